Source: an optimization exercise on an open RTL-to-GDS flow (aim: small area, a short achievable clock period and few clock cycles per item). Production flows keep margins and buffers that such runs may drop. At most, simulation tests tie the RTL to the original design; equivalence was not proved. Order is by start time. A run may have started before the one above it ended, and the first run may already hold edits. Some runs may be left out. An edit can pass the tests and still lose a function that they never use. Function not checked in runs 3, 4, 9 to 19, 22 and 25: the RTL went through the layout flow alone. Power and IR drop assume default switching activity.

File: flow/config.mk
export PLATFORM = sky130hd
export DESIGN_NAME = sort_top
export DESIGN_NICKNAME = sort_top
export VERILOG_FILES = /design/flow/design.v
export SDC_FILE = /design/flow/constraint.sdc
export NUM_CORES = 4
export LEC_CHECK = 0
export CAP_MARGIN = 20
export CORE_MARGIN = 2
export CORE_UTILIZATION = 40
export PLACE_DENSITY = 0.6
export SLEW_MARGIN = 20
File: flow/constraint.sdc
create_clock -name core_clock -period 6.5 [get_ports {t_clk}]
set_input_delay 1.3000 -clock core_clock [delete_from_list [all_inputs] [get_ports {t_clk}]]
set_output_delay 1.3000 -clock core_clock [all_outputs]
set_load 0.01 [all_outputs]
File: flow/design.v
`timescale 1ns / 1ps
module dp_comp(a,b,lt,gt,eq);
parameter datawidth = 8;
input [datawidth-1:0] a,b;
output reg lt,gt,eq;
always @(a or b) begin
lt <= 0;
gt <= 0;
eq <= 0;
	if (a<b)
		lt <= 1;
	else if (a>b)
		gt <= 1;
	else
		eq <= 1; 
end
endmodule
`timescale 1ns / 1ps
module dp_inc(a,b);
parameter  datawidth = 8;
input [datawidth-1:0] a;
output reg [datawidth-1:0] b;
always@(a) begin
	b<=a+1;
end
endmodule
`timescale 1ns / 1ps
module dp_sub(a,b,c);
parameter datawidth = 8;
input [datawidth-1:0] a,b;
output reg [datawidth-1:0] c;
always@(a or b) begin
	c <= a-b;
end
endmodule
`timescale 1ns / 1ps
module dp_mux2x1(a,b,sel,c);
parameter datawidth = 8;
input [datawidth-1:0] a,b;
input sel;
output reg [datawidth-1:0] c;
always@(a or b or sel) begin
	if (sel == 1)
		c <= a;
	else
		c <= b;
end
endmodule
`timescale 1ns / 1ps
module dp_reg(a,b,clk,clr,ld);
parameter datawidth = 8;
input[datawidth-1:0] a;
input clr, ld, clk;
output reg [datawidth-1:0] b;
always@(posedge clk) begin
	if (clr == 1)
		b <= 0;
	else if (ld == 1)
		b <= a;
end
endmodule
`timescale 1ns / 1ps
module DataMemory(Address, WriteData, Clk, MemWrite, MemRead, ReadData); 
    input [4:0] Address;   
    input [7:0] WriteData;  
    input Clk;
    input MemWrite;         
    input MemRead;          
    output reg[7:0] ReadData; 
    reg [7:0] Memory[0:31];    
    always @(posedge Clk) begin      
        if (MemWrite==1)
            Memory[Address] <= WriteData;
    end
    always @(Address or MemRead) begin
        if (MemRead == 1)
            ReadData <= Memory[Address];    
    else
        ReadData <= 8'h00;
    end 
endmodule
`timescale 1ns / 1ps
module datapath(d_clk,d_c_clr,d_c_ld,d_d_ld,d_d_clr,d_t1_ld,d_t2_ld,d_sel_add,d_sel_data,d_c_lt_n_1, d_d_lt_n_1_c, d_t1_gt_t2,d_n,d_wdata,d_address, d_rdata,d_i_clr, d_i_ld, d_done,d_i_lt_n_1);
input [7:0] d_rdata;
input [5:0] d_n;
input d_clk,d_c_clr,d_c_ld,d_d_ld,d_d_clr,d_t1_ld,d_t2_ld,d_sel_add,d_sel_data,d_i_clr,d_i_ld,d_done;
output d_t1_gt_t2,d_c_lt_n_1,d_d_lt_n_1_c,d_i_lt_n_1;
output [4:0] d_address;
output [7:0] d_wdata;
wire [5:0] d_c_input,d_c_val,d_d_input,d_d_val,d_n_1,d_n_1_c,d_i_input,d_i_val,d_add_d;
wire [7:0] d_temp1,d_temp2;
dp_reg #(.datawidth (6)) c_reg (d_c_input, d_c_val,d_clk,d_c_clr,d_c_ld);
dp_inc #(.datawidth (6)) c_inc (d_c_val, d_c_input);
dp_sub #(.datawidth (6)) c_sub (d_n,1,d_n_1);
dp_comp #(.datawidth (6)) c_lt(d_c_val,d_n_1,d_c_lt_n_1,,);
dp_reg #(.datawidth (6)) d_reg (d_d_input, d_d_val,d_clk,d_d_clr,d_d_ld);
dp_inc #(.datawidth (6)) d_inc (d_d_val, d_d_input);
dp_sub #(.datawidth (6)) d_sub (d_n_1,d_c_val,d_n_1_c);
dp_comp #(.datawidth (6)) d_lt(d_d_val,d_n_1_c,d_d_lt_n_1_c,,);
dp_mux2x1 #(.datawidth (6)) mux2x1_1 (d_d_input, d_d_val, d_sel_add,d_add_d);
dp_reg #(.datawidth (6)) i_reg (d_i_input, d_i_val,d_clk,d_i_clr,d_i_ld);
dp_inc #(.datawidth (6)) i_inc (d_i_val, d_i_input);
dp_comp #(.datawidth (6)) i_lt(d_i_val,d_n_1,d_i_lt_n_1,,);
dp_mux2x1 #(.datawidth (5)) mux2x1_2 (d_i_val, d_add_d, d_done,d_address);
dp_reg #(.datawidth (8)) temp1_reg (d_rdata, d_temp1,d_clk,0,d_t1_ld);
dp_reg #(.datawidth (8)) temp2_reg (d_rdata, d_temp2,d_clk,0,d_t2_ld);
dp_comp #(.datawidth (8)) t1t2_gt(d_temp1,d_temp2,,d_t1_gt_t2,);
dp_mux2x1 #(.datawidth (8)) mux2x1_3 (d_temp2,d_temp1,d_sel_data,d_wdata);
endmodule
`timescale 1ns / 1ps
module controller(c_clk,c_rst,c_go,c_c_ld,c_c_clr,c_d_ld,c_d_clr,c_t1_ld,c_t2_ld,c_sel_add,c_sel_data,c_c_lt_n_1,c_d_lt_n_1_c,c_t1_gt_t2, c_re, c_we,c_i_clr,c_i_ld,c_done,c_i_lt_n_1,c_idle);
input c_clk,c_rst,c_go,c_c_lt_n_1,c_d_lt_n_1_c,c_t1_gt_t2,c_i_lt_n_1;
output reg c_c_ld,c_c_clr,c_d_ld,c_d_clr,c_t1_ld,c_t2_ld,c_sel_add,c_sel_data,c_re,c_we,c_i_clr,c_i_ld,c_done;
output c_idle;
reg [3:0] state, nstate;
parameter [3:0] s_wait = 0, init_c = 1, check_c = 2, init_d = 3, check_d = 4, read_t1 = 5, read_t2 = 6, check_t1_t2 = 7, write_t1 = 8, write_t2 = 9, inc_d = 10, inc_c = 11, check_i = 12, read_sorted = 13, inc_i = 14;
always@(state, c_go, c_c_lt_n_1, c_d_lt_n_1_c, c_t1_gt_t2, c_i_lt_n_1) begin
c_c_ld <= 0;
c_c_clr <= 0;
c_d_ld <= 0;
c_d_clr <= 0;
c_t1_ld <= 0;
c_t2_ld <= 0;
c_sel_add <= 0;
c_sel_data <= 0;
c_we <= 0;
c_i_clr <= 0;
c_i_ld <= 0;
c_re <= 0;
c_done <= 0;
case(state)
	s_wait: begin
	   c_done <= 0;
	   c_re <= 0;
	   if (c_go == 0 )
			nstate <= s_wait;
	   else
			nstate <= init_c;
	end
	init_c: begin
	   c_c_clr <= 1;
	   c_c_ld <= 0;
	   c_d_clr <= 0;
	   c_d_ld <= 0;
	   c_i_clr <= 1;
       c_i_ld <= 0;
       c_re <= 0;
	   nstate <= check_c;	
	end
	check_c: begin
	   c_c_clr <= 0;
	   c_c_ld <= 0;
	   if (c_c_lt_n_1 == 1)
		  nstate <= init_d;
	   else 
		  nstate <= check_i;
	end
	init_d: begin
	   c_d_clr <= 1;
	   nstate <= check_d;
	end
    check_d: begin
	   c_d_clr <= 0;
	   c_d_ld <= 0;
	   if (c_d_lt_n_1_c == 1)
		  nstate <= read_t1;
	   else 
		  nstate <= inc_c;
	end
	read_t1: begin
	   c_t1_ld <= 1;
	   c_sel_add <= 0;
	   c_done <= 0;
	   c_re <= 1;
	   nstate <= read_t2;
	end
	read_t2: begin
	   c_t1_ld <= 0;
	   c_t2_ld <= 1;
	   c_sel_add <= 1;
	   c_done <= 0;
	   c_re <= 1;
	   nstate <= check_t1_t2;
	end
	check_t1_t2: begin
	   c_t2_ld <= 0;
	   c_re <= 0;
	   if (c_t1_gt_t2 == 1)
	       nstate <= write_t1;
		else
		   nstate <= inc_d;
	end
	write_t1: begin
	   c_we <= 1;
	   c_sel_add <= 1;
	   c_sel_data <= 0;
	   c_done <= 0;
	   nstate <= write_t2;
	end
	write_t2: begin
	   c_we <= 1;
	   c_sel_add <= 0;
	   c_sel_data <= 1;
	   c_done <= 0;
	   nstate <= inc_d;
	end
	inc_d: begin
	   c_d_ld <= 1;
	   c_we <= 0;
	   c_re <= 0;
	   nstate <= check_d;
	end
	inc_c: begin
	   c_c_ld <= 1;
	   nstate <= check_c;
	end
	check_i: begin
	   c_i_clr <= 0;
       c_i_ld <= 0;
       c_done <= 1;    
       nstate <= read_sorted;
    end
    read_sorted: begin
        c_re <= 1;
        c_done <= 1;
        if (c_i_lt_n_1 == 1)
           nstate <= inc_i;
        else
           nstate <= s_wait;
     end
     inc_i: begin
        c_done <= 1;
        c_i_ld <= 1;
        nstate <= check_i;
     end 
	default: begin
		nstate <= s_wait;
	end
	endcase
end
assign c_idle = (state == s_wait);
always@(posedge c_clk) begin
	if (c_rst==1) begin
		state <= s_wait;
	end
	else begin
	   state <= nstate;
	end
end
endmodule
`timescale 1ns / 1ps
module sort_top ( t_go, t_rst, t_clk, t_n, t_wr_en, t_wr_addr, t_wr_data, t_sorted_data, t_done);
input t_go, t_rst, t_clk;
input [5:0] t_n;
input t_wr_en;
input [4:0] t_wr_addr;
input [7:0] t_wr_data;
output [7:0] t_sorted_data;
output t_done;
wire t_c_ld,t_c_clr,t_d_ld,t_d_clr,t_t1_ld,t_t1_clr,t_t2_ld,t_t2_clr,t_sel_add,t_sel_data,t_c_lt_n_1,t_d_lt_n_1_c,t_t1_gt_t2,t_re,t_we,t_i_clr,t_i_ld,t_i_lt_n_1;
wire [4:0] t_address;
wire [7:0] t_wdata;
wire t_done_phase, t_idle;
wire [4:0] m_address;
wire [7:0] m_wdata;
wire m_we;
assign m_address = t_idle ? t_wr_addr : t_address;
assign m_wdata = t_idle ? t_wr_data : t_wdata;
assign m_we = t_idle ? t_wr_en : t_we;
assign t_done = t_done_phase & t_re;
controller sort_controller (t_clk,t_rst,t_go,t_c_ld,t_c_clr,t_d_ld,t_d_clr,t_t1_ld,t_t2_ld,t_sel_add,t_sel_data,t_c_lt_n_1,t_d_lt_n_1_c,t_t1_gt_t2,t_re,t_we,t_i_clr,t_i_ld,t_done_phase,t_i_lt_n_1,t_idle);
datapath sort_datapath(t_clk,t_c_clr,t_c_ld,t_d_ld,t_d_clr,t_t1_ld,t_t2_ld,t_sel_add,t_sel_data,t_c_lt_n_1,t_d_lt_n_1_c,t_t1_gt_t2,t_n,t_wdata,t_address,t_sorted_data,t_i_clr,t_i_ld,t_done_phase,t_i_lt_n_1);
DataMemory sort_datamemory(m_address,m_wdata,t_clk,m_we,t_re,t_sorted_data); 
endmodule
File: flow/run.sh
#!/bin/bash
# synth_recipe.tcl (not shown) runs the flow's synth.tcl, then flattens the netlist and writes it again
# the make line also repeats each setting of config.mk as NAME=value (left out here)
make -C /OpenROAD-flow-scripts/flow DESIGN_CONFIG=/design/flow/config.mk WORK_HOME=/design/flow/orfs CLKGATE_MAP_FILE= SYNTH_SCRIPT=/design/flow/synth_recipe.tcl finish
==> run notes, run 1 <==
- Area of the core region: 32620 um2
- Status: no timing/DRC/antenna violations
- Top cells by instance count after synthesis: sky130_fd_sc_hd__edfxtp_1 (272), sky130_fd_sc_hd__nand2_1 (239), sky130_fd_sc_hd__nand3_1 (102)
- CTS tree: built
- Worst reg2reg path endpoint: sort_datamemory.Memory[25][1]
- Number of cells produced by synthesis: 1125
- Cell depth of the worst hold path: 2
- Reported max-cap violation count: 0
- Largest net degree at the start of global routing: 51
- Power share of the combinational group: 30.5%
- Number of filler instances in the final layout: 2934
- Setup TNS Final: 0 ps
- Share of power burned in registers: 40.5%
- RSZ-0062 raised after global routing: false
- Routed len/inst: 20.24 um
- Post-CTS Repair Setup Buffers: 0
- Clk Latency, worst-skew pair: 580 ps
- Via count of the first global-routing pass: 8445
- Number of synthesized register bits: 294
- Post-layout nets: 1216
- Internal power: 0.003764 W
- Post-layout power: 0.005721 W
- Critical Path Fanout Max: 35
- Die Outline Area: 34670 um2
- Minimum setup slack among reg-to-reg paths: 2450 ps
- Fraction of final layout cells sized beyond drive strength 1: 8.670%
- Synthesis-to-finish area growth: 14.24%
- Leading area contributor after synthesis: sky130_fd_sc_hd__edfxtp_1
- Maximum clock frequency: 0.1611 GHz
- Synthesized netlist net count: 1177
- Worst Max-Slew Pin Slew: 968.1 ps
- CP arrival: 4910 ps
- WS Path Type: reg -> out
- Initial drt markers: 891
- Most frequently used cell type in the post-synthesis netlist: sky130_fd_sc_hd__edfxtp_1
- Origin of the critical flop-to-flop path: sort_controller.state[0]
- Clock Sinks: 294
- Avg Vias per Cell: 5.487
- Number of enable-type register cells in the synthesized netlist: 272
- Worst clock skew on the final layout: 21.24 ps
- Number of cells on the worst reg-to-reg path: 7
- H-Tree Depth: 1
- Syn Area/Cell: 11.80 um2
- Number of antenna-violating nets in the routed design: 0
- TritonCTS buffer count: 31
- Setup crit start kind: register
- Cts hold-fix bufs: 0
- Antenna fix cells: 0
- Critical Path Source: sort_controller.state[1]
- FP Rows: 66
- Gpl congestion: 0.9066
- Largest vdd supply drop: 0.0002484 V
- HPWL after detailed placement: 21.68 mm
- Share of the clock period used by the worst path after layout: 95.48%
- First-pass GRT wire length: 50.22 mm
- Final Setup Violations: 0
- Cell Pwr Density: 377.2 nW/um2
- Synthesized cell area: 13280 um2
- Required time reported for the critical path endpoint: 5200 ps
- Port Buf Inserts: 31
- Via count: 8944
- Effective utilization at floorplan: 40.71%
- Share of flip-flops with an asynchronous set or reset after synthesis: 0%
- Number of search-and-repair iterations in the first detailed-routing pass: 5
- Cell types with the largest area share after synthesis: sky130_fd_sc_hd__edfxtp_1 (62%), sky130_fd_sc_hd__nand2_1 (6.8%), sky130_fd_sc_hd__nand3_1 (3.8%)
- Clock tree buffer depth: 3
- Clock root buffer: sky130_fd_sc_hd__clkbuf_16
- Die H: 186.2 um
- Share of synthesized area occupied by flip-flops and latches: 64.83%
- Initial antenna violation count: 0
- Main synth FF type: sky130_fd_sc_hd__edfxtp_1
- Drc violations: 0
- Pins Over Slew Limit: 0
- Min-Delay Endpoint: sort_datapath.i_reg.b[5]
- Die width: 186.2 um
- Final routed wirelength across all metal layers: 32.99 mm
- Minimum period implied by the final worst setup slack: 6206 ps
- Overall routing resource usage: 19.12%
- GRT overflow: 0
- Endpoints failing hold: 0
- IO Count: 32
- Slew Limit Headroom: 35.22%
- Crit end category: primary output
- Clock network power share: 29.0%
- Count of distinct cell types in the synthesized netlist: 65
- Pleak: 5.438 nW
- Start point of the worst min-delay path: sort_datapath.i_reg.b[5]
- Type of the tightest min-delay check: reg -> reg
- Top cell type's share of synthesized area: 61.52%
- Reg clk slew, reported paths: 60 ps
- Number of warnings issued by yosys: 16
- Psw: 0.001957 W
- Post-cts gate resize count: 0
- Fraction of power spent switching nets: 34.21%
[layer usage]
layer | track usage [%] | routed length [um] | part of all wire [%] | vias to the layer above
met3 | 3.583 | 2536 | 7.7 | 52
met5 | 0 | 0 | 0 | -
met1 | 27.37 | 14910 | 45 | 4368
met2 | 30.23 | 14900 | 45 | 339
li1 | - | - | - | 4185
met4 | 4.630 | 640 | 1.9 | 0
[sequential cells by signal, summed over array words and instances (netlist names)]
name / cells
sort_datapath.i_reg.b: 6
sort_datamemory.Memory: 256
sort_datapath.d_reg.b: 6
sort_datapath.temp1_reg.b: 8
sort_datapath.temp2_reg.b: 8
sort_datapath.c_reg.b: 6
sort_controller.state: 4
[worst max-delay path by stage]
stage | to | depth (start not counted)
after global placement | t_sorted_data[3] | 8
after global routing | t_sorted_data[7] | 10
after CTS | t_sorted_data[6] | 8
final | t_sorted_data[7] | 10
after detailed placement | t_sorted_data[6] | 7
after floorplan | t_sorted_data[2] | 9
[cell usage in the layout (no fill, tap or decap), types with 21 or more instances in the layout]
cell,n
sky130_fd_sc_hd__edfxtp_1,272
sky130_fd_sc_hd__nand2_1,239
sky130_fd_sc_hd__nand3_1,102
sky130_fd_sc_hd__nor2_1,65
sky130_fd_sc_hd__a21oi_1,59
sky130_fd_sc_hd__mux2i_1,48
sky130_fd_sc_hd__clkbuf_16,31
sky130_fd_sc_hd__clkdlybuf4s50_1,31
sky130_fd_sc_hd__buf_4,31
sky130_fd_sc_hd__ha_1,28
sky130_fd_sc_hd__o21ai_0,25
sky130_fd_sc_hd__inv_1,25
sky130_fd_sc_hd__dfxtp_1,21
[stage by stage]
stage	std cells	cell area, um2	util [%]	setup slack [ps]	hold WS, ps
finish	1630	15170	46.50	294.1	552.7
global route	1630	15170	46.50	2.359	591.4
floorplan	1125	13280	-	2319	485.5
CTS	1629	15140	46.40	145.7	549.0
global placement	1572	14180	43.47	696.1	525.0
detailed placement	1572	14180	43.47	639.6	534.5
[final cells by class]
cell class,instances,area [um2],share of cell area (%)
Sequential cell,294,8610,56.76
Multi-Input combinational cell,746,4342,28.62
Clock buffer,38,802.0,5.287
Timing Repair Buffer,65,610.6,4.025
Tap cell,442,553.0,3.646
Clock inverter,19,153.9,1.015
Inverter,26,97.59,0.6434
[power groups by stage]
stage	Sequential [W]	Clock [W]	Combinational, W
floorplan	0.00234	0	0.00112
global placement	0.00235	0	0.00171
detailed placement	0.00235	0	0.00171
CTS	0.00232	0.00169	0.00172
global route	0.00232	0.00176	0.00191
finish	0.00232	0.00166	0.00174
[critical path, stage by stage (launching register included)]
cell and delay (ps):
sky130_fd_sc_hd__dfxtp_1 550, sky130_fd_sc_hd__buf_4 300, sky130_fd_sc_hd__nor4_4 660, sky130_fd_sc_hd__nand2_1 230
sky130_fd_sc_hd__o21a_2 450, sky130_fd_sc_hd__buf_4 330, sky130_fd_sc_hd__nand3_1 80, sky130_fd_sc_hd__a21oi_1 100
sky130_fd_sc_hd__or4_1 490, sky130_fd_sc_hd__nor4_2 460, sky130_fd_sc_hd__clkdlybuf4s50_1 650
[cell families (layout without fill, tap and decap cells)]
kind of cell / count (synthesis) / after routing / share of synthesized area, %
DFF: 294 / 294 / 64.83
and+or+nand+nor: 478 / 478 / 16.24
xor gates and xnor gates: 20 / 20 / 1.319
adders and majority gates: 29 / 29 / 2.789
muxes: 49 / 49 / 3.703
AOI/OAI and AO/OA: 170 / 170 / 8.217
buffers and inverters: 85 / 148 / 2.902
Testbench counts, summed over its fixed seeds: cycles 153,520, items 1,645.
==> inputs of run 2 (changes only) <==
==> flow/design.v (replaced) <==
`timescale 1ns / 1ps
module sort_top ( t_go, t_rst, t_clk, t_n, t_wr_en, t_wr_addr, t_wr_data, t_sorted_data, t_done);
input t_go, t_rst, t_clk;
input [5:0] t_n;
input t_wr_en;
input [4:0] t_wr_addr;
input [7:0] t_wr_data;
output [7:0] t_sorted_data;
output t_done;
localparam N = 32;
reg       wv;
reg [4:0] wa;
reg [7:0] wd;
reg       busy;
reg [5:0] nreg;
reg [5:0] rem;
reg [7:0] v  [0:N-1];
reg [4:0] a  [0:N-1];
reg       vl [0:N-1];
wire ins_mode = wv & ~busy;
wire [N:0]   h;    
wire [N-1:0] m;    
wire [N-1:0] d;    
wire [N-1:0] ins;  
genvar k;
generate
  for (k = 0; k < N; k = k + 1) begin : g_cmp
    assign h[k] = ~vl[k] | (v[k] > wd);
    assign m[k] = vl[k] & (a[k] == wa);
    assign ins[k] = d[k] ? h[k+1] : h[k];
  end
endgenerate
assign h[N] = 1'b1;
wire [N-1:0] p0 = m;
wire [N-1:0] p1, p2, p3, p4, p5;
generate
  for (k = 0; k < N; k = k + 1) begin : g_pre
    assign p1[k] = (k >= 1)  ? (p0[k] | p0[(k >= 1)  ? k-1  : 0]) : p0[k];
    assign p2[k] = (k >= 2)  ? (p1[k] | p1[(k >= 2)  ? k-2  : 0]) : p1[k];
    assign p3[k] = (k >= 4)  ? (p2[k] | p2[(k >= 4)  ? k-4  : 0]) : p2[k];
    assign p4[k] = (k >= 8)  ? (p3[k] | p3[(k >= 8)  ? k-8  : 0]) : p3[k];
    assign p5[k] = (k >= 16) ? (p4[k] | p4[(k >= 16) ? k-16 : 0]) : p4[k];
  end
endgenerate
assign d = p5;
generate
  for (k = 0; k < N; k = k + 1) begin : g_cell
    wire insp = (k == 0) ? 1'b0 : ins[k-1];
    wire dp   = (k == 0) ? 1'b0 : d[k-1];
    wire s_right = busy | (ins_mode & ~ins[k] & d[k]);
    wire s_left  = ins_mode & ins[k] & insp & ~dp;
    wire s_w     = ins_mode & ins[k] & ~insp;
    wire [7:0] vr = (k == N-1) ? 8'd0 : v[(k == N-1) ? k : k+1];
    wire [4:0] ar = (k == N-1) ? 5'd0 : a[(k == N-1) ? k : k+1];
    wire       lr = (k == N-1) ? 1'b0 : vl[(k == N-1) ? k : k+1];
    wire [7:0] vlf = (k == 0) ? 8'd0 : v[(k == 0) ? k : k-1];
    wire [4:0] alf = (k == 0) ? 5'd0 : a[(k == 0) ? k : k-1];
    wire       llf = (k == 0) ? 1'b0 : vl[(k == 0) ? k : k-1];
    always @(posedge t_clk) begin
      if (s_right) begin
        v[k] <= vr; a[k] <= ar;
      end else if (s_w) begin
        v[k] <= wd; a[k] <= wa;
      end else if (s_left) begin
        v[k] <= vlf; a[k] <= alf;
      end
      if (t_rst)
        vl[k] <= 1'b0;
      else if (s_right)
        vl[k] <= lr;
      else if (s_w)
        vl[k] <= 1'b1;
      else if (s_left)
        vl[k] <= llf;
    end
  end
endgenerate
wire good = vl[0] & ({1'b0, a[0]} < nreg);
assign t_done = busy & good;
assign t_sorted_data = v[0];
always @(posedge t_clk) begin
  wa <= t_wr_addr;
  wd <= t_wr_data;
  nreg <= t_n;
  if (t_rst) begin
    wv <= 1'b0;
    busy <= 1'b0;
  end else begin
    wv <= t_wr_en & ~busy;
    if (!busy) begin
      if (t_go) busy <= 1'b1;
      rem <= t_n;
    end else if (good) begin
      rem <= rem - 6'd1;
      if (rem == 6'd1) busy <= 1'b0;
    end
  end
end
endmodule
==> run notes, run 2 <==
- Most frequently used cell type in the post-synthesis netlist: sky130_fd_sc_hd__edfxtp_1
- Count of distinct cell types in the synthesized netlist: 99
- Number of cells on the worst reg-to-reg path: 10
- Main synth FF type: sky130_fd_sc_hd__edfxtp_1
- Worst Max-Slew Pin Slew: 1077 ps
- Number of enable-type register cells in the synthesized netlist: 409
- WS Path Type: reg -> reg
- Share of flip-flops with an asynchronous set or reset after synthesis: 0%
- Share of power burned in registers: 45.0%
- Reg clk slew, reported paths: 60 ps
- Fraction of final layout cells sized beyond drive strength 1: 8.920%
- Overall routing resource usage: 23.48%
- Share of the clock period used by the worst path after layout: 77.22%
- Routed len/inst: 23.25 um
- Worst-path cell chain: xor2_1, nor4_1, a32oi_1, and3_2, nand4_4, nor3_2, mux2i_1, nand3_1, nand3_1, o221ai_1
- Initial drt markers: 2416
- FP Rows: 105
- Register containing the most flip-flops in the final layout: v
- TritonCTS buffer count: 56
- Maximum clock frequency: 0.1992 GHz
- Status: no timing/DRC/antenna violations
- GRT overflow: 0
- RSZ-0062 raised after global routing: false
- Via count: 26382
- Port Buf Inserts: 31
- Post-CTS Repair Setup Buffers: 0
- Number of flip-flops in the largest register: 256
- Pleak: 14.75 nW
- Share of synthesized area occupied by flip-flops and latches: 41.16%
- Top cell type's share of synthesized area: 37.16%
- Crit end category: register
- Minimum setup slack among reg-to-reg paths: 1480 ps
- Fraction of power spent switching nets: 31.38%
- Critical Path Fanout Max: 64
- Number of synthesized register bits: 475
- Antenna fix cells: 0
- Leading cell type in the layout, fill and taps excluded: sky130_fd_sc_hd__edfxtp_1
- Slew Limit Headroom: 28.14%
- Leading area contributor after synthesis: sky130_fd_sc_hd__edfxtp_1
- Commonest non-fill, non-tap cells in the layout: sky130_fd_sc_hd__edfxtp_1 (409), sky130_fd_sc_hd__nor2_1 (306), sky130_fd_sc_hd__a21oi_1 (299)
- Area of the core region: 81980 um2
- H-Tree Depth: 2
- Post-cts gate resize count: 0
- Cts hold-fix bufs: 0
- Effective utilization at floorplan: 40.31%
- Worst setup timing slack at the placement stage: 1576 ps
- Psw: 0.002970 W
- Via count of the first global-routing pass: 25334
- CP most frequent cell: sky130_fd_sc_hd__nand3_1
- Origin of the critical flop-to-flop path: wa[3]
- Clock tree buffer depth: 3
- Setup crit start kind: register
- Internal power: 0.006495 W
- Number of search-and-repair iterations in the first detailed-routing pass: 6
- Drc violations: 0
- Number of cells produced by synthesis: 3285
- Type of the tightest min-delay check: reg -> reg
- First-pass GRT wire length: 156.0 mm
- Cell Pwr Density: 259.3 nW/um2
- Setup TNS Final: 0 ps
- Start point of the worst min-delay path: v[31][6]
- Number of warnings issued by yosys: 4
- Die Outline Area: 84930 um2
- Avg Vias per Cell: 6.027
- Worst clock skew on the final layout: 26.38 ps
- Crit path max-delay cell type: sky130_fd_sc_hd__dfxtp_4
- Synthesis-to-finish area growth: 10.48%
- Worst reg2reg path endpoint: v[22][0]
- Synthesized cell area: 33050 um2
- Synthesized netlist net count: 3570
- Largest registers in the final layout: v: 256 flops, a: 160 flops, vl: 32 flops
- Final Setup Violations: 0
- Initial antenna violation count: 0
- Setup slack after layout: 1481 ps
- Cell types with the largest area share after synthesis: sky130_fd_sc_hd__edfxtp_1 (37%), sky130_fd_sc_hd__ha_1 (9.9%), sky130_fd_sc_hd__mux2i_1 (8.7%)
- Reported max-cap violation count: 0
- Largest vdd supply drop: 0.0001931 V
- Post-layout nets: 3545
- Syn Area/Cell: 10.06 um2
- Endpoints failing hold: 0
- Largest stage delay on the critical path: 990 ps
- Gpl congestion: 0.8619
- Final routed wirelength across all metal layers: 101.7 mm
- Minimum period implied by the final worst setup slack: 5019 ps
- Clk Latency, worst-skew pair: 640 ps
- Cell depth of the worst hold path: 2
- Power share of the combinational group: 20.7%
- Clock root buffer: sky130_fd_sc_hd__clkbuf_16
- Clock Sinks: 475
- HPWL after detailed placement: 71.64 mm
- Pins Over Slew Limit: 0
- IO Count: 32
- Clock network power share: 34.3%
- CP arrival: 5360 ps
- Required time reported for the critical path endpoint: 6840 ps
- Number of antenna-violating nets in the routed design: 0
- Top cells by instance count after synthesis: sky130_fd_sc_hd__edfxtp_1 (409), sky130_fd_sc_hd__nor2_1 (308), sky130_fd_sc_hd__a21oi_1 (307)
- Largest net degree at the start of global routing: 65
- Min-Delay Endpoint: v[31][6]
- Die width: 291.4 um
- Die H: 291.4 um
- CTS tree: built
==> run 2: changes by cell type in the layout (fill, tap and decap cells not counted), moves of 70 or more <==
cell / previous run / this run
sky130_fd_sc_hd__nor2_1: 65 / 306
sky130_fd_sc_hd__edfxtp_1: 272 / 409
sky130_fd_sc_hd__nand2_1: 239 / 146
sky130_fd_sc_hd__ha_1: 28 / 262
sky130_fd_sc_hd__xor2_1: 12 / 112
sky130_fd_sc_hd__a21oi_1: 59 / 299
sky130_fd_sc_hd__inv_1: 25 / 119
sky130_fd_sc_hd__o21ai_0: 25 / 115
sky130_fd_sc_hd__o221ai_1: 0 / 70
sky130_fd_sc_hd__mux2i_1: 48 / 287
==> run 2: worst max-delay path, delay by kind of cell (launching register included) <==
kind                      cells  cell delay (ps)
DFF                           1              990
AOI/OAI and AO/OA             2              630
and+or+nand+nor               6             2560
muxes                         1              290
xor gates and xnor gates      1              200
==> run 2: cell type report <==
class | count | area (um2)
repair buffers | 125 | 1044
clock inverters | 30 | 247.7
well taps | 1070 | 1339
flip-flops and latches | 475 | 13630
clock buffers | 75 | 1598
multi-input cells | 2475 | 18170
inverters | 127 | 476.7
fillers | 7903 | 45470
==> run 2: kinds of logic after synthesis <==
group	count (synthesis)	share of synthesized area, %
simple gates	907	13.86
compound gates	841	16.93
buf+inv	335	4.608
flops	475	41.16
mux	301	9.170
fa+ha+maj	262	9.920
xor+xnor	164	4.347
==> run 2: how the worst max path moves through the flow <==
stage / from / end / slack, ps / cells after the start
final: wa[3] / v[22][0] / 1480 / 10
after global placement: wa[3] / v[11][4] / 1510 / 9
after floorplan: wd[5] / vl[22] / 1530 / 12
after CTS: wd[4] / v[10][6] / 1540 / 10
after detailed placement: wd[4] / v[10][4] / 1580 / 10
after global routing: wa[3] / v[22][0] / 1110 / 10
==> run 2: stage by stage <==
stage                     power, W  hold WS [ps]  std cells  utilization (%)  area, um2
after global placement    0.006196         483.5       4268            42.10      34520
final                     0.009465         499.0       4377            44.53      36510
after global routing      0.009906         527.1       4377            44.53      36510
after CTS                 0.009477         501.4       4375            44.41      36410
after floorplan           0.005553         468.9       3285                -      33050
after detailed placement  0.006238         493.2       4270            42.16      34560
==> run 2: power by group through the flow <==
stage	Clock, W	Combinational, W	Sequential [W]
6_report	0.00325	0.00196	0.00426
5_1_grt	0.00340	0.00221	0.00429
3_3_place_gp	0	0.00189	0.00431
3_5_place_dp	0	0.00193	0.00431
4_1_cts	0.00329	0.00194	0.00425
2_1_floorplan	0	0.00148	0.00408
==> run 2: per-layer routing <==
layer / wire length [um] / track usage [%] / share of wire [%]
met4: 2648 / 6.211 / 2.6
met2: 46190 / 37.55 / 45
met1: 47140 / 33.65 / 46
met3: 5776 / 2.688 / 5.7
met5: 0 / 0 / 0
Testbench counts for the RTL of run 2, summed over its fixed seeds: cycles 3,354, items 1,645.
==> inputs of run 3 (changes only) <==
--- a/flow/design.v
+++ b/flow/design.v
@@ -18,6 +18,25 @@
 reg [4:0] a  [0:N-1];
 reg       vl [0:N-1];
 wire ins_mode = wv & ~busy;
+function gt8(input [7:0] x, input [7:0] y);
+  reg [7:0] g, l;
+  reg [3:0] g1, l1;
+  reg [1:0] g2, l2;
+  integer i;
+  begin
+    g = x & ~y;
+    l = ~x & y;
+    for (i = 0; i < 4; i = i + 1) begin
+      g1[i] = g[2*i+1] | (~l[2*i+1] & g[2*i]);
+      l1[i] = l[2*i+1] | (~g[2*i+1] & l[2*i]);
+    end
+    for (i = 0; i < 2; i = i + 1) begin
+      g2[i] = g1[2*i+1] | (~l1[2*i+1] & g1[2*i]);
+      l2[i] = l1[2*i+1] | (~g1[2*i+1] & l1[2*i]);
+    end
+    gt8 = g2[1] | (~l2[1] & g2[0]);
+  end
+endfunction
 wire [N:0]   h;    
 wire [N-1:0] m;    
 wire [N-1:0] d;    
@@ -25,7 +44,7 @@
 genvar k;
 generate
   for (k = 0; k < N; k = k + 1) begin : g_cmp
-    assign h[k] = ~vl[k] | (v[k] > wd);
+    assign h[k] = ~vl[k] | gt8(v[k], wd);
     assign m[k] = vl[k] & (a[k] == wa);
     assign ins[k] = d[k] ? h[k+1] : h[k];
   end
@@ -56,22 +75,11 @@
     wire [7:0] vlf = (k == 0) ? 8'd0 : v[(k == 0) ? k : k-1];
     wire [4:0] alf = (k == 0) ? 5'd0 : a[(k == 0) ? k : k-1];
     wire       llf = (k == 0) ? 1'b0 : vl[(k == 0) ? k : k-1];
+    wire s_hold = ~(s_right | s_w | s_left);
     always @(posedge t_clk) begin
-      if (s_right) begin
-        v[k] <= vr; a[k] <= ar;
-      end else if (s_w) begin
-        v[k] <= wd; a[k] <= wa;
-      end else if (s_left) begin
-        v[k] <= vlf; a[k] <= alf;
-      end
-      if (t_rst)
-        vl[k] <= 1'b0;
-      else if (s_right)
-        vl[k] <= lr;
-      else if (s_w)
-        vl[k] <= 1'b1;
-      else if (s_left)
-        vl[k] <= llf;
+      v[k] <= ({8{s_right}} & vr) | ({8{s_w}} & wd) | ({8{s_left}} & vlf) | ({8{s_hold}} & v[k]);
+      a[k] <= ({5{s_right}} & ar) | ({5{s_w}} & wa) | ({5{s_left}} & alf) | ({5{s_hold}} & a[k]);
+      vl[k] <= ~t_rst & ((s_right & lr) | s_w | (s_left & llf) | (s_hold & vl[k]));
     end
   end
 endgenerate
==> run notes, run 3 <==
- Status: no timing/DRC/antenna violations
- Number of search-and-repair iterations in the first detailed-routing pass: 14
- Post-cts gate resize count: 0
- Final cell utilization of the core: 45.08%
- WS Path Type: reg -> reg
- Number of cells produced by synthesis: 3247
- Setup TNS Final: 0 ps
- Main synth FF type: sky130_fd_sc_hd__dfxtp_1
- Minimum period implied by the final worst setup slack: 5539 ps
- Die width: 265.1 um
- H-Tree Depth: 2
- Met2 global-route usage: 47.61%
- Crit end category: register
- GRT met3 Usage: 6.971%
- Slew Limit Headroom: 14.70%
- Routed len/inst: 28.56 um
- Top cells by instance count after synthesis: sky130_fd_sc_hd__dfxtp_1 (469), sky130_fd_sc_hd__nand2_1 (441), sky130_fd_sc_hd__a222oi_1 (222)
- Share of the clock period used by the worst path after layout: 85.21%
- Crit path max-delay cell type: sky130_fd_sc_hd__dfxtp_2
- Register containing the most flip-flops in the final layout: v
- Worst-path cell chain: xor2_1, nor4_1, a32o_1, or4_1, nor3_1, a21oi_1, or2_2, o2bb2ai_1, a21boi_1, a221o_1
- GRT overflow: 0
- Clock Sinks: 475
- Via count: 28471
- Final Setup Violations: 0
- Largest net degree at the start of global routing: 51
- Avg Vias per Cell: 6.963
- Post-CTS Repair Setup Buffers: 0
- Number of flip-flops in the largest register: 256
- Number of enable-type register cells in the synthesized netlist: 6
- Largest registers in the final layout: v: 256 flops, a: 160 flops, vl: 32 flops
- Cell Pwr Density: 371.5 nW/um2
- Post-layout nets: 3201
- Die Outline Area: 70260 um2
- Met1 Resource Use GR: 43.76%
- Worst Max-Slew Pin Slew: 1276 ps
- Required time reported for the critical path endpoint: 7010 ps
- Final routed wirelength across all metal layers: 116.8 mm
- Worst clock skew on the final layout: 29.42 ps
- Synthesized netlist net count: 3276
- Initial drt markers: 5607
- Synthesis-to-finish area growth: 11.26%
- Maximum clock frequency: 0.1805 GHz
- Drc violations: 0
- Share of flip-flops with an asynchronous set or reset after synthesis: 0%
- Initial antenna violation count: 3
- Count of distinct cell types in the synthesized netlist: 85
- Via count of the first global-routing pass: 26620
- Port Buf Inserts: 31
- Reg clk slew, reported paths: 60 ps
- Overall routing resource usage: 32.08%
- Leading area contributor after synthesis: sky130_fd_sc_hd__dfxtp_1
- CTS tree: built
- Number of warnings issued by yosys: 4
- Largest stage delay on the critical path: 960 ps
- Leading cell type in the layout, fill and taps excluded: sky130_fd_sc_hd__dfxtp_1
- Setup crit start kind: register
- RSZ-0062 raised after global routing: false
- CP arrival: 6050 ps
- Number of filler instances in the final layout: 6451
- IO Count: 32
- Area of the core region: 67280 um2
- FP Rows: 95
- Endpoints failing hold: 0
- Commonest non-fill, non-tap cells in the layout: sky130_fd_sc_hd__dfxtp_1 (455), sky130_fd_sc_hd__nand2_1 (439), sky130_fd_sc_hd__a222oi_1 (222)
- Layer carrying the most global-route usage: met2
- Number of synthesized register bits: 475
- Post-layout power: 0.01127 W
- Type of the tightest min-delay check: reg -> reg
- Reported max-cap violation count: 0
- Clock tree buffer depth: 3
- Pleak: 11.32 nW
- Die H: 265.1 um
- Syn Area/Cell: 8.396 um2
- Setup slack after layout: 961.3 ps
- Share of synthesized area occupied by flip-flops and latches: 35.10%
- Fraction of final layout cells sized beyond drive strength 1: 8.771%
- HPWL after detailed placement: 79.43 mm
- Synthesized cell area: 27260 um2
- Critical Path Fanout Max: 31
- Pins Over Slew Limit: 0
- TritonCTS buffer count: 54
- First-pass GRT wire length: 173.2 mm
- Effective utilization at floorplan: 40.52%
- Most frequently used cell type in the post-synthesis netlist: sky130_fd_sc_hd__dfxtp_1
- Number of antenna-violating nets in the routed design: 0
- Gpl congestion: 0.9800
- Cell types with the largest area share after synthesis: sky130_fd_sc_hd__dfxtp_1 (34%), sky130_fd_sc_hd__a222oi_1 (8.2%), sky130_fd_sc_hd__nand2_1 (6.1%)
- Cts hold-fix bufs: 0
- Top cell type's share of synthesized area: 34.44%
- Clock root buffer: sky130_fd_sc_hd__clkbuf_16
- Largest vdd supply drop: 0.0002471 V
- Worst setup timing slack at the placement stage: 1182 ps
- Clk Latency, worst-skew pair: 630 ps
==> run 3: cell types whose count changed after synthesis, sizes merged, moves of 242 or more <==
cell	change
a21oi	-242
dfxtp	+403
edfxtp	-403
ha	-256
mux2i	-274
nand2	+293
==> run 3: kinds of logic (layout without fill, tap and decap cells) <==
group	count (synthesis)	after routing	synth area share, %
and+or+nand+nor	978	978	17.51
xor gates and xnor gates	164	164	5.269
DFF	475	475	35.10
buffers and inverters	433	401	6.265
AOI/OAI and AO/OA	1095	1095	32.00
other	0	1	0
muxes	22	22	0.8628
adders and majority gates	80	80	2.992
==> run 3: final timing paths <==
| kind | from | endpoint | slack (ps) | cells past startpoint |
|---|---|---|---|---|
| max reg2reg | wa[3] | v[24][3] | 960 | 10 |
| min reg2reg | v[2][4] | v[2][4] | 460 | 2 |
| min | v[2][4] | v[2][4] | 460 | 2 |
| max | wa[3] | v[24][3] | 960 | 10 |
==> run 3: worst max-delay path: cells and delay by family (launching register included) <==
kind,cells,cell delay [ps]
compound gates,5,2310
simple gates,4,1910
flops,1,960
xor+xnor,1,200
==> run 3: layer usage <==
metal	vias to the layer above	wire length [um]
met5	-	13
met2	1960	49260
met1	13794	46700
li1	12361	-
met3	354	14510
met4	2	6266
==> run 3: cell type report <==
cell class / count / area, um2 / share of cell area, %
clock buffer: 77 / 1558 / 5.136
sequential: 475 / 9587 / 31.61
timing repair buffer: 131 / 1099 / 3.622
tap: 873 / 1092 / 3.601
multi-input combinational: 2339 / 16160 / 53.27
inverter: 171 / 641.9 / 2.116
clock inverter: 22 / 195.2 / 0.6435
antenna: 1 / 2.502 / 0.008250
==> run 3: through the flow <==
stage          hold slack, ps  area (um2)  cells
6_report                464.8       30330   4089
5_1_grt                 499.9       30330   4088
4_1_cts                 470.0       30270   4085
3_5_place_dp            460.4       28510   3986
3_3_place_gp            457.0       28480   3985
2_1_floorplan           435.9       27260   3247
==> run 3: where the power goes <==
part	internal (W)	leakage (nW)	switching (W)	total, W
sequential	0.00387	3.91	0.00158	0.00545
combinational	0.00140	6.54	0.00132	0.00272
clock	0.00178	0.865	0.00132	0.00309
==> inputs of run 4 (changes only) <==
==> flow/design.v (replaced) <==
`timescale 1ns / 1ps
module sort_top ( t_go, t_rst, t_clk, t_n, t_wr_en, t_wr_addr, t_wr_data, t_sorted_data, t_done);
input t_go, t_rst, t_clk;
input [5:0] t_n;
input t_wr_en;
input [4:0] t_wr_addr;
input [7:0] t_wr_data;
output [7:0] t_sorted_data;
output t_done;
localparam N = 32;
reg [7:0] v [0:N-1];
reg       sorting;       
reg       outp;          
reg       phase;         
reg [5:0] cnt;           
wire idle = ~sorting & ~outp;
wire go = idle & t_go;
wire round = go | sorting;
wire rphase = sorting & phase;     
function gt8(input [7:0] x, input [7:0] y);
  reg [7:0] g, l;
  reg [3:0] g1, l1;
  reg [1:0] g2, l2;
  integer i;
  begin
    g = x & ~y;
    l = ~x & y;
    for (i = 0; i < 4; i = i + 1) begin
      g1[i] = g[2*i+1] | (~l[2*i+1] & g[2*i]);
      l1[i] = l[2*i+1] | (~g[2*i+1] & l[2*i]);
    end
    for (i = 0; i < 2; i = i + 1) begin
      g2[i] = g1[2*i+1] | (~l1[2*i+1] & g1[2*i]);
      l2[i] = l1[2*i+1] | (~g1[2*i+1] & l1[2*i]);
    end
    gt8 = g2[1] | (~l2[1] & g2[0]);
  end
endfunction
wire [N-2:0] sw;
genvar k;
generate
  for (k = 0; k < N-1; k = k + 1) begin : g_pair
    wire in_n = (t_n > k + 1);
    wire par = (k % 2 == 1);
    assign sw[k] = round & (rphase == par) & in_n & gt8(v[k], v[k+1]);
  end
endgenerate
generate
  for (k = 0; k < N; k = k + 1) begin : g_cell
    wire s_wr    = idle & t_wr_en & (t_wr_addr == k);
    wire s_right = outp | ((k < N-1) ? sw[(k < N-1) ? k : 0] : 1'b0);
    wire s_left  = (k > 0) ? sw[(k > 0) ? k-1 : 0] : 1'b0;
    wire s_hold  = ~(s_wr | s_right | s_left);
    wire [7:0] vr = (k < N-1) ? v[(k < N-1) ? k+1 : k] : 8'd0;
    wire [7:0] vf = (k > 0) ? v[(k > 0) ? k-1 : k] : 8'd0;
    always @(posedge t_clk)
      v[k] <= ({8{s_wr}} & t_wr_data) | ({8{s_right}} & vr) | ({8{s_left}} & vf) | ({8{s_hold}} & v[k]);
  end
endgenerate
assign t_sorted_data = v[0];
assign t_done = outp;
always @(posedge t_clk) begin
  if (t_rst) begin
    sorting <= 1'b0;
    outp <= 1'b0;
  end else if (go) begin
    phase <= 1'b1;
    if (t_n == 6'd1) begin
      outp <= 1'b1;
      cnt <= t_n;
    end else begin
      sorting <= 1'b1;
      cnt <= t_n - 6'd1;
    end
  end else if (sorting) begin
    phase <= ~phase;
    if (cnt == 6'd1) begin
      sorting <= 1'b0;
      outp <= 1'b1;
      cnt <= t_n;
    end else begin
      cnt <= cnt - 6'd1;
    end
  end else if (outp) begin
    if (cnt == 6'd1) outp <= 1'b0;
    cnt <= cnt - 6'd1;
  end
end
endmodule
--- a/flow/config.mk
+++ b/flow/config.mk
@@ -8,5 +8,6 @@
 export CAP_MARGIN = 20
 export CORE_MARGIN = 2
 export CORE_UTILIZATION = 40
-export PLACE_DENSITY = 0.6
+export PLACE_DENSITY = 0.5
+export SETUP_SLACK_MARGIN = 4.0
 export SLEW_MARGIN = 20
==> run notes, run 4 <==
- Final design instance area without fill: 24890 um2
- WS Path Type: in -> reg
- Final Setup Violations: 0
- Fraction of the mapped netlist area in simple logic gates: 19.98%
- Avg Vias per Cell: 6.645
- Initial antenna violation count: 0
- FP Rows: 78
- Largest registers in the final layout: v: 256 flops, cnt: 6 flops
- Critical Path Fanout Max: 6
- Reported max-cap violation count: 0
- Largest family of logic cells by synthesized area: compound AO/OA/AOI/OAI gates
- Reg clk slew, reported paths: 60 ps
- Number of flip-flops in the largest register: 256
- Share of flip-flops with an asynchronous set or reset after synthesis: 0%
- Largest vdd supply drop: 0.0002255 V
- Setup TNS Final: 0 ps
- Top cells by instance count after synthesis: sky130_fd_sc_hd__dfxtp_1 (258), sky130_fd_sc_hd__nand2_1 (196), sky130_fd_sc_hd__inv_1 (159)
- Setup crit start kind: input port
- Adder-cell share of the synthesized area: 5.878%
- Compound-gate portion of the synthesized area: 38.14%
- RSZ-0062 raised after global routing: true
- Cell types with the largest area share after synthesis: sky130_fd_sc_hd__dfxtp_1 (28%), sky130_fd_sc_hd__a221o_1 (8.0%), sky130_fd_sc_hd__maj3_1 (5.2%)
- Number of antenna-violating nets in the routed design: 0
- TritonCTS buffer count: 36
- Worst clock skew on the final layout: 10.23 ps
- Synthesized netlist net count: 2362
- Drc violations: 0
- Syn Area/Cell: 7.952 um2
- Effective utilization at floorplan: 40.72%
- Die Outline Area: 48140 um2
- Endpoints failing hold: 0
- Area of the core region: 45580 um2
- Number of filler instances in the final layout: 4221
- Routed len/inst: 25.55 um
- Main synth FF type: sky130_fd_sc_hd__dfxtp_1
- Overall routing resource usage: 32.27%
- Die width: 219.4 um
- Number of warnings issued by yosys: 2
- Largest net degree at the start of global routing: 50
- IO Count: 32
- HPWL after detailed placement: 51.39 mm
- GRT overflow: 0
- Post-layout power: 0.01166 W
- Clock root buffer: sky130_fd_sc_hd__clkbuf_16
- Number of synthesized register bits: 265
- Multiplexer share of the synthesized area: 0%
- Die H: 219.4 um
- Minimum period implied by the final worst setup slack: 2800 ps
- Cts hold-fix bufs: 0
- Clock Sinks: 265
- Crit end category: register
- Number of cells produced by synthesis: 2334
- Pleak: 9.034 nW
- CTS tree: built
- Worst Max-Slew Pin Slew: 901.5 ps
- Top cell type's share of synthesized area: 27.83%
- XOR/XNOR share of the synthesized area: 0.1888%
- Commonest non-fill, non-tap cells in the layout: sky130_fd_sc_hd__dfxtp_1 (235), sky130_fd_sc_hd__nand2_1 (160), sky130_fd_sc_hd__inv_1 (155)
- Leading area contributor after synthesis: sky130_fd_sc_hd__dfxtp_1
- Share of synthesized area occupied by flip-flops and latches: 28.96%
- Fraction of final layout cells sized beyond drive strength 1: 26.37%
- Number of search-and-repair iterations in the first detailed-routing pass: 8
- Most frequently used cell type in the post-synthesis netlist: sky130_fd_sc_hd__dfxtp_1
- Number of enable-type register cells in the synthesized netlist: 7
- Clk Latency, worst-skew pair: 550 ps
- Required time reported for the critical path endpoint: 6930 ps
- Synthesized cell area: 18560 um2
- Leading cell type in the layout, fill and taps excluded: sky130_fd_sc_hd__dfxtp_1
- Pins Over Slew Limit: 0
- Via count: 20751
- Cell Pwr Density: 468.3 nW/um2
- Via count of the first global-routing pass: 19520
- Synthesis-to-finish area growth: 34.10%
- Type of the tightest min-delay check: reg -> reg
- Count of distinct cell types in the synthesized netlist: 86
- Register containing the most flip-flops in the final layout: v
- Gpl congestion: 0.8682
- Initial drt markers: 2213
- Post-layout nets: 2524
- Maximum clock frequency: 0.3572 GHz
- Clock tree buffer depth: 3
- Slew Limit Headroom: 39.90%
- H-Tree Depth: 2
- Port Buf Inserts: 31
- Area of placed instances: 19920 um2
- Share of the clock period used by the worst path after layout: 43.07%
- CP arrival: 3230 ps
- Final routed wirelength across all metal layers: 79.78 mm
- Status: no timing/DRC/antenna violations
- First-pass GRT wire length: 120.6 mm
[run 4: power by group]
part	internal, W	total, W	switching [W]	leakage [nW]
registers	0.00231	0.00354	0.00123	2.21
clock network	0.00131	0.00211	0.000809	0.605
logic	0.00289	0.00600	0.00311	6.22
total	0.00651	0.0117	0.00515	9.03
[run 4: logic make-up (layout without fill, tap and decap cells)]
| group | count (synthesis) | after routing |
|---|---|---|
| AND/OR/NAND/NOR | 731 | 738 |
| adder cells (fa/ha/maj) | 107 | 107 |
| XOR/XNOR | 4 | 4 |
| flip-flops | 265 | 265 |
| other | 0 | 1 |
| buffers and inverters | 325 | 494 |
| AO/OA/AOI/OAI | 902 | 914 |
[run 4: critical path, stage by stage]
cell                      delay, ps
sky130_fd_sc_hd__buf_8           80
sky130_fd_sc_hd__or3b_4         430
sky130_fd_sc_hd__buf_12         150
sky130_fd_sc_hd__nand2_8         90
sky130_fd_sc_hd__o21ai_4        120
sky130_fd_sc_hd__nor3b_4        350
sky130_fd_sc_hd__nor2_1          90
sky130_fd_sc_hd__nor4b_4        140
sky130_fd_sc_hd__buf_4          170
sky130_fd_sc_hd__a221o_1        290
[run 4: area by class of cell]
cell class	count	area [um2]	share of cell area, %
diodes	1	2.502	0.01005
well taps	600	750.7	3.016
inverters	159	616.8	2.478
repair buffers	271	2725	10.95
flip-flops and latches	265	5424	21.79
clock inverters	15	198.9	0.7993
multi-input cells	1763	14140	56.81
clock buffers	49	1031	4.142
[run 4: worst paths after layout]
check / startpoint / cells after the start / slack (ps) / endpoint
worst min register to register: v[0][0] / 2 / 520 / v[1][0]
worst max register to register: v[5][4] / 9 / 3840 / v[4][7]
worst min-delay path: v[0][0] / 2 / 520 / v[1][0]
worst max-delay path: t_go / 10 / 3700 / v[27][1]
[run 4: stage by stage]
stage	worst slack (ps)	hold WS, ps	util [%]	std cells
2_1_floorplan	3250	476.9	-	2334
3_3_place_gp	1998	515.6	43.68	2827
3_5_place_dp	1897	515.8	43.70	2827
4_1_cts	3740	529.2	51.92	3066
5_1_grt	3673	546.7	54.61	3122
6_report	3700	521.7	54.61	3123
[run 4: routing by layer]
metal / GRT usage, % / up-vias / wire (um)
met5: 0 / - / 0
met4: 12.32 / 0 / 2924
met3: 5.184 / 153 / 5363
met2: 50.75 / 810 / 36350
met1: 44.17 / 10342 / 35150
li1: - / 9446 / -
[run 4: timing repair]
| item | 4_1_cts | 5_1_grt |
|---|---|---|
| cloned | 21 | 5 |
| endpoints found under the setup margin | 273 | 262 |
| pin swaps | 112 | 75 |
| buffers inserted | 154 | 51 |
| gates resized for setup | 344 | 153 |
==> inputs of run 5 (changes only) <==
--- a/flow/design.v
+++ b/flow/design.v
@@ -9,12 +9,16 @@
 output t_done;
 localparam N = 32;
 reg [7:0] v [0:N-1];
+reg       go_q, wv_q;
+reg [5:0] n_q;
+reg [4:0] wa_q;
+reg [7:0] wd_q;
 reg       sorting;       
 reg       outp;          
 reg       phase;         
 reg [5:0] cnt;           
 wire idle = ~sorting & ~outp;
-wire go = idle & t_go;
+wire go = idle & go_q;
 wire round = go | sorting;
 wire rphase = sorting & phase;     
 function gt8(input [7:0] x, input [7:0] y);
@@ -40,44 +44,56 @@
 genvar k;
 generate
   for (k = 0; k < N-1; k = k + 1) begin : g_pair
-    wire in_n = (t_n > k + 1);
+    wire in_n = (n_q > k + 1);
     wire par = (k % 2 == 1);
     assign sw[k] = round & (rphase == par) & in_n & gt8(v[k], v[k+1]);
   end
 endgenerate
 generate
   for (k = 0; k < N; k = k + 1) begin : g_cell
-    wire s_wr    = idle & t_wr_en & (t_wr_addr == k);
+    wire s_wr    = idle & wv_q & (wa_q == k);
     wire s_right = outp | ((k < N-1) ? sw[(k < N-1) ? k : 0] : 1'b0);
     wire s_left  = (k > 0) ? sw[(k > 0) ? k-1 : 0] : 1'b0;
     wire s_hold  = ~(s_wr | s_right | s_left);
     wire [7:0] vr = (k < N-1) ? v[(k < N-1) ? k+1 : k] : 8'd0;
     wire [7:0] vf = (k > 0) ? v[(k > 0) ? k-1 : k] : 8'd0;
     always @(posedge t_clk)
-      v[k] <= ({8{s_wr}} & t_wr_data) | ({8{s_right}} & vr) | ({8{s_left}} & vf) | ({8{s_hold}} & v[k]);
+      v[k] <= ({8{s_wr}} & wd_q) | ({8{s_right}} & vr) | ({8{s_left}} & vf) | ({8{s_hold}} & v[k]);
   end
 endgenerate
 assign t_sorted_data = v[0];
 assign t_done = outp;
+always @(posedge t_clk) begin
+  n_q <= t_n;
+  wa_q <= t_wr_addr;
+  wd_q <= t_wr_data;
+  if (t_rst) begin
+    go_q <= 1'b0;
+    wv_q <= 1'b0;
+  end else begin
+    go_q <= t_go;
+    wv_q <= t_wr_en;
+  end
+end
 always @(posedge t_clk) begin
   if (t_rst) begin
     sorting <= 1'b0;
     outp <= 1'b0;
   end else if (go) begin
     phase <= 1'b1;
-    if (t_n == 6'd1) begin
+    if (n_q == 6'd1) begin
       outp <= 1'b1;
-      cnt <= t_n;
+      cnt <= n_q;
     end else begin
       sorting <= 1'b1;
-      cnt <= t_n - 6'd1;
+      cnt <= n_q - 6'd1;
     end
   end else if (sorting) begin
     phase <= ~phase;
     if (cnt == 6'd1) begin
       sorting <= 1'b0;
       outp <= 1'b1;
-      cnt <= t_n;
+      cnt <= n_q;
     end else begin
       cnt <= cnt - 6'd1;
     end
==> run notes, run 5 <==
- Post-layout nets: 2403
- Most frequently used cell type in the post-synthesis netlist: sky130_fd_sc_hd__dfxtp_1
- Count of distinct cell types in the synthesized netlist: 91
- Gpl congestion: 0.8537
- Worst-case hold slack: 485.2 ps
- Largest vdd supply drop: 0.0002431 V
- Crit path capture: t_sorted_data[2]
- CTS tree: built
- Via count of the first global-routing pass: 18292
- Die Outline Area: 49240 um2
- Leading cell type in the layout, fill and taps excluded: sky130_fd_sc_hd__nand2_1
- Fraction of power spent switching nets: 42.33%
- Type of the tightest min-delay check: reg -> reg
- Via count: 20015
- Number of cells on the worst reg-to-reg path: 8
- Number of warnings issued by yosys: 2
- Post-layout power: 0.01044 W
- Syn Area/Cell: 8.075 um2
- Die H: 221.9 um
- RSZ-0062 raised after global routing: true
- Status: no timing/DRC/antenna violations
- Clock network power share: 22.5%
- Overall routing resource usage: 29.35%
- Routed len/inst: 25.20 um
- Commonest non-fill, non-tap cells in the layout: sky130_fd_sc_hd__nand2_1 (235), sky130_fd_sc_hd__dfxtp_1 (213), sky130_fd_sc_hd__inv_1 (144)
- Port Buf Inserts: 31
- Clock root buffer: sky130_fd_sc_hd__clkbuf_16
- Number of cells on the critical path: 1
- Number of placed cells counting well taps: 2841
- Pins Over Slew Limit: 0
- Reg clk slew, reported paths: 60 ps
- IO Count: 32
- Critical Path Fanout Max: 5
- Final routed wirelength across all metal layers: 75.91 mm
- FP Rows: 79
- CP bufs+invs: 1
- Final Setup Violations: 0
- Critical Path Source: v[0][2]
- Fraction of final layout cells sized beyond drive strength 1: 18.88%
- Slew Limit Headroom: 46.21%
- Clock Sinks: 286
- Cts hold-fix bufs: 0
- Die width: 221.9 um
- HPWL after detailed placement: 48.69 mm
- Worst setup timing slack at the placement stage: 3048 ps
- Setup slack after layout: 4021 ps
- Leading area contributor after synthesis: sky130_fd_sc_hd__dfxtp_1
- GRT overflow: 0
- WS Path Type: reg -> out
- Crit path max-delay cell type: sky130_fd_sc_hd__dfxtp_2
- H-Tree Depth: 2
- Clk Latency, worst-skew pair: 560 ps
- Minimum period implied by the final worst setup slack: 2479 ps
- Minimum setup slack among reg-to-reg paths: 4030 ps
- Number of filler instances in the final layout: 4448
- Cell types with the largest area share after synthesis: sky130_fd_sc_hd__dfxtp_1 (29%), sky130_fd_sc_hd__a221o_1 (6.5%), sky130_fd_sc_hd__a32o_1 (4.8%)
- Register containing the most flip-flops in the final layout: v
- Top cells by instance count after synthesis: sky130_fd_sc_hd__dfxtp_1 (279), sky130_fd_sc_hd__nand2_1 (241), sky130_fd_sc_hd__inv_1 (149)
- Effective utilization at floorplan: 40.62%
- Main synth FF type: sky130_fd_sc_hd__dfxtp_1
- Worst clock skew on the final layout: 14.57 ps
- CP arrival: 1180 ps
- Reported max-cap violation count: 0
- Crit end category: primary output
- Largest registers in the final layout: v: 256 flops, wd_q: 8 flops
- Largest stage delay on the critical path: 370 ps
- Number of antenna-violating nets in the routed design: 0
- Number of enable-type register cells in the synthesized netlist: 7
- Drc violations: 0
- Worst Max-Slew Pin Slew: 804.8 ps
- Initial drt markers: 2182
- Worst reg2reg path endpoint: v[29][7]
- Endpoints failing hold: 0
- Family with the most delay on the worst path: flip-flops
- Origin of the critical flop-to-flop path: n_q[3]
- Largest net degree at the start of global routing: 69
- Initial antenna violation count: 0
- Share of flip-flops with an asynchronous set or reset after synthesis: 0%
- Avg Vias per Cell: 6.645
- Setup TNS Final: 0 ps
- Internal power: 0.006019 W
- Share of power burned in registers: 34.8%
- Required time reported for the critical path endpoint: 5200 ps
- Maximum clock frequency: 0.4034 GHz
- Worst-path cell chain: clkdlybuf4s15_1
- Psw: 0.004417 W
- Non-filler cells, final: 3012
- Synthesis-to-finish area growth: 20.76%
- Cell Pwr Density: 455.1 nW/um2
- Synthesized cell area: 18990 um2
- Setup crit start kind: register
- Synthesized netlist net count: 2380
- Share of synthesized area occupied by flip-flops and latches: 30.52%
- Number of flip-flops in the largest register: 256
- First-pass GRT wire length: 114.7 mm
- Clock tree buffer depth: 3
- Share of the clock period used by the worst path after layout: 38.14%
- Number of cells produced by synthesis: 2352
- Number of search-and-repair iterations in the first detailed-routing pass: 5
- Number of synthesized register bits: 286
- Antenna fix cells: 0
- TritonCTS buffer count: 39
- Power share of the combinational group: 42.7%
- Area of the core region: 46750 um2
- Pleak: 8.328 nW
- Top cell type's share of synthesized area: 29.41%
## run 5: cell types whose count changed after synthesis, moves of 25 or more
cell,change
sky130_fd_sc_hd__o21ai_0,-33
sky130_fd_sc_hd__a221o_1,-25
sky130_fd_sc_hd__nor2_1,-42
sky130_fd_sc_hd__a32o_1,+74
sky130_fd_sc_hd__nand2_1,+45
sky130_fd_sc_hd__nand2b_1,-28
sky130_fd_sc_hd__and3_1,+30
## run 5: layout make-up
type                            count  area (um2)  share of cell area (%)
Clock buffer                       61        1262                   5.505
Clock inverter                     10       152.6                  0.6656
Inverter                          149       565.5                   2.466
Multi-Input combinational cell   1737       12790                   55.77
Sequential cell                   286        5943                   25.91
Tap cell                          607       759.5                   3.312
Timing Repair Buffer              162        1461                   6.372
## run 5: tightest hold or removal path, cell delays in order (launching register included)
cell and delay [ps]:
sky130_fd_sc_hd__dfxtp_2 340, sky130_fd_sc_hd__nand2_1 60, sky130_fd_sc_hd__o21ai_1 50
## run 5: cells by family (layout without fill, tap and decap cells)
family	after synthesis	count (layout)	synth area share [%]
xor gates and xnor gates	4	4	0.1845
and+or+nand+nor	772	773	20.49
buffers and inverters	334	382	6.911
DFF	286	286	30.52
AOI/OAI and AO/OA	846	850	35.93
adders and majority gates	110	110	5.969
## run 5: stage by stage
stage	util, %	cell area, um2
after detailed placement	41.95	19610
after floorplan	-	19000
after global routing	49.05	22930
after CTS	47.23	22080
final	49.05	22930
after global placement	41.95	19610
## run 5: worst min-delay path by stage
stage                        start       end  slack [ps]  depth (start not counted)
after floorplan            v[5][1]   v[5][1]         440                          2
after global placement     v[5][1]   v[5][1]         480                          2
after detailed placement   v[5][1]   v[5][1]         490                          2
after CTS                  v[5][1]   v[5][1]         500                          2
after global routing      v[10][0]  v[10][0]         500                          1
final                     v[26][1]  v[26][1]         490                          2
## run 5: power by group through the flow
stage	Clock, W	Sequential, W	Combinational, W
3_3_place_gp	0	0.00354	0.00365
4_1_cts	0.00239	0.00354	0.00406
3_5_place_dp	0	0.00355	0.00370
6_report	0.00235	0.00363	0.00445
2_1_floorplan	0	0.00297	0.00311
5_1_grt	0.00246	0.00372	0.00485
## run 5: timing repair
action                     in CTS  in global routing
buffers inserted               47                 42
hold endpoints to repair        0                  0
cloned                          3                  8
setup endpoints to repair     278                225
gates resized for setup       184                135
pin swaps                      23                 57
## run 5: per-layer routing
layer	wire (um)	share of wire (%)	up-vias	track usage, %
met5	0	0	-	0
met4	2382	3.1	0	9.874
met3	6706	8.8	120	5.990
met2	31460	41	926	41.89
met1	35370	47	9799	43.46
li1	-	-	9170	-
Testbench counts for the RTL of run 5, summed over its fixed seeds: cycles 4,999, items 1,645.
==> inputs of run 6 (changes only) <==
--- a/flow/config.mk
+++ b/flow/config.mk
@@ -9,5 +9,5 @@
 export CORE_MARGIN = 2
 export CORE_UTILIZATION = 40
 export PLACE_DENSITY = 0.5
-export SETUP_SLACK_MARGIN = 4.0
+export SETUP_SLACK_MARGIN = 2.5
 export SLEW_MARGIN = 20
==> run notes, run 6 <==
- Crit end category: primary output
- Commonest non-fill, non-tap cells in the layout: sky130_fd_sc_hd__dfxtp_1 (278), sky130_fd_sc_hd__nand2_1 (241), sky130_fd_sc_hd__inv_1 (148)
- Critical Path Fanout Max: 60
- Number of cells on the worst reg-to-reg path: 8
- Most frequently used cell type in the post-synthesis netlist: sky130_fd_sc_hd__dfxtp_1
- GRT overflow: 0
- Number of warnings issued by yosys: 2
- Syn Area/Cell: 8.075 um2
- HPWL after detailed placement: 45.29 mm
- Via count of the first global-routing pass: 17753
- Top cells by instance count after synthesis: sky130_fd_sc_hd__dfxtp_1 (279), sky130_fd_sc_hd__nand2_1 (241), sky130_fd_sc_hd__inv_1 (149)
- Cell depth of the worst hold path: 2
- WS Path Type: reg -> out
- Leading area contributor after synthesis: sky130_fd_sc_hd__dfxtp_1
- Fraction of final layout cells sized beyond drive strength 1: 7.338%
- Final routed wirelength across all metal layers: 67.20 mm
- Worst-case hold slack: 481.1 ps
- Number of search-and-repair iterations in the first detailed-routing pass: 5
- Reported max-cap violation count: 0
- Top cell type's share of synthesized area: 29.41%
- Overall routing resource usage: 26.48%
- CTS tree: built
- Area of placed instances: 19610 um2
- Minimum setup slack among reg-to-reg paths: 2900 ps
- First-pass GRT wire length: 105.4 mm
- Number of filler instances in the final layout: 4694
- Slew Limit Headroom: 24.37%
- Worst Max-Slew Pin Slew: 1134 ps
- Largest vdd supply drop: 0.0002015 V
- Share of synthesized area occupied by flip-flops and latches: 30.52%
- Number of cells produced by synthesis: 2352
- Required time reported for the critical path endpoint: 5200 ps
- Clk Latency, worst-skew pair: 560 ps
- Clock root buffer: sky130_fd_sc_hd__clkbuf_16
- RSZ-0062 raised after global routing: false
- H-Tree Depth: 2
- Register containing the most flip-flops in the final layout: v
- Via count: 19064
- Clock tree buffer depth: 3
- Port Buf Inserts: 31
- Cell Pwr Density: 449.7 nW/um2
- Final Setup Violations: 0
- Minimum period implied by the final worst setup slack: 3827 ps
- Worst clock skew on the final layout: 13.05 ps
- Main synth FF type: sky130_fd_sc_hd__dfxtp_1
- Reg clk slew, reported paths: 60 ps
- Die H: 221.9 um
- Effective utilization at floorplan: 40.62%
- Initial antenna violation count: 0
- Min-Delay Endpoint: v[5][1]
- Start point of the worst min-delay path: v[5][1]
- Setup TNS Final: 0 ps
- Post-cts gate resize count: 1
- Maximum clock frequency: 0.2613 GHz
- FP Rows: 79
- Setup crit start kind: register
- Cts hold-fix bufs: 0
- Leading cell type in the layout, fill and taps excluded: sky130_fd_sc_hd__dfxtp_1
- Endpoints failing hold: 0
- Synthesis-to-finish area growth: 10.04%
- Die width: 221.9 um
- Initial drt markers: 1525
- Final cell utilization of the core: 44.70%
- Die Outline Area: 49240 um2
- Type of the tightest min-delay check: reg -> reg
- CP arrival: 2530 ps
- Avg Vias per Cell: 6.551
- Share of flip-flops with an asynchronous set or reset after synthesis: 0%
- Gpl congestion: 0.8426
- Routed len/inst: 23.09 um
- Largest registers in the final layout: v: 256 flops, wd_q: 8 flops
- Number of enable-type register cells in the synthesized netlist: 7
- Final design instance area without fill: 20900 um2
- Largest net degree at the start of global routing: 61
- Origin of the critical flop-to-flop path: outp
- Area of the core region: 46750 um2
- Worst reg2reg path endpoint: v[28][7]
- Number of flip-flops in the largest register: 256
- Synthesized netlist net count: 2380
- Clock Sinks: 286
- Share of the clock period used by the worst path after layout: 58.88%
- Cell types with the largest area share after synthesis: sky130_fd_sc_hd__dfxtp_1 (29%), sky130_fd_sc_hd__a221o_1 (6.5%), sky130_fd_sc_hd__a32o_1 (4.8%)
- Status: no timing/DRC/antenna violations
- Pleak: 7.501 nW
- TritonCTS buffer count: 38
- Pins Over Slew Limit: 0
- Count of distinct cell types in the synthesized netlist: 91
- Number of antenna-violating nets in the routed design: 0
- Drc violations: 0
- Synthesized cell area: 18990 um2
- Antenna fix cells: 0
- Post-layout power: 0.009398 W
- Post-CTS Repair Setup Buffers: 0
- Post-layout nets: 2304
- Number of synthesized register bits: 286
- IO Count: 32
==> run 6: through the flow <==
stage	std cells	setup slack, ps
floorplan	2352	3859
global placement	2841	2875
detailed placement	2841	2832
CTS	2908	2660
global route	2910	2595
finish	2910	2673
==> run 6: worst max-delay path by stage <==
| stage | slack, ps | start | depth (start not counted) | end |
|---|---|---|---|---|
| after floorplan | 3860 | n_q[0] | 11 | v[9][7] |
| after global placement | 2870 | outp | 7 | v[5][6] |
| after detailed placement | 2830 | outp | 7 | v[5][2] |
| after CTS | 2660 | outp | 2 | t_done |
| after global routing | 2590 | outp | 2 | t_done |
| final | 2670 | outp | 2 | t_done |
==> run 6: worst max-delay path: stages (launching register included) <==
cell	delay (ps)
sky130_fd_sc_hd__dfxtp_4	800
sky130_fd_sc_hd__buf_6	500
sky130_fd_sc_hd__clkdlybuf4s50_1	630
==> run 6: power breakdown <==
group          switching, W  internal [W]  total [W]  leakage (nW)
clock              0.000848       0.00131    0.00215         0.641
sequential          0.00109       0.00238    0.00348          2.37
combinational       0.00204       0.00173    0.00377          4.49
==> run 6: metal layers <==
metal / global-route usage, % / up-vias / part of all wire (%)
li1: - / 8966 / -
met1: 38.48 / 9379 / 48
met2: 41.06 / 625 / 44
met3: 3.141 / 94 / 6.0
met4: 7.563 / 0 / 2.3
met5: 0 / - / 0
==> run 6: cell type report <==
type                            count  area, um2  area share (%)
Clock buffer                       56       1194           5.712
Clock inverter                     11      80.08          0.3832
Inverter                          149      559.3           2.676
Multi-Input combinational cell   1732      11910           57.00
Sequential cell                   286       5799           27.75
Tap cell                          607      759.5           3.634
Timing Repair Buffer               69      594.3           2.844
==> run 6: kinds of logic after synthesis <==
logic type,count (synthesis),share of synthesized area [%]
simple gates,772,20.49
xor+xnor,4,0.1845
fa+ha+maj,110,5.969
flops,286,30.52
compound gates,846,35.93
buf+inv,334,6.911
==> inputs of run 7 (changes only) <==
--- a/flow/config.mk
+++ b/flow/config.mk
@@ -9,5 +9,5 @@
 export CORE_MARGIN = 2
 export CORE_UTILIZATION = 40
 export PLACE_DENSITY = 0.5
-export SETUP_SLACK_MARGIN = 2.5
+export SETUP_SLACK_MARGIN = 4.4
 export SLEW_MARGIN = 20
==> run notes, run 7 <==
- Critical Path Source: v[1][0]
- WS Path Type: reg -> reg
- Syn Area/Cell: 8.075 um2
- Post-layout nets: 2609
- Register containing the most flip-flops in the final layout: v
- Worst-path cell chain: nor2b_4, maj3_2, maj3_2, o211ai_1, a221oi_4, buf_12, buf_4, a32oi_1, o221ai_1
- Number of cells produced by synthesis: 2352
- Cell types with the largest area share after synthesis: sky130_fd_sc_hd__dfxtp_1 (29%), sky130_fd_sc_hd__a221o_1 (6.5%), sky130_fd_sc_hd__a32o_1 (4.8%)
- RSZ-0062 raised after global routing: true
- XOR/XNOR share of the synthesized area: 0.1845%
- Setup crit start kind: register
- Leading cell type in the layout, fill and taps excluded: sky130_fd_sc_hd__nand2_1
- Share of the clock period used by the worst path after layout: 39.93%
- FP Rows: 79
- Clock tree buffer depth: 3
- H-Tree Depth: 2
- Family with the most delay on the worst path: compound AO/OA/AOI/OAI gates
- Critical Path Fanout Max: 7
- Minimum period implied by the final worst setup slack: 2596 ps
- Final routed wirelength across all metal layers: 81.54 mm
- Synthesized netlist net count: 2380
- Initial antenna violation count: 0
- Via count of the first global-routing pass: 20079
- IO Count: 32
- Endpoints failing hold: 0
- Initial drt markers: 2298
- Largest registers in the final layout: v: 256 flops, wd_q: 8 flops
- Multiplexer share of the synthesized area: 0%
- Origin of the critical flop-to-flop path: v[1][0]
- Share of power burned in registers: 30.8%
- Number of search-and-repair iterations in the first detailed-routing pass: 5
- Highest metal used: met4
- Clk Latency, worst-skew pair: 580 ps
- Fraction of the mapped netlist area in simple logic gates: 20.49%
- Largest family of logic cells by synthesized area: compound AO/OA/AOI/OAI gates
- Avg Vias per Cell: 6.652
- Effective utilization at floorplan: 40.62%
- Crit end category: register
- Largest vdd supply drop: 0.0002721 V
- Power share of the combinational group: 51.5%
- Crit path max-delay cell type: sky130_fd_sc_hd__o211ai_1
- Most frequently used cell type in the post-synthesis netlist: sky130_fd_sc_hd__dfxtp_1
- Clock network power share: 17.6%
- Synthesis-to-finish area growth: 43.07%
- Number of antenna-violating nets in the routed design: 0
- TritonCTS buffer count: 37
- Total met2 wirelength after detailed routing: 38.23 mm
- Pleak: 10.08 nW
- Port Buf Inserts: 31
- Number of synthesized register bits: 286
- Adder-cell share of the synthesized area: 5.969%
- Required time reported for the critical path endpoint: 6920 ps
- Clock root buffer: sky130_fd_sc_hd__clkbuf_16
- Commonest non-fill, non-tap cells in the layout: sky130_fd_sc_hd__nand2_1 (218), sky130_fd_sc_hd__buf_4 (209), sky130_fd_sc_hd__inv_1 (135)
- Psw: 0.005154 W
- Start point of the worst min-delay path: v[10][5]
- Clock Sinks: 286
- Number of enable-type register cells in the synthesized netlist: 7
- Main synth FF type: sky130_fd_sc_hd__dfxtp_1
- Final design instance area without fill: 27170 um2
- Count of distinct cell types in the synthesized netlist: 91
- Cell Pwr Density: 442.1 nW/um2
- CTS tree: built
- Drc violations: 0
- CP arrival: 3020 ps
- Maximum clock frequency: 0.3853 GHz
- Fraction of final layout cells sized beyond drive strength 1: 38.49%
- Area of placed instances: 20230 um2
- Fraction of power spent switching nets: 42.91%
- Top cells by instance count after synthesis: sky130_fd_sc_hd__dfxtp_1 (279), sky130_fd_sc_hd__nand2_1 (241), sky130_fd_sc_hd__inv_1 (149)
- Top cell type's share of synthesized area: 29.41%
- Worst Max-Slew Pin Slew: 621.4 ps
- First-pass GRT wire length: 122.2 mm
- Number of flip-flops in the largest register: 256
- Slew Limit Headroom: 58.26%
- Leading area contributor after synthesis: sky130_fd_sc_hd__dfxtp_1
- Setup TNS Final: 0 ps
- Number of warnings issued by yosys: 2
- Status: no timing/DRC/antenna violations
- CP most frequent cell: sky130_fd_sc_hd__maj3_2
- Die Outline Area: 49240 um2
- Area of the core region: 46750 um2
- Internal power: 0.006858 W
- Reg clk slew, reported paths: 60 ps
- HPWL after detailed placement: 46.93 mm
- Largest stage delay on the critical path: 450 ps
- WL met3: 5.166 mm
- Cts hold-fix bufs: 0
- Final Setup Violations: 0
- Type of the tightest min-delay check: reg -> reg
- Die H: 221.9 um
- Routed len/inst: 25.38 um
- Wire length on met1: 35.67 mm
- Pins Over Slew Limit: 0
- Reported max-cap violation count: 0
- Overall routing resource usage: 31.08%
- Number of filler instances in the final layout: 4140
- Worst clock skew on the final layout: 23.64 ps
- Via count: 21374
- Share of synthesized area occupied by flip-flops and latches: 30.52%
- Largest net degree at the start of global routing: 59
- Die width: 221.9 um
- Antenna fix cells: 0
- Compound-gate portion of the synthesized area: 35.93%
- Gpl congestion: 0.8724
- GRT overflow: 0
- Synthesized cell area: 18990 um2
- CP bufs+invs: 2
- Share of flip-flops with an asynchronous set or reset after synthesis: 0%
==> run 7: per-stage QoR <==
step / power (W) / hold slack [ps] / std cells / setup slack (ps) / util, %
after global routing: 0.01263 / 496.3 / 3213 / 3856 / 58.12
final: 0.01201 / 473.2 / 3213 / 3904 / 58.12
after global placement: 0.007468 / 483.2 / 2831 / 3065 / 43.28
after CTS: 0.01118 / 482.2 / 3119 / 3865 / 53.96
after floorplan: 0.006431 / 442.9 / 2352 / 4139 / -
after detailed placement: 0.007530 / 491.0 / 2831 / 2994 / 43.28
==> run 7: power groups by stage <==
| stage | Sequential [W] | Combinational [W] | Clock [W] |
|---|---|---|---|
| after floorplan | 0.00301 | 0.00342 | 0 |
| after global placement | 0.00356 | 0.00391 | 0 |
| after detailed placement | 0.00356 | 0.00397 | 0 |
| after CTS | 0.00359 | 0.00545 | 0.00214 |
| after global routing | 0.00381 | 0.00660 | 0.00222 |
| final | 0.00370 | 0.00619 | 0.00212 |
==> run 7: area by class of cell <==
class	instances	area [um2]	area share [%]
multi-input cells	1756	14890	54.81
clock inverters	5	78.83	0.2901
flip-flops and latches	286	6165	22.69
well taps	607	759.5	2.795
inverters	149	578.1	2.127
clock buffers	59	1131	4.163
repair buffers	351	3567	13.13
==> run 7: logic make-up after synthesis <==
group / count (synthesis)
adders and majority gates: 110
xor gates and xnor gates: 4
AOI/OAI and AO/OA: 846
buffers and inverters: 334
and+or+nand+nor: 772
DFF: 286
==> run 7: per-layer routing <==
layer | GRT usage [%] | up-vias
li1 | - | 9642
met1 | 42.92 | 10701
met2 | 50.73 | 865
met3 | 3.803 | 166
met4 | 9.241 | 0
met5 | 0 | -
==> run 7: what timing repair did <==
action / in CTS / in global routing
pin swaps: 202 / 166
setup buffers: 197 / 86
gates cloned: 27 / 8
setup endpoints to repair: 280 / 268
resized for setup: 523 / 293
==> run 7: worst register-to-register path, delay by kind of cell (launching register included) <==
kind	cells	cell delay, ps
adders and majority gates	2	600
DFF	1	340
AOI/OAI and AO/OA	4	1070
and+or+nand+nor	1	120
buffers and inverters	2	330
==> run 7: path summary, 6_finish.rpt <==
path / cells after the start / slack [ps] / to
min reg2reg: 1 / 470 / v[10][5]
min: 1 / 470 / v[10][5]
max reg2reg: 9 / 3900 / v[2][4]
max: 9 / 3900 / v[2][4]
==> inputs of run 8 (changes only) <==
==> flow/flow/run.sh (new file) <==
#!/bin/bash
# The standard layout (standard.sh), except that abc maps the logic with an
# area-oriented script (flow/area.abc) in place of ORFS's speed script. The
# synthesis is otherwise synth_recipe.tcl unchanged, so the registers and their
# names are the standard synthesis's. Each tool's output goes to a log here.
set -euo pipefail
W=$PWD
{
  printf 'proc abc {args} {\n'
  printf '  set i [lsearch -exact $args -script]\n'
  printf '  if {$i >= 0} { lset args [expr {$i + 1}] %s }\n' "$W/flow/area.abc"
  printf '  yosys abc {*}$args\n'
  printf '}\n'
  cat "$W/synth_recipe.tcl"
} > "$W/area_synth.tcl"
sed "s#SYNTH_SCRIPT=[^ ]*synth_recipe.tcl#SYNTH_SCRIPT=$W/area_synth.tcl#" "$W/standard.sh" > "$W/area_standard.sh"
grep -q "SYNTH_SCRIPT=$W/area_synth.tcl" "$W/area_standard.sh"
bash "$W/area_standard.sh" > "$W/make.log" 2>&1
==> flow/flow/area.abc (new file) <==
strash
dch
map -a
topo
stime -c
==> flow/standard.sh (new file) <==
#!/bin/bash
# synth_recipe.tcl (not shown) runs the flow's synth.tcl, then flattens the netlist and writes it again
# the make line also repeats each setting of config.mk as NAME=value (left out here)
make -C /OpenROAD-flow-scripts/flow DESIGN_CONFIG=/design/flow/config.mk WORK_HOME=/design/flow/orfs CLKGATE_MAP_FILE= SYNTH_SCRIPT=/design/flow/synth_recipe.tcl "${@:-finish}"
--- a/flow/config.mk
+++ b/flow/config.mk
@@ -9,5 +9,5 @@
 export CORE_MARGIN = 2
 export CORE_UTILIZATION = 40
 export PLACE_DENSITY = 0.5
-export SETUP_SLACK_MARGIN = 4.4
+export SETUP_SLACK_MARGIN = 4.0
 export SLEW_MARGIN = 20
removed: flow/run.sh
==> run notes, run 8 <==
- Share of flip-flops with an asynchronous set or reset after synthesis: 0%
- Worst-path cell chain: clkdlybuf4s15_1
- Effective utilization at floorplan: 40.48%
- Overall routing resource usage: 28.24%
- Clk Latency, worst-skew pair: 560 ps
- Leading area contributor after synthesis: sky130_fd_sc_hd__dfxtp_1
- Via count: 17858
- Worst setup timing slack at the placement stage: 2804 ps
- Number of warnings issued by yosys: 2
- Synthesized cell area: 16080 um2
- Number of enable-type register cells in the synthesized netlist: 7
- Synthesized netlist net count: 2357
- Syn Area/Cell: 6.906 um2
- Leading cell type in the layout, fill and taps excluded: sky130_fd_sc_hd__nand2_1
- Clock tree buffer depth: 3
- Register containing the most flip-flops in the final layout: v
- CTS tree: built
- Die width: 204.5 um
- CP arrival: 1180 ps
- Port Buf Inserts: 31
- Setup crit start kind: register
- Endpoints failing hold: 0
- Start point of the worst min-delay path: v[0][4]
- Antenna fix cells: 0
- Largest stage delay on the critical path: 370 ps
- Area of the core region: 39730 um2
- Critical Path Fanout Max: 4
- Share of the clock period used by the worst path after layout: 38.10%
- Largest registers in the final layout: v: 256 flops, wd_q: 8 flops
- TritonCTS buffer count: 37
- Type of the tightest min-delay check: reg -> reg
- Most frequently used cell type in the post-synthesis netlist: sky130_fd_sc_hd__nand2_1
- Crit path max-delay cell type: sky130_fd_sc_hd__dfxtp_2
- Gpl congestion: 0.9284
- Final routed wirelength across all metal layers: 58.95 mm
- Top cells by instance count after synthesis: sky130_fd_sc_hd__nand2_1 (461), sky130_fd_sc_hd__clkinv_1 (375), sky130_fd_sc_hd__nor2_1 (317)
- Die H: 204.5 um
- Die Outline Area: 41830 um2
- Crit end category: primary output
- Number of synthesized register bits: 286
- FP Rows: 73
- Initial antenna violation count: 1
- Number of cells on the worst reg-to-reg path: 6
- Status: no timing/DRC/antenna violations
- Fraction of final layout cells sized beyond drive strength 1: 11.52%
- Origin of the critical flop-to-flop path: outp
- Non-filler cells, final: 2999
- Initial drt markers: 1348
- Minimum period implied by the final worst setup slack: 2476 ps
- CP bufs+invs: 1
- Number of antenna-violating nets in the routed design: 0
- Family with the most delay on the worst path: flip-flops
- Clock Sinks: 286
- Area used by sequential logic in the layout: 5824 um2
- Worst Max-Slew Pin Slew: 670.9 ps
- Number of placed cells counting well taps: 2894
- Top cell type's share of synthesized area: 34.73%
- Reg clk slew, reported paths: 50 ps
- Via count of the first global-routing pass: 17093
- Largest net degree at the start of global routing: 32
- Synthesis-to-finish area growth: 19.65%
- Minimum setup slack among reg-to-reg paths: 4100 ps
- Main synth FF type: sky130_fd_sc_hd__dfxtp_1
- Count of distinct cell types in the synthesized netlist: 27
- Pleak: 6.357 nW
- Number of filler instances in the final layout: 4115
- Avg Vias per Cell: 5.955
- GRT overflow: 0
- Pins Over Slew Limit: 0
- RSZ-0062 raised after global routing: true
- Commonest non-fill, non-tap cells in the layout: sky130_fd_sc_hd__nand2_1 (426), sky130_fd_sc_hd__clkinv_1 (340), sky130_fd_sc_hd__nor2_1 (269)
- Cell types with the largest area share after synthesis: sky130_fd_sc_hd__dfxtp_1 (35%), sky130_fd_sc_hd__nand2_1 (11%), sky130_fd_sc_hd__o221ai_1 (9.5%)
- Share of synthesized area occupied by flip-flops and latches: 36.03%
- H-Tree Depth: 2
- Clock root buffer: sky130_fd_sc_hd__clkbuf_16
- HPWL after detailed placement: 42.49 mm
- Post-layout nets: 2476
- Area used by multi-input combinational logic: 9433 um2
- Reported max-cap violation count: 0
- Routed len/inst: 19.66 um
- Final Setup Violations: 0
- Worst clock skew on the final layout: 19.07 ps
- Slew Limit Headroom: 55.27%
- Drc violations: 0
- Setup slack after layout: 4024 ps
- WS Path Type: reg -> out
- IO Count: 32
- Largest vdd supply drop: 0.0002299 V
- First-pass GRT wire length: 94.21 mm
- Cell Pwr Density: 479.9 nW/um2
- Number of search-and-repair iterations in the first detailed-routing pass: 5
- Min-Delay Endpoint: v[0][4]
- Worst reg2reg path endpoint: v[5][5]
- Maximum clock frequency: 0.4038 GHz
- Number of cells produced by synthesis: 2329
- Cell depth of the worst hold path: 2
- Required time reported for the critical path endpoint: 5200 ps
- Setup TNS Final: 0 ps
- Number of flip-flops in the largest register: 256
==> run 8: layout make-up <==
type	instances	area share, %
Multi-Input combinational cell	1669	49.02
Sequential cell	286	30.26
Inverter	375	7.516
Clock buffer	57	5.942
Timing Repair Buffer	79	3.608
Tap cell	525	3.413
Clock inverter	8	0.2406
==> run 8: how the worst max path moves through the flow <==
| stage | startpoint | to | slack (ps) | cells after the start |
|---|---|---|---|---|
| floorplan | n_q[4] | v[28][0] | 3990 | 10 |
| global placement | outp | v[2][3] | 2990 | 12 |
| detailed placement | outp | v[2][2] | 2800 | 12 |
| CTS | n_q[0] | v[15][4] | 3950 | 8 |
| global route | v[2][6] | v[2][1] | 3950 | 9 |
| finish | v[0][0] | t_sorted_data[0] | 4020 | 1 |
==> run 8: power by group <==
part | switching (W) | internal [W]
registers | 0.000706 | 0.00240
clock network | 0.000833 | 0.00121
logic | 0.00262 | 0.00147
total | 0.00416 | 0.00508
==> run 8: worst reg2reg max path, stage by stage (launching register included) <==
cell	delay (ps)
sky130_fd_sc_hd__dfxtp_4	370
sky130_fd_sc_hd__buf_4	300
sky130_fd_sc_hd__clkinv_2	580
sky130_fd_sc_hd__nand2_1	530
sky130_fd_sc_hd__nor2_1	80
sky130_fd_sc_hd__nand2_1	260
sky130_fd_sc_hd__o221ai_1	160
==> run 8: metal layers <==
| metal | track usage (%) | routed length [um] |
|---|---|---|
| met2 | 45.67 | 26530 |
| met1 | 38.65 | 27510 |
| met3 | 4.773 | 3379 |
| met4 | 8.100 | 1517 |
| met5 | 0 | 12 |
==> run 8: cells by family after synthesis <==
kind of cell / count (synthesis) / synth area share, %
XOR/XNOR: 4 / 0.2178
adder cells (fa/ha/maj): 5 / 0.3890
AND/OR/NAND/NOR: 837 / 20.09
AO/OA/AOI/OAI: 822 / 34.52
buffers and inverters: 375 / 8.751
flip-flops: 286 / 36.03
==> run 8: what timing repair did <==
item                                    4_1_cts  5_1_grt
gates cloned                                  0        1
buffers inserted                             24       15
endpoints found under the setup margin      265      260
hold buffers                                  0        0
gates resized for setup                     151       84
pin swaps                                    14        9
==> run 8: stage by stage <==
| step | total power [W] | hold slack, ps | utilization, % | instance area [um2] |
|---|---|---|---|---|
| 6_report | 0.009236 | 492.3 | 48.44 | 19240 |
| 5_1_grt | 0.009938 | 505.6 | 48.44 | 19240 |
| 4_1_cts | 0.009115 | 507.7 | 47.59 | 18910 |
| 3_5_place_dp | 0.006735 | 508.1 | 43.16 | 17150 |
| 3_3_place_gp | 0.006701 | 495.3 | 43.16 | 17150 |
| 2_1_floorplan | 0.005566 | 466.3 | - | 16110 |
==> inputs of run 9 (changes only) <==
==> flow/design.v (replaced) <==
`timescale 1ns / 1ps
module sort_top ( t_go, t_rst, t_clk, t_n, t_wr_en, t_wr_addr, t_wr_data, t_sorted_data, t_done);
input t_go, t_rst, t_clk;
input [5:0] t_n;
input t_wr_en;
input [4:0] t_wr_addr;
input [7:0] t_wr_data;
output [7:0] t_sorted_data;
output t_done;
localparam N = 32;
reg [7:0] v [0:N-1];
reg       act_e;         
reg       act_o;         
reg       outp;          
reg [5:0] cnt;           
reg [5:0] n_q;           
reg       calm;          
wire idle = ~act_e & ~act_o & ~outp;
function gt8(input [7:0] x, input [7:0] y);
  reg [7:0] g, l;
  reg [3:0] g1, l1;
  reg [1:0] g2, l2;
  integer i;
  begin
    g = x & ~y;
    l = ~x & y;
    for (i = 0; i < 4; i = i + 1) begin
      g1[i] = g[2*i+1] | (~l[2*i+1] & g[2*i]);
      l1[i] = l[2*i+1] | (~g[2*i+1] & l[2*i]);
    end
    for (i = 0; i < 2; i = i + 1) begin
      g2[i] = g1[2*i+1] | (~l1[2*i+1] & g1[2*i]);
      l2[i] = l1[2*i+1] | (~g1[2*i+1] & l1[2*i]);
    end
    gt8 = g2[1] | (~l2[1] & g2[0]);
  end
endfunction
wire [N-2:0] sw;
genvar k;
generate
  for (k = 0; k < N-1; k = k + 1) begin : g_pair
    wire act = (k % 2 == 1) ? act_o : act_e;
    assign sw[k] = act & (n_q > k + 1) & gt8(v[k], v[k+1]);
  end
endgenerate
generate
  for (k = 0; k < N; k = k + 1) begin : g_cell
    wire s_wr    = t_wr_en & (t_wr_addr == k);
    wire s_right = outp | ((k < N-1) ? sw[(k < N-1) ? k : 0] : 1'b0);
    wire s_left  = (k > 0) ? sw[(k > 0) ? k-1 : 0] : 1'b0;
    wire s_hold  = ~(s_wr | s_right | s_left);
    wire [7:0] vr = (k < N-1) ? v[(k < N-1) ? k+1 : k] : 8'd0;
    wire [7:0] vf = (k > 0) ? v[(k > 0) ? k-1 : k] : 8'd0;
    always @(posedge t_clk)
      v[k] <= ({8{s_wr}} & t_wr_data) | ({8{s_right}} & vr) | ({8{s_left}} & vf) | ({8{s_hold}} & v[k]);
  end
endgenerate
assign t_sorted_data = v[0];
assign t_done = outp;
always @(posedge t_clk) begin
  n_q <= t_n;
  if (t_rst) begin
    act_e <= 1'b0;
    act_o <= 1'b0;
    outp <= 1'b0;
  end else if (idle) begin
    act_e <= t_go;
    cnt <= t_n;
    calm <= 1'b0;
  end else if (act_e | act_o) begin
    calm <= ~(|sw);
    if (cnt == 6'd1 || (calm && !(|sw))) begin
      act_e <= 1'b0;
      act_o <= 1'b0;
      outp <= 1'b1;
      cnt <= n_q;
    end else begin
      act_e <= act_o;
      act_o <= act_e;
      cnt <= cnt - 6'd1;
    end
  end else begin
    if (cnt == 6'd1) outp <= 1'b0;
    cnt <= cnt - 6'd1;
  end
end
endmodule
==> run notes, run 9 <==
- Fraction of power spent switching nets: 45.55%
- Post-layout nets: 2445
- CTS tree: built
- Overall routing resource usage: 27.88%
- Reported max-cap violation count: 0
- Pins Over Slew Limit: 0
- Area of placed instances: 17020 um2
- Die width: 202.1 um
- Cell Pwr Density: 477.1 nW/um2
- Crit end category: register
- Worst setup timing slack at the placement stage: 2419 ps
- Effective utilization at floorplan: 40.61%
- Number of search-and-repair iterations in the first detailed-routing pass: 6
- Power share of the combinational group: 46.2%
- Cts hold-fix bufs: 0
- Internal power: 0.005183 W
- Number of warnings issued by yosys: 2
- Area of the core region: 38650 um2
- Final routed wirelength across all metal layers: 57.85 mm
- Number of filler instances in the final layout: 3868
- GRT overflow: 0
- Die H: 202.1 um
- IO Count: 32
- Maximum clock frequency: 0.3282 GHz
- Minimum period implied by the final worst setup slack: 3047 ps
- HPWL after detailed placement: 41.52 mm
- Final cell utilization of the core: 51.63%
- Slew Limit Headroom: 35.92%
- Reg clk slew, reported paths: 60 ps
- Final Setup Violations: 0
- CP arrival: 3350 ps
- WS Path Type: reg -> reg
- Required time reported for the critical path endpoint: 6800 ps
- Avg Vias per Cell: 5.916
- First-pass GRT wire length: 92.18 mm
- Number of antenna-violating nets in the routed design: 0
- Worst Max-Slew Pin Slew: 961.2 ps
- Synthesized cell area: 15700 um2
- Share of synthesized area occupied by flip-flops and latches: 35.14%
- Setup crit start kind: register
- Cell types with the largest area share after synthesis: sky130_fd_sc_hd__dfxtp_1 (34%), sky130_fd_sc_hd__nand2_1 (13%), sky130_fd_sc_hd__a22oi_1 (9.0%)
- Antenna fix cells: 0
- Clock network power share: 19.8%
- Critical Path Fanout Max: 6
- Largest registers in the final layout: v: 256 flops, cnt: 6 flops, n_q: 6 flops
- Endpoints failing hold: 0
- Type of the tightest min-delay check: reg -> reg
- TritonCTS buffer count: 35
- Post-layout power: 0.009520 W
- Largest vdd supply drop: 0.0002225 V
- Share of power burned in registers: 34.0%
- Number of synthesized register bits: 272
- Pleak: 6.939 nW
- Leading area contributor after synthesis: sky130_fd_sc_hd__dfxtp_1
- Area used by multi-input combinational logic: 10020 um2
- Fraction of final layout cells sized beyond drive strength 1: 23.27%
- Worst clock skew on the final layout: 16.02 ps
- Commonest non-fill, non-tap cells in the layout: sky130_fd_sc_hd__nand2_1 (504), sky130_fd_sc_hd__clkinv_1 (235), sky130_fd_sc_hd__a22oi_1 (188)
- Initial antenna violation count: 0
- Routed len/inst: 19.52 um
- FP Rows: 72
- Most frequently used cell type in the post-synthesis netlist: sky130_fd_sc_hd__nand2_1
- Synthesized netlist net count: 2276
- H-Tree Depth: 2
- RSZ-0062 raised after global routing: true
- Syn Area/Cell: 6.973 um2
- Top cell type's share of synthesized area: 33.80%
- Synthesis-to-finish area growth: 27.13%
- Via count of the first global-routing pass: 16574
- Main synth FF type: sky130_fd_sc_hd__dfxtp_1
- Drc violations: 0
- Share of the clock period used by the worst path after layout: 46.88%
- Area used by sequential logic in the layout: 5644 um2
- Initial drt markers: 1127
- Number of cells produced by synthesis: 2251
- Via count: 17528
- Largest net degree at the start of global routing: 32
- Leading cell type in the layout, fill and taps excluded: sky130_fd_sc_hd__nand2_1
- Share of flip-flops with an asynchronous set or reset after synthesis: 0%
- Clock tree buffer depth: 3
- Psw: 0.004337 W
- Clk Latency, worst-skew pair: 550 ps
- Die Outline Area: 40840 um2
- Count of distinct cell types in the synthesized netlist: 29
- Top cells by instance count after synthesis: sky130_fd_sc_hd__nand2_1 (531), sky130_fd_sc_hd__clkinv_1 (351), sky130_fd_sc_hd__dfxtp_1 (265)
- Number of enable-type register cells in the synthesized netlist: 7
- Final design instance area without fill: 19950 um2
- Setup TNS Final: 0 ps
- Setup slack after layout: 3453 ps
- Gpl congestion: 0.8653
- Register containing the most flip-flops in the final layout: v
- Clock Sinks: 272
- Clock root buffer: sky130_fd_sc_hd__clkbuf_16
- Number of flip-flops in the largest register: 256
- Port Buf Inserts: 31
- Status: no timing/DRC/antenna violations
run 9: cells by family (layout without fill, tap and decap cells):
family / Yosys count / after routing / share of synthesized area, %
buffers and inverters: 351 / 543 / 8.394
and+or+nand+nor: 832 / 834 / 20.75
DFF: 272 / 272 / 35.14
adders and majority gates: 2 / 2 / 0.1594
xor gates and xnor gates: 4 / 4 / 0.2232
AOI/OAI and AO/OA: 790 / 790 / 35.34
run 9: power groups by stage:
stage,registers [W],logic (W),clock network [W]
floorplan,0.00295,0.00292,0
detailed placement,0.00317,0.00391,0
CTS,0.00316,0.00419,0.00192
global placement,0.00317,0.00387,0
global route,0.00334,0.00495,0.00199
finish,0.00324,0.00440,0.00189
run 9: metal layers:
metal | routed length (um) | GRT usage, % | vias up
met5 | 0 | 0 | -
met4 | 1293 | 8.446 | 0
met3 | 2427 | 2.806 | 81
met2 | 27000 | 45.99 | 437
met1 | 27120 | 38.54 | 8389
li1 | - | - | 8621
run 9: path summary, 6_finish.rpt:
check | startpoint | endpoint | slack, ps | cells after the start
min reg2reg | v[4][4] | v[4][4] | 460 | 2
max reg2reg | n_q[5] | cnt[5] | 3450 | 13
min | v[4][4] | v[4][4] | 460 | 2
max | n_q[5] | cnt[5] | 3450 | 13
run 9: final cells by class:
class	count	area share (%)
Clock buffer	59	5.355
Clock inverter	3	0.07524
Inverter	351	7.249
Multi-Input combinational cell	1630	50.22
Sequential cell	272	28.29
Tap cell	518	3.248
Timing Repair Buffer	129	5.524
Timing Repair inverter	1	0.04389
run 9: worst max-delay path: stages, from the launching register on:
cell and delay [ps]:
sky130_fd_sc_hd__dfxtp_4 380, sky130_fd_sc_hd__nor2_4 150, sky130_fd_sc_hd__clkinv_4 100, sky130_fd_sc_hd__buf_4 150
sky130_fd_sc_hd__o311ai_4 330, sky130_fd_sc_hd__nand4_1 200, sky130_fd_sc_hd__nor4_4 400, sky130_fd_sc_hd__nand4_1 200
sky130_fd_sc_hd__o21ai_2 220, sky130_fd_sc_hd__clkinv_2 100, sky130_fd_sc_hd__nor2_4 220, sky130_fd_sc_hd__clkinv_4 130
sky130_fd_sc_hd__o21ai_2 140, sky130_fd_sc_hd__o21ai_1 70
run 9: through the flow:
step           hold slack [ps]  instances
3_5_place_dp             456.8       2806
5_1_grt                  480.7       2963
6_report                 462.7       2963
3_3_place_gp             445.2       2806
2_1_floorplan            436.7       2251
4_1_cts                  468.3       2933
run 9: what timing repair did:
action	in CTS	in global routing
buffers inserted	62	30
pin swaps	42	43
cloned	3	0
setup endpoints to repair	275	259
gates resized for setup	241	216
==> inputs of run 10 (changes only) <==
==> flow/design.v (replaced) <==
`timescale 1ns / 1ps
module sort_top ( t_go, t_rst, t_clk, t_n, t_wr_en, t_wr_addr, t_wr_data, t_sorted_data, t_done);
input t_go, t_rst, t_clk;
input [5:0] t_n;
input t_wr_en;
input [4:0] t_wr_addr;
input [7:0] t_wr_data;
output [7:0] t_sorted_data;
output t_done;
localparam R = 4;        
localparam C = 8;        
reg [7:0] v [0:R-1][0:C-1];
reg       act_e;         
reg       act_o;         
reg       merge;         
reg       calm;          
reg [3:0] cnt;           
reg [5:0] left;          
reg [3:0] rl [0:R-1];    
reg [5:0] n_q;           
reg [7:0] out_q;
reg       done_q;
wire idle = ~act_e & ~act_o & ~merge;
function gt8(input [7:0] x, input [7:0] y);
  reg [7:0] g, l;
  reg [3:0] g1, l1;
  reg [1:0] g2, l2;
  integer i;
  begin
    g = x & ~y;
    l = ~x & y;
    for (i = 0; i < 4; i = i + 1) begin
      g1[i] = g[2*i+1] | (~l[2*i+1] & g[2*i]);
      l1[i] = l[2*i+1] | (~g[2*i+1] & l[2*i]);
    end
    for (i = 0; i < 2; i = i + 1) begin
      g2[i] = g1[2*i+1] | (~l1[2*i+1] & g1[2*i]);
      l2[i] = l1[2*i+1] | (~g1[2*i+1] & l1[2*i]);
    end
    gt8 = g2[1] | (~l2[1] & g2[0]);
  end
endfunction
wire [C-2:0] sw [0:R-1];
wire [R-1:0] row_sw;
wire [R-1:0] hv;
wire [R-1:0] win;
genvar r, j, q;
generate
  for (r = 0; r < R; r = r + 1) begin : g_row
    for (j = 0; j < C-1; j = j + 1) begin : g_pair
      wire act = (j % 2 == 1) ? act_o : act_e;
      assign sw[r][j] = act & (n_q > R * (j + 1) + r) & gt8(v[r][j], v[r][j+1]);
    end
    assign row_sw[r] = |sw[r];
    assign hv[r] = (rl[r] != 4'd0);
    wire [R-1:0] beats;
    for (q = 0; q < R; q = q + 1) begin : g_beat
      if (q == r) begin : g_self
        assign beats[q] = 1'b1;
      end else if (q < r) begin : g_lo
        assign beats[q] = ~hv[q] | gt8(v[q][0], v[r][0]);
      end else begin : g_hi
        assign beats[q] = ~hv[q] | ~gt8(v[r][0], v[q][0]);
      end
    end
    assign win[r] = hv[r] & (&beats);
  end
endgenerate
generate
  for (r = 0; r < R; r = r + 1) begin : g_rc
    for (j = 0; j < C; j = j + 1) begin : g_cell
      wire s_wr    = t_wr_en & (t_wr_addr == R * j + r);
      wire s_right = (merge & win[r]) | ((j < C-1) ? sw[r][(j < C-1) ? j : 0] : 1'b0);
      wire s_left  = (j > 0) ? sw[r][(j > 0) ? j-1 : 0] : 1'b0;
      wire s_hold  = ~(s_wr | s_right | s_left);
      wire [7:0] vr = (j < C-1) ? v[r][(j < C-1) ? j+1 : j] : 8'd0;
      wire [7:0] vf = (j > 0) ? v[r][(j > 0) ? j-1 : j] : 8'd0;
      always @(posedge t_clk)
        v[r][j] <= ({8{s_wr}} & t_wr_data) | ({8{s_right}} & vr) | ({8{s_left}} & vf) | ({8{s_hold}} & v[r][j]);
    end
    always @(posedge t_clk) begin
      if (idle)
        rl[r] <= (t_n + (R - 1 - r)) >> 2;
      else if (merge & win[r])
        rl[r] <= rl[r] - 4'd1;
    end
  end
endgenerate
wire [7:0] head_min = ({8{win[0]}} & v[0][0]) | ({8{win[1]}} & v[1][0]) | ({8{win[2]}} & v[2][0]) | ({8{win[3]}} & v[3][0]);
assign t_sorted_data = out_q;
assign t_done = done_q;
always @(posedge t_clk) begin
  n_q <= t_n;
  out_q <= head_min;
  if (t_rst) begin
    act_e <= 1'b0;
    act_o <= 1'b0;
    merge <= 1'b0;
    done_q <= 1'b0;
  end else begin
    done_q <= merge;
    if (idle) begin
      act_e <= t_go;
      cnt <= (t_n + 6'd3) >> 2;
      left <= t_n;
      calm <= 1'b0;
    end else if (act_e | act_o) begin
      calm <= ~(|row_sw);
      if (cnt == 4'd1 || (calm && !(|row_sw))) begin
        act_e <= 1'b0;
        act_o <= 1'b0;
        merge <= 1'b1;
      end else begin
        act_e <= act_o;
        act_o <= act_e;
        cnt <= cnt - 4'd1;
      end
    end else begin
      if (left == 6'd1) merge <= 1'b0;
      left <= left - 6'd1;
    end
  end
end
endmodule
==> run notes, run 10 <==
- Status: no timing/DRC/antenna violations
- Family with the most delay on the worst path: buffers and inverters
- Reg clk slew, reported paths: 60 ps
- H-Tree Depth: 2
- Worst clock skew on the final layout: 18.13 ps
- Post-layout nets: 2733
- Area of placed instances: 18510 um2
- Start point of the worst min-delay path: v[15][7]
- Number of enable-type register cells in the synthesized netlist: 27
- Largest stage delay on the critical path: 590 ps
- Avg Vias per Cell: 6.191
- Top cell type's share of synthesized area: 31.97%
- Initial drt markers: 1903
- Die H: 211.1 um
- Post-layout power: 0.01250 W
- Min-Delay Endpoint: v[15][7]
- Number of placed cells counting well taps: 2981
- Cell depth of the worst hold path: 2
- Required time reported for the critical path endpoint: 6690 ps
- GRT overflow: 0
- Effective utilization at floorplan: 40.72%
- Register containing the most flip-flops in the final layout: v
- Antenna fix cells: 0
- Worst-path cell chain: nor2_1, clkinv_1, nor2_2, clkinv_1, o21ai_1
- Largest net degree at the start of global routing: 41
- Die width: 211.1 um
- Synthesized netlist net count: 2439
- Cell types with the largest area share after synthesis: sky130_fd_sc_hd__dfxtp_1 (32%), sky130_fd_sc_hd__nand2_1 (11%), sky130_fd_sc_hd__clkinv_1 (8.5%)
- Share of the clock period used by the worst path after layout: 40.55%
- Worst Max-Slew Pin Slew: 801.4 ps
- Largest vdd supply drop: 0.0002819 V
- Setup TNS Final: 0 ps
- Main synth FF type: sky130_fd_sc_hd__dfxtp_1
- TritonCTS buffer count: 38
- Number of search-and-repair iterations in the first detailed-routing pass: 5
- Port Buf Inserts: 31
- Number of synthesized register bits: 301
- Clock Sinks: 301
- Number of flip-flops in the largest register: 256
- Critical Path Fanout Max: 10
- FP Rows: 75
- Overall routing resource usage: 32.45%
- Reported max-cap violation count: 0
- Share of synthesized area occupied by flip-flops and latches: 36.70%
- Commonest non-fill, non-tap cells in the layout: sky130_fd_sc_hd__nand2_1 (453), sky130_fd_sc_hd__clkinv_1 (206), sky130_fd_sc_hd__dfxtp_1 (180), sky130_fd_sc_hd__buf_4 (180), sky130_fd_sc_hd__a22oi_1 (151)
- Clock root buffer: sky130_fd_sc_hd__clkbuf_16
- Synthesis-to-finish area growth: 40.42%
- RSZ-0062 raised after global routing: true
- Routed len/inst: 22.77 um
- Drc violations: 0
- Pleak: 8.795 nW
- Origin of the critical flop-to-flop path: act_e
- Via count: 20195
- Minimum setup slack among reg-to-reg paths: 3860 ps
- Clk Latency, worst-skew pair: 570 ps
- Number of warnings issued by yosys: 3
- Setup crit start kind: register
- IO Count: 32
- CTS tree: built
- Pins Over Slew Limit: 0
- Count of distinct cell types in the synthesized netlist: 35
- Final routed wirelength across all metal layers: 74.28 mm
- Number of antenna-violating nets in the routed design: 0
- Clock tree buffer depth: 3
- Cts hold-fix bufs: 0
- Type of the tightest min-delay check: reg -> reg
- Worst reg2reg path endpoint: rl[1][3]
- Crit path max-delay cell type: sky130_fd_sc_hd__o21ai_1
- Most frequently used cell type in the post-synthesis netlist: sky130_fd_sc_hd__nand2_1
- Number of cells on the worst reg-to-reg path: 5
- Leading cell type in the layout, fill and taps excluded: sky130_fd_sc_hd__nand2_1
- First-pass GRT wire length: 112.0 mm
- Minimum period implied by the final worst setup slack: 2636 ps
- Die Outline Area: 44560 um2
- Crit end category: register
- Initial antenna violation count: 0
- Maximum clock frequency: 0.3794 GHz
- Fraction of final layout cells sized beyond drive strength 1: 32.50%
- Slew Limit Headroom: 46.24%
- Leading area contributor after synthesis: sky130_fd_sc_hd__dfxtp_1
- Endpoints failing hold: 0
- CP most frequent cell: sky130_fd_sc_hd__clkinv_1
- Gpl congestion: 0.9808
- Synthesized cell area: 17160 um2
- Top cells by instance count after synthesis: sky130_fd_sc_hd__nand2_1 (500), sky130_fd_sc_hd__clkinv_1 (389), sky130_fd_sc_hd__dfxtp_1 (274)
- Cell Pwr Density: 518.9 nW/um2
- Syn Area/Cell: 7.143 um2
- CP bufs+invs: 2
- Final Setup Violations: 0
- HPWL after detailed placement: 50.36 mm
- Final design instance area without fill: 24090 um2
- Non-filler cells, final: 3262
- Number of cells produced by synthesis: 2402
- WS Path Type: reg -> reg
- Via count of the first global-routing pass: 18794
- Largest registers in the final layout: v: 256 flops, rl: 16 flops, out_q: 8 flops
- Share of flip-flops with an asynchronous set or reset after synthesis: 0%
- Area of the core region: 42130 um2
- CP arrival: 2820 ps
## run 10: worst max path at each step
stage | start | endpoint | slack [ps] | depth (start not counted)
global placement | v[3][6] | cnt[1] | 2560 | 12
finish | act_e | rl[1][3] | 3860 | 5
floorplan | t_wr_en | v[18][1] | 3830 | 7
global route | v[16][1] | v[29][5] | 3830 | 16
CTS | v[16][1] | v[19][5] | 3890 | 13
detailed placement | v[3][6] | cnt[2] | 2650 | 12
## run 10: report_power, final
| group | leakage, nW | internal (W) | switching [W] |
|---|---|---|---|
| Combinational | 5.59 | 0.00259 | 0.00393 |
| Clock | 0.614 | 0.00129 | 0.000869 |
| Sequential | 2.59 | 0.00278 | 0.00105 |
| Total | 8.79 | 0.00666 | 0.00584 |
## run 10: logic make-up (layout without fill, tap and decap cells)
| family | after synthesis | after routing | share of synthesized area [%] |
|---|---|---|---|
| compound gates | 834 | 834 | 33.55 |
| mux | 1 | 1 | 0.05835 |
| buf+inv | 389 | 707 | 8.511 |
| flops | 301 | 301 | 36.70 |
| fa+ha+maj | 14 | 14 | 1.021 |
| xor+xnor | 11 | 11 | 0.5616 |
| simple gates | 852 | 855 | 19.60 |
## run 10: what timing repair did
item,CTS,global route
resized for setup,567,277
buffers inserted,138,73
endpoints found under the setup margin,299,282
pin swaps,101,83
gates cloned,3,0
## run 10: area by class of cell
cell class                      count  area (um2)
Timing Repair Buffer              251        2315
Inverter                          389        1827
Clock inverter                      5       50.05
Fill cell                        3888       18040
Multi-Input combinational cell   1715       11550
Tap cell                          539       674.4
Clock buffer                       62        1195
Sequential cell                   301        6481
## run 10: tightest hold or removal path: stages (launching register included)
cell and delay (ps):
sky130_fd_sc_hd__dfxtp_1 330, sky130_fd_sc_hd__nand2_1 60, sky130_fd_sc_hd__o221ai_1 60
## run 10: routing by layer
layer / track usage [%] / part of all wire, % / vias up
met5: 0 / 0 / -
met4: 12.17 / 4.1 / 0
met3: 6.185 / 7.6 / 185
met2: 51.62 / 46 / 868
met1: 43.66 / 42 / 9713
li1: - / - / 9429
## run 10: stage by stage
stage               hold WS, ps  util [%]  setup WS (ps)
floorplan                 436.7         -           3827
global placement          446.2     43.94           2563
detailed placement        455.2     43.94           2648
CTS                       468.4     53.97           3892
global route              508.9     57.18           3829
finish                    480.8     57.18           3864
==> inputs of run 11 (changes only) <==
--- a/flow/design.v
+++ b/flow/design.v
@@ -13,7 +13,8 @@
 reg       act_e;         
 reg       act_o;         
 reg       merge;         
-reg       calm;          
+reg       calm1;         
+reg       calm2;         
 reg [3:0] cnt;           
 reg [5:0] left;          
 reg [3:0] rl [0:R-1];    
@@ -103,10 +104,12 @@
       act_e <= t_go;
       cnt <= (t_n + 6'd3) >> 2;
       left <= t_n;
-      calm <= 1'b0;
+      calm1 <= 1'b0;
+      calm2 <= 1'b0;
     end else if (act_e | act_o) begin
-      calm <= ~(|row_sw);
-      if (cnt == 4'd1 || (calm && !(|row_sw))) begin
+      calm1 <= ~(|row_sw);
+      calm2 <= calm1;
+      if (cnt == 4'd1 || (calm1 && calm2)) begin
         act_e <= 1'b0;
         act_o <= 1'b0;
         merge <= 1'b1;
==> run notes, run 11 <==
- Status: no timing/DRC/antenna violations
- Largest vdd supply drop: 0.0002759 V
- RSZ-0062 raised after global routing: true
- Adder-cell share of the synthesized area: 1.036%
- Via count of the first global-routing pass: 18168
- Largest net degree at the start of global routing: 26
- Final design instance area without fill: 23040 um2
- Number of synthesized register bits: 302
- Cell types with the largest area share after synthesis: sky130_fd_sc_hd__dfxtp_1 (32%), sky130_fd_sc_hd__o221ai_1 (9.7%), sky130_fd_sc_hd__nand2_1 (8.3%)
- Effective utilization at floorplan: 40.39%
- Gpl congestion: 0.9491
- Initial antenna violation count: 0
- Share of flip-flops with an asynchronous set or reset after synthesis: 0%
- Synthesized cell area: 16910 um2
- Number of enable-type register cells in the synthesized netlist: 28
- Fraction of final layout cells sized beyond drive strength 1: 27.04%
- Critical Path Fanout Max: 8
- Synthesis-to-finish area growth: 36.27%
- HPWL after detailed placement: 49.67 mm
- Most frequently used cell type in the post-synthesis netlist: sky130_fd_sc_hd__nand2_1
- Final cell utilization of the core: 55.05%
- Avg Vias per Cell: 6.272
- Worst Max-Slew Pin Slew: 786.7 ps
- Initial drt markers: 2110
- Crit end category: register
- Post-layout nets: 2583
- Via count: 19525
- Required time reported for the critical path endpoint: 6940 ps
- Die Outline Area: 43930 um2
- Clock Sinks: 302
- CP arrival: 3160 ps
- Setup crit start kind: register
- Setup TNS Final: 0 ps
- Syn Area/Cell: 7.357 um2
- Largest family of logic cells by synthesized area: compound AO/OA/AOI/OAI gates
- Area of placed instances: 18170 um2
- Main synth FF type: sky130_fd_sc_hd__dfxtp_1
- H-Tree Depth: 2
- TritonCTS buffer count: 38
- Reported max-cap violation count: 0
- IO Count: 32
- Largest stage delay on the critical path: 480 ps
- Port Buf Inserts: 31
- Overall routing resource usage: 31.94%
- CP most frequent cell: sky130_fd_sc_hd__clkinv_4
- Number of filler instances in the final layout: 3943
- Type of the tightest min-delay check: reg -> reg
- Top cells by instance count after synthesis: sky130_fd_sc_hd__nand2_1 (373), sky130_fd_sc_hd__clkinv_1 (371), sky130_fd_sc_hd__dfxtp_1 (274)
- Die width: 209.6 um
- FP Rows: 75
- Share of synthesized area occupied by flip-flops and latches: 37.42%
- Top cell type's share of synthesized area: 32.45%
- Pins Over Slew Limit: 0
- Leading cell type in the layout, fill and taps excluded: sky130_fd_sc_hd__nand2_1
- Clk Latency, worst-skew pair: 570 ps
- Endpoints failing hold: 0
- Worst clock skew on the final layout: 21.67 ps
- Slew Limit Headroom: 47.23%
- Largest registers in the final layout: v: 256 flops, rl: 16 flops, out_q: 8 flops
- Maximum clock frequency: 0.3674 GHz
- Final Setup Violations: 0
- Register containing the most flip-flops in the final layout: v
- WS Path Type: reg -> reg
- Clock root buffer: sky130_fd_sc_hd__clkbuf_16
- First-pass GRT wire length: 109.4 mm
- Commonest non-fill, non-tap cells in the layout: sky130_fd_sc_hd__nand2_1 (329), sky130_fd_sc_hd__clkinv_1 (260), sky130_fd_sc_hd__dfxtp_1 (235)
- Die H: 209.6 um
- XOR/XNOR share of the synthesized area: 0.4663%
- Worst-path cell chain: nor2_1, o21ai_0, nand3_2, o211a_4, a2111oi_4, nand2_2, clkinv_4, nor2_4, clkinv_4, nor3_4, buf_6, a221oi_2, o21ai_1
- Reg clk slew, reported paths: 60 ps
- Fraction of the mapped netlist area in simple logic gates: 18.18%
- Leading area contributor after synthesis: sky130_fd_sc_hd__dfxtp_1
- Area of the core region: 41850 um2
- Number of search-and-repair iterations in the first detailed-routing pass: 7
- Synthesized netlist net count: 2335
- Multiplexer share of the synthesized area: 0%
- Routed len/inst: 23.15 um
- Cell Pwr Density: 522.4 nW/um2
- Number of warnings issued by yosys: 3
- Number of antenna-violating nets in the routed design: 0
- Count of distinct cell types in the synthesized netlist: 38
- Number of flip-flops in the largest register: 256
- Final routed wirelength across all metal layers: 72.06 mm
- Crit path max-delay cell type: sky130_fd_sc_hd__a2111oi_4
- Minimum period implied by the final worst setup slack: 2722 ps
- Number of cells produced by synthesis: 2298
- GRT overflow: 0
- Clock tree buffer depth: 3
- Pleak: 8.103 nW
- Compound-gate portion of the synthesized area: 34.67%
- CTS tree: built
- Drc violations: 0
- Share of the clock period used by the worst path after layout: 41.88%
- Antenna fix cells: 0
==> run 11: cell types whose count changed in the layout (fill, tap and decap cells not counted), moves of 15 or more <==
cell	before	now
sky130_fd_sc_hd__a22oi_1	151	134
sky130_fd_sc_hd__a21oi_1	85	104
sky130_fd_sc_hd__clkinv_1	206	260
sky130_fd_sc_hd__nand2_1	453	329
sky130_fd_sc_hd__o221ai_1	111	129
sky130_fd_sc_hd__dfxtp_2	67	17
sky130_fd_sc_hd__dfxtp_1	180	235
sky130_fd_sc_hd__clkinv_2	76	40
sky130_fd_sc_hd__o22ai_1	38	62
sky130_fd_sc_hd__a31oi_1	71	27
sky130_fd_sc_hd__nor2_1	124	177
sky130_fd_sc_hd__buf_4	180	138
sky130_fd_sc_hd__o2111ai_1	44	29
sky130_fd_sc_hd__o221ai_2	26	56
==> run 11: where the power goes <==
| group | switching, W | total [W] | internal, W |
|---|---|---|---|
| clock network | 0.000878 | 0.00220 | 0.00132 |
| registers | 0.000990 | 0.00374 | 0.00275 |
| logic | 0.00365 | 0.00610 | 0.00245 |
| total | 0.00552 | 0.0120 | 0.00651 |
==> run 11: routing by layer <==
layer | global-route usage (%) | share of wire [%] | vias up
met2 | 50.07 | 45 | 805
met3 | 5.447 | 7.9 | 177
met5 | 0 | 0 | -
met4 | 11.74 | 3.7 | 0
li1 | - | - | 9126
met1 | 44.23 | 43 | 9417
==> run 11: cells by family after synthesis <==
logic type,Yosys count
compound gates,831
simple gates,771
buf+inv,371
flops,302
fa+ha+maj,14
xor+xnor,9
==> run 11: path summary, 6_finish.rpt <==
path | endpoint | depth (start not counted) | slack [ps] | start
worst max register to register | v[14][7] | 13 | 3780 | v[0][5]
worst min-delay path | v[7][3] | 2 | 480 | v[7][3]
worst min register to register | v[7][3] | 2 | 480 | v[7][3]
worst max-delay path | v[14][7] | 13 | 3780 | v[0][5]
==> run 11: cell type report <==
| type | instances | area [um2] | area share (%) |
|---|---|---|---|
| multi-input combinational | 1629 | 11210 | 48.67 |
| tap | 539 | 674.4 | 2.927 |
| clock inverter | 8 | 90.09 | 0.3910 |
| sequential | 302 | 6430 | 27.91 |
| inverter | 371 | 1640 | 7.120 |
| clock buffer | 60 | 1177 | 5.111 |
| timing repair buffer | 204 | 1813 | 7.869 |
==> run 11: timing repair <==
item                       CTS  global route
gates resized for setup    365           281
pin swaps                   58            73
setup buffers              105            59
setup endpoints to repair  303           282
cloned                       4             0
hold buffers                 0             0
==> run 11: critical path: cells and delay by family, from the launching register on <==
| kind | cells | cell delay (ps) |
|---|---|---|
| compound gates | 5 | 1250 |
| buf+inv | 3 | 340 |
| simple gates | 5 | 540 |
| flops | 1 | 460 |
==> run 11: metrics by stage <==
| stage | setup slack, ps | std cells | hold WS, ps | total power, W |
|---|---|---|---|---|
| 2_1_floorplan | 3907 | 2298 | 443.5 | 0.006542 |
| 3_3_place_gp | 2637 | 2877 | 457.4 | 0.007985 |
| 3_5_place_dp | 2682 | 2877 | 459.1 | 0.008017 |
| 4_1_cts | 3767 | 3054 | 476.0 | 0.01105 |
| 5_1_grt | 3677 | 3113 | 512.5 | 0.01276 |
| 6_report | 3778 | 3113 | 483.6 | 0.01204 |
==> inputs of run 12 (changes only) <==
--- a/flow/config.mk
+++ b/flow/config.mk
@@ -7,7 +7,8 @@
 export LEC_CHECK = 0
 export CAP_MARGIN = 20
 export CORE_MARGIN = 2
-export CORE_UTILIZATION = 40
-export PLACE_DENSITY = 0.5
+export CORE_UTILIZATION = 55
+export CTS_BUF_LIST = sky130_fd_sc_hd__clkbuf_8
+export PLACE_DENSITY = 0.65
 export SETUP_SLACK_MARGIN = 4.0
 export SLEW_MARGIN = 20
==> run notes, run 12 <==
- Post-layout nets: 2583
- Largest registers in the final layout: v: 256 flops, rl: 16 flops, out_q: 8 flops
- Minimum setup slack among reg-to-reg paths: 3780 ps
- Maximum clock frequency: 0.3679 GHz
- IO Count: 32
- Power share of the combinational group: 51.6%
- Clock Sinks: 302
- Area used by multi-input combinational logic: 11240 um2
- Origin of the critical flop-to-flop path: v[24][0]
- Number of warnings issued by yosys: 3
- Reported max-cap violation count: 0
- Effective utilization at floorplan: 55.56%
- Pleak: 8.026 nW
- Leading cell type in the layout, fill and taps excluded: sky130_fd_sc_hd__nand2_1
- Number of synthesized register bits: 302
- Setup TNS Final: 0 ps
- Clock tree buffer depth: 3
- Worst Max-Slew Pin Slew: 851.8 ps
- Crit path capture: v[13][2]
- Largest net degree at the start of global routing: 26
- Count of distinct cell types in the synthesized netlist: 38
- Fraction of power spent switching nets: 47.67%
- Number of search-and-repair iterations in the first detailed-routing pass: 8
- Psw: 0.005419 W
- Type of the tightest min-delay check: reg -> reg
- H-Tree Depth: 2
- Share of synthesized area occupied by flip-flops and latches: 37.42%
- Worst clock skew on the final layout: 35.60 ps
- Overall routing resource usage: 40.18%
- Status: no timing/DRC/antenna violations
- Register containing the most flip-flops in the final layout: v
- WS Path Type: reg -> reg
- Syn Area/Cell: 7.357 um2
- Largest vdd supply drop: 0.0002557 V
- Reg clk slew, reported paths: 60 ps
- Clk Latency, worst-skew pair: 640 ps
- TritonCTS buffer count: 53
- Cell types with the largest area share after synthesis: sky130_fd_sc_hd__dfxtp_1 (32%), sky130_fd_sc_hd__o221ai_1 (9.7%), sky130_fd_sc_hd__nand2_1 (8.3%)
- First-pass GRT wire length: 101.2 mm
- Initial antenna violation count: 2
- Minimum period implied by the final worst setup slack: 2718 ps
- Setup slack after layout: 3782 ps
- Commonest non-fill, non-tap cells in the layout: sky130_fd_sc_hd__nand2_1 (325), sky130_fd_sc_hd__clkinv_1 (279), sky130_fd_sc_hd__dfxtp_1 (235)
- Internal power: 0.005948 W
- Die H: 179.3 um
- Clock network power share: 15.6%
- CTS tree: built
- Synthesized netlist net count: 2335
- Initial drt markers: 2754
- Crit end category: register
- Final Setup Violations: 0
- Area of the core region: 30430 um2
- Pins Over Slew Limit: 0
- Number of enable-type register cells in the synthesized netlist: 28
- Fraction of final layout cells sized beyond drive strength 1: 26.83%
- Worst reg2reg path endpoint: v[13][2]
- GRT overflow: 0
- Share of flip-flops with an asynchronous set or reset after synthesis: 0%
- Share of the clock period used by the worst path after layout: 41.82%
- RSZ-0062 raised after global routing: true
- Most frequently used cell type in the post-synthesis netlist: sky130_fd_sc_hd__nand2_1
- Critical Path Source: v[24][0]
- Gpl congestion: 1.062
- Required time reported for the critical path endpoint: 7060 ps
- Top cells by instance count after synthesis: sky130_fd_sc_hd__nand2_1 (373), sky130_fd_sc_hd__clkinv_1 (371), sky130_fd_sc_hd__dfxtp_1 (274)
- Die Outline Area: 32160 um2
- Routed len/inst: 23.00 um
- Die width: 179.3 um
- Final routed wirelength across all metal layers: 68.69 mm
- Endpoints failing hold: 0
- Leading area contributor after synthesis: sky130_fd_sc_hd__dfxtp_1
- Via count of the first global-routing pass: 18183
- Number of cells on the worst reg-to-reg path: 14
- Worst setup timing slack at the placement stage: 2776 ps
- Synthesized cell area: 16910 um2
- CP arrival: 3280 ps
- Antenna fix cells: 0
- Cell depth of the worst hold path: 2
- Synthesis-to-finish area growth: 33.67%
- Number of filler instances in the final layout: 2334
- Area used by sequential logic in the layout: 6432 um2
- Clock root buffer: sky130_fd_sc_hd__clkbuf_8
- FP Rows: 64
- Share of power burned in registers: 32.7%
- Via count: 20386
- Top cell type's share of synthesized area: 32.45%
- Post-layout power: 0.01137 W
- Number of cells produced by synthesis: 2298
- Critical Path Fanout Max: 8
- Number of antenna-violating nets in the routed design: 0
- Slew Limit Headroom: 43.06%
- Main synth FF type: sky130_fd_sc_hd__dfxtp_1
- Avg Vias per Cell: 6.827
- Setup crit start kind: register
- Port Buf Inserts: 31
- Cell Pwr Density: 503.0 nW/um2
- Number of flip-flops in the largest register: 256
- Drc violations: 0
- HPWL after detailed placement: 45.05 mm
[run 12: cell counts after synthesis]
Identical to the previous run, type by type.
[run 12: area by class of cell]
type / count / area share [%]
multi-input cells: 1628 / 49.75
flip-flops and latches: 302 / 28.46
repair buffers: 188 / 7.818
inverters: 371 / 7.087
clock buffers: 62 / 3.776
well taps: 396 / 2.193
clock inverters: 37 / 0.8194
repair inverters: 2 / 0.09413
[run 12: routing by layer]
layer | GRT usage (%) | part of all wire (%) | vias to the layer above
met5 | 0 | 0.064 | -
met2 | 61.17 | 44 | 1424
li1 | - | - | 9097
met4 | 16.87 | 4.8 | 2
met3 | 10.75 | 13 | 315
met1 | 53.78 | 39 | 9548
[run 12: timing repair]
item                       4_1_cts  5_1_grt
hold endpoints to repair         0        0
buffers inserted                98       49
setup endpoints to repair      299      282
hold buffers                     0        0
gates cloned                     4        2
pin swaps                       43       74
resized for setup              349      309
[run 12: stage by stage]
stage | std cells | instance area (um2) | hold slack, ps | util [%]
after floorplan | 2298 | 17130 | 443.5 | -
after global placement | 2734 | 18000 | 457.5 | 59.15
after detailed placement | 2734 | 18000 | 464.0 | 59.15
after CTS | 2935 | 20970 | 479.3 | 68.91
after global routing | 2986 | 22600 | 518.9 | 74.26
final | 2986 | 22600 | 480.0 | 74.26
[run 12: kinds of logic after synthesis]
logic type	share of synthesized area, %
xor+xnor	0.4662
buf+inv	8.237
flops	37.42
fa+ha+maj	1.036
simple gates	18.18
compound gates	34.67
[run 12: worst max-delay path, cell delays in order, from the launching register on]
cell and delay [ps]:
sky130_fd_sc_hd__dfxtp_1 350, sky130_fd_sc_hd__clkinv_2 120, sky130_fd_sc_hd__a22oi_2 90, sky130_fd_sc_hd__o41ai_4 410, sky130_fd_sc_hd__nand3_1 170, sky130_fd_sc_hd__a41oi_2 320
sky130_fd_sc_hd__a2111oi_4 90, sky130_fd_sc_hd__nand2_2 190, sky130_fd_sc_hd__clkinv_4 110, sky130_fd_sc_hd__buf_6 130, sky130_fd_sc_hd__buf_6 110, sky130_fd_sc_hd__nor2_4 100
sky130_fd_sc_hd__o211ai_1 120, sky130_fd_sc_hd__buf_4 200, sky130_fd_sc_hd__o221ai_2 140
[run 12: how the worst min path moves through the flow]
stage / end / slack (ps) / from
after floorplan: v[29][0] / 440 / v[28][0]
after global placement: v[7][7] / 460 / v[7][7]
after detailed placement: v[7][3] / 460 / v[7][3]
after CTS: v[7][3] / 480 / v[7][3]
after global routing: v[31][7] / 520 / v[31][7]
final: v[7][3] / 480 / v[7][3]
[run 12: power by group through the flow]
stage	logic [W]	registers (W)	clock network, W
floorplan	0.00323	0.00331	0
global placement	0.00423	0.00358	0
detailed placement	0.00432	0.00359	0
CTS	0.00494	0.00361	0.00177
global route	0.00631	0.00380	0.00185
finish	0.00587	0.00372	0.00177
==> inputs of run 13 (changes only) <==
--- a/flow/config.mk
+++ b/flow/config.mk
@@ -10,5 +10,5 @@
 export CORE_UTILIZATION = 55
 export CTS_BUF_LIST = sky130_fd_sc_hd__clkbuf_8
 export PLACE_DENSITY = 0.65
-export SETUP_SLACK_MARGIN = 4.0
+export SETUP_SLACK_MARGIN = 3.6
 export SLEW_MARGIN = 20
==> run notes, run 13 <==
- Status: no timing/DRC/antenna violations
- TritonCTS buffer count: 51
- Worst-path cell chain: clkdlybuf4s50_1, clkinv_1, nor2_4, clkinv_1, nor2_1, clkinv_1, nor2_4, nor3_2, clkinv_1, o221ai_1
- Cell types with the largest area share after synthesis: sky130_fd_sc_hd__dfxtp_1 (32%), sky130_fd_sc_hd__o221ai_1 (9.7%), sky130_fd_sc_hd__nand2_1 (8.3%)
- Worst clock skew on the final layout: 17.57 ps
- RSZ-0062 raised after global routing: true
- Synthesized netlist net count: 2335
- Family with the most delay on the worst path: buffers and inverters
- First-pass GRT wire length: 98.08 mm
- Cell Pwr Density: 509.3 nW/um2
- Critical Path Fanout Max: 5
- Largest registers in the final layout: v: 256 flops, rl: 16 flops, out_q: 8 flops
- Register containing the most flip-flops in the final layout: v
- Clock tree buffer depth: 3
- Die H: 179.3 um
- Synthesis-to-finish area growth: 19.41%
- Post-layout nets: 2481
- CP bufs+invs: 5
- Largest net degree at the start of global routing: 36
- Die Outline Area: 32160 um2
- Count of distinct cell types in the synthesized netlist: 38
- Main synth FF type: sky130_fd_sc_hd__dfxtp_1
- Clock Sinks: 302
- Initial antenna violation count: 2
- Leading area contributor after synthesis: sky130_fd_sc_hd__dfxtp_1
- WS Path Type: in -> reg
- Via count of the first global-routing pass: 17361
- Number of flip-flops in the largest register: 256
- IO Count: 32
- CTS tree: built
- Final Setup Violations: 0
- Required time reported for the critical path endpoint: 6940 ps
- Reg clk slew, reported paths: 60 ps
- Top cells by instance count after synthesis: sky130_fd_sc_hd__nand2_1 (373), sky130_fd_sc_hd__clkinv_1 (371), sky130_fd_sc_hd__dfxtp_1 (274)
- Largest stage delay on the critical path: 590 ps
- Drc violations: 0
- Worst Max-Slew Pin Slew: 1097 ps
- Port Buf Inserts: 31
- Gpl congestion: 1.013
- Overall routing resource usage: 38.85%
- Routed len/inst: 22.23 um
- Crit path max-delay cell type: sky130_fd_sc_hd__clkdlybuf4s50_1
- Share of flip-flops with an asynchronous set or reset after synthesis: 0%
- GRT overflow: 0
- Effective utilization at floorplan: 55.56%
- Most frequently used cell type in the post-synthesis netlist: sky130_fd_sc_hd__nand2_1
- CP arrival: 3340 ps
- Endpoints failing hold: 0
- Pleak: 7.042 nW
- Type of the tightest min-delay check: reg -> reg
- Pins Over Slew Limit: 0
- CP most frequent cell: sky130_fd_sc_hd__clkinv_1
- FP Rows: 64
- Fraction of final layout cells sized beyond drive strength 1: 13.97%
- Via count: 19417
- Initial drt markers: 2322
- Area of the core region: 30430 um2
- Leading cell type in the layout, fill and taps excluded: sky130_fd_sc_hd__nand2_1
- Final cell utilization of the core: 66.34%
- Minimum period implied by the final worst setup slack: 2891 ps
- Die width: 179.3 um
- HPWL after detailed placement: 45.16 mm
- Reported max-cap violation count: 0
- Number of enable-type register cells in the synthesized netlist: 28
- Share of the clock period used by the worst path after layout: 44.48%
- Top cell type's share of synthesized area: 32.45%
- Avg Vias per Cell: 6.737
- Synthesized cell area: 16910 um2
- Number of antenna-violating nets in the routed design: 0
- Commonest non-fill, non-tap cells in the layout: sky130_fd_sc_hd__nand2_1 (352), sky130_fd_sc_hd__clkinv_1 (320), sky130_fd_sc_hd__dfxtp_1 (248)
- Number of placed cells counting well taps: 2736
- Worst setup timing slack at the placement stage: 2265 ps
- Maximum clock frequency: 0.3459 GHz
- Number of warnings issued by yosys: 3
- Slew Limit Headroom: 26.77%
- Non-filler cells, final: 2882
- Number of filler instances in the final layout: 2684
- Number of cells produced by synthesis: 2298
- Number of synthesized register bits: 302
- H-Tree Depth: 2
- Share of synthesized area occupied by flip-flops and latches: 37.42%
- Clk Latency, worst-skew pair: 580 ps
- Clock root buffer: sky130_fd_sc_hd__clkbuf_8
- Crit end category: register
- Number of search-and-repair iterations in the first detailed-routing pass: 6
- Largest vdd supply drop: 0.0002969 V
- Setup slack after layout: 3609 ps
- Final routed wirelength across all metal layers: 64.07 mm
- Syn Area/Cell: 7.357 um2
- Setup crit start kind: input port
- Setup TNS Final: 0 ps
==> run 13: cell count changes in the layout (fill, tap and decap cells not counted), sizes merged <==
cell | previous run | this run
dlymetal6s2s | 3 | 0
clkinvlp | 8 | 6
clkdlybuf4s50 | 14 | 31
dlygate4sd2 | 6 | 0
clkdlybuf4s15 | 6 | 0
diode | 0 | 2
clkinv | 349 | 351
inv | 52 | 40
nor2 | 270 | 267
buf | 158 | 62
bufinv | 1 | 4
==> run 13: layout make-up <==
class,count,area [um2],share of cell area (%)
clock buffers,63,867.1,4.295
inverters,371,1481,7.339
multi-input cells,1625,9947,49.27
flip-flops and latches,302,6384,31.62
diodes,2,5.005,0.02479
clock inverters,30,201.4,0.9979
well taps,396,495.5,2.454
repair buffers,93,805.8,3.992
==> run 13: power breakdown <==
part | internal, W | switching [W]
Clock | 0.000992 | 0.000814
Combinational | 0.00178 | 0.00303
Sequential | 0.00271 | 0.000953
Total | 0.00549 | 0.00479
==> run 13: path summary, 6_finish.rpt <==
check,startpoint,end,slack [ps],cells after the start
worst max register to register,act_o,v[4][7],3640,6
worst min-delay path,v[7][7],v[7][7],480,2
worst min register to register,v[7][7],v[7][7],480,2
worst max-delay path,t_wr_addr[0],v[28][6],3610,10
==> run 13: per-layer routing <==
layer  part of all wire [%]  track usage, %  routed length [um]
met5                  0.025               0                  16
met4                    4.0           15.69                2584
met3                     11           9.203                7345
met2                     43           58.11               27560
met1                     41           53.88               26560
==> run 13: logic make-up (layout without fill, tap and decap cells) <==
family | count (synthesis) | after routing | synth area share (%)
other cells | 0 | 2 | 0
fa+ha+maj | 14 | 14 | 1.036
flops | 302 | 302 | 37.42
compound gates | 831 | 831 | 34.67
simple gates | 771 | 771 | 18.18
xor+xnor | 9 | 9 | 0.4662
buf+inv | 371 | 557 | 8.237
==> run 13: repair_timing <==
item	CTS	global route
cloned	0	1
hold buffers	0	0
pin swaps	9	24
endpoints found under the setup margin	273	262
gates resized for setup	146	138
setup buffers	12	38
==> run 13: metrics by stage <==
stage,hold slack (ps),total power (W),area (um2)
after floorplan,443.5,0.006472,16930
after global placement,457.3,0.007727,17820
after detailed placement,464.0,0.007844,17820
after CTS,479.7,0.009845,19450
after global routing,498.8,0.01094,20180
final,476.5,0.01028,20190
==> run 13: tightest hold or removal path, delay by kind of cell (launching register included) <==
family | cells | cell delay [ps]
AND/OR/NAND/NOR | 1 | 60
flip-flops | 1 | 330
AO/OA/AOI/OAI | 1 | 50
==> inputs of run 14 (changes only) <==
--- a/flow/design.v
+++ b/flow/design.v
@@ -7,21 +7,21 @@
 input [7:0] t_wr_data;
 output [7:0] t_sorted_data;
 output t_done;
-localparam R = 4;        
-localparam C = 8;        
+localparam R = 2;        
+localparam C = 16;       
 reg [7:0] v [0:R-1][0:C-1];
 reg       act_e;         
 reg       act_o;         
 reg       merge;         
 reg       calm1;         
 reg       calm2;         
-reg [3:0] cnt;           
+reg [4:0] cnt;           
 reg [5:0] left;          
-reg [3:0] rl [0:R-1];    
+reg [4:0] rl [0:R-1];    
 reg [5:0] n_q;           
 reg [7:0] out_q;
 reg       done_q;
-wire idle = ~act_e & ~act_o & ~merge;
+reg       idle;          
 function gt8(input [7:0] x, input [7:0] y);
   reg [7:0] g, l;
   reg [3:0] g1, l1;
@@ -53,7 +53,7 @@
       assign sw[r][j] = act & (n_q > R * (j + 1) + r) & gt8(v[r][j], v[r][j+1]);
     end
     assign row_sw[r] = |sw[r];
-    assign hv[r] = (rl[r] != 4'd0);
+    assign hv[r] = (rl[r] != 5'd0);
     wire [R-1:0] beats;
     for (q = 0; q < R; q = q + 1) begin : g_beat
       if (q == r) begin : g_self
@@ -81,13 +81,13 @@
     end
     always @(posedge t_clk) begin
       if (idle)
-        rl[r] <= (t_n + (R - 1 - r)) >> 2;
+        rl[r] <= (t_n + (R - 1 - r)) >> 1;
       else if (merge & win[r])
-        rl[r] <= rl[r] - 4'd1;
+        rl[r] <= rl[r] - 5'd1;
     end
   end
 endgenerate
-wire [7:0] head_min = ({8{win[0]}} & v[0][0]) | ({8{win[1]}} & v[1][0]) | ({8{win[2]}} & v[2][0]) | ({8{win[3]}} & v[3][0]);
+wire [7:0] head_min = ({8{win[0]}} & v[0][0]) | ({8{win[1]}} & v[1][0]);
 assign t_sorted_data = out_q;
 assign t_done = done_q;
 always @(posedge t_clk) begin
@@ -97,29 +97,34 @@
     act_e <= 1'b0;
     act_o <= 1'b0;
     merge <= 1'b0;
+    idle <= 1'b1;
     done_q <= 1'b0;
   end else begin
     done_q <= merge;
     if (idle) begin
       act_e <= t_go;
-      cnt <= (t_n + 6'd3) >> 2;
+      idle <= ~t_go;
+      cnt <= (t_n + 6'd1) >> 1;
       left <= t_n;
       calm1 <= 1'b0;
       calm2 <= 1'b0;
     end else if (act_e | act_o) begin
       calm1 <= ~(|row_sw);
       calm2 <= calm1;
-      if (cnt == 4'd1 || (calm1 && calm2)) begin
+      if (cnt == 5'd1 || (calm1 && calm2)) begin
         act_e <= 1'b0;
         act_o <= 1'b0;
         merge <= 1'b1;
       end else begin
         act_e <= act_o;
         act_o <= act_e;
-        cnt <= cnt - 4'd1;
+        cnt <= cnt - 5'd1;
       end
     end else begin
-      if (left == 6'd1) merge <= 1'b0;
+      if (left == 6'd1) begin
+        merge <= 1'b0;
+        idle <= 1'b1;
+      end
       left <= left - 6'd1;
     end
   end
==> flow/config.mk (replaced) <==
export PLATFORM = sky130hd
export DESIGN_NAME = sort_top
export DESIGN_NICKNAME = sort_top
export VERILOG_FILES = /design/flow/design.v
export SDC_FILE = /design/flow/constraint.sdc
export NUM_CORES = 4
export LEC_CHECK = 0
export CAP_MARGIN = 20
export CORE_MARGIN = 2
export CORE_UTILIZATION = 40
export PLACE_DENSITY = 0.5
export SETUP_SLACK_MARGIN = 4.0
export SLEW_MARGIN = 20
==> run notes, run 14 <==
- Number of enable-type register cells in the synthesized netlist: 23
- Number of flip-flops in the largest register: 256
- H-Tree Depth: 2
- Top cell type's share of synthesized area: 32.70%
- Origin of the critical flop-to-flop path: v[30][2]
- Register containing the most flip-flops in the final layout: v
- Setup crit start kind: register
- Clock tree buffer depth: 3
- Critical Path Source: out_q[7]
- Leading area contributor after synthesis: sky130_fd_sc_hd__dfxtp_1
- Clock Sinks: 298
- Via count: 18817
- Drc violations: 0
- Largest net degree at the start of global routing: 30
- Final design instance area without fill: 21000 um2
- Share of synthesized area occupied by flip-flops and latches: 36.80%
- Final Setup Violations: 0
- Final routed wirelength across all metal layers: 63.89 mm
- Die Outline Area: 43740 um2
- Pleak: 7.427 nW
- Status: no timing/DRC/antenna violations
- Start point of the worst min-delay path: v[31][5]
- Pins Over Slew Limit: 0
- Clk Latency, worst-skew pair: 550 ps
- Largest vdd supply drop: 0.0002675 V
- Overall routing resource usage: 28.80%
- RSZ-0062 raised after global routing: true
- Crit end category: primary output
- CTS tree: built
- Count of distinct cell types in the synthesized netlist: 28
- Crit path max-delay cell type: sky130_fd_sc_hd__dfxtp_1
- Slew Limit Headroom: 28.96%
- Critical Path Fanout Max: 1
- Initial drt markers: 1735
- Setup slack after layout: 4037 ps
- Non-filler cells, final: 3177
- Cts hold-fix bufs: 0
- Reg clk slew, reported paths: 60 ps
- Worst clock skew on the final layout: 15.46 ps
- Largest stage delay on the critical path: 340 ps
- Die width: 209.2 um
- Via count of the first global-routing pass: 17631
- Commonest non-fill, non-tap cells in the layout: sky130_fd_sc_hd__nand2_1 (658), sky130_fd_sc_hd__clkinv_1 (284), sky130_fd_sc_hd__dfxtp_1 (230)
- Post-layout nets: 2643
- Clock root buffer: sky130_fd_sc_hd__clkbuf_16
- Fraction of final layout cells sized beyond drive strength 1: 17.25%
- Number of cells produced by synthesis: 2442
- TritonCTS buffer count: 39
- Number of filler instances in the final layout: 4275
- Required time reported for the critical path endpoint: 5200 ps
- Port Buf Inserts: 31
- Synthesis-to-finish area growth: 24.71%
- Synthesized cell area: 16830 um2
- Number of search-and-repair iterations in the first detailed-routing pass: 6
- Number of warnings issued by yosys: 3
- Most frequently used cell type in the post-synthesis netlist: sky130_fd_sc_hd__nand2_1
- Antenna fix cells: 0
- Share of flip-flops with an asynchronous set or reset after synthesis: 0%
- Area of the core region: 41760 um2
- Syn Area/Cell: 6.894 um2
- Area of placed instances: 17920 um2
- IO Count: 32
- GRT overflow: 0
- Maximum clock frequency: 0.4060 GHz
- Family with the most delay on the worst path: flip-flops
- Number of placed cells counting well taps: 3019
- Share of the clock period used by the worst path after layout: 37.89%
- Worst Max-Slew Pin Slew: 1066 ps
- Worst-case hold slack: 476.6 ps
- Main synth FF type: sky130_fd_sc_hd__dfxtp_1
- Type of the tightest min-delay check: reg -> reg
- CP arrival: 1160 ps
- Routed len/inst: 20.11 um
- Endpoints failing hold: 0
- WS Path Type: reg -> out
- First-pass GRT wire length: 100.5 mm
- CP bufs+invs: 1
- Top cells by instance count after synthesis: sky130_fd_sc_hd__nand2_1 (698), sky130_fd_sc_hd__clkinv_1 (377), sky130_fd_sc_hd__dfxtp_1 (275)
- Die H: 209.2 um
- Leading cell type in the layout, fill and taps excluded: sky130_fd_sc_hd__nand2_1
- Reported max-cap violation count: 0
- Minimum period implied by the final worst setup slack: 2463 ps
- Effective utilization at floorplan: 40.31%
- Cell types with the largest area share after synthesis: sky130_fd_sc_hd__dfxtp_1 (33%), sky130_fd_sc_hd__nand2_1 (16%), sky130_fd_sc_hd__clkinv_1 (8.4%)
- FP Rows: 75
- Initial antenna violation count: 0
- HPWL after detailed placement: 45.86 mm
- Number of antenna-violating nets in the routed design: 0
- Synthesized netlist net count: 2474
- Setup TNS Final: 0 ps
- Worst setup timing slack at the placement stage: 2725 ps
- Number of synthesized register bits: 298
- Cell Pwr Density: 466.4 nW/um2
- Largest registers in the final layout: v: 256 flops, rl: 10 flops, out_q: 8 flops
- Avg Vias per Cell: 5.923
- Worst-path cell chain: dlygate4sd2_1
- Gpl congestion: 0.8748
-- run 14: layout make-up --
class / count / area [um2] / share of cell area, %
clock buffers: 58 / 1200 / 5.715
clock inverters: 10 / 100.1 / 0.4768
inverters: 377 / 1570 / 7.479
multi-input cells: 1767 / 10080 / 48.03
flip-flops and latches: 298 / 6262 / 29.83
well taps: 539 / 674.4 / 3.212
repair buffers: 128 / 1104 / 5.256
-- run 14: final timing paths --
path                                          to  depth (start not counted)  slack (ps)
worst min-delay path                    v[31][5]                          2         480
worst max register to register             calm1                          8        4040
worst max-delay path            t_sorted_data[7]                          1        4040
worst min register to register          v[31][5]                          2         480
-- run 14: what timing repair did --
action,in CTS,in global routing
resized for setup,192,198
pin swaps,27,29
setup endpoints to repair,288,261
cloned,0,2
buffers inserted,32,56
-- run 14: per-layer routing --
metal / vias up / global-route usage, % / part of all wire [%]
li1: 9156 / - / -
met4: 0 / 9.409 / 2.7
met2: 597 / 45.03 / 44
met5: - / 0 / 0
met3: 105 / 3.291 / 5.8
met1: 8959 / 41.33 / 47
-- run 14: metrics by stage --
step	power [W]	utilization, %
2_1_floorplan	0.005897	-
3_3_place_gp	0.007142	42.91
3_5_place_dp	0.007170	42.91
4_1_cts	0.009528	47.98
5_1_grt	0.01049	50.28
6_report	0.009793	50.28
-- run 14: cell families (layout without fill, tap and decap cells) --
group,Yosys count,count (layout),share of synthesized area (%)
and+or+nand+nor,1045,1045,24.09
AOI/OAI and AO/OA,705,705,29.62
buffers and inverters,377,573,8.406
DFF,298,298,36.80
adders and majority gates,9,9,0.6689
xor gates and xnor gates,8,8,0.4162
-- run 14: report_power, final --
group          switching, W  internal [W]  leakage, nW
registers          0.000909       0.00260         2.53
logic               0.00252       0.00156         4.25
clock network      0.000857       0.00135        0.643
total               0.00429       0.00550         7.43
-- run 14: worst reg2reg max path: cells and delay by family (launching register included) --
family          cells  cell delay, ps
compound gates      3             520
buf+inv             1             240
flops               1             400
simple gates        4            1080
==> inputs of run 15 (changes only) <==
==> flow/design.v (replaced) <==
`timescale 1ns / 1ps
module sort_top ( t_go, t_rst, t_clk, t_n, t_wr_en, t_wr_addr, t_wr_data, t_sorted_data, t_done);
input t_go, t_rst, t_clk;
input [5:0] t_n;
input t_wr_en;
input [4:0] t_wr_addr;
input [7:0] t_wr_data;
output [7:0] t_sorted_data;
output t_done;
localparam N = 32;
reg [7:0] v [0:N-1];
reg       act_e;         
reg       act_o;         
reg       outp;          
reg [5:0] cnt;           
reg [5:0] n_q;           
reg       calm1;         
reg       calm2;         
wire idle = ~act_e & ~act_o & ~outp;
function gt8(input [7:0] x, input [7:0] y);
  reg [7:0] g, l;
  reg [3:0] g1, l1;
  reg [1:0] g2, l2;
  integer i;
  begin
    g = x & ~y;
    l = ~x & y;
    for (i = 0; i < 4; i = i + 1) begin
      g1[i] = g[2*i+1] | (~l[2*i+1] & g[2*i]);
      l1[i] = l[2*i+1] | (~g[2*i+1] & l[2*i]);
    end
    for (i = 0; i < 2; i = i + 1) begin
      g2[i] = g1[2*i+1] | (~l1[2*i+1] & g1[2*i]);
      l2[i] = l1[2*i+1] | (~g1[2*i+1] & l1[2*i]);
    end
    gt8 = g2[1] | (~l2[1] & g2[0]);
  end
endfunction
wire [N-2:0] sw;
genvar k;
generate
  for (k = 0; k < N-1; k = k + 1) begin : g_pair
    wire act = (k % 2 == 1) ? act_o : act_e;
    assign sw[k] = act & (n_q > k + 1) & gt8(v[k], v[k+1]);
  end
endgenerate
generate
  for (k = 0; k < N; k = k + 1) begin : g_cell
    wire s_wr    = t_wr_en & (t_wr_addr == k);
    wire s_right = outp | ((k < N-1) ? sw[(k < N-1) ? k : 0] : 1'b0);
    wire s_left  = (k > 0) ? sw[(k > 0) ? k-1 : 0] : 1'b0;
    wire s_hold  = ~(s_wr | s_right | s_left);
    wire [7:0] vr = (k < N-1) ? v[(k < N-1) ? k+1 : k] : 8'd0;
    wire [7:0] vf = (k > 0) ? v[(k > 0) ? k-1 : k] : 8'd0;
    always @(posedge t_clk)
      v[k] <= ({8{s_wr}} & t_wr_data) | ({8{s_right}} & vr) | ({8{s_left}} & vf) | ({8{s_hold}} & v[k]);
  end
endgenerate
assign t_sorted_data = v[0];
assign t_done = outp;
always @(posedge t_clk) begin
  n_q <= t_n;
  if (t_rst) begin
    act_e <= 1'b0;
    act_o <= 1'b0;
    outp <= 1'b0;
  end else if (idle) begin
    act_e <= t_go;
    cnt <= t_n;
    calm1 <= 1'b0;
    calm2 <= 1'b0;
  end else if (act_e | act_o) begin
    calm1 <= ~(|sw);
    calm2 <= calm1;
    if (cnt == 6'd1 || (calm1 && calm2)) begin
      act_e <= 1'b0;
      act_o <= 1'b0;
      outp <= 1'b1;
      cnt <= n_q;
    end else begin
      act_e <= act_o;
      act_o <= act_e;
      cnt <= cnt - 6'd1;
    end
  end else begin
    if (cnt == 6'd1) outp <= 1'b0;
    cnt <= cnt - 6'd1;
  end
end
endmodule
==> run notes, run 15 <==
- Status: no timing/DRC/antenna violations
- Effective utilization at floorplan: 40.79%
- Count of distinct cell types in the synthesized netlist: 27
- CP bufs+invs: 1
- Setup crit start kind: register
- Syn Area/Cell: 6.854 um2
- Number of synthesized register bits: 273
- Required time reported for the critical path endpoint: 5200 ps
- Post-layout nets: 2483
- Synthesized cell area: 15840 um2
- Via count: 17784
- Pins Over Slew Limit: 0
- Fraction of final layout cells sized beyond drive strength 1: 14.38%
- FP Rows: 72
- Maximum clock frequency: 0.4049 GHz
- Cell depth of the worst hold path: 2
- Share of the clock period used by the worst path after layout: 37.99%
- Initial drt markers: 1344
- Die H: 203.0 um
- Origin of the critical flop-to-flop path: n_q[5]
- Cts hold-fix bufs: 0
- Commonest non-fill, non-tap cells in the layout: sky130_fd_sc_hd__nand2_1 (578), sky130_fd_sc_hd__clkinv_1 (305), sky130_fd_sc_hd__dfxtp_1 (248)
- Drc violations: 0
- Number of flip-flops in the largest register: 256
- Register containing the most flip-flops in the final layout: v
- Clock Sinks: 273
- Minimum setup slack among reg-to-reg paths: 4040 ps
- Number of warnings issued by yosys: 2
- Pleak: 6.758 nW
- Minimum period implied by the final worst setup slack: 2470 ps
- Largest registers in the final layout: v: 256 flops, cnt: 6 flops, n_q: 6 flops
- Routed len/inst: 19.48 um
- Family with the most delay on the worst path: flip-flops
- Share of synthesized area occupied by flip-flops and latches: 35.01%
- Top cells by instance count after synthesis: sky130_fd_sc_hd__nand2_1 (598), sky130_fd_sc_hd__clkinv_1 (365), sky130_fd_sc_hd__dfxtp_1 (265)
- Largest family of logic cells by synthesized area: compound AO/OA/AOI/OAI gates
- Crit end category: primary output
- RSZ-0062 raised after global routing: true
- TritonCTS buffer count: 37
- XOR/XNOR share of the synthesized area: 0.2212%
- CTS tree: built
- Gpl congestion: 0.8476
- Antenna fix cells: 0
- Worst clock skew on the final layout: 13.34 ps
- Number of search-and-repair iterations in the first detailed-routing pass: 5
- Crit path max-delay cell type: sky130_fd_sc_hd__dfxtp_2
- Setup TNS Final: 0 ps
- Number of antenna-violating nets in the routed design: 0
- Cell types with the largest area share after synthesis: sky130_fd_sc_hd__dfxtp_1 (33%), sky130_fd_sc_hd__nand2_1 (14%), sky130_fd_sc_hd__clkinv_1 (8.6%)
- Port Buf Inserts: 31
- Worst reg2reg path endpoint: calm1
- Number of cells on the worst reg-to-reg path: 9
- Main synth FF type: sky130_fd_sc_hd__dfxtp_1
- Die Outline Area: 41200 um2
- Reported max-cap violation count: 0
- Clock root buffer: sky130_fd_sc_hd__clkbuf_16
- Start point of the worst min-delay path: v[28][2]
- Slew Limit Headroom: 34.57%
- Worst-case hold slack: 482.9 ps
- WS Path Type: reg -> out
- Critical Path Fanout Max: 4
- Multiplexer share of the synthesized area: 0%
- Via count of the first global-routing pass: 17034
- Reg clk slew, reported paths: 60 ps
- Area of the core region: 38830 um2
- Largest vdd supply drop: 0.0002060 V
- Min-Delay Endpoint: v[28][2]
- Share of flip-flops with an asynchronous set or reset after synthesis: 0%
- Final routed wirelength across all metal layers: 58.47 mm
- Adder-cell share of the synthesized area: 0.1580%
- Overall routing resource usage: 28.13%
- Leading area contributor after synthesis: sky130_fd_sc_hd__dfxtp_1
- Worst Max-Slew Pin Slew: 981.5 ps
- CP arrival: 1170 ps
- Endpoints failing hold: 0
- Leading cell type in the layout, fill and taps excluded: sky130_fd_sc_hd__nand2_1
- HPWL after detailed placement: 42.24 mm
- Synthesis-to-finish area growth: 24.15%
- Die width: 203.0 um
- Compound-gate portion of the synthesized area: 33.67%
- Fraction of the mapped netlist area in simple logic gates: 22.29%
- Avg Vias per Cell: 5.926
- Final Setup Violations: 0
- Worst-path cell chain: clkdlybuf4s15_1
- Initial antenna violation count: 0
- Number of enable-type register cells in the synthesized netlist: 8
- Type of the tightest min-delay check: reg -> reg
- Post-layout power: 0.009693 W
- Largest net degree at the start of global routing: 32
- Number of cells produced by synthesis: 2311
- Clk Latency, worst-skew pair: 550 ps
- Top cell type's share of synthesized area: 33.49%
- Largest stage delay on the critical path: 380 ps
- IO Count: 32
- First-pass GRT wire length: 93.31 mm
- Cell Pwr Density: 492.9 nW/um2
- GRT overflow: 0
- Most frequently used cell type in the post-synthesis netlist: sky130_fd_sc_hd__nand2_1
- Clock tree buffer depth: 3
- Synthesized netlist net count: 2336
- H-Tree Depth: 2
==> run 15: cell count changes in the layout (fill, tap and decap cells not counted), sizes merged, moves of 19 or more <==
cell / change
o2111ai: -81
nor2: -50
inv: -24
a22oi: +75
o21ai: -30
clkinv: +19
o211ai: +91
o221ai: -36
nor3: +24
nand2: -100
a31oi: +51
o22ai: -27
buf: -22
==> run 15: cell type report <==
cell class | instances | area (um2)
Fill cell | 3903 | 19160
Timing Repair Buffer | 108 | 992.2
Sequential cell | 273 | 5572
Clock inverter | 4 | 23.77
Multi-Input combinational cell | 1673 | 9813
Tap cell | 518 | 648.1
Clock buffer | 60 | 1145
Inverter | 365 | 1470
==> run 15: worst max-delay path by stage <==
stage,start,endpoint,depth (start not counted)
finish,v[0][0],t_sorted_data[0],1
global placement,v[29][3],v[28][0],12
detailed placement,t_wr_addr[3],v[12][7],10
floorplan,v[29][3],v[28][0],12
CTS,n_q[5],calm1,9
global route,n_q[2],calm1,10
==> run 15: per-layer routing <==
layer / up-vias / share of wire [%] / track usage (%)
met5: - / 0 / 0
met4: 0 / 3.2 / 10.90
met3: 123 / 4.9 / 4.141
met2: 445 / 46 / 45.46
met1: 8522 / 46 / 37.85
li1: 8694 / - / -
==> run 15: cell families (layout without fill, tap and decap cells) <==
group	count (synthesis)	in the layout
XOR/XNOR	4	4
buffers and inverters	365	537
flip-flops	273	273
adder cells (fa/ha/maj)	2	2
AND/OR/NAND/NOR	903	903
AO/OA/AOI/OAI	764	764
==> run 15: per-stage QoR <==
step,setup WS [ps],std cells,util (%),instance area (um2)
floorplan,3946,2311,-,15950
global placement,2806,2867,43.63,16940
detailed placement,2818,2867,43.63,16940
CTS,3958,2976,49.37,19170
global route,3883,3001,50.64,19660
finish,4030,3001,50.64,19660
==> run 15: what timing repair did <==
action / in CTS / in global routing
buffers inserted: 45 / 24
gates cloned: 0 / 1
pin swaps: 32 / 32
gates resized for setup: 202 / 103
setup endpoints to repair: 266 / 258
==> run 15: report_power, final <==
group | internal, W | switching (W)
clock | 0.00120 | 0.000798
sequential | 0.00243 | 0.000942
combinational | 0.00161 | 0.00271
total | 0.00524 | 0.00445
==> inputs of run 16 (changes only) <==
==> flow/design.v (replaced) <==
`timescale 1ns / 1ps
module sort_top ( t_go, t_rst, t_clk, t_n, t_wr_en, t_wr_addr, t_wr_data, t_sorted_data, t_done);
input t_go, t_rst, t_clk;
input [5:0] t_n;
input t_wr_en;
input [4:0] t_wr_addr;
input [7:0] t_wr_data;
output [7:0] t_sorted_data;
output t_done;
localparam R = 4;        
localparam C = 8;        
reg [7:0] v [0:R-1][0:C-1];
reg       act_e;         
reg       act_o;         
reg       merge;         
reg       calm1;         
reg       calm2;         
reg [3:0] cnt;           
reg [5:0] left;          
reg [3:0] rl [0:R-1];    
reg [5:0] n_q;           
reg [7:0] out_q;
reg       done_q;
reg       idle;          
function gt8(input [7:0] x, input [7:0] y);
  reg [7:0] g, l;
  reg [3:0] g1, l1;
  reg [1:0] g2, l2;
  integer i;
  begin
    g = x & ~y;
    l = ~x & y;
    for (i = 0; i < 4; i = i + 1) begin
      g1[i] = g[2*i+1] | (~l[2*i+1] & g[2*i]);
      l1[i] = l[2*i+1] | (~g[2*i+1] & l[2*i]);
    end
    for (i = 0; i < 2; i = i + 1) begin
      g2[i] = g1[2*i+1] | (~l1[2*i+1] & g1[2*i]);
      l2[i] = l1[2*i+1] | (~g1[2*i+1] & l1[2*i]);
    end
    gt8 = g2[1] | (~l2[1] & g2[0]);
  end
endfunction
wire [C-2:0] sw [0:R-1];
wire [R-1:0] row_sw;
wire [R-1:0] hv;
wire [R-1:0] win;
genvar r, j, q;
generate
  for (r = 0; r < R; r = r + 1) begin : g_row
    for (j = 0; j < C-1; j = j + 1) begin : g_pair
      wire act = (j % 2 == 1) ? act_o : act_e;
      assign sw[r][j] = act & (n_q > R * (j + 1) + r) & gt8(v[r][j], v[r][j+1]);
    end
    assign row_sw[r] = |sw[r];
    assign hv[r] = (rl[r] != 4'd0);
    wire [R-1:0] beats;
    for (q = 0; q < R; q = q + 1) begin : g_beat
      if (q == r) begin : g_self
        assign beats[q] = 1'b1;
      end else if (q < r) begin : g_lo
        assign beats[q] = ~hv[q] | gt8(v[q][0], v[r][0]);
      end else begin : g_hi
        assign beats[q] = ~hv[q] | ~gt8(v[r][0], v[q][0]);
      end
    end
    assign win[r] = hv[r] & (&beats);
  end
endgenerate
generate
  for (r = 0; r < R; r = r + 1) begin : g_rc
    for (j = 0; j < C; j = j + 1) begin : g_cell
      wire s_wr    = t_wr_en & (t_wr_addr == R * j + r);
      wire s_right = (merge & win[r]) | ((j < C-1) ? sw[r][(j < C-1) ? j : 0] : 1'b0);
      wire s_left  = (j > 0) ? sw[r][(j > 0) ? j-1 : 0] : 1'b0;
      wire s_hold  = ~(s_wr | s_right | s_left);
      wire [7:0] vr = (j < C-1) ? v[r][(j < C-1) ? j+1 : j] : 8'd0;
      wire [7:0] vf = (j > 0) ? v[r][(j > 0) ? j-1 : j] : 8'd0;
      always @(posedge t_clk)
        v[r][j] <= ({8{s_wr}} & t_wr_data) | ({8{s_right}} & vr) | ({8{s_left}} & vf) | ({8{s_hold}} & v[r][j]);
    end
    always @(posedge t_clk) begin
      if (idle)
        rl[r] <= (t_n + (R - 1 - r)) >> 2;
      else if (merge & win[r])
        rl[r] <= rl[r] - 4'd1;
    end
  end
endgenerate
wire [7:0] head_min = ({8{win[0]}} & v[0][0]) | ({8{win[1]}} & v[1][0]) | ({8{win[2]}} & v[2][0]) | ({8{win[3]}} & v[3][0]);
assign t_sorted_data = out_q;
assign t_done = done_q;
always @(posedge t_clk) begin
  n_q <= t_n;
  out_q <= head_min;
  if (t_rst) begin
    act_e <= 1'b0;
    act_o <= 1'b0;
    merge <= 1'b0;
    idle <= 1'b1;
    done_q <= 1'b0;
  end else begin
    done_q <= merge;
    if (idle) begin
      act_e <= t_go;
      idle <= ~t_go;
      cnt <= (t_n + 6'd3) >> 2;
      left <= t_n;
      calm1 <= 1'b0;
      calm2 <= 1'b0;
    end else if (act_e | act_o) begin
      calm1 <= ~(|row_sw);
      calm2 <= calm1;
      if (cnt == 4'd1 || (calm1 && calm2)) begin
        act_e <= 1'b0;
        act_o <= 1'b0;
        merge <= 1'b1;
      end else begin
        act_e <= act_o;
        act_o <= act_e;
        cnt <= cnt - 4'd1;
      end
    end else begin
      if (left == 6'd1) begin
        merge <= 1'b0;
        idle <= 1'b1;
      end
      left <= left - 6'd1;
    end
  end
end
endmodule
--- a/flow/config.mk
+++ b/flow/config.mk
@@ -7,7 +7,8 @@
 export LEC_CHECK = 0
 export CAP_MARGIN = 20
 export CORE_MARGIN = 2
-export CORE_UTILIZATION = 40
-export PLACE_DENSITY = 0.5
-export SETUP_SLACK_MARGIN = 4.0
+export CORE_UTILIZATION = 55
+export CTS_BUF_LIST = sky130_fd_sc_hd__clkbuf_8
+export PLACE_DENSITY = 0.65
+export SETUP_SLACK_MARGIN = 3.3
 export SLEW_MARGIN = 20
==> run notes, run 16 <==
- Final cell utilization of the core: 64.05%
- Met2 global-route usage: 57.02%
- Clock root buffer: sky130_fd_sc_hd__clkbuf_8
- Drc violations: 0
- Clk Latency, worst-skew pair: 610 ps
- Number of antenna-violating nets in the routed design: 0
- Reported max-cap violation count: 0
- RSZ-0062 raised after global routing: true
- Endpoints failing hold: 0
- Layer carrying the most global-route usage: met2
- Number of warnings issued by yosys: 3
- Share of synthesized area occupied by flip-flops and latches: 37.56%
- Type of the tightest min-delay check: reg -> reg
- Most frequently used cell type in the post-synthesis netlist: sky130_fd_sc_hd__clkinv_1
- Critical Path Fanout Max: 11
- Synthesized cell area: 16900 um2
- Worst Max-Slew Pin Slew: 897.9 ps
- H-Tree Depth: 2
- Routed len/inst: 21.04 um
- FP Rows: 64
- Cts hold-fix bufs: 0
- Maximum clock frequency: 0.3053 GHz
- Status: no timing/DRC/antenna violations
- Main synth FF type: sky130_fd_sc_hd__dfxtp_1
- Post-layout nets: 2426
- Required time reported for the critical path endpoint: 6760 ps
- Number of cells produced by synthesis: 2265
- Fraction of final layout cells sized beyond drive strength 1: 8.840%
- Number of flip-flops in the largest register: 256
- Fraction of power spent switching nets: 45.80%
- Gpl congestion: 0.9795
- Via count: 18587
- Number of enable-type register cells in the synthesized netlist: 28
- Pleak: 6.777 nW
- Overall routing resource usage: 36.24%
- Final Setup Violations: 0
- Worst clock skew on the final layout: 41.62 ps
- Clock Sinks: 303
- Area of placed instances: 17790 um2
- Initial antenna violation count: 2
- Slew Limit Headroom: 39.77%
- IO Count: 32
- Count of distinct cell types in the synthesized netlist: 38
- Psw: 0.004430 W
- Number of search-and-repair iterations in the first detailed-routing pass: 6
- Final routed wirelength across all metal layers: 59.60 mm
- Reg clk slew, reported paths: 60 ps
- Die width: 179.3 um
- Die H: 179.3 um
- GRT overflow: 0
- Clock tree buffer depth: 3
- CTS tree: built
- Largest registers in the final layout: v: 256 flops, rl: 16 flops, out_q: 8 flops
- Synthesized netlist net count: 2302
- Leading cell type in the layout, fill and taps excluded: sky130_fd_sc_hd__clkinv_1
- HPWL after detailed placement: 43.23 mm
- Share of the clock period used by the worst path after layout: 50.39%
- Avg Vias per Cell: 6.563
- Die Outline Area: 32140 um2
- Internal power: 0.005243 W
- CP arrival: 3540 ps
- Number of synthesized register bits: 303
- Met1 Resource Use GR: 48.69%
- WS Path Type: reg -> reg
- Leading area contributor after synthesis: sky130_fd_sc_hd__dfxtp_1
- Largest net degree at the start of global routing: 39
- Share of flip-flops with an asynchronous set or reset after synthesis: 0%
- Minimum period implied by the final worst setup slack: 3275 ps
- Final design instance area without fill: 19490 um2
- Largest vdd supply drop: 0.0002530 V
- Crit end category: register
- Via count of the first global-routing pass: 16614
- Register containing the most flip-flops in the final layout: v
- Cell Pwr Density: 496.3 nW/um2
- Share of power burned in registers: 36.7%
- Commonest non-fill, non-tap cells in the layout: sky130_fd_sc_hd__clkinv_1 (352), sky130_fd_sc_hd__nand2_1 (304), sky130_fd_sc_hd__dfxtp_1 (271)
- First-pass GRT wire length: 91.68 mm
- GRT met3 Usage: 6.446%
- Top cells by instance count after synthesis: sky130_fd_sc_hd__clkinv_1 (366), sky130_fd_sc_hd__nand2_1 (314), sky130_fd_sc_hd__nor2_1 (283)
- Cell types with the largest area share after synthesis: sky130_fd_sc_hd__dfxtp_1 (33%), sky130_fd_sc_hd__o221ai_1 (10%), sky130_fd_sc_hd__clkinv_1 (8.1%)
- Effective utilization at floorplan: 55.53%
- Port Buf Inserts: 31
- Clock network power share: 18.2%
- TritonCTS buffer count: 53
- Setup crit start kind: register
- Pins Over Slew Limit: 0
- Top cell type's share of synthesized area: 32.58%
- Syn Area/Cell: 7.460 um2
- Setup TNS Final: 0 ps
- Synthesis-to-finish area growth: 15.35%
- Area of the core region: 30430 um2
- Initial drt markers: 2303
- Power share of the combinational group: 45.1%
==> run 16: cell count changes after synthesis, moves of 9 or more <==
cell and change:
sky130_fd_sc_hd__dfxtp_1 +10, sky130_fd_sc_hd__nand3_1 +9, sky130_fd_sc_hd__o221ai_1 +123, sky130_fd_sc_hd__o211ai_1 -14
sky130_fd_sc_hd__ha_1 +12, sky130_fd_sc_hd__nor2_1 +77, sky130_fd_sc_hd__a21oi_1 +35, sky130_fd_sc_hd__o2111ai_1 -72
sky130_fd_sc_hd__edfxtp_1 +20, sky130_fd_sc_hd__a31oi_1 -68, sky130_fd_sc_hd__nand2_1 -284, sky130_fd_sc_hd__o22ai_1 +51
==> run 16: cells by family (layout without fill, tap and decap cells) <==
kind of cell / after synthesis / count (layout) / synth area share [%]
other: 0 / 4 / 0
flip-flops: 303 / 303 / 37.56
AO/OA/AOI/OAI: 857 / 857 / 35.82
AND/OR/NAND/NOR: 713 / 714 / 16.84
XOR/XNOR: 12 / 12 / 0.6220
adder cells (fa/ha/maj): 14 / 14 / 1.037
buffers and inverters: 366 / 532 / 8.130
==> run 16: repair_timing <==
item / 4_1_cts / 5_1_grt
endpoints found under the setup margin: 273 / 257
setup buffers: 10 / 15
cloned: 0 / 1
gates resized for setup: 55 / 62
pin swaps: 2 / 3
hold endpoints to repair: 0 / 0
==> run 16: stage by stage <==
step | total power (W) | cells | worst slack, ps | hold slack [ps]
after floorplan | 0.006339 | 2265 | 3669 | 443.6
after global placement | 0.007496 | 2704 | 2095 | 458.7
after detailed placement | 0.007618 | 2704 | 2180 | 468.6
after CTS | 0.009460 | 2812 | 3258 | 483.5
after global routing | 0.01034 | 2828 | 3127 | 500.1
final | 0.009673 | 2832 | 3225 | 485.8
==> run 16: cell type report <==
cell class              instances  area, um2
clock buffers                  69      949.7
diodes                          4      10.01
clock inverters                29      122.6
multi-input cells            1597       9557
flip-flops and latches        303       6351
repair buffers                 68      600.6
well taps                     396      495.5
fillers                      2760      10940
inverters                     366       1405
==> run 16: critical path, stage by stage (launching register included) <==
cell	delay, ps
sky130_fd_sc_hd__dfxtp_1	500
sky130_fd_sc_hd__clkinv_2	200
sky130_fd_sc_hd__a221oi_1	420
sky130_fd_sc_hd__nor4_2	110
sky130_fd_sc_hd__a2111oi_2	380
sky130_fd_sc_hd__o21a_1	180
sky130_fd_sc_hd__nand3_2	200
sky130_fd_sc_hd__nor2_1	160
sky130_fd_sc_hd__buf_4	270
sky130_fd_sc_hd__clkinv_1	270
sky130_fd_sc_hd__nand2_1	240
==> run 16: per-layer routing <==
layer | vias to the layer above | part of all wire [%]
met5 | - | 0.023
met4 | 2 | 4.7
met1 | 8774 | 42
li1 | 8784 | -
met3 | 188 | 8.7
met2 | 839 | 44
==> run 16: path summary, 6_finish.rpt <==
kind / depth (start not counted) / slack [ps] / startpoint / to
min reg2reg: 2 / 490 / v[6][6] / v[6][6]
max: 10 / 3220 / v[24][3] / rl[2][0]
max reg2reg: 10 / 3220 / v[24][3] / rl[2][0]
min: 2 / 490 / v[6][6] / v[6][6]
==> run 16: power by group through the flow <==
stage	Combinational [W]	Clock, W	Sequential [W]
2_1_floorplan	0.00306	0	0.00328
3_3_place_gp	0.00398	0	0.00351
3_5_place_dp	0.00409	0	0.00353
4_1_cts	0.00418	0.00178	0.00350
5_1_grt	0.00484	0.00187	0.00364
6_report	0.00436	0.00176	0.00355
==> inputs of run 17 (changes only) <==
--- a/flow/design.v
+++ b/flow/design.v
@@ -7,17 +7,17 @@
 input [7:0] t_wr_data;
 output [7:0] t_sorted_data;
 output t_done;
-localparam R = 4;        
-localparam C = 8;        
+localparam R = 2;        
+localparam C = 16;       
 reg [7:0] v [0:R-1][0:C-1];
 reg       act_e;         
 reg       act_o;         
 reg       merge;         
 reg       calm1;         
 reg       calm2;         
-reg [3:0] cnt;           
+reg [4:0] cnt;           
 reg [5:0] left;          
-reg [3:0] rl [0:R-1];    
+reg [4:0] rl [0:R-1];    
 reg [5:0] n_q;           
 reg [7:0] out_q;
 reg       done_q;
@@ -45,6 +45,14 @@
 wire [R-1:0] row_sw;
 wire [R-1:0] hv;
 wire [R-1:0] win;
+reg          b_lt;
+assign win[0] = hv[0] & (~hv[1] | ~b_lt);
+assign win[1] = hv[1] & (~hv[0] | b_lt);
+wire [R-1:0] adv;
+assign adv[0] = (merge & win[0]) | sw[0][0];
+assign adv[1] = (merge & win[1]) | sw[1][0];
+wire b_lt_next = adv[0] ? (adv[1] ? gt8(v[0][1], v[1][1]) : gt8(v[0][1], v[1][0]))
+                        : (adv[1] ? gt8(v[0][0], v[1][1]) : gt8(v[0][0], v[1][0]));
 genvar r, j, q;
 generate
   for (r = 0; r < R; r = r + 1) begin : g_row
@@ -53,18 +61,7 @@
       assign sw[r][j] = act & (n_q > R * (j + 1) + r) & gt8(v[r][j], v[r][j+1]);
     end
     assign row_sw[r] = |sw[r];
-    assign hv[r] = (rl[r] != 4'd0);
-    wire [R-1:0] beats;
-    for (q = 0; q < R; q = q + 1) begin : g_beat
-      if (q == r) begin : g_self
-        assign beats[q] = 1'b1;
-      end else if (q < r) begin : g_lo
-        assign beats[q] = ~hv[q] | gt8(v[q][0], v[r][0]);
-      end else begin : g_hi
-        assign beats[q] = ~hv[q] | ~gt8(v[r][0], v[q][0]);
-      end
-    end
-    assign win[r] = hv[r] & (&beats);
+    assign hv[r] = (rl[r] != 5'd0);
   end
 endgenerate
 generate
@@ -81,18 +78,19 @@
     end
     always @(posedge t_clk) begin
       if (idle)
-        rl[r] <= (t_n + (R - 1 - r)) >> 2;
+        rl[r] <= (t_n + (R - 1 - r)) >> 1;
       else if (merge & win[r])
-        rl[r] <= rl[r] - 4'd1;
+        rl[r] <= rl[r] - 5'd1;
     end
   end
 endgenerate
-wire [7:0] head_min = ({8{win[0]}} & v[0][0]) | ({8{win[1]}} & v[1][0]) | ({8{win[2]}} & v[2][0]) | ({8{win[3]}} & v[3][0]);
+wire [7:0] head_min = ({8{win[0]}} & v[0][0]) | ({8{win[1]}} & v[1][0]);
 assign t_sorted_data = out_q;
 assign t_done = done_q;
 always @(posedge t_clk) begin
   n_q <= t_n;
   out_q <= head_min;
+  b_lt <= b_lt_next;
   if (t_rst) begin
     act_e <= 1'b0;
     act_o <= 1'b0;
@@ -104,21 +102,21 @@
     if (idle) begin
       act_e <= t_go;
       idle <= ~t_go;
-      cnt <= (t_n + 6'd3) >> 2;
+      cnt <= (t_n + 6'd1) >> 1;
       left <= t_n;
       calm1 <= 1'b0;
       calm2 <= 1'b0;
     end else if (act_e | act_o) begin
       calm1 <= ~(|row_sw);
       calm2 <= calm1;
-      if (cnt == 4'd1 || (calm1 && calm2)) begin
+      if (cnt == 5'd1 || (calm1 && calm2)) begin
         act_e <= 1'b0;
         act_o <= 1'b0;
         merge <= 1'b1;
       end else begin
         act_e <= act_o;
         act_o <= act_e;
-        cnt <= cnt - 4'd1;
+        cnt <= cnt - 5'd1;
       end
     end else begin
       if (left == 6'd1) begin
==> flow/config.mk (replaced) <==
export PLATFORM = sky130hd
export DESIGN_NAME = sort_top
export DESIGN_NICKNAME = sort_top
export VERILOG_FILES = /design/flow/design.v
export SDC_FILE = /design/flow/constraint.sdc
export NUM_CORES = 4
export LEC_CHECK = 0
export CAP_MARGIN = 20
export CORE_MARGIN = 2
export CORE_UTILIZATION = 40
export PLACE_DENSITY = 0.5
export SETUP_SLACK_MARGIN = 4.0
export SLEW_MARGIN = 20
==> run notes, run 17 <==
- Status: no timing/DRC/antenna violations
- Highest metal used: met4
- Number of flip-flops in the largest register: 256
- Synthesized cell area: 17060 um2
- Endpoints failing hold: 0
- Psw: 0.004782 W
- Die H: 210.5 um
- Top cell type's share of synthesized area: 32.39%
- Required time reported for the critical path endpoint: 5200 ps
- Clock root buffer: sky130_fd_sc_hd__clkbuf_16
- Initial antenna violation count: 0
- Slew Limit Headroom: 40.87%
- Family with the most delay on the worst path: flip-flops
- Final cell utilization of the core: 51.14%
- Power share of the combinational group: 44.8%
- RSZ-0062 raised after global routing: true
- Cell types with the largest area share after synthesis: sky130_fd_sc_hd__dfxtp_1 (32%), sky130_fd_sc_hd__nand2_1 (12%), sky130_fd_sc_hd__clkinv_1 (8.4%)
- Final Setup Violations: 0
- Share of synthesized area occupied by flip-flops and latches: 36.44%
- Share of flip-flops with an asynchronous set or reset after synthesis: 0%
- Overall routing resource usage: 30.26%
- Register containing the most flip-flops in the final layout: v
- FP Rows: 75
- Syn Area/Cell: 7.129 um2
- CP bufs+invs: 1
- Gpl congestion: 0.8871
- Die Outline Area: 44310 um2
- Internal power: 0.005721 W
- Number of synthesized register bits: 299
- Antenna fix cells: 0
- Start point of the worst min-delay path: v[9][3]
- Leading cell type in the layout, fill and taps excluded: sky130_fd_sc_hd__nand2_1
- Setup crit start kind: register
- First-pass GRT wire length: 105.4 mm
- WL met3: 4.376 mm
- Critical Path Source: out_q[2]
- Area used by multi-input combinational logic: 10440 um2
- Clk Latency, worst-skew pair: 560 ps
- Fraction of power spent switching nets: 45.53%
- CTS tree: built
- Final routed wirelength across all metal layers: 67.37 mm
- Worst clock skew on the final layout: 13.95 ps
- Largest registers in the final layout: v: 256 flops, rl: 10 flops, out_q: 8 flops
- Clock network power share: 20.9%
- Type of the tightest min-delay check: reg -> reg
- Number of cells produced by synthesis: 2393
- Pleak: 7.504 nW
- Count of distinct cell types in the synthesized netlist: 32
- IO Count: 32
- Maximum clock frequency: 0.4092 GHz
- Cell Pwr Density: 488.5 nW/um2
- Leading area contributor after synthesis: sky130_fd_sc_hd__dfxtp_1
- Number of enable-type register cells in the synthesized netlist: 23
- Avg Vias per Cell: 6.128
- Setup TNS Final: 0 ps
- Synthesis-to-finish area growth: 26.03%
- Area used by sequential logic in the layout: 6272 um2
- Reported max-cap violation count: 0
- Area of the core region: 42040 um2
- Wire length on met1: 29.16 mm
- Final design instance area without fill: 21500 um2
- Largest vdd supply drop: 0.0002461 V
- Number of antenna-violating nets in the routed design: 0
- HPWL after detailed placement: 47.96 mm
- Total met2 wirelength after detailed routing: 31.35 mm
- Commonest non-fill, non-tap cells in the layout: sky130_fd_sc_hd__nand2_1 (524), sky130_fd_sc_hd__clkinv_1 (280), sky130_fd_sc_hd__dfxtp_1 (237)
- Area of placed instances: 18210 um2
- Worst setup timing slack at the placement stage: 2880 ps
- Main synth FF type: sky130_fd_sc_hd__dfxtp_1
- Origin of the critical flop-to-flop path: v[28][2]
- Number of search-and-repair iterations in the first detailed-routing pass: 6
- Reg clk slew, reported paths: 60 ps
- Setup slack after layout: 4056 ps
- H-Tree Depth: 2
- Clock tree buffer depth: 3
- Die width: 210.5 um
- Minimum period implied by the final worst setup slack: 2444 ps
- Top cells by instance count after synthesis: sky130_fd_sc_hd__nand2_1 (553), sky130_fd_sc_hd__clkinv_1 (384), sky130_fd_sc_hd__dfxtp_1 (276)
- Effective utilization at floorplan: 40.58%
- Worst Max-Slew Pin Slew: 886.9 ps
- Share of the clock period used by the worst path after layout: 37.60%
- Clock Sinks: 299
- Drc violations: 0
- Synthesized netlist net count: 2425
- CP arrival: 1140 ps
- Number of filler instances in the final layout: 4183
- Port Buf Inserts: 31
- Pins Over Slew Limit: 0
- Critical Path Fanout Max: 1
- TritonCTS buffer count: 39
- Largest stage delay on the critical path: 320 ps
- Cts hold-fix bufs: 0
- Crit end category: primary output
- GRT overflow: 0
- Number of warnings issued by yosys: 3
- Via count of the first global-routing pass: 18347
- Worst-path cell chain: dlygate4sd2_1
- Initial drt markers: 1776
- Largest net degree at the start of global routing: 30
- Via count: 19280
- Worst-case hold slack: 467.8 ps
- Routed len/inst: 21.42 um
- Share of power burned in registers: 34.3%
- Fraction of final layout cells sized beyond drive strength 1: 19.18%
- Post-layout nets: 2610
- WS Path Type: reg -> out
- Most frequently used cell type in the post-synthesis netlist: sky130_fd_sc_hd__nand2_1
- Crit path max-delay cell type: sky130_fd_sc_hd__dfxtp_1
==> run 17: cell types whose count changed in the layout (fill, tap and decap cells not counted), sizes merged, moves of 22 or more <==
cell	before	now
clkinv	360	338
clkdlybuf4s50	31	7
buf	37	117
o221ai	200	121
o22ai	70	47
nor2	284	220
nand2	314	553
a21oi	120	80
a31oi	37	96
o2111ai	5	71
==> run 17: worst register-to-register path: stages (launching register included) <==
cell and delay (ps):
sky130_fd_sc_hd__dfxtp_2 400, sky130_fd_sc_hd__clkinv_1 170, sky130_fd_sc_hd__nand2_1 100, sky130_fd_sc_hd__a21oi_1 60, sky130_fd_sc_hd__a31oi_1 170, sky130_fd_sc_hd__o21ai_0 150, sky130_fd_sc_hd__nand2_2 160, sky130_fd_sc_hd__clkinv_4 120
sky130_fd_sc_hd__nor4_4 300, sky130_fd_sc_hd__nand4_1 330, sky130_fd_sc_hd__nor3_2 270
==> run 17: through the flow <==
step	instances	power, W
6_report	3146	0.01050
5_1_grt	3146	0.01126
4_1_cts	3108	0.01023
3_5_place_dp	2974	0.007790
3_3_place_gp	2974	0.007725
2_1_floorplan	2393	0.006398
==> run 17: final cells by class <==
class | count | share of cell area (%)
Timing Repair Buffer | 140 | 5.599
Inverter | 384 | 7.554
Sequential cell | 299 | 29.17
Clock inverter | 11 | 0.5296
Timing Repair inverter | 2 | 0.06402
Multi-Input combinational cell | 1712 | 48.58
Tap cell | 539 | 3.137
Clock buffer | 59 | 5.366
==> run 17: power by group through the flow <==
stage	Combinational, W	Sequential (W)	Clock [W]
after floorplan	0.00313	0.00327	0
after global placement	0.00416	0.00356	0
after detailed placement	0.00423	0.00356	0
after CTS	0.00447	0.00354	0.00222
after global routing	0.00526	0.00371	0.00229
final	0.00471	0.00360	0.00219
==> run 17: final timing paths <==
| path | depth (start not counted) | slack [ps] | to |
|---|---|---|---|
| worst min-delay path | 2 | 470 | v[9][3] |
| worst min register to register | 2 | 470 | v[9][3] |
| worst max register to register | 10 | 4100 | calm1 |
| worst max-delay path | 1 | 4060 | t_sorted_data[2] |
==> run 17: cell families (layout without fill, tap and decap cells) <==
family / after synthesis / after routing / share of synthesized area, %
flip-flops: 299 / 299 / 36.44
AND/OR/NAND/NOR: 886 / 888 / 20.53
AO/OA/AOI/OAI: 808 / 808 / 33.56
adder cells (fa/ha/maj): 9 / 9 / 0.6601
buffers and inverters: 384 / 596 / 8.449
XOR/XNOR: 7 / 7 / 0.3594
==> run 17: what timing repair did <==
action | in CTS | in global routing
gates cloned | 4 | 0
setup endpoints to repair | 283 | 264
pin swaps | 40 | 19
buffers inserted | 60 | 38
gates resized for setup | 252 | 146
hold endpoints to repair | 0 | 0
==> run 17: layer usage <==
metal | track usage [%] | vias up
met1 | 40.16 | 9249
met5 | 0 | -
met2 | 49.53 | 680
met3 | 4.380 | 149
li1 | - | 9202
met4 | 12.26 | 0
==> inputs of run 18 (changes only) <==
--- a/flow/config.mk
+++ b/flow/config.mk
@@ -9,5 +9,5 @@
 export CORE_MARGIN = 2
 export CORE_UTILIZATION = 40
 export PLACE_DENSITY = 0.5
-export SETUP_SLACK_MARGIN = 4.0
+export SETUP_SLACK_MARGIN = 3.6
 export SLEW_MARGIN = 20
==> run notes, run 18 <==
- Leading cell type in the layout, fill and taps excluded: sky130_fd_sc_hd__nand2_1
- Effective utilization at floorplan: 40.58%
- Main synth FF type: sky130_fd_sc_hd__dfxtp_1
- Final cell utilization of the core: 48.33%
- Number of filler instances in the final layout: 4284
- Drc violations: 0
- Syn Area/Cell: 7.129 um2
- Top cells by instance count after synthesis: sky130_fd_sc_hd__nand2_1 (553), sky130_fd_sc_hd__clkinv_1 (384), sky130_fd_sc_hd__dfxtp_1 (276)
- Reported max-cap violation count: 0
- Crit end category: register
- Fraction of final layout cells sized beyond drive strength 1: 10.39%
- Area of the core region: 42040 um2
- Non-filler cells, final: 3089
- First-pass GRT wire length: 100.2 mm
- Cell types with the largest area share after synthesis: sky130_fd_sc_hd__dfxtp_1 (32%), sky130_fd_sc_hd__nand2_1 (12%), sky130_fd_sc_hd__clkinv_1 (8.4%)
- Worst setup timing slack at the placement stage: 2439 ps
- Setup crit start kind: input port
- Share of synthesized area occupied by flip-flops and latches: 36.44%
- Crit path max-delay cell type: sky130_fd_sc_hd__clkdlybuf4s50_1
- Synthesized netlist net count: 2425
- Share of flip-flops with an asynchronous set or reset after synthesis: 0%
- Register containing the most flip-flops in the final layout: v
- Area of placed instances: 18090 um2
- Die Outline Area: 44310 um2
- Port Buf Inserts: 31
- HPWL after detailed placement: 46.55 mm
- Number of enable-type register cells in the synthesized netlist: 23
- Count of distinct cell types in the synthesized netlist: 32
- Number of search-and-repair iterations in the first detailed-routing pass: 6
- Initial drt markers: 1599
- TritonCTS buffer count: 39
- Status: no timing/DRC/antenna violations
- Number of flip-flops in the largest register: 256
- Top cell type's share of synthesized area: 32.39%
- Multiplexer share of the synthesized area: 0%
- Minimum period implied by the final worst setup slack: 2794 ps
- Type of the tightest min-delay check: reg -> reg
- Antenna fix cells: 0
- CP arrival: 3230 ps
- Maximum clock frequency: 0.3579 GHz
- Clock Sinks: 299
- Adder-cell share of the synthesized area: 0.6601%
- FP Rows: 75
- Compound-gate portion of the synthesized area: 33.56%
- CTS tree: built
- Required time reported for the critical path endpoint: 6940 ps
- Number of warnings issued by yosys: 3
- RSZ-0062 raised after global routing: true
- Fraction of the mapped netlist area in simple logic gates: 20.53%
- Final routed wirelength across all metal layers: 64.59 mm
- Synthesized cell area: 17060 um2
- Gpl congestion: 0.8895
- Cell Pwr Density: 500.2 nW/um2
- XOR/XNOR share of the synthesized area: 0.3594%
- Via count: 18507
- Synthesis-to-finish area growth: 19.10%
- Largest stage delay on the critical path: 530 ps
- Clk Latency, worst-skew pair: 570 ps
- Number of synthesized register bits: 299
- Die width: 210.5 um
- Avg Vias per Cell: 5.991
- GRT overflow: 0
- Most frequently used cell type in the post-synthesis netlist: sky130_fd_sc_hd__nand2_1
- Slew Limit Headroom: 36.43%
- Number of cells produced by synthesis: 2393
- Commonest non-fill, non-tap cells in the layout: sky130_fd_sc_hd__nand2_1 (533), sky130_fd_sc_hd__clkinv_1 (354), sky130_fd_sc_hd__dfxtp_1 (272)
- Overall routing resource usage: 28.78%
- Largest family of logic cells by synthesized area: compound AO/OA/AOI/OAI gates
- Reg clk slew, reported paths: 50 ps
- Number of placed cells counting well taps: 2974
- Clock tree buffer depth: 3
- Area used by multi-input combinational logic: 9963 um2
- Number of antenna-violating nets in the routed design: 0
- Via count of the first global-routing pass: 17368
- Pins Over Slew Limit: 0
- Final Setup Violations: 0
- CP bufs+invs: 3
- Worst-path cell chain: clkdlybuf4s50_1, clkinv_1, nor2_1, clkinv_4, nor2_2, nor3_4, nand2_1, o211ai_1
- Largest registers in the final layout: v: 256 flops, rl: 10 flops, out_q: 8 flops
- WS Path Type: in -> reg
- Setup slack after layout: 3706 ps
- IO Count: 32
- Share of the clock period used by the worst path after layout: 42.99%
- Routed len/inst: 20.91 um
- Initial antenna violation count: 1
- Post-layout nets: 2552
- Setup TNS Final: 0 ps
- Endpoints failing hold: 0
- H-Tree Depth: 2
- Largest net degree at the start of global routing: 30
- Final design instance area without fill: 20320 um2
- Clock root buffer: sky130_fd_sc_hd__clkbuf_16
- Critical Path Fanout Max: 15
- Largest vdd supply drop: 0.0002713 V
- Leading area contributor after synthesis: sky130_fd_sc_hd__dfxtp_1
- Worst Max-Slew Pin Slew: 952.2 ps
- Pleak: 6.943 nW
- Area used by sequential logic in the layout: 6221 um2
- Family with the most delay on the worst path: buffers and inverters
- Die H: 210.5 um
- Worst clock skew on the final layout: 27.38 ps
## run 18: stage by stage
step / power, W / hold slack, ps
2_1_floorplan: 0.006388 / 421.8
3_3_place_gp: 0.007701 / 445.0
3_5_place_dp: 0.007755 / 450.8
4_1_cts: 0.01003 / 465.3
5_1_grt: 0.01093 / 481.2
6_report: 0.01016 / 463.7
## run 18: kinds of logic after synthesis
family / count (synthesis)
simple gates: 886
flops: 299
fa+ha+maj: 9
compound gates: 808
buf+inv: 384
xor+xnor: 7
## run 18: final timing paths
kind,start,to,slack (ps),depth (start not counted)
max,t_wr_en,v[17][2],3710,8
min reg2reg,v[9][3],v[9][3],460,2
min,v[9][3],v[9][3],460,2
max reg2reg,n_q[5],calm1,3730,9
## run 18: cell type report
class | instances | area share (%)
Sequential cell | 299 | 30.62
Timing Repair Buffer | 86 | 3.424
Clock inverter | 5 | 0.2463
Multi-Input combinational cell | 1710 | 49.04
Clock buffer | 66 | 6.054
Inverter | 384 | 7.298
Tap cell | 539 | 3.319
## run 18: layer usage
metal  part of all wire, %  vias up  global-route usage (%)
li1                      -     9068                       -
met5                     0        -                       0
met3                   6.4      136                   5.066
met2                    46      573                   46.73
met1                    44     8730                   38.09
met4                   3.8        0                   11.27
## run 18: worst min-delay path, delay by kind of cell, from the launching register on
kind,cells,cell delay (ps)
DFF,1,330
and+or+nand+nor,2,100
## run 18: power by group
group          switching [W]  leakage, nW  internal [W]
Clock               0.000864        0.631       0.00132
Combinational        0.00276         3.79       0.00164
Sequential          0.000951         2.53       0.00262
## run 18: repair_timing
action	in CTS	in global routing
resized for setup	110	71
setup buffers	1	43
endpoints found under the setup margin	255	255
hold buffers	0	0
pin swaps	2	23
==> inputs of run 19 (changes only) <==
==> flow/flow/run.sh (replaced) <==
#!/bin/bash
# The standard layout (standard.sh), except that abc maps the logic with an
# area-oriented script (flow/area.abc) in place of ORFS's speed script, and
# that the make variables listed in flow/make_args.txt (one per line) are
# added to ORFS's make command line. The synthesis is otherwise
# synth_recipe.tcl unchanged, so the registers and their names are the
# standard synthesis's. Each tool's output goes to a log here.
set -euo pipefail
W=$PWD
{
  printf 'proc abc {args} {\n'
  printf '  set i [lsearch -exact $args -script]\n'
  printf '  if {$i >= 0} { lset args [expr {$i + 1}] %s }\n' "$W/flow/area.abc"
  printf '  yosys abc {*}$args\n'
  printf '}\n'
  cat "$W/synth_recipe.tcl"
} > "$W/area_synth.tcl"
EXTRA=""
if [[ -f "$W/flow/make_args.txt" ]]; then
  while IFS= read -r line; do
    [[ -n "$line" ]] && EXTRA+=" '$line'"
  done < "$W/flow/make_args.txt"
fi
sed -e "s#SYNTH_SCRIPT=[^ ]*synth_recipe.tcl#SYNTH_SCRIPT=$W/area_synth.tcl#" \
    -e "s#^make -C \([^ ]*\) #make -C \1$EXTRA #" "$W/standard.sh" > "$W/area_standard.sh"
grep -q "SYNTH_SCRIPT=$W/area_synth.tcl" "$W/area_standard.sh"
bash "$W/area_standard.sh" > "$W/make.log" 2>&1
==> flow/flow/make_args.txt (new file) <==
MATCH_CELL_FOOTPRINT=0
BUFFER_PORTS_ARGS=-buffer_cell sky130_fd_sc_hd__buf_2
--- a/flow/config.mk
+++ b/flow/config.mk
@@ -9,5 +9,5 @@
 export CORE_MARGIN = 2
 export CORE_UTILIZATION = 40
 export PLACE_DENSITY = 0.5
-export SETUP_SLACK_MARGIN = 3.6
+export SETUP_SLACK_MARGIN = 4.0
 export SLEW_MARGIN = 20
==> run notes, run 19 <==
- Final routed wirelength across all metal layers: 67.64 mm
- Initial drt markers: 1682
- Family with the most delay on the worst path: buffers and inverters
- Minimum setup slack among reg-to-reg paths: 3990 ps
- Cts hold-fix bufs: 0
- Leading cell type in the layout, fill and taps excluded: sky130_fd_sc_hd__nand2_1
- RSZ-0062 raised after global routing: true
- Clock root buffer: sky130_fd_sc_hd__clkbuf_16
- Synthesized cell area: 17060 um2
- Via count: 19134
- Type of the tightest min-delay check: reg -> reg
- Via count of the first global-routing pass: 17929
- Leading area contributor after synthesis: sky130_fd_sc_hd__dfxtp_1
- Reported max-cap violation count: 0
- Number of cells on the critical path: 3
- Setup crit start kind: input port
- Clock tree buffer depth: 3
- Top cells by instance count after synthesis: sky130_fd_sc_hd__nand2_1 (553), sky130_fd_sc_hd__clkinv_1 (384), sky130_fd_sc_hd__dfxtp_1 (276)
- Register containing the most flip-flops in the final layout: v
- CP bufs+invs: 2
- Overall routing resource usage: 30.06%
- Number of flip-flops in the largest register: 256
- Number of cells produced by synthesis: 2393
- Origin of the critical flop-to-flop path: n_q[2]
- Largest registers in the final layout: v: 256 flops, rl: 10 flops, out_q: 8 flops
- Worst clock skew on the final layout: 14.93 ps
- Share of synthesized area occupied by flip-flops and latches: 36.44%
- Crit path capture: v[0][1]
- WS Path Type: in -> reg
- Number of synthesized register bits: 299
- Setup slack after layout: 3959 ps
- Main synth FF type: sky130_fd_sc_hd__dfxtp_1
- FP Rows: 75
- Largest stage delay on the critical path: 750 ps
- Crit path max-delay cell type: sky130_fd_sc_hd__buf_2
- Count of distinct cell types in the synthesized netlist: 32
- Crit end category: register
- Worst-case hold slack: 463.0 ps
- Largest vdd supply drop: 0.0002884 V
- Number of placed cells counting well taps: 2973
- First-pass GRT wire length: 104.8 mm
- Reg clk slew, reported paths: 60 ps
- Worst reg2reg path endpoint: v[6][5]
- Die Outline Area: 44310 um2
- Die H: 210.5 um
- Top cell type's share of synthesized area: 32.39%
- Effective utilization at floorplan: 40.58%
- Worst setup timing slack at the placement stage: 2937 ps
- CP arrival: 3020 ps
- Endpoints failing hold: 0
- H-Tree Depth: 2
- Number of cells on the worst reg-to-reg path: 11
- Cell Pwr Density: 495.8 nW/um2
- Synthesized netlist net count: 2425
- Syn Area/Cell: 7.129 um2
- Number of enable-type register cells in the synthesized netlist: 23
- Slew Limit Headroom: 31.57%
- Share of the clock period used by the worst path after layout: 39.10%
- Critical Path Source: t_wr_data[1]
- Port Buf Inserts: 31
- Post-layout nets: 2600
- HPWL after detailed placement: 48.46 mm
- Critical Path Fanout Max: 29
- Clk Latency, worst-skew pair: 560 ps
- Routed len/inst: 21.58 um
- Drc violations: 0
- Pleak: 7.263 nW
- Avg Vias per Cell: 6.105
- Status: no timing/DRC/antenna violations
- Cell types with the largest area share after synthesis: sky130_fd_sc_hd__dfxtp_1 (32%), sky130_fd_sc_hd__nand2_1 (12%), sky130_fd_sc_hd__clkinv_1 (8.4%)
- Final design instance area without fill: 21000 um2
- CTS tree: built
- Die width: 210.5 um
- GRT overflow: 0
- Worst Max-Slew Pin Slew: 1026 ps
- Share of flip-flops with an asynchronous set or reset after synthesis: 0%
- Synthesis-to-finish area growth: 23.13%
- Final Setup Violations: 0
- IO Count: 32
- Required time reported for the critical path endpoint: 6980 ps
- Number of antenna-violating nets in the routed design: 0
- Largest net degree at the start of global routing: 30
- Clock Sinks: 299
- Setup TNS Final: 0 ps
- Fraction of final layout cells sized beyond drive strength 1: 15.88%
- Non-filler cells, final: 3134
- Most frequently used cell type in the post-synthesis netlist: sky130_fd_sc_hd__nand2_1
- Worst-path cell chain: buf_2, clkinv_1, o221ai_1
- Gpl congestion: 0.8813
- Area of placed instances: 18110 um2
- Maximum clock frequency: 0.3935 GHz
- Commonest non-fill, non-tap cells in the layout: sky130_fd_sc_hd__nand2_1 (528), sky130_fd_sc_hd__clkinv_1 (318), sky130_fd_sc_hd__dfxtp_1 (264)
- Initial antenna violation count: 1
- Antenna fix cells: 0
- Number of warnings issued by yosys: 3
- Pins Over Slew Limit: 0
- Minimum period implied by the final worst setup slack: 2541 ps
- TritonCTS buffer count: 38
- Area of the core region: 42040 um2
- Number of search-and-repair iterations in the first detailed-routing pass: 5
run 19: worst min path at each step:
stage,start,endpoint,slack [ps],cells after the start
after floorplan,merge,done_q,420,2
after global placement,v[30][3],v[30][3],450,2
after detailed placement,v[9][0],v[9][0],460,2
after CTS,v[9][3],v[9][3],470,2
after global routing,merge,done_q,510,2
final,merge,done_q,460,2
run 19: area by class of cell:
| cell class | count | area, um2 |
|---|---|---|
| Multi-Input combinational cell | 1710 | 10300 |
| Fill cell | 4178 | 21040 |
| Tap cell | 539 | 674.4 |
| Sequential cell | 299 | 6233 |
| Inverter | 384 | 1531 |
| Timing Repair Buffer | 134 | 1036 |
| Clock buffer | 63 | 1209 |
| Clock inverter | 4 | 16.27 |
| Timing Repair inverter | 1 | 7.507 |
run 19: per-stage QoR:
stage / utilization (%) / power (W)
6_report: 49.96 / 0.01041
5_1_grt: 49.96 / 0.01118
4_1_cts: 48.30 / 0.01019
3_5_place_dp: 43.09 / 0.007783
3_3_place_gp: 43.09 / 0.007725
2_1_floorplan: - / 0.006404
run 19: worst reg2reg max path, stage by stage (launching register included):
cell and delay [ps]:
sky130_fd_sc_hd__dfxtp_1 480, sky130_fd_sc_hd__clkinv_1 190, sky130_fd_sc_hd__nor2_1 220, sky130_fd_sc_hd__nor2_4 70, sky130_fd_sc_hd__a211oi_1 410, sky130_fd_sc_hd__nand2_4 180, sky130_fd_sc_hd__clkinvlp_4 190, sky130_fd_sc_hd__nor2_4 60
sky130_fd_sc_hd__clkinv_1 80, sky130_fd_sc_hd__nor3_4 50, sky130_fd_sc_hd__buf_12 140, sky130_fd_sc_hd__a221o_2 320
run 19: kinds of logic (layout without fill, tap and decap cells):
group	Yosys count	after routing	share of synthesized area, %
XOR/XNOR	7	7	0.3594
AND/OR/NAND/NOR	886	886	20.53
buffers and inverters	384	586	8.449
adder cells (fa/ha/maj)	9	9	0.6601
AO/OA/AOI/OAI	808	808	33.56
flip-flops	299	299	36.44
run 19: power breakdown:
part	total (W)	switching, W	internal (W)	leakage (nW)
clock network	0.00211	0.000852	0.00126	0.600
registers	0.00361	0.000981	0.00262	2.53
logic	0.00470	0.00292	0.00178	4.13
total	0.0104	0.00475	0.00566	7.26
run 19: timing repair:
item,in CTS,in global routing
gates cloned,1,0
pin swaps,15,21
hold endpoints to repair,0,0
buffers inserted,45,48
resized for setup,151,98
setup endpoints to repair,268,254
run 19: per-layer routing:
metal / global-route usage (%) / part of all wire, % / wire length, um / vias up
met5: 0 / 0.013 / 9 / -
met4: 10.85 / 3.9 / 2608 / 2
met3: 4.648 / 6.0 / 4045 / 148
met2: 49.67 / 46 / 31320 / 641
met1: 39.83 / 44 / 29650 / 9182
li1: - / - / - / 9161
==> inputs of run 20 (changes only) <==
--- a/flow/design.v
+++ b/flow/design.v
@@ -16,7 +16,6 @@
 reg       calm1;         
 reg       calm2;         
 reg [4:0] cnt;           
-reg [5:0] left;          
 reg [4:0] rl [0:R-1];    
 reg [5:0] n_q;           
 reg [7:0] out_q;
@@ -103,7 +102,6 @@
       act_e <= t_go;
       idle <= ~t_go;
       cnt <= (t_n + 6'd1) >> 1;
-      left <= t_n;
       calm1 <= 1'b0;
       calm2 <= 1'b0;
     end else if (act_e | act_o) begin
@@ -119,11 +117,10 @@
         cnt <= cnt - 5'd1;
       end
     end else begin
-      if (left == 6'd1) begin
+      if ((rl[0] == 5'd1 && rl[1] == 5'd0) || (rl[0] == 5'd0 && rl[1] == 5'd1)) begin
         merge <= 1'b0;
         idle <= 1'b1;
       end
-      left <= left - 6'd1;
     end
   end
 end
==> flow/flow/make_args.txt (replaced) <==
MATCH_CELL_FOOTPRINT=0
BUFFER_PORTS_ARGS=-buffer_cell sky130_fd_sc_hd__buf_4
==> run notes, run 20 <==
- Via count: 18511
- Number of antenna-violating nets in the routed design: 0
- Psw: 0.004633 W
- CP arrival: 2880 ps
- Die H: 208.4 um
- Share of synthesized area occupied by flip-flops and latches: 36.12%
- Gpl congestion: 0.8893
- Critical Path Fanout Max: 6
- First-pass GRT wire length: 100.2 mm
- Crit end category: register
- Number of cells produced by synthesis: 2366
- Synthesized netlist net count: 2398
- Routed len/inst: 20.95 um
- Initial drt markers: 1720
- GRT overflow: 0
- Start point of the worst min-delay path: v[16][3]
- Slew Limit Headroom: 39.52%
- Required time reported for the critical path endpoint: 6880 ps
- Final routed wirelength across all metal layers: 64.40 mm
- Internal power: 0.005492 W
- WS Path Type: reg -> reg
- Final design instance area without fill: 20420 um2
- Area of the core region: 41020 um2
- Initial antenna violation count: 0
- Worst clock skew on the final layout: 17.52 ps
- Reg clk slew, reported paths: 60 ps
- Endpoints failing hold: 0
- TritonCTS buffer count: 36
- Clk Latency, worst-skew pair: 550 ps
- Top cells by instance count after synthesis: sky130_fd_sc_hd__nand2_1 (546), sky130_fd_sc_hd__clkinv_1 (374), sky130_fd_sc_hd__dfxtp_1 (276)
- RSZ-0062 raised after global routing: true
- Cell Pwr Density: 495.9 nW/um2
- Largest vdd supply drop: 0.0002165 V
- Largest net degree at the start of global routing: 30
- Origin of the critical flop-to-flop path: n_q[5]
- Pleak: 6.987 nW
- Number of flip-flops in the largest register: 256
- Setup crit start kind: register
- CTS tree: built
- Clock tree buffer depth: 3
- Antenna fix cells: 0
- Clock Sinks: 293
- Clock root buffer: sky130_fd_sc_hd__clkbuf_16
- HPWL after detailed placement: 46.33 mm
- Leading area contributor after synthesis: sky130_fd_sc_hd__dfxtp_1
- Clock network power share: 18.8%
- Syn Area/Cell: 7.063 um2
- Number of enable-type register cells in the synthesized netlist: 17
- Reported max-cap violation count: 0
- Area used by multi-input combinational logic: 10110 um2
- Cell types with the largest area share after synthesis: sky130_fd_sc_hd__dfxtp_1 (33%), sky130_fd_sc_hd__nand2_1 (12%), sky130_fd_sc_hd__clkinv_1 (8.4%)
- Area of placed instances: 17780 um2
- Count of distinct cell types in the synthesized netlist: 29
- Status: no timing/DRC/antenna violations
- Type of the tightest min-delay check: reg -> reg
- Number of cells on the worst reg-to-reg path: 9
- Share of flip-flops with an asynchronous set or reset after synthesis: 0%
- Fraction of final layout cells sized beyond drive strength 1: 15.46%
- Power share of the combinational group: 45.6%
- Maximum clock frequency: 0.4002 GHz
- Number of warnings issued by yosys: 3
- Worst reg2reg path endpoint: calm1
- Drc violations: 0
- Die width: 208.4 um
- Register containing the most flip-flops in the final layout: v
- Setup TNS Final: 0 ps
- Largest registers in the final layout: v: 256 flops, rl: 10 flops, out_q: 8 flops
- Number of synthesized register bits: 293
- Pins Over Slew Limit: 0
- Effective utilization at floorplan: 40.74%
- Die Outline Area: 43430 um2
- Worst Max-Slew Pin Slew: 900.3 ps
- Share of power burned in registers: 35.5%
- Fraction of power spent switching nets: 45.76%
- Cell depth of the worst hold path: 2
- Minimum setup slack among reg-to-reg paths: 4000 ps
- Synthesized cell area: 16710 um2
- IO Count: 32
- Leading cell type in the layout, fill and taps excluded: sky130_fd_sc_hd__nand2_1
- Synthesis-to-finish area growth: 22.19%
- Post-layout nets: 2555
- Final Setup Violations: 0
- Most frequently used cell type in the post-synthesis netlist: sky130_fd_sc_hd__nand2_1
- FP Rows: 74
- Overall routing resource usage: 29.00%
- Number of search-and-repair iterations in the first detailed-routing pass: 6
- Min-Delay Endpoint: v[16][3]
- Avg Vias per Cell: 6.022
- H-Tree Depth: 2
- Area used by sequential logic in the layout: 6062 um2
- Number of filler instances in the final layout: 4122
- Top cell type's share of synthesized area: 33.06%
- Via count of the first global-routing pass: 17138
- Port Buf Inserts: 31
- Main synth FF type: sky130_fd_sc_hd__dfxtp_1
- Share of the clock period used by the worst path after layout: 38.44%
- Commonest non-fill, non-tap cells in the layout: sky130_fd_sc_hd__nand2_1 (517), sky130_fd_sc_hd__clkinv_1 (305), sky130_fd_sc_hd__dfxtp_1 (257)
- Minimum period implied by the final worst setup slack: 2499 ps
run 20: cell types whose count changed in the layout (fill, tap and decap cells not counted), sizes merged, moves of 13 or more:
cell    delta
o211ai    -14
a22oi     -13
buf       -16
o21ai     +32
clkinv    -14
a21oi     +20
run 20: worst max-delay path by stage:
stage                 start  endpoint  slack [ps]
floorplan           t_wr_en  v[29][0]        3840
finish               n_q[5]     calm1        4000
global placement     n_q[5]      b_lt        2910
global route        v[4][3]     calm1        3860
detailed placement   n_q[5]      b_lt        2790
CTS                  n_q[3]     calm1        3990
run 20: final cells by class:
| class | instances | area share [%] |
|---|---|---|
| multi-input combinational | 1699 | 49.53 |
| sequential | 293 | 29.69 |
| inverter | 374 | 7.377 |
| clock buffer | 57 | 5.196 |
| timing repair buffer | 118 | 4.920 |
| tap | 532 | 3.260 |
| timing repair inverter | 1 | 0.02451 |
run 20: cell families after synthesis:
family,count (synthesis),share of synthesized area [%]
AO/OA/AOI/OAI,823,34.14
XOR/XNOR,9,0.4717
adder cells (fa/ha/maj),9,0.6739
buffers and inverters,374,8.401
flip-flops,293,36.12
AND/OR/NAND/NOR,858,20.19
run 20: worst max-delay path, stage by stage, from the launching register on:
cell	delay, ps
sky130_fd_sc_hd__dfxtp_2	360
sky130_fd_sc_hd__nor2_4	200
sky130_fd_sc_hd__inv_2	130
sky130_fd_sc_hd__nor2_4	210
sky130_fd_sc_hd__a21oi_1	190
sky130_fd_sc_hd__nand2_2	190
sky130_fd_sc_hd__clkinvlp_4	170
sky130_fd_sc_hd__nor4_4	470
sky130_fd_sc_hd__nand4_1	170
sky130_fd_sc_hd__nor4_1	230
run 20: power by group through the flow:
stage / Clock, W / Combinational (W) / Sequential [W]
after floorplan: 0 / 0.00312 / 0.00326
after detailed placement: 0 / 0.00418 / 0.00357
final: 0.00190 / 0.00462 / 0.00360
after global routing: 0.00200 / 0.00520 / 0.00371
after global placement: 0 / 0.00412 / 0.00357
after CTS: 0.00194 / 0.00437 / 0.00355
run 20: layer usage:
| layer | part of all wire, % | vias to the layer above | GRT usage, % | routed length (um) |
|---|---|---|---|---|
| li1 | - | 9016 | - | - |
| met2 | 43 | 600 | 44.35 | 27830 |
| met4 | 3.2 | 0 | 9.402 | 2055 |
| met5 | 0 | - | 0 | 0 |
| met1 | 47 | 8765 | 41.74 | 30570 |
| met3 | 6.1 | 130 | 4.287 | 3948 |
run 20: per-stage QoR:
step | hold slack, ps | instances | total power [W] | worst slack [ps] | utilization [%]
after floorplan | 437.1 | 2366 | 0.006377 | 3838 | -
after global placement | 456.2 | 2933 | 0.007693 | 2912 | 43.34
after detailed placement | 459.0 | 2933 | 0.007747 | 2791 | 43.34
after CTS | 474.9 | 3018 | 0.009858 | 3995 | 47.62
after global routing | 498.3 | 3074 | 0.01090 | 3863 | 49.78
final | 472.2 | 3074 | 0.01013 | 4001 | 49.78
run 20: timing repair:
| action | in CTS | in global routing |
|---|---|---|
| buffers inserted | 28 | 55 |
| pin swaps | 12 | 32 |
| gates cloned | 0 | 1 |
| gates resized for setup | 140 | 120 |
| setup endpoints to repair | 268 | 259 |
| hold buffers | 0 | 0 |
Testbench counts for the RTL of run 20, summed over its fixed seeds: cycles 4,189, items 1,645.
==> inputs of run 21 (changes only) <==
==> flow/flow/make_args.txt (replaced) <==
MATCH_CELL_FOOTPRINT=0
==> run notes, run 21 <==
- Routed len/inst: 20.84 um
- Antenna fix cells: 0
- Maximum clock frequency: 0.4021 GHz
- Die width: 208.4 um
- Cell Pwr Density: 495.8 nW/um2
- Port Buf Inserts: 31
- Leading area contributor after synthesis: sky130_fd_sc_hd__dfxtp_1
- RSZ-0062 raised after global routing: true
- Final design instance area without fill: 20910 um2
- Start point of the worst min-delay path: v[16][3]
- Required time reported for the critical path endpoint: 6960 ps
- CP bufs+invs: 2
- CP arrival: 2950 ps
- GRT overflow: 0
- Count of distinct cell types in the synthesized netlist: 29
- Commonest non-fill, non-tap cells in the layout: sky130_fd_sc_hd__nand2_1 (510), sky130_fd_sc_hd__clkinv_1 (299), sky130_fd_sc_hd__dfxtp_1 (253)
- Via count: 18672
- Clock Sinks: 293
- Worst Max-Slew Pin Slew: 993.2 ps
- Number of placed cells counting well taps: 2939
- Non-filler cells, final: 3110
- Die H: 208.4 um
- Setup crit start kind: input port
- Die Outline Area: 43430 um2
- Crit path max-delay cell type: sky130_fd_sc_hd__buf_2
- Crit end category: register
- Worst-path cell chain: buf_2, clkinv_1, o221ai_1
- Critical Path Fanout Max: 28
- Fraction of final layout cells sized beyond drive strength 1: 16.68%
- Drc violations: 0
- Minimum period implied by the final worst setup slack: 2487 ps
- Via count of the first global-routing pass: 17322
- Synthesized netlist net count: 2398
- Status: no timing/DRC/antenna violations
- Avg Vias per Cell: 6.004
- Cell types with the largest area share after synthesis: sky130_fd_sc_hd__dfxtp_1 (33%), sky130_fd_sc_hd__nand2_1 (12%), sky130_fd_sc_hd__clkinv_1 (8.4%)
- Number of enable-type register cells in the synthesized netlist: 17
- Final Setup Violations: 0
- Pins Over Slew Limit: 0
- HPWL after detailed placement: 46.55 mm
- Largest registers in the final layout: v: 256 flops, rl: 10 flops, out_q: 8 flops
- Reported max-cap violation count: 0
- Type of the tightest min-delay check: reg -> reg
- Share of the clock period used by the worst path after layout: 38.26%
- Endpoints failing hold: 0
- Number of filler instances in the final layout: 4148
- Largest stage delay on the critical path: 740 ps
- Number of synthesized register bits: 293
- Origin of the critical flop-to-flop path: v[28][2]
- Number of search-and-repair iterations in the first detailed-routing pass: 7
- Slew Limit Headroom: 33.79%
- Area of placed instances: 17860 um2
- Post-layout nets: 2586
- Number of warnings issued by yosys: 3
- Share of synthesized area occupied by flip-flops and latches: 36.12%
- Register containing the most flip-flops in the final layout: v
- Leading cell type in the layout, fill and taps excluded: sky130_fd_sc_hd__nand2_1
- Number of cells produced by synthesis: 2366
- Reg clk slew, reported paths: 60 ps
- Largest vdd supply drop: 0.0002556 V
- Area used by sequential logic in the layout: 6070 um2
- Syn Area/Cell: 7.063 um2
- Worst clock skew on the final layout: 25.27 ps
- First-pass GRT wire length: 100.4 mm
- Share of flip-flops with an asynchronous set or reset after synthesis: 0%
- WS Path Type: in -> reg
- Family with the most delay on the worst path: buffers and inverters
- Initial drt markers: 1488
- Setup TNS Final: 0 ps
- Critical Path Source: t_wr_data[3]
- CTS tree: built
- Main synth FF type: sky130_fd_sc_hd__dfxtp_1
- Clock tree buffer depth: 3
- Clk Latency, worst-skew pair: 570 ps
- Final routed wirelength across all metal layers: 64.81 mm
- Synthesis-to-finish area growth: 25.14%
- Overall routing resource usage: 29.01%
- Clock root buffer: sky130_fd_sc_hd__clkbuf_16
- FP Rows: 74
- Effective utilization at floorplan: 40.74%
- Area used by multi-input combinational logic: 10180 um2
- Initial antenna violation count: 0
- Top cells by instance count after synthesis: sky130_fd_sc_hd__nand2_1 (546), sky130_fd_sc_hd__clkinv_1 (374), sky130_fd_sc_hd__dfxtp_1 (276)
- Number of flip-flops in the largest register: 256
- Pleak: 7.337 nW
- Gpl congestion: 0.8711
- Synthesized cell area: 16710 um2
- Most frequently used cell type in the post-synthesis netlist: sky130_fd_sc_hd__nand2_1
- Number of antenna-violating nets in the routed design: 0
- Top cell type's share of synthesized area: 33.06%
- IO Count: 32
- Area of the core region: 41020 um2
- H-Tree Depth: 2
- Largest net degree at the start of global routing: 30
- TritonCTS buffer count: 38
run 21: cell counts after synthesis:
Identical to the previous run, type by type.
run 21: worst reg2reg max path, stage by stage, from the launching register on:
cell and delay, ps:
sky130_fd_sc_hd__dfxtp_1 400, sky130_fd_sc_hd__clkinv_1 190, sky130_fd_sc_hd__nor3_1 290, sky130_fd_sc_hd__a311oi_2 100, sky130_fd_sc_hd__o311ai_2 320, sky130_fd_sc_hd__nand4_1 220, sky130_fd_sc_hd__inv_2 160, sky130_fd_sc_hd__buf_4 150
sky130_fd_sc_hd__nor3_4 40, sky130_fd_sc_hd__buf_4 150, sky130_fd_sc_hd__a221o_2 320
run 21: power by group:
group          total, W  switching [W]  internal [W]  leakage (nW)
registers       0.00360       0.000989       0.00261          2.47
clock network   0.00208       0.000832       0.00125         0.580
logic           0.00469        0.00289       0.00180          4.29
total            0.0104        0.00471       0.00566          7.34
run 21: path summary, 6_finish.rpt:
path	slack, ps	endpoint	depth (start not counted)
max reg2reg	4040	v[29][4]	10
min reg2reg	480	v[16][3]	2
max	4010	v[0][3]	3
min	480	v[16][3]	2
run 21: cell type report:
cell class | count | share of cell area, %
multi-input combinational | 1701 | 48.69
tap | 532 | 3.183
timing repair buffer | 146 | 6.168
clock inverter | 11 | 0.6163
clock buffer | 53 | 5.062
sequential | 293 | 29.02
inverter | 374 | 7.257
run 21: logic make-up after synthesis:
logic type / Yosys count / share of synthesized area, %
buffers and inverters: 374 / 8.401
xor gates and xnor gates: 9 / 0.4717
AOI/OAI and AO/OA: 823 / 34.14
DFF: 293 / 36.12
and+or+nand+nor: 858 / 20.19
adders and majority gates: 9 / 0.6739
run 21: stage by stage:
stage	setup slack [ps]	hold slack [ps]	utilization (%)	power, W
after floorplan	3838	437.1	-	0.006377
after global placement	2750	456.1	43.54	0.007709
after detailed placement	2675	465.4	43.54	0.007773
after CTS	3769	479.9	49.04	0.01006
after global routing	3877	517.2	50.99	0.01115
final	4013	480.4	50.99	0.01037
run 21: what timing repair did:
item,in CTS,in global routing
pin swaps,28,23
setup endpoints to repair,277,266
gates cloned,2,1
hold buffers,0,0
buffers inserted,45,59
resized for setup,181,128
run 21: routing by layer:
layer  wire, um  up-vias  share of wire, %  GRT usage (%)
li1           -     9067                 -              -
met1      29790     8859                46          40.34
met2      29190      639                45          46.48
met3       4190      107               6.5          4.543
met4       1629        0               2.5          8.236
met5          0        -                 0              0
==> inputs of run 22 (changes only) <==
--- a/flow/design.v
+++ b/flow/design.v
@@ -17,7 +17,6 @@
 reg       calm2;         
 reg [4:0] cnt;           
 reg [4:0] rl [0:R-1];    
-reg [5:0] n_q;           
 reg [7:0] out_q;
 reg       done_q;
 reg       idle;          
@@ -56,8 +55,8 @@
 generate
   for (r = 0; r < R; r = r + 1) begin : g_row
     for (j = 0; j < C-1; j = j + 1) begin : g_pair
-      wire act = (j % 2 == 1) ? act_o : act_e;
-      assign sw[r][j] = act & (n_q > R * (j + 1) + r) & gt8(v[r][j], v[r][j+1]);
+      wire act = (j % 2 == 1) ? act_o : (act_e | (idle & t_go));
+      assign sw[r][j] = act & (t_n > R * (j + 1) + r) & gt8(v[r][j], v[r][j+1]);
     end
     assign row_sw[r] = |sw[r];
     assign hv[r] = (rl[r] != 5'd0);
@@ -87,7 +86,6 @@
 assign t_sorted_data = out_q;
 assign t_done = done_q;
 always @(posedge t_clk) begin
-  n_q <= t_n;
   out_q <= head_min;
   b_lt <= b_lt_next;
   if (t_rst) begin
@@ -99,10 +97,15 @@
   end else begin
     done_q <= merge;
     if (idle) begin
-      act_e <= t_go;
       idle <= ~t_go;
-      cnt <= (t_n + 6'd1) >> 1;
-      calm1 <= 1'b0;
+      if (t_go) begin
+        if (t_n <= 6'd2)
+          merge <= 1'b1;
+        else
+          act_o <= 1'b1;
+      end
+      cnt <= ((t_n + 6'd1) >> 1) - 5'd1;
+      calm1 <= ~(|row_sw);
       calm2 <= 1'b0;
     end else if (act_e | act_o) begin
       calm1 <= ~(|row_sw);
==> flow/flow/make_args.txt (replaced) <==
MATCH_CELL_FOOTPRINT=0
BUFFER_PORTS_ARGS=-buffer_cell sky130_fd_sc_hd__buf_4
--- a/flow/config.mk
+++ b/flow/config.mk
@@ -9,5 +9,5 @@
 export CORE_MARGIN = 2
 export CORE_UTILIZATION = 40
 export PLACE_DENSITY = 0.5
-export SETUP_SLACK_MARGIN = 4.0
+export SETUP_SLACK_MARGIN = 4.2
 export SLEW_MARGIN = 20
==> run notes, run 22 <==
- Status: no timing/DRC/antenna violations
- Fraction of final layout cells sized beyond drive strength 1: 25.27%
- H-Tree Depth: 2
- Clk Latency, worst-skew pair: 560 ps
- Cell depth of the worst hold path: 2
- Die H: 209.6 um
- Area of placed instances: 18530 um2
- Final cell utilization of the core: 55.76%
- Leading area contributor after synthesis: sky130_fd_sc_hd__dfxtp_1
- Share of the clock period used by the worst path after layout: 44.29%
- Fraction of power spent switching nets: 45.31%
- Worst reg2reg path endpoint: calm1
- Power share of the combinational group: 50.3%
- Pleak: 8.187 nW
- Largest registers in the final layout: v: 256 flops, rl: 10 flops, out_q: 8 flops
- Type of the tightest min-delay check: reg -> reg
- Maximum clock frequency: 0.3474 GHz
- GRT met3 Usage: 3.442%
- WS Path Type: in -> reg
- Met2 global-route usage: 52.17%
- Worst clock skew on the final layout: 27.61 ps
- Psw: 0.004830 W
- Synthesis-to-finish area growth: 38.00%
- Share of synthesized area occupied by flip-flops and latches: 34.98%
- Antenna fix cells: 0
- Clock tree buffer depth: 3
- Final design instance area without fill: 23340 um2
- Number of enable-type register cells in the synthesized netlist: 17
- Min-Delay Endpoint: v[10][2]
- Commonest non-fill, non-tap cells in the layout: sky130_fd_sc_hd__nand2_1 (515), sky130_fd_sc_hd__clkinv_1 (298), sky130_fd_sc_hd__dfxtp_1 (263)
- Overall routing resource usage: 30.28%
- Internal power: 0.005831 W
- Die width: 209.6 um
- Port Buf Inserts: 31
- Number of antenna-violating nets in the routed design: 0
- Largest vdd supply drop: 0.0002534 V
- Cell types with the largest area share after synthesis: sky130_fd_sc_hd__dfxtp_1 (32%), sky130_fd_sc_hd__nand2_1 (13%), sky130_fd_sc_hd__clkinv_1 (8.3%)
- Crit end category: register
- Slew Limit Headroom: 46.79%
- Setup slack after layout: 3621 ps
- Avg Vias per Cell: 6.019
- Area of the core region: 41850 um2
- Origin of the critical flop-to-flop path: v[27][5]
- Cts hold-fix bufs: 0
- RSZ-0062 raised after global routing: true
- Share of power burned in registers: 30.0%
- Final Setup Violations: 0
- Number of flip-flops in the largest register: 256
- CTS tree: built
- Post-layout nets: 2741
- Critical Path Fanout Max: 4
- Endpoints failing hold: 0
- Synthesized netlist net count: 2469
- Largest net degree at the start of global routing: 31
- Layer carrying the most global-route usage: met2
- Number of cells produced by synthesis: 2433
- Minimum period implied by the final worst setup slack: 2879 ps
- Clock root buffer: sky130_fd_sc_hd__clkbuf_16
- Main synth FF type: sky130_fd_sc_hd__dfxtp_1
- Pins Over Slew Limit: 0
- Minimum setup slack among reg-to-reg paths: 3800 ps
- Initial antenna violation count: 0
- Final routed wirelength across all metal layers: 68.30 mm
- Number of warnings issued by yosys: 3
- Leading cell type in the layout, fill and taps excluded: sky130_fd_sc_hd__nand2_1
- Initial drt markers: 1249
- Most frequently used cell type in the post-synthesis netlist: sky130_fd_sc_hd__nand2_1
- Routed len/inst: 20.91 um
- Cell Pwr Density: 456.8 nW/um2
- Post-layout power: 0.01066 W
- CP arrival: 3270 ps
- GRT overflow: 0
- Setup crit start kind: input port
- TritonCTS buffer count: 37
- Via count: 19657
- Die Outline Area: 43940 um2
- Number of synthesized register bits: 287
- Via count of the first global-routing pass: 18540
- Drc violations: 0
- Syn Area/Cell: 6.950 um2
- Effective utilization at floorplan: 40.40%
- Synthesized cell area: 16910 um2
- Top cells by instance count after synthesis: sky130_fd_sc_hd__nand2_1 (600), sky130_fd_sc_hd__clkinv_1 (374), sky130_fd_sc_hd__dfxtp_1 (270)
- Setup TNS Final: 0 ps
- IO Count: 32
- Reported max-cap violation count: 0
- Number of cells on the worst reg-to-reg path: 10
- Gpl congestion: 0.8831
- Number of search-and-repair iterations in the first detailed-routing pass: 5
- First-pass GRT wire length: 105.0 mm
- Start point of the worst min-delay path: v[10][2]
- Share of flip-flops with an asynchronous set or reset after synthesis: 0%
- FP Rows: 75
- Worst setup timing slack at the placement stage: 2575 ps
- Register containing the most flip-flops in the final layout: v
- Top cell type's share of synthesized area: 31.96%
- Required time reported for the critical path endpoint: 6890 ps
- Clock Sinks: 287
- Worst Max-Slew Pin Slew: 795.2 ps
- Clock network power share: 19.8%
- Met1 Resource Use GR: 39.05%
- Reg clk slew, reported paths: 60 ps
- HPWL after detailed placement: 47.16 mm
- Count of distinct cell types in the synthesized netlist: 33
run 22: changes by cell type in the layout (fill, tap and decap cells not counted), sizes merged, moves of 19 or more:
cell,change
nor2,+19
nand2,+55
o211ai,+20
o21ai,-26
buf,+110
o221ai,-36
run 22: kinds of logic (layout without fill, tap and decap cells):
family | count (synthesis) | in the layout | share of synthesized area, %
AO/OA/AOI/OAI | 801 | 801 | 33.04
adder cells (fa/ha/maj) | 13 | 13 | 0.9619
flip-flops | 287 | 287 | 34.98
AND/OR/NAND/NOR | 943 | 944 | 21.92
multiplexers | 2 | 2 | 0.1184
buffers and inverters | 374 | 667 | 8.302
XOR/XNOR | 13 | 13 | 0.6733
run 22: worst max path at each step:
stage               startpoint  cells after the start        to
floorplan               t_n[5]                     12     calm1
global placement        t_n[4]                     11     calm1
detailed placement      t_n[3]                     14     calm1
CTS                     t_n[4]                     14     calm1
global route            t_n[4]                     16  v[26][4]
finish                  t_n[4]                     12     calm1
run 22: power groups by stage:
| stage | clock network (W) | registers (W) | logic [W] |
|---|---|---|---|
| floorplan | 0 | 0.00293 | 0.00306 |
| global placement | 0 | 0.00317 | 0.00408 |
| detailed placement | 0 | 0.00316 | 0.00415 |
| CTS | 0.00215 | 0.00314 | 0.00473 |
| global route | 0.00221 | 0.00328 | 0.00588 |
| finish | 0.00211 | 0.00319 | 0.00536 |
run 22: area by class of cell:
type                            count  area (um2)
Fill cell                        3970       18520
Multi-Input combinational cell   1773       11760
Sequential cell                   287        5924
Timing Repair Buffer              232        2216
Inverter                          374        1548
Clock buffer                       56        1140
Tap cell                          539       674.4
Clock inverter                      5       78.83
run 22: worst max-delay path, stage by stage:
cell and delay [ps]:
sky130_fd_sc_hd__buf_12 90, sky130_fd_sc_hd__clkinvlp_4 130, sky130_fd_sc_hd__nor2_4 180, sky130_fd_sc_hd__inv_4 50, sky130_fd_sc_hd__nor3_4 210, sky130_fd_sc_hd__buf_6 140, sky130_fd_sc_hd__a211oi_4 70, sky130_fd_sc_hd__nand2_2 140
sky130_fd_sc_hd__clkinvlp_4 140, sky130_fd_sc_hd__nor4_4 510, sky130_fd_sc_hd__nand3_1 150, sky130_fd_sc_hd__nor4_2 140
run 22: layer usage:
metal | vias to the layer above | share of wire, %
met5 | - | 0
met4 | 0 | 3.3
met3 | 153 | 5.0
met2 | 573 | 49
met1 | 9492 | 43
li1 | 9439 | -
run 22: timing repair:
| item | in CTS | in global routing |
|---|---|---|
| pin swaps | 66 | 77 |
| setup endpoints to repair | 285 | 276 |
| gates resized for setup | 234 | 216 |
| gates cloned | 1 | 1 |
| hold endpoints to repair | 0 | 0 |
| setup buffers | 127 | 72 |
run 22: stage by stage:
stage | std cells | hold slack [ps]
finish | 3266 | 467.6
global route | 3266 | 497.7
CTS | 3193 | 465.7
detailed placement | 3004 | 451.6
global placement | 3004 | 445.6
floorplan | 2433 | 436.7
==> inputs of run 23 (changes only) <==
--- a/flow/design.v
+++ b/flow/design.v
@@ -17,6 +17,7 @@
 reg       calm2;         
 reg [4:0] cnt;           
 reg [4:0] rl [0:R-1];    
+reg [5:0] n_q;           
 reg [7:0] out_q;
 reg       done_q;
 reg       idle;          
@@ -55,8 +56,8 @@
 generate
   for (r = 0; r < R; r = r + 1) begin : g_row
     for (j = 0; j < C-1; j = j + 1) begin : g_pair
-      wire act = (j % 2 == 1) ? act_o : (act_e | (idle & t_go));
-      assign sw[r][j] = act & (t_n > R * (j + 1) + r) & gt8(v[r][j], v[r][j+1]);
+      wire act = (j % 2 == 1) ? act_o : act_e;
+      assign sw[r][j] = act & (n_q > R * (j + 1) + r) & gt8(v[r][j], v[r][j+1]);
     end
     assign row_sw[r] = |sw[r];
     assign hv[r] = (rl[r] != 5'd0);
@@ -86,6 +87,7 @@
 assign t_sorted_data = out_q;
 assign t_done = done_q;
 always @(posedge t_clk) begin
+  n_q <= t_n;
   out_q <= head_min;
   b_lt <= b_lt_next;
   if (t_rst) begin
@@ -97,15 +99,10 @@
   end else begin
     done_q <= merge;
     if (idle) begin
+      act_e <= t_go;
       idle <= ~t_go;
-      if (t_go) begin
-        if (t_n <= 6'd2)
-          merge <= 1'b1;
-        else
-          act_o <= 1'b1;
-      end
-      cnt <= ((t_n + 6'd1) >> 1) - 5'd1;
-      calm1 <= ~(|row_sw);
+      cnt <= (t_n + 6'd1) >> 1;
+      calm1 <= 1'b0;
       calm2 <= 1'b0;
     end else if (act_e | act_o) begin
       calm1 <= ~(|row_sw);
--- a/flow/config.mk
+++ b/flow/config.mk
@@ -9,5 +9,5 @@
 export CORE_MARGIN = 2
 export CORE_UTILIZATION = 40
 export PLACE_DENSITY = 0.5
-export SETUP_SLACK_MARGIN = 4.2
+export SETUP_SLACK_MARGIN = 4.4
 export SLEW_MARGIN = 20
==> run notes, run 23 <==
- Worst Max-Slew Pin Slew: 621.2 ps
- Worst clock skew on the final layout: 24.11 ps
- Initial antenna violation count: 0
- Number of search-and-repair iterations in the first detailed-routing pass: 6
- HPWL after detailed placement: 46.33 mm
- Internal power: 0.006375 W
- Largest vdd supply drop: 0.0002425 V
- CTS tree: built
- Largest registers in the final layout: v: 256 flops, rl: 10 flops, out_q: 8 flops
- Largest net degree at the start of global routing: 30
- RSZ-0062 raised after global routing: true
- TritonCTS buffer count: 37
- Clock root buffer: sky130_fd_sc_hd__clkbuf_16
- Synthesized cell area: 16710 um2
- Gpl congestion: 0.9210
- Number of placed cells counting well taps: 2930
- WS Path Type: reg -> reg
- Crit path max-delay cell type: sky130_fd_sc_hd__nor4_4
- Type of the tightest min-delay check: reg -> reg
- Power share of the combinational group: 50.6%
- Reported max-cap violation count: 0
- Cell Pwr Density: 482.3 nW/um2
- Share of flip-flops with an asynchronous set or reset after synthesis: 0%
- Worst setup timing slack at the placement stage: 2802 ps
- Cts hold-fix bufs: 0
- Share of power burned in registers: 32.2%
- Pleak: 8.734 nW
- Area of the core region: 41020 um2
- Synthesis-to-finish area growth: 47.63%
- Number of warnings issued by yosys: 3
- Setup crit start kind: register
- Share of the clock period used by the worst path after layout: 36.33%
- Leading cell type in the layout, fill and taps excluded: sky130_fd_sc_hd__nand2_1
- Critical Path Fanout Max: 5
- Most frequently used cell type in the post-synthesis netlist: sky130_fd_sc_hd__nand2_1
- Avg Vias per Cell: 6.046
- Register containing the most flip-flops in the final layout: v
- Number of antenna-violating nets in the routed design: 0
- H-Tree Depth: 2
- Non-filler cells, final: 3254
- Commonest non-fill, non-tap cells in the layout: sky130_fd_sc_hd__nand2_1 (440), sky130_fd_sc_hd__buf_4 (196), sky130_fd_sc_hd__dfxtp_1 (185)
- Syn Area/Cell: 7.063 um2
- Minimum period implied by the final worst setup slack: 2361 ps
- Die Outline Area: 43430 um2
- GRT overflow: 0
- Status: no timing/DRC/antenna violations
- Clock network power share: 17.2%
- Fraction of power spent switching nets: 46.42%
- Via count: 19674
- Reg clk slew, reported paths: 60 ps
- Overall routing resource usage: 29.86%
- Clock Sinks: 293
- Setup TNS Final: 0 ps
- Number of cells on the worst reg-to-reg path: 10
- Share of synthesized area occupied by flip-flops and latches: 36.12%
- Number of synthesized register bits: 293
- CP arrival: 2730 ps
- Worst-path cell chain: inv_4, o211ai_1, o221ai_1, o211ai_1, nand2_1, nand2_4, clkinvlp_4, nor4_4, nand4_1, nor4_2
- Drc violations: 0
- Crit end category: register
- Maximum clock frequency: 0.4235 GHz
- Endpoints failing hold: 0
- Number of cells produced by synthesis: 2366
- Antenna fix cells: 0
- Via count of the first global-routing pass: 17680
- Top cells by instance count after synthesis: sky130_fd_sc_hd__nand2_1 (546), sky130_fd_sc_hd__clkinv_1 (374), sky130_fd_sc_hd__dfxtp_1 (276)
- Number of enable-type register cells in the synthesized netlist: 17
- Leading area contributor after synthesis: sky130_fd_sc_hd__dfxtp_1
- Cell depth of the worst hold path: 2
- Psw: 0.005523 W
- Area of placed instances: 18010 um2
- Fraction of final layout cells sized beyond drive strength 1: 40.67%
- Critical Path Source: v[7][1]
- CP most frequent cell: sky130_fd_sc_hd__o211ai_1
- Initial drt markers: 1500
- Number of flip-flops in the largest register: 256
- Final routed wirelength across all metal layers: 69.31 mm
- Origin of the critical flop-to-flop path: v[7][1]
- Main synth FF type: sky130_fd_sc_hd__dfxtp_1
- Synthesized netlist net count: 2398
- Pins Over Slew Limit: 0
- Required time reported for the critical path endpoint: 6870 ps
- Largest stage delay on the critical path: 490 ps
- First-pass GRT wire length: 103.2 mm
- IO Count: 32
- Slew Limit Headroom: 57.51%
- Effective utilization at floorplan: 40.74%
- Port Buf Inserts: 31
- Crit path capture: calm1
- Count of distinct cell types in the synthesized netlist: 29
- Setup slack after layout: 4139 ps
- Top cell type's share of synthesized area: 33.06%
- Clk Latency, worst-skew pair: 560 ps
- FP Rows: 74
- Die H: 208.4 um
- Worst reg2reg path endpoint: calm1
- Cell types with the largest area share after synthesis: sky130_fd_sc_hd__dfxtp_1 (33%), sky130_fd_sc_hd__nand2_1 (12%), sky130_fd_sc_hd__clkinv_1 (8.4%)
- Final Setup Violations: 0
- Die width: 208.4 um
- Clock tree buffer depth: 3
- Routed len/inst: 21.30 um
- Post-layout nets: 2732
- Final design instance area without fill: 24670 um2
- Minimum setup slack among reg-to-reg paths: 4140 ps
## run 23: cell count changes in the layout (fill, tap and decap cells not counted), moves of 22 or more
cell | before | now
sky130_fd_sc_hd__buf_4 | 142 | 196
sky130_fd_sc_hd__nand2_2 | 47 | 69
sky130_fd_sc_hd__clkinvlp_4 | 23 | 48
sky130_fd_sc_hd__a22oi_1 | 144 | 96
sky130_fd_sc_hd__dfxtp_1 | 263 | 185
sky130_fd_sc_hd__dfxtp_2 | 7 | 76
sky130_fd_sc_hd__inv_2 | 37 | 130
sky130_fd_sc_hd__o221ai_2 | 38 | 85
sky130_fd_sc_hd__nand2_1 | 515 | 440
sky130_fd_sc_hd__a22oi_2 | 8 | 48
sky130_fd_sc_hd__o21ai_1 | 12 | 38
sky130_fd_sc_hd__nor2_1 | 154 | 113
sky130_fd_sc_hd__clkinv_1 | 298 | 174
## run 23: how the worst min path moves through the flow
stage / slack (ps) / endpoint / startpoint
2_1_floorplan: 440 / v[16][3] / v[16][3]
3_3_place_gp: 460 / v[16][3] / v[16][3]
3_5_place_dp: 460 / v[12][3] / v[12][3]
4_1_cts: 490 / v[12][3] / v[12][3]
5_1_grt: 510 / v[4][3] / v[4][3]
6_report: 500 / v[13][1] / v[14][1]
## run 23: metrics by stage
step | hold WS (ps) | util [%] | total power (W)
after global routing | 512.1 | 60.15 | 0.01271
after CTS | 492.6 | 52.52 | 0.01076
final | 496.4 | 60.15 | 0.01190
after global placement | 455.3 | 43.91 | 0.007741
after detailed placement | 462.0 | 43.91 | 0.007799
after floorplan | 443.6 | - | 0.006427
## run 23: timing repair
action | 4_1_cts | 5_1_grt
resized for setup | 398 | 556
endpoints found under the setup margin | 280 | 277
pin swaps | 68 | 138
setup buffers | 132 | 125
gates cloned | 2 | 4
hold endpoints to repair | 0 | 0
## run 23: cells by family after synthesis
| kind of cell | share of synthesized area (%) |
|---|---|
| xor+xnor | 0.4717 |
| fa+ha+maj | 0.6739 |
| buf+inv | 8.401 |
| flops | 36.12 |
| simple gates | 20.19 |
| compound gates | 34.14 |
## run 23: power groups by stage
stage	Sequential, W	Clock (W)	Combinational [W]
after floorplan	0.00326	0	0.00317
after global placement	0.00355	0	0.00419
after detailed placement	0.00355	0	0.00424
after CTS	0.00365	0.00208	0.00503
after global routing	0.00395	0.00214	0.00662
final	0.00383	0.00205	0.00602
## run 23: critical path: cells and delay by family (launching register included)
family                 cells  cell delay [ps]
buffers and inverters      2              200
AO/OA/AOI/OAI              3              460
flip-flops                 1              390
AND/OR/NAND/NOR            5             1120
## run 23: per-layer routing
metal | GRT usage, % | vias to the layer above | share of wire, %
met5 | 0 | - | 0
li1 | - | 9370 | -
met1 | 43.17 | 9555 | 46
met2 | 46.07 | 600 | 45
met3 | 3.426 | 149 | 5.6
met4 | 9.973 | 0 | 3.4
## run 23: cell type report
type / count / area [um2]
timing repair inverter: 2 / 12.51
fill: 3697 / 16350
sequential: 293 / 6187
clock buffer: 54 / 1094
multi-input combinational: 1702 / 12160
clock inverter: 7 / 67.56
timing repair buffer: 290 / 2829
inverter: 374 / 1660
tap: 532 / 665.6
Testbench counts for the RTL of run 23, summed over its fixed seeds: cycles 4,189, items 1,645.
==> inputs of run 24 (changes only) <==
--- a/flow/config.mk
+++ b/flow/config.mk
@@ -9,5 +9,5 @@
 export CORE_MARGIN = 2
 export CORE_UTILIZATION = 40
 export PLACE_DENSITY = 0.5
-export SETUP_SLACK_MARGIN = 4.4
+export SETUP_SLACK_MARGIN = 4.2
 export SLEW_MARGIN = 20
==> run notes, run 24 <==
- Status: no timing/DRC/antenna violations
- Crit path capture: calm1
- Syn Area/Cell: 7.063 um2
- Via count of the first global-routing pass: 17390
- Worst setup timing slack at the placement stage: 3064 ps
- Largest net degree at the start of global routing: 30
- Number of cells on the worst reg-to-reg path: 11
- Area of the core region: 41020 um2
- Clock network power share: 19.5%
- Top cell type's share of synthesized area: 33.06%
- Reg clk slew, reported paths: 60 ps
- Most frequently used cell type in the post-synthesis netlist: sky130_fd_sc_hd__nand2_1
- WL met3: 3.933 mm
- Setup slack after layout: 4168 ps
- Critical Path Source: v[12][3]
- Effective utilization at floorplan: 40.74%
- Die width: 208.4 um
- WS Path Type: reg -> reg
- Setup crit start kind: register
- HPWL after detailed placement: 46.80 mm
- Slew Limit Headroom: 51.06%
- Worst reg2reg path endpoint: calm1
- Commonest non-fill, non-tap cells in the layout: sky130_fd_sc_hd__nand2_1 (510), sky130_fd_sc_hd__clkinv_1 (244), sky130_fd_sc_hd__dfxtp_1 (217)
- Leading cell type in the layout, fill and taps excluded: sky130_fd_sc_hd__nand2_1
- Initial drt markers: 1634
- Final Setup Violations: 0
- Clock tree buffer depth: 3
- Largest vdd supply drop: 0.0002541 V
- Type of the tightest min-delay check: reg -> reg
- Pleak: 7.603 nW
- GRT overflow: 0
- Share of synthesized area occupied by flip-flops and latches: 36.12%
- Synthesized netlist net count: 2398
- Clock root buffer: sky130_fd_sc_hd__clkbuf_16
- Largest registers in the final layout: v: 256 flops, rl: 10 flops, out_q: 8 flops
- Port Buf Inserts: 31
- Post-layout nets: 2620
- IO Count: 32
- Power share of the combinational group: 46.6%
- Initial antenna violation count: 0
- Leading area contributor after synthesis: sky130_fd_sc_hd__dfxtp_1
- Worst clock skew on the final layout: 27.07 ps
- Main synth FF type: sky130_fd_sc_hd__dfxtp_1
- Die H: 208.4 um
- Number of antenna-violating nets in the routed design: 0
- Maximum clock frequency: 0.4288 GHz
- Top cells by instance count after synthesis: sky130_fd_sc_hd__nand2_1 (546), sky130_fd_sc_hd__clkinv_1 (374), sky130_fd_sc_hd__dfxtp_1 (276)
- Fraction of final layout cells sized beyond drive strength 1: 24.02%
- CTS tree: built
- Antenna fix cells: 0
- Endpoints failing hold: 0
- Routed len/inst: 20.91 um
- Pins Over Slew Limit: 0
- First-pass GRT wire length: 101.2 mm
- Number of filler instances in the final layout: 4066
- Psw: 0.004877 W
- Minimum setup slack among reg-to-reg paths: 4170 ps
- Avg Vias per Cell: 6.032
- Number of flip-flops in the largest register: 256
- Worst Max-Slew Pin Slew: 728.5 ps
- Drc violations: 0
- Minimum period implied by the final worst setup slack: 2332 ps
- Origin of the critical flop-to-flop path: v[12][3]
- Overall routing resource usage: 29.30%
- Share of power burned in registers: 34.0%
- Number of cells produced by synthesis: 2366
- Via count: 18982
- Final routed wirelength across all metal layers: 65.81 mm
- Gpl congestion: 0.9095
- Register containing the most flip-flops in the final layout: v
- Share of flip-flops with an asynchronous set or reset after synthesis: 0%
- Total met2 wirelength after detailed routing: 29.31 mm
- Critical Path Fanout Max: 4
- H-Tree Depth: 2
- Synthesized cell area: 16710 um2
- Clock Sinks: 293
- Share of the clock period used by the worst path after layout: 35.88%
- Fraction of power spent switching nets: 45.48%
- Highest metal used: met4
- Wire length on met1: 30.83 mm
- Cell Pwr Density: 494.5 nW/um2
- Cell types with the largest area share after synthesis: sky130_fd_sc_hd__dfxtp_1 (33%), sky130_fd_sc_hd__nand2_1 (12%), sky130_fd_sc_hd__clkinv_1 (8.4%)
- Required time reported for the critical path endpoint: 6900 ps
- Internal power: 0.005846 W
- TritonCTS buffer count: 37
- FP Rows: 74
- Clk Latency, worst-skew pair: 570 ps
- RSZ-0062 raised after global routing: true
- Number of synthesized register bits: 293
- Die Outline Area: 43430 um2
- Crit end category: register
- Reported max-cap violation count: 0
- Count of distinct cell types in the synthesized netlist: 29
- Setup TNS Final: 0 ps
- Synthesis-to-finish area growth: 29.76%
- Number of enable-type register cells in the synthesized netlist: 17
- CP arrival: 2730 ps
- Number of warnings issued by yosys: 3
- Number of search-and-repair iterations in the first detailed-routing pass: 5
run 24: changes by cell type in the layout (fill, tap and decap cells not counted), moves of 47 or more:
cell	change
sky130_fd_sc_hd__buf_6	-47
sky130_fd_sc_hd__o221ai_1	+83
sky130_fd_sc_hd__nand2_2	-52
sky130_fd_sc_hd__clkinv_1	+70
sky130_fd_sc_hd__o221ai_2	-83
sky130_fd_sc_hd__nand2_1	+70
run 24: how the worst min path moves through the flow:
| stage | cells after the start | end | start | slack [ps] |
|---|---|---|---|---|
| floorplan | 2 | v[16][3] | v[16][3] | 440 |
| global placement | 2 | v[16][3] | v[16][3] | 460 |
| detailed placement | 2 | v[16][3] | v[16][3] | 460 |
| CTS | 2 | v[16][3] | v[16][3] | 480 |
| global route | 2 | v[16][3] | v[16][3] | 500 |
| finish | 2 | v[16][3] | v[16][3] | 480 |
run 24: final cells by class:
| cell class | instances | area, um2 | share of cell area, % |
|---|---|---|---|
| Multi-Input combinational cell | 1699 | 10510 | 48.49 |
| Sequential cell | 293 | 6125 | 28.24 |
| Timing Repair Buffer | 183 | 1607 | 7.409 |
| Inverter | 374 | 1550 | 7.149 |
| Clock buffer | 59 | 1185 | 5.464 |
| Tap cell | 532 | 665.6 | 3.070 |
| Clock inverter | 7 | 38.79 | 0.1789 |
run 24: logic make-up (layout without fill, tap and decap cells):
logic type	after synthesis	count (layout)	synth area share, %
compound gates	823	823	34.14
xor+xnor	9	9	0.4717
fa+ha+maj	9	9	0.6739
buf+inv	374	623	8.401
flops	293	293	36.12
simple gates	858	858	20.19
run 24: power groups by stage:
stage / clock [W] / sequential, W / combinational [W]
floorplan: 0 / 0.00326 / 0.00314
global route: 0.00220 / 0.00374 / 0.00555
global placement: 0 / 0.00354 / 0.00418
detailed placement: 0 / 0.00355 / 0.00424
CTS: 0.00213 / 0.00354 / 0.00457
finish: 0.00209 / 0.00364 / 0.00499
run 24: worst max-delay path: stages (launching register included):
cell                         delay (ps)
sky130_fd_sc_hd__dfxtp_1            350
sky130_fd_sc_hd__inv_2               70
sky130_fd_sc_hd__buf_4              140
sky130_fd_sc_hd__nand2_1             90
sky130_fd_sc_hd__nand3_1            130
sky130_fd_sc_hd__a31oi_4            230
sky130_fd_sc_hd__o21ai_4            110
sky130_fd_sc_hd__nand3_2            120
sky130_fd_sc_hd__clkinvlp_4         120
sky130_fd_sc_hd__nor4_4             300
sky130_fd_sc_hd__nand4_1            250
sky130_fd_sc_hd__nor4_2             260
run 24: through the flow:
step	cells	utilization, %	total power [W]	instance area [um2]	hold WS, ps
2_1_floorplan	2366	-	0.006399	17000	443.6
3_3_place_gp	2932	43.69	0.007722	17920	456.1
3_5_place_dp	2932	43.71	0.007785	17930	462.0
4_1_cts	3054	49.59	0.01025	20340	476.2
5_1_grt	3147	52.87	0.01148	21680	499.8
6_report	3147	52.87	0.01072	21680	476.8
run 24: timing repair:
action / 4_1_cts / 5_1_grt
pin swaps: 27 / 60
resized for setup: 212 / 216
hold buffers: 0 / 0
gates cloned: 0 / 0
setup endpoints to repair: 277 / 258
buffers inserted: 56 / 93
hold endpoints to repair: 0 / 0
run 24: routing by layer:
layer / global-route usage (%) / vias to the layer above
met4: 9.030 / 0
met2: 46.00 / 647
met5: 0 / -
met1: 42.02 / 9068
li1: - / 9144
met3: 3.336 / 123
==> inputs of run 25 (changes only) <==
--- a/flow/design.v
+++ b/flow/design.v
@@ -17,7 +17,6 @@
 reg       calm2;         
 reg [4:0] cnt;           
 reg [4:0] rl [0:R-1];    
-reg [5:0] n_q;           
 reg [7:0] out_q;
 reg       done_q;
 reg       idle;          
@@ -56,8 +55,8 @@
 generate
   for (r = 0; r < R; r = r + 1) begin : g_row
     for (j = 0; j < C-1; j = j + 1) begin : g_pair
-      wire act = (j % 2 == 1) ? act_o : act_e;
-      assign sw[r][j] = act & (n_q > R * (j + 1) + r) & gt8(v[r][j], v[r][j+1]);
+      wire act = (j % 2 == 1) ? act_o : (act_e | (idle & t_go));
+      assign sw[r][j] = act & (t_n > R * (j + 1) + r) & gt8(v[r][j], v[r][j+1]);
     end
     assign row_sw[r] = |sw[r];
     assign hv[r] = (rl[r] != 5'd0);
@@ -87,7 +86,6 @@
 assign t_sorted_data = out_q;
 assign t_done = done_q;
 always @(posedge t_clk) begin
-  n_q <= t_n;
   out_q <= head_min;
   b_lt <= b_lt_next;
   if (t_rst) begin
@@ -99,9 +97,14 @@
   end else begin
     done_q <= merge;
     if (idle) begin
-      act_e <= t_go;
       idle <= ~t_go;
-      cnt <= (t_n + 6'd1) >> 1;
+      if (t_go) begin
+        if (t_n <= 6'd2)
+          merge <= 1'b1;
+        else
+          act_o <= 1'b1;
+      end
+      cnt <= ((t_n + 6'd1) >> 1) - 5'd1;
       calm1 <= 1'b0;
       calm2 <= 1'b0;
     end else if (act_e | act_o) begin
==> run notes, run 25 <==
- Count of distinct cell types in the synthesized netlist: 37
- Share of flip-flops with an asynchronous set or reset after synthesis: 0%
- Antenna fix cells: 0
- Number of flip-flops in the largest register: 256
- Cell Pwr Density: 466.3 nW/um2
- Number of synthesized register bits: 287
- Cell types with the largest area share after synthesis: sky130_fd_sc_hd__dfxtp_1 (32%), sky130_fd_sc_hd__nand2_1 (13%), sky130_fd_sc_hd__clkinv_1 (8.4%)
- Routed len/inst: 21.47 um
- Most frequently used cell type in the post-synthesis netlist: sky130_fd_sc_hd__nand2_1
- Synthesized cell area: 16910 um2
- Area of placed instances: 18530 um2
- Largest net degree at the start of global routing: 30
- Share of synthesized area occupied by flip-flops and latches: 34.98%
- GRT overflow: 0
- Type of the tightest min-delay check: reg -> reg
- Clock root buffer: sky130_fd_sc_hd__clkbuf_16
- Die width: 209.6 um
- Area used by multi-input combinational logic: 12070 um2
- Pins Over Slew Limit: 0
- Main synth FF type: sky130_fd_sc_hd__dfxtp_1
- H-Tree Depth: 2
- Die Outline Area: 43940 um2
- Minimum setup slack among reg-to-reg paths: 3930 ps
- Worst Max-Slew Pin Slew: 796.3 ps
- Number of warnings issued by yosys: 3
- Commonest non-fill, non-tap cells in the layout: sky130_fd_sc_hd__nand2_1 (519), sky130_fd_sc_hd__clkinv_1 (305), sky130_fd_sc_hd__dfxtp_1 (256)
- Die H: 209.6 um
- Clock tree buffer depth: 3
- Number of enable-type register cells in the synthesized netlist: 17
- Largest vdd supply drop: 0.0002695 V
- Number of cells produced by synthesis: 2418
- Worst clock skew on the final layout: 18.26 ps
- Leading area contributor after synthesis: sky130_fd_sc_hd__dfxtp_1
- WS Path Type: in -> reg
- Top cells by instance count after synthesis: sky130_fd_sc_hd__nand2_1 (601), sky130_fd_sc_hd__clkinv_1 (378), sky130_fd_sc_hd__dfxtp_1 (270)
- Number of search-and-repair iterations in the first detailed-routing pass: 5
- IO Count: 32
- Largest stage delay on the critical path: 290 ps
- Drc violations: 0
- Clk Latency, worst-skew pair: 570 ps
- Top cell type's share of synthesized area: 31.96%
- Effective utilization at floorplan: 40.41%
- Setup crit start kind: input port
- Share of the clock period used by the worst path after layout: 42.74%
- Setup TNS Final: 0 ps
- Final design instance area without fill: 23960 um2
- Critical Path Fanout Max: 8
- CP arrival: 3180 ps
- Family with the most delay on the worst path: simple AND/OR/NAND/NOR gates
- CP bufs+invs: 4
- Crit end category: register
- Gpl congestion: 0.8958
- Status: no timing/DRC/antenna violations
- Maximum clock frequency: 0.3600 GHz
- TritonCTS buffer count: 39
- Number of filler instances in the final layout: 3877
- RSZ-0062 raised after global routing: true
- Required time reported for the critical path endpoint: 6900 ps
- Pleak: 8.373 nW
- Area of the core region: 41850 um2
- Worst-path cell chain: buf_12, clkinvlp_4, buf_12, nor3_4, buf_6, a221oi_4, nand2_2, nand4_1, nor3_2, nand3_2, nor3_2
- Synthesized netlist net count: 2455
- Register containing the most flip-flops in the final layout: v
- Syn Area/Cell: 6.994 um2
- Port Buf Inserts: 31
- Number of antenna-violating nets in the routed design: 0
- Final routed wirelength across all metal layers: 70.33 mm
- Largest registers in the final layout: v: 256 flops, rl: 10 flops, out_q: 8 flops
- Final Setup Violations: 0
- Avg Vias per Cell: 6.061
- Reg clk slew, reported paths: 60 ps
- Post-layout power: 0.01117 W
- Minimum period implied by the final worst setup slack: 2778 ps
- Fraction of final layout cells sized beyond drive strength 1: 27.69%
- Post-layout nets: 2745
- Initial antenna violation count: 0
- Endpoints failing hold: 0
- Reported max-cap violation count: 0
- CTS tree: built
- Crit path max-delay cell type: sky130_fd_sc_hd__nor3_4
- Leading cell type in the layout, fill and taps excluded: sky130_fd_sc_hd__nand2_1
- FP Rows: 75
- Via count: 19856
- Overall routing resource usage: 31.10%
- Initial drt markers: 1662
- Via count of the first global-routing pass: 18618
- Slew Limit Headroom: 46.75%
- First-pass GRT wire length: 108.0 mm
- HPWL after detailed placement: 48.90 mm
- Clock Sinks: 287
- Area used by sequential logic in the layout: 5933 um2
- Cts hold-fix bufs: 0
- Synthesis-to-finish area growth: 41.68%
## run 25: cell types whose count changed after synthesis, sizes merged, moves of 6 or more
| cell | previous run | this run |
|---|---|---|
| nand3 | 46 | 54 |
| nand2 | 546 | 601 |
| a21oi | 100 | 79 |
| o221ai | 126 | 97 |
| o211ai | 82 | 101 |
| o2111ai | 69 | 75 |
| nor2 | 206 | 215 |
| nand4 | 8 | 2 |
| dfxtp | 276 | 270 |
| o21ai | 135 | 103 |
## run 25: through the flow
step           hold WS, ps  util [%]  cells  setup WS, ps
3_5_place_dp         448.1     44.28   2989          2678
5_1_grt              475.9     57.25   3276          3664
6_report             460.4     57.25   3276          3722
2_1_floorplan        433.6         -   2418          3579
3_3_place_gp         443.3     44.28   2989          2733
4_1_cts              460.6     53.07   3196          3794
## run 25: tightest hold or removal path, stage by stage (launching register included)
cell	delay (ps)
sky130_fd_sc_hd__dfxtp_1	330
sky130_fd_sc_hd__nand2_1	50
sky130_fd_sc_hd__nand3_1	50
## run 25: layout make-up
type | count | area share [%]
Timing Repair Buffer | 249 | 9.885
Sequential cell | 287 | 24.76
Clock buffer | 61 | 5.180
Multi-Input combinational cell | 1753 | 50.37
Inverter | 378 | 6.694
Tap cell | 539 | 2.814
Clock inverter | 9 | 0.2924
## run 25: cell families (layout without fill, tap and decap cells)
kind of cell	Yosys count	in the layout	share of synthesized area (%)
xor+xnor	14	14	0.7250
fa+ha+maj	14	14	1.036
flops	287	287	34.98
compound gates	796	796	33.22
mux	3	3	0.1776
buf+inv	378	697	8.389
simple gates	926	926	21.48
## run 25: path summary, 6_finish.rpt
path | from | cells after the start | endpoint
worst max-delay path | t_n[2] | 11 | calm1
worst min-delay path | v[27][0] | 2 | v[27][0]
worst max register to register | v[22][1] | 11 | v[23][1]
worst min register to register | v[27][0] | 2 | v[27][0]
## run 25: power breakdown
group | switching (W) | internal (W) | leakage (nW)
logic | 0.00341 | 0.00231 | 5.31
registers | 0.000817 | 0.00243 | 2.41
clock network | 0.000870 | 0.00135 | 0.658
total | 0.00509 | 0.00608 | 8.37
## run 25: what timing repair did
item,CTS,global route
setup buffers,137,80
gates resized for setup,290,247
pin swaps,98,110
endpoints found under the setup margin,284,277
## run 25: layer usage
metal / up-vias / global-route usage (%) / wire, um
met5: - / 0 / 0
met4: 0 / 10.44 / 2281
met3: 136 / 4.220 / 3928
met2: 632 / 51.51 / 33330
met1: 9649 / 41.78 / 30790
li1: 9439 / - / -
==> inputs of run 26 (changes only) <==
--- a/flow/design.v
+++ b/flow/design.v
@@ -17,6 +17,7 @@
 reg       calm2;         
 reg [4:0] cnt;           
 reg [4:0] rl [0:R-1];    
+reg [5:0] n_q;           
 reg [7:0] out_q;
 reg       done_q;
 reg       idle;          
@@ -55,8 +56,8 @@
 generate
   for (r = 0; r < R; r = r + 1) begin : g_row
     for (j = 0; j < C-1; j = j + 1) begin : g_pair
-      wire act = (j % 2 == 1) ? act_o : (act_e | (idle & t_go));
-      assign sw[r][j] = act & (t_n > R * (j + 1) + r) & gt8(v[r][j], v[r][j+1]);
+      wire act = (j % 2 == 1) ? act_o : act_e;
+      assign sw[r][j] = act & (n_q > R * (j + 1) + r) & gt8(v[r][j], v[r][j+1]);
     end
     assign row_sw[r] = |sw[r];
     assign hv[r] = (rl[r] != 5'd0);
@@ -86,6 +87,7 @@
 assign t_sorted_data = out_q;
 assign t_done = done_q;
 always @(posedge t_clk) begin
+  n_q <= t_n;
   out_q <= head_min;
   b_lt <= b_lt_next;
   if (t_rst) begin
@@ -97,14 +99,9 @@
   end else begin
     done_q <= merge;
     if (idle) begin
+      act_e <= t_go;
       idle <= ~t_go;
-      if (t_go) begin
-        if (t_n <= 6'd2)
-          merge <= 1'b1;
-        else
-          act_o <= 1'b1;
-      end
-      cnt <= ((t_n + 6'd1) >> 1) - 5'd1;
+      cnt <= (t_n + 6'd1) >> 1;
       calm1 <= 1'b0;
       calm2 <= 1'b0;
     end else if (act_e | act_o) begin
==> flow/flow/area.abc (replaced) <==
strash
dch
map -a
strash
dch
map -a
strash
dch
map -a
strash
dch
map -a
strash
dch
map -a
strash
dch
map -a
strash
dch
map -a
strash
dch
map -a
strash
dch
map -a
strash
dch
map -a
topo
stime -c
==> run notes, run 26 <==
- Status: no timing/DRC/antenna violations
- Reported max-cap violation count: 0
- Number of synthesized register bits: 293
- Number of cells on the worst reg-to-reg path: 11
- Non-filler cells, final: 2806
- Worst-case hold slack: 490.9 ps
- Gpl congestion: 0.8717
- Largest vdd supply drop: 0.0002784 V
- Number of flip-flops in the largest register: 256
- Final Setup Violations: 0
- Fraction of final layout cells sized beyond drive strength 1: 37.06%
- Worst clock skew on the final layout: 13.99 ps
- FP Rows: 72
- Effective utilization at floorplan: 40.50%
- Share of the clock period used by the worst path after layout: 38.49%
- Antenna fix cells: 0
- Fraction of power spent switching nets: 43.51%
- Die H: 201.6 um
- Crit end category: register
- Drc violations: 0
- Largest registers in the final layout: v: 256 flops, rl: 10 flops, out_q: 8 flops
- Leading area contributor after synthesis: sky130_fd_sc_hd__dfxtp_1
- Count of distinct cell types in the synthesized netlist: 33
- Largest net degree at the start of global routing: 27
- Synthesized cell area: 15620 um2
- Syn Area/Cell: 7.931 um2
- Die Outline Area: 40640 um2
- IO Count: 32
- Share of synthesized area occupied by flip-flops and latches: 38.65%
- CTS tree: built
- Synthesis-to-finish area growth: 41.69%
- WS Path Type: reg -> reg
- Maximum clock frequency: 0.3997 GHz
- Clock network power share: 18.3%
- Final routed wirelength across all metal layers: 65.51 mm
- Post-layout nets: 2296
- Setup crit start kind: register
- RSZ-0062 raised after global routing: true
- Commonest non-fill, non-tap cells in the layout: sky130_fd_sc_hd__nand2_1 (210), sky130_fd_sc_hd__dfxtp_1 (208), sky130_fd_sc_hd__clkinv_1 (195)
- Number of placed cells counting well taps: 2521
- H-Tree Depth: 2
- Number of warnings issued by yosys: 3
- Worst setup timing slack at the placement stage: 2783 ps
- Internal power: 0.006069 W
- Most frequently used cell type in the post-synthesis netlist: sky130_fd_sc_hd__clkinv_1
- Setup TNS Final: 0 ps
- Routed len/inst: 23.35 um
- Main synth FF type: sky130_fd_sc_hd__dfxtp_1
- Cts hold-fix bufs: 0
- Type of the tightest min-delay check: reg -> reg
- Share of flip-flops with an asynchronous set or reset after synthesis: 0%
- Register containing the most flip-flops in the final layout: v
- Port Buf Inserts: 31
- Overall routing resource usage: 31.41%
- Clock Sinks: 293
- Top cells by instance count after synthesis: sky130_fd_sc_hd__clkinv_1 (301), sky130_fd_sc_hd__nand2_1 (290), sky130_fd_sc_hd__dfxtp_1 (276)
- Number of cells produced by synthesis: 1969
- Required time reported for the critical path endpoint: 6870 ps
- First-pass GRT wire length: 101.4 mm
- Number of enable-type register cells in the synthesized netlist: 17
- Clock tree buffer depth: 3
- Synthesized netlist net count: 2001
- Via count: 17864
- TritonCTS buffer count: 37
- Clock root buffer: sky130_fd_sc_hd__clkbuf_16
- Initial antenna violation count: 1
- Die width: 201.6 um
- Initial drt markers: 1355
- HPWL after detailed placement: 45.15 mm
- Pleak: 7.949 nW
- GRT overflow: 0
- Cell Pwr Density: 485.6 nW/um2
- Share of power burned in registers: 35.1%
- Number of antenna-violating nets in the routed design: 0
- Worst Max-Slew Pin Slew: 743.5 ps
- Final cell utilization of the core: 57.39%
- Via count of the first global-routing pass: 16824
- Top cell type's share of synthesized area: 35.38%
- Psw: 0.004674 W
- Power share of the combinational group: 46.6%
- Pins Over Slew Limit: 0
- Endpoints failing hold: 0
- Reg clk slew, reported paths: 60 ps
- Slew Limit Headroom: 50.05%
- Number of search-and-repair iterations in the first detailed-routing pass: 5
- Cell types with the largest area share after synthesis: sky130_fd_sc_hd__dfxtp_1 (35%), sky130_fd_sc_hd__a22oi_1 (13%), sky130_fd_sc_hd__clkinv_1 (7.2%)
- Cell depth of the worst hold path: 2
- Setup slack after layout: 3998 ps
- Leading cell type in the layout, fill and taps excluded: sky130_fd_sc_hd__nand2_1
- Minimum period implied by the final worst setup slack: 2502 ps
- Clk Latency, worst-skew pair: 550 ps
- Area of the core region: 38560 um2
- Critical Path Fanout Max: 7
- CP arrival: 2870 ps
- Avg Vias per Cell: 6.366
[run 26: changes by cell type in the layout (fill, tap and decap cells not counted), moves of 56 or more]
cell	before	now
sky130_fd_sc_hd__nand2_1	519	210
sky130_fd_sc_hd__clkinv_1	305	195
sky130_fd_sc_hd__o22ai_1	49	156
sky130_fd_sc_hd__a31oi_1	95	9
sky130_fd_sc_hd__nor2_1	145	72
sky130_fd_sc_hd__a22oi_1	129	187
sky130_fd_sc_hd__o2111ai_1	59	2
sky130_fd_sc_hd__a22oi_2	18	74
[run 26: critical path: stages, from the launching register on]
cell and delay (ps):
sky130_fd_sc_hd__dfxtp_4 400, sky130_fd_sc_hd__nor2_4 190, sky130_fd_sc_hd__nor2_1 100, sky130_fd_sc_hd__nor2_2 180, sky130_fd_sc_hd__inv_2 110, sky130_fd_sc_hd__a31oi_4 210
sky130_fd_sc_hd__a211oi_1 100, sky130_fd_sc_hd__nand2_2 120, sky130_fd_sc_hd__nand4_1 210, sky130_fd_sc_hd__nor3_4 330, sky130_fd_sc_hd__nand3_2 140, sky130_fd_sc_hd__nor4_4 240
[run 26: final timing paths]
kind                                from        to  slack [ps]
worst min-delay path            v[29][1]  v[29][1]         490
worst max-delay path              n_q[2]     calm1        4000
worst min register to register  v[29][1]  v[29][1]         490
worst max register to register    n_q[2]     calm1        4000
[run 26: cell type report]
type | count | area [um2]
Timing Repair inverter | 1 | 7.507
Fill cell | 3536 | 16430
Sequential cell | 293 | 6161
Multi-Input combinational cell | 1375 | 10460
Timing Repair Buffer | 255 | 2460
Inverter | 301 | 1269
Tap cell | 518 | 648.1
Clock inverter | 5 | 25.02
Clock buffer | 58 | 1095
[run 26: through the flow]
| stage | area, um2 | power [W] |
|---|---|---|
| finish | 22130 | 0.01074 |
| global route | 22130 | 0.01144 |
| CTS | 20440 | 0.01013 |
| detailed placement | 16750 | 0.007299 |
| global placement | 16750 | 0.007280 |
| floorplan | 15840 | 0.006049 |
[run 26: repair_timing]
action | CTS | global route
cloned | 2 | 0
pin swaps | 70 | 91
gates resized for setup | 403 | 263
endpoints found under the hold margin | 0 | 0
setup buffers | 133 | 87
setup endpoints to repair | 275 | 275
[run 26: power by group through the flow]
| stage | registers (W) | logic [W] | clock network, W |
|---|---|---|---|
| 2_1_floorplan | 0.00327 | 0.00278 | 0 |
| 3_3_place_gp | 0.00361 | 0.00367 | 0 |
| 3_5_place_dp | 0.00359 | 0.00370 | 0 |
| 4_1_cts | 0.00364 | 0.00449 | 0.00200 |
| 5_1_grt | 0.00388 | 0.00549 | 0.00207 |
| 6_report | 0.00377 | 0.00501 | 0.00197 |
[run 26: per-layer routing]
| metal | share of wire (%) | track usage (%) |
|---|---|---|
| met5 | 0 | 0 |
| met4 | 3.3 | 10.82 |
| met3 | 6.1 | 4.260 |
| met2 | 47 | 51.11 |
| met1 | 44 | 42.78 |
[run 26: cells by family after synthesis]
family / after synthesis / synth area share [%]
buf+inv: 301 / 7.235
fa+ha+maj: 9 / 0.7211
flops: 293 / 38.65
xor+xnor: 5 / 0.2805
compound gates: 861 / 40.29
simple gates: 500 / 12.82
Testbench counts for the RTL of run 26, summed over its fixed seeds: cycles 4,189, items 1,645.
==> inputs of run 27 (changes only) <==
--- a/flow/config.mk
+++ b/flow/config.mk
@@ -7,7 +7,7 @@
 export LEC_CHECK = 0
 export CAP_MARGIN = 20
 export CORE_MARGIN = 2
-export CORE_UTILIZATION = 40
-export PLACE_DENSITY = 0.5
+export CORE_UTILIZATION = 45
+export PLACE_DENSITY = 0.6
 export SETUP_SLACK_MARGIN = 4.2
 export SLEW_MARGIN = 20
==> run notes, run 27 <==
- Antenna fix cells: 0
- Crit end category: register
- CP arrival: 3010 ps
- Clock root buffer: sky130_fd_sc_hd__clkbuf_16
- Commonest non-fill, non-tap cells in the layout: sky130_fd_sc_hd__buf_4 (230), sky130_fd_sc_hd__nand2_1 (223), sky130_fd_sc_hd__a22oi_1 (207)
- Critical Path Source: v[28][0]
- Gpl congestion: 0.9113
- Via count: 18575
- RSZ-0062 raised after global routing: true
- Required time reported for the critical path endpoint: 6800 ps
- Critical Path Fanout Max: 4
- Fraction of final layout cells sized beyond drive strength 1: 38.49%
- Top cell type's share of synthesized area: 35.38%
- Final Setup Violations: 0
- Most frequently used cell type in the post-synthesis netlist: sky130_fd_sc_hd__clkinv_1
- Endpoints failing hold: 0
- Area of placed instances: 16650 um2
- Initial antenna violation count: 0
- Number of cells produced by synthesis: 1969
- Largest stage delay on the critical path: 390 ps
- HPWL after detailed placement: 41.88 mm
- Clock Sinks: 293
- IO Count: 32
- Leading area contributor after synthesis: sky130_fd_sc_hd__dfxtp_1
- Minimum period implied by the final worst setup slack: 2704 ps
- Maximum clock frequency: 0.3698 GHz
- Number of synthesized register bits: 293
- CTS tree: built
- Slew Limit Headroom: 47.98%
- Avg Vias per Cell: 6.643
- Die width: 190.3 um
- Synthesized netlist net count: 2001
- Number of warnings issued by yosys: 3
- Number of search-and-repair iterations in the first detailed-routing pass: 7
- Reported max-cap violation count: 0
- Synthesized cell area: 15620 um2
- Area of the core region: 34370 um2
- Initial drt markers: 2161
- Type of the tightest min-delay check: reg -> reg
- Largest registers in the final layout: v: 256 flops, rl: 10 flops, out_q: 8 flops
- Port Buf Inserts: 31
- Main synth FF type: sky130_fd_sc_hd__dfxtp_1
- Cell types with the largest area share after synthesis: sky130_fd_sc_hd__dfxtp_1 (35%), sky130_fd_sc_hd__a22oi_1 (13%), sky130_fd_sc_hd__clkinv_1 (7.2%)
- H-Tree Depth: 2
- Count of distinct cell types in the synthesized netlist: 33
- Drc violations: 0
- Start point of the worst min-delay path: v[16][4]
- Largest vdd supply drop: 0.0002787 V
- Worst-path cell chain: clkinv_1, a31oi_1, o21ai_1, nand4_1, a32oi_1, nand3_2, inv_2, nor3_2, nand4_1, nor4_4, nand3_2, nor4_4
- Number of enable-type register cells in the synthesized netlist: 17
- Syn Area/Cell: 7.931 um2
- Share of the clock period used by the worst path after layout: 41.61%
- Clock tree buffer depth: 3
- Area used by multi-input combinational logic: 10400 um2
- Die Outline Area: 36210 um2
- TritonCTS buffer count: 36
- Number of filler instances in the final layout: 2841
- Routed len/inst: 23.07 um
- GRT overflow: 0
- Minimum setup slack among reg-to-reg paths: 3800 ps
- Largest net degree at the start of global routing: 27
- Setup crit start kind: register
- First-pass GRT wire length: 96.45 mm
- Worst Max-Slew Pin Slew: 775.6 ps
- Cts hold-fix bufs: 0
- WS Path Type: reg -> reg
- Non-filler cells, final: 2796
- Die H: 190.3 um
- Overall routing resource usage: 33.23%
- Effective utilization at floorplan: 45.43%
- Cell Pwr Density: 481.7 nW/um2
- Reg clk slew, reported paths: 60 ps
- Final design instance area without fill: 22400 um2
- Pleak: 8.263 nW
- Setup TNS Final: 0 ps
- Worst clock skew on the final layout: 16.54 ps
- Number of flip-flops in the largest register: 256
- Leading cell type in the layout, fill and taps excluded: sky130_fd_sc_hd__buf_4
- Register containing the most flip-flops in the final layout: v
- Number of antenna-violating nets in the routed design: 0
- Pins Over Slew Limit: 0
- Share of flip-flops with an asynchronous set or reset after synthesis: 0%
- Crit path max-delay cell type: sky130_fd_sc_hd__dfxtp_1
- Number of placed cells counting well taps: 2456
- Status: no timing/DRC/antenna violations
- Origin of the critical flop-to-flop path: v[28][0]
- Via count of the first global-routing pass: 17019
- Top cells by instance count after synthesis: sky130_fd_sc_hd__clkinv_1 (301), sky130_fd_sc_hd__nand2_1 (290), sky130_fd_sc_hd__dfxtp_1 (276)
- Area used by sequential logic in the layout: 6176 um2
- Clk Latency, worst-skew pair: 540 ps
- FP Rows: 68
- Synthesis-to-finish area growth: 43.45%
- Share of synthesized area occupied by flip-flops and latches: 38.65%
- Post-layout nets: 2347
- Final routed wirelength across all metal layers: 64.50 mm
[run 27: path summary, 6_finish.rpt]
check / endpoint / cells after the start
worst min-delay path: v[16][4] / 2
worst min register to register: v[16][4] / 2
worst max register to register: calm1 / 12
worst max-delay path: calm1 / 12
[run 27: logic make-up (layout without fill, tap and decap cells)]
kind of cell	after synthesis	after routing	synth area share, %
AND/OR/NAND/NOR	500	501	12.82
buffers and inverters	301	672	7.235
flip-flops	293	293	38.65
XOR/XNOR	5	5	0.2805
AO/OA/AOI/OAI	861	861	40.29
adder cells (fa/ha/maj)	9	9	0.7211
[run 27: report_power, final]
part | leakage (nW) | total (W) | switching [W] | internal [W]
logic | 5.19 | 0.00503 | 0.00275 | 0.00228
registers | 2.49 | 0.00374 | 0.00111 | 0.00263
clock network | 0.581 | 0.00202 | 0.000818 | 0.00120
total | 8.26 | 0.0108 | 0.00468 | 0.00611
[run 27: worst max-delay path, delay by kind of cell, from the launching register on]
kind | cells | cell delay [ps]
AOI/OAI and AO/OA | 3 | 460
buffers and inverters | 2 | 250
DFF | 1 | 390
and+or+nand+nor | 7 | 1380
[run 27: layout make-up]
class                   instances  area share [%]
clock buffers                  56           4.898
clock inverters                 8          0.3239
inverters                     301           5.613
multi-input cells            1376           46.44
flip-flops and latches        293           27.57
well taps                     455           2.541
repair buffers                306           12.58
repair inverters                1         0.03351
[run 27: stage by stage]
step | hold slack [ps] | total power, W | utilization (%) | setup WS (ps)
6_report | 485.3 | 0.01079 | 65.17 | 3796
5_1_grt | 516.8 | 0.01140 | 65.17 | 3649
4_1_cts | 483.1 | 0.009940 | 58.73 | 3717
3_5_place_dp | 468.1 | 0.007223 | 48.45 | 2334
3_3_place_gp | 454.7 | 0.007175 | 48.45 | 2128
2_1_floorplan | 424.7 | 0.006049 | - | 3867
[run 27: what timing repair did]
item | CTS | global route
buffers inserted | 143 | 129
setup endpoints to repair | 269 | 284
pin swaps | 73 | 92
resized for setup | 354 | 301
gates cloned | 1 | 3
[run 27: per-layer routing]
layer	track usage, %	vias to the layer above	share of wire, %
li1	-	8374	-
met1	45.10	8985	41
met2	52.97	996	46
met3	5.502	220	9.0
met4	12.70	0	4.4
met5	0	-	0
==> inputs of run 28 (changes only) <==
==> flow/flow/area.abc (replaced) <==
strash
dch
map -a
topo
stime -c
--- a/flow/config.mk
+++ b/flow/config.mk
@@ -7,7 +7,7 @@
 export LEC_CHECK = 0
 export CAP_MARGIN = 20
 export CORE_MARGIN = 2
-export CORE_UTILIZATION = 45
-export PLACE_DENSITY = 0.6
-export SETUP_SLACK_MARGIN = 4.2
+export CORE_UTILIZATION = 40
+export PLACE_DENSITY = 0.5
+export SETUP_SLACK_MARGIN = 4.1
 export SLEW_MARGIN = 20
==> run notes, run 28 <==
- Leading area contributor after synthesis: sky130_fd_sc_hd__dfxtp_1
- Count of distinct cell types in the synthesized netlist: 29
- IO Count: 32
- Area used by sequential logic in the layout: 6076 um2
- Final Setup Violations: 0
- Pleak: 7.229 nW
- Largest vdd supply drop: 0.0002496 V
- Largest registers in the final layout: v: 256 flops, rl: 10 flops, out_q: 8 flops
- Worst clock skew on the final layout: 19.25 ps
- Cell depth of the worst hold path: 2
- Worst-case hold slack: 487.4 ps
- Clock tree buffer depth: 3
- CP arrival: 2780 ps
- Area used by multi-input combinational logic: 10320 um2
- Endpoints failing hold: 0
- Top cell type's share of synthesized area: 33.06%
- Maximum clock frequency: 0.4147 GHz
- Share of the clock period used by the worst path after layout: 37.10%
- Number of cells produced by synthesis: 2366
- Die width: 208.4 um
- Setup TNS Final: 0 ps
- Share of synthesized area occupied by flip-flops and latches: 36.12%
- Share of flip-flops with an asynchronous set or reset after synthesis: 0%
- Post-layout nets: 2572
- Effective utilization at floorplan: 40.74%
- Cell types with the largest area share after synthesis: sky130_fd_sc_hd__dfxtp_1 (33%), sky130_fd_sc_hd__nand2_1 (12%), sky130_fd_sc_hd__clkinv_1 (8.4%)
- Critical Path Fanout Max: 5
- RSZ-0062 raised after global routing: true
- Syn Area/Cell: 7.063 um2
- Start point of the worst min-delay path: v[21][3]
- Setup crit start kind: register
- Critical Path Source: n_q[5]
- Register containing the most flip-flops in the final layout: v
- Area of placed instances: 17880 um2
- Die H: 208.4 um
- Type of the tightest min-delay check: reg -> reg
- First-pass GRT wire length: 100.7 mm
- Number of synthesized register bits: 293
- Gpl congestion: 0.9071
- Overall routing resource usage: 29.10%
- CTS tree: built
- Reg clk slew, reported paths: 60 ps
- Top cells by instance count after synthesis: sky130_fd_sc_hd__nand2_1 (546), sky130_fd_sc_hd__clkinv_1 (374), sky130_fd_sc_hd__dfxtp_1 (276)
- Clock root buffer: sky130_fd_sc_hd__clkbuf_16
- Synthesis-to-finish area growth: 24.99%
- Slew Limit Headroom: 49.45%
- Final design instance area without fill: 20890 um2
- Worst Max-Slew Pin Slew: 752.5 ps
- Main synth FF type: sky130_fd_sc_hd__dfxtp_1
- Worst setup timing slack at the placement stage: 2837 ps
- Clock Sinks: 293
- Minimum period implied by the final worst setup slack: 2411 ps
- Crit path capture: calm1
- Number of cells on the worst reg-to-reg path: 10
- Setup slack after layout: 4089 ps
- Leading cell type in the layout, fill and taps excluded: sky130_fd_sc_hd__nand2_1
- Routed len/inst: 20.84 um
- Synthesized netlist net count: 2398
- Non-filler cells, final: 3097
- Number of search-and-repair iterations in the first detailed-routing pass: 5
- Largest net degree at the start of global routing: 30
- Avg Vias per Cell: 6.036
- Via count of the first global-routing pass: 17154
- Number of enable-type register cells in the synthesized netlist: 17
- Cts hold-fix bufs: 0
- Required time reported for the critical path endpoint: 6870 ps
- Synthesized cell area: 16710 um2
- Number of flip-flops in the largest register: 256
- Minimum setup slack among reg-to-reg paths: 4090 ps
- Area of the core region: 41020 um2
- Pins Over Slew Limit: 0
- GRT overflow: 0
- FP Rows: 74
- Commonest non-fill, non-tap cells in the layout: sky130_fd_sc_hd__nand2_1 (513), sky130_fd_sc_hd__clkinv_1 (268), sky130_fd_sc_hd__dfxtp_1 (250)
- Drc violations: 0
- HPWL after detailed placement: 46.68 mm
- Clk Latency, worst-skew pair: 550 ps
- Reported max-cap violation count: 0
- H-Tree Depth: 2
- Number of placed cells counting well taps: 2932
- Fraction of final layout cells sized beyond drive strength 1: 18.83%
- Initial drt markers: 1360
- Status: no timing/DRC/antenna violations
- Number of antenna-violating nets in the routed design: 0
- Initial antenna violation count: 1
- Origin of the critical flop-to-flop path: n_q[5]
- Port Buf Inserts: 31
- Worst reg2reg path endpoint: calm1
- Crit end category: register
- Cell Pwr Density: 497.2 nW/um2
- TritonCTS buffer count: 37
- Most frequently used cell type in the post-synthesis netlist: sky130_fd_sc_hd__nand2_1
- Die Outline Area: 43430 um2
- Final routed wirelength across all metal layers: 64.54 mm
- WS Path Type: reg -> reg
- Number of filler instances in the final layout: 4177
- Number of warnings issued by yosys: 3
- Via count: 18692
- Antenna fix cells: 0
## run 28: cell types whose count changed after synthesis, sizes merged, moves of 26 or more
cell / before / now
nand2: 290 / 546
a22oi: 261 / 144
o22ai: 156 / 47
a31oi: 11 / 93
nor2: 129 / 206
clkinv: 301 / 374
o2111ai: 3 / 69
a221o: 58 / 7
o21ai: 86 / 135
a21oi: 61 / 100
a221oi: 26 / 0
## run 28: repair_timing
action                     in CTS  in global routing
hold endpoints to repair        0                  0
setup endpoints to repair     268                266
resized for setup             155                164
pin swaps                      19                 35
setup buffers                  39                 62
gates cloned                    0                  0
## run 28: worst min path at each step
stage,endpoint,slack [ps]
5_1_grt,v[4][0],510
2_1_floorplan,v[16][3],440
3_5_place_dp,v[16][3],460
3_3_place_gp,v[16][3],450
6_report,v[22][3],490
4_1_cts,v[16][3],470
## run 28: metal layers
layer	wire [um]	vias up	global-route usage [%]
met5	10	-	0
met4	1782	2	9.228
met3	3818	110	3.094
met2	28550	632	45.16
met1	30370	8878	42.20
li1	-	9070	-
## run 28: stage by stage
step | total power (W) | util [%]
global placement | 0.007712 | 43.58
finish | 0.01038 | 50.92
detailed placement | 0.007769 | 43.58
global route | 0.01115 | 50.92
CTS | 0.01008 | 48.61
floorplan | 0.006390 | -
## run 28: where the power goes
group          total, W  internal, W  switching (W)  leakage [nW]
Combinational   0.00474      0.00181        0.00293          4.16
Clock           0.00205      0.00122       0.000824         0.595
Sequential      0.00359      0.00261       0.000987          2.47
## run 28: cells by family after synthesis
group	after synthesis	synth area share (%)
XOR/XNOR	9	0.4717
flip-flops	293	36.12
AND/OR/NAND/NOR	858	20.19
adder cells (fa/ha/maj)	9	0.6739
AO/OA/AOI/OAI	823	34.14
buffers and inverters	374	8.401
## run 28: cell type report
type / count / share of cell area (%)
multi-input combinational: 1699 / 49.40
clock buffer: 60 / 5.613
timing repair buffer: 135 / 5.206
inverter: 374 / 7.410
sequential: 293 / 29.09
tap: 532 / 3.187
clock inverter: 4 / 0.09585
## run 28: critical path, stage by stage, from the launching register on
cell and delay (ps):
sky130_fd_sc_hd__dfxtp_4 420, sky130_fd_sc_hd__clkinvlp_4 160, sky130_fd_sc_hd__nand2_4 130, sky130_fd_sc_hd__nor3_4 60
sky130_fd_sc_hd__nand2_1 60, sky130_fd_sc_hd__a21oi_1 150, sky130_fd_sc_hd__nand2_4 160, sky130_fd_sc_hd__clkinvlp_4 160
sky130_fd_sc_hd__nor4_4 400, sky130_fd_sc_hd__nand4_1 230, sky130_fd_sc_hd__nor4_1 290
==> inputs of run 29 (changes only) <==
--- a/flow/config.mk
+++ b/flow/config.mk
@@ -9,5 +9,5 @@
 export CORE_MARGIN = 2
 export CORE_UTILIZATION = 40
 export PLACE_DENSITY = 0.5
-export SETUP_SLACK_MARGIN = 4.1
+export SETUP_SLACK_MARGIN = 4.3
 export SLEW_MARGIN = 20
==> run notes, run 29 <==
- Via count: 19222
- First-pass GRT wire length: 101.5 mm
- Number of warnings issued by yosys: 3
- Number of cells on the worst reg-to-reg path: 8
- Commonest non-fill, non-tap cells in the layout: sky130_fd_sc_hd__nand2_1 (488), sky130_fd_sc_hd__clkinv_1 (198), sky130_fd_sc_hd__dfxtp_1 (192)
- Number of synthesized register bits: 293
- Die H: 208.4 um
- Avg Vias per Cell: 6.071
- Post-layout nets: 2641
- Area of the core region: 41020 um2
- H-Tree Depth: 2
- Overall routing resource usage: 29.45%
- WS Path Type: in -> reg
- Leading area contributor after synthesis: sky130_fd_sc_hd__dfxtp_1
- Cell Pwr Density: 490.5 nW/um2
- Top cell type's share of synthesized area: 33.06%
- Pleak: 7.875 nW
- Power share of the combinational group: 48.1%
- Share of synthesized area occupied by flip-flops and latches: 36.12%
- Synthesis-to-finish area growth: 34.24%
- Clock root buffer: sky130_fd_sc_hd__clkbuf_16
- Status: no timing/DRC/antenna violations
- Reg clk slew, reported paths: 60 ps
- Required time reported for the critical path endpoint: 6910 ps
- Die Outline Area: 43430 um2
- FP Rows: 74
- Port Buf Inserts: 31
- Share of power burned in registers: 33.6%
- Syn Area/Cell: 7.063 um2
- Via count of the first global-routing pass: 17537
- Share of flip-flops with an asynchronous set or reset after synthesis: 0%
- Pins Over Slew Limit: 0
- Largest net degree at the start of global routing: 30
- Largest vdd supply drop: 0.0002366 V
- Initial drt markers: 1611
- Reported max-cap violation count: 0
- GRT overflow: 0
- Final Setup Violations: 0
- CTS tree: built
- Die width: 208.4 um
- Drc violations: 0
- Maximum clock frequency: 0.4321 GHz
- Count of distinct cell types in the synthesized netlist: 29
- Setup TNS Final: 0 ps
- Worst Max-Slew Pin Slew: 708.5 ps
- Crit end category: register
- Number of antenna-violating nets in the routed design: 0
- Final design instance area without fill: 22430 um2
- Clock tree buffer depth: 3
- Leading cell type in the layout, fill and taps excluded: sky130_fd_sc_hd__nand2_1
- Top cells by instance count after synthesis: sky130_fd_sc_hd__nand2_1 (546), sky130_fd_sc_hd__clkinv_1 (374), sky130_fd_sc_hd__dfxtp_1 (276)
- Largest registers in the final layout: v: 256 flops, rl: 10 flops, out_q: 8 flops
- HPWL after detailed placement: 46.46 mm
- Number of cells produced by synthesis: 2366
- Number of flip-flops in the largest register: 256
- TritonCTS buffer count: 36
- Effective utilization at floorplan: 40.74%
- WL met3: 4.087 mm
- Share of the clock period used by the worst path after layout: 35.61%
- Synthesized cell area: 16710 um2
- Psw: 0.005040 W
- Register containing the most flip-flops in the final layout: v
- Synthesized netlist net count: 2398
- Initial antenna violation count: 1
- Cell types with the largest area share after synthesis: sky130_fd_sc_hd__dfxtp_1 (33%), sky130_fd_sc_hd__nand2_1 (12%), sky130_fd_sc_hd__clkinv_1 (8.4%)
- Cts hold-fix bufs: 0
- IO Count: 32
- Type of the tightest min-delay check: reg -> reg
- Antenna fix cells: 0
- Highest metal used: met5
- Clock network power share: 18.3%
- Minimum period implied by the final worst setup slack: 2314 ps
- Final routed wirelength across all metal layers: 66.65 mm
- RSZ-0062 raised after global routing: true
- Clock Sinks: 293
- Slew Limit Headroom: 52.41%
- Setup crit start kind: input port
- CP arrival: 2720 ps
- Critical Path Fanout Max: 8
- Number of enable-type register cells in the synthesized netlist: 17
- Internal power: 0.005964 W
- Endpoints failing hold: 0
- Clk Latency, worst-skew pair: 550 ps
- Fraction of power spent switching nets: 45.81%
- Total met2 wirelength after detailed routing: 29.74 mm
- Area of placed instances: 17980 um2
- Routed len/inst: 21.05 um
- Worst clock skew on the final layout: 17.29 ps
- Gpl congestion: 0.9091
- Main synth FF type: sky130_fd_sc_hd__dfxtp_1
- Fraction of final layout cells sized beyond drive strength 1: 30.49%
- Number of filler instances in the final layout: 3961
- Number of search-and-repair iterations in the first detailed-routing pass: 6
- Cell depth of the worst hold path: 2
- Most frequently used cell type in the post-synthesis netlist: sky130_fd_sc_hd__nand2_1
- Wire length on met1: 30.81 mm
## run 29: worst paths after layout
kind | start | to | slack (ps)
max | t_wr_en | v[28][7] | 4190
min | v[19][3] | v[20][3] | 490
max reg2reg | n_q[3] | calm1 | 4210
min reg2reg | v[19][3] | v[20][3] | 490
## run 29: logic make-up (layout without fill, tap and decap cells)
kind of cell    Yosys count  count (layout)  share of synthesized area [%]
simple gates            858             861                          20.19
compound gates          823             823                          34.14
buf+inv                 374             639                          8.401
flops                   293             293                          36.12
fa+ha+maj                 9               9                         0.6739
xor+xnor                  9               9                         0.4717
## run 29: power by group through the flow
stage          clock [W]  sequential (W)  combinational (W)
3_3_place_gp           0         0.00355            0.00418
6_report         0.00201         0.00369            0.00530
5_1_grt          0.00210         0.00381            0.00587
2_1_floorplan          0         0.00326            0.00316
3_5_place_dp           0         0.00355            0.00426
4_1_cts          0.00204         0.00356            0.00471
## run 29: per-stage QoR
stage / std cells / util, % / setup slack (ps) / total power, W / hold slack (ps)
floorplan: 2366 / - / 3849 / 0.006419 / 443.6
global placement: 2931 / 43.83 / 3179 / 0.007739 / 456.4
detailed placement: 2931 / 43.83 / 3171 / 0.007808 / 459.0
CTS: 3083 / 50.44 / 4198 / 0.01031 / 473.7
global route: 3166 / 54.69 / 4068 / 0.01179 / 507.8
finish: 3166 / 54.69 / 4186 / 0.01100 / 489.9
## run 29: layout make-up
cell class	count	area, um2	area share, %
inverters	374	1555	6.933
clock inverters	8	87.58	0.3904
multi-input cells	1702	11090	49.43
clock buffers	55	1054	4.696
repair buffers	202	1812	8.076
well taps	532	665.6	2.967
flip-flops and latches	293	6171	27.51
## run 29: critical path, stage by stage
cell                         delay, ps
sky130_fd_sc_hd__buf_8              90
sky130_fd_sc_hd__clkinvlp_4        120
sky130_fd_sc_hd__nor2_4            180
sky130_fd_sc_hd__clkinvlp_4        160
sky130_fd_sc_hd__buf_12            180
sky130_fd_sc_hd__buf_6             120
sky130_fd_sc_hd__nor2_4            170
sky130_fd_sc_hd__nor3_2             70
sky130_fd_sc_hd__inv_2             180
sky130_fd_sc_hd__o221ai_2          130
## run 29: repair_timing
item | CTS | global route
pin swaps | 45 | 83
buffers inserted | 89 | 79
gates resized for setup | 266 | 358
cloned | 0 | 4
endpoints found under the setup margin | 280 | 269
## run 29: routing by layer
metal | GRT usage [%] | vias to the layer above
li1 | - | 9182
met3 | 4.332 | 126
met2 | 45.69 | 638
met1 | 41.69 | 9274
met4 | 10.02 | 2
met5 | 0 | -
==> inputs of run 30 (changes only) <==
--- a/flow/design.v
+++ b/flow/design.v
@@ -13,7 +13,8 @@
 reg       act_e;         
 reg       act_o;         
 reg       merge;         
-reg       calm1;         
+reg [3:0] calm_q;        
+wire      calm1 = &calm_q;  
 reg       calm2;         
 reg [4:0] cnt;           
 reg [4:0] rl [0:R-1];    
@@ -42,6 +43,7 @@
 endfunction
 wire [C-2:0] sw [0:R-1];
 wire [R-1:0] row_sw;
+wire [2*R-1:0] half_sw;
 wire [R-1:0] hv;
 wire [R-1:0] win;
 reg          b_lt;
@@ -60,6 +62,8 @@
       assign sw[r][j] = act & (n_q > R * (j + 1) + r) & gt8(v[r][j], v[r][j+1]);
     end
     assign row_sw[r] = |sw[r];
+    assign half_sw[2*r]   = |sw[r][C/2-1:0];
+    assign half_sw[2*r+1] = |sw[r][C-2:C/2];
     assign hv[r] = (rl[r] != 5'd0);
   end
 endgenerate
@@ -102,10 +106,10 @@
       act_e <= t_go;
       idle <= ~t_go;
       cnt <= (t_n + 6'd1) >> 1;
-      calm1 <= 1'b0;
+      calm_q <= 4'd0;
       calm2 <= 1'b0;
     end else if (act_e | act_o) begin
-      calm1 <= ~(|row_sw);
+      calm_q <= ~half_sw;
       calm2 <= calm1;
       if (cnt == 5'd1 || (calm1 && calm2)) begin
         act_e <= 1'b0;
--- a/flow/config.mk
+++ b/flow/config.mk
@@ -9,5 +9,5 @@
 export CORE_MARGIN = 2
 export CORE_UTILIZATION = 40
 export PLACE_DENSITY = 0.5
-export SETUP_SLACK_MARGIN = 4.3
+export SETUP_SLACK_MARGIN = 4.2
 export SLEW_MARGIN = 20
==> run notes, run 30 <==
- Status: no timing/DRC/antenna violations
- Number of flip-flops in the largest register: 256
- Clk Latency, worst-skew pair: 560 ps
- Pleak: 7.232 nW
- Overall routing resource usage: 28.46%
- Number of antenna-violating nets in the routed design: 0
- Minimum setup slack among reg-to-reg paths: 4240 ps
- Main synth FF type: sky130_fd_sc_hd__dfxtp_1
- Setup TNS Final: 0 ps
- Number of cells produced by synthesis: 2329
- Avg Vias per Cell: 5.972
- Die width: 208.1 um
- Cell depth of the worst hold path: 2
- Worst Max-Slew Pin Slew: 766.3 ps
- HPWL after detailed placement: 45.97 mm
- Drc violations: 0
- Worst clock skew on the final layout: 19.41 ps
- Die Outline Area: 43310 um2
- Share of power burned in registers: 35.6%
- Number of cells on the critical path: 1
- Internal power: 0.005449 W
- Syn Area/Cell: 7.155 um2
- Crit end category: primary output
- Final Setup Violations: 0
- CP arrival: 980 ps
- Top cell type's share of synthesized area: 33.16%
- Required time reported for the critical path endpoint: 5200 ps
- Fraction of power spent switching nets: 44.05%
- Slew Limit Headroom: 48.52%
- CTS tree: built
- Power share of the combinational group: 43.3%
- RSZ-0062 raised after global routing: true
- Largest stage delay on the critical path: 320 ps
- Number of synthesized register bits: 296
- Clock Sinks: 296
- Final cell utilization of the core: 50.69%
- Number of search-and-repair iterations in the first detailed-routing pass: 5
- Clock root buffer: sky130_fd_sc_hd__clkbuf_16
- Via count of the first global-routing pass: 17100
- Routed len/inst: 20.62 um
- Worst-path cell chain: buf_6
- Via count: 18377
- Port Buf Inserts: 31
- Crit path max-delay cell type: sky130_fd_sc_hd__dfxtp_2
- Post-layout nets: 2549
- Type of the tightest min-delay check: reg -> reg
- GRT overflow: 0
- Count of distinct cell types in the synthesized netlist: 30
- Cell Pwr Density: 468.5 nW/um2
- FP Rows: 74
- IO Count: 32
- Post-layout power: 0.009740 W
- Family with the most delay on the worst path: flip-flops
- Endpoints failing hold: 0
- Most frequently used cell type in the post-synthesis netlist: sky130_fd_sc_hd__nand2_1
- Area of the core region: 41020 um2
- Pins Over Slew Limit: 0
- Top cells by instance count after synthesis: sky130_fd_sc_hd__nand2_1 (509), sky130_fd_sc_hd__clkinv_1 (382), sky130_fd_sc_hd__dfxtp_1 (276)
- Reg clk slew, reported paths: 60 ps
- Critical Path Fanout Max: 1
- Share of flip-flops with an asynchronous set or reset after synthesis: 0%
- Share of the clock period used by the worst path after layout: 35.13%
- Fraction of final layout cells sized beyond drive strength 1: 19.10%
- Psw: 0.004291 W
- Largest vdd supply drop: 0.0003024 V
- CP bufs+invs: 1
- Leading area contributor after synthesis: sky130_fd_sc_hd__dfxtp_1
- Cell types with the largest area share after synthesis: sky130_fd_sc_hd__dfxtp_1 (33%), sky130_fd_sc_hd__nand2_1 (11%), sky130_fd_sc_hd__clkinv_1 (8.6%)
- TritonCTS buffer count: 37
- Clock network power share: 21.1%
- Synthesized cell area: 16660 um2
- Final routed wirelength across all metal layers: 63.45 mm
- Share of synthesized area occupied by flip-flops and latches: 36.76%
- Largest registers in the final layout: v: 256 flops, rl: 10 flops, out_q: 8 flops
- Number of enable-type register cells in the synthesized netlist: 20
- Commonest non-fill, non-tap cells in the layout: sky130_fd_sc_hd__nand2_1 (458), sky130_fd_sc_hd__clkinv_1 (297), sky130_fd_sc_hd__dfxtp_1 (249)
- Setup crit start kind: register
- Leading cell type in the layout, fill and taps excluded: sky130_fd_sc_hd__nand2_1
- H-Tree Depth: 2
- Gpl congestion: 0.8817
- Synthesized netlist net count: 2361
- Clock tree buffer depth: 3
- Initial antenna violation count: 0
- Die H: 208.1 um
- WS Path Type: reg -> out
- Initial drt markers: 1367
- Effective utilization at floorplan: 40.63%
- Largest net degree at the start of global routing: 31
- Number of warnings issued by yosys: 3
- Minimum period implied by the final worst setup slack: 2284 ps
- Reported max-cap violation count: 0
- Register containing the most flip-flops in the final layout: v
- Synthesis-to-finish area growth: 24.77%
- First-pass GRT wire length: 98.55 mm
- Maximum clock frequency: 0.4379 GHz
- Antenna fix cells: 0
- Number of cells on the worst reg-to-reg path: 12
## run 30: path summary, 6_finish.rpt
kind	start	endpoint
min reg2reg	v[15][6]	v[14][6]
min	v[15][6]	v[14][6]
max	done_q	t_done
max reg2reg	rl[1][0]	b_lt
## run 30: power by group through the flow
stage | logic, W | registers, W | clock network, W
4_1_cts | 0.00392 | 0.00342 | 0.00209
2_1_floorplan | 0.00281 | 0.00317 | 0
3_3_place_gp | 0.00370 | 0.00345 | 0
3_5_place_dp | 0.00374 | 0.00344 | 0
6_report | 0.00422 | 0.00347 | 0.00205
5_1_grt | 0.00471 | 0.00357 | 0.00216
## run 30: through the flow
stage	worst slack, ps	instances	area, um2	hold WS [ps]
final	4216	3077	20790	496.6
after global routing	4133	3077	20790	527.5
after CTS	4103	2993	19700	504.5
after detailed placement	3160	2896	17770	488.7
after global placement	3181	2896	17770	473.1
after floorplan	3966	2329	16840	437.1
## run 30: kinds of logic (layout without fill, tap and decap cells)
family	Yosys count	after routing	share of synthesized area, %
AO/OA/AOI/OAI	784	784	33.51
adder cells (fa/ha/maj)	9	9	0.6757
flip-flops	296	296	36.76
AND/OR/NAND/NOR	849	850	19.98
buffers and inverters	382	597	8.604
XOR/XNOR	9	9	0.4730
## run 30: final cells by class
cell class,count,area (um2)
Timing Repair Buffer,148,1181
Multi-Input combinational cell,1652,10050
Inverter,382,1546
Clock buffer,58,1107
Tap cell,532,665.6
Clock inverter,9,72.57
Sequential cell,296,6165
Fill cell,4123,20220
## run 30: what timing repair did
item                       in CTS  in global routing
setup endpoints to repair     281                269
cloned                          1                  0
hold buffers                    0                  0
buffers inserted               29                 84
resized for setup             169                140
pin swaps                      13                 30
## run 30: per-layer routing
layer | vias up | wire, um | global-route usage (%)
met5 | - | 0 | 0
met4 | 0 | 1748 | 9.377
met3 | 112 | 4111 | 3.894
met2 | 581 | 28530 | 45.72
met1 | 8691 | 29060 | 39.39
li1 | 8993 | - | -
Testbench counts for the RTL of run 30, summed over its fixed seeds: cycles 4,189, items 1,645.
==> inputs of run 31 (changes only) <==
--- a/flow/config.mk
+++ b/flow/config.mk
@@ -8,6 +8,8 @@
 export CAP_MARGIN = 20
 export CORE_MARGIN = 2
 export CORE_UTILIZATION = 40
+export CTS_CLUSTER_DIAMETER = 60
+export CTS_CLUSTER_SIZE = 24
 export PLACE_DENSITY = 0.5
-export SETUP_SLACK_MARGIN = 4.2
+export SETUP_SLACK_MARGIN = 4.3
 export SLEW_MARGIN = 20
==> run notes, run 31 <==
- Status: no timing/DRC/antenna violations
- Family with the most delay on the worst path: flip-flops
- Share of the clock period used by the worst path after layout: 35.08%
- Number of warnings issued by yosys: 3
- Setup crit start kind: register
- Met2 global-route usage: 45.37%
- Area used by multi-input combinational logic: 10380 um2
- Gpl congestion: 0.9162
- Final Setup Violations: 0
- Die H: 208.1 um
- Area used by sequential logic in the layout: 6223 um2
- Number of cells produced by synthesis: 2329
- Number of antenna-violating nets in the routed design: 0
- RSZ-0062 raised after global routing: true
- Die width: 208.1 um
- Area of the core region: 41020 um2
- Reg clk slew, reported paths: 70 ps
- Top cell type's share of synthesized area: 33.16%
- WS Path Type: reg -> out
- Required time reported for the critical path endpoint: 5200 ps
- TritonCTS buffer count: 37
- Crit end category: primary output
- Non-filler cells, final: 3115
- Reported max-cap violation count: 0
- Number of search-and-repair iterations in the first detailed-routing pass: 6
- Maximum clock frequency: 0.4385 GHz
- Clock tree buffer depth: 3
- Synthesis-to-finish area growth: 29.53%
- Number of placed cells counting well taps: 2894
- Leading area contributor after synthesis: sky130_fd_sc_hd__dfxtp_1
- Final routed wirelength across all metal layers: 64.68 mm
- Register containing the most flip-flops in the final layout: v
- Minimum period implied by the final worst setup slack: 2280 ps
- FP Rows: 74
- Most frequently used cell type in the post-synthesis netlist: sky130_fd_sc_hd__nand2_1
- Top cells by instance count after synthesis: sky130_fd_sc_hd__nand2_1 (509), sky130_fd_sc_hd__clkinv_1 (382), sky130_fd_sc_hd__dfxtp_1 (276)
- Slew Limit Headroom: 54.28%
- Crit path max-delay cell type: sky130_fd_sc_hd__dfxtp_2
- Port Buf Inserts: 31
- GRT overflow: 0
- Largest stage delay on the critical path: 320 ps
- Post-layout nets: 2588
- Synthesized cell area: 16660 um2
- Type of the tightest min-delay check: reg -> reg
- CTS tree: built
- Cts hold-fix bufs: 0
- Pins Over Slew Limit: 0
- Worst Max-Slew Pin Slew: 685.8 ps
- Number of filler instances in the final layout: 4110
- Clock Sinks: 296
- Cell Pwr Density: 462.6 nW/um2
- Worst clock skew on the final layout: 22.53 ps
- Clock root buffer: sky130_fd_sc_hd__clkbuf_16
- Layer carrying the most global-route usage: met2
- Setup TNS Final: 0 ps
- Pleak: 7.507 nW
- Largest registers in the final layout: v: 256 flops, rl: 10 flops, out_q: 8 flops
- Die Outline Area: 43310 um2
- First-pass GRT wire length: 100.5 mm
- Number of synthesized register bits: 296
- Via count: 18697
- Met1 Resource Use GR: 40.49%
- Leading cell type in the layout, fill and taps excluded: sky130_fd_sc_hd__nand2_1
- Number of flip-flops in the largest register: 256
- IO Count: 32
- Fraction of final layout cells sized beyond drive strength 1: 25.76%
- Via count of the first global-routing pass: 17319
- HPWL after detailed placement: 45.94 mm
- Share of synthesized area occupied by flip-flops and latches: 36.76%
- Critical Path Fanout Max: 1
- Routed len/inst: 20.76 um
- Initial antenna violation count: 0
- H-Tree Depth: 2
- Number of enable-type register cells in the synthesized netlist: 20
- Share of flip-flops with an asynchronous set or reset after synthesis: 0%
- Largest net degree at the start of global routing: 32
- Initial drt markers: 1550
- GRT met3 Usage: 3.562%
- Main synth FF type: sky130_fd_sc_hd__dfxtp_1
- Drc violations: 0
- CP bufs+invs: 1
- Synthesized netlist net count: 2361
- Commonest non-fill, non-tap cells in the layout: sky130_fd_sc_hd__nand2_1 (448), sky130_fd_sc_hd__clkinv_1 (254), sky130_fd_sc_hd__dfxtp_1 (218)
- Clk Latency, worst-skew pair: 560 ps
- Cell types with the largest area share after synthesis: sky130_fd_sc_hd__dfxtp_1 (33%), sky130_fd_sc_hd__nand2_1 (11%), sky130_fd_sc_hd__clkinv_1 (8.6%)
- Worst-path cell chain: buf_6
- Effective utilization at floorplan: 40.63%
- Syn Area/Cell: 7.155 um2
- CP arrival: 980 ps
- Largest vdd supply drop: 0.0002397 V
- Avg Vias per Cell: 6.002
- Count of distinct cell types in the synthesized netlist: 30
- Overall routing resource usage: 28.98%
- Endpoints failing hold: 0
## run 31: area by class of cell
| type | instances | area share [%] |
|---|---|---|
| Clock inverter | 21 | 0.8695 |
| Timing Repair Buffer | 188 | 7.193 |
| Multi-Input combinational cell | 1651 | 48.07 |
| Tap cell | 532 | 3.084 |
| Sequential cell | 296 | 28.83 |
| Inverter | 382 | 7.437 |
| Clock buffer | 44 | 4.504 |
| Antenna cell | 1 | 0.01159 |
## run 31: where the power goes
group / internal (W) / switching, W / total, W
clock network: 0.00113 / 0.000893 / 0.00202
registers: 0.00259 / 0.000938 / 0.00353
logic: 0.00178 / 0.00265 / 0.00443
total: 0.00550 / 0.00448 / 0.00998
## run 31: metal layers
layer | share of wire (%) | up-vias
li1 | - | 9065
met2 | 45 | 574
met1 | 46 | 8933
met4 | 3.7 | 0
met3 | 5.6 | 125
met5 | 0 | -
## run 31: final timing paths
path	slack (ps)	cells past startpoint	to	start
min reg2reg	500	2	v[18][0]	v[19][0]
max reg2reg	4350	12	b_lt	n_q[5]
max	4220	1	t_sorted_data[3]	out_q[3]
min	500	2	v[18][0]	v[19][0]
## run 31: logic make-up after synthesis
family                   synth area share (%)
XOR/XNOR                               0.4730
AO/OA/AOI/OAI                           33.51
adder cells (fa/ha/maj)                0.6757
flip-flops                              36.76
AND/OR/NAND/NOR                         19.98
buffers and inverters                   8.604
## run 31: repair_timing
| item | in CTS | in global routing |
|---|---|---|
| resized for setup | 233 | 201 |
| gates cloned | 0 | 0 |
| buffers inserted | 64 | 91 |
| pin swaps | 27 | 54 |
| setup endpoints to repair | 295 | 283 |
## run 31: metrics by stage
| stage | hold slack (ps) | worst slack (ps) | utilization, % | instance area, um2 | total power (W) |
|---|---|---|---|---|---|
| after floorplan | 448.2 | 3966 | - | 16960 | 0.005989 |
| after global placement | 482.1 | 3038 | 43.58 | 17880 | 0.007179 |
| after detailed placement | 479.3 | 3136 | 43.58 | 17880 | 0.007206 |
| after CTS | 496.3 | 4191 | 49.53 | 20310 | 0.009591 |
| after global routing | 531.0 | 4185 | 52.62 | 21580 | 0.01067 |
| final | 498.1 | 4220 | 52.63 | 21590 | 0.009985 |
==> inputs of run 32 (changes only) <==
==> flow/flow/make_args.txt (replaced) <==
MATCH_CELL_FOOTPRINT=0
BUFFER_PORTS_ARGS=-buffer_cell sky130_fd_sc_hd__buf_4
CTS_ARGS=-sink_clustering_enable -repair_clock_nets -dont_use_dummy_load
--- a/flow/config.mk
+++ b/flow/config.mk
@@ -8,8 +8,6 @@
 export CAP_MARGIN = 20
 export CORE_MARGIN = 2
 export CORE_UTILIZATION = 40
-export CTS_CLUSTER_DIAMETER = 60
-export CTS_CLUSTER_SIZE = 24
 export PLACE_DENSITY = 0.5
-export SETUP_SLACK_MARGIN = 4.3
+export SETUP_SLACK_MARGIN = 4.2
 export SLEW_MARGIN = 20
==> run notes, run 32 <==
- Antenna fix cells: 0
- Gpl congestion: 0.8817
- First-pass GRT wire length: 98.28 mm
- Clock root buffer: sky130_fd_sc_hd__clkbuf_16
- Share of the clock period used by the worst path after layout: 35.35%
- HPWL after detailed placement: 45.97 mm
- Final Setup Violations: 0
- Port Buf Inserts: 31
- Die H: 208.1 um
- GRT overflow: 0
- Pins Over Slew Limit: 0
- Fraction of final layout cells sized beyond drive strength 1: 19.01%
- Die Outline Area: 43310 um2
- Via count of the first global-routing pass: 17067
- Setup slack after layout: 4202 ps
- Commonest non-fill, non-tap cells in the layout: sky130_fd_sc_hd__nand2_1 (459), sky130_fd_sc_hd__clkinv_1 (293), sky130_fd_sc_hd__dfxtp_1 (251)
- Maximum clock frequency: 0.4352 GHz
- Overall routing resource usage: 28.42%
- Endpoints failing hold: 0
- Synthesis-to-finish area growth: 23.82%
- Most frequently used cell type in the post-synthesis netlist: sky130_fd_sc_hd__nand2_1
- Area of the core region: 41020 um2
- Setup crit start kind: register
- Minimum period implied by the final worst setup slack: 2298 ps
- Number of filler instances in the final layout: 4135
- Top cells by instance count after synthesis: sky130_fd_sc_hd__nand2_1 (509), sky130_fd_sc_hd__clkinv_1 (382), sky130_fd_sc_hd__dfxtp_1 (276)
- Syn Area/Cell: 7.155 um2
- Effective utilization at floorplan: 40.63%
- Via count: 18518
- Number of flip-flops in the largest register: 256
- Worst setup timing slack at the placement stage: 3160 ps
- Setup TNS Final: 0 ps
- Die width: 208.1 um
- Number of enable-type register cells in the synthesized netlist: 20
- Leading area contributor after synthesis: sky130_fd_sc_hd__dfxtp_1
- Initial antenna violation count: 1
- Post-layout nets: 2559
- Reported max-cap violation count: 0
- Status: no timing/DRC/antenna violations
- IO Count: 32
- Top cell type's share of synthesized area: 33.16%
- Register containing the most flip-flops in the final layout: v
- Largest registers in the final layout: v: 256 flops, rl: 10 flops, out_q: 8 flops
- Leading cell type in the layout, fill and taps excluded: sky130_fd_sc_hd__nand2_1
- Worst Max-Slew Pin Slew: 771.1 ps
- Initial drt markers: 1462
- Clk Latency, worst-skew pair: 570 ps
- Largest net degree at the start of global routing: 31
- Critical Path Fanout Max: 8
- Number of antenna-violating nets in the routed design: 0
- Largest vdd supply drop: 0.0002786 V
- Slew Limit Headroom: 48.20%
- Avg Vias per Cell: 6.058
- Routed len/inst: 20.85 um
- TritonCTS buffer count: 37
- Crit end category: register
- Number of search-and-repair iterations in the first detailed-routing pass: 6
- Drc violations: 0
- H-Tree Depth: 2
- Cell types with the largest area share after synthesis: sky130_fd_sc_hd__dfxtp_1 (33%), sky130_fd_sc_hd__nand2_1 (11%), sky130_fd_sc_hd__clkinv_1 (8.6%)
- Clock Sinks: 296
- FP Rows: 74
- CP arrival: 2750 ps
- Clock tree buffer depth: 3
- WS Path Type: reg -> reg
- Reg clk slew, reported paths: 60 ps
- RSZ-0062 raised after global routing: true
- CTS tree: built
- Number of synthesized register bits: 296
- Synthesized cell area: 16660 um2
- Type of the tightest min-delay check: reg -> reg
- Main synth FF type: sky130_fd_sc_hd__dfxtp_1
- Share of flip-flops with an asynchronous set or reset after synthesis: 0%
- Worst clock skew on the final layout: 35.75 ps
- Pleak: 7.137 nW
- Synthesized netlist net count: 2361
- Share of synthesized area occupied by flip-flops and latches: 36.76%
- Cell Pwr Density: 459.4 nW/um2
- Number of warnings issued by yosys: 3
- Count of distinct cell types in the synthesized netlist: 30
- Cts hold-fix bufs: 0
- Final routed wirelength across all metal layers: 63.75 mm
- Required time reported for the critical path endpoint: 6950 ps
- Number of cells produced by synthesis: 2329
==> run 32: cell counts after synthesis <==
Identical to the previous run, type by type.
==> run 32: layer usage <==
metal,routed length (um),GRT usage (%),vias up
li1,-,-,8996
met1,29450,39.23,8824
met2,28760,45.51,583
met3,3712,4.045,113
met4,1823,9.700,2
met5,9,0,-
==> run 32: worst max-delay path: stages, from the launching register on <==
cell                       delay [ps]
sky130_fd_sc_hd__edfxtp_1         430
sky130_fd_sc_hd__clkinv_1          90
sky130_fd_sc_hd__ha_1             200
sky130_fd_sc_hd__nand3_4          120
sky130_fd_sc_hd__a21oi_2          170
sky130_fd_sc_hd__inv_2             70
sky130_fd_sc_hd__nor2_1           150
sky130_fd_sc_hd__buf_6            230
sky130_fd_sc_hd__buf_4            180
sky130_fd_sc_hd__nor2_4            40
sky130_fd_sc_hd__buf_4            140
sky130_fd_sc_hd__buf_4            130
sky130_fd_sc_hd__a32o_1           240
==> run 32: cells by family (layout without fill, tap and decap cells) <==
family,after synthesis,count (layout),share of synthesized area [%]
AOI/OAI and AO/OA,784,784,33.51
xor gates and xnor gates,9,9,0.4730
adders and majority gates,9,9,0.6757
buffers and inverters,382,577,8.604
DFF,296,296,36.76
and+or+nand+nor,849,850,19.98
==> run 32: through the flow <==
step	utilization (%)	hold slack, ps	total power [W]	std cells	cell area (um2)
3_3_place_gp	43.33	473.1	0.007145	2896	17770
2_1_floorplan	-	437.1	0.005976	2329	16840
5_1_grt	50.31	526.4	0.01017	3057	20630
6_report	50.31	497.1	0.009480	3057	20630
4_1_cts	47.30	503.5	0.009140	2963	19400
3_5_place_dp	43.33	488.7	0.007177	2896	17770
==> run 32: area by class of cell <==
type,count,area [um2],share of cell area (%)
inverters,382,1551,7.519
clock buffers,37,925.9,4.487
well taps,532,665.6,3.226
flip-flops and latches,296,6165,29.88
multi-input cells,1652,10060,48.75
repair buffers,158,1266,6.137
==> run 32: repair_timing <==
action | in CTS | in global routing
setup endpoints to repair | 276 | 271
cloned | 1 | 0
resized for setup | 148 | 153
buffers inserted | 29 | 94
hold endpoints to repair | 0 | 0
pin swaps | 12 | 36
==> run 32: worst paths after layout <==
| path | start | end | slack [ps] | depth (start not counted) |
|---|---|---|---|---|
| setup reg to reg | rl[1][0] | b_lt | 4200 | 12 |
| setup / recovery | rl[1][0] | b_lt | 4200 | 12 |
| hold / removal | v[15][6] | v[14][6] | 500 | 2 |
| hold reg to reg | v[15][6] | v[14][6] | 500 | 2 |
==> run 32: report_power, final <==
group | switching [W] | total (W) | leakage [nW] | internal [W]
clock network | 0.000776 | 0.00177 | 0.456 | 0.000997
registers | 0.000900 | 0.00347 | 2.51 | 0.00257
logic | 0.00255 | 0.00424 | 4.17 | 0.00168
==> inputs of run 33 (changes only) <==
==> flow/flow/make_args.txt (replaced) <==
MATCH_CELL_FOOTPRINT=0
BUFFER_PORTS_ARGS=-buffer_cell sky130_fd_sc_hd__buf_4
--- a/flow/config.mk
+++ b/flow/config.mk
@@ -7,7 +7,7 @@
 export LEC_CHECK = 0
 export CAP_MARGIN = 20
 export CORE_MARGIN = 2
-export CORE_UTILIZATION = 40
-export PLACE_DENSITY = 0.5
+export CORE_UTILIZATION = 35
+export PLACE_DENSITY = 0.45
 export SETUP_SLACK_MARGIN = 4.2
 export SLEW_MARGIN = 20
==> run notes, run 33 <==
- Reg clk slew, reported paths: 50 ps
- Number of cells produced by synthesis: 2329
- Share of synthesized area occupied by flip-flops and latches: 36.76%
- GRT overflow: 0
- Worst-path cell chain: buf_6
- Pins Over Slew Limit: 0
- Top cells by instance count after synthesis: sky130_fd_sc_hd__nand2_1 (509), sky130_fd_sc_hd__clkinv_1 (382), sky130_fd_sc_hd__dfxtp_1 (276)
- Number of synthesized register bits: 296
- Number of antenna-violating nets in the routed design: 0
- Minimum period implied by the final worst setup slack: 2282 ps
- Leading area contributor after synthesis: sky130_fd_sc_hd__dfxtp_1
- Via count of the first global-routing pass: 17189
- Synthesis-to-finish area growth: 26.89%
- Clock tree buffer depth: 3
- H-Tree Depth: 2
- Number of search-and-repair iterations in the first detailed-routing pass: 6
- Largest net degree at the start of global routing: 32
- Cell depth of the worst hold path: 2
- Clk Latency, worst-skew pair: 560 ps
- Clock Sinks: 296
- Initial drt markers: 1529
- FP Rows: 79
- Top cell type's share of synthesized area: 33.16%
- Slew Limit Headroom: 42.13%
- Share of the clock period used by the worst path after layout: 35.11%
- Post-layout nets: 2563
- Number of cells on the worst reg-to-reg path: 7
- Final routed wirelength across all metal layers: 66.40 mm
- Largest vdd supply drop: 0.0002325 V
- Drc violations: 0
- Type of the tightest min-delay check: reg -> reg
- Die Outline Area: 49380 um2
- Setup crit start kind: register
- Routed len/inst: 20.98 um
- Most frequently used cell type in the post-synthesis netlist: sky130_fd_sc_hd__nand2_1
- CP arrival: 980 ps
- Cell types with the largest area share after synthesis: sky130_fd_sc_hd__dfxtp_1 (33%), sky130_fd_sc_hd__nand2_1 (11%), sky130_fd_sc_hd__clkinv_1 (8.6%)
- Worst reg2reg path endpoint: calm_q[2]
- Crit path max-delay cell type: sky130_fd_sc_hd__dfxtp_2
- Register containing the most flip-flops in the final layout: v
- RSZ-0062 raised after global routing: true
- Die H: 222.2 um
- Min-Delay Endpoint: v[14][6]
- Effective utilization at floorplan: 35.64%
- Share of flip-flops with an asynchronous set or reset after synthesis: 0%
- HPWL after detailed placement: 47.98 mm
- Overall routing resource usage: 26.10%
- Initial antenna violation count: 0
- Reported max-cap violation count: 0
- Worst Max-Slew Pin Slew: 861.5 ps
- Main synth FF type: sky130_fd_sc_hd__dfxtp_1
- Maximum clock frequency: 0.4381 GHz
- Number of enable-type register cells in the synthesized netlist: 20
- Crit end category: primary output
- WS Path Type: reg -> out
- Worst clock skew on the final layout: 10.93 ps
- Family with the most delay on the worst path: flip-flops
- Pleak: 7.336 nW
- Gpl congestion: 0.8963
- Number of warnings issued by yosys: 3
- Port Buf Inserts: 31
- Cell Pwr Density: 468.6 nW/um2
- Status: no timing/DRC/antenna violations
- Area of the core region: 46750 um2
- Fraction of final layout cells sized beyond drive strength 1: 20.57%
- Antenna fix cells: 0
- Setup slack after layout: 4218 ps
- Count of distinct cell types in the synthesized netlist: 30
- Endpoints failing hold: 0
- First-pass GRT wire length: 102.4 mm
- IO Count: 32
- Number of flip-flops in the largest register: 256
- Via count: 18461
- Die width: 222.2 um
- Start point of the worst min-delay path: v[15][6]
- Critical Path Fanout Max: 1
- Largest registers in the final layout: v: 256 flops, rl: 10 flops, out_q: 8 flops
- Avg Vias per Cell: 5.835
- Setup TNS Final: 0 ps
- Number of cells on the critical path: 1
- Syn Area/Cell: 7.155 um2
- Origin of the critical flop-to-flop path: n_q[2]
- Largest stage delay on the critical path: 320 ps
- Final design instance area without fill: 21150 um2
- Clock root buffer: sky130_fd_sc_hd__clkbuf_16
- Worst setup timing slack at the placement stage: 3226 ps
- Minimum setup slack among reg-to-reg paths: 4260 ps
- CP bufs+invs: 1
- Area of placed instances: 17850 um2
- TritonCTS buffer count: 38
- Final Setup Violations: 0
- Required time reported for the critical path endpoint: 5200 ps
- Leading cell type in the layout, fill and taps excluded: sky130_fd_sc_hd__nand2_1
- Commonest non-fill, non-tap cells in the layout: sky130_fd_sc_hd__nand2_1 (454), sky130_fd_sc_hd__clkinv_1 (286), sky130_fd_sc_hd__dfxtp_1 (238)
- CTS tree: built
- Synthesized cell area: 16660 um2
- Synthesized netlist net count: 2361
-- run 33: changes by cell type in the layout (fill, tap and decap cells not counted), moves of 7 or more --
cell	change
sky130_fd_sc_hd__clkbuf_1	+13
sky130_fd_sc_hd__clkbuf_8	+8
sky130_fd_sc_hd__clkinv_1	-7
sky130_fd_sc_hd__dfxtp_1	-13
sky130_fd_sc_hd__dfxtp_2	+8
sky130_fd_sc_hd__inv_2	+11
sky130_fd_sc_hd__nand2_4	+7
-- run 33: per-stage QoR --
| stage | hold WS (ps) | utilization [%] | total power (W) | instances |
|---|---|---|---|---|
| 3_3_place_gp | 472.5 | 38.18 | 0.007224 | 2969 |
| 5_1_grt | 507.3 | 45.23 | 0.01062 | 3164 |
| 4_1_cts | 494.9 | 42.73 | 0.009599 | 3077 |
| 3_5_place_dp | 470.2 | 38.18 | 0.007241 | 2969 |
| 6_report | 493.7 | 45.23 | 0.009909 | 3164 |
| 2_1_floorplan | 437.1 | - | 0.005976 | 2329 |
-- run 33: logic make-up after synthesis --
logic type | after synthesis | synth area share, %
AOI/OAI and AO/OA | 784 | 33.51
xor gates and xnor gates | 9 | 0.4730
adders and majority gates | 9 | 0.6757
buffers and inverters | 382 | 8.604
DFF | 296 | 36.76
and+or+nand+nor | 849 | 19.98
-- run 33: power breakdown --
part,total (W),switching (W),internal (W),leakage [nW]
clock,0.00212,0.000846,0.00128,0.598
combinational,0.00428,0.00260,0.00168,4.23
sequential,0.00350,0.000929,0.00258,2.51
total,0.00991,0.00437,0.00553,7.34
-- run 33: repair_timing --
| action | 4_1_cts | 5_1_grt |
|---|---|---|
| hold buffers | 0 | 0 |
| buffers inserted | 41 | 87 |
| endpoints found under the setup margin | 289 | 280 |
| resized for setup | 195 | 167 |
| pin swaps | 12 | 38 |
| cloned | 1 | 0 |
-- run 33: worst min-delay path: cells and delay by family (launching register included) --
family | cells | cell delay (ps)
flops | 1 | 330
compound gates | 1 | 70
simple gates | 1 | 60
-- run 33: worst max-delay path by stage --
stage | slack [ps] | end | start
3_5_place_dp | 3230 | v[5][0] | t_wr_en
2_1_floorplan | 3970 | v[7][0] | t_wr_addr[1]
3_3_place_gp | 3180 | v[5][0] | t_wr_en
6_report | 4220 | t_sorted_data[1] | out_q[1]
4_1_cts | 4100 | v[17][1] | t_wr_en
5_1_grt | 4160 | v[30][5] | rl[0][2]
-- run 33: layout make-up --
cell class / count / area (um2)
fillers: 4830 / 25610
multi-input cells: 1651 / 10150
flip-flops and latches: 296 / 6193
inverters: 382 / 1541
repair buffers: 162 / 1274
clock buffers: 62 / 1185
well taps: 607 / 759.5
clock inverters: 4 / 46.29
-- run 33: routing by layer --
| layer | track usage [%] | up-vias | wire length (um) |
|---|---|---|---|
| li1 | - | 9003 | - |
| met5 | 0 | - | 0 |
| met3 | 4.033 | 66 | 3536 |
| met1 | 36.39 | 8891 | 31370 |
| met4 | 4.708 | 0 | 890 |
| met2 | 42.96 | 501 | 30600 |
==> inputs of run 34 (changes only) <==
==> flow/flow/make_args.txt (replaced) <==
MATCH_CELL_FOOTPRINT=0
BUFFER_PORTS_ARGS=-buffer_cell sky130_fd_sc_hd__buf_4
CTS_ARGS=-sink_clustering_enable -repair_clock_nets -sink_clustering_size 40 -sink_clustering_max_diameter 80
--- a/flow/config.mk
+++ b/flow/config.mk
@@ -7,7 +7,7 @@
 export LEC_CHECK = 0
 export CAP_MARGIN = 20
 export CORE_MARGIN = 2
-export CORE_UTILIZATION = 35
-export PLACE_DENSITY = 0.45
+export CORE_UTILIZATION = 40
+export PLACE_DENSITY = 0.5
 export SETUP_SLACK_MARGIN = 4.2
 export SLEW_MARGIN = 20
==> run notes, run 34 <==
- Synthesized cell area: 16660 um2
- Internal power: 0.004984 W
- HPWL after detailed placement: 45.97 mm
- Critical Path Fanout Max: 1
- Share of power burned in registers: 37.5%
- Most frequently used cell type in the post-synthesis netlist: sky130_fd_sc_hd__nand2_1
- Largest registers in the final layout: v: 256 flops, rl: 10 flops, out_q: 8 flops
- Count of distinct cell types in the synthesized netlist: 30
- Initial drt markers: 1584
- Number of cells on the worst reg-to-reg path: 6
- Cell Pwr Density: 451.1 nW/um2
- Number of search-and-repair iterations in the first detailed-routing pass: 6
- Minimum setup slack among reg-to-reg paths: 4220 ps
- Start point of the worst min-delay path: v[15][6]
- Overall routing resource usage: 27.96%
- Number of placed cells counting well taps: 2896
- Clock Sinks: 296
- Routed len/inst: 20.74 um
- Worst clock skew on the final layout: 20.86 ps
- Synthesis-to-finish area growth: 23.17%
- Top cell type's share of synthesized area: 33.16%
- Required time reported for the critical path endpoint: 5200 ps
- Final routed wirelength across all metal layers: 63.42 mm
- Port Buf Inserts: 31
- Syn Area/Cell: 7.155 um2
- First-pass GRT wire length: 97.58 mm
- Cell types with the largest area share after synthesis: sky130_fd_sc_hd__dfxtp_1 (33%), sky130_fd_sc_hd__nand2_1 (11%), sky130_fd_sc_hd__clkinv_1 (8.6%)
- Number of warnings issued by yosys: 3
- Largest net degree at the start of global routing: 31
- Crit path max-delay cell type: sky130_fd_sc_hd__dfxtp_2
- Setup crit start kind: register
- Effective utilization at floorplan: 40.63%
- Setup TNS Final: 0 ps
- GRT overflow: 0
- Clk Latency, worst-skew pair: 570 ps
- Reported max-cap violation count: 0
- Number of enable-type register cells in the synthesized netlist: 20
- Worst setup timing slack at the placement stage: 3160 ps
- Type of the tightest min-delay check: reg -> reg
- Power share of the combinational group: 45.6%
- Final Setup Violations: 0
- Slew Limit Headroom: 48.17%
- Fraction of power spent switching nets: 46.17%
- Share of synthesized area occupied by flip-flops and latches: 36.76%
- Setup slack after layout: 4185 ps
- Worst-path cell chain: buf_6
- Die width: 208.1 um
- Leading cell type in the layout, fill and taps excluded: sky130_fd_sc_hd__nand2_1
- IO Count: 32
- Largest vdd supply drop: 0.0002501 V
- CP arrival: 1020 ps
- Largest stage delay on the critical path: 340 ps
- Die H: 208.1 um
- Commonest non-fill, non-tap cells in the layout: sky130_fd_sc_hd__nand2_1 (457), sky130_fd_sc_hd__clkinv_1 (291), sky130_fd_sc_hd__dfxtp_1 (243)
- Antenna fix cells: 0
- Min-Delay Endpoint: v[14][6]
- Number of cells on the critical path: 1
- Non-filler cells, final: 3058
- Clock tree buffer depth: 3
- TritonCTS buffer count: 22
- Main synth FF type: sky130_fd_sc_hd__dfxtp_1
- Post-layout nets: 2542
- WS Path Type: reg -> out
- Minimum period implied by the final worst setup slack: 2316 ps
- Area of the core region: 41020 um2
- Maximum clock frequency: 0.4319 GHz
- Die Outline Area: 43310 um2
- Number of antenna-violating nets in the routed design: 0
- Number of flip-flops in the largest register: 256
- RSZ-0062 raised after global routing: true
- Drc violations: 0
- Pins Over Slew Limit: 0
- Clock network power share: 16.9%
- FP Rows: 74
- Share of flip-flops with an asynchronous set or reset after synthesis: 0%
- Via count: 18487
- Gpl congestion: 0.8817
- Register containing the most flip-flops in the final layout: v
- Via count of the first global-routing pass: 16969
- Pleak: 7.068 nW
- Worst reg2reg path endpoint: act_e
- Number of cells produced by synthesis: 2329
- Cell depth of the worst hold path: 2
- Top cells by instance count after synthesis: sky130_fd_sc_hd__nand2_1 (509), sky130_fd_sc_hd__clkinv_1 (382), sky130_fd_sc_hd__dfxtp_1 (276)
- Worst-case hold slack: 502.6 ps
- Cts hold-fix bufs: 0
- Worst Max-Slew Pin Slew: 771.5 ps
- Endpoints failing hold: 0
- Family with the most delay on the worst path: flip-flops
- Number of synthesized register bits: 296
- Avg Vias per Cell: 6.045
- CP bufs+invs: 1
- Initial antenna violation count: 1
- CTS tree: built
- Synthesized netlist net count: 2361
- Share of the clock period used by the worst path after layout: 35.62%
- Fraction of final layout cells sized beyond drive strength 1: 19.68%
- Origin of the critical flop-to-flop path: act_e
- Clock root buffer: sky130_fd_sc_hd__clkbuf_16
- Reg clk slew, reported paths: 100 ps
- Status: no timing/DRC/antenna violations
- Psw: 0.004275 W
- Crit end category: primary output
- H-Tree Depth: 1
- Leading area contributor after synthesis: sky130_fd_sc_hd__dfxtp_1
## run 34: cell families (layout without fill, tap and decap cells)
logic type | Yosys count | after routing | synth area share [%]
buffers and inverters | 382 | 579 | 8.604
AND/OR/NAND/NOR | 849 | 849 | 19.98
flip-flops | 296 | 296 | 36.76
adder cells (fa/ha/maj) | 9 | 9 | 0.6757
AO/OA/AOI/OAI | 784 | 784 | 33.51
XOR/XNOR | 9 | 9 | 0.4730
## run 34: cell type report
cell class / count / area (um2)
fillers: 4158 / 20490
multi-input cells: 1651 / 10080
flip-flops and latches: 296 / 6177
inverters: 382 / 1553
repair buffers: 157 / 1266
well taps: 532 / 665.6
clock buffers: 24 / 589.3
clock inverters: 16 / 198.9
## run 34: repair_timing
action | CTS | global route
gates cloned | 0 | 1
hold endpoints to repair | 0 | 0
pin swaps | 12 | 38
gates resized for setup | 154 | 170
buffers inserted | 32 | 89
endpoints found under the setup margin | 281 | 278
## run 34: routing by layer
| metal | share of wire [%] | vias to the layer above | GRT usage (%) |
|---|---|---|---|
| met3 | 5.6 | 103 | 3.336 |
| met1 | 47 | 8820 | 39.33 |
| li1 | - | 8967 | - |
| met4 | 2.6 | 2 | 7.988 |
| met2 | 45 | 595 | 45.07 |
| met5 | 0.019 | - | 0 |
## run 34: worst max-delay path by stage
stage / slack, ps / end / start
final: 4180 / t_sorted_data[1] / out_q[1]
after global routing: 4140 / t_sorted_data[0] / out_q[0]
after CTS: 4070 / v[23][0] / t_wr_en
after detailed placement: 3160 / v[19][6] / n_q[5]
after global placement: 3180 / v[0][4] / n_q[5]
after floorplan: 3970 / v[7][0] / t_wr_addr[1]
## run 34: per-stage QoR
stage | area [um2] | utilization, % | total power [W]
2_1_floorplan | 16840 | - | 0.005976
3_3_place_gp | 17770 | 43.33 | 0.007145
3_5_place_dp | 17770 | 43.33 | 0.007177
4_1_cts | 19290 | 47.02 | 0.008929
5_1_grt | 20530 | 50.04 | 0.009943
6_report | 20530 | 50.04 | 0.009259
## run 34: power by group through the flow
stage | Sequential [W] | Clock (W) | Combinational, W
2_1_floorplan | 0.00317 | 0 | 0.00281
3_3_place_gp | 0.00345 | 0 | 0.00370
3_5_place_dp | 0.00344 | 0 | 0.00374
4_1_cts | 0.00342 | 0.00160 | 0.00391
5_1_grt | 0.00357 | 0.00166 | 0.00471
6_report | 0.00347 | 0.00157 | 0.00422
==> inputs of run 35 (changes only) <==
==> flow/flow/area.abc (replaced) <==
strash
dch
map -a
strash
dch
map -a
topo
stime -c
==> flow/flow/make_args.txt (replaced) <==
MATCH_CELL_FOOTPRINT=0
BUFFER_PORTS_ARGS=-buffer_cell sky130_fd_sc_hd__buf_4
==> run notes, run 35 <==
- Status: no timing/DRC/antenna violations
- Type of the tightest min-delay check: reg -> reg
- Pins Over Slew Limit: 0
- Share of flip-flops with an asynchronous set or reset after synthesis: 0%
- Setup TNS Final: 0 ps
- Share of synthesized area occupied by flip-flops and latches: 37.80%
- Psw: 0.004621 W
- CTS tree: built
- Largest registers in the final layout: v: 256 flops, rl: 10 flops, out_q: 8 flops
- Area used by sequential logic in the layout: 6220 um2
- Worst-case hold slack: 492.2 ps
- IO Count: 32
- Share of power burned in registers: 34.9%
- HPWL after detailed placement: 44.87 mm
- Main synth FF type: sky130_fd_sc_hd__dfxtp_1
- Register containing the most flip-flops in the final layout: v
- Fraction of final layout cells sized beyond drive strength 1: 29.25%
- Number of warnings issued by yosys: 3
- Clock network power share: 20.1%
- Synthesized netlist net count: 2179
- Reg clk slew, reported paths: 60 ps
- Fraction of power spent switching nets: 43.92%
- Largest vdd supply drop: 0.0002452 V
- Cell depth of the worst hold path: 2
- CP arrival: 2810 ps
- Avg Vias per Cell: 6.210
- Endpoints failing hold: 0
- Initial drt markers: 1667
- Synthesis-to-finish area growth: 34.54%
- Via count of the first global-routing pass: 16924
- Number of flip-flops in the largest register: 256
- RSZ-0062 raised after global routing: true
- Minimum setup slack among reg-to-reg paths: 4200 ps
- Clock root buffer: sky130_fd_sc_hd__clkbuf_16
- Maximum clock frequency: 0.4191 GHz
- Leading cell type in the layout, fill and taps excluded: sky130_fd_sc_hd__nand2_1
- Minimum period implied by the final worst setup slack: 2386 ps
- Drc violations: 0
- Die H: 205.3 um
- Area of placed instances: 17440 um2
- Leading area contributor after synthesis: sky130_fd_sc_hd__dfxtp_1
- Critical Path Fanout Max: 8
- Routed len/inst: 22.01 um
- Gpl congestion: 0.9020
- Internal power: 0.005901 W
- Number of cells produced by synthesis: 2147
- Via count: 18463
- Most frequently used cell type in the post-synthesis netlist: sky130_fd_sc_hd__nand2_1
- H-Tree Depth: 2
- Largest net degree at the start of global routing: 27
- Overall routing resource usage: 30.53%
- Syn Area/Cell: 7.549 um2
- Initial antenna violation count: 1
- Clock tree buffer depth: 3
- Clock Sinks: 296
- Final Setup Violations: 0
- Top cells by instance count after synthesis: sky130_fd_sc_hd__nand2_1 (362), sky130_fd_sc_hd__clkinv_1 (308), sky130_fd_sc_hd__dfxtp_1 (276)
- FP Rows: 73
- Number of synthesized register bits: 296
- Effective utilization at floorplan: 40.70%
- TritonCTS buffer count: 38
- Worst clock skew on the final layout: 20.83 ps
- GRT overflow: 0
- Reported max-cap violation count: 0
- Commonest non-fill, non-tap cells in the layout: sky130_fd_sc_hd__nand2_1 (315), sky130_fd_sc_hd__a22oi_1 (229), sky130_fd_sc_hd__dfxtp_1 (219)
- WS Path Type: in -> reg
- Post-layout nets: 2454
- Number of enable-type register cells in the synthesized netlist: 20
- Cell Pwr Density: 482.5 nW/um2
- Count of distinct cell types in the synthesized netlist: 37
- Die Outline Area: 42140 um2
- Share of the clock period used by the worst path after layout: 36.71%
- Synthesized cell area: 16210 um2
- Top cell type's share of synthesized area: 34.09%
- Final routed wirelength across all metal layers: 65.45 mm
- Cts hold-fix bufs: 0
- Clk Latency, worst-skew pair: 570 ps
- Pleak: 7.824 nW
- Antenna fix cells: 0
- Setup crit start kind: input port
- Crit end category: register
- Required time reported for the critical path endpoint: 6930 ps
- Number of filler instances in the final layout: 3869
- Number of cells on the worst reg-to-reg path: 9
- First-pass GRT wire length: 101.0 mm
- Number of antenna-violating nets in the routed design: 0
- Area used by multi-input combinational logic: 10380 um2
- Final design instance area without fill: 21800 um2
- Cell types with the largest area share after synthesis: sky130_fd_sc_hd__dfxtp_1 (34%), sky130_fd_sc_hd__a22oi_1 (12%), sky130_fd_sc_hd__nand2_1 (8.4%)
- Die width: 205.3 um
- Number of search-and-repair iterations in the first detailed-routing pass: 7
- Slew Limit Headroom: 51.23%
- Area of the core region: 39820 um2
- Worst Max-Slew Pin Slew: 728.8 ps
- Power share of the combinational group: 45.0%
- Port Buf Inserts: 31
==> run 35: cell count changes in the layout (fill, tap and decap cells not counted), moves of 65 or more <==
| cell | previous run | this run |
|---|---|---|
| sky130_fd_sc_hd__o211ai_1 | 26 | 114 |
| sky130_fd_sc_hd__buf_4 | 140 | 205 |
| sky130_fd_sc_hd__nand2_1 | 457 | 315 |
| sky130_fd_sc_hd__a22oi_1 | 151 | 229 |
| sky130_fd_sc_hd__clkinv_1 | 291 | 190 |
| sky130_fd_sc_hd__o221ai_1 | 155 | 86 |
| sky130_fd_sc_hd__o2111ai_1 | 96 | 5 |
==> run 35: stage by stage <==
stage / util [%] / cells / worst slack (ps) / total power (W)
after CTS: 50.89 / 2876 / 4167 / 0.009960
after detailed placement: 43.79 / 2704 / 2923 / 0.007525
after global routing: 54.75 / 2973 / 4069 / 0.01124
after floorplan: - / 2147 / 3787 / 0.006264
after global placement: 43.79 / 2704 / 2951 / 0.007496
final: 54.75 / 2973 / 4114 / 0.01052
==> run 35: path summary, 6_finish.rpt <==
path,from,endpoint
setup / recovery,t_wr_addr[1],v[29][2]
hold / removal,v[23][2],v[23][2]
setup reg to reg,n_q[3],v[3][3]
hold reg to reg,v[23][2],v[23][2]
==> run 35: final cells by class <==
cell class,count,share of cell area [%]
clock inverter,4,0.2525
multi-input combinational,1543,47.62
sequential,296,28.52
inverter,308,6.088
timing repair buffer,235,9.129
tap,525,3.013
clock buffer,62,5.377
==> run 35: worst max-delay path: stages <==
cell and delay [ps]:
sky130_fd_sc_hd__buf_4 120, sky130_fd_sc_hd__clkinv_1 100, sky130_fd_sc_hd__nor2_2 250, sky130_fd_sc_hd__nand2_1 230, sky130_fd_sc_hd__nor2_4 250, sky130_fd_sc_hd__nor3_4 70
sky130_fd_sc_hd__buf_12 140, sky130_fd_sc_hd__a221o_2 340
==> run 35: power groups by stage <==
stage | Sequential (W) | Combinational, W | Clock [W]
2_1_floorplan | 0.00329 | 0.00298 | 0
3_3_place_gp | 0.00361 | 0.00389 | 0
3_5_place_dp | 0.00359 | 0.00393 | 0
4_1_cts | 0.00356 | 0.00425 | 0.00215
5_1_grt | 0.00378 | 0.00523 | 0.00223
6_report | 0.00367 | 0.00474 | 0.00212
==> run 35: what timing repair did <==
item	CTS	global route
setup endpoints to repair	290	267
gates cloned	0	1
buffers inserted	106	96
pin swaps	54	73
gates resized for setup	235	243
==> run 35: logic make-up (layout without fill, tap and decap cells) <==
group                      Yosys count  count (layout)  synth area share (%)
buffers and inverters              308             609                 7.133
DFF                                296             296                 37.80
xor gates and xnor gates             5               5                0.2703
AOI/OAI and AO/OA                  851             851                 37.21
adders and majority gates           11              11                0.8184
and+or+nand+nor                    676             676                 16.77
==> run 35: layer usage <==
metal	track usage (%)	vias to the layer above	share of wire, %
met2	46.71	737	44
li1	-	8693	-
met1	44.46	8903	46
met3	4.482	128	7.3
met4	8.684	2	3.2
met5	0	-	0.037
==> inputs of run 36 (changes only) <==
==> flow/flow/area.abc (replaced) <==
strash
dch
map -a
topo
stime -c
--- a/flow/config.mk
+++ b/flow/config.mk
@@ -9,5 +9,5 @@
 export CORE_MARGIN = 2
 export CORE_UTILIZATION = 40
 export PLACE_DENSITY = 0.5
-export SETUP_SLACK_MARGIN = 4.2
+export SETUP_SLACK_MARGIN = 4.25
 export SLEW_MARGIN = 20
==> run notes, run 36 <==
- Status: no timing/DRC/antenna violations
- Leading cell type in the layout, fill and taps excluded: sky130_fd_sc_hd__nand2_1
- Reported max-cap violation count: 0
- Pleak: 7.373 nW
- Worst-path cell chain: buf_6
- Clock Sinks: 296
- Commonest non-fill, non-tap cells in the layout: sky130_fd_sc_hd__nand2_1 (453), sky130_fd_sc_hd__clkinv_1 (264), sky130_fd_sc_hd__dfxtp_1 (239)
- Gpl congestion: 0.8787
- GRT overflow: 0
- Cell Pwr Density: 462.3 nW/um2
- Area of the core region: 41020 um2
- Area of placed instances: 17930 um2
- Crit end category: primary output
- Critical Path Fanout Max: 1
- Synthesized cell area: 16660 um2
- Top cell type's share of synthesized area: 33.16%
- Via count of the first global-routing pass: 17142
- Number of warnings issued by yosys: 3
- Register containing the most flip-flops in the final layout: v
- Number of antenna-violating nets in the routed design: 0
- Avg Vias per Cell: 5.967
- Effective utilization at floorplan: 40.63%
- Synthesis-to-finish area growth: 27.04%
- Slew Limit Headroom: 57.33%
- Port Buf Inserts: 31
- Family with the most delay on the worst path: flip-flops
- IO Count: 32
- Largest vdd supply drop: 0.0001952 V
- CTS tree: built
- Largest stage delay on the critical path: 320 ps
- Overall routing resource usage: 28.52%
- Clk Latency, worst-skew pair: 570 ps
- H-Tree Depth: 2
- WS Path Type: reg -> out
- Pins Over Slew Limit: 0
- Largest net degree at the start of global routing: 31
- Share of flip-flops with an asynchronous set or reset after synthesis: 0%
- Crit path max-delay cell type: sky130_fd_sc_hd__dfxtp_2
- Share of synthesized area occupied by flip-flops and latches: 36.76%
- Clock root buffer: sky130_fd_sc_hd__clkbuf_16
- Die width: 208.1 um
- Type of the tightest min-delay check: reg -> reg
- Setup crit start kind: register
- Die H: 208.1 um
- Required time reported for the critical path endpoint: 5200 ps
- CP bufs+invs: 1
- CP arrival: 990 ps
- Number of enable-type register cells in the synthesized netlist: 20
- Number of cells produced by synthesis: 2329
- Main synth FF type: sky130_fd_sc_hd__dfxtp_1
- Most frequently used cell type in the post-synthesis netlist: sky130_fd_sc_hd__nand2_1
- TritonCTS buffer count: 37
- Syn Area/Cell: 7.155 um2
- Fraction of final layout cells sized beyond drive strength 1: 22.88%
- Routed len/inst: 20.59 um
- Largest registers in the final layout: v: 256 flops, rl: 10 flops, out_q: 8 flops
- Minimum period implied by the final worst setup slack: 2285 ps
- Reg clk slew, reported paths: 60 ps
- Die Outline Area: 43310 um2
- Number of flip-flops in the largest register: 256
- Initial antenna violation count: 2
- Top cells by instance count after synthesis: sky130_fd_sc_hd__nand2_1 (509), sky130_fd_sc_hd__clkinv_1 (382), sky130_fd_sc_hd__dfxtp_1 (276)
- Endpoints failing hold: 0
- First-pass GRT wire length: 98.39 mm
- Share of the clock period used by the worst path after layout: 35.16%
- HPWL after detailed placement: 45.78 mm
- Leading area contributor after synthesis: sky130_fd_sc_hd__dfxtp_1
- Final Setup Violations: 0
- Maximum clock frequency: 0.4376 GHz
- Final design instance area without fill: 21170 um2
- Cts hold-fix bufs: 0
- Synthesized netlist net count: 2361
- Worst clock skew on the final layout: 18.88 ps
- Setup TNS Final: 0 ps
- Worst Max-Slew Pin Slew: 637.7 ps
- Initial drt markers: 1505
- Clock tree buffer depth: 3
- Cell types with the largest area share after synthesis: sky130_fd_sc_hd__dfxtp_1 (33%), sky130_fd_sc_hd__nand2_1 (11%), sky130_fd_sc_hd__clkinv_1 (8.6%)
- RSZ-0062 raised after global routing: true
- Final routed wirelength across all metal layers: 63.70 mm
- Number of synthesized register bits: 296
- Drc violations: 0
- Post-layout nets: 2565
- Cell depth of the worst hold path: 2
- Number of search-and-repair iterations in the first detailed-routing pass: 6
- Count of distinct cell types in the synthesized netlist: 30
- Number of cells on the worst reg-to-reg path: 9
- Number of cells on the critical path: 1
- Number of filler instances in the final layout: 4136
- FP Rows: 74
- Via count: 18462
==> run 36: cell count changes after synthesis, sizes merged, moves of 25 or more <==
cell | before | now
o2111ai | 6 | 99
nor3 | 47 | 22
o211ai | 114 | 26
o221ai | 92 | 162
nand2 | 362 | 509
clkinv | 308 | 382
o22ai | 112 | 76
a22oi | 252 | 152
nor2 | 190 | 238
==> run 36: report_power, final <==
part	internal, W	switching, W	leakage, nW
Sequential	0.00258	0.000909	2.51
Clock	0.00115	0.000855	0.558
Combinational	0.00171	0.00259	4.30
Total	0.00543	0.00436	7.37
==> run 36: final timing paths <==
path	start	slack [ps]	end
setup / recovery	out_q[2]	4210	t_sorted_data[2]
hold / removal	v[15][6]	490	v[14][6]
setup reg to reg	n_q[0]	4310	v[5][0]
hold reg to reg	v[15][6]	490	v[14][6]
==> run 36: worst register-to-register path, cell delays in order (launching register included) <==
cell and delay (ps):
sky130_fd_sc_hd__dfxtp_1 570, sky130_fd_sc_hd__clkinv_1 210, sky130_fd_sc_hd__nor2_4 250, sky130_fd_sc_hd__nand3_1 110
sky130_fd_sc_hd__a21oi_1 250, sky130_fd_sc_hd__nand2_2 130, sky130_fd_sc_hd__clkinvlp_4 150, sky130_fd_sc_hd__nor2_1 60
sky130_fd_sc_hd__nand2_2 180, sky130_fd_sc_hd__o221ai_1 130
==> run 36: metrics by stage <==
| stage | utilization [%] | hold WS, ps | setup slack, ps | instances | power [W] |
|---|---|---|---|---|---|
| 6_report | 51.62 | 486.4 | 4215 | 3094 | 0.009788 |
| 4_1_cts | 48.73 | 490.7 | 4190 | 3013 | 0.009438 |
| 3_5_place_dp | 43.72 | 476.3 | 3050 | 2894 | 0.007214 |
| 3_3_place_gp | 43.72 | 473.8 | 3119 | 2894 | 0.007187 |
| 5_1_grt | 51.61 | 508.3 | 4174 | 3093 | 0.01049 |
| 2_1_floorplan | - | 448.2 | 3965 | 2329 | 0.005998 |
==> run 36: cell type report <==
cell class | count | area, um2 | share of cell area, %
Multi-Input combinational cell | 1651 | 10260 | 48.47
Sequential cell | 296 | 6182 | 29.20
Inverter | 382 | 1569 | 7.411
Timing Repair Buffer | 165 | 1354 | 6.394
Clock buffer | 56 | 1080 | 5.100
Tap cell | 532 | 665.6 | 3.144
Clock inverter | 11 | 57.56 | 0.2719
Antenna cell | 1 | 2.502 | 0.01182
==> run 36: metal layers <==
layer | global-route usage (%) | wire length (um)
met1 | 39.54 | 29040
met2 | 43.73 | 27800
met3 | 5.509 | 4203
met4 | 11.04 | 2646
met5 | 0 | 12
==> run 36: kinds of logic after synthesis <==
family                     count (synthesis)  share of synthesized area [%]
and+or+nand+nor                          849                          19.98
AOI/OAI and AO/OA                        784                          33.51
buffers and inverters                    382                          8.604
DFF                                      296                          36.76
xor gates and xnor gates                   9                         0.4730
adders and majority gates                  9                         0.6757
==> run 36: timing repair <==
action                     CTS  global route
setup buffers               52            80
gates resized for setup    173           183
pin swaps                   15            49
hold endpoints to repair     0             0
setup endpoints to repair  280           285
==> inputs of run 37 (changes only) <==
--- a/flow/config.mk
+++ b/flow/config.mk
@@ -8,6 +8,7 @@
 export CAP_MARGIN = 20
 export CORE_MARGIN = 2
 export CORE_UTILIZATION = 40
+export GPL_ROUTABILITY_DRIVEN = 0
 export PLACE_DENSITY = 0.5
-export SETUP_SLACK_MARGIN = 4.25
+export SETUP_SLACK_MARGIN = 4.2
 export SLEW_MARGIN = 20
==> run notes, run 37 <==
- Overall routing resource usage: 28.46%
- Drc violations: 0
- Initial drt markers: 1324
- Leading area contributor after synthesis: sky130_fd_sc_hd__dfxtp_1
- Via count of the first global-routing pass: 17459
- Count of distinct cell types in the synthesized netlist: 30
- Number of antenna-violating nets in the routed design: 0
- Synthesized cell area: 16660 um2
- Slew Limit Headroom: 52.13%
- Effective utilization at floorplan: 40.63%
- First-pass GRT wire length: 99.48 mm
- Number of flip-flops in the largest register: 256
- Worst clock skew on the final layout: 23.08 ps
- Status: no timing/DRC/antenna violations
- Largest registers in the final layout: v: 256 flops, rl: 10 flops, out_q: 8 flops
- Cell Pwr Density: 463.4 nW/um2
- Clock tree buffer depth: 3
- Top cell type's share of synthesized area: 33.16%
- Worst Max-Slew Pin Slew: 712.6 ps
- Family with the most delay on the worst path: flip-flops
- Port Buf Inserts: 31
- Largest stage delay on the critical path: 320 ps
- Via count: 18554
- Clock root buffer: sky130_fd_sc_hd__clkbuf_16
- Crit path max-delay cell type: sky130_fd_sc_hd__dfxtp_2
- Number of synthesized register bits: 296
- CTS tree: built
- Clock Sinks: 296
- Top cells by instance count after synthesis: sky130_fd_sc_hd__nand2_1 (509), sky130_fd_sc_hd__clkinv_1 (382), sky130_fd_sc_hd__dfxtp_1 (276)
- Number of enable-type register cells in the synthesized netlist: 20
- Largest net degree at the start of global routing: 32
- Number of cells produced by synthesis: 2329
- CP arrival: 1000 ps
- Largest vdd supply drop: 0.0002282 V
- Area of placed instances: 17780 um2
- Share of synthesized area occupied by flip-flops and latches: 36.76%
- Commonest non-fill, non-tap cells in the layout: sky130_fd_sc_hd__nand2_1 (449), sky130_fd_sc_hd__clkinv_1 (284), sky130_fd_sc_hd__dfxtp_1 (248)
- Reg clk slew, reported paths: 60 ps
- TritonCTS buffer count: 38
- Clk Latency, worst-skew pair: 560 ps
- Share of the clock period used by the worst path after layout: 35.39%
- Reported max-cap violation count: 0
- Die Outline Area: 43310 um2
- Synthesis-to-finish area growth: 26.59%
- Leading cell type in the layout, fill and taps excluded: sky130_fd_sc_hd__nand2_1
- Register containing the most flip-flops in the final layout: v
- Antenna fix cells: 0
- Crit end category: primary output
- Cts hold-fix bufs: 0
- WS Path Type: reg -> out
- Avg Vias per Cell: 6.008
- Most frequently used cell type in the post-synthesis netlist: sky130_fd_sc_hd__nand2_1
- Final Setup Violations: 0
- Share of flip-flops with an asynchronous set or reset after synthesis: 0%
- Syn Area/Cell: 7.155 um2
- Routed len/inst: 20.57 um
- Pins Over Slew Limit: 0
- H-Tree Depth: 2
- Initial antenna violation count: 0
- GRT overflow: 0
- Required time reported for the critical path endpoint: 5200 ps
- Worst-path cell chain: buf_6
- Number of warnings issued by yosys: 3
- Die H: 208.1 um
- Area of the core region: 41020 um2
- Setup crit start kind: register
- Type of the tightest min-delay check: reg -> reg
- Minimum period implied by the final worst setup slack: 2300 ps
- Final design instance area without fill: 21100 um2
- Final routed wirelength across all metal layers: 63.51 mm
- Cell types with the largest area share after synthesis: sky130_fd_sc_hd__dfxtp_1 (33%), sky130_fd_sc_hd__nand2_1 (11%), sky130_fd_sc_hd__clkinv_1 (8.6%)
- Number of search-and-repair iterations in the first detailed-routing pass: 5
- CP bufs+invs: 1
- Pleak: 7.320 nW
- Critical Path Fanout Max: 1
- Synthesized netlist net count: 2361
- Fraction of final layout cells sized beyond drive strength 1: 21.48%
- FP Rows: 74
- Setup TNS Final: 0 ps
- HPWL after detailed placement: 45.91 mm
- Endpoints failing hold: 0
- Main synth FF type: sky130_fd_sc_hd__dfxtp_1
- Number of filler instances in the final layout: 4075
- Maximum clock frequency: 0.4348 GHz
- IO Count: 32
- RSZ-0062 raised after global routing: true
- Post-layout nets: 2565
- Die width: 208.1 um
[run 37: cell counts after synthesis]
Identical to the previous run, type by type.
[run 37: report_power, final]
group          switching [W]  internal, W
logic                0.00260      0.00172
registers           0.000900      0.00257
clock network       0.000829      0.00116
total                0.00433      0.00545
[run 37: worst paths after layout]
path             from          endpoint  slack [ps]  cells past startpoint
max          out_q[2]  t_sorted_data[2]        4200                      1
min          v[15][6]          v[14][6]         490                      2
max reg2reg  v[21][2]         calm_q[2]        4220                      7
min reg2reg  v[15][6]          v[14][6]         490                      2
[run 37: final cells by class]
| type | count | area [um2] | area share, % |
|---|---|---|---|
| multi-input cells | 1651 | 10230 | 48.51 |
| flip-flops and latches | 296 | 6168 | 29.24 |
| clock buffers | 57 | 1094 | 5.184 |
| clock inverters | 6 | 40.04 | 0.1898 |
| inverters | 382 | 1549 | 7.342 |
| well taps | 532 | 665.6 | 3.155 |
| repair buffers | 164 | 1346 | 6.382 |
[run 37: metal layers]
metal,GRT usage [%],wire length (um),up-vias
li1,-,-,9008
met1,39.29,29540,8914
met2,45.83,28900,522
met3,3.683,3326,110
met4,9.725,1749,0
met5,0,0,-
[run 37: what timing repair did]
item	CTS	global route
resized for setup	176	182
cloned	0	0
hold endpoints to repair	0	0
endpoints found under the setup margin	272	279
pin swaps	14	42
buffers inserted	30	98
[run 37: kinds of logic (layout without fill, tap and decap cells)]
kind of cell / count (synthesis) / in the layout / share of synthesized area (%)
compound gates: 784 / 784 / 33.51
simple gates: 849 / 849 / 19.98
flops: 296 / 296 / 36.76
buf+inv: 382 / 609 / 8.604
fa+ha+maj: 9 / 9 / 0.6757
xor+xnor: 9 / 9 / 0.4730
[run 37: through the flow]
stage	setup WS (ps)	hold slack [ps]	power, W	util, %	cells
after CTS	4112	502.7	0.009354	48.02	2990
after detailed placement	3189	488.1	0.007187	43.34	2897
after global placement	3219	478.4	0.007147	43.34	2897
after global routing	4106	519.0	0.01048	51.43	3088
final	4200	487.2	0.009776	51.43	3088
after floorplan	3966	437.1	0.005976	-	2329
==> inputs of run 38 (changes only) <==
--- a/flow/config.mk
+++ b/flow/config.mk
@@ -7,8 +7,7 @@
 export LEC_CHECK = 0
 export CAP_MARGIN = 20
 export CORE_MARGIN = 2
-export CORE_UTILIZATION = 40
-export GPL_ROUTABILITY_DRIVEN = 0
-export PLACE_DENSITY = 0.5
+export CORE_UTILIZATION = 55
+export PLACE_DENSITY = 0.65
 export SETUP_SLACK_MARGIN = 4.2
 export SLEW_MARGIN = 20
==> run notes, run 38 <==
- Slew Limit Headroom: 42.36%
- Number of search-and-repair iterations in the first detailed-routing pass: 6
- Clock root buffer: sky130_fd_sc_hd__clkbuf_16
- Initial drt markers: 1788
- Share of synthesized area occupied by flip-flops and latches: 36.76%
- Number of flip-flops in the largest register: 256
- Reported max-cap violation count: 0
- Largest net degree at the start of global routing: 32
- Clk Latency, worst-skew pair: 520 ps
- WS Path Type: reg -> reg
- Effective utilization at floorplan: 56.08%
- Cell Pwr Density: 465.8 nW/um2
- Syn Area/Cell: 7.155 um2
- Synthesized cell area: 16660 um2
- Largest vdd supply drop: 0.0003068 V
- Antenna fix cells: 0
- Die width: 178.1 um
- Commonest non-fill, non-tap cells in the layout: sky130_fd_sc_hd__nand2_1 (455), sky130_fd_sc_hd__clkinv_1 (294), sky130_fd_sc_hd__dfxtp_1 (260)
- Overall routing resource usage: 35.71%
- Count of distinct cell types in the synthesized netlist: 30
- Worst Max-Slew Pin Slew: 857.9 ps
- Largest registers in the final layout: v: 256 flops, rl: 10 flops, out_q: 8 flops
- Pleak: 7.139 nW
- IO Count: 32
- Number of synthesized register bits: 296
- Start point of the worst min-delay path: v[15][3]
- Top cells by instance count after synthesis: sky130_fd_sc_hd__nand2_1 (509), sky130_fd_sc_hd__clkinv_1 (382), sky130_fd_sc_hd__dfxtp_1 (276)
- Cell depth of the worst hold path: 2
- TritonCTS buffer count: 35
- Share of the clock period used by the worst path after layout: 34.96%
- Min-Delay Endpoint: v[14][3]
- Required time reported for the critical path endpoint: 6880 ps
- Cts hold-fix bufs: 0
- Reg clk slew, reported paths: 60 ps
- Leading area contributor after synthesis: sky130_fd_sc_hd__dfxtp_1
- H-Tree Depth: 2
- Post-layout power: 0.009531 W
- Setup crit start kind: register
- HPWL after detailed placement: 41.17 mm
- Worst-case hold slack: 510.1 ps
- RSZ-0062 raised after global routing: true
- Top cell type's share of synthesized area: 33.16%
- CTS tree: built
- Minimum setup slack among reg-to-reg paths: 4230 ps
- Drc violations: 0
- Synthesized netlist net count: 2361
- Synthesis-to-finish area growth: 22.79%
- GRT overflow: 0
- CP arrival: 2650 ps
- Final Setup Violations: 0
- Number of warnings issued by yosys: 3
- Number of cells produced by synthesis: 2329
- Die H: 178.1 um
- Gpl congestion: 0.9263
- Final routed wirelength across all metal layers: 59.01 mm
- Minimum period implied by the final worst setup slack: 2273 ps
- Number of enable-type register cells in the synthesized netlist: 20
- Endpoints failing hold: 0
- Clock Sinks: 296
- Pins Over Slew Limit: 0
- Origin of the critical flop-to-flop path: n_q[1]
- Worst reg2reg path endpoint: v[5][5]
- FP Rows: 63
- Worst clock skew on the final layout: 15.10 ps
- Share of flip-flops with an asynchronous set or reset after synthesis: 0%
- Number of cells on the worst reg-to-reg path: 9
- Leading cell type in the layout, fill and taps excluded: sky130_fd_sc_hd__nand2_1
- Status: no timing/DRC/antenna violations
- Critical Path Fanout Max: 8
- Maximum clock frequency: 0.4400 GHz
- Setup TNS Final: 0 ps
- Number of filler instances in the final layout: 2597
- Routed len/inst: 20.17 um
- Avg Vias per Cell: 6.480
- Cell types with the largest area share after synthesis: sky130_fd_sc_hd__dfxtp_1 (33%), sky130_fd_sc_hd__nand2_1 (11%), sky130_fd_sc_hd__clkinv_1 (8.6%)
- Initial antenna violation count: 0
- Area of the core region: 29720 um2
- Via count: 18961
- Die Outline Area: 31710 um2
- Main synth FF type: sky130_fd_sc_hd__dfxtp_1
- Fraction of final layout cells sized beyond drive strength 1: 18.57%
- Type of the tightest min-delay check: reg -> reg
- Port Buf Inserts: 31
- First-pass GRT wire length: 90.89 mm
- Crit end category: register
- Post-layout nets: 2544
- Clock tree buffer depth: 3
- Most frequently used cell type in the post-synthesis netlist: sky130_fd_sc_hd__nand2_1
- Register containing the most flip-flops in the final layout: v
- Number of antenna-violating nets in the routed design: 0
- Via count of the first global-routing pass: 16901
[run 38: layout make-up]
class                   count  area [um2]  area share (%)
multi-input cells        1651       10040           49.06
well taps                 390       488.0           2.385
clock buffers              58        1065           5.204
repair buffers            146        1125           5.497
flip-flops and latches    296        6156           30.08
inverters                 382        1549           7.570
clock inverters             3       40.04          0.1957
[run 38: how the worst max path moves through the flow]
stage / start / to / slack, ps / depth (start not counted)
finish: n_q[1] / v[5][5] / 4230 / 9
floorplan: t_wr_addr[1] / v[7][0] / 3970 / 9
global route: v[5][1] / v[5][0] / 4080 / 10
global placement: t_wr_addr[2] / v[1][6] / 3410 / 9
CTS: t_wr_en / v[23][4] / 4080 / 8
detailed placement: rl[0][2] / v[22][5] / 3250 / 12
[run 38: what timing repair did]
| action | CTS | global route |
|---|---|---|
| hold endpoints to repair | 0 | 0 |
| setup endpoints to repair | 270 | 270 |
| gates resized for setup | 129 | 163 |
| setup buffers | 26 | 85 |
| pin swaps | 11 | 38 |
| cloned | 1 | 0 |
[run 38: layer usage]
| metal | wire length (um) | part of all wire [%] | track usage [%] |
|---|---|---|---|
| met1 | 24760 | 42 | 48.52 |
| met2 | 26440 | 45 | 57.22 |
| met3 | 5450 | 9.2 | 5.818 |
| met4 | 2353 | 4.0 | 13.01 |
| met5 | 0 | 0 | 0 |
[run 38: metrics by stage]
step,std cells,cell area (um2),worst slack [ps],utilization [%]
global route,2926,20460,4077,68.86
global placement,2753,17590,3410,59.18
CTS,2841,19260,4080,64.82
floorplan,2329,16840,3966,-
detailed placement,2753,17590,3250,59.18
finish,2926,20460,4227,68.86
[run 38: where the power goes]
group          total, W  internal, W  switching [W]  leakage, nW
registers       0.00346      0.00257       0.000896         2.50
clock network   0.00193      0.00115       0.000778        0.539
logic           0.00414      0.00163        0.00251         4.10
[run 38: logic make-up after synthesis]
family	synth area share [%]
xor+xnor	0.4730
compound gates	33.51
fa+ha+maj	0.6757
buf+inv	8.604
simple gates	19.98
flops	36.76
[run 38: worst max-delay path, stage by stage (launching register included)]
cell and delay (ps):
sky130_fd_sc_hd__dfxtp_2 490, sky130_fd_sc_hd__clkinv_1 190, sky130_fd_sc_hd__nor2_2 300, sky130_fd_sc_hd__nand3_1 150
sky130_fd_sc_hd__a21oi_2 270, sky130_fd_sc_hd__nand2_1 180, sky130_fd_sc_hd__clkinvlp_4 180, sky130_fd_sc_hd__nor2_1 60
sky130_fd_sc_hd__nand2_2 160, sky130_fd_sc_hd__o2111ai_1 130
==> inputs of run 39 (changes only) <==
--- a/flow/config.mk
+++ b/flow/config.mk
@@ -7,7 +7,7 @@
 export LEC_CHECK = 0
 export CAP_MARGIN = 20
 export CORE_MARGIN = 2
-export CORE_UTILIZATION = 55
-export PLACE_DENSITY = 0.65
+export CORE_UTILIZATION = 50
+export PLACE_DENSITY = 0.55
 export SETUP_SLACK_MARGIN = 4.2
 export SLEW_MARGIN = 20
==> run notes, run 39 <==
- GRT overflow: 0
- Largest stage delay on the critical path: 300 ps
- Routed len/inst: 19.92 um
- Worst setup timing slack at the placement stage: 3257 ps
- Die width: 186.6 um
- Slew Limit Headroom: 37.94%
- Largest net degree at the start of global routing: 32
- Origin of the critical flop-to-flop path: v[1][5]
- Clk Latency, worst-skew pair: 530 ps
- Initial drt markers: 1733
- Setup crit start kind: register
- Setup TNS Final: 0 ps
- Via count of the first global-routing pass: 16953
- Worst-path cell chain: buf_4
- Layer carrying the most global-route usage: met2
- Critical Path Fanout Max: 1
- Cell depth of the worst hold path: 2
- Gpl congestion: 0.9279
- Port Buf Inserts: 31
- Worst Max-Slew Pin Slew: 923.7 ps
- Via count: 18657
- Worst clock skew on the final layout: 17.61 ps
- Number of filler instances in the final layout: 3097
- Share of flip-flops with an asynchronous set or reset after synthesis: 0%
- Share of the clock period used by the worst path after layout: 34.66%
- Start point of the worst min-delay path: v[15][3]
- Synthesized netlist net count: 2361
- TritonCTS buffer count: 36
- Crit path max-delay cell type: sky130_fd_sc_hd__dfxtp_1
- Largest vdd supply drop: 0.0002521 V
- Fraction of final layout cells sized beyond drive strength 1: 17.86%
- Maximum clock frequency: 0.4439 GHz
- Pins Over Slew Limit: 0
- Effective utilization at floorplan: 50.96%
- Worst reg2reg path endpoint: b_lt
- Family with the most delay on the worst path: flip-flops
- Leading area contributor after synthesis: sky130_fd_sc_hd__dfxtp_1
- Pleak: 7.058 nW
- Number of synthesized register bits: 296
- Status: no timing/DRC/antenna violations
- IO Count: 32
- Leading cell type in the layout, fill and taps excluded: sky130_fd_sc_hd__nand2_1
- Initial antenna violation count: 0
- Required time reported for the critical path endpoint: 5200 ps
- Crit end category: primary output
- Number of cells on the worst reg-to-reg path: 10
- Die Outline Area: 34810 um2
- Share of synthesized area occupied by flip-flops and latches: 36.76%
- RSZ-0062 raised after global routing: true
- CP bufs+invs: 1
- Reg clk slew, reported paths: 60 ps
- Largest registers in the final layout: v: 256 flops, rl: 10 flops, out_q: 8 flops
- Number of cells produced by synthesis: 2329
- Commonest non-fill, non-tap cells in the layout: sky130_fd_sc_hd__nand2_1 (453), sky130_fd_sc_hd__clkinv_1 (299), sky130_fd_sc_hd__dfxtp_1 (265)
- Endpoints failing hold: 0
- Number of antenna-violating nets in the routed design: 0
- Reported max-cap violation count: 0
- Die H: 186.6 um
- CTS tree: built
- Antenna fix cells: 0
- WS Path Type: reg -> out
- HPWL after detailed placement: 41.86 mm
- Minimum setup slack among reg-to-reg paths: 4260 ps
- Top cells by instance count after synthesis: sky130_fd_sc_hd__nand2_1 (509), sky130_fd_sc_hd__clkinv_1 (382), sky130_fd_sc_hd__dfxtp_1 (276)
- Main synth FF type: sky130_fd_sc_hd__dfxtp_1
- Number of enable-type register cells in the synthesized netlist: 20
- Number of search-and-repair iterations in the first detailed-routing pass: 8
- CP arrival: 950 ps
- Minimum period implied by the final worst setup slack: 2253 ps
- Met1 Resource Use GR: 44.25%
- Clock root buffer: sky130_fd_sc_hd__clkbuf_16
- First-pass GRT wire length: 92.10 mm
- Worst-case hold slack: 498.3 ps
- Cell Pwr Density: 463.3 nW/um2
- Clock tree buffer depth: 3
- Final routed wirelength across all metal layers: 59.02 mm
- Area of the core region: 32700 um2
- Register containing the most flip-flops in the final layout: v
- Min-Delay Endpoint: v[14][3]
- Count of distinct cell types in the synthesized netlist: 30
- Overall routing resource usage: 32.40%
- Avg Vias per Cell: 6.299
- Number of flip-flops in the largest register: 256
- FP Rows: 66
- Met2 global-route usage: 51.72%
- Clock Sinks: 296
- H-Tree Depth: 2
- GRT met3 Usage: 5.454%
- Post-layout nets: 2536
- Type of the tightest min-delay check: reg -> reg
- Final Setup Violations: 0
- Cts hold-fix bufs: 0
- Drc violations: 0
- Cell types with the largest area share after synthesis: sky130_fd_sc_hd__dfxtp_1 (33%), sky130_fd_sc_hd__nand2_1 (11%), sky130_fd_sc_hd__clkinv_1 (8.6%)
- Setup slack after layout: 4247 ps
- Top cell type's share of synthesized area: 33.16%
- Syn Area/Cell: 7.155 um2
- Number of warnings issued by yosys: 3
- Most frequently used cell type in the post-synthesis netlist: sky130_fd_sc_hd__nand2_1
- Synthesis-to-finish area growth: 21.89%
- Synthesized cell area: 16660 um2
run 39: cell types whose count changed in the layout (fill, tap and decap cells not counted), sizes merged:
| cell | delta |
|---|---|
| clkinv | +8 |
| inv | +5 |
| clkinvlp | -6 |
| clkbuf | -13 |
| buf | -10 |
run 39: cells by family (layout without fill, tap and decap cells):
| kind of cell | after synthesis | after routing | share of synthesized area (%) |
|---|---|---|---|
| AO/OA/AOI/OAI | 784 | 784 | 33.51 |
| XOR/XNOR | 9 | 9 | 0.4730 |
| adder cells (fa/ha/maj) | 9 | 9 | 0.6757 |
| buffers and inverters | 382 | 573 | 8.604 |
| flip-flops | 296 | 296 | 36.76 |
| AND/OR/NAND/NOR | 849 | 849 | 19.98 |
run 39: routing by layer:
layer | up-vias | part of all wire, %
met5 | - | 0
met4 | 0 | 3.6
met3 | 143 | 7.9
met2 | 723 | 45
met1 | 8840 | 44
li1 | 8951 | -
run 39: through the flow:
step / cell area, um2 / instances / utilization (%) / total power [W]
floorplan: 16840 / 2329 / - / 0.005976
global placement: 17640 / 2804 / 53.95 / 0.007053
detailed placement: 17640 / 2804 / 53.95 / 0.007127
CTS: 19380 / 2893 / 59.28 / 0.009099
global route: 20310 / 2962 / 62.11 / 0.01004
finish: 20310 / 2962 / 62.11 / 0.009411
run 39: timing repair:
| action | 4_1_cts | 5_1_grt |
|---|---|---|
| buffers inserted | 34 | 69 |
| gates cloned | 1 | 0 |
| gates resized for setup | 152 | 127 |
| setup endpoints to repair | 269 | 269 |
| pin swaps | 19 | 39 |
run 39: area by class of cell:
class / count / area [um2] / area share, %
sequential: 296 / 6147 / 30.26
timing repair buffer: 137 / 1070 / 5.267
multi-input combinational: 1651 / 9991 / 49.19
tap: 442 / 553.0 / 2.723
clock buffer: 44 / 952.2 / 4.688
clock inverter: 10 / 73.82 / 0.3634
inverter: 382 / 1525 / 7.509
run 39: tightest hold or removal path, stage by stage (launching register included):
cell,delay (ps)
sky130_fd_sc_hd__dfxtp_1,330
sky130_fd_sc_hd__nand2_1,60
sky130_fd_sc_hd__o2111ai_1,70
run 39: how the worst max path moves through the flow:
stage / endpoint / from / cells after the start
4_1_cts: v[6][5] / t_wr_en / 8
5_1_grt: v[23][1] / v[23][7] / 12
6_report: t_done / done_q / 1
3_5_place_dp: v[22][2] / rl[0][2] / 12
2_1_floorplan: v[7][0] / t_wr_addr[1] / 9
3_3_place_gp: v[1][6] / t_wr_addr[2] / 9
run 39: report_power, final:
part           switching (W)  internal [W]
clock network       0.000778       0.00107
logic                0.00250       0.00160
registers           0.000898       0.00256
==> inputs of run 40 (changes only) <==
--- a/flow/config.mk
+++ b/flow/config.mk
@@ -8,6 +8,6 @@
 export CAP_MARGIN = 20
 export CORE_MARGIN = 2
 export CORE_UTILIZATION = 50
-export PLACE_DENSITY = 0.55
+export PLACE_DENSITY = 0.6
 export SETUP_SLACK_MARGIN = 4.2
 export SLEW_MARGIN = 20
==> run notes, run 40 <==
- CTS tree: built
- Antenna fix cells: 0
- Synthesis-to-finish area growth: 21.89%
- Start point of the worst min-delay path: v[15][3]
- Reported max-cap violation count: 0
- Number of search-and-repair iterations in the first detailed-routing pass: 8
- Family with the most delay on the worst path: flip-flops
- Largest vdd supply drop: 0.0002521 V
- Avg Vias per Cell: 6.299
- Routed len/inst: 19.92 um
- Die Outline Area: 34810 um2
- Main synth FF type: sky130_fd_sc_hd__dfxtp_1
- CP arrival: 950 ps
- Min-Delay Endpoint: v[14][3]
- Clk Latency, worst-skew pair: 530 ps
- Via count: 18657
- Post-layout power: 0.009411 W
- Final routed wirelength across all metal layers: 59.02 mm
- Worst Max-Slew Pin Slew: 923.7 ps
- Area used by sequential logic in the layout: 6147 um2
- Die width: 186.6 um
- Critical Path Fanout Max: 1
- Cell types with the largest area share after synthesis: sky130_fd_sc_hd__dfxtp_1 (33%), sky130_fd_sc_hd__nand2_1 (11%), sky130_fd_sc_hd__clkinv_1 (8.6%)
- Number of flip-flops in the largest register: 256
- Share of synthesized area occupied by flip-flops and latches: 36.76%
- Largest stage delay on the critical path: 300 ps
- Clock root buffer: sky130_fd_sc_hd__clkbuf_16
- Number of synthesized register bits: 296
- Effective utilization at floorplan: 50.96%
- Top cells by instance count after synthesis: sky130_fd_sc_hd__nand2_1 (509), sky130_fd_sc_hd__clkinv_1 (382), sky130_fd_sc_hd__dfxtp_1 (276)
- First-pass GRT wire length: 92.10 mm
- Status: no timing/DRC/antenna violations
- Initial drt markers: 1733
- Crit end category: primary output
- RSZ-0062 raised after global routing: true
- Worst clock skew on the final layout: 17.61 ps
- Most frequently used cell type in the post-synthesis netlist: sky130_fd_sc_hd__nand2_1
- Number of antenna-violating nets in the routed design: 0
- Largest registers in the final layout: v: 256 flops, rl: 10 flops, out_q: 8 flops
- Via count of the first global-routing pass: 16953
- Area used by multi-input combinational logic: 9991 um2
- H-Tree Depth: 2
- Overall routing resource usage: 32.40%
- Gpl congestion: 0.9279
- Leading area contributor after synthesis: sky130_fd_sc_hd__dfxtp_1
- Final cell utilization of the core: 62.11%
- Synthesized netlist net count: 2361
- Origin of the critical flop-to-flop path: v[1][5]
- Final Setup Violations: 0
- Worst reg2reg path endpoint: b_lt
- Type of the tightest min-delay check: reg -> reg
- Die H: 186.6 um
- WS Path Type: reg -> out
- Worst setup timing slack at the placement stage: 3257 ps
- Worst-path cell chain: buf_4
- Initial antenna violation count: 0
- Final design instance area without fill: 20310 um2
- GRT overflow: 0
- Number of enable-type register cells in the synthesized netlist: 20
- Cell Pwr Density: 463.3 nW/um2
- Top cell type's share of synthesized area: 33.16%
- Pins Over Slew Limit: 0
- Reg clk slew, reported paths: 60 ps
- Count of distinct cell types in the synthesized netlist: 30
- FP Rows: 66
- Area of placed instances: 17640 um2
- IO Count: 32
- Port Buf Inserts: 31
- Synthesized cell area: 16660 um2
- Number of cells on the critical path: 1
- Critical Path Source: done_q
- Cell depth of the worst hold path: 2
- Clock Sinks: 296
- Setup TNS Final: 0 ps
- Number of warnings issued by yosys: 3
- Number of filler instances in the final layout: 3097
- Post-layout nets: 2536
- Crit path max-delay cell type: sky130_fd_sc_hd__dfxtp_1
- Setup slack after layout: 4247 ps
- Minimum setup slack among reg-to-reg paths: 4260 ps
- TritonCTS buffer count: 36
- Drc violations: 0
- Commonest non-fill, non-tap cells in the layout: sky130_fd_sc_hd__nand2_1 (453), sky130_fd_sc_hd__clkinv_1 (299), sky130_fd_sc_hd__dfxtp_1 (265)
- Pleak: 7.058 nW
- HPWL after detailed placement: 41.86 mm
- Minimum period implied by the final worst setup slack: 2253 ps
- Required time reported for the critical path endpoint: 5200 ps
- Clock tree buffer depth: 3
- Slew Limit Headroom: 37.94%
- Setup crit start kind: register
- Largest net degree at the start of global routing: 32
- Area of the core region: 32700 um2
- Fraction of final layout cells sized beyond drive strength 1: 17.86%
- Share of the clock period used by the worst path after layout: 34.66%
- Share of flip-flops with an asynchronous set or reset after synthesis: 0%
- CP bufs+invs: 1
- Endpoints failing hold: 0
- Leading cell type in the layout, fill and taps excluded: sky130_fd_sc_hd__nand2_1
- Register containing the most flip-flops in the final layout: v
- Syn Area/Cell: 7.155 um2
- Number of cells on the worst reg-to-reg path: 10
- Maximum clock frequency: 0.4439 GHz
- Number of cells produced by synthesis: 2329
==> run 40: cell counts in the layout (fill, tap and decap cells not counted) <==
Identical to the previous run, type by type.
==> run 40: worst max-delay path by stage <==
stage	endpoint	slack, ps
detailed placement	v[22][2]	3260
global placement	v[1][6]	3340
global route	v[23][1]	4120
floorplan	v[7][0]	3970
CTS	v[6][5]	4100
finish	t_done	4250
==> run 40: power by group <==
part | total [W] | internal, W | switching [W]
Clock | 0.00184 | 0.00107 | 0.000778
Sequential | 0.00346 | 0.00256 | 0.000898
Combinational | 0.00411 | 0.00160 | 0.00250
==> run 40: logic make-up after synthesis <==
| group | after synthesis | share of synthesized area, % |
|---|---|---|
| xor+xnor | 9 | 0.4730 |
| flops | 296 | 36.76 |
| compound gates | 784 | 33.51 |
| fa+ha+maj | 9 | 0.6757 |
| buf+inv | 382 | 8.604 |
| simple gates | 849 | 19.98 |
==> run 40: metrics by stage <==
stage | hold slack (ps) | instances
floorplan | 437.1 | 2329
CTS | 493.2 | 2893
global placement | 473.9 | 2804
detailed placement | 480.1 | 2804
global route | 516.3 | 2962
finish | 498.3 | 2962
==> run 40: final cells by class <==
| type | instances | share of cell area, % |
|---|---|---|
| multi-input cells | 1651 | 49.19 |
| flip-flops and latches | 296 | 30.26 |
| inverters | 382 | 7.509 |
| repair buffers | 137 | 5.267 |
| clock buffers | 44 | 4.688 |
| well taps | 442 | 2.723 |
| clock inverters | 10 | 0.3634 |
==> run 40: what timing repair did <==
item | 4_1_cts | 5_1_grt
resized for setup | 152 | 127
endpoints found under the setup margin | 269 | 269
hold buffers | 0 | 0
gates cloned | 1 | 0
endpoints found under the hold margin | 0 | 0
buffers inserted | 34 | 69
pin swaps | 19 | 39
==> run 40: metal layers <==
metal	up-vias	track usage [%]	wire length, um
met2	723	51.72	26490
met1	8840	44.25	25710
met4	0	11.57	2146
li1	8951	-	-
met5	-	0	0
met3	143	5.454	4666
==> inputs of run 41 (changes only) <==
--- a/flow/config.mk
+++ b/flow/config.mk
@@ -7,7 +7,7 @@
 export LEC_CHECK = 0
 export CAP_MARGIN = 20
 export CORE_MARGIN = 2
-export CORE_UTILIZATION = 50
-export PLACE_DENSITY = 0.6
+export CORE_UTILIZATION = 45
+export PLACE_DENSITY = 0.55
 export SETUP_SLACK_MARGIN = 4.2
 export SLEW_MARGIN = 20
==> run notes, run 41 <==
- Largest registers in the final layout: v: 256 flops, rl: 10 flops, out_q: 8 flops
- Area used by sequential logic in the layout: 6178 um2
- Clk Latency, worst-skew pair: 550 ps
- HPWL after detailed placement: 43.77 mm
- Largest stage delay on the critical path: 300 ps
- Synthesized netlist net count: 2361
- Area of the core region: 36520 um2
- CTS tree: built
- Family with the most delay on the worst path: flip-flops
- Via count of the first global-routing pass: 17159
- Overall routing resource usage: 31.73%
- Largest net degree at the start of global routing: 32
- Top cell type's share of synthesized area: 33.16%
- Avg Vias per Cell: 6.195
- Most frequently used cell type in the post-synthesis netlist: sky130_fd_sc_hd__nand2_1
- Clock tree buffer depth: 3
- Number of cells produced by synthesis: 2329
- Final routed wirelength across all metal layers: 61.77 mm
- H-Tree Depth: 2
- Worst clock skew on the final layout: 9.842 ps
- Minimum period implied by the final worst setup slack: 2270 ps
- Maximum clock frequency: 0.4406 GHz
- Register containing the most flip-flops in the final layout: v
- Share of synthesized area occupied by flip-flops and latches: 36.76%
- Setup TNS Final: 0 ps
- Leading cell type in the layout, fill and taps excluded: sky130_fd_sc_hd__nand2_1
- Critical Path Source: out_q[2]
- Start point of the worst min-delay path: v[19][0]
- Synthesized cell area: 16660 um2
- Top cells by instance count after synthesis: sky130_fd_sc_hd__nand2_1 (509), sky130_fd_sc_hd__clkinv_1 (382), sky130_fd_sc_hd__dfxtp_1 (276)
- CP arrival: 970 ps
- Type of the tightest min-delay check: reg -> reg
- WS Path Type: reg -> out
- TritonCTS buffer count: 37
- Setup crit start kind: register
- Number of antenna-violating nets in the routed design: 0
- Clock root buffer: sky130_fd_sc_hd__clkbuf_16
- Worst Max-Slew Pin Slew: 880.5 ps
- Slew Limit Headroom: 40.85%
- Cell Pwr Density: 470.1 nW/um2
- Origin of the critical flop-to-flop path: rl[1][0]
- Gpl congestion: 0.8817
- Final cell utilization of the core: 56.31%
- Final Setup Violations: 0
- Die H: 196.4 um
- Number of enable-type register cells in the synthesized netlist: 20
- FP Rows: 70
- Syn Area/Cell: 7.155 um2
- Routed len/inst: 20.65 um
- Via count: 18528
- Initial antenna violation count: 0
- Reg clk slew, reported paths: 60 ps
- First-pass GRT wire length: 97.66 mm
- Crit end category: primary output
- Drc violations: 0
- Cell types with the largest area share after synthesis: sky130_fd_sc_hd__dfxtp_1 (33%), sky130_fd_sc_hd__nand2_1 (11%), sky130_fd_sc_hd__clkinv_1 (8.6%)
- Leading area contributor after synthesis: sky130_fd_sc_hd__dfxtp_1
- Area used by multi-input combinational logic: 10070 um2
- Number of search-and-repair iterations in the first detailed-routing pass: 5
- Count of distinct cell types in the synthesized netlist: 30
- IO Count: 32
- Largest vdd supply drop: 0.0002848 V
- Pins Over Slew Limit: 0
- Die width: 196.4 um
- Effective utilization at floorplan: 45.63%
- Status: no timing/DRC/antenna violations
- Critical Path Fanout Max: 1
- Die Outline Area: 38590 um2
- Commonest non-fill, non-tap cells in the layout: sky130_fd_sc_hd__nand2_1 (453), sky130_fd_sc_hd__clkinv_1 (287), sky130_fd_sc_hd__dfxtp_1 (246)
- Share of the clock period used by the worst path after layout: 34.92%
- Number of filler instances in the final layout: 3650
- GRT overflow: 0
- CP bufs+invs: 1
- Clock Sinks: 296
- Number of flip-flops in the largest register: 256
- Port Buf Inserts: 31
- Share of flip-flops with an asynchronous set or reset after synthesis: 0%
- Main synth FF type: sky130_fd_sc_hd__dfxtp_1
- Cts hold-fix bufs: 0
- Number of warnings issued by yosys: 3
- Synthesis-to-finish area growth: 23.41%
- Antenna fix cells: 0
- Number of synthesized register bits: 296
- Post-layout nets: 2533
- Required time reported for the critical path endpoint: 5200 ps
- Crit path max-delay cell type: sky130_fd_sc_hd__dfxtp_1
- Worst-path cell chain: buf_4
- Fraction of final layout cells sized beyond drive strength 1: 19.74%
- Endpoints failing hold: 0
- Pleak: 7.116 nW
- RSZ-0062 raised after global routing: true
- Reported max-cap violation count: 0
- Initial drt markers: 1545
[run 41: cell count changes in the layout (fill, tap and decap cells not counted), moves of 4 or more]
cell	before	now
sky130_fd_sc_hd__o221ai_1	160	155
sky130_fd_sc_hd__dfxtp_2	8	24
sky130_fd_sc_hd__nor2_1	159	155
sky130_fd_sc_hd__clkinv_1	299	287
sky130_fd_sc_hd__clkbuf_8	0	8
sky130_fd_sc_hd__inv_2	60	65
sky130_fd_sc_hd__dfxtp_1	265	246
sky130_fd_sc_hd__buf_6	1	10
sky130_fd_sc_hd__clkinvlp_4	22	26
sky130_fd_sc_hd__o221ai_2	2	7
sky130_fd_sc_hd__buf_4	132	119
sky130_fd_sc_hd__nor2_4	50	54
[run 41: path summary, 6_finish.rpt]
check	end	slack [ps]	cells past startpoint
setup / recovery	t_sorted_data[2]	4230	1
hold reg to reg	v[18][0]	500	2
setup reg to reg	rl[0][1]	4240	10
hold / removal	v[18][0]	500	2
[run 41: area by class of cell]
class                   instances  area share [%]
multi-input cells            1651           48.98
clock inverters                 7          0.3103
repair inverters                1         0.02434
repair buffers                132           5.098
inverters                     382           7.495
flip-flops and latches        296           30.04
well taps                     468           2.847
clock buffers                  54           5.202
[run 41: metal layers]
layer  global-route usage, %  wire length, um  vias up  part of all wire, %
li1                        -                -     8943                    -
met1                   44.21            27950     8839                   45
met2                   51.38            27930      617                   45
met3                   4.483             4054      129                  6.6
met4                   8.782             1840        0                  3.0
met5                       0                0        -                    0
[run 41: kinds of logic after synthesis]
logic type / share of synthesized area [%]
and+or+nand+nor: 19.98
AOI/OAI and AO/OA: 33.51
buffers and inverters: 8.604
DFF: 36.76
xor gates and xnor gates: 0.4730
adders and majority gates: 0.6757
[run 41: what timing repair did]
action                                  in CTS  in global routing
buffers inserted                            43                 54
gates cloned                                 1                  1
resized for setup                          150                190
pin swaps                                   13                 35
endpoints found under the setup margin     273                277
[run 41: stage by stage]
step / cells / hold slack (ps) / cell area [um2] / power (W) / setup WS [ps]
after global placement: 2831 / 477.7 / 17680 / 0.007092 / 3323
after global routing: 2991 / 514.3 / 20570 / 0.01036 / 4118
after detailed placement: 2831 / 483.9 / 17680 / 0.007141 / 3281
after floorplan: 2329 / 437.1 / 16840 / 0.005976 / 3966
final: 2991 / 499.4 / 20570 / 0.009668 / 4230
after CTS: 2936 / 492.1 / 19610 / 0.009348 / 4101
[run 41: power breakdown]
| part | internal [W] | switching [W] |
|---|---|---|
| logic | 0.00164 | 0.00254 |
| clock network | 0.00117 | 0.000831 |
| registers | 0.00257 | 0.000908 |

-- separate check: timing with driven ports --
How much do the figures lean on ideal ports? The routed layouts below were timed once more, with nothing changed but the port constraints. Step 1 assumes that a clkbuf_16 drives the clock port and a buf_2 every other input. Step 2 moves the port delays by t, midway between the first and last clock arrival at a register: inputs arrive t later, outputs are due t later. That takes back most of the time a late clock gives input paths. Three values: ideal ports, drivers, drivers and shift; two values: the first two.
run | shift t [ns] | slack for setup (ns) | worst setup path after step 2 | pins driven straight from the clock port
run 1 | 0.617 | 0.294 / 0.243 / 0.590 | input to output | 1
run 2 | 0.692 | 1.481 / 1.481 / 1.481 | register to register | 1
run 3 | 0.681 | 0.961 / 0.961 / 0.961 | register to register | 1
run 4 | 0.607 | 3.700 / 3.682 / 3.076 | input to register | 1
run 5 | 0.609 | 4.021 / 3.964 / 3.677 | input to register | 1
run 6 | 0.617 | 2.673 / 2.614 / 2.904 | register to register | 1
run 7 | 0.622 | 3.904 / 3.904 / 3.828 | input to register | 1
run 8 | 0.605 | 4.024 / 3.970 / 3.646 | input to register | 1
run 9 | 0.599 | 3.453 / 3.453 / 3.453 | register to register | 1
run 10 | 0.618 | 3.864 / 3.864 / 3.438 | input to register | 1
run 11 | 0.624 | 3.778 / 3.778 / 3.355 | input to register | 1
run 12 | 0.677 | 3.782 / 3.782 / 3.187 | input to register | 1
run 13 | 0.625 | 3.609 / 3.632 / 3.007 | input to register | 1
run 14 | 0.605 | 4.037 / 3.979 / 3.482 | input to register | 1
run 15 | 0.599 | 4.030 / 3.971 / 3.532 | input to register | 1
run 16 | 0.641 | 3.225 / 3.225 / 2.742 | input to register | 1
run 17 | 0.611 | 4.056 / 3.999 / 3.516 | input to register | 1
run 18 | 0.611 | 3.706 / 3.726 / 3.118 | input to register | 1
run 19 | 0.617 | 3.959 / 3.991 / 3.379 | input to register | 1
run 20 | 0.606 | 4.001 / 4.001 / 3.526 | input to register | 1
run 21 | 0.613 | 4.013 / 4.043 / 3.434 | input to register | 1
run 22 | 0.605 | 3.621 / 3.576 / 2.971 | input to register | 1
run 23 | 0.608 | 4.139 / 4.139 / 3.699 | input to register | 1
run 24 | 0.617 | 4.168 / 4.149 / 3.658 | input to register | 1
run 25 | 0.623 | 3.722 / 3.718 / 3.096 | input to register | 1
run 26 | 0.598 | 3.998 / 3.998 / 3.514 | input to register | 1
run 27 | 0.593 | 3.796 / 3.796 / 3.444 | input to register | 1
run 28 | 0.605 | 4.089 / 4.089 / 3.583 | input to register | 1
run 29 | 0.597 | 4.186 / 4.167 / 3.594 | input to register | 1
run 30 | 0.617 | 4.216 / 4.153 / 3.684 | input to register | 1
run 31 | 0.607 | 4.220 / 4.158 / 3.737 | input to register | 1
run 32 | 0.611 | 4.202 / 4.159 / 3.653 | input to register | 1
run 33 | 0.613 | 4.218 / 4.161 / 3.713 | input to register | 1
run 34 | 0.620 | 4.184 / 4.123 / 3.684 | input to register | 1
run 35 | 0.605 | 4.114 / 4.137 / 3.532 | input to register | 1
run 36 | 0.613 | 4.215 / 4.157 / 3.727 | input to register | 1
run 37 | 0.614 | 4.200 / 4.139 / 3.677 | input to register | 1
run 38 | 0.571 | 4.227 / 4.187 / 3.739 | input to register | 1
run 39 | 0.577 | 4.247 / 4.189 / 3.743 | input to register | 1
run 40 | 0.577 | 4.247 / 4.189 / 3.743 | input to register | 1
run 41 | 0.604 | 4.230 / 4.171 / 3.716 | input to register | 1
After both steps setup and hold are still met in every run listed. The setup slack of run 22, which loses most, moves by -0.045 ns with the drivers and by -0.650 ns with both steps.
